This design comes from an exercise in tuning for small area, a short achievable clock period and few clock cycles per item on the open sky130 flow, not from production work.
RTL that was checked went through simulation tests only; none was proved equivalent to the original.
The runs stand in the order in which they began. Some may have run side by side, so a run need not build on the results above it, and the first need not be the original design.
Not every run is shown, and edits may drop behaviour that the tests do not exercise.
No functional check of the RTL was part of runs 1 to 8, 10, 11, 24, 25, 28, 33, 34, 39, 44 and 45.
No activity file was given, so power comes from the tool's default toggle rates.

`config.mk`:
```
export PLATFORM = sky130hd
export DESIGN_NAME = SSE
export DESIGN_NICKNAME = SSE
export VERILOG_FILES = /design/flow/design.v
export SDC_FILE = /design/flow/constraint.sdc
export NUM_CORES = 4
export LEC_CHECK = 0
export CAP_MARGIN = 20
export CORE_MARGIN = 2
export CORE_UTILIZATION = 40
export PLACE_DENSITY = 0.6
export SLEW_MARGIN = 20
```
`constraint.sdc`:
```
create_clock -name core_clock -period 10.0 [get_ports {clk}]
set_input_delay 2.0000 -clock core_clock [delete_from_list [all_inputs] [get_ports {clk}]]
set_output_delay 2.0000 -clock core_clock [all_outputs]
set_load 0.01 [all_outputs]
```
`design.v`:
```
module adder_fp(
	input logic clk, rst, start, op,
	input logic [31:0] A, B,
	output logic ready, busy,
	output logic [31:0] Y	
);
	logic [3:0] state;
	parameter idle = 4'd0, checks = 4'd1, operation = 4'd2, addition = 4'd3, subtraction = 4'd4, leadingZero = 4'd5, 
		finished = 4'd6;
	logic A_sign, B_sign, isSet, group2;
	logic [23:0] A_mantissa, B_mantissa, final_mantissa;
	logic [7:0] A_exponent, B_exponent, final_exponent;
	logic [24:0] output_mantissa;
	always_ff @(posedge clk) begin
		if (rst) begin
			state <= idle;
			ready <= 0;
			busy <= 0;
		end
		else case(state)
			idle: begin
				ready <= 0;
				busy <= 0;
				if (start) begin
					state <= checks;
					A_sign <= A[31];
					A_exponent <= A[30:23];
					A_mantissa <= {1'b1, A[22:0]};
					B_sign <= B[31];
					B_exponent <= B[30:23];
					B_mantissa <= {1'b1, B[22:0]};
					isSet <= 0;
					group2 <= 0;
				end
			end
			checks: begin
				busy <= 1;
				if(((A_exponent == 8'b11111111) && (A_mantissa[22:0] > 0)) || ((B_exponent == 8'b11111111) && (B_mantissa[22:0] > 0))) begin
					Y <= {1'b0,8'b11111111,22'b0,1'b1};
					isSet <= 1;
					state <= finished;
				end
				else if ((A_exponent == 8'b11111111 && A_mantissa[22:0] == 0) && (B_exponent == 8'b11111111 && B_mantissa[22:0] == 0)) begin
					if (A_sign == B_sign) begin
						Y <= {A_sign, A_exponent, A_mantissa[22:0]};
						isSet <= 1;
						state <= finished;
					end
					else begin
						Y <= {1'b0,8'b11111111,22'b0,1'b1};
						isSet <= 1;
						state <= finished;
					end
				end
				else if (A_exponent == 8'b11111111 && A_mantissa[22:0] == 0) begin
					Y <= {A_sign, A_exponent, A_mantissa[22:0]};
					isSet <= 1;
					state <= finished;
				end
				else if (B_exponent == 8'b11111111 && B_mantissa[22:0] == 0) begin
					Y <= {B_sign, B_exponent, B_mantissa[22:0]};
					isSet <= 1;
					state <= finished;
				end
				else if (A_exponent == 0 && B_exponent == 0) begin
					Y <= 0;
					isSet <= 1;
					state <= finished;
				end
				else if (A_exponent == 0) begin
					Y <= {B_sign ^ op, B_exponent, B_mantissa[22:0]};
					isSet <= 1;
					state <= finished;
				end
				else if (B_exponent == 0) begin
					Y <= {A_sign, A_exponent, A_mantissa[22:0]};
					isSet <= 1;
					state <= finished;
				end
				else begin
					if (A_exponent < B_exponent) begin
						A_mantissa <= A_mantissa >> (B_exponent - A_exponent);
						final_exponent <= B_exponent;
					end
					else begin 
						B_mantissa <= B_mantissa >> (A_exponent - B_exponent);
						final_exponent <= A_exponent;
					end
					state <= operation;
				end
			end
			operation: begin
					if ((!op && !A_sign && !B_sign) || (!op && A_sign && B_sign) || (op && !A_sign && B_sign) || (op && A_sign && !B_sign)) begin
						output_mantissa <= A_mantissa + B_mantissa;
						state <= addition;
					end
					else begin
						group2 <= 1;
						state <= subtraction;
					end
			end
			addition: begin
				if (output_mantissa[24] == 1) begin
					final_exponent <= final_exponent + 1;
					if (output_mantissa[0] == 1) begin
						final_mantissa <= output_mantissa[24:1] + 1;
					end
					else begin
						final_mantissa <= output_mantissa[24:1];
					end
					if (final_exponent == 255) begin
						final_mantissa <= 0;
					end
				end
				else begin
					final_mantissa <= output_mantissa[23:0];
				end
				state <= finished;
			end
			subtraction: begin
				if (A_mantissa < B_mantissa) begin 
					output_mantissa <= B_mantissa - A_mantissa;
					state <= leadingZero;
				end
				else if (B_mantissa < A_mantissa) begin
					output_mantissa <= A_mantissa - B_mantissa;
					state <= leadingZero;
				end
				else begin
						Y <= 0;
						isSet <= 1;
						state <= finished;
				end
			end
			leadingZero: begin
				if (output_mantissa[23] != 0) begin
					final_mantissa <= output_mantissa[23:0];
					state <= finished;
				end
				else begin
					output_mantissa <= output_mantissa << 1;
					final_exponent <= final_exponent - 1;
					state <= leadingZero;
				end
			end
			finished: begin
				if (isSet) begin
				end
				else if ((A_mantissa < B_mantissa) && group2 ) begin
					Y <= {!A_sign, final_exponent, final_mantissa[22:0]};
				end
				else begin
					Y <= {A_sign, final_exponent, final_mantissa[22:0]};
				end
				ready <= 1;
				state <= idle; 
			end
		endcase
	end
endmodule
module multiplier_fp(
	input logic clk, rst, start,
	input logic [31:0] A, B,
	output logic ready, busy,
	output logic [31:0] Y
);
	logic [3:0] state;
	parameter idle = 4'd0, checks = 4'd1, normalize = 4'd2, round = 4'd3, stillnormalized = 4'd4, finished = 4'd5;
	logic A_sign, B_sign, isSet;
	logic [23:0] A_mantissa, B_mantissa;
	logic [24:0] final_mantissa;
	logic [7:0] A_exponent, B_exponent;
	logic signed [9:0] final_exponent;
	logic [47:0] output_mantissa;
	always_ff @(posedge clk) begin
		if (rst) begin
			state <= idle;
			ready <= 0;
			busy <= 0;
		end
		else case(state)
			idle: begin
				ready <= 0;
				busy <= 0;
				if (start) begin
					state <= checks;
					A_sign <= A[31];
					A_exponent <= A[30:23];
					A_mantissa <= {1'b1, A[22:0]};
					B_sign <= B[31];
					B_exponent <= B[30:23];
					B_mantissa <= {1'b1, B[22:0]};
					isSet <= 0;
				end
			end
			checks: begin
				busy <= 1;
				if(((A_exponent == 8'b11111111) && (A_mantissa[22:0] > 0)) || ((B_exponent == 8'b11111111) && (B_mantissa[22:0] > 0))) begin
					Y <= {1'b0,8'b11111111,22'b0,1'b1};
					isSet <= 1;
					state <= finished;
				end
				else if ((A_exponent == 8'b11111111 && A_mantissa[22:0] == 0) && (B_exponent == 8'b11111111 && B_mantissa[22:0] == 0)) begin
					if (A_sign == B_sign) begin
						Y <= {A_sign, A_exponent, A_mantissa[22:0]};
						isSet <= 1;
						state <= finished;
					end
					else begin
						Y <= {1'b0,8'b11111111,22'b0,1'b1};
						isSet <= 1;
						state <= finished;
					end
				end
				else if (A_exponent == 8'b11111111 && A_mantissa[22:0] == 0) begin
					Y <= {A_sign, A_exponent, A_mantissa[22:0]};
					isSet <= 1;
					state <= finished;
				end
				else if (B_exponent == 8'b11111111 && B_mantissa[22:0] == 0) begin
					Y <= {B_sign, B_exponent, B_mantissa[22:0]};
					isSet <= 1;
					state <= finished;
				end
				else if (A_exponent == 0 || B_exponent == 0) begin
					Y <= {A_sign ^ B_sign, 31'b0};
					isSet <= 1;
					state <= finished;
				end
				else begin
					final_exponent <= (A_exponent + B_exponent) - 127;
					output_mantissa <= A_mantissa * B_mantissa;
					state <= normalize;
				end
			end
			normalize: begin
				if(final_exponent > 254) begin
					Y <= {A_sign ^ B_sign, 8'b11111111, 23'b0};
					state <= finished;
					isSet <= 1;
				end
				else if(final_exponent < 1) begin
					Y <= {A_sign ^ B_sign, 31'b0};
					state <= finished;
					isSet <= 1;
				end
				else if (output_mantissa[47] == 1) begin
					final_exponent <= final_exponent + 1;
					output_mantissa <= output_mantissa >> 23;
					state <= round;
				end
				else begin
					final_mantissa <= output_mantissa[46:23];
					state <= finished;
				end
			end
			round: begin
				if(final_exponent[8] == 1) begin
					Y <= {1'b0,8'b11111111,22'b0,1'b1};
					state <= finished;
					isSet <= 1;
				end
				else begin
					if (output_mantissa[0] == 1) begin
						final_mantissa <= output_mantissa[24:1] + 1;
					end
					else begin
						final_mantissa <= output_mantissa[24:1];
					end
				end
				state <= stillnormalized;
			end
			stillnormalized: begin
				if(final_exponent[8] == 1) begin
					Y <= {1'b0,8'b11111111,22'b0,1'b1};
					state <= finished;
					isSet <= 1;
				end
				else if(final_mantissa[24] == 1) begin
					if (final_mantissa[0] == 0) begin
						final_mantissa <= final_mantissa >> 1;
						final_exponent <= final_exponent + 1;
						state <= finished;
					end
					else begin
						final_mantissa <= final_mantissa[24:1] + 1;
						final_exponent <= final_exponent + 1;
						state <= stillnormalized;
					end
				end
				else begin
					state <= finished;
				end
			end
			finished: begin
				if (isSet) begin
				end
				else if( A_sign == B_sign ) begin
					Y <= {1'b0, final_exponent[7:0], final_mantissa[22:0]};
				end
				else begin
					Y <= {1'b1, final_exponent[7:0], final_mantissa[22:0]};
				end
				ready <= 1;
				state <= idle;
			end
		endcase
	end
endmodule
module SSE (
	input  logic        clk,
	input  logic        rst,
	input  logic        in_valid,
	input  logic        in_last,
	input  logic [31:0] A,
	input  logic [31:0] B,
	output logic        in_ready,
	output logic        out_valid,
	output logic [31:0] Y
);
	logic [31:0] difference, product, sum, acc, acc_in;
	logic start1, ready1, busy1, start2, ready2, busy2, start3, ready3, busy3;
	logic run1, full1, last1;
	logic run2, full2, last2;
	logic run3, last3;
	logic have1, free1, have2, free2, free3;
	adder_fp adder1 (
		.clk(clk), .rst(rst), .start(start1), .op(1'b1),
		.A(A), .B(B),
		.ready(ready1), .busy(busy1),
		.Y(difference)
	);
	multiplier_fp multiplier1 (
		.clk(clk), .rst(rst), .start(start2),
		.A(difference), .B(difference),
		.ready(ready2), .busy(busy2),
		.Y(product)
	);
	adder_fp adder2 (
		.clk(clk), .rst(rst), .start(start3), .op(1'b0),
		.A(acc_in), .B(product),
		.ready(ready3), .busy(busy3),
		.Y(sum)
	);
	assign have1 = full1 | ready1;
	assign free1 = ~run1 | ready1;
	assign have2 = full2 | ready2;
	assign free2 = ~run2 | ready2;
	assign free3 = ~run3 | ready3;
	assign start3 = have2 & free3;
	assign start2 = have1 & free2 & (~have2 | start3);
	assign in_ready = ~rst & free1 & (~have1 | start2);
	assign start1 = in_valid & in_ready;
	assign acc_in = ready3 ? (last3 ? 32'd0 : sum) : acc;
	always_ff @(posedge clk) begin
		if (rst) begin
			run1 <= 0;
			full1 <= 0;
			last1 <= 0;
			run2 <= 0;
			full2 <= 0;
			last2 <= 0;
			run3 <= 0;
			last3 <= 0;
			acc <= 0;
			out_valid <= 0;
			Y <= 0;
		end
		else begin
			run1 <= start1 | (run1 & ~ready1);
			full1 <= have1 & ~start2;
			if (start1) last1 <= in_last;
			run2 <= start2 | (run2 & ~ready2);
			full2 <= have2 & ~start3;
			if (start2) last2 <= last1;
			run3 <= start3 | (run3 & ~ready3);
			if (start3) last3 <= last2;
			acc <= acc_in;
			out_valid <= ready3 & last3;
			if (ready3 & last3) Y <= sum;
		end
	end
endmodule
```
`run.sh`:
```
#!/bin/bash
# synth_recipe.tcl (not shown) runs the flow's synth.tcl, then flattens the netlist and writes it again
# the make line also repeats each setting of config.mk as NAME=value (left out here)
make -C /OpenROAD-flow-scripts/flow DESIGN_CONFIG=/design/flow/config.mk WORK_HOME=/design/flow/orfs CLKGATE_MAP_FILE= SYNTH_SCRIPT=/design/flow/synth_recipe.tcl finish
```
==> summary.txt, run 1 <==
Status
  – Status: finished clean

Timing
  – Slew @ Worst Pin: 1.08 ns
  – Relative slew slack: 0.276
  – Final setup fails: 0
  – Hold Vio Cnt, Final: 0
  – Tmin final: about 8.1 ns
  – Max Slew Vio Count: 0
  – Crit share post-route: 0.808
  – RSZ-0062 raised after global routing: false
  – Peak Freq: 0.124 GHz
  – Hold_ws: about 0.42 ns
  – Setup TNS: 0 ns
  – Clk_skew: between 0.03 and 0.04 ns

Layout
  – Nets@finish: between 7,000 and 8,000
  – Fraction of layout cells with a size suffix above 1: 0.0547
  – Fill cells: ~13,000
  – Layout area overhead: 9.80%

Critical path
  – Worst R2R Setup Slack: 1.92 ns
  – Worst path bufs/invs: 5
  – CP Capture Type: register
  – Crit Path Class: reg2reg
  – Critical path arrival: 8.47 ns
  – CP cell instances: clkinv_1, nor2_1, fa_1, fa_1, inv_1, fa_1, inv_1, fa_1, fa_1, fa_1, inv_1, fa_1, inv_1, ha_1, a21o_1, a21o_1, a21oi_1, o21ai_0, a211o_1, a221o_1, a41oi_1, o21ai_0, xnor2_1, nor2_1
  – WP depth: 24
  – Slowest stage delay, CP: roughly 0.7 ns
  – Worst reg2reg path depth: 24
  – Crit path top cell by count: fa_1
  – Crit start category: register
  – Worst Path Required: approximately 10 ns
  – Critical Path Slowest Stage Cell: edfxtp_1
  – Crit path max-delay family: adder cells
  – CP max FO: 11

Synth
  – Ys async rst share: 0
  – Dominant synthesized flop cell: edfxtp_1
  – Post-synth EDFFs: 460
  – Mapped cell area: around 55,000 µm²
  – Synth area leader: edfxtp_1
  – Synth top area share: 0.253
  – FF+latch count, synth: 545
  – Post-synth top cells: inv_1, nand2_1, nor2_1
  – Ys Warns: 3
  – Seq/Total Area, Yosys: 0.284
  – Distinct cells, synth: 84
  – Synth area leaders: edfxtp_1, fa_1, ha_1
  – Count leader, synth: inv_1
  – Mapped Cells: about 6,200
  – Avg Inst Size Synth: just under 9 µm²

Pwr
  – P_int: around 5.3 mW
  – Max VDD drop: about 0.14 mV
  – Gate power share: 0.355
  – Switching portion of total power: 0.373
  – NetSw: roughly 3.2 mW
  – Pwr/cell area: 142 nW/µm²
  – Pleak: about 26 nW
  – Clk pwr share: 0.307
  – Sequential Power Share: 0.338

Place
  – Input/output buffers: 101
  – Dpl hpwl: 131,000 µm
  – Gp weighted congestion: roughly 0.94

Floorplan
  – DIE HEIGHT: 373 µm
  – Num rows: around 140
  – Core Footprint: 135,000 µm²
  – Die width: 373 µm
  – Full die area: about 140,000 µm²
  – Starting density of the core: 0.403
  – Ports: 102

Clocking
  – CTS tree: done
  – Root Driver: clkbuf_16
  – H-tree depth: 3
  – CTS Buf Count: 67
  – CTS Hold Bufs: 0
  – Clock-pin transition on the worst setup and hold timing paths: 0.06 ns
  – CTS Buffer Depth: 3
  – Clock sink count: 545
  – Post-CTS Setup Bufs: 0
  – Clock Latency Late Sink: a little under 0.7 ns
  – Resize count post-CTS: 0

Detailed routing
  – Final ANT Viol Nets: 0
  – First-pass iteration count of the detailed router: 6
  – Vias: between 40,000 and 50,000
  – Drt total wl: 170,000 µm
  – Routed wire length per instance: 21.3 µm
  – Drt via density: ~5.7
  – Initial drt markers: between 4,000 and 5,000
  – DRC viols: 0

Global route
  – Initial antenna violation count: 2
  – Vias in the first global route: 43,900
  – Largest net degree at the start of global routing: 71
  – Residual overflow from global routing: 0
  – Gr usage total: 0.240
  – First-pass GRT wire length: ~260,000 µm

Hold path
  – Hold Path Stages: 0
  – Worst hold-check path type: reg2reg

Run
  – Max-cap violation count: 0
==> power by group through the flow <==
stage | clock, mW | sequential [mW] | combinational, mW
finish | 2.61 | 2.87 | 3.01
global route | 2.74 | 2.88 | 3.32
CTS | 2.65 | 2.86 | 2.97
detailed placement | 0 | 2.91 | 2.95
global placement | 0 | 2.91 | 2.94
floorplan | 0 | 2.83 | 2.13
==> worst reg2reg max path, stage by stage (launching register included) <==
cell	delay, ns
edfxtp_1	0.72
clkinv_1	0.49
nor2_1	0.36
fa_1	0.48
fa_1	0.53
inv_1	0.06
fa_1	0.53
inv_1	0.05
fa_1	0.42
fa_1	0.50
fa_1	0.58
inv_1	0.06
fa_1	0.49
inv_1	0.06
ha_1	0.38
a21o_1	0.21
a21o_1	0.17
a21oi_1	0.22
o21ai_0	0.15
a211o_1	0.33
a221o_1	0.37
a41oi_1	0.30
o21ai_0	0.16
xnor2_1	0.15
nor2_1	0.05
==> state kept, by name (all words and copies together), names as in the netlist, 10 cells and up <==
| signal | count |
|---|---|
| multiplier1.Y | 32 |
| adder1.output_mantissa | 25 |
| multiplier1.B_mantissa | 23 |
| multiplier1.final_mantissa | 25 |
| adder1.final_mantissa | 23 |
| acc | 32 |
| adder2.B_mantissa | 24 |
| multiplier1.final_exponent | 10 |
| adder1.A_mantissa | 24 |
| multiplier1.output_mantissa | 48 |
| Y | 32 |
| adder2.final_mantissa | 23 |
| adder2.output_mantissa | 25 |
| adder2.A_mantissa | 24 |
| adder1.Y | 32 |
| adder1.B_mantissa | 24 |
| adder2.Y | 32 |
==> cells by family (layout without fill, tap and decap cells) <==
group | after synthesis | in the layout | synth area share
simple gates | 1842 | 1842 | 0.151
compound gates | 1439 | 1439 | 0.167
buf+inv | 1165 | 1192 | 0.0815
fa+ha+maj | 815 | 815 | 0.247
flops | 545 | 545 | 0.284
xor+xnor | 198 | 198 | 0.0318
mux | 153 | 153 | 0.0375
other cells | 0 | 2 | 0
==> path summary, 6_finish.rpt <==
path,endpoint,from
max,multiplier1.output_mantissa[46],multiplier1.B_mantissa[4]
min,adder2.B_sign,multiplier1.Y[31]
max reg2reg,multiplier1.output_mantissa[46],multiplier1.B_mantissa[4]
min reg2reg,adder2.B_sign,multiplier1.Y[31]
==> area by class of cell <==
class	instances	area, µm²	share of cell area
Timing Repair Buffer	213	1860	0.0310
Inverter	855	3210	0.0535
Antenna cell	2	5.00	0.0000835
Sequential cell	545	15500	0.259
Tap cell	1781	2230	0.0372
Clock inverter	45	549	0.00916
Clock buffer	79	1750	0.0292
Multi-Input combinational cell	4447	34800	0.581
==> placed cells by master, fill, tap and decap left out, drive strengths merged, types with 40 or more instances in the layout <==
master           n
dfxtp           85
a211oi          44
nor2           473
o221ai          55
a21oi          424
nand2          773
a22o            46
ha             380
mux2i          104
a21o            69
nor4            42
xor2            87
xnor2          111
nand3          106
clkbuf          79
nand4           63
nor3            66
fa             435
edfxtp         460
o211ai          43
clkdlybuf4s50  100
inv            853
buf            113
and2           114
mux4            40
o21ai          391
nor2b           60
==> per-stage QoR <==
step	power (mW)	area [µm²]	utilization	setup WS [ns]	cells
finish	8.49	60000	0.443	1.92	7967
detailed placement	5.86	57600	0.425	2.01	7841
CTS	8.49	59900	0.442	1.99	7965
global placement	5.85	57600	0.425	2.07	7840
global route	8.94	59900	0.443	1.45	7965
floorplan	4.96	54600	-	2.65	6157
==> metal layers <==
metal,track usage,part of all wire
met5,0,0.000065
met4,0.0788,0.036
met3,0.0390,0.068
met2,0.388,0.47
met1,0.326,0.43
## Run 2: large edit since run 1, in outline
design.v: 383 -> 829 lines; modules unchanged: 0
  sse_acc: new, 85 lines, not shown
  sse_sq_tree: new, 564 lines, shown in part
  SSE: edited, 74 -> 180 lines, not shown
  removed: adder_fp, multiplier_fp
==> module sse_sq_tree as of run 2, first 30 of 564 lines <==
module sse_sq_tree (
	input  logic [22:0] f,
	output logic [47:0] r0,
	output logic [47:0] r1
);
	wire t1 = (f[0] & f[17]) ^ (f[1] & f[16]);
	wire t2 = (f[0] & f[17]) & (f[1] & f[16]);
	wire t3 = (f[0] & f[18]) ^ (f[1] & f[17]);
	wire t4 = (f[0] & f[18]) & (f[1] & f[17]);
	wire t5 = (f[0] & f[19]) ^ (f[1] & f[18]) ^ (f[2] & f[17]);
	wire t6 = ((f[0] & f[19]) & (f[1] & f[18])) | ((f[0] & f[19]) & (f[2] & f[17])) | ((f[1] & f[18]) & (f[2] & f[17]));
	wire t7 = (f[3] & f[16]) ^ (f[4] & f[15]);
	wire t8 = (f[3] & f[16]) & (f[4] & f[15]);
	wire t9 = (f[0] & f[20]) ^ (f[1] & f[19]) ^ (f[2] & f[18]);
	wire t10 = ((f[0] & f[20]) & (f[1] & f[19])) | ((f[0] & f[20]) & (f[2] & f[18])) | ((f[1] & f[19]) & (f[2] & f[18]));
	wire t11 = (f[3] & f[17]) ^ (f[4] & f[16]);
	wire t12 = (f[3] & f[17]) & (f[4] & f[16]);
	wire t13 = (f[0] & f[21]) ^ (f[1] & f[20]) ^ (f[2] & f[19]);
	wire t14 = ((f[0] & f[21]) & (f[1] & f[20])) | ((f[0] & f[21]) & (f[2] & f[19])) | ((f[1] & f[20]) & (f[2] & f[19]));
	wire t15 = (f[3] & f[18]) ^ (f[4] & f[17]) ^ (f[5] & f[16]);
	wire t16 = ((f[3] & f[18]) & (f[4] & f[17])) | ((f[3] & f[18]) & (f[5] & f[16])) | ((f[4] & f[17]) & (f[5] & f[16]));
	wire t17 = (f[6] & f[15]) ^ (f[7] & f[14]);
	wire t18 = (f[6] & f[15]) & (f[7] & f[14]);
	wire t19 = (f[0] & f[22]) ^ (f[1] & f[21]) ^ (f[2] & f[20]);
	wire t20 = ((f[0] & f[22]) & (f[1] & f[21])) | ((f[0] & f[22]) & (f[2] & f[20])) | ((f[1] & f[21]) & (f[2] & f[20]));
	wire t21 = (f[3] & f[19]) ^ (f[4] & f[18]) ^ (f[5] & f[17]);
	wire t22 = ((f[3] & f[19]) & (f[4] & f[18])) | ((f[3] & f[19]) & (f[5] & f[17])) | ((f[4] & f[18]) & (f[5] & f[17]));
	wire t23 = (f[6] & f[16]) ^ (f[7] & f[15]);
	wire t24 = (f[6] & f[16]) & (f[7] & f[15]);
	wire t25 = f[0] ^ (f[1] & f[22]) ^ (f[2] & f[21]);
==> run 2 against run 1 <==
Net effect: still clean; clock skew is 0.016 ns lower; die area down 39%; sequential share of layout area down 2.6 points; synthesized cell count shrank 37%; hold slack got worse by 0.10 ns; register-to-register slack better by 1.2 ns; clock-buffer cell count is 20 lower; first-iteration DRC count fell by 53%; via count is 38% lower; largest cell class unchanged.
==> summary.txt, run 2 <==
Synth
  – Synth area leader: dfxtp_1
  – Distinct cells, synth: 107 (+27%)
  – Seq/Total Area, Yosys: 0.259 (-0.0256)
  – FF+latch count, synth: 411 (-25%)
  – Avg Inst Size Synth: 8.49 µm² (-4.2%)
  – Synth area leaders: dfxtp_1, fa_1, ha_1
  – Largest family of logic cells by synthesized area: adder cells
  – Synth Area in XOR/XNOR: 0.0407 (+0.00896)
  – Post-Synth Simple-Gate Area: 0.187 (+0.0360)
  – Multiplexer share of the synthesized area: 0.0624 (+0.0249)
  – Dominant synthesized flop cell: dfxtp_1
  – Post-synth top cells: dfxtp_1, inv_1, nand2_1
  – Mapped Cells: 3,893 (-37%)
  – Post-Synth Adder-Cell Area: 0.203 (-0.0438)
  – Compound-gate portion of the synthesized area: 0.182 (+0.0141)
  – Ys Warns: 2 (-1)
  – Post-synth EDFFs: 32 (-93%)
  – Count leader, synth: dfxtp_1
  – Synth top area share: 0.229 (-0.0235)
  – Ys async rst share: 0 (unchanged)
  – Mapped cell area: 33,100 µm² (-39%)

Clocking
  – Clock sink count: 411 (-25%)
  – Clock-pin transition on the worst setup and hold timing paths: 0.06 ns (about the same)
  – CTS Hold Bufs: 0 (unchanged)
  – Root Driver: clkbuf_16
  – CTS Buffer Depth: 3 (unchanged)
  – H-tree depth: 2 (-1)
  – Resize count post-CTS: 0 (unchanged)
  – CTS tree: done
  – CTS Buf Count: 47 (-30%)
  – Post-CTS Setup Bufs: 0 (unchanged)
  – Clock Latency Late Sink: 0.61 ns (-0.07 ns)

Timing
  – RSZ-0062 raised after global routing: false
  – Hold Vio Cnt, Final: 0 (unchanged)
  – Peak Freq: 0.145 GHz (+17%)
  – Setup TNS: 0 ns (unchanged)
  – Relative slew slack: 0.291 (+0.0148)
  – Tmin final: 6.88 ns (-1.20 ns)
  – Max Slew Vio Count: 0 (unchanged)
  – Clk_skew: 0.0216 ns (-0.0155 ns)
  – Slew @ Worst Pin: 1.06 ns (-0.0220 ns)
  – Crit share post-route: 0.688 (-0.120)
  – Final setup fails: 0 (unchanged)

Detailed routing
  – Drt via density: 5.58 (-1.3%)
  – Drt total wl: 92,600 µm (-45%)
  – Routed wl met3: 4770 µm (-59%)
  – Wl on met1: 41,000 µm (-44%)
  – First-pass iteration count of the detailed router: 6 (unchanged)
  – Initial drt markers: 2,015 (-53%)
  – DRC viols: 0 (unchanged)
  – Vias: 27,800 (-38%)
  – Final ANT Viol Nets: 0 (unchanged)
  – Routed wire length per instance: 18.6 µm (-13%)
  – Top routing layer in use: met4
  – Met2 WL: 44,100 µm (-44%)

Floorplan
  – Die width: 291 µm (-22%)
  – Full die area: 85,000 µm² (-39%)
  – Core Footprint: 82,000 µm² (-39%)
  – DIE HEIGHT: 291 µm (-22%)
  – Starting density of the core: 0.403 (about the same)
  – Ports: 102 (unchanged)
  – Num rows: 105 (-22%)

Run
  – Max-cap violation count: 0 (unchanged)

Place
  – Gp weighted congestion: 0.904 (-3.6%)
  – Input/output buffers: 101 (unchanged)
  – Dpl hpwl: 70,400 µm (-46%)

Global route
  – Vias in the first global route: 27,400 (-38%)
  – Residual overflow from global routing: 0 (unchanged)
  – Gr usage total: 0.216 (-0.0237)
  – Largest net degree at the start of global routing: 56 (-21%)
  – Initial antenna violation count: 0 (-2)
  – First-pass GRT wire length: 150,000 µm (-43%)

Critical path
  – Worst Path Required: 10.34 ns (-0.05 ns)
  – CP Capture Type: register
  – CP max FO: 26 (+15)
  – Crit start category: register
  – Worst reg2reg path depth: 26 (+8.3%)
  – Crit Path Class: reg2reg
  – Critical path arrival: 7.21 ns (-1.26 ns)

Status
  – Status: finished clean

Layout
  – Fill cells: 8,121 (-38%)
  – Ant. Diodes: 0 (-2)
  – Leading cell types in the layout, fill and taps excluded: dfxtp_1, inv_1, nand2_1
  – Fraction of layout cells with a size suffix above 1: 0.0679 (+0.0133)
  – Layout area overhead: 10.9%
  – Multi-input logic area: 22,400 µm² (-36%)
  – Nets@finish: 4,357 (-38%)
  – Area taken by flip-flops and latches: 8550 µm² (-45%)
  – Commonest non-fill, non-tap cell in the layout: dfxtp_1

Hold path
  – Hold Path Stages: 0 (unchanged)
  – Worst hold-check path type: reg2reg
==> run 2: changes by cell type after synthesis, sizes merged, moves of 153 or more <==
cell,previous run,this run
fa,435,208
edfxtp,460,32
dfxtp,85,379
o21ai,391,194
inv,847,367
ha,380,203
nand2,773,339
a21oi,424,271
==> run 2: logic make-up after synthesis <==
logic type	Yosys count
compound gates	924
buf+inv	583
mux	171
xor+xnor	152
flops	411
fa+ha+maj	411
simple gates	1241
==> run 2: cell type report <==
| cell class | instances | share of cell area |
|---|---|---|
| Clock buffer | 59 | 0.0347 |
| Clock inverter | 28 | 0.00945 |
| Timing Repair Buffer | 149 | 0.0374 |
| Sequential cell | 411 | 0.233 |
| Multi-Input combinational cell | 2899 | 0.611 |
| Tap cell | 1070 | 0.0365 |
| Inverter | 370 | 0.0379 |
==> run 2: through the flow <==
step           worst slack (ns)  cells  hold slack, ns   util  instance area [µm²]
3_5_place_dp               3.28   4899           0.312  0.427                35000
5_1_grt                    2.50   4986           0.319  0.447                36700
4_1_cts                    3.25   4986           0.312  0.447                36600
6_report                   3.12   4986           0.316  0.447                36700
2_1_floorplan              4.16   3893           0.310      -                33100
3_3_place_gp               3.39   4899           0.310  0.427                35000
==> run 2: worst paths after layout <==
path,to,slack [ns],from
setup / recovery,acc.acc[29],3.12,acc.shP[0]
hold / removal,acc.p2[13],0.32,p1[13]
setup reg to reg,acc.acc[29],3.12,acc.shP[0]
hold reg to reg,acc.p2[13],0.32,p1[13]
==> run 2: worst max-delay path, cell delays in order, from the launching register on <==
cell	delay [ns]
dfxtp_1	1.01
inv_1	0.41
a21oi_1	0.32
mux2i_1	0.19
nand2_1	0.11
o21ai_0	0.09
o22ai_1	0.23
ha_1	0.23
fa_1	0.21
a21o_1	0.14
a21oi_1	0.12
o21bai_1	0.33
nand2_1	0.19
o221ai_1	0.32
a21oi_1	0.15
o31ai_2	0.47
a31oi_2	0.14
buf_4	0.24
inv_2	0.36
ha_1	0.26
ha_1	0.19
nand3b_1	0.16
a21oi_1	0.27
nand3_1	0.10
o21ai_0	0.09
a22oi_1	0.09
o22a_1	0.19
==> run 2: metal layers <==
metal / up-vias / GRT usage
met1: 13300 / 0.283
met5: - / 0
met4: 0 / 0.0650
li1: 13500 / -
met2: 835 / 0.371
met3: 169 / 0.0267
Power of run 2 is not shown: the default activity estimate is doubtful for this run.
==> run 3, diff against run 2 <==
--- a/config.mk
+++ b/config.mk
@@ -9,4 +9,5 @@
 export CORE_MARGIN = 2
 export CORE_UTILIZATION = 40
 export PLACE_DENSITY = 0.6
+export SETUP_SLACK_MARGIN = 5
 export SLEW_MARGIN = 20
==> run 3 against run 2 <==
Net effect: clock-buffer cell count decreased by 3; synthesized cell count unchanged; clock skew up 0.025 ns; critical path type unchanged; highest routed layer unchanged; largest cell class unchanged.
==> summary.txt, run 3 <==
Timing
  – Relative slew slack: 0.273 (-0.0178)
  – Final setup fails: 0 (unchanged)
  – Peak Freq: 0.197 GHz (+35%)
  – Clk_skew: 0.0464 ns (+0.0248 ns)
  – Max Slew Vio Count: 0 (unchanged)
  – Crit share post-route: 0.508 (-0.180)
  – Slew @ Worst Pin: 1.09 ns (+0.0328 ns)
  – Tmin final: 5.08 ns (-1.80 ns)
  – Hold Vio Cnt, Final: 0 (unchanged)
  – Setup TNS: 0 ns (unchanged)
  – RSZ-0062 raised after global routing: true

Critical path
  – Reg-to-reg startpoint: acc.acc[13]
  – Worst Path Required: 10.34 ns (about the same)
  – Crit start category: register
  – WP depth: 17 (-35%)
  – Slowest stage delay, CP: 0.54 ns (-0.47 ns)
  – Crit path top cell by count: mux4_2
  – Crit Path Class: reg2reg
  – CP startpoint: acc.acc[13]
  – Critical path arrival: 5.42 ns (-1.79 ns)
  – Worst reg2reg path depth: 17 (-35%)
  – CP cell instances: mux4_2, mux4_2, inv_2, o22ai_2, ha_2, buf_4, a21o_1, a21o_4, a2111oi_2, o21bai_1, xor2_2, nand4_1, or4_4, nor3_4, a211o_1, o2111ai_1, a22o_1
  – Critical Path Slowest Stage Cell: or4_4
  – Crit path max-delay family: compound AO/OA/AOI/OAI gates
  – CP Capture Type: register
  – Worst path bufs/invs: 2 (-1)
  – CP max FO: 6 (-77%)

Hold path
  – Worst hold-check path type: reg2reg
  – Hold_sp: p1[31]
  – Hold Path Stages: 0 (unchanged)

Floorplan
  – Core Footprint: 82,000 µm² (unchanged)
  – Die width: 291 µm (unchanged)
  – Starting density of the core: 0.403 (unchanged)
  – Num rows: 105 (unchanged)
  – DIE HEIGHT: 291 µm (unchanged)
  – Ports: 102 (unchanged)
  – Full die area: 85,000 µm² (unchanged)

Synth
  – Ys async rst share: 0 (unchanged)
  – Mapped Cells: 3,893 (unchanged)
  – Synth Area in XOR/XNOR: 0.0407 (unchanged)
  – Post-Synth Simple-Gate Area: 0.187 (unchanged)
  – Avg Inst Size Synth: 8.49 µm² (unchanged)
  – FF+latch count, synth: 411 (unchanged)
  – Seq/Total Area, Yosys: 0.259 (unchanged)
  – Synth top area share: 0.229 (unchanged)
  – Post-synth EDFFs: 32 (unchanged)
  – Synth area leader: dfxtp_1
  – Post-synth top cells: dfxtp_1, inv_1, nand2_1
  – Ys Warns: 2 (unchanged)
  – Largest family of logic cells by synthesized area: adder cells
  – Post-Synth Adder-Cell Area: 0.203 (unchanged)
  – Distinct cells, synth: 107 (unchanged)
  – Dominant synthesized flop cell: dfxtp_1
  – Compound-gate portion of the synthesized area: 0.182 (unchanged)
  – Mapped cell area: 33,100 µm² (unchanged)
  – Count leader, synth: dfxtp_1
  – Multiplexer share of the synthesized area: 0.0624 (unchanged)
  – Synth area leaders: dfxtp_1, fa_1, ha_1

Global route
  – Gr usage total: 0.221 (+0.00536)
  – Vias in the first global route: 28,000 (+2.2%)
  – Initial antenna violation count: 0 (unchanged)
  – Largest net degree at the start of global routing: 55 (-1.8%)
  – Residual overflow from global routing: 0 (unchanged)
  – First-pass GRT wire length: 153,000 µm (+2.1%)

Layout
  – Nets@finish: 4,464 (+2.5%)
  – Ant. Diodes: 0 (unchanged)
  – Leading cell types in the layout, fill and taps excluded: dfxtp_1, inv_1, nand2_1
  – Fraction of layout cells with a size suffix above 1: 0.125 (+0.0566)
  – Layout area overhead: 17.0%
  – Commonest non-fill, non-tap cell in the layout: dfxtp_1
  – Final core occ: 0.472 (+0.0248)

Clocking
  – Root Driver: clkbuf_16
  – Clock Latency Late Sink: 0.63 ns (+0.02 ns)
  – CTS Hold Bufs: 0 (unchanged)
  – Clock-pin transition on the worst setup and hold timing paths: 0.06 ns (about the same)
  – CTS Buf Count: 48 (+2.1%)
  – Clock sink count: 411 (unchanged)
  – CTS Buffer Depth: 3 (unchanged)
  – CTS tree: done
  – H-tree depth: 2 (unchanged)

Place
  – Dpl hpwl: 70,800 µm (+0.61%)
  – Gp weighted congestion: 0.929 (+2.7%)
  – Input/output buffers: 101 (unchanged)

Detailed routing
  – First-pass iteration count of the detailed router: 6 (unchanged)
  – Routed wire length per instance: 19.1 µm (+2.6%)
  – Drt via density: 5.62 (+0.75%)
  – Drt total wl: 97,000 µm (+4.8%)
  – Initial drt markers: 2,174 (+7.9%)
  – Vias: 28,600 (+2.9%)
  – DRC viols: 0 (unchanged)
  – Final ANT Viol Nets: 0 (unchanged)

Status
  – Status: finished clean

Run
  – Max-cap violation count: 0 (unchanged)
-- run 3: cell counts after synthesis --
No cell type changed its count.
-- run 3: path summary, 6_finish.rpt --
check | slack, ns | end
hold / removal | 0.32 | acc.p2[31]
setup reg to reg | 4.92 | acc.acc[18]
hold reg to reg | 0.32 | acc.p2[31]
setup / recovery | 4.92 | acc.acc[18]
-- run 3: what timing repair did --
| action | in CTS | in global routing |
|---|---|---|
| endpoints found under the setup margin | 55 | 38 |
| cloned | 6 | 3 |
| pin swaps | 34 | 39 |
| gates resized for setup | 111 | 103 |
| buffers inserted | 40 | 58 |
-- run 3: logic make-up (layout without fill, tap and decap cells) --
kind of cell               count (synthesis)  count (layout)
AOI/OAI and AO/OA                        924             924
xor gates and xnor gates                 152             152
adders and majority gates                411             411
buffers and inverters                    583             712
DFF                                      411             411
muxes                                    171             171
and+or+nand+nor                         1241            1241
-- run 3: cell type report --
class                      instances  area, µm²
timing repair buffer             252       2350
sequential                       411       8560
inverter                         370       1410
timing repair inverter             3       22.5
tap                             1070       1340
multi-input combinational       2899      23300
fill                            7900      43300
clock buffer                      56       1300
clock inverter                    31        385
-- run 3: layer usage --
metal / vias up / part of all wire / track usage
met3: 208 / 0.056 / 0.0246
met4: 0 / 0.034 / 0.0684
met5: - / 0 / 0
met2: 973 / 0.48 / 0.388
met1: 13800 / 0.43 / 0.285
li1: 13700 / - / -
-- run 3: through the flow --
stage	instance area (µm²)	cells	hold slack [ns]	setup slack, ns
3_3_place_gp	35000	4898	0.310	3.61
3_5_place_dp	35000	4898	0.312	3.52
4_1_cts	37600	5031	0.317	4.87
5_1_grt	38700	5092	0.321	4.68
6_report	38700	5092	0.317	4.92
2_1_floorplan	33100	3893	0.310	4.99
-- run 3: worst reg2reg max path: stages, from the launching register on --
cell	delay, ns
edfxtp_1	0.53
mux4_2	0.52
mux4_2	0.50
inv_2	0.08
o22ai_2	0.08
ha_2	0.23
buf_4	0.13
a21o_1	0.15
a21o_4	0.23
a2111oi_2	0.46
o21bai_1	0.19
xor2_2	0.26
nand4_1	0.20
or4_4	0.55
nor3_4	0.24
a211o_1	0.16
o2111ai_1	0.10
a22o_1	0.23
Power of run 3 is not shown: the default activity estimate is doubtful for this run.
==> run 4, diff against run 3 <==
--- a/design.v
+++ b/design.v
@@ -10,7 +10,9 @@
 	localparam logic [31:0] NAN = 32'h7f800001;
 	logic [31:0] p2, acc;
 	logic        v6, l6, fresh;
-	logic [4:0]  shA, shP;
+	logic [23:0] yp;
+	logic [3:0]  shH;    
+	logic [7:0]  shL;    
 	logic        selP;
 	logic        as, ps;
 	logic [7:0]  ae, pe;
@@ -26,50 +28,68 @@
 	assign pZ = ~(|pe);
 	logic normal;
 	assign normal = ~aZ & ~aNaN & ~aInf & ~pNaN & ~pInf & ~pZ;
-	logic [23:0] ya, yp;
+	logic [23:0] ya;
 	logic [24:0] S, S1;
 	logic        ovf;
-	logic [7:0]  E;
-	assign ya = {1'b1, af} >> shA;
-	assign yp = {1'b1, pf} >> shP;
-	assign S = {1'b0, ya} + {1'b0, yp};
-	assign S1 = {1'b0, ya} + {1'b0, yp} + 25'd1;
+	logic [7:0]  E, E1;
+	logic [23:0] ma, yh;
+	assign ma = {1'b1, af};
+	always_comb begin
+		for (int i = 0; i < 24; i++) begin
+			yh[i] = (shH[0] & ma[i]) | (shH[1] & (i + 8 < 24 ? ma[(i + 8) % 24] : 1'b0))
+				| (shH[2] & (i + 16 < 24 ? ma[(i + 16) % 24] : 1'b0));
+			ya[i] = 0;
+			for (int j = 0; j < 8; j++)
+				if (i + j < 24) ya[i] = ya[i] | (shL[j] & yh[i + j]);
+		end
+	end
+	sse_cadd #(.W(24)) add (.a(ya), .b(yp), .s0(S), .s1(S1));
 	assign ovf = S[24];
 	assign E = selP ? pe : ae;
-	logic [31:0] res;
+	assign E1 = E + 8'd1;
+	logic [31:0] nres, sres;
+	assign nres = ovf ? {as, E1, S1[23:1]} : {as, E, S[22:0]};
 	always_comb begin
-		if (aZ) res = pNaN ? NAN : pZ ? 32'd0 : p2;
-		else if (aNaN | pNaN) res = NAN;
-		else if (aInf & pInf) res = (as == ps) ? acc : NAN;
-		else if (aInf) res = acc;
-		else if (pInf) res = p2;
-		else if (pZ) res = acc;
-		else res = {as, E + {7'd0, ovf}, ovf ? S1[23:1] : S[22:0]};
+		if (~v6) sres = acc;
+		else if (aZ) sres = pNaN ? NAN : pZ ? 32'd0 : p2;
+		else if (aNaN | pNaN) sres = NAN;
+		else if (aInf & pInf) sres = (as == ps) ? acc : NAN;
+		else if (aInf) sres = acc;
+		else if (pInf) sres = p2;
+		else sres = acc;
 	end
-	logic [7:0]  eb, e1n;
-	logic [8:0]  dP0, dP1, dA0, dA1;
-	logic [4:0]  shA0, shP0, shA1, shP1;
+	logic [7:0]  e1n;
+	logic [23:0] m1n, yp0, yp1;
+	logic [8:0]  dP0, dA0;
+	logic [4:0]  shA0, shA1, shA;
 	logic        sel0, sel1, inc;
 	assign e1n = p1[30:23];
-	assign eb = (v6 & (aZ | (normal & selP))) ? pe : ae;
-	assign inc = v6 & normal & ovf;
-	assign dP0 = {1'b0, eb} - {1'b0, e1n};
-	assign dP1 = {1'b0, eb} + 9'd1 - {1'b0, e1n};
-	assign dA0 = {1'b0, e1n} - {1'b0, eb};
-	assign dA1 = {1'b0, e1n} - {1'b0, eb} - 9'd1;
+	assign m1n = {1'b1, p1[22:0]};
+	assign inc = v6 & ~aZ & ~pZ & ovf;
+	logic       ebP;
+	logic [8:0] dPa, dPp, dAa, dAp;
+	assign ebP = v6 & (aZ | selP);
+	assign dPa = {1'b0, ae} - {1'b0, e1n};
+	assign dPp = {1'b0, pe} - {1'b0, e1n};
+	assign dAa = {1'b0, e1n} - {1'b0, ae};
+	assign dAp = {1'b0, e1n} - {1'b0, pe};
+	assign dP0 = ebP ? dPp : dPa;
+	assign dA0 = ebP ? dAp : dAa;
 	assign sel0 = dP0[8];
-	assign sel1 = dP1[8];
-	assign shP0 = sel0 ? 5'd0 : (dP0[7:0] > 8'd23) ? 5'd31 : dP0[4:0];
-	assign shA0 = ~sel0 ? 5'd0 : (dA0[7:0] > 8'd23) ? 5'd31 : dA0[4:0];
-	assign shP1 = sel1 ? 5'd0 : (dP1[7:0] > 8'd23) ? 5'd31 : dP1[4:0];
-	assign shA1 = ~sel1 ? 5'd0 : (dA1[7:0] > 8'd23) ? 5'd31 : dA1[4:0];
+	assign sel1 = sel0 & (dA0 != 9'd1);
+	assign yp0 = sel0 ? m1n : (dP0[7:0] > 8'd23) ? 24'd0 : (m1n >> dP0[4:0]);
+	assign yp1 = sel0 ? m1n : {1'b0, yp0[23:1]};
+	assign shA0 = ~sel0 ? 5'd0 : (dA0[7:0] > 8'd23) ? 5'd24 : dA0[4:0];
+	assign shA1 = ~sel1 ? 5'd0 : (dA0[7:0] > 8'd24) ? 5'd24 : (dA0[4:0] - 5'd1);
+	assign shA = inc ? shA1 : shA0;
 	always_ff @(posedge clk) begin
 		p2 <= p1;
 		l6 <= l5;
-		if (v6) acc <= res;
+		acc <= (v6 & normal) ? nres : sres;
 		selP <= inc ? sel1 : sel0;
-		shA <= inc ? shA1 : shA0;
-		shP <= inc ? shP1 : shP0;
+		shH <= {1'b0, shA[4:3] == 2'd2, shA[4:3] == 2'd1, shA[4:3] == 2'd0};
+		for (int j = 0; j < 8; j++) shL[j] <= (shA[2:0] == j);
+		yp <= inc ? yp1 : yp0;
 		if (rst) begin
 			v6 <= 0;
 			fresh <= 1;
@@ -83,6 +103,35 @@
 	end
 	assign Y = acc;
 endmodule
+module sse_cadd #(parameter int W = 24) (
+	input  logic [W-1:0] a,
+	input  logic [W-1:0] b,
+	output logic [W:0]   s0,
+	output logic [W:0]   s1
+);
+	localparam int L = $clog2(W);
+	logic [W-1:0] g [0:L];
+	logic [W-1:0] p [0:L];
+	assign g[0] = a & b;
+	assign p[0] = a ^ b;
+	genvar l, i;
+	generate
+		for (l = 0; l < L; l++) begin : g_lvl
+			for (i = 0; i < W; i++) begin : g_bit
+				if (i >= (1 << l)) begin : g_op
+					assign g[l + 1][i] = g[l][i] | (p[l][i] & g[l][i - (1 << l)]);
+					assign p[l + 1][i] = p[l][i] & p[l][i - (1 << l)];
+				end
+				else begin : g_pass
+					assign g[l + 1][i] = g[l][i];
+					assign p[l + 1][i] = p[l][i];
+				end
+			end
+		end
+	endgenerate
+	assign s0 = {g[L][W-1], p[0] ^ {g[L][W-2:0], 1'b0}};
+	assign s1 = {g[L][W-1] | p[L][W-1], p[0] ^ {g[L][W-2:0] | p[L][W-2:0], 1'b1}};
+endmodule
 module sse_sq_tree (
 	input  logic [22:0] f,
 	output logic [47:0] r0,
@@ -752,29 +801,67 @@
 		sub2 <= sub1;
 	end
 	logic [24:0] inc3;
-	logic [31:0] addres3;
 	assign inc3 = r2 + 25'd1;
-	assign addres3 = r2[24] ? {s2, e2 + 8'd1, inc3[23:1]} : {s2, e2, r2[22:0]};
-	logic [23:0] n16, n8, n4, n2, n1;
+	logic [31:0] zx;
+	logic [7:0]  nz1;
+	logic [15:0] nc1;
+	logic [3:0]  nz2;
+	logic [11:0] nc2;
+	logic [1:0]  nz3;
+	logic [7:0]  nc3;
 	logic [4:0]  lz;
-	assign lz[4] = ~(|r2[23:8]);
-	assign n16 = lz[4] ? {r2[7:0], 16'd0} : r2[23:0];
-	assign lz[3] = ~(|n16[23:16]);
-	assign n8 = lz[3] ? {n16[15:0], 8'd0} : n16;
-	assign lz[2] = ~(|n8[23:20]);
-	assign n4 = lz[2] ? {n8[19:0], 4'd0} : n8;
-	assign lz[1] = ~(|n4[23:22]);
-	assign n2 = lz[1] ? {n4[21:0], 2'd0} : n4;
-	assign lz[0] = ~n2[23];
-	assign n1 = lz[0] ? {n2[22:0], 1'd0} : n2;
-	logic [31:0] subres3;
-	assign subres3 = (r2[23:0] == 0) ? 32'd0 : {s2, e2 - {3'd0, lz}, n1[22:0]};
-	logic [31:0] d3;
-	always_ff @(posedge clk) d3 <= sub2 ? subres3 : addres3;
+	assign zx = {r2[23:0], 8'hff};
+	genvar gi;
+	generate
+		for (gi = 0; gi < 8; gi++) begin : g_l1
+			logic [3:0] q;
+			assign q = zx[4 * gi +: 4];
+			assign nz1[gi] = |q;
+			assign nc1[2 * gi +: 2] = q[3] ? 2'd0 : q[2] ? 2'd1 : q[1] ? 2'd2 : 2'd3;
+		end
+		for (gi = 0; gi < 4; gi++) begin : g_l2
+			assign nz2[gi] = nz1[2 * gi + 1] | nz1[2 * gi];
+			assign nc2[3 * gi +: 3] = nz1[2 * gi + 1] ? {1'b0, nc1[4 * gi + 2 +: 2]} : {1'b1, nc1[4 * gi +: 2]};
+		end
+		for (gi = 0; gi < 2; gi++) begin : g_l3
+			assign nz3[gi] = nz2[2 * gi + 1] | nz2[2 * gi];
+			assign nc3[4 * gi +: 4] = nz2[2 * gi + 1] ? {1'b0, nc2[6 * gi + 3 +: 3]} : {1'b1, nc2[6 * gi +: 3]};
+		end
+	endgenerate
+	assign lz = nz3[1] ? {1'b0, nc3[7:4]} : {1'b1, nc3[3:0]};
+	logic [23:0] n1;
+	assign n1 = r2[23:0] << lz;
+	logic        s3;
+	logic [7:0]  e3;
+	logic [4:0]  lz3;
+	logic [22:0] f3;
+	always_ff @(posedge clk) begin
+		if (sub2) begin
+			if (r2[23:0] == 0) begin
+				s3 <= 0;
+				e3 <= 0;
+				lz3 <= 0;
+			end
+			else begin
+				s3 <= s2;
+				e3 <= e2;
+				lz3 <= lz;
+			end
+			f3 <= n1[22:0];
+		end
+		else begin
+			s3 <= s2;
+			e3 <= r2[24] ? e2 + 8'd1 : e2;
+			lz3 <= 0;
+			f3 <= r2[24] ? inc3[23:1] : r2[22:0];
+		end
+	end
 	logic        sd;
 	logic [7:0]  ed;
 	logic [22:0] fd;
-	assign {sd, ed, fd} = d3;
+	assign sd = s3;
+	assign ed = e3 - {3'd0, lz3};
+	assign fd = f3;
 	logic [9:0] ex4;
 	assign ex4 = {1'b0, ed, 1'b0} - 10'd127;
 	logic [47:0] q0, q1;
==> run 4 against run 3 <==
Net effect: still clean; core utilization down 1.1 points; sequential share of layout area increased by 2.1 points; via count fell by 0.97%; hold slack better by 0.0089 ns; wire length about the same; global-route usage up 0.20 points; critical path type unchanged.
==> summary.txt, run 4 <==
Layout
  – Layout area overhead: 14.0%
  – Commonest non-fill, non-tap cell in the layout: dfxtp_1
  – Fraction of layout cells with a size suffix above 1: 0.0813 (-0.0433)
  – Leading cell types in the layout, fill and taps excluded: dfxtp_1, inv_1, nand2_1
  – Nets@finish: 4,375 (-2.0%)
  – Ant. Diodes: 0 (unchanged)
  – Fill cells: 7,983 (+1.1%)

Critical path
  – CP max FO: 11 (+5)
  – Worst r2r dst: acc.acc[28]
  – Worst path bufs/invs: 3 (+1)
  – Worst reg2reg path depth: 18 (+1)
  – Worst R2R Setup Slack: 5.07 ns (+0.14 ns)
  – Reg-to-reg startpoint: acc.acc[20]
  – Worst Path Required: 10.37 ns (+0.03 ns)
  – CP startpoint: acc.acc[20]
  – Crit path max-delay family: compound AO/OA/AOI/OAI gates
  – Critical Path Slowest Stage Cell: edfxtp_1
  – Crit path to: acc.acc[28]
  – CP cell instances: buf_4, a22o_1, a222oi_1, nand3_1, ha_1, and2_1, and3_1, a221o_1, o21ba_4, a2111o_1, a31o_4, a21oi_4, buf_12, clkbuf_16, nand4b_1, a31oi_1, o22ai_1, a21oi_1
  – Critical path arrival: 5.31 ns (-0.11 ns)
  – CP Capture Type: register
  – WP depth: 18 (+1)
  – Crit Path Class: reg2reg
  – Crit start category: register
  – Slowest stage delay, CP: 0.47 ns (-0.07 ns)

Clocking
  – Root Driver: clkbuf_16
  – CTS Buf Count: 51 (+6.3%)
  – CTS tree: done
  – Clock sink count: 441 (+7.3%)
  – Clock-pin transition on the worst setup and hold timing paths: 0.06 ns (about the same)
  – CTS Hold Bufs: 0 (unchanged)
  – Clock Latency Late Sink: 0.64 ns (about the same)
  – H-tree depth: 2 (unchanged)
  – CTS Buffer Depth: 3 (unchanged)

Global route
  – Initial antenna violation count: 0 (unchanged)
  – Vias in the first global route: 27,700 (-1.3%)
  – Largest net degree at the start of global routing: 53 (-3.6%)
  – Gr usage total: 0.223 (+0.00200)
  – First-pass GRT wire length: 154,000 µm (+0.87%)
  – Residual overflow from global routing: 0 (unchanged)

Detailed routing
  – Met2 WL: 45,600 µm (-2.4%)
  – Initial drt markers: 2,414 (+11%)
  – Drt total wl: 97,000 µm (about the same)
  – Routed wire length per instance: 19.3 µm (+1.5%)
  – First-pass iteration count of the detailed router: 6 (unchanged)
  – Top routing layer in use: met4
  – Final ANT Viol Nets: 0 (unchanged)
  – Routed wl met3: 5620 µm (+3.0%)
  – DRC viols: 0 (unchanged)
  – Drt via density: 5.65 (+0.47%)
  – Vias: 28,400 (-0.97%)
  – Wl on met1: 42,800 µm (+3.1%)

Hold path
  – Hold_sp: l5
  – Worst hold-check path type: reg2reg

Floorplan
  – DIE HEIGHT: 292 µm (+0.19%)
  – Starting density of the core: 0.404 (+0.000879)
  – Core Footprint: 82,100 µm² (+0.16%)
  – Ports: 102 (unchanged)
  – Die width: 292 µm (+0.19%)
  – Num rows: 105 (unchanged)
  – Full die area: 85,300 µm² (+0.37%)

Timing
  – Slew @ Worst Pin: 1.06 ns (-0.0298 ns)
  – Hold Vio Cnt, Final: 0 (unchanged)
  – Max Slew Vio Count: 0 (unchanged)
  – Final setup fails: 0 (unchanged)
  – Peak Freq: 0.203 GHz (+2.9%)
  – Clk_skew: 0.0567 ns (+0.0103 ns)
  – Tmin final: 4.93 ns (-0.145 ns)
  – RSZ-0062 raised after global routing: true
  – Crit share post-route: 0.493 (-0.0145)
  – Setup TNS: 0 ns (unchanged)
  – Relative slew slack: 0.293 (+0.0199)

Place
  – Dpl hpwl: 70,900 µm (+0.11%)
  – Input/output buffers: 101 (unchanged)
  – Gp weighted congestion: 0.972 (+4.7%)

Synth
  – Mapped Cells: 3,873 (-0.51%)
  – Post-synth top cells: dfxtp_1, inv_1, nand2_1
  – Avg Inst Size Synth: 8.57 µm² (+0.90%)
  – Post-synth EDFFs: 32 (unchanged)
  – Dominant synthesized flop cell: dfxtp_1
  – Synth top area share: 0.247 (+0.0172)
  – Seq/Total Area, Yosys: 0.276 (+0.0171)
  – Ys Warns: 5 (+3)
  – Synth area leaders: dfxtp_1, fa_1, ha_1
  – Synth area leader: dfxtp_1
  – Count leader, synth: dfxtp_1
  – Ys async rst share: 0 (unchanged)
  – Mapped cell area: 33,200 µm² (+0.38%)
  – FF+latch count, synth: 441 (+7.3%)
  – Distinct cells, synth: 89 (-17%)

Status
  – Status: finished clean

Run
  – Max-cap violation count: 0 (unchanged)
[run 4: cell count changes after synthesis, sizes merged, moves of 14 or more]
cell,change
dfxtp,+30
o22ai,-33
a21oi,-29
nand3,+31
a22o,+24
nor2,-54
a22oi,+33
a211oi,-16
xnor2,+23
nor3,-25
a222oi,+15
nand3b,-14
mux2i,+42
[run 4: cells by family after synthesis]
family | share of synthesized area
AO/OA/AOI/OAI | 0.181
XOR/XNOR | 0.0435
adder cells (fa/ha/maj) | 0.197
buffers and inverters | 0.0681
flip-flops | 0.276
multiplexers | 0.0633
AND/OR/NAND/NOR | 0.172
[run 4: worst min path at each step]
stage,end,depth (start not counted),slack [ns]
3_5_place_dp,l4,0,0.31
6_report,acc.l6,0,0.33
2_1_floorplan,acc.l6,0,0.31
4_1_cts,l1,0,0.33
5_1_grt,e2[0],0,0.33
3_3_place_gp,s2,0,0.31
[run 4: area by class of cell]
cell class / count / area [µm²] / share of cell area
multi-input cells: 2835 / 22200 / 0.586
flip-flops and latches: 441 / 9160 / 0.242
repair buffers: 201 / 1910 / 0.0506
inverters: 377 / 1420 / 0.0374
clock buffers: 57 / 1340 / 0.0354
well taps: 1070 / 1340 / 0.0354
clock inverters: 38 / 503 / 0.0133
[run 4: routing by layer]
| metal | global-route usage | vias to the layer above |
|---|---|---|
| met5 | 0 | - |
| met4 | 0.0698 | 0 |
| met3 | 0.0257 | 178 |
| met2 | 0.377 | 942 |
| met1 | 0.299 | 13700 |
| li1 | - | 13500 |
[run 4: through the flow]
step	hold WS [ns]	area (µm²)	cells	utilization	setup WS, ns
5_1_grt	0.332	37800	5019	0.461	4.91
3_3_place_gp	0.310	35100	4865	0.427	3.70
2_1_floorplan	0.310	33200	3873	-	5.00
3_5_place_dp	0.312	35100	4865	0.427	3.64
6_report	0.326	37800	5019	0.461	5.07
4_1_cts	0.327	37300	4985	0.454	5.02
[run 4: repair_timing]
item,CTS,global route
setup buffers,21,32
endpoints found under the setup margin,68,89
endpoints found under the hold margin,0,0
pin swaps,8,28
gates cloned,4,1
gates resized for setup,23,65
Power of run 4 is not shown: the default activity estimate is doubtful for this run.
==> run 5, diff against run 4 <==
==> flow/run.sh (new file) <==
#!/bin/bash
set -euo pipefail
bash standard.sh SETUP_SLACK_MARGIN=6.5 finish > standard.log 2>&1
==> standard.sh (new file) <==
#!/bin/bash
# synth_recipe.tcl (not shown) runs the flow's synth.tcl, then flattens the netlist and writes it again
# the make line also repeats each setting of config.mk as NAME=value (left out here)
make -C /OpenROAD-flow-scripts/flow DESIGN_CONFIG=/design/flow/config.mk WORK_HOME=/design/flow/orfs CLKGATE_MAP_FILE= SYNTH_SCRIPT=/design/flow/synth_recipe.tcl "${@:-finish}"
removed: run.sh
==> run 5 against run 4 <==
Net effect: hold slack got worse by 0.020 ns; wire length is 7.4% higher; core utilization is 4.3 points higher; worst setup slack better by 0.18 ns; critical path type unchanged; largest cell class unchanged.
==> summary.txt, run 5 <==
Place
  – Placed cells: 4,868 (+0.062%)
  – Dpl hpwl: 71,700 µm (+1.2%)
  – Input/output buffers: 101 (unchanged)
  – Gp weighted congestion: 0.988 (+1.6%)
  – Pre-CTS setup slack: 4.06 ns (+0.423 ns)

Floorplan
  – Starting density of the core: 0.404 (unchanged)
  – Num rows: 105 (unchanged)
  – DIE HEIGHT: 292 µm (unchanged)
  – Full die area: 85,300 µm² (unchanged)
  – Core Footprint: 82,100 µm² (unchanged)
  – Die width: 292 µm (unchanged)
  – Ports: 102 (unchanged)

Critical path
  – Critical path arrival: 5.10 ns (-0.21 ns)
  – Worst Path Required: 10.35 ns (-0.02 ns)
  – CP max FO: 8 (-3)
  – Crit path to: acc.acc[29]
  – Worst R2R Setup Slack: 5.25 ns (+0.18 ns)
  – Crit start category: register
  – Reg-to-reg startpoint: acc.acc[15]
  – Crit Path Class: reg2reg
  – CP startpoint: acc.acc[15]
  – Worst r2r dst: acc.acc[29]
  – Worst reg2reg path depth: 19 (+1)
  – CP Capture Type: register

Synth
  – Seq/Total Area, Yosys: 0.276 (unchanged)
  – Ys Warns: 5 (unchanged)
  – Synth top area share: 0.247 (unchanged)
  – Distinct cells, synth: 89 (unchanged)
  – Post-synth EDFFs: 32 (unchanged)
  – Avg Inst Size Synth: 8.57 µm² (unchanged)
  – Post-synth top cells: dfxtp_1, inv_1, nand2_1
  – FF+latch count, synth: 441 (unchanged)
  – Mapped cell area: 33,200 µm² (unchanged)
  – Synth area leaders: dfxtp_1, fa_1, ha_1
  – Dominant synthesized flop cell: dfxtp_1
  – Ys async rst share: 0 (unchanged)
  – Count leader, synth: dfxtp_1
  – Synth area leader: dfxtp_1
  – Mapped Cells: 3,873 (unchanged)

Layout
  – Layout area overhead: 24.6%
  – Fraction of layout cells with a size suffix above 1: 0.195 (+0.114)
  – Commonest non-fill, non-tap cell in the layout: dfxtp_1
  – Final core occ: 0.504 (+0.0428)
  – Leading cell types in the layout, fill and taps excluded: dfxtp_1, inv_1, nand2_1
  – Final Instance Count excl. Fillers: 5,182 (+3.2%)
  – Ant. Diodes: 0 (unchanged)
  – Nets@finish: 4,539 (+3.7%)

Clocking
  – CTS Buffer Depth: 3 (unchanged)
  – Clock-pin transition on the worst setup and hold timing paths: 0.06 ns (about the same)
  – CTS tree: done
  – Clock Latency Late Sink: 0.63 ns (about the same)
  – CTS Buf Count: 50 (-2.0%)
  – Root Driver: clkbuf_16
  – Clock sink count: 441 (unchanged)
  – H-tree depth: 2 (unchanged)
  – CTS Hold Bufs: 0 (unchanged)

Timing
  – Tmin final: 4.75 ns (-0.181 ns)
  – Hold Vio Cnt, Final: 0 (unchanged)
  – Peak Freq: 0.210 GHz (+3.8%)
  – Relative slew slack: 0.375 (+0.0812)
  – Crit share post-route: 0.475 (-0.0181)
  – Final setup fails: 0 (unchanged)
  – Max Slew Vio Count: 0 (unchanged)
  – Slew @ Worst Pin: 0.937 ns (-0.122 ns)
  – Clk_skew: 0.0572 ns (+0.000470 ns)
  – Setup TNS: 0 ns (unchanged)
  – Final worst slack: 5.25 ns (+0.181 ns)
  – RSZ-0062 raised after global routing: true

Detailed routing
  – Initial drt markers: 2,333 (-3.4%)
  – Drt via density: 5.70 (+0.88%)
  – Routed wire length per instance: 20.1 µm (+4.0%)
  – Drt total wl: 104,000 µm (+7.4%)
  – Vias: 29,500 (+4.2%)
  – First-pass iteration count of the detailed router: 9 (+3)
  – Final ANT Viol Nets: 0 (unchanged)
  – DRC viols: 0 (unchanged)

Status
  – Status: finished clean

Global route
  – Residual overflow from global routing: 0 (unchanged)
  – First-pass GRT wire length: 160,000 µm (+3.7%)
  – Initial antenna violation count: 0 (unchanged)
  – Gr usage total: 0.232 (+0.00855)
  – Largest net degree at the start of global routing: 46 (-13%)
  – Vias in the first global route: 28,500 (+3.1%)

Hold path
  – Worst hold-check path type: reg2reg

Run
  – Max-cap violation count: 0 (unchanged)
[run 5: cells by family (layout without fill, tap and decap cells)]
family                   after synthesis  in the layout  share of synthesized area
AO/OA/AOI/OAI                        912            912                      0.181
XOR/XNOR                             165            165                     0.0435
adder cells (fa/ha/maj)              400            400                      0.197
buffers and inverters                598            831                     0.0681
flip-flops                           441            441                      0.276
multiplexers                         190            192                     0.0633
AND/OR/NAND/NOR                     1167           1171                      0.172
[run 5: area by class of cell]
class	instances	area, µm²
Sequential cell	441	9190
Timing Repair Buffer	361	3680
Multi-Input combinational cell	2840	23900
Clock inverter	30	415
Fill cell	7514	40800
Tap cell	1070	1340
Clock buffer	63	1410
Inverter	377	1450
[run 5: timing repair]
item,4_1_cts,5_1_grt
setup buffers,136,64
pin swaps,96,91
cloned,15,6
resized for setup,413,254
setup endpoints to repair,204,196
[run 5: how the worst min path moves through the flow]
stage,cells after the start,endpoint,start,slack (ns)
finish,0,acc.p2[31],p1[31],0.31
global route,0,e2[1],e1[1],0.33
CTS,0,acc.p2[31],p1[31],0.30
detailed placement,0,e2[0],e1[0],0.31
global placement,0,e2[2],e1[2],0.31
floorplan,0,acc.l6,l5,0.31
[run 5: critical path, cell delays in order (launching register included)]
cell	delay, ns
edfxtp_1	0.42
a221o_2	0.41
a22o_1	0.22
or4_4	0.54
ha_4	0.18
inv_2	0.05
fa_2	0.20
nor2b_2	0.05
o21ai_2	0.15
a21oi_2	0.09
o311a_1	0.32
o21ba_2	0.21
a2111o_1	0.39
a31o_4	0.24
a21oi_4	0.22
buf_12	0.18
nor3_2	0.06
or3_1	0.35
a21oi_2	0.17
a21oi_2	0.04
[run 5: stage by stage]
| stage | area, µm² | hold slack (ns) |
|---|---|---|
| 3_3_place_gp | 35300 | 0.312 |
| 3_5_place_dp | 35300 | 0.312 |
| 2_1_floorplan | 33500 | 0.310 |
| 5_1_grt | 41400 | 0.329 |
| 4_1_cts | 39800 | 0.304 |
| 6_report | 41400 | 0.306 |
[run 5: layer usage]
layer,part of all wire,global-route usage
met4,0.034,0.0762
met1,0.43,0.307
met5,0,0
met2,0.47,0.389
met3,0.066,0.0328
Power of run 5 is not shown: the default activity estimate is doubtful for this run.
==> run 6, diff against run 5 <==
--- a/design.v
+++ b/design.v
@@ -8,23 +8,23 @@
 	output logic [31:0] Y
 );
 	localparam logic [31:0] NAN = 32'h7f800001;
-	logic [31:0] p2, acc;
+	logic [31:0] acc;
+	logic        ps;
+	logic [7:0]  pe;
+	logic        pNaN, pInf;   
 	logic        v6, l6, fresh;
 	logic [23:0] yp;
 	logic [3:0]  shH;    
 	logic [7:0]  shL;    
 	logic        selP;
-	logic        as, ps;
-	logic [7:0]  ae, pe;
-	logic [22:0] af, pf;
+	logic        as;
+	logic [7:0]  ae;
+	logic [22:0] af;
 	assign {as, ae, af} = acc;
-	assign {ps, pe, pf} = p2;
-	logic aNaN, aInf, aZ, pNaN, pInf, pZ;
+	logic aNaN, aInf, aZ, pZ;
 	assign aNaN = (&ae) & (|af);
 	assign aInf = (&ae) & ~(|af);
 	assign aZ = fresh | ~(|ae);
-	assign pNaN = (&pe) & (|pf);
-	assign pInf = (&pe) & ~(|pf);
 	assign pZ = ~(|pe);
 	logic normal;
 	assign normal = ~aZ & ~aNaN & ~aInf & ~pNaN & ~pInf & ~pZ;
@@ -51,11 +51,11 @@
 	assign nres = ovf ? {as, E1, S1[23:1]} : {as, E, S[22:0]};
 	always_comb begin
 		if (~v6) sres = acc;
-		else if (aZ) sres = pNaN ? NAN : pZ ? 32'd0 : p2;
+		else if (aZ) sres = pNaN ? NAN : pZ ? 32'd0 : {ps, pe, yp[22:0]};
 		else if (aNaN | pNaN) sres = NAN;
 		else if (aInf & pInf) sres = (as == ps) ? acc : NAN;
 		else if (aInf) sres = acc;
-		else if (pInf) sres = p2;
+		else if (pInf) sres = {ps, 8'hff, 23'd0};
 		else sres = acc;
 	end
 	logic [7:0]  e1n;
@@ -82,14 +82,19 @@
 	assign shA0 = ~sel0 ? 5'd0 : (dA0[7:0] > 8'd23) ? 5'd24 : dA0[4:0];
 	assign shA1 = ~sel1 ? 5'd0 : (dA0[7:0] > 8'd24) ? 5'd24 : (dA0[4:0] - 5'd1);
 	assign shA = inc ? shA1 : shA0;
+	logic azn;
+	assign azn = v6 ? (l6 | (aZ & pZ)) : aZ;
 	always_ff @(posedge clk) begin
-		p2 <= p1;
+		ps <= p1[31];
+		pe <= p1[30:23];
+		pNaN <= (&p1[30:23]) & (|p1[22:0]);
+		pInf <= (&p1[30:23]) & ~(|p1[22:0]);
 		l6 <= l5;
 		acc <= (v6 & normal) ? nres : sres;
 		selP <= inc ? sel1 : sel0;
 		shH <= {1'b0, shA[4:3] == 2'd2, shA[4:3] == 2'd1, shA[4:3] == 2'd0};
 		for (int j = 0; j < 8; j++) shL[j] <= (shA[2:0] == j);
-		yp <= inc ? yp1 : yp0;
+		yp <= azn ? m1n : inc ? yp1 : yp0;
 		if (rst) begin
 			v6 <= 0;
 			fresh <= 1;
==> run.sh (new file) <==
#!/bin/bash
# synth_recipe.tcl (not shown) runs the flow's synth.tcl, then flattens the netlist and writes it again
# the make line also repeats each setting of config.mk as NAME=value (left out here)
make -C /OpenROAD-flow-scripts/flow DESIGN_CONFIG=/design/flow/config.mk WORK_HOME=/design/flow/orfs CLKGATE_MAP_FILE= SYNTH_SCRIPT=/design/flow/synth_recipe.tcl finish
--- a/config.mk
+++ b/config.mk
@@ -5,6 +5,7 @@
 export SDC_FILE = /design/flow/constraint.sdc
 export NUM_CORES = 4
 export LEC_CHECK = 0
+export ABC_AREA = 1
 export CAP_MARGIN = 20
 export CORE_MARGIN = 2
 export CORE_UTILIZATION = 40
removed: flow/run.sh
removed: standard.sh
==> run 6 against run 5 <==
Net effect: still clean on timing, DRC and antenna; clock-buffer cell count decreased by 1; critical path depth is 2 lower; sequential share of layout area fell by 0.38 points; register-to-register slack hardly changed; hold slack improved by 0.019 ns; first-iteration DRC count rose by 24%; synthesized cell count grew 38%; wire length grew 7.9%; synthesized area grew 8.7%; highest routed layer unchanged.
==> summary.txt, run 6 <==
Global route
  – First-pass GRT wire length: 180,000 µm (+13%)
  – Vias in the first global route: 33,300 (+17%)
  – Largest net degree at the start of global routing: 45 (-2.2%)
  – Residual overflow from global routing: 0 (unchanged)
  – Gr usage total: 0.240 (+0.00757)
  – Initial antenna violation count: 2 (+2)

Clocking
  – CTS Buf Count: 48 (-4.0%)
  – CTS tree: done
  – Clock Latency Late Sink: 0.61 ns (-0.02 ns)
  – Root Driver: clkbuf_16
  – Clock sink count: 420 (-4.8%)
  – Clock-pin transition on the worst setup and hold timing paths: 0.06 ns (about the same)
  – H-tree depth: 2 (unchanged)
  – CTS Buffer Depth: 3 (unchanged)

Floorplan
  – Full die area: 92,600 µm² (+8.6%)
  – Core Footprint: 89,700 µm² (+9.3%)
  – Num rows: 110 (+4.8%)
  – DIE HEIGHT: 304 µm (+4.2%)
  – Die width: 304 µm (+4.2%)
  – Ports: 102 (unchanged)
  – Starting density of the core: 0.402 (-0.00201)

Timing
  – Setup TNS: 0 ns (unchanged)
  – Hold Vio Cnt, Final: 0 (unchanged)
  – Tmin final: 4.76 ns (+0.00876 ns)
  – Final setup fails: 0 (unchanged)
  – Peak Freq: 0.210 GHz (-0.18%)
  – Relative slew slack: 0.276 (-0.0985)
  – RSZ-0062 raised after global routing: true
  – Clk_skew: 0.0302 ns (-0.0269 ns)
  – Crit share post-route: 0.476 (+0.000876)
  – Max Slew Vio Count: 0 (unchanged)
  – Final worst slack: 5.24 ns (-0.00876 ns)
  – Slew @ Worst Pin: 1.08 ns (+0.148 ns)

Critical path
  – Critical Path Slowest Stage Cell: o221ai_1
  – Crit path max-delay family: compound AO/OA/AOI/OAI gates
  – Worst reg2reg path depth: 17 (-2)
  – CP cell instances: clkinvlp_4, o221ai_1, a22o_1, nor4_1, inv_1, ha_1, inv_1, fa_1, o21ai_1, nand3_1, nand2_1, nand3b_1, nand3_4, clkinvlp_4, buf_4, o21ai_0, o21ai_0
  – WP depth: 17 (-2)
  – CP max FO: 15 (+7)
  – Slowest stage delay, CP: 0.64 ns (+0.10 ns)
  – Critical path arrival: 5.01 ns (-0.09 ns)
  – Crit Path Class: reg2reg
  – CP Capture Type: register
  – Worst Path Required: 10.25 ns (-0.10 ns)
  – Worst path bufs/invs: 5 (+3)
  – Crit start category: register

Synth
  – Ys Warns: 5 (unchanged)
  – Dominant synthesized flop cell: dfxtp_1
  – Mapped Cells: 5,337 (+38%)
  – Post-synth EDFFs: 32 (unchanged)
  – Synth top area share: 0.215 (-0.0315)
  – Distinct cells, synth: 74 (-17%)
  – Synth area leaders: dfxtp_1, nand2_1, fa_1
  – Post-synth top cells: nand2_1, inv_1, dfxtp_1
  – Synth area leader: dfxtp_1
  – Count leader, synth: nand2_1
  – Seq/Total Area, Yosys: 0.242 (-0.0338)
  – Mapped cell area: 36,100 µm² (+8.7%)
  – Avg Inst Size Synth: 6.76 µm² (-21%)
  – FF+latch count, synth: 420 (-4.8%)
  – Ys async rst share: 0 (unchanged)

Run
  – Max-cap violation count: 0 (unchanged)

Detailed routing
  – First-pass iteration count of the detailed router: 8 (-1)
  – Vias: 34,400 (+16%)
  – Initial drt markers: 2,884 (+24%)
  – DRC viols: 0 (unchanged)
  – Drt via density: 5.23 (-8.2%)
  – Drt total wl: 112,000 µm (+7.9%)
  – Final ANT Viol Nets: 0 (unchanged)
  – Routed wire length per instance: 17.1 µm (-15%)

Layout
  – Leading cell types in the layout, fill and taps excluded: nand2_1, inv_1, dfxtp_1
  – Commonest non-fill, non-tap cell in the layout: nand2_1
  – Nets@finish: 5,822 (+28%)
  – Fill cells: 9,444 (+26%)
  – Multi-input logic area: 22,900 µm² (-4.2%)
  – Layout area overhead: 10.8%
  – Fraction of layout cells with a size suffix above 1: 0.0491 (-0.146)
  – Ant. Diodes: 0 (unchanged)
  – Area taken by flip-flops and latches: 8730 µm² (-5.0%)

Place
  – Pre-CTS setup slack: 3.59 ns (-0.469 ns)
  – Gp weighted congestion: 0.969 (-1.9%)
  – Dpl hpwl: 86,500 µm (+21%)
  – Input/output buffers: 101 (unchanged)

Hold path
  – Worst hold-check path type: reg2reg
  – Hold Path Stages: 0 (unchanged)

Status
  – Status: finished clean
[run 6: repair_timing]
| action | in CTS | in global routing |
|---|---|---|
| hold buffers | 0 | 0 |
| cloned | 5 | 0 |
| pin swaps | 4 | 2 |
| buffers inserted | 8 | 19 |
| endpoints found under the setup margin | 56 | 77 |
| gates resized for setup | 23 | 15 |
[run 6: final cells by class]
type                       count  area share
tap                         1176      0.0368
clock inverter                27     0.00798
sequential                   420       0.218
timing repair buffer         167      0.0378
multi-input combinational   3721       0.572
clock buffer                  62      0.0326
timing repair inverter         2    0.000375
inverter                     994      0.0944
[run 6: worst paths after layout]
kind / start / end / slack (ns)
hold reg to reg: l3 / l4 / 0.33
setup reg to reg: acc.shH[1] / acc.acc[19] / 5.24
setup / recovery: acc.shH[1] / acc.acc[19] / 5.24
hold / removal: l3 / l4 / 0.33
[run 6: layer usage]
metal	vias to the layer above	global-route usage	routed length, µm	part of all wire
li1	17000	-	-	-
met1	16000	0.316	49600	0.44
met2	1124	0.407	52300	0.47
met3	223	0.0249	6460	0.057
met4	0	0.0835	3990	0.035
met5	-	0	0	0
[run 6: stage by stage]
stage	hold WS (ns)	instance area, µm²	cells	util
2_1_floorplan	0.310	36100	5337	-
3_3_place_gp	0.311	37900	6448	0.423
3_5_place_dp	0.312	38000	6448	0.423
4_1_cts	0.325	39800	6550	0.443
5_1_grt	0.330	40000	6569	0.446
6_report	0.325	40000	6569	0.446
[run 6: logic make-up after synthesis]
family / synth area share
flops: 0.242
mux: 0.00139
buf+inv: 0.129
xor+xnor: 0.0375
fa+ha+maj: 0.181
compound gates: 0.144
simple gates: 0.265
Power of run 6 is not shown: the default activity estimate is doubtful for this run.
==> run 7, diff against run 6 <==
--- a/config.mk
+++ b/config.mk
@@ -5,7 +5,6 @@
 export SDC_FILE = /design/flow/constraint.sdc
 export NUM_CORES = 4
 export LEC_CHECK = 0
-export ABC_AREA = 1
 export CAP_MARGIN = 20
 export CORE_MARGIN = 2
 export CORE_UTILIZATION = 40
==> run 7 against run 6 <==
Net effect: die area shrank 8.4%; flip-flop and latch count unchanged; core utilization rose by 0.72 points; synthesized area fell by 8.5%; critical path depth is the same; non-clock buffer count up 13; critical endpoint is now acc.acc[21]; first-iteration DRC count is 21% lower; via count fell by 18%; clock-buffer cell count decreased by 5; cell count shrank 24%; clock skew increased by 0.0012 ns; fmax down 0.12%.
==> summary.txt, run 7 <==
Timing
  – RSZ-0062 raised after global routing: true
  – Clk_skew: 0.0314 ns (+0.00121 ns)
  – Crit share post-route: 0.477 (+0.000550)
  – Peak Freq: 0.210 GHz (-0.12%)
  – Final worst slack: 5.23 ns (-0.00550 ns)
  – Max Slew Vio Count: 0 (unchanged)
  – Hold Vio Cnt, Final: 0 (unchanged)
  – Final setup fails: 0 (unchanged)
  – Slew @ Worst Pin: 1.12 ns (+0.0334 ns)
  – Setup TNS: 0 ns (unchanged)
  – Tmin final: 4.77 ns (+0.00550 ns)
  – Relative slew slack: 0.248 (-0.0284)

Synth
  – Count leader, synth: dfxtp_1
  – Ys Warns: 5 (unchanged)
  – Post-synth EDFFs: 32 (unchanged)
  – Seq/Total Area, Yosys: 0.264 (+0.0225)
  – Ys async rst share: 0 (unchanged)
  – Mapped Cells: 3,888 (-27%)
  – Mapped cell area: 33,000 µm² (-8.5%)
  – Synth top area share: 0.235 (+0.0200)
  – FF+latch count, synth: 420 (unchanged)
  – Synth area leaders: dfxtp_1, fa_1, ha_1
  – Avg Inst Size Synth: 8.49 µm² (+26%)
  – Synth area leader: dfxtp_1
  – Post-synth top cells: dfxtp_1, inv_1, nand2_1
  – Dominant synthesized flop cell: dfxtp_1
  – Distinct cells, synth: 88 (+19%)

Critical path
  – CP max FO: 8 (-7)
  – Worst r2r dst: acc.acc[21]
  – Critical path arrival: 5.13 ns (+0.12 ns)
  – Worst Path Required: 10.36 ns (+0.11 ns)
  – Crit Path Class: reg2reg
  – Worst reg2reg path depth: 17 (unchanged)
  – Worst R2R Setup Slack: 5.23 ns (about the same)
  – CP Capture Type: register
  – Reg-to-reg startpoint: acc.acc[15]
  – Crit start category: register

Global route
  – Gr usage total: 0.220 (-0.0199)
  – Initial antenna violation count: 0 (-2)
  – Vias in the first global route: 27,900 (-16%)
  – Largest net degree at the start of global routing: 37 (-18%)
  – First-pass GRT wire length: 152,000 µm (-16%)
  – Residual overflow from global routing: 0 (unchanged)

Layout
  – Fill cells: 8,090 (-14%)
  – Layout area overhead: 12.3%
  – Commonest non-fill, non-tap cell in the layout: dfxtp_1
  – Ant. Diodes: 0 (unchanged)
  – Nets@finish: 4,369 (-25%)
  – Final std cell area, no fill: 37,100 µm² (-7.3%)
  – Fraction of layout cells with a size suffix above 1: 0.0693 (+0.0201)
  – Multi-input logic area: 22,200 µm² (-2.8%)
  – Area taken by flip-flops and latches: 8750 µm² (+0.20%)
  – Leading cell types in the layout, fill and taps excluded: dfxtp_1, inv_1, nand2_1

Floorplan
  – Full die area: 84,900 µm² (-8.4%)
  – Starting density of the core: 0.403 (+0.00123)
  – Num rows: 105 (-4.5%)
  – Ports: 102 (unchanged)
  – DIE HEIGHT: 291 µm (-4.3%)
  – Core Footprint: 81,800 µm² (-8.8%)
  – Die width: 291 µm (-4.3%)

Detailed routing
  – Initial drt markers: 2,282 (-21%)
  – Routed wire length per instance: 18.9 µm (+10%)
  – Final ANT Viol Nets: 0 (unchanged)
  – DRC viols: 0 (unchanged)
  – Vias: 28,200 (-18%)
  – First-pass iteration count of the detailed router: 6 (-2)
  – Drt total wl: 94,600 µm (-16%)
  – Drt via density: 5.62 (+7.4%)

Clocking
  – Clock sink count: 420 (unchanged)
  – Clock-pin transition on the worst setup and hold timing paths: 0.06 ns (about the same)
  – CTS Buf Count: 50 (+4.2%)
  – Root Driver: clkbuf_16
  – CTS Hold Bufs: 0 (unchanged)
  – Clock Latency Late Sink: 0.62 ns (about the same)
  – H-tree depth: 2 (unchanged)
  – CTS tree: done
  – CTS Buffer Depth: 3 (unchanged)

Place
  – Dpl hpwl: 70,700 µm (-18%)
  – Pre-CTS setup slack: 4.46 ns (+0.872 ns)
  – Input/output buffers: 101 (unchanged)
  – Placed cell area: 34,900 µm² (-7.9%)
  – Gp weighted congestion: 0.941 (-2.9%)

Hold path
  – Hold Path Stages: 0 (unchanged)
  – Hold Path Sink: s2
  – Hold_sp: s1
  – Worst hold-check path type: reg2reg

Run
  – Max-cap violation count: 0 (unchanged)

Status
  – Status: finished clean
## run 7: per-stage QoR
step	utilization	cells	hold WS, ns
after floorplan	-	3888	0.310
after global placement	0.427	4884	0.310
after detailed placement	0.427	4884	0.312
after CTS	0.449	4985	0.319
after global routing	0.453	5012	0.328
final	0.453	5012	0.320
## run 7: per-layer routing
| metal | GRT usage | routed length, µm |
|---|---|---|
| met2 | 0.371 | 44600 |
| met3 | 0.0279 | 5070 |
| met1 | 0.292 | 42200 |
| met5 | 0 | 0 |
| met4 | 0.0679 | 2720 |
## run 7: worst max path at each step
stage	slack, ns	startpoint	to	depth (start not counted)
after floorplan	5.05	acc.acc[28]	acc.shL[2]	18
after global placement	4.54	acc.acc[27]	acc.shL[2]	20
after detailed placement	4.46	acc.shH[0]	acc.shH[2]	18
after CTS	5.01	acc.acc[22]	acc.shL[1]	19
after global routing	4.91	acc.acc[27]	acc.yp[22]	16
final	5.23	acc.acc[15]	acc.acc[21]	17
## run 7: critical path, stage by stage (launching register included)
cell	delay (ns)
edfxtp_1	0.48
a221o_2	0.46
a22o_1	0.25
or4_1	0.59
ha_1	0.26
inv_1	0.08
fa_1	0.23
nor2b_1	0.06
o21ai_1	0.26
a21oi_2	0.11
o21ai_2	0.19
and3b_1	0.25
o21a_1	0.21
o31ai_2	0.13
a221oi_2	0.31
o21ai_0	0.14
xor2_1	0.18
a221o_1	0.32
## run 7: cell families (layout without fill, tap and decap cells)
group                      after synthesis  after routing  share of synthesized area
adders and majority gates              400            400                      0.198
AOI/OAI and AO/OA                      928            928                      0.183
xor gates and xnor gates               155            155                     0.0411
buffers and inverters                  597            651                     0.0684
and+or+nand+nor                       1152           1152                      0.171
DFF                                    420            420                      0.264
muxes                                  236            236                     0.0750
## run 7: layout make-up
cell class / count / area share
inverter: 378 / 0.0384
sequential: 420 / 0.236
clock buffer: 57 / 0.0355
tap: 1070 / 0.0361
multi-input combinational: 2871 / 0.599
clock inverter: 36 / 0.0108
timing repair buffer: 180 / 0.0436
## run 7: timing repair
| item | 4_1_cts | 5_1_grt |
|---|---|---|
| resized for setup | 13 | 38 |
| setup buffers | 8 | 27 |
| pin swaps | 2 | 3 |
| endpoints found under the setup margin | 48 | 63 |
Power of run 7 is not shown: the default activity estimate is doubtful for this run.
==> run 8, diff against run 7 <==
--- a/design.v
+++ b/design.v
@@ -47,17 +47,15 @@
 	assign ovf = S[24];
 	assign E = selP ? pe : ae;
 	assign E1 = E + 8'd1;
-	logic [31:0] nres, sres;
+	logic [31:0] nres, pval, res;
+	logic        selN, selA, selP2, selNaN;
 	assign nres = ovf ? {as, E1, S1[23:1]} : {as, E, S[22:0]};
-	always_comb begin
-		if (~v6) sres = acc;
-		else if (aZ) sres = pNaN ? NAN : pZ ? 32'd0 : {ps, pe, yp[22:0]};
-		else if (aNaN | pNaN) sres = NAN;
-		else if (aInf & pInf) sres = (as == ps) ? acc : NAN;
-		else if (aInf) sres = acc;
-		else if (pInf) sres = {ps, 8'hff, 23'd0};
-		else sres = acc;
-	end
+	assign pval = {ps, pe, aZ ? yp[22:0] : 23'd0};
+	assign selN = v6 & normal;
+	assign selNaN = v6 & (aZ ? pNaN : (aNaN | pNaN | (aInf & pInf & (as != ps))));
+	assign selA = ~v6 | (~aZ & ~aNaN & ~pNaN & (aInf ? (~pInf | (as == ps)) : (~pInf & pZ)));
+	assign selP2 = v6 & (aZ ? (~pNaN & ~pZ) : (~aNaN & ~pNaN & ~aInf & pInf));
+	assign res = ({32{selN}} & nres) | ({32{selA}} & acc) | ({32{selP2}} & pval) | ({32{selNaN}} & NAN);
 	logic [7:0]  e1n;
 	logic [23:0] m1n, yp0, yp1;
 	logic [8:0]  dP0, dA0;
@@ -90,7 +88,7 @@
 		pNaN <= (&p1[30:23]) & (|p1[22:0]);
 		pInf <= (&p1[30:23]) & ~(|p1[22:0]);
 		l6 <= l5;
-		acc <= (v6 & normal) ? nres : sres;
+		acc <= res;
 		selP <= inc ? sel1 : sel0;
 		shH <= {1'b0, shA[4:3] == 2'd2, shA[4:3] == 2'd1, shA[4:3] == 2'd0};
 		for (int j = 0; j < 8; j++) shL[j] <= (shA[2:0] == j);
==> run 8 against run 7 <==
Net effect: synthesized cell count up 0.39%; non-clock buffer count is 14 lower; still clean; sequential share of layout area is 0.72 points lower; highest routed layer unchanged; critical endpoint is now acc.shL[3].
==> summary.txt, run 8 <==
Synth
  – Distinct cells, synth: 97 (+10%)
  – Mapped Cells: 3,903 (+0.39%)
  – Synth area leader: dfxtp_1
  – FF+latch count, synth: 420 (unchanged)
  – Mapped cell area: 32,900 µm² (-0.38%)
  – Avg Inst Size Synth: 8.43 µm² (-0.76%)
  – Synth area leaders: dfxtp_1, fa_1, ha_1
  – Synth Area in XOR/XNOR: 0.0402 (-0.000909)
  – Multiplexer share of the synthesized area: 0.0672 (-0.00778)
  – Post-synth EDFFs: 0 (-100%)
  – Synth top area share: 0.256 (+0.0204)
  – Post-Synth Adder-Cell Area: 0.198 (+0.000751)
  – Count leader, synth: dfxtp_1
  – Ys Warns: 5 (unchanged)
  – Compound-gate portion of the synthesized area: 0.192 (+0.00975)
  – Seq/Total Area, Yosys: 0.256 (-0.00873)
  – Post-Synth Simple-Gate Area: 0.178 (+0.00723)
  – Post-synth top cells: dfxtp_1, nand2_1, inv_1
  – Largest family of logic cells by synthesized area: adder cells
  – Ys async rst share: 0 (unchanged)
  – Dominant synthesized flop cell: dfxtp_1

Place
  – Pre-CTS setup slack: 4.16 ns (-0.302 ns)
  – Gp weighted congestion: 0.913 (-3.0%)
  – Dpl hpwl: 70,300 µm (-0.66%)
  – Input/output buffers: 101 (unchanged)
  – Placed cells: 4,899 (+0.31%)

Critical path
  – Crit Path Class: reg2reg
  – CP startpoint: acc.shH[1]
  – Crit start category: register
  – Reg-to-reg startpoint: acc.shH[1]
  – CP max FO: 31 (+23)
  – Worst Path Required: 10.51 ns (+0.15 ns)
  – Worst r2r dst: acc.shL[3]
  – Critical path arrival: 5.30 ns (+0.17 ns)
  – Worst reg2reg path depth: 17 (unchanged)
  – Worst R2R Setup Slack: 5.21 ns (-0.02 ns)
  – CP Capture Type: register
  – Crit path to: acc.shL[3]

Detailed routing
  – Final ANT Viol Nets: 0 (unchanged)
  – DRC viols: 0 (unchanged)
  – Drt via density: 5.62 (about the same)
  – Routed wire length per instance: 18.7 µm (-1.1%)
  – Vias: 28,000 (-0.38%)
  – Drt total wl: 93,200 µm (-1.5%)
  – Initial drt markers: 2,083 (-8.7%)
  – First-pass iteration count of the detailed router: 6 (unchanged)

Global route
  – Gr usage total: 0.219 (-0.00106)
  – Vias in the first global route: 27,500 (-1.3%)
  – Largest net degree at the start of global routing: 43 (+16%)
  – Residual overflow from global routing: 0 (unchanged)
  – Initial antenna violation count: 0 (unchanged)
  – First-pass GRT wire length: 151,000 µm (-0.51%)

Timing
  – Final setup fails: 0 (unchanged)
  – Tmin final: 4.79 ns (+0.0208 ns)
  – Crit share post-route: 0.479 (+0.00208)
  – Peak Freq: 0.209 GHz (-0.43%)
  – Slew @ Worst Pin: 1.01 ns (-0.104 ns)
  – Clk_skew: 0.0276 ns (-0.00385 ns)
  – RSZ-0062 raised after global routing: true
  – Hold Vio Cnt, Final: 0 (unchanged)
  – Final worst slack: 5.21 ns (-0.0208 ns)
  – Max Slew Vio Count: 0 (unchanged)
  – Hold_ws: 0.310 ns (-0.00960 ns)
  – Relative slew slack: 0.319 (+0.0712)
  – Setup TNS: 0 ns (unchanged)

Clocking
  – CTS Buf Count: 47 (-6.0%)
  – Root Driver: clkbuf_16
  – H-tree depth: 2 (unchanged)
  – CTS Hold Bufs: 0 (unchanged)
  – Clock sink count: 420 (unchanged)
  – CTS tree: done
  – Clock Latency Late Sink: 0.62 ns (about the same)
  – Clock-pin transition on the worst setup and hold timing paths: 0.06 ns (about the same)
  – CTS Buffer Depth: 3 (unchanged)

Run
  – Max-cap violation count: 0 (unchanged)

Layout
  – Nets@finish: 4,356 (-0.30%)
  – Commonest non-fill, non-tap cell in the layout: dfxtp_1
  – Ant. Diodes: 0 (unchanged)
  – Leading cell types in the layout, fill and taps excluded: dfxtp_1, nand2_1, inv_1
  – Layout area overhead: 11.9%
  – Fraction of layout cells with a size suffix above 1: 0.0671 (-0.00220)
  – Final Instance Count excl. Fillers: 4,992 (-0.40%)

Floorplan
  – Full die area: 84,500 µm² (-0.37%)
  – Num rows: 105 (unchanged)
  – Die width: 291 µm (-0.19%)
  – Core Footprint: 81,700 µm² (-0.16%)
  – Ports: 102 (unchanged)
  – Starting density of the core: 0.402 (-0.000883)
  – DIE HEIGHT: 291 µm (-0.19%)

Status
  – Status: finished clean

Hold path
  – Worst hold-check path type: reg2reg
==> run 8: metal layers <==
layer | part of all wire | track usage | vias up
met5 | 0 | 0 | -
met4 | 0.028 | 0.0642 | 0
met3 | 0.051 | 0.0235 | 164
met2 | 0.48 | 0.374 | 815
met1 | 0.44 | 0.291 | 13500
li1 | - | - | 13600
==> run 8: kinds of logic after synthesis <==
| logic type | count (synthesis) |
|---|---|
| AO/OA/AOI/OAI | 932 |
| XOR/XNOR | 151 |
| adder cells (fa/ha/maj) | 400 |
| buffers and inverters | 590 |
| flip-flops | 420 |
| multiplexers | 210 |
| AND/OR/NAND/NOR | 1200 |
==> run 8: area by class of cell <==
type / count / area, µm²
clock buffers: 59 / 1300
clock inverters: 24 / 370
fillers: 8053 / 44900
inverters: 359 / 1350
multi-input cells: 2894 / 22500
flip-flops and latches: 420 / 8420
well taps: 1070 / 1340
repair buffers: 166 / 1520
==> run 8: how the worst min path moves through the flow <==
stage               slack, ns  start  cells after the start     end
detailed placement       0.31  e1[2]                      0   e2[2]
global placement         0.31  e1[7]                      0   e2[7]
floorplan                0.31     l5                      0  acc.l6
CTS                      0.31     s1                      0      s2
finish                   0.31     s1                      0      s2
global route             0.32     s1                      0      s2
==> run 8: worst max-delay path: stages (launching register included) <==
cell and delay (ns):
dfxtp_4 0.40, a221o_2 0.41, buf_4 0.16, a222oi_1 0.33, nand3_1 0.15, ha_2 0.42
a21o_1 0.17, a21oi_4 0.08, o2111ai_1 0.25, or3b_4 0.44, a21boi_2 0.21, o21ai_2 0.09
a2111oi_2 0.43, nor2_2 0.10, buf_12 0.18, and3_1 0.21, a221o_1 0.41, a221oi_1 0.22
==> run 8: stage by stage <==
step	utilization	cell area [µm²]
finish	0.450	36800
global route	0.450	36800
CTS	0.448	36600
detailed placement	0.427	34900
global placement	0.427	34900
floorplan	-	32900
==> run 8: repair_timing <==
action	in CTS	in global routing
setup endpoints to repair	66	74
buffers inserted	2	7
hold endpoints to repair	0	0
gates resized for setup	21	29
pin swaps	4	5
cloned	1	0
Power of run 8 is not shown: the default activity estimate is doubtful for this run.
==> run 9, diff against run 8 <==
--- a/design.v
+++ b/design.v
@@ -47,15 +47,17 @@
 	assign ovf = S[24];
 	assign E = selP ? pe : ae;
 	assign E1 = E + 8'd1;
-	logic [31:0] nres, pval, res;
-	logic        selN, selA, selP2, selNaN;
+	logic [31:0] nres, sres;
 	assign nres = ovf ? {as, E1, S1[23:1]} : {as, E, S[22:0]};
-	assign pval = {ps, pe, aZ ? yp[22:0] : 23'd0};
-	assign selN = v6 & normal;
-	assign selNaN = v6 & (aZ ? pNaN : (aNaN | pNaN | (aInf & pInf & (as != ps))));
-	assign selA = ~v6 | (~aZ & ~aNaN & ~pNaN & (aInf ? (~pInf | (as == ps)) : (~pInf & pZ)));
-	assign selP2 = v6 & (aZ ? (~pNaN & ~pZ) : (~aNaN & ~pNaN & ~aInf & pInf));
-	assign res = ({32{selN}} & nres) | ({32{selA}} & acc) | ({32{selP2}} & pval) | ({32{selNaN}} & NAN);
+	always_comb begin
+		if (~v6) sres = acc;
+		else if (aZ) sres = pNaN ? NAN : pZ ? 32'd0 : {ps, pe, yp[22:0]};
+		else if (aNaN | pNaN) sres = NAN;
+		else if (aInf & pInf) sres = (as == ps) ? acc : NAN;
+		else if (aInf) sres = acc;
+		else if (pInf) sres = {ps, 8'hff, 23'd0};
+		else sres = acc;
+	end
 	logic [7:0]  e1n;
 	logic [23:0] m1n, yp0, yp1;
 	logic [8:0]  dP0, dA0;
@@ -88,7 +90,7 @@
 		pNaN <= (&p1[30:23]) & (|p1[22:0]);
 		pInf <= (&p1[30:23]) & ~(|p1[22:0]);
 		l6 <= l5;
-		acc <= res;
+		acc <= (v6 & normal) ? nres : sres;
 		selP <= inc ? sel1 : sel0;
 		shH <= {1'b0, shA[4:3] == 2'd2, shA[4:3] == 2'd1, shA[4:3] == 2'd0};
 		for (int j = 0; j < 8; j++) shL[j] <= (shA[2:0] == j);
@@ -106,13 +108,12 @@
 	end
 	assign Y = acc;
 endmodule
-module sse_cadd #(parameter int W = 24) (
+module sse_cadd #(parameter int W = 24, parameter int L = 5) (
 	input  logic [W-1:0] a,
 	input  logic [W-1:0] b,
 	output logic [W:0]   s0,
 	output logic [W:0]   s1
 );
-	localparam int L = $clog2(W);
 	logic [W-1:0] g [0:L];
 	logic [W-1:0] p [0:L];
 	assign g[0] = a & b;
==> run 9 against run 8 <==
Net effect: largest cell class unchanged; critical path depth unchanged; synthesized cell count decreased by 0.38%; clock skew increased by 0.0039 ns; cell count increased by 0.40%; first-iteration DRC count increased by 9.6%.
==> summary.txt, run 9 <==
Synth
  – Post-synth top cells: dfxtp_1, inv_1, nand2_1
  – Ys Warns: 5 (unchanged)
  – Ys async rst share: 0 (unchanged)
  – Mapped cell area: 33,000 µm² (+0.38%)
  – FF+latch count, synth: 420 (unchanged)
  – Dominant synthesized flop cell: dfxtp_1
  – Post-synth EDFFs: 32 (+32)
  – Mapped Cells: 3,888 (-0.38%)
  – Seq/Total Area, Yosys: 0.264 (+0.00873)
  – Synth area leader: dfxtp_1
  – Avg Inst Size Synth: 8.49 µm² (+0.77%)
  – Synth area leaders: dfxtp_1, fa_1, ha_1
  – Post-Synth Adder-Cell Area: 0.198 (-0.000751)
  – Distinct cells, synth: 88 (-9.3%)
  – Multiplexer share of the synthesized area: 0.0750 (+0.00778)
  – Count leader, synth: dfxtp_1
  – Compound-gate portion of the synthesized area: 0.183 (-0.00975)
  – Synth top area share: 0.235 (-0.0204)
  – Post-Synth Simple-Gate Area: 0.171 (-0.00723)
  – Synth Area in XOR/XNOR: 0.0411 (+0.000909)
  – Largest family of logic cells by synthesized area: adder cells

Timing
  – Peak Freq: 0.210 GHz (+0.44%)
  – Hold Vio Cnt, Final: 0 (unchanged)
  – RSZ-0062 raised after global routing: true
  – Final setup fails: 0 (unchanged)
  – Relative slew slack: 0.248 (-0.0712)
  – Clk_skew: 0.0314 ns (+0.00385 ns)
  – Max Slew Vio Count: 0 (unchanged)
  – Tmin final: 4.77 ns (-0.0208 ns)
  – Crit share post-route: 0.477 (-0.00208)
  – Setup TNS: 0 ns (unchanged)
  – Slew @ Worst Pin: 1.12 ns (+0.104 ns)

Clocking
  – Clock-pin transition on the worst setup and hold timing paths: 0.06 ns (about the same)
  – Clock sink count: 420 (unchanged)
  – Clock Latency Late Sink: 0.62 ns (about the same)
  – CTS Buffer Depth: 3 (unchanged)
  – Root Driver: clkbuf_16
  – CTS Buf Count: 50 (+6.4%)
  – CTS tree: done
  – H-tree depth: 2 (unchanged)

Global route
  – First-pass GRT wire length: 152,000 µm (+0.51%)
  – Residual overflow from global routing: 0 (unchanged)
  – Largest net degree at the start of global routing: 37 (-14%)
  – Gr usage total: 0.220 (+0.00106)
  – Vias in the first global route: 27,900 (+1.3%)
  – Initial antenna violation count: 0 (unchanged)

Place
  – Gp weighted congestion: 0.941 (+3.1%)
  – Dpl hpwl: 70,700 µm (+0.66%)
  – Placed cells: 4,884 (-0.31%)
  – Input/output buffers: 101 (unchanged)

Hold path
  – Hold_sp: s1
  – Worst hold-check path type: reg2reg

Critical path
  – CP startpoint: acc.acc[15]
  – Critical path arrival: 5.13 ns (-0.17 ns)
  – CP Capture Type: register
  – Crit path max-delay family: compound AO/OA/AOI/OAI gates
  – Crit start category: register
  – Crit Path Class: reg2reg
  – Worst Path Required: 10.36 ns (-0.15 ns)
  – CP max FO: 8 (-74%)
  – Slowest stage delay, CP: 0.59 ns (+0.15 ns)
  – Critical Path Slowest Stage Cell: or4_1
  – CP cell instances: a221o_2, a22o_1, or4_1, ha_1, inv_1, fa_1, nor2b_1, o21ai_1, a21oi_2, o21ai_2, and3b_1, o21a_1, o31ai_2, a221oi_2, o21ai_0, xor2_1, a221o_1
  – Reg-to-reg startpoint: acc.acc[15]
  – Worst path bufs/invs: 1 (-1)

Layout
  – Leading cell types in the layout, fill and taps excluded: dfxtp_1, inv_1, nand2_1
  – Final Instance Count excl. Fillers: 5,012 (+0.40%)
  – Commonest non-fill, non-tap cell in the layout: dfxtp_1
  – Ant. Diodes: 0 (unchanged)
  – Layout area overhead: 12.3%
  – Fill cells: 8,090 (+0.46%)
  – Nets@finish: 4,369 (+0.30%)
  – Fraction of layout cells with a size suffix above 1: 0.0693 (+0.00220)

Floorplan
  – Starting density of the core: 0.403 (+0.000883)
  – DIE HEIGHT: 291 µm (+0.19%)
  – Die width: 291 µm (+0.19%)
  – Ports: 102 (unchanged)
  – Full die area: 84,900 µm² (+0.38%)
  – Core Footprint: 81,800 µm² (+0.16%)
  – Num rows: 105 (unchanged)

Detailed routing
  – Drt total wl: 94,600 µm (+1.5%)
  – DRC viols: 0 (unchanged)
  – First-pass iteration count of the detailed router: 6 (unchanged)
  – Drt via density: 5.62 (about the same)
  – Routed wire length per instance: 18.9 µm (+1.1%)
  – Final ANT Viol Nets: 0 (unchanged)
  – Vias: 28,200 (+0.38%)
  – Initial drt markers: 2,282 (+9.6%)

Status
  – Status: finished clean

Run
  – Max-cap violation count: 0 (unchanged)
==> run 9: cell count changes in the layout (fill, tap and decap cells not counted), moves of 19 or more <==
cell      before  now
a21oi_1      227  255
a22oi_1       71   48
dfxtp_1      412  377
edfxtp_1       0   32
inv_1        353  372
mux2i_1      177  208
nand2_1      358  335
nand3_1       92   64
o22ai_1       25   45
==> run 9: cells by family after synthesis <==
logic type                 Yosys count
buffers and inverters              597
AOI/OAI and AO/OA                  928
adders and majority gates          400
muxes                              236
xor gates and xnor gates           155
and+or+nand+nor                   1152
DFF                                420
==> run 9: final timing paths <==
| kind | end | slack [ns] | cells past startpoint |
|---|---|---|---|
| setup / recovery | acc.acc[21] | 5.23 | 17 |
| hold / removal | s2 | 0.32 | 0 |
| setup reg to reg | acc.acc[21] | 5.23 | 17 |
| hold reg to reg | s2 | 0.32 | 0 |
==> run 9: through the flow <==
| step | area, µm² | hold WS (ns) | setup WS, ns | utilization |
|---|---|---|---|---|
| 2_1_floorplan | 33000 | 0.310 | 5.05 | - |
| 3_3_place_gp | 34900 | 0.310 | 4.54 | 0.427 |
| 3_5_place_dp | 34900 | 0.312 | 4.46 | 0.427 |
| 4_1_cts | 36700 | 0.319 | 5.01 | 0.449 |
| 5_1_grt | 37100 | 0.328 | 4.91 | 0.453 |
| 6_report | 37100 | 0.320 | 5.23 | 0.453 |
==> run 9: cell type report <==
| class | count | area [µm²] | share of cell area |
|---|---|---|---|
| Clock buffer | 57 | 1320 | 0.0355 |
| Clock inverter | 36 | 400 | 0.0108 |
| Inverter | 378 | 1420 | 0.0384 |
| Multi-Input combinational cell | 2871 | 22200 | 0.599 |
| Sequential cell | 420 | 8750 | 0.236 |
| Tap cell | 1070 | 1340 | 0.0361 |
| Timing Repair Buffer | 180 | 1620 | 0.0436 |
==> run 9: routing by layer <==
layer  GRT usage  part of all wire  vias to the layer above
met5           0                 0                        -
met4      0.0679             0.029                        0
met3      0.0279             0.054                      170
met2       0.371              0.47                      888
met1       0.292              0.45                    13500
li1            -                 -                    13500
==> run 9: worst register-to-register path, delay by kind of cell (launching register included) <==
kind                       cells  cell delay, ns
buffers and inverters          1            0.08
xor gates and xnor gates       1            0.18
adders and majority gates      2            0.49
DFF                            1            0.48
AOI/OAI and AO/OA             10            2.38
and+or+nand+nor                3            0.90
==> run 9: what timing repair did <==
action,CTS,global route
setup buffers,8,27
hold buffers,0,0
gates resized for setup,13,38
pin swaps,2,3
endpoints found under the hold margin,0,0
endpoints found under the setup margin,48,63
Testbench counts for the RTL of run 9, summed over its fixed seeds: cycles 8,154, items 8,082.
Power of run 9 is not shown: the default activity estimate is doubtful for this run.
==> run 10, diff against run 9 <==
--- a/design.v
+++ b/design.v
@@ -47,17 +47,15 @@
 	assign ovf = S[24];
 	assign E = selP ? pe : ae;
 	assign E1 = E + 8'd1;
-	logic [31:0] nres, sres;
+	logic [31:0] nres, pval, res;
+	logic        selN, selA, selP2, selNaN;
 	assign nres = ovf ? {as, E1, S1[23:1]} : {as, E, S[22:0]};
-	always_comb begin
-		if (~v6) sres = acc;
-		else if (aZ) sres = pNaN ? NAN : pZ ? 32'd0 : {ps, pe, yp[22:0]};
-		else if (aNaN | pNaN) sres = NAN;
-		else if (aInf & pInf) sres = (as == ps) ? acc : NAN;
-		else if (aInf) sres = acc;
-		else if (pInf) sres = {ps, 8'hff, 23'd0};
-		else sres = acc;
-	end
+	assign pval = {ps, pe, aZ ? yp[22:0] : 23'd0};
+	assign selN = v6 & normal;
+	assign selNaN = v6 & (aZ ? pNaN : (aNaN | pNaN | (aInf & pInf & (as != ps))));
+	assign selA = ~v6 | (~aZ & ~aNaN & ~pNaN & (aInf ? (~pInf | (as == ps)) : (~pInf & pZ)));
+	assign selP2 = v6 & (aZ ? (~pNaN & ~pZ) : (~aNaN & ~pNaN & ~aInf & pInf));
+	assign res = ({32{selN}} & nres) | ({32{selA}} & acc) | ({32{selP2}} & pval) | ({32{selNaN}} & NAN);
 	logic [7:0]  e1n;
 	logic [23:0] m1n, yp0, yp1;
 	logic [8:0]  dP0, dA0;
@@ -90,7 +88,7 @@
 		pNaN <= (&p1[30:23]) & (|p1[22:0]);
 		pInf <= (&p1[30:23]) & ~(|p1[22:0]);
 		l6 <= l5;
-		acc <= (v6 & normal) ? nres : sres;
+		acc <= res;
 		selP <= inc ? sel1 : sel0;
 		shH <= {1'b0, shA[4:3] == 2'd2, shA[4:3] == 2'd1, shA[4:3] == 2'd0};
 		for (int j = 0; j < 8; j++) shL[j] <= (shA[2:0] == j);
@@ -136,6 +134,54 @@
 	assign s0 = {g[L][W-1], p[0] ^ {g[L][W-2:0], 1'b0}};
 	assign s1 = {g[L][W-1] | p[L][W-1], p[0] ^ {g[L][W-2:0] | p[L][W-2:0], 1'b1}};
 endmodule
+module sse_add #(parameter int W = 24, parameter int L = 5) (
+	input  logic [W-1:0] a,
+	input  logic [W-1:0] b,
+	input  logic         ci,
+	output logic [W:0]   s
+);
+	logic [W:0] g [0:L];
+	logic [W:0] p [0:L];
+	assign g[0] = {a & b, ci};
+	assign p[0] = {a ^ b, 1'b0};
+	genvar l, i;
+	generate
+		for (l = 0; l < L; l++) begin : g_lvl
+			for (i = 0; i <= W; i++) begin : g_bit
+				if ((i >> l) & 1) begin : g_op
+					assign g[l + 1][i] = g[l][i] | (p[l][i] & g[l][((i >> l) << l) - 1]);
+					assign p[l + 1][i] = p[l][i] & p[l][((i >> l) << l) - 1];
+				end
+				else begin : g_pass
+					assign g[l + 1][i] = g[l][i];
+					assign p[l + 1][i] = p[l][i];
+				end
+			end
+		end
+	endgenerate
+	assign s = {g[L][W], p[0][W:1] ^ g[L][W-1:0]};
+endmodule
+module sse_inc #(parameter int W = 24, parameter int L = 5) (
+	input  logic [W-1:0] a,
+	output logic [W:0]   s
+);
+	logic [W-1:0] p [0:L];
+	assign p[0] = a;
+	genvar l, i;
+	generate
+		for (l = 0; l < L; l++) begin : g_lvl
+			for (i = 0; i < W; i++) begin : g_bit
+				if ((i >> l) & 1) begin : g_op
+					assign p[l + 1][i] = p[l][i] & p[l][((i >> l) << l) - 1];
+				end
+				else begin : g_pass
+					assign p[l + 1][i] = p[l][i];
+				end
+			end
+		end
+	endgenerate
+	assign s = {p[L][W-1], a ^ {p[L][W-2:0], 1'b1}};
+endmodule
 module sse_sq_tree (
 	input  logic [22:0] f,
 	output logic [47:0] r0,
@@ -794,7 +840,7 @@
 		end
 	end
 	logic [24:0] sum2;
-	assign sum2 = {1'b0, 1'b1, x1} + {1'b0, sub1 ? ~y1 : y1} + {24'd0, sub1};
+	sse_add #(.W(24), .L(5)) add1 (.a({1'b1, x1}), .b(sub1 ? ~y1 : y1), .ci(sub1), .s(sum2));
 	logic [24:0] r2;
 	logic [7:0]  e2;
 	logic        s2, sub2;
@@ -805,7 +851,9 @@
 		sub2 <= sub1;
 	end
 	logic [24:0] inc3;
-	assign inc3 = r2 + 25'd1;
+	logic [25:0] inc3x;
+	assign inc3 = inc3x[24:0];
+	sse_inc #(.W(25), .L(5)) inc1 (.a(r2), .s(inc3x));
 	logic [31:0] zx;
 	logic [7:0]  nz1;
 	logic [15:0] nc1;
@@ -898,9 +946,11 @@
 	logic [47:0] P;
 	logic [24:0] U;
 	logic [25:0] R;
-	assign P = r40 + r41;
+	logic [48:0] Px;
+	sse_add #(.W(48), .L(6)) add2 (.a(r40), .b(r41), .ci(1'b0), .s(Px));
+	assign P = Px[47:0];
 	assign U = P[47:23];
-	assign R = {1'b0, U} + 26'd1;
+	sse_inc #(.W(25), .L(5)) inc2 (.a(U), .s(R));
 	logic [31:0] p5;
 	always_comb begin
 		if (spec5i) p5 = {ssp5i, {8{esp5i}}, 22'd0, nsp5i};
==> run 10 against run 9 <==
Net effect: cell count decreased by 2.1%; synthesized area is 2.3% lower; hold slack gained 0.0028 ns; register-to-register slack got worse by 0.06 ns; core utilization about the same; final area decreased by 2.1%; critical path type unchanged.
==> summary.txt, run 10 <==
Status
  – Status: finished clean

Place
  – Placed cell area: 34,200 µm² (-2.0%)
  – Dpl hpwl: 67,700 µm (-4.2%)
  – Input/output buffers: 101 (unchanged)
  – Gp weighted congestion: 0.933 (-0.83%)

Floorplan
  – Full die area: 82,900 µm² (-2.3%)
  – Core Footprint: 80,200 µm² (-2.1%)
  – Num rows: 104 (-0.95%)
  – DIE HEIGHT: 288 µm (-1.1%)
  – Ports: 102 (unchanged)
  – Die width: 288 µm (-1.1%)
  – Starting density of the core: 0.402 (-0.000953)

Detailed routing
  – DRC viols: 0 (unchanged)
  – Initial drt markers: 2,195 (-3.8%)
  – First-pass iteration count of the detailed router: 8 (+2)
  – Final ANT Viol Nets: 0 (unchanged)
  – Vias: 27,200 (-3.5%)
  – Drt via density: 5.54 (-1.4%)
  – Drt total wl: 90,700 µm (-4.1%)
  – Routed wire length per instance: 18.5 µm (-2.0%)

Synth
  – Mapped cell area: 32,300 µm² (-2.3%)
  – Avg Inst Size Synth: 8.48 µm² (-0.19%)
  – FF+latch count, synth: 420 (unchanged)
  – Post-synth top cells: dfxtp_1, inv_1, nand2_1
  – Synth area leader: dfxtp_1
  – Ys Warns: 13 (+8)
  – Dominant synthesized flop cell: dfxtp_1
  – Seq/Total Area, Yosys: 0.261 (-0.00372)
  – Ys async rst share: 0 (unchanged)
  – Post-synth EDFFs: 0 (-100%)
  – Mapped Cells: 3,806 (-2.1%)
  – Distinct cells, synth: 82 (-6.8%)
  – Synth top area share: 0.261 (+0.0254)
  – Count leader, synth: dfxtp_1
  – Synth area leaders: dfxtp_1, fa_1, ha_1

Layout
  – Fraction of layout cells with a size suffix above 1: 0.0697 (+0.000447)
  – Nets@finish: 4,288 (-1.9%)
  – Layout area overhead: 12.5%
  – Ant. Diodes: 0 (unchanged)
  – Commonest non-fill, non-tap cell in the layout: dfxtp_1
  – Leading cell types in the layout, fill and taps excluded: dfxtp_1, inv_1, nand2_1
  – Final std cell area, no fill: 36,300 µm² (-2.1%)

Global route
  – Initial antenna violation count: 1 (+1)
  – Residual overflow from global routing: 0 (unchanged)
  – First-pass GRT wire length: 145,000 µm (-4.3%)
  – Vias in the first global route: 26,600 (-4.6%)
  – Gr usage total: 0.217 (-0.00241)
  – Largest net degree at the start of global routing: 41 (+11%)

Timing
  – Setup TNS: 0 ns (unchanged)
  – Relative slew slack: 0.311 (+0.0632)
  – RSZ-0062 raised after global routing: true
  – Tmin final: 4.83 ns (+0.0638 ns)
  – Final setup fails: 0 (unchanged)
  – Hold Vio Cnt, Final: 0 (unchanged)
  – Max Slew Vio Count: 0 (unchanged)
  – Clk_skew: 0.0286 ns (-0.00282 ns)
  – Crit share post-route: 0.483 (+0.00638)
  – Peak Freq: 0.207 GHz (-1.3%)
  – Slew @ Worst Pin: 1.03 ns (-0.0864 ns)

Critical path
  – CP cell instances: a221o_2, a22o_1, or4_4, ha_2, fa_2, a21o_1, a211oi_2, o21ai_2, a221o_1, a2111o_1, a31oi_4, nor2b_1, o21a_1, o41ai_2, xnor2_1, o221ai_1
  – CP max FO: 5 (-3)
  – CP Capture Type: register
  – Worst path bufs/invs: 0 (-1)
  – Critical path arrival: 5.30 ns (+0.17 ns)
  – Critical Path Slowest Stage Cell: or4_4
  – Crit path max-delay family: compound AO/OA/AOI/OAI gates
  – Worst Path Required: 10.47 ns (+0.11 ns)
  – Crit start category: register
  – Slowest stage delay, CP: 0.57 ns (-0.02 ns)
  – Crit Path Class: reg2reg

Clocking
  – Clock sink count: 420 (unchanged)
  – CTS Buffer Depth: 3 (unchanged)
  – CTS Buf Count: 49 (-2.0%)
  – Clock Latency Late Sink: 0.61 ns (about the same)
  – Root Driver: clkbuf_16
  – Clock-pin transition on the worst setup and hold timing paths: 0.06 ns (about the same)
  – CTS Hold Bufs: 0 (unchanged)
  – H-tree depth: 2 (unchanged)
  – CTS tree: done

Run
  – Max-cap violation count: 0 (unchanged)

Hold path
  – Worst hold-check path type: reg2reg
==> run 10: cell families (layout without fill, tap and decap cells) <==
| family | after synthesis | in the layout | synth area share |
|---|---|---|---|
| AO/OA/AOI/OAI | 857 | 857 | 0.180 |
| AND/OR/NAND/NOR | 1134 | 1135 | 0.169 |
| flip-flops | 420 | 420 | 0.261 |
| buffers and inverters | 615 | 653 | 0.0722 |
| multiplexers | 204 | 204 | 0.0665 |
| adder cells (fa/ha/maj) | 412 | 412 | 0.208 |
| XOR/XNOR | 164 | 164 | 0.0445 |
==> run 10: timing repair <==
action / in CTS / in global routing
gates cloned: 1 / 1
gates resized for setup: 35 / 38
pin swaps: 7 / 14
setup buffers: 4 / 13
setup endpoints to repair: 109 / 94
==> run 10: path summary, 6_finish.rpt <==
path	end	cells after the start	slack (ns)	startpoint
setup / recovery	acc.acc[21]	16	5.17	acc.acc[15]
hold / removal	acc.l6	0	0.32	l5
setup reg to reg	acc.acc[21]	16	5.17	acc.acc[15]
hold reg to reg	acc.l6	0	0.32	l5
==> run 10: worst reg2reg max path, cell delays in order, from the launching register on <==
cell and delay (ns):
dfxtp_1 0.37, a221o_2 0.43, a22o_1 0.24, or4_4 0.57, ha_2 0.23, fa_2 0.39
a21o_1 0.22, a211oi_2 0.27, o21ai_2 0.12, a221o_1 0.34, a2111o_1 0.44, a31oi_4 0.18
nor2b_1 0.07, o21a_1 0.19, o41ai_2 0.35, xnor2_1 0.16, o221ai_1 0.14
==> run 10: area by class of cell <==
| type | count | area (µm²) |
|---|---|---|
| Tap cell | 1060 | 1330 |
| Timing Repair Buffer | 173 | 1600 |
| Clock buffer | 65 | 1370 |
| Multi-Input combinational cell | 2772 | 21800 |
| Clock inverter | 23 | 269 |
| Sequential cell | 420 | 8420 |
| Fill cell | 7920 | 43900 |
| Inverter | 392 | 1470 |
==> run 10: layer usage <==
layer / global-route usage / share of wire
met5: 0 / 0
met4: 0.0639 / 0.027
met3: 0.0258 / 0.057
met2: 0.363 / 0.47
met1: 0.294 / 0.45
==> run 10: metrics by stage <==
step / utilization / std cells / worst slack [ns] / hold WS (ns)
2_1_floorplan: - / 3806 / 4.91 / 0.310
3_3_place_gp: 0.427 / 4798 / 4.36 / 0.312
3_5_place_dp: 0.427 / 4798 / 4.23 / 0.315
4_1_cts: 0.450 / 4891 / 5.01 / 0.330
5_1_grt: 0.453 / 4905 / 4.91 / 0.340
6_report: 0.453 / 4905 / 5.17 / 0.323
Power of run 10 is not shown: the default activity estimate is doubtful for this run.
==> run 11, diff against run 10 <==
--- a/design.v
+++ b/design.v
@@ -1,7 +1,9 @@
 module sse_acc (
 	input  logic        clk,
 	input  logic        rst,
-	input  logic [31:0] p1,
+	input  logic        ps1,
+	input  logic [7:0]  pe1,
+	input  logic [24:0] pu1,
 	input  logic        v5,
 	input  logic        l5,
 	output logic        out_valid,
@@ -9,10 +11,10 @@
 );
 	localparam logic [31:0] NAN = 32'h7f800001;
 	logic [31:0] acc;
+	logic        v6, l6, fresh;
 	logic        ps;
 	logic [7:0]  pe;
 	logic        pNaN, pInf;   
-	logic        v6, l6, fresh;
 	logic [23:0] yp;
 	logic [3:0]  shH;    
 	logic [7:0]  shL;    
@@ -43,7 +45,7 @@
 				if (i + j < 24) ya[i] = ya[i] | (shL[j] & yh[i + j]);
 		end
 	end
-	sse_cadd #(.W(24)) add (.a(ya), .b(yp), .s0(S), .s1(S1));
+	sse_cadd #(.W(24), .L(5)) add (.a(ya), .b(yp), .s0(S), .s1(S1));
 	assign ovf = S[24];
 	assign E = selP ? pe : ae;
 	assign E1 = E + 8'd1;
@@ -56,43 +58,70 @@
 	assign selA = ~v6 | (~aZ & ~aNaN & ~pNaN & (aInf ? (~pInf | (as == ps)) : (~pInf & pZ)));
 	assign selP2 = v6 & (aZ ? (~pNaN & ~pZ) : (~aNaN & ~pNaN & ~aInf & pInf));
 	assign res = ({32{selN}} & nres) | ({32{selA}} & acc) | ({32{selP2}} & pval) | ({32{selNaN}} & NAN);
+	logic [25:0] pinc;
+	logic [22:0] f1n;
+	logic [23:0] m1n;
 	logic [7:0]  e1n;
-	logic [23:0] m1n, yp0, yp1;
-	logic [8:0]  dP0, dA0;
-	logic [4:0]  shA0, shA1, shA;
-	logic        sel0, sel1, inc;
-	assign e1n = p1[30:23];
-	assign m1n = {1'b1, p1[22:0]};
-	assign inc = v6 & ~aZ & ~pZ & ovf;
-	logic       ebP;
-	logic [8:0] dPa, dPp, dAa, dAp;
+	sse_inc #(.W(25), .L(5)) inc1 (.a(pu1), .s(pinc));
+	assign f1n = pu1[24] ? pinc[23:1] : pu1[22:0];
+	assign m1n = {1'b1, f1n};
+	assign e1n = pe1;
+	logic       ebP, inc;
 	assign ebP = v6 & (aZ | selP);
+	assign inc = v6 & ~aZ & ~pZ & ovf;
+	logic [8:0]  dPa, dPp, dP0;
+	logic        sel0;
+	logic [23:0] yp0, yp1;
 	assign dPa = {1'b0, ae} - {1'b0, e1n};
 	assign dPp = {1'b0, pe} - {1'b0, e1n};
-	assign dAa = {1'b0, e1n} - {1'b0, ae};
-	assign dAp = {1'b0, e1n} - {1'b0, pe};
 	assign dP0 = ebP ? dPp : dPa;
-	assign dA0 = ebP ? dAp : dAa;
 	assign sel0 = dP0[8];
-	assign sel1 = sel0 & (dA0 != 9'd1);
 	assign yp0 = sel0 ? m1n : (dP0[7:0] > 8'd23) ? 24'd0 : (m1n >> dP0[4:0]);
 	assign yp1 = sel0 ? m1n : {1'b0, yp0[23:1]};
-	assign shA0 = ~sel0 ? 5'd0 : (dA0[7:0] > 8'd23) ? 5'd24 : dA0[4:0];
-	assign shA1 = ~sel1 ? 5'd0 : (dA0[7:0] > 8'd24) ? 5'd24 : (dA0[4:0] - 5'd1);
-	assign shA = inc ? shA1 : shA0;
+	logic [8:0]  dA [0:3];     
+	logic [3:0]  shHc [0:3];
+	logic [7:0]  shLc [0:3];
+	logic [3:0]  selc;
+	assign dA[0] = {1'b0, e1n} - {1'b0, ae};
+	assign dA[1] = {1'b0, e1n} + {1'b1, ~ae};
+	assign dA[2] = {1'b0, e1n} - {1'b0, pe};
+	assign dA[3] = {1'b0, e1n} + {1'b1, ~pe};
+	always_comb
+		for (int c = 0; c < 4; c++) begin
+			selc[c] = ~dA[c][8] & (dA[c] != 0);
+			if (~selc[c]) begin
+				shHc[c] = 4'b0001;
+				shLc[c] = 8'b00000001;
+			end
+			else begin
+				shHc[c] = (dA[c][7:5] != 0) ? 4'b0000 : {1'b0, dA[c][4:3] == 2'd2, dA[c][4:3] == 2'd1, dA[c][4:3] == 2'd0};
+				for (int j = 0; j < 8; j++) shLc[c][j] = (dA[c][2:0] == j);
+			end
+		end
+	logic [3:0] shH0, shH1;
+	logic [7:0] shL0, shL1;
+	logic       sel1;
+	assign shH0 = ebP ? shHc[2] : shHc[0];
+	assign shH1 = ebP ? shHc[3] : shHc[1];
+	assign shL0 = ebP ? shLc[2] : shLc[0];
+	assign shL1 = ebP ? shLc[3] : shLc[1];
+	assign sel1 = ebP ? selc[3] : selc[1];
 	logic azn;
 	assign azn = v6 ? (l6 | (aZ & pZ)) : aZ;
+	logic [23:0] ypc0, ypc1;
+	assign ypc0 = azn ? m1n : yp0;
+	assign ypc1 = azn ? m1n : yp1;
 	always_ff @(posedge clk) begin
-		ps <= p1[31];
-		pe <= p1[30:23];
-		pNaN <= (&p1[30:23]) & (|p1[22:0]);
-		pInf <= (&p1[30:23]) & ~(|p1[22:0]);
+		ps <= ps1;
+		pe <= e1n;
+		pNaN <= (&e1n) & (|f1n);
+		pInf <= (&e1n) & ~(|f1n);
 		l6 <= l5;
 		acc <= res;
 		selP <= inc ? sel1 : sel0;
-		shH <= {1'b0, shA[4:3] == 2'd2, shA[4:3] == 2'd1, shA[4:3] == 2'd0};
-		for (int j = 0; j < 8; j++) shL[j] <= (shA[2:0] == j);
-		yp <= azn ? m1n : inc ? yp1 : yp0;
+		shH <= inc ? shH1 : shH0;
+		shL <= inc ? shL1 : shL0;
+		yp <= inc ? ypc1 : ypc0;
 		if (rst) begin
 			v6 <= 0;
 			fresh <= 1;
@@ -113,26 +142,28 @@
 	output logic [W:0]   s1
 );
 	logic [W-1:0] g [0:L];
-	logic [W-1:0] p [0:L];
+	logic [W-1:0] t [0:L];
+	logic [W-1:0] h;
 	assign g[0] = a & b;
-	assign p[0] = a ^ b;
+	assign t[0] = a | b;
+	assign h = a ^ b;
 	genvar l, i;
 	generate
 		for (l = 0; l < L; l++) begin : g_lvl
 			for (i = 0; i < W; i++) begin : g_bit
 				if (i >= (1 << l)) begin : g_op
-					assign g[l + 1][i] = g[l][i] | (p[l][i] & g[l][i - (1 << l)]);
-					assign p[l + 1][i] = p[l][i] & p[l][i - (1 << l)];
+					assign g[l + 1][i] = g[l][i] | (t[l][i] & g[l][i - (1 << l)]);
+					assign t[l + 1][i] = t[l][i] & t[l][i - (1 << l)];
 				end
 				else begin : g_pass
 					assign g[l + 1][i] = g[l][i];
-					assign p[l + 1][i] = p[l][i];
+					assign t[l + 1][i] = t[l][i];
 				end
 			end
 		end
 	endgenerate
-	assign s0 = {g[L][W-1], p[0] ^ {g[L][W-2:0], 1'b0}};
-	assign s1 = {g[L][W-1] | p[L][W-1], p[0] ^ {g[L][W-2:0] | p[L][W-2:0], 1'b1}};
+	assign s0 = {g[L][W-1], h ^ {g[L][W-2:0], 1'b0}};
+	assign s1 = {g[L][W-1] | t[L][W-1], h ^ {g[L][W-2:0] | t[L][W-2:0], 1'b1}};
 endmodule
 module sse_add #(parameter int W = 24, parameter int L = 5) (
 	input  logic [W-1:0] a,
@@ -758,30 +789,25 @@
 	output logic [31:0] Y
 );
 	localparam logic [31:0] NAN = 32'h7f800001;
-	logic v0, v1, v2, v3, v4, v5;
-	logic l0, l1, l2, l3, l4, l5;
+	logic v0, v2, v3, v4, v5;
+	logic l0, l2, l3, l4, l5;
 	always_ff @(posedge clk) begin
 		if (rst) begin
 			in_ready <= 0;
-			{v0, v1, v2, v3, v4, v5} <= 0;
+			{v0, v2, v3, v4, v5} <= 0;
 		end
 		else begin
 			in_ready <= 1;
 			v0 <= in_valid & in_ready;
-			{v1, v2, v3, v4, v5} <= {v0, v1, v2, v3, v4};
+			{v2, v3, v4, v5} <= {v0, v2, v3, v4};
 		end
-		{l0, l1, l2, l3, l4, l5} <= {in_last, l0, l1, l2, l3, l4};
-	end
-	logic [31:0] a0, b0;
-	always_ff @(posedge clk) begin
-		a0 <= A;
-		b0 <= B;
+		{l0, l2, l3, l4, l5} <= {in_last, l0, l2, l3, l4};
 	end
 	logic        sA, sB;
 	logic [7:0]  eA, eB;
 	logic [22:0] fA, fB;
-	assign {sA, eA, fA} = a0;
-	assign {sB, eB, fB} = b0;
+	assign {sA, eA, fA} = A;
+	assign {sB, eB, fB} = B;
 	logic nanA, nanB, infA, infB, zA, zB;
 	assign nanA = (&eA) & (|fA);
 	assign nanB = (&eB) & (|fB);
@@ -789,27 +815,26 @@
 	assign infB = (&eB) & ~(|fB);
 	assign zA = ~(|eA);
 	assign zB = ~(|eB);
-	logic        spec1;
-	logic [31:0] sval1;
+	logic        spec;
+	logic [31:0] sval;
 	always_comb begin
-		spec1 = 1;
-		if (nanA | nanB) sval1 = NAN;
-		else if (infA & infB) sval1 = (sA == sB) ? a0 : NAN;
-		else if (infA) sval1 = a0;
-		else if (infB) sval1 = b0;
-		else if (zA & zB) sval1 = 0;
-		else if (zA) sval1 = {~sB, b0[30:0]};
-		else if (zB) sval1 = a0;
+		spec = 1;
+		if (nanA | nanB) sval = NAN;
+		else if (infA & infB) sval = (sA == sB) ? A : NAN;
+		else if (infA) sval = A;
+		else if (infB) sval = B;
+		else if (zA & zB) sval = 0;
+		else if (zA) sval = {~sB, B[30:0]};
+		else if (zB) sval = A;
 		else begin
-			spec1 = 0;
-			sval1 = a0;
+			spec = 0;
+			sval = A;
 		end
 	end
 	logic [8:0]  dAB;
 	logic [7:0]  dBA;
 	logic        aLess, eEq, fLess, swp;
 	logic [7:0]  k;
-	logic [23:0] ysrc, ysh;
 	assign dAB = {1'b0, eA} - {1'b0, eB};
 	assign dBA = eB - eA;
 	assign aLess = dAB[8];
@@ -817,38 +842,39 @@
 	assign fLess = fA < fB;
 	assign swp = aLess | (eEq & fLess);
 	assign k = aLess ? dBA : dAB[7:0];
-	assign ysrc = aLess ? {1'b1, fA} : {1'b1, fB};
-	assign ysh = (k > 8'd23) ? 24'd0 : (ysrc >> k[4:0]);
-	logic [22:0] x1;
-	logic [23:0] y1;
-	logic [7:0]  e1;
-	logic        s1, sub1;
+	logic [22:0] x0, y0;
+	logic [4:0]  k0;
+	logic [7:0]  e0;
+	logic        s0, sub0;
 	always_ff @(posedge clk) begin
-		if (spec1) begin
-			x1 <= sval1[22:0];
-			y1 <= 0;
-			e1 <= sval1[30:23];
-			s1 <= sval1[31];
-			sub1 <= 0;
+		y0 <= (swp ? fA : fB) ^ {23{sA == sB}};
+		if (spec) begin
+			x0 <= sval[22:0];
+			k0 <= 5'd24;
+			e0 <= sval[30:23];
+			s0 <= sval[31];
+			sub0 <= 0;
 		end
 		else begin
-			x1 <= swp ? fB : fA;
-			y1 <= (eEq & fLess) ? {1'b1, fA} : ysh;
-			e1 <= aLess ? eB : eA;
-			s1 <= (sA == sB) ? (swp ^ sA) : sA;
-			sub1 <= (sA == sB);
+			x0 <= swp ? fB : fA;
+			k0 <= (k > 8'd23) ? 5'd24 : k[4:0];
+			e0 <= aLess ? eB : eA;
+			s0 <= (sA == sB) ? (swp ^ sA) : sA;
+			sub0 <= (sA == sB);
 		end
 	end
+	logic [23:0] y1;
+	assign y1 = ({~sub0, y0} >> k0) | ({24{sub0}} & ~(24'hffffff >> k0));
 	logic [24:0] sum2;
-	sse_add #(.W(24), .L(5)) add1 (.a({1'b1, x1}), .b(sub1 ? ~y1 : y1), .ci(sub1), .s(sum2));
+	sse_add #(.W(24), .L(5)) add1 (.a({1'b1, x0}), .b(y1), .ci(sub0), .s(sum2));
 	logic [24:0] r2;
 	logic [7:0]  e2;
 	logic        s2, sub2;
 	always_ff @(posedge clk) begin
-		r2 <= {sum2[24] & ~sub1, sum2[23:0]};
-		e2 <= e1;
-		s2 <= s1;
-		sub2 <= sub1;
+		r2 <= {sum2[24] & ~sub0, sum2[23:0]};
+		e2 <= e0;
+		s2 <= s0;
+		sub2 <= sub0;
 	end
 	logic [24:0] inc3;
 	logic [25:0] inc3x;
@@ -944,27 +970,37 @@
 		nsp5i <= nsp4;
 	end
 	logic [47:0] P;
-	logic [24:0] U;
-	logic [25:0] R;
 	logic [48:0] Px;
+	logic [24:0] U;
 	sse_add #(.W(48), .L(6)) add2 (.a(r40), .b(r41), .ci(1'b0), .s(Px));
 	assign P = Px[47:0];
 	assign U = P[47:23];
-	sse_inc #(.W(25), .L(5)) inc2 (.a(U), .s(R));
-	logic [31:0] p5;
+	logic        ps5;
+	logic [7:0]  pe5;
+	logic [24:0] pu5;
 	always_comb begin
-		if (spec5i) p5 = {ssp5i, {8{esp5i}}, 22'd0, nsp5i};
-		else if (U[24]) begin
-			if (R[25]) p5 = {1'b0, e4 + 8'd2, 23'd0};
-			else p5 = {1'b0, e4 + 8'd1, R[23:1]};
+		if (spec5i) begin
+			ps5 = ssp5i;
+			pe5 = {8{esp5i}};
+			pu5 = {24'd0, nsp5i};
+		end
+		else begin
+			ps5 = 0;
+			pe5 = U[24] ? ((&U) ? e4 + 8'd2 : e4 + 8'd1) : e4;
+			pu5 = U;
 		end
-		else p5 = {1'b0, e4, U[22:0]};
 	end
-	logic [31:0] p1;
-	always_ff @(posedge clk) p1 <= p5;
+	logic        ps1;
+	logic [7:0]  pe1;
+	logic [24:0] pu1;
+	always_ff @(posedge clk) begin
+		ps1 <= ps5;
+		pe1 <= pe5;
+		pu1 <= pu5;
+	end
 	sse_acc acc (
 		.clk(clk), .rst(rst),
-		.p1(p1), .v5(v5), .l5(l5),
+		.ps1(ps1), .pe1(pe1), .pu1(pu1), .v5(v5), .l5(l5),
 		.out_valid(out_valid), .Y(Y)
 	);
 endmodule
==> run 11 against run 10 <==
Net effect: synthesized area rose by 2.6%; fmax barely moved; wire length rose by 9.8%; flip-flop and latch count fell by 60; non-clock buffer count fell by 20; clock-buffer cell count fell by 7; first-iteration DRC count fell by 4.0%; still clean on timing, DRC and antenna; final area rose by 1.5%; critical path type is now in2reg; synthesized cell count rose by 6.2%; via count rose by 6.2%.
==> summary.txt, run 11 <==
Hold path
  – Worst hold-check path type: reg2reg
  – Hold Path Sink: e2[1]
  – Hold_sp: e0[1]
  – Hold Path Stages: 0 (unchanged)

Floorplan
  – Num rows: 105 (+0.96%)
  – Die width: 292 µm (+1.3%)
  – Starting density of the core: 0.404 (+0.00134)
  – Core Footprint: 82,000 µm² (+2.3%)
  – Full die area: 85,100 µm² (+2.6%)
  – Ports: 102 (unchanged)
  – DIE HEIGHT: 292 µm (+1.3%)

Clocking
  – Root Driver: clkbuf_16
  – H-tree depth: 2 (unchanged)
  – Clock sink count: 360 (-14%)
  – CTS Buffer Depth: 3 (unchanged)
  – CTS Buf Count: 44 (-10%)
  – CTS tree: done
  – Clock-pin transition on the worst setup and hold timing paths: 0.07 ns (about the same)
  – Clock Latency Late Sink: 0.59 ns (-0.02 ns)

Critical path
  – CP cell instances: clkdlybuf4s50_1, inv_1, ha_1, a21o_1, a21o_1, a21o_1, a211oi_1, o21ai_0, a21oi_1, o211a_1, a21oi_1, o21ai_4, buf_12, a21oi_2, a22o_1
  – Worst Path Required: 10.53 ns (+0.06 ns)
  – Worst path bufs/invs: 3 (+3)
  – Slowest stage delay, CP: 0.63 ns (+0.06 ns)
  – Crit start category: input port
  – Reg-to-reg startpoint: acc.shH[2]
  – CP max FO: 37 (+32)
  – Crit path top cell by count: a21o_1
  – CP Capture Type: register
  – Crit path max-delay family: compound AO/OA/AOI/OAI gates
  – Worst R2R Setup Slack: 5.18 ns (about the same)
  – Worst reg2reg path depth: 19 (+3)
  – Critical path arrival: 5.36 ns (+0.06 ns)
  – Crit Path Class: in2reg
  – Worst r2r dst: acc.acc[21]
  – Critical Path Slowest Stage Cell: clkdlybuf4s50_1

Timing
  – Crit share post-route: 0.483 (about the same)
  – Final setup fails: 0 (unchanged)
  – Setup TNS: 0 ns (unchanged)
  – Tmin final: 4.83 ns (+0.00197 ns)
  – RSZ-0062 raised after global routing: false
  – Peak Freq: 0.207 GHz (about the same)
  – Max Slew Vio Count: 0 (unchanged)
  – Hold Vio Cnt, Final: 0 (unchanged)
  – Hold_ws: 0.324 ns (+0.00106 ns)
  – Slew @ Worst Pin: 1.07 ns (+0.0406 ns)
  – Relative slew slack: 0.284 (-0.0268)
  – Clk_skew: 0.0277 ns (-0.000900 ns)

Synth
  – Synth area leader: dfxtp_1
  – Avg Inst Size Synth: 8.19 µm² (-3.4%)
  – Mapped Cells: 4,041 (+6.2%)
  – Dominant synthesized flop cell: dfxtp_1
  – Mapped cell area: 33,100 µm² (+2.6%)
  – Post-synth EDFFs: 0 (unchanged)
  – FF+latch count, synth: 360 (-14%)
  – Ys Warns: 16 (+3)
  – Count leader, synth: inv_1
  – Synth area leaders: dfxtp_1, fa_1, ha_1
  – Ys async rst share: 0 (unchanged)
  – Distinct cells, synth: 98 (+20%)
  – Post-synth top cells: inv_1, dfxtp_1, nand2_1
  – Synth top area share: 0.218 (-0.0429)
  – Seq/Total Area, Yosys: 0.218 (-0.0429)

Global route
  – Most crowded layer after global routing: met2
  – Residual overflow from global routing: 0 (unchanged)
  – Largest net degree at the start of global routing: 53 (+29%)
  – Met2 Usage GRT: 0.390 (+0.0268)
  – M3 GR Usage: 0.0288 (+0.00302)
  – Initial antenna violation count: 2 (+1)
  – Gr usage total: 0.230 (+0.0125)
  – Vias in the first global route: 28,200 (+5.8%)
  – First-pass GRT wire length: 157,000 µm (+8.3%)
  – Met1 Track Usage GR: 0.296 (+0.00251)

Layout
  – Fill cells: 8,203 (+3.6%)
  – Commonest non-fill, non-tap cell in the layout: inv_1
  – Fraction of layout cells with a size suffix above 1: 0.0669 (-0.00282)
  – Nets@finish: 4,530 (+5.6%)
  – Layout area overhead: 11.3%
  – Leading cell types in the layout, fill and taps excluded: inv_1, dfxtp_1, nand2_1
  – Final core occ: 0.449 (-0.00339)
  – Final std cell area, no fill: 36,800 µm² (+1.5%)

Detailed routing
  – Final ANT Viol Nets: 0 (unchanged)
  – Vias: 28,800 (+6.2%)
  – Drt via density: 5.63 (+1.7%)
  – Drt total wl: 99,600 µm (+9.8%)
  – DRC viols: 0 (unchanged)
  – Initial drt markers: 2,108 (-4.0%)
  – First-pass iteration count of the detailed router: 6 (-2)
  – Routed wire length per instance: 19.4 µm (+5.1%)

Run
  – Max-cap violation count: 0 (unchanged)

Place
  – Input/output buffers: 101 (unchanged)
  – Gp weighted congestion: 0.931 (-0.29%)
  – Placed cell area: 34,900 µm² (+1.9%)
  – Dpl hpwl: 75,400 µm (+11%)

Status
  – Status: finished clean
## run 11: worst max path at each step
stage | startpoint | to | depth (start not counted)
global placement | acc.shH[0] | acc.yp[3] | 15
detailed placement | acc.shH[0] | acc.yp[0] | 17
finish | B[8] | x0[9] | 15
global route | acc.shH[2] | acc.acc[21] | 17
CTS | acc.shH[0] | acc.yp[0] | 18
floorplan | k0[1] | r2[24] | 18
## run 11: what timing repair did
action,4_1_cts,5_1_grt
cloned,0,1
buffers inserted,3,6
gates resized for setup,26,56
pin swaps,4,5
hold buffers,0,0
setup endpoints to repair,88,90
## run 11: per-stage QoR
step / worst slack (ns) / cells
CTS: 4.98 / 5114
global placement: 4.18 / 5030
finish: 5.17 / 5123
floorplan: 5.13 / 4041
detailed placement: 4.06 / 5030
global route: 4.97 / 5122
## run 11: layer usage
| layer | wire, µm | vias to the layer above |
|---|---|---|
| li1 | - | 13900 |
| met1 | 42800 | 13800 |
| met2 | 47600 | 963 |
| met3 | 5430 | 191 |
| met4 | 3700 | 0 |
| met5 | 0 | - |
## run 11: final cells by class
type	instances	area, µm²	area share
diodes	1	2.50	0.0000679
clock buffers	58	1220	0.0332
clock inverters	23	335	0.00910
inverters	468	1760	0.0478
multi-input cells	2989	23500	0.637
flip-flops and latches	360	7230	0.196
well taps	1070	1340	0.0363
repair buffers	153	1470	0.0398
repair inverters	1	5.00	0.000136
## run 11: cells by family (layout without fill, tap and decap cells)
family / after synthesis / after routing / share of synthesized area
other: 0 / 1 / 0
AOI/OAI and AO/OA: 927 / 927 / 0.185
buffers and inverters: 692 / 703 / 0.0805
DFF: 360 / 360 / 0.218
muxes: 186 / 186 / 0.0632
adders and majority gates: 445 / 445 / 0.216
xor gates and xnor gates: 186 / 186 / 0.0492
and+or+nand+nor: 1245 / 1245 / 0.188
Power of run 11 is not shown: the default activity estimate is doubtful for this run.
==> run 12, diff against run 11 <==
--- a/design.v
+++ b/design.v
@@ -66,51 +66,40 @@
 	assign f1n = pu1[24] ? pinc[23:1] : pu1[22:0];
 	assign m1n = {1'b1, f1n};
 	assign e1n = pe1;
-	logic       ebP, inc;
-	assign ebP = v6 & (aZ | selP);
-	assign inc = v6 & ~aZ & ~pZ & ovf;
-	logic [8:0]  dPa, dPp, dP0;
-	logic        sel0;
 	logic [23:0] yp0, yp1;
+	logic [8:0]  dP0, dA0;
+	logic [4:0]  shA0, shA1;
+	logic        sel0, sel1, inc;
+	logic       ebP;
+	logic [8:0] dPa, dPp, dAa, dAp;
+	assign ebP = v6 & (aZ | selP);
 	assign dPa = {1'b0, ae} - {1'b0, e1n};
 	assign dPp = {1'b0, pe} - {1'b0, e1n};
+	assign dAa = {1'b0, e1n} - {1'b0, ae};
+	assign dAp = {1'b0, e1n} - {1'b0, pe};
 	assign dP0 = ebP ? dPp : dPa;
+	assign dA0 = ebP ? dAp : dAa;
+	assign inc = v6 & ~aZ & ~pZ & ovf;
 	assign sel0 = dP0[8];
+	assign sel1 = sel0 & (dA0 != 9'd1);
 	assign yp0 = sel0 ? m1n : (dP0[7:0] > 8'd23) ? 24'd0 : (m1n >> dP0[4:0]);
 	assign yp1 = sel0 ? m1n : {1'b0, yp0[23:1]};
-	logic [8:0]  dA [0:3];     
-	logic [3:0]  shHc [0:3];
-	logic [7:0]  shLc [0:3];
-	logic [3:0]  selc;
-	assign dA[0] = {1'b0, e1n} - {1'b0, ae};
-	assign dA[1] = {1'b0, e1n} + {1'b1, ~ae};
-	assign dA[2] = {1'b0, e1n} - {1'b0, pe};
-	assign dA[3] = {1'b0, e1n} + {1'b1, ~pe};
-	always_comb
-		for (int c = 0; c < 4; c++) begin
-			selc[c] = ~dA[c][8] & (dA[c] != 0);
-			if (~selc[c]) begin
-				shHc[c] = 4'b0001;
-				shLc[c] = 8'b00000001;
-			end
-			else begin
-				shHc[c] = (dA[c][7:5] != 0) ? 4'b0000 : {1'b0, dA[c][4:3] == 2'd2, dA[c][4:3] == 2'd1, dA[c][4:3] == 2'd0};
-				for (int j = 0; j < 8; j++) shLc[c][j] = (dA[c][2:0] == j);
-			end
-		end
-	logic [3:0] shH0, shH1;
-	logic [7:0] shL0, shL1;
-	logic       sel1;
-	assign shH0 = ebP ? shHc[2] : shHc[0];
-	assign shH1 = ebP ? shHc[3] : shHc[1];
-	assign shL0 = ebP ? shLc[2] : shLc[0];
-	assign shL1 = ebP ? shLc[3] : shLc[1];
-	assign sel1 = ebP ? selc[3] : selc[1];
+	assign shA0 = ~sel0 ? 5'd0 : (dA0[7:0] > 8'd23) ? 5'd24 : dA0[4:0];
+	assign shA1 = ~sel1 ? 5'd0 : (dA0[7:0] > 8'd24) ? 5'd24 : (dA0[4:0] - 5'd1);
 	logic azn;
 	assign azn = v6 ? (l6 | (aZ & pZ)) : aZ;
 	logic [23:0] ypc0, ypc1;
+	logic [3:0]  shH0, shH1;
+	logic [7:0]  shL0, shL1;
 	assign ypc0 = azn ? m1n : yp0;
 	assign ypc1 = azn ? m1n : yp1;
+	assign shH0 = {1'b0, shA0[4:3] == 2'd2, shA0[4:3] == 2'd1, shA0[4:3] == 2'd0};
+	assign shH1 = {1'b0, shA1[4:3] == 2'd2, shA1[4:3] == 2'd1, shA1[4:3] == 2'd0};
+	always_comb
+		for (int j = 0; j < 8; j++) begin
+			shL0[j] = (shA0[2:0] == j);
+			shL1[j] = (shA1[2:0] == j);
+		end
 	always_ff @(posedge clk) begin
 		ps <= ps1;
 		pe <= e1n;
@@ -847,7 +836,7 @@
 	logic [7:0]  e0;
 	logic        s0, sub0;
 	always_ff @(posedge clk) begin
-		y0 <= (swp ? fA : fB) ^ {23{sA == sB}};
+		y0 <= swp ? fA : fB;
 		if (spec) begin
 			x0 <= sval[22:0];
 			k0 <= 5'd24;
@@ -864,9 +853,9 @@
 		end
 	end
 	logic [23:0] y1;
-	assign y1 = ({~sub0, y0} >> k0) | ({24{sub0}} & ~(24'hffffff >> k0));
+	assign y1 = {1'b1, y0} >> k0;
 	logic [24:0] sum2;
-	sse_add #(.W(24), .L(5)) add1 (.a({1'b1, x0}), .b(y1), .ci(sub0), .s(sum2));
+	sse_add #(.W(24), .L(5)) add1 (.a({1'b1, x0}), .b(sub0 ? ~y1 : y1), .ci(sub0), .s(sum2));
 	logic [24:0] r2;
 	logic [7:0]  e2;
 	logic        s2, sub2;
==> run 12 against run 11 <==
Net effect: clock skew is 0.0080 ns lower; critical path depth is 1 higher; first-iteration DRC count fell by 0.24%; cell count shrank 3.1%; synthesized cell count down 3.5%; wire length fell by 7.2%; hold slack better by 0.00071 ns; via count shrank 4.1%; die area down 3.2%; flip-flop and latch count stayed put; sequential share of layout area is 0.56 points higher; core utilization up 0.35 points.
==> summary.txt, run 12 <==
Floorplan
  – Core Footprint: 79,100 µm² (-3.5%)
  – Num rows: 103 (-1.9%)
  – Starting density of the core: 0.405 (+0.00107)
  – Full die area: 82,400 µm² (-3.2%)
  – Ports: 102 (unchanged)
  – DIE HEIGHT: 287 µm (-1.6%)
  – Die width: 287 µm (-1.6%)

Synth
  – Post-synth EDFFs: 0 (unchanged)
  – Mapped cell area: 32,000 µm² (-3.2%)
  – Dominant synthesized flop cell: dfxtp_1
  – Seq/Total Area, Yosys: 0.225 (+0.00725)
  – Post-synth top cells: inv_1, dfxtp_1, nor2_1
  – Distinct cells, synth: 100 (+2.0%)
  – Mapped Cells: 3,901 (-3.5%)
  – Synth area leader: dfxtp_1
  – FF+latch count, synth: 360 (unchanged)
  – Count leader, synth: inv_1
  – Ys async rst share: 0 (unchanged)
  – Synth area leaders: dfxtp_1, fa_1, ha_1
  – Ys Warns: 13 (-3)
  – Avg Inst Size Synth: 8.21 µm² (+0.25%)
  – Synth top area share: 0.225 (+0.00725)

Timing
  – RSZ-0062 raised after global routing: true
  – Setup TNS: 0 ns (unchanged)
  – Final setup fails: 0 (unchanged)
  – Clk_skew: 0.0197 ns (-0.00804 ns)
  – Relative slew slack: 0.265 (-0.0195)
  – Peak Freq: 0.206 GHz (-0.19%)
  – Max Slew Vio Count: 0 (unchanged)
  – Crit share post-route: 0.484 (+0.000942)
  – Tmin final: 4.84 ns (+0.00942 ns)
  – Hold Vio Cnt, Final: 0 (unchanged)
  – Slew @ Worst Pin: 1.10 ns (+0.0269 ns)

Run
  – Max-cap violation count: 0 (unchanged)

Critical path
  – Worst path bufs/invs: 2 (-1)
  – Crit path top cell by count: or3_1
  – Crit start category: register
  – Crit path max-delay family: simple AND/OR/NAND/NOR gates
  – Critical path arrival: 5.31 ns (-0.05 ns)
  – CP Capture Type: register
  – Crit Path Class: reg2reg
  – Critical Path Slowest Stage Cell: dfxtp_1
  – CP cell instances: a22oi_1, nand2_1, or3_1, inv_1, ha_1, or3_1, or3_1, a221oi_2, o2111ai_1, nand3_1, a31o_2, buf_8, or4b_4, o22ai_2, a22oi_2, nor2b_1
  – CP max FO: 54 (+46%)
  – Slowest stage delay, CP: 0.95 ns (+0.32 ns)
  – Worst Path Required: 10.47 ns (-0.06 ns)

Layout
  – Layout area overhead: 11.8%
  – Commonest non-fill, non-tap cell in the layout: inv_1
  – Fraction of layout cells with a size suffix above 1: 0.0715 (+0.00462)
  – Fill cells: 7,871 (-4.0%)
  – Nets@finish: 4,385 (-3.2%)
  – Ant. Diodes: 0 (-1)
  – Multi-input logic area: 22,500 µm² (-4.0%)
  – Leading cell types in the layout, fill and taps excluded: inv_1, dfxtp_1, nor2_1
  – Area taken by flip-flops and latches: 7230 µm² (about the same)

Global route
  – Vias in the first global route: 26,700 (-5.3%)
  – Initial antenna violation count: 0 (-2)
  – Largest net degree at the start of global routing: 58 (+9.4%)
  – Met1 Track Usage GR: 0.297 (+0.000664)
  – Most crowded layer after global routing: met2
  – First-pass GRT wire length: 148,000 µm (-6.3%)
  – Residual overflow from global routing: 0 (unchanged)
  – Gr usage total: 0.221 (-0.00866)
  – Met2 Usage GRT: 0.376 (-0.0141)
  – M3 GR Usage: 0.0248 (-0.00401)

Clocking
  – H-tree depth: 2 (unchanged)
  – CTS tree: done
  – Root Driver: clkbuf_16
  – Clock-pin transition on the worst setup and hold timing paths: 0.06 ns (about the same)
  – Clock sink count: 360 (unchanged)
  – CTS Buf Count: 43 (-2.3%)
  – CTS Buffer Depth: 3 (unchanged)
  – Clock Latency Late Sink: 0.58 ns (about the same)

Detailed routing
  – Drt via density: 5.57 (-1.1%)
  – Routed wire length per instance: 18.6 µm (-4.3%)
  – First-pass iteration count of the detailed router: 6 (unchanged)
  – DRC viols: 0 (unchanged)
  – Initial drt markers: 2,103 (-0.24%)
  – Final ANT Viol Nets: 0 (unchanged)
  – Drt total wl: 92,400 µm (-7.2%)
  – Vias: 27,700 (-4.1%)

Place
  – Input/output buffers: 101 (unchanged)
  – Dpl hpwl: 69,600 µm (-7.6%)
  – Gp weighted congestion: 0.932 (+0.13%)

Status
  – Status: finished clean

Hold path
  – Worst hold-check path type: reg2reg
-- run 12: layout make-up --
type                    instances  area share
clock buffers                  55      0.0335
inverters                     449      0.0472
flip-flops and latches        360       0.202
repair buffers                161      0.0434
multi-input cells            2867       0.629
clock inverters                24     0.00831
well taps                    1050      0.0367
-- run 12: per-stage QoR --
stage	hold WS [ns]	worst slack, ns	cells	util	instance area, µm²
finish	0.325	5.16	4966	0.453	35800
global route	0.332	4.98	4966	0.453	35800
CTS	0.326	5.01	4955	0.448	35500
detailed placement	0.312	3.99	4874	0.428	33800
global placement	0.312	4.01	4874	0.428	33800
floorplan	0.310	5.07	3901	-	32000
-- run 12: cell families after synthesis --
logic type / Yosys count / synth area share
flip-flops: 360 / 0.225
XOR/XNOR: 168 / 0.0459
AO/OA/AOI/OAI: 914 / 0.191
AND/OR/NAND/NOR: 1176 / 0.180
multiplexers: 174 / 0.0587
buffers and inverters: 674 / 0.0813
adder cells (fa/ha/maj): 435 / 0.218
-- run 12: final timing paths --
check                           startpoint    endpoint  slack (ns)  cells after the start
worst max-delay path            acc.shL[1]  acc.shL[2]        5.16                     16
worst min-delay path                    l0          l2        0.32                      0
worst max register to register  acc.shL[1]  acc.shL[2]        5.16                     16
worst min register to register          l0          l2        0.32                      0
-- run 12: timing repair --
item	in CTS	in global routing
pin swaps	3	9
hold buffers	0	0
buffers inserted	2	8
setup endpoints to repair	68	65
resized for setup	32	68
gates cloned	0	2
-- run 12: layer usage --
layer	up-vias	wire length [µm]	share of wire
li1	13400	-	-
met2	778	44100	0.48
met1	13400	41300	0.45
met5	-	0	0
met4	0	2130	0.023
met3	133	4840	0.052
Testbench counts for the RTL of run 12, summed over its fixed seeds: cycles 8,146, items 8,082.
Power of run 12 is not shown: the default activity estimate is doubtful for this run.
==> run 13, diff against run 12 <==
==> flow/run.sh (new file) <==
#!/bin/bash
set -euo pipefail
bash standard.sh SETUP_SLACK_MARGIN=6.0 finish > standard.log 2>&1
==> standard.sh (new file) <==
#!/bin/bash
# synth_recipe.tcl (not shown) runs the flow's synth.tcl, then flattens the netlist and writes it again
# the make line also repeats each setting of config.mk as NAME=value (left out here)
make -C /OpenROAD-flow-scripts/flow DESIGN_CONFIG=/design/flow/config.mk WORK_HOME=/design/flow/orfs CLKGATE_MAP_FILE= SYNTH_SCRIPT=/design/flow/synth_recipe.tcl "${@:-finish}"
removed: run.sh
==> run 13 against run 12 <==
Net effect: worst setup slack better by 0.41 ns; highest routed layer is now met5; non-clock buffer count rose by 176; synthesized cell count did not move; die area stayed put; critical endpoint is now pe1[0].
==> summary.txt, run 13 <==
Global route
  – Gr usage total: 0.232 (+0.0112)
  – First-pass GRT wire length: 155,000 µm (+5.2%)
  – Largest net degree at the start of global routing: 55 (-5.2%)
  – Vias in the first global route: 28,100 (+5.4%)
  – Residual overflow from global routing: 0 (unchanged)
  – Initial antenna violation count: 1 (+1)

Clocking
  – CTS Buf Count: 45 (+4.7%)
  – H-tree depth: 2 (unchanged)
  – CTS tree: done
  – Clock sink count: 360 (unchanged)
  – Root Driver: clkbuf_16
  – Clock Latency Late Sink: 0.60 ns (+0.02 ns)
  – CTS Buffer Depth: 3 (unchanged)
  – Clock-pin transition on the worst setup and hold timing paths: 0.06 ns (about the same)
  – CTS Hold Bufs: 0 (unchanged)

Timing
  – Final setup fails: 0 (unchanged)
  – Crit share post-route: 0.443 (-0.0411)
  – Hold_ws: 0.327 ns (+0.00190 ns)
  – Tmin final: 4.43 ns (-0.411 ns)
  – Slew @ Worst Pin: 1.33 ns (+0.235 ns)
  – RSZ-0062 raised after global routing: true
  – Setup TNS: 0 ns (unchanged)
  – Clk_skew: 0.0217 ns (+0.00201 ns)
  – Peak Freq: 0.226 GHz (+9.3%)
  – Hold Vio Cnt, Final: 0 (unchanged)
  – Max Slew Vio Count: 0 (unchanged)
  – Relative slew slack: 0.107 (-0.157)

Synth
  – Seq/Total Area, Yosys: 0.225 (unchanged)
  – Synth top area share: 0.225 (unchanged)
  – Dominant synthesized flop cell: dfxtp_1
  – Ys Warns: 13 (unchanged)
  – Count leader, synth: inv_1
  – Distinct cells, synth: 100 (unchanged)
  – Synth area leader: dfxtp_1
  – FF+latch count, synth: 360 (unchanged)
  – Post-synth top cells: inv_1, dfxtp_1, nor2_1
  – Mapped Cells: 3,901 (unchanged)
  – Post-synth EDFFs: 0 (unchanged)
  – Avg Inst Size Synth: 8.21 µm² (unchanged)
  – Mapped cell area: 32,000 µm² (unchanged)
  – Ys async rst share: 0 (unchanged)
  – Synth area leaders: dfxtp_1, fa_1, ha_1

Floorplan
  – Full die area: 82,400 µm² (unchanged)
  – DIE HEIGHT: 287 µm (unchanged)
  – Die width: 287 µm (unchanged)
  – Starting density of the core: 0.405 (unchanged)
  – Num rows: 103 (unchanged)
  – Ports: 102 (unchanged)
  – Core Footprint: 79,100 µm² (unchanged)

Detailed routing
  – Routed wire length per instance: 19.3 µm (+3.9%)
  – Final ANT Viol Nets: 0 (unchanged)
  – Vias: 28,900 (+4.7%)
  – DRC viols: 0 (unchanged)
  – Initial drt markers: 1,835 (-13%)
  – First-pass iteration count of the detailed router: 7 (+1)
  – Drt total wl: 99,600 µm (+7.8%)
  – Drt via density: 5.62 (+0.93%)

Place
  – Dpl hpwl: 69,400 µm (-0.32%)
  – Gp weighted congestion: 0.935 (+0.28%)
  – Placed cell area: 34,100 µm² (+0.66%)
  – Input/output buffers: 101 (unchanged)

Critical path
  – CP max FO: 2 (-96%)
  – Crit Path Class: reg2reg
  – Worst Path Required: 10.53 ns (+0.06 ns)
  – CP Capture Type: register
  – Critical path arrival: 4.96 ns (-0.35 ns)
  – Worst R2R Setup Slack: 5.57 ns (+0.41 ns)
  – Crit start category: register

Layout
  – Fill cells: 7,457 (-5.3%)
  – Fraction of layout cells with a size suffix above 1: 0.193 (+0.122)
  – Ant. Diodes: 0 (unchanged)
  – Final std cell area, no fill: 39,900 µm² (+11%)
  – Nets@finish: 4,569 (+4.2%)
  – Layout area overhead: 24.7%
  – Leading cell types in the layout, fill and taps excluded: inv_1, dfxtp_1, nor2_1
  – Commonest non-fill, non-tap cell in the layout: inv_1

Hold path
  – Worst hold-check path type: reg2reg

Run
  – Max-cap violation count: 0 (unchanged)

Status
  – Status: finished clean
==> run 13: cell count changes in the layout (fill, tap and decap cells not counted), sizes merged, moves of 5 or more <==
cell / previous run / this run
clkbuf: 57 / 66
clkdlybuf4s50: 98 / 54
dlygate4sd2: 0 / 20
inv: 449 / 444
buf: 58 / 234
clkdlybuf4s15: 0 / 19
==> run 13: final cells by class <==
| class | count | area [µm²] | share of cell area |
|---|---|---|---|
| tap | 1050 | 1310 | 0.0329 |
| clock buffer | 59 | 1280 | 0.0320 |
| sequential | 360 | 7300 | 0.183 |
| clock inverter | 22 | 355 | 0.00890 |
| inverter | 449 | 1720 | 0.0431 |
| timing repair buffer | 337 | 3510 | 0.0879 |
| multi-input combinational | 2873 | 24500 | 0.612 |
==> run 13: final timing paths <==
check | start | to | cells after the start
max | add2.b[4] | pe1[0] | 18
min | l4 | l5 | 0
max reg2reg | add2.b[4] | pe1[0] | 18
min reg2reg | l4 | l5 | 0
==> run 13: critical path, stage by stage (launching register included) <==
cell and delay (ns):
dfxtp_1 0.30, ha_1 0.28, a41o_1 0.19, a211o_1 0.27, a221o_1 0.41, a22oi_2 0.21, a211oi_2 0.12, buf_4 0.19
o21ai_4 0.15, inv_2 0.05, fa_1 0.40, xnor2_2 0.18, nor4_2 0.29, nand3_1 0.12, a2111oi_2 0.24, nand4b_1 0.24
nor4_2 0.27, nand4_1 0.30, nand2_1 0.15
==> run 13: what timing repair did <==
| item | in CTS | in global routing |
|---|---|---|
| pin swaps | 149 | 155 |
| gates resized for setup | 389 | 341 |
| cloned | 11 | 11 |
| endpoints found under the setup margin | 167 | 153 |
| buffers inserted | 112 | 63 |
==> run 13: cells by family after synthesis <==
| family | synth area share |
|---|---|
| compound gates | 0.191 |
| xor+xnor | 0.0459 |
| fa+ha+maj | 0.218 |
| buf+inv | 0.0813 |
| flops | 0.225 |
| mux | 0.0587 |
| simple gates | 0.180 |
==> run 13: metrics by stage <==
step           utilization  setup slack, ns  std cells
2_1_floorplan            -             5.49       3901
3_3_place_gp         0.430             3.61       4871
3_5_place_dp         0.430             3.58       4871
4_1_cts              0.480             5.27       5075
5_1_grt              0.505             5.37       5150
6_report             0.505             5.57       5150
==> run 13: per-layer routing <==
metal | share of wire | GRT usage | up-vias
met5 | 0.00013 | 0 | -
met4 | 0.030 | 0.0686 | 2
met3 | 0.054 | 0.0267 | 191
met2 | 0.48 | 0.397 | 915
met1 | 0.43 | 0.307 | 14100
li1 | - | - | 13800
Power of run 13 is not shown: the default activity estimate is doubtful for this run.
==> run 14, diff against run 13 <==
==> flow/run.sh (replaced) <==
#!/bin/bash
set -euo pipefail
bash standard.sh SETUP_SLACK_MARGIN=6.3 finish > standard.log 2>&1
==> run 14 against run 13 <==
Net effect: still clean; clock skew rose by 0.0021 ns; non-clock buffer count is 41 higher; final area increased by 1.8%; core utilization increased by 0.90 points; first-iteration DRC count rose by 21%; flip-flop and latch count did not move; worst setup slack improved by 0.092 ns; critical path depth did not move; hold slack worse by 0.0049 ns; critical endpoint unchanged.
==> summary.txt, run 14 <==
Synth
  – Mapped Cells: 3,901 (unchanged)
  – Post-Synth Adder-Cell Area: 0.218 (unchanged)
  – Distinct cells, synth: 100 (unchanged)
  – Largest family of logic cells by synthesized area: adder cells
  – Post-Synth Simple-Gate Area: 0.180 (unchanged)
  – Seq/Total Area, Yosys: 0.225 (unchanged)
  – Synth top area share: 0.225 (unchanged)
  – Ys Warns: 13 (unchanged)
  – Avg Inst Size Synth: 8.21 µm² (unchanged)
  – Post-synth top cells: inv_1, dfxtp_1, nor2_1
  – Ys async rst share: 0 (unchanged)
  – Post-synth EDFFs: 0 (unchanged)
  – Compound-gate portion of the synthesized area: 0.191 (unchanged)
  – Synth Area in XOR/XNOR: 0.0459 (unchanged)
  – Synth area leaders: dfxtp_1, fa_1, ha_1
  – Multiplexer share of the synthesized area: 0.0587 (unchanged)
  – Mapped cell area: 32,000 µm² (unchanged)
  – FF+latch count, synth: 360 (unchanged)
  – Synth area leader: dfxtp_1
  – Count leader, synth: inv_1
  – Dominant synthesized flop cell: dfxtp_1

Layout
  – Leading cell types in the layout, fill and taps excluded: inv_1, dfxtp_1, nor2_1
  – Nets@finish: 4,611 (+0.92%)
  – Fraction of layout cells with a size suffix above 1: 0.213 (+0.0200)
  – Ant. Diodes: 0 (unchanged)
  – Layout area overhead: 26.9%
  – Commonest non-fill, non-tap cell in the layout: inv_1

Detailed routing
  – First-pass iteration count of the detailed router: 7 (unchanged)
  – Drt via density: 5.70 (+1.4%)
  – DRC viols: 0 (unchanged)
  – Routed wire length per instance: 19.7 µm (+2.1%)
  – Initial drt markers: 2,224 (+21%)
  – Final ANT Viol Nets: 0 (unchanged)
  – Vias: 29,600 (+2.2%)
  – Drt total wl: 102,000 µm (+2.9%)

Critical path
  – CP cell instances: ha_1, a41o_1, a211o_1, a221o_1, a22oi_2, a211oi_2, buf_4, o21ai_4, inv_2, fa_2, nand3_2, nor4_2, nand3_1, a2111oi_4, nand4b_1, nor4_2, nand4_1, nand2_1
  – Crit path top cell by count: nor4_2
  – CP max FO: 2 (unchanged)
  – Worst Path Required: 10.53 ns (about the same)
  – CP Capture Type: register
  – Worst path bufs/invs: 2 (unchanged)
  – Critical Path Slowest Stage Cell: fa_2
  – Critical path arrival: 4.87 ns (-0.09 ns)
  – Crit start category: register
  – Crit path max-delay family: compound AO/OA/AOI/OAI gates
  – Crit Path Class: reg2reg
  – Slowest stage delay, CP: 0.58 ns (+0.17 ns)

Floorplan
  – Full die area: 82,400 µm² (unchanged)
  – Ports: 102 (unchanged)
  – DIE HEIGHT: 287 µm (unchanged)
  – Num rows: 103 (unchanged)
  – Core Footprint: 79,100 µm² (unchanged)
  – Die width: 287 µm (unchanged)
  – Starting density of the core: 0.405 (unchanged)

Timing
  – Clk_skew: 0.0238 ns (+0.00213 ns)
  – Max Slew Vio Count: 0 (unchanged)
  – Relative slew slack: 0.212 (+0.105)
  – Slew @ Worst Pin: 1.18 ns (-0.152 ns)
  – Crit share post-route: 0.434 (-0.00919)
  – Peak Freq: 0.230 GHz (+2.1%)
  – Final setup fails: 0 (unchanged)
  – Hold Vio Cnt, Final: 0 (unchanged)
  – RSZ-0062 raised after global routing: true
  – Setup TNS: 0 ns (unchanged)
  – Tmin final: 4.34 ns (-0.0919 ns)

Clocking
  – H-tree depth: 2 (unchanged)
  – Clock-pin transition on the worst setup and hold timing paths: 0.06 ns (about the same)
  – CTS tree: done
  – Clock sink count: 360 (unchanged)
  – Clock Latency Late Sink: 0.60 ns (about the same)
  – CTS Buffer Depth: 3 (unchanged)
  – Root Driver: clkbuf_16
  – CTS Hold Bufs: 0 (unchanged)
  – CTS Buf Count: 45 (unchanged)

Global route
  – First-pass GRT wire length: 160,000 µm (+3.0%)
  – Gr usage total: 0.240 (+0.00785)
  – Vias in the first global route: 28,700 (+2.1%)
  – Residual overflow from global routing: 0 (unchanged)
  – Largest net degree at the start of global routing: 55 (unchanged)
  – Initial antenna violation count: 0 (-1)

Hold path
  – Worst hold-check path type: reg2reg

Place
  – Gp weighted congestion: 0.959 (+2.6%)
  – Dpl hpwl: 69,400 µm (about the same)
  – Input/output buffers: 101 (unchanged)

Run
  – Max-cap violation count: 0 (unchanged)

Status
  – Status: finished clean
run 14: final timing paths:
kind	from	endpoint	slack, ns	cells past startpoint
worst max-delay path	add2.b[4]	pe1[0]	5.66	18
worst min-delay path	l3	l4	0.32	0
worst max register to register	add2.b[4]	pe1[0]	5.66	18
worst min register to register	l3	l4	0.32	0
run 14: what timing repair did:
action | in CTS | in global routing
endpoints found under the setup margin | 205 | 173
endpoints found under the hold margin | 0 | 0
gates resized for setup | 507 | 239
buffers inserted | 152 | 63
cloned | 21 | 4
pin swaps | 165 | 131
run 14: logic make-up (layout without fill, tap and decap cells):
logic type                 after synthesis  after routing
xor gates and xnor gates               168            168
muxes                                  174            174
and+or+nand+nor                       1176           1179
adders and majority gates              435            435
AOI/OAI and AO/OA                      914            917
DFF                                    360            360
buffers and inverters                  674            909
run 14: area by class of cell:
cell class	instances	area, µm²
fillers	7268	38500
multi-input cells	2873	24800
flip-flops and latches	360	7320
repair buffers	378	3930
inverters	449	1740
well taps	1050	1310
clock buffers	57	1220
clock inverters	24	294
repair inverters	1	5.00
run 14: routing by layer:
layer / vias up / track usage / share of wire
li1: 13900 / - / -
met1: 14400 / 0.319 / 0.42
met2: 1121 / 0.402 / 0.48
met3: 230 / 0.0337 / 0.067
met4: 0 / 0.0764 / 0.033
met5: - / 0 / 0
run 14: through the flow:
| step | setup WS (ns) | hold WS, ns | cell area (µm²) | util | std cells |
|---|---|---|---|---|---|
| 2_1_floorplan | 5.49 | 0.310 | 32800 | - | 3901 |
| 3_3_place_gp | 4.01 | 0.312 | 34300 | 0.433 | 4871 |
| 3_5_place_dp | 4.01 | 0.312 | 34300 | 0.433 | 4871 |
| 4_1_cts | 5.39 | 0.327 | 39100 | 0.494 | 5125 |
| 5_1_grt | 5.48 | 0.328 | 40700 | 0.514 | 5192 |
| 6_report | 5.66 | 0.322 | 40700 | 0.514 | 5192 |
Power of run 14 is not shown: the default activity estimate is doubtful for this run.
==> run 15, diff against run 14 <==
==> flow/run.sh (replaced) <==
#!/bin/bash
set -euo pipefail
bash standard.sh SETUP_SLACK_MARGIN=5.6 finish > standard.log 2>&1
==> run 15 against run 14 <==
Net effect: clock skew is 0.00050 ns higher; clock-buffer cell count up 1; via count shrank 4.1%; cell count shrank 3.1%; critical path type unchanged; wire length is 6.6% lower; hold slack better by 0.0023 ns; register-to-register slack worse by 0.04 ns; core utilization fell by 4.1 points; synthesized cell count is the same; sequential share of layout area grew 1.5 points.
==> summary.txt, run 15 <==
Critical path
  – Worst R2R Setup Slack: 5.62 ns (-0.04 ns)
  – CP max FO: 2 (unchanged)
  – Crit Path Class: reg2reg
  – CP cell instances: ha_4, a41o_1, a211o_1, a221o_1, a22oi_2, a211oi_2, buf_4, o21ai_4, inv_2, fa_2, xnor2_2, nor4_4, nand3_1, a2111oi_2, nand4b_1, nor4_4, nand4_1, nand2_1
  – Crit path max-delay family: compound AO/OA/AOI/OAI gates
  – Crit path top cell by count: nor4_4
  – Worst path bufs/invs: 2 (unchanged)
  – Worst r2r dst: pe1[0]
  – Slowest stage delay, CP: 0.38 ns (-0.20 ns)
  – Critical Path Slowest Stage Cell: a221o_1
  – Crit start category: register
  – Worst reg2reg path depth: 18 (unchanged)
  – Worst Path Required: 10.53 ns (about the same)
  – CP Capture Type: register
  – Critical path arrival: 4.91 ns (+0.04 ns)
  – Reg-to-reg startpoint: add2.b[4]

Layout
  – Nets@finish: 4,450 (-3.5%)
  – Fraction of layout cells with a size suffix above 1: 0.115 (-0.0986)
  – Fill cells: 7,690 (+5.8%)
  – Commonest non-fill, non-tap cell in the layout: inv_1
  – Leading cell types in the layout, fill and taps excluded: inv_1, dfxtp_1, nor2_1
  – Layout area overhead: 16.7%

Global route
  – First-pass GRT wire length: 152,000 µm (-5.0%)
  – Largest net degree at the start of global routing: 55 (unchanged)
  – Residual overflow from global routing: 0 (unchanged)
  – Gr usage total: 0.227 (-0.0129)
  – Vias in the first global route: 27,300 (-4.9%)
  – Initial antenna violation count: 1 (+1)

Hold path
  – Hold Path Stages: 0 (unchanged)
  – Hold Path Sink: acc.l6
  – Hold_sp: l5
  – Worst hold-check path type: reg2reg

Synth
  – Ys async rst share: 0 (unchanged)
  – Synth area leader: dfxtp_1
  – Mapped Cells: 3,901 (unchanged)
  – Avg Inst Size Synth: 8.21 µm² (unchanged)
  – Synth area leaders: dfxtp_1, fa_1, ha_1
  – Dominant synthesized flop cell: dfxtp_1
  – Mapped cell area: 32,000 µm² (unchanged)
  – Ys Warns: 13 (unchanged)
  – Post-synth top cells: inv_1, dfxtp_1, nor2_1
  – Seq/Total Area, Yosys: 0.225 (unchanged)
  – Synth top area share: 0.225 (unchanged)
  – FF+latch count, synth: 360 (unchanged)
  – Distinct cells, synth: 100 (unchanged)
  – Count leader, synth: inv_1
  – Post-synth EDFFs: 0 (unchanged)

Place
  – Dpl hpwl: 68,900 µm (-0.66%)
  – Input/output buffers: 101 (unchanged)
  – Gp weighted congestion: 0.958 (about the same)

Status
  – Status: finished clean

Clocking
  – CTS Buffer Depth: 3 (unchanged)
  – CTS tree: done
  – CTS Hold Bufs: 0 (unchanged)
  – Clock Latency Late Sink: 0.60 ns (about the same)
  – Clock-pin transition on the worst setup and hold timing paths: 0.06 ns (about the same)
  – H-tree depth: 2 (unchanged)
  – Root Driver: clkbuf_16
  – Clock sink count: 360 (unchanged)
  – CTS Buf Count: 45 (unchanged)

Run
  – Max-cap violation count: 0 (unchanged)

Detailed routing
  – Routed wire length per instance: 19.0 µm (-3.6%)
  – Drt total wl: 95,700 µm (-6.6%)
  – Vias: 28,400 (-4.1%)
  – Drt via density: 5.64 (-1.0%)
  – Final ANT Viol Nets: 0 (unchanged)
  – First-pass iteration count of the detailed router: 6 (-1)
  – DRC viols: 0 (unchanged)
  – Initial drt markers: 2,222 (-0.090%)

Timing
  – Final setup fails: 0 (unchanged)
  – Clk_skew: 0.0243 ns (+0.000503 ns)
  – Setup TNS: 0 ns (unchanged)
  – RSZ-0062 raised after global routing: true
  – Peak Freq: 0.228 GHz (-1.0%)
  – Hold Vio Cnt, Final: 0 (unchanged)
  – Tmin final: 4.38 ns (+0.0445 ns)
  – Relative slew slack: 0.201 (-0.0113)
  – Crit share post-route: 0.438 (+0.00445)
  – Slew @ Worst Pin: 1.17 ns (-0.0133 ns)
  – Max Slew Vio Count: 0 (unchanged)

Floorplan
  – Starting density of the core: 0.405 (unchanged)
  – DIE HEIGHT: 287 µm (unchanged)
  – Die width: 287 µm (unchanged)
  – Core Footprint: 79,100 µm² (unchanged)
  – Num rows: 103 (unchanged)
  – Full die area: 82,400 µm² (unchanged)
  – Ports: 102 (unchanged)
## run 15: cell counts after synthesis
Identical to the previous run, type by type.
## run 15: timing repair
item                       4_1_cts  5_1_grt
gates cloned                     7        2
buffers inserted                42       31
setup endpoints to repair      140      116
pin swaps                       47       65
gates resized for setup        179      118
## run 15: worst max path at each step
stage,endpoint,cells after the start,slack [ns],from
3_3_place_gp,x0[20],14,4.04,A[23]
4_1_cts,pe1[0],18,5.39,add2.b[4]
6_report,pe1[0],18,5.62,add2.b[4]
3_5_place_dp,x0[6],14,3.97,A[23]
2_1_floorplan,k0[3],14,5.49,A[23]
5_1_grt,pe1[0],18,5.43,add2.b[4]
## run 15: metal layers
metal | vias to the layer above | routed length, µm | global-route usage
li1 | 13500 | - | -
met4 | 0 | 2580 | 0.0671
met5 | - | 0 | 0
met1 | 13800 | 42300 | 0.307
met2 | 905 | 45500 | 0.382
met3 | 146 | 5250 | 0.0255
## run 15: cell type report
class / count / area (µm²) / share of cell area
repair buffers: 222 / 2230 / 0.0597
inverters: 449 / 1710 / 0.0458
flip-flops and latches: 360 / 7280 / 0.195
multi-input cells: 2869 / 23200 / 0.621
diodes: 1 / 2.50 / 0.0000669
well taps: 1050 / 1310 / 0.0351
clock inverters: 22 / 383 / 0.0102
clock buffers: 58 / 1240 / 0.0333
## run 15: per-stage QoR
stage                     instance area [µm²]  instances  setup WS [ns]  utilization  hold WS (ns)
final                                   37400       5031           5.62        0.473         0.324
after global routing                    37400       5030           5.43        0.473         0.328
after floorplan                         32100       3901           5.49            -         0.310
after global placement                  33900       4868           4.04        0.428         0.311
after CTS                               36600       4997           5.39        0.463         0.326
after detailed placement                33900       4868           3.97        0.428         0.312
## run 15: cells by family after synthesis
| group | Yosys count | synth area share |
|---|---|---|
| AND/OR/NAND/NOR | 1176 | 0.180 |
| XOR/XNOR | 168 | 0.0459 |
| AO/OA/AOI/OAI | 914 | 0.191 |
| multiplexers | 174 | 0.0587 |
| flip-flops | 360 | 0.225 |
| adder cells (fa/ha/maj) | 435 | 0.218 |
| buffers and inverters | 674 | 0.0813 |
Power of run 15 is not shown: the default activity estimate is doubtful for this run.
==> run 16, diff against run 15 <==
--- a/config.mk
+++ b/config.mk
@@ -8,6 +8,7 @@
 export CAP_MARGIN = 20
 export CORE_MARGIN = 2
 export CORE_UTILIZATION = 40
+export CTS_BUF_LIST = sky130_fd_sc_hd__clkbuf_4 sky130_fd_sc_hd__clkbuf_8
 export PLACE_DENSITY = 0.6
 export SETUP_SLACK_MARGIN = 5
 export SLEW_MARGIN = 20
==> run 16 against run 15 <==
Net effect: worst setup slack got worse by 0.0050 ns; flip-flop and latch count unchanged; critical path type unchanged; critical endpoint unchanged; synthesized area unchanged; cell count increased by 0.80%; still clean on timing, DRC and antenna.
==> summary.txt, run 16 <==
Detailed routing
  – DRC viols: 0 (unchanged)
  – Drt total wl: 95,500 µm (-0.19%)
  – First-pass iteration count of the detailed router: 8 (+2)
  – Routed wire length per instance: 18.8 µm (-0.98%)
  – Vias: 28,500 (+0.38%)
  – Drt via density: 5.62 (-0.41%)
  – Initial drt markers: 2,248 (+1.2%)
  – Final ANT Viol Nets: 0 (unchanged)

Timing
  – Relative slew slack: 0.187 (-0.0135)
  – Hold_ws: 0.322 ns (-0.00164 ns)
  – RSZ-0062 raised after global routing: true
  – Slew @ Worst Pin: 1.21 ns (+0.0396 ns)
  – Setup TNS: 0 ns (unchanged)
  – Crit share post-route: 0.439 (+0.000496)
  – Tmin final: 4.39 ns (+0.00496 ns)
  – Max Slew Vio Count: 0 (unchanged)
  – Hold Vio Cnt, Final: 0 (unchanged)
  – Peak Freq: 0.228 GHz (-0.11%)
  – Final setup fails: 0 (unchanged)
  – Clk_skew: 0.0324 ns (+0.00811 ns)

Floorplan
  – Die width: 287 µm (unchanged)
  – Starting density of the core: 0.405 (unchanged)
  – Core Footprint: 79,100 µm² (unchanged)
  – Full die area: 82,400 µm² (unchanged)
  – DIE HEIGHT: 287 µm (unchanged)
  – Num rows: 103 (unchanged)
  – Ports: 102 (unchanged)

Synth
  – Synth top area share: 0.225 (unchanged)
  – Count leader, synth: inv_1
  – Mapped cell area: 32,000 µm² (unchanged)
  – FF+latch count, synth: 360 (unchanged)
  – Post-synth top cells: inv_1, dfxtp_1, nor2_1
  – Synth area leader: dfxtp_1
  – Mapped Cells: 3,901 (unchanged)
  – Ys async rst share: 0 (unchanged)
  – Synth area leaders: dfxtp_1, fa_1, ha_1
  – Ys Warns: 13 (unchanged)
  – Distinct cells, synth: 100 (unchanged)
  – Post-synth EDFFs: 0 (unchanged)
  – Dominant synthesized flop cell: dfxtp_1
  – Seq/Total Area, Yosys: 0.225 (unchanged)
  – Avg Inst Size Synth: 8.21 µm² (unchanged)

Layout
  – Final Instance Count excl. Fillers: 5,071 (+0.80%)
  – Commonest non-fill, non-tap cell in the layout: inv_1
  – Nets@finish: 4,468 (+0.40%)
  – Fill cells: 7,742 (+0.68%)
  – Layout area overhead: 16.3%
  – Fraction of layout cells with a size suffix above 1: 0.126 (+0.0110)
  – Final std cell area, no fill: 37,200 µm² (-0.41%)
  – Leading cell types in the layout, fill and taps excluded: inv_1, dfxtp_1, nor2_1

Global route
  – First-pass GRT wire length: 153,000 µm (+0.43%)
  – Met2 Usage GRT: 0.382 (+0.000542)
  – Vias in the first global route: 27,600 (+0.98%)
  – Largest net degree at the start of global routing: 55 (unchanged)
  – Gr usage total: 0.229 (+0.00141)
  – M3 GR Usage: 0.0340 (+0.00857)
  – Met1 Track Usage GR: 0.305 (-0.00161)
  – Initial antenna violation count: 2 (+1)
  – Most crowded layer after global routing: met2
  – Residual overflow from global routing: 0 (unchanged)

Hold path
  – Hold Path Stages: 0 (unchanged)
  – Worst hold-check path type: reg2reg
  – Hold Path Sink: e2[6]
  – Hold_sp: e0[6]

Clocking
  – CTS Buf Count: 70 (+56%)
  – CTS tree: done
  – Clock Latency Late Sink: 0.66 ns (+0.06 ns)
  – CTS Buffer Depth: 3 (unchanged)
  – Clock sink count: 360 (unchanged)
  – Clock-pin transition on the worst setup and hold timing paths: 0.06 ns (about the same)
  – H-tree depth: 3 (+1)
  – Root Driver: clkbuf_8

Place
  – Dpl hpwl: 68,900 µm (unchanged)
  – Placed cell area: 33,900 µm² (unchanged)
  – Placed cells: 4,868 (unchanged)
  – Gp weighted congestion: 0.958 (unchanged)
  – Input/output buffers: 101 (unchanged)

Critical path
  – Worst reg2reg path depth: 18 (unchanged)
  – CP max FO: 2 (unchanged)
  – Slowest stage delay, CP: 0.38 ns (about the same)
  – CP Capture Type: register
  – CP cell instances: ha_4, a41o_1, a211o_1, a221o_1, a22oi_2, a211oi_2, buf_4, o21ai_4, inv_2, fa_2, xnor2_2, nor4_4, nand3_1, a2111oi_2, nand4b_1, nor4_4, nand4_1, nand2_1
  – Crit path top cell by count: nor4_4
  – Critical path arrival: 4.97 ns (+0.06 ns)
  – Critical Path Slowest Stage Cell: a221o_1
  – Worst r2r dst: pe1[0]
  – Worst Path Required: 10.58 ns (+0.05 ns)
  – Crit Path Class: reg2reg
  – Crit start category: register
  – Reg-to-reg startpoint: add2.b[4]
  – Worst R2R Setup Slack: 5.61 ns (about the same)

Status
  – Status: finished clean

Run
  – Max-cap violation count: 0 (unchanged)
-- run 16: worst max-delay path by stage --
stage,startpoint,endpoint
4_1_cts,add2.b[4],pe1[0]
2_1_floorplan,A[23],k0[3]
5_1_grt,add2.b[4],pe1[0]
3_5_place_dp,A[23],x0[6]
6_report,add2.b[4],pe1[0]
3_3_place_gp,A[23],x0[20]
-- run 16: cells by family (layout without fill, tap and decap cells) --
| group | Yosys count | count (layout) | share of synthesized area |
|---|---|---|---|
| AOI/OAI and AO/OA | 914 | 916 | 0.191 |
| xor gates and xnor gates | 168 | 168 | 0.0459 |
| adders and majority gates | 435 | 435 | 0.218 |
| buffers and inverters | 674 | 791 | 0.0813 |
| DFF | 360 | 360 | 0.225 |
| muxes | 174 | 174 | 0.0587 |
| other | 0 | 1 | 0 |
| and+or+nand+nor | 1176 | 1176 | 0.180 |
-- run 16: worst max-delay path, delay by kind of cell, from the launching register on --
kind / cells / cell delay, ns
flops: 1 / 0.33
xor+xnor: 1 / 0.18
fa+ha+maj: 2 / 0.58
simple gates: 6 / 1.30
buf+inv: 2 / 0.23
compound gates: 7 / 1.69
-- run 16: per-layer routing --
| layer | vias to the layer above | part of all wire |
|---|---|---|
| li1 | 13600 | - |
| met1 | 13900 | 0.44 |
| met2 | 900 | 0.47 |
| met3 | 176 | 0.055 |
| met4 | 0 | 0.027 |
| met5 | - | 0 |
-- run 16: cell type report --
type	instances	area [µm²]	area share
Multi-Input combinational cell	2869	23200	0.624
Sequential cell	360	7280	0.196
Timing Repair Buffer	215	2130	0.0573
Inverter	449	1710	0.0460
Tap cell	1050	1310	0.0353
Clock buffer	94	1190	0.0320
Clock inverter	33	369	0.00991
Antenna cell	1	2.50	0.0000672
-- run 16: what timing repair did --
item                                    CTS  global route
gates resized for setup                 165           124
endpoints found under the setup margin  140           117
hold buffers                              0             0
buffers inserted                         41            26
cloned                                    7             1
pin swaps                                42            66
-- run 16: per-stage QoR --
stage	util	setup slack, ns
floorplan	-	5.49
global placement	0.428	4.04
detailed placement	0.428	3.97
CTS	0.461	5.38
global route	0.471	5.45
finish	0.471	5.61
Power of run 16 is not shown: the default activity estimate is doubtful for this run.
==> run 17, diff against run 16 <==
--- a/design.v
+++ b/design.v
@@ -823,14 +823,12 @@
 	logic [8:0]  dAB;
 	logic [7:0]  dBA;
 	logic        aLess, eEq, fLess, swp;
-	logic [7:0]  k;
 	assign dAB = {1'b0, eA} - {1'b0, eB};
 	assign dBA = eB - eA;
 	assign aLess = dAB[8];
 	assign eEq = (eA == eB);
 	assign fLess = fA < fB;
-	assign swp = aLess | (eEq & fLess);
-	assign k = aLess ? dBA : dAB[7:0];
+	assign swp = A[30:0] < B[30:0];    
 	logic [22:0] x0, y0;
 	logic [4:0]  k0;
 	logic [7:0]  e0;
@@ -846,7 +844,7 @@
 		end
 		else begin
 			x0 <= swp ? fB : fA;
-			k0 <= (k > 8'd23) ? 5'd24 : k[4:0];
+			k0 <= aLess ? ((dBA > 8'd23) ? 5'd24 : dBA[4:0]) : ((dAB[7:0] > 8'd23) ? 5'd24 : dAB[4:0]);
 			e0 <= aLess ? eB : eA;
 			s0 <= (sA == sB) ? (swp ^ sA) : sA;
 			sub0 <= (sA == sB);
@@ -975,7 +973,7 @@
 		end
 		else begin
 			ps5 = 0;
-			pe5 = U[24] ? ((&U) ? e4 + 8'd2 : e4 + 8'd1) : e4;
+			pe5 = U[24] ? e4 + 8'd1 : e4;
 			pu5 = U;
 		end
 	end
--- a/config.mk
+++ b/config.mk
@@ -8,7 +8,6 @@
 export CAP_MARGIN = 20
 export CORE_MARGIN = 2
 export CORE_UTILIZATION = 40
-export CTS_BUF_LIST = sky130_fd_sc_hd__clkbuf_4 sky130_fd_sc_hd__clkbuf_8
 export PLACE_DENSITY = 0.6
 export SETUP_SLACK_MARGIN = 5
 export SLEW_MARGIN = 20
==> run 17 against run 16 <==
Net effect: still clean; largest cell class unchanged; critical path depth decreased by 2; synthesized cell count decreased by 1.5%; non-clock buffer count increased by 1; clock skew increased by 0.028 ns; critical path type unchanged; worst setup slack improved by 0.073 ns.
==> summary.txt, run 17 <==
Global route
  – Vias in the first global route: 26,800 (-2.8%)
  – Residual overflow from global routing: 0 (unchanged)
  – Gr usage total: 0.216 (-0.0132)
  – First-pass GRT wire length: 145,000 µm (-5.2%)
  – Initial antenna violation count: 0 (-2)
  – Largest net degree at the start of global routing: 51 (-7.3%)

Critical path
  – Crit start category: register
  – Crit Path Class: reg2reg
  – Critical Path Slowest Stage Cell: or4_4
  – CP cell instances: a22oi_2, nand2_2, a22o_1, or4_4, ha_4, fa_2, nand2b_1, a21oi_1, o21ai_2, a21oi_4, o21ai_2, a21oi_4, a21o_4, or3_4, mux2_4, and3_1
  – Worst reg2reg path depth: 16 (-2)
  – CP max FO: 13 (+11)
  – Worst Path Required: 10.49 ns (-0.09 ns)
  – CP Capture Type: register
  – Slowest stage delay, CP: 0.57 ns (+0.19 ns)
  – Critical path arrival: 4.81 ns (-0.16 ns)

Place
  – Dpl hpwl: 65,300 µm (-5.3%)
  – Gp weighted congestion: 0.946 (-1.2%)
  – Pre-CTS setup slack: 3.76 ns (-0.205 ns)
  – Input/output buffers: 101 (unchanged)

Timing
  – Final setup fails: 0 (unchanged)
  – Tmin final: 4.32 ns (-0.0727 ns)
  – Hold Vio Cnt, Final: 0 (unchanged)
  – Slew @ Worst Pin: 1.25 ns (+0.0386 ns)
  – Final worst slack: 5.68 ns (+0.0727 ns)
  – RSZ-0062 raised after global routing: true
  – Max Slew Vio Count: 0 (unchanged)
  – Clk_skew: 0.0602 ns (+0.0278 ns)
  – Crit share post-route: 0.432 (-0.00727)
  – Relative slew slack: 0.162 (-0.0249)
  – Peak Freq: 0.232 GHz (+1.7%)
  – Setup TNS: 0 ns (unchanged)

Floorplan
  – Ports: 102 (unchanged)
  – Die width: 286 µm (-0.24%)
  – Core Footprint: 79,000 µm² (-0.16%)
  – Full die area: 82,000 µm² (-0.47%)
  – Starting density of the core: 0.404 (-0.00129)
  – Num rows: 103 (unchanged)
  – DIE HEIGHT: 286 µm (-0.24%)

Synth
  – Mapped cell area: 31,900 µm² (-0.48%)
  – Synth top area share: 0.226 (+0.00109)
  – Synth area leader: dfxtp_1
  – Mapped Cells: 3,844 (-1.5%)
  – Seq/Total Area, Yosys: 0.226 (+0.00109)
  – FF+latch count, synth: 360 (unchanged)
  – Post-synth top cells: inv_1, dfxtp_1, nand2_1
  – Ys async rst share: 0 (unchanged)
  – Ys Warns: 13 (unchanged)
  – Post-synth EDFFs: 0 (unchanged)
  – Avg Inst Size Synth: 8.29 µm² (+1.0%)
  – Synth area leaders: dfxtp_1, fa_1, ha_1
  – Distinct cells, synth: 95 (-5.0%)
  – Dominant synthesized flop cell: dfxtp_1
  – Count leader, synth: inv_1

Layout
  – Commonest non-fill, non-tap cell in the layout: inv_1
  – Ant. Diodes: 0 (-1)
  – Area taken by flip-flops and latches: 7250 µm² (-0.46%)
  – Fill cells: 7,624 (-1.5%)
  – Leading cell types in the layout, fill and taps excluded: inv_1, dfxtp_1, nand2_1
  – Layout area overhead: 15.9%
  – Multi-input logic area: 23,000 µm² (-0.98%)
  – Nets@finish: 4,394 (-1.7%)
  – Fraction of layout cells with a size suffix above 1: 0.111 (-0.0146)

Detailed routing
  – Vias: 27,900 (-2.0%)
  – Final ANT Viol Nets: 0 (unchanged)
  – Initial drt markers: 2,205 (-1.9%)
  – Drt total wl: 90,700 µm (-5.0%)
  – First-pass iteration count of the detailed router: 6 (-2)
  – DRC viols: 0 (unchanged)
  – Routed wire length per instance: 18.2 µm (-3.2%)
  – Drt via density: 5.61 (-0.18%)

Status
  – Status: finished clean

Clocking
  – Clock-pin transition on the worst setup and hold timing paths: 0.06 ns (about the same)
  – CTS tree: done
  – CTS Buf Count: 45 (-36%)
  – Root Driver: clkbuf_16
  – CTS Buffer Depth: 3 (unchanged)
  – CTS Hold Bufs: 0 (unchanged)
  – Clock Latency Late Sink: 0.61 ns (-0.05 ns)
  – Clock sink count: 360 (unchanged)
  – H-tree depth: 2 (-1)

Hold path
  – Hold Path Stages: 0 (unchanged)
  – Worst hold-check path type: reg2reg

Run
  – Max-cap violation count: 0 (unchanged)
[run 17: what timing repair did]
action                     4_1_cts  5_1_grt
gates cloned                     3        4
setup buffers                   28       39
resized for setup               98      119
pin swaps                       25       50
setup endpoints to repair      124      145
[run 17: layer usage]
layer | part of all wire | global-route usage
met1 | 0.45 | 0.293
met2 | 0.47 | 0.361
met3 | 0.059 | 0.0248
met4 | 0.029 | 0.0598
met5 | 0 | 0
[run 17: worst max-delay path: cells and delay by family, from the launching register on]
family	cells	cell delay [ns]
compound gates	8	1.55
simple gates	5	1.37
fa+ha+maj	2	0.55
flops	1	0.42
mux	1	0.30
[run 17: final cells by class]
| cell class | count | share of cell area |
|---|---|---|
| tap | 1050 | 0.0355 |
| multi-input combinational | 2819 | 0.622 |
| clock inverter | 30 | 0.0115 |
| inverter | 449 | 0.0458 |
| timing repair buffer | 216 | 0.0562 |
| sequential | 360 | 0.196 |
| clock buffer | 53 | 0.0324 |
[run 17: through the flow]
step           hold WS (ns)  std cells   util  cell area, µm²
2_1_floorplan         0.310       3844      -           32000
3_3_place_gp          0.313       4820  0.428           33800
3_5_place_dp          0.314       4820  0.428           33800
4_1_cts               0.328       4934  0.457           36100
5_1_grt               0.334       4977  0.468           37000
6_report              0.325       4977  0.468           37000
[run 17: worst paths after layout]
path / startpoint / slack (ns) / end
setup / recovery: acc.acc[21] / 5.68 / acc.shL[2]
hold / removal: e0[7] / 0.32 / e2[7]
hold reg to reg: e0[7] / 0.32 / e2[7]
setup reg to reg: acc.acc[21] / 5.68 / acc.shL[2]
[run 17: logic make-up after synthesis]
family | after synthesis | share of synthesized area
AOI/OAI and AO/OA | 886 | 0.186
muxes | 187 | 0.0673
DFF | 360 | 0.226
xor gates and xnor gates | 153 | 0.0420
adders and majority gates | 435 | 0.219
buffers and inverters | 668 | 0.0799
and+or+nand+nor | 1155 | 0.180
Testbench counts for the RTL of run 17, summed over its fixed seeds: cycles 8,146, items 8,082.
Power of run 17 is not shown: the default activity estimate is doubtful for this run.
==> run 18, diff against run 17 <==
==> flow/run.sh (replaced) <==
#!/bin/bash
set -euo pipefail
bash standard.sh SETUP_SLACK_MARGIN=5.8 finish > standard.log 2>&1
==> run 18 against run 17 <==
Net effect: fmax rose by 0.54%; register-to-register slack improved by 0.02 ns; first-iteration DRC count fell by 5.9%; critical path depth rose by 2; still clean; clock skew fell by 0.034 ns; cell count rose by 0.68%; synthesized area did not move.
==> summary.txt, run 18 <==
Timing
  – Peak Freq: 0.233 GHz (+0.54%)
  – Final setup fails: 0 (unchanged)
  – RSZ-0062 raised after global routing: true
  – Clk_skew: 0.0261 ns (-0.0341 ns)
  – Hold Vio Cnt, Final: 0 (unchanged)
  – Tmin final: 4.29 ns (-0.0230 ns)
  – Setup TNS: 0 ns (unchanged)
  – Relative slew slack: 0.244 (+0.0814)
  – Crit share post-route: 0.429 (-0.00230)
  – Slew @ Worst Pin: 1.13 ns (-0.113 ns)
  – Max Slew Vio Count: 0 (unchanged)

Layout
  – Commonest non-fill, non-tap cell in the layout: inv_1
  – Fraction of layout cells with a size suffix above 1: 0.137 (+0.0256)
  – Area taken by flip-flops and latches: 7270 µm² (+0.35%)
  – Leading cell types in the layout, fill and taps excluded: inv_1, dfxtp_1, nand2_1
  – Multi-input logic area: 23,400 µm² (+1.8%)
  – Ant. Diodes: 0 (unchanged)
  – Nets@finish: 4,428 (+0.77%)
  – Layout area overhead: 18.4%
  – Fill cells: 7,589 (-0.46%)

Global route
  – M3 GR Usage: 0.0256 (+0.000795)
  – Residual overflow from global routing: 0 (unchanged)
  – Initial antenna violation count: 0 (unchanged)
  – Met1 Track Usage GR: 0.295 (+0.00181)
  – Gr usage total: 0.220 (+0.00424)
  – First-pass GRT wire length: 147,000 µm (+1.5%)
  – Vias in the first global route: 27,000 (+0.74%)
  – Largest net degree at the start of global routing: 51 (unchanged)
  – Most crowded layer after global routing: met2
  – Met2 Usage GRT: 0.371 (+0.00975)

Floorplan
  – Starting density of the core: 0.404 (unchanged)
  – Core Footprint: 79,000 µm² (unchanged)
  – Ports: 102 (unchanged)
  – Num rows: 103 (unchanged)
  – Die width: 286 µm (unchanged)
  – Full die area: 82,000 µm² (unchanged)
  – DIE HEIGHT: 286 µm (unchanged)

Synth
  – Synth area leader: dfxtp_1
  – Synth area leaders: dfxtp_1, fa_1, ha_1
  – Ys Warns: 13 (unchanged)
  – Count leader, synth: inv_1
  – Avg Inst Size Synth: 8.29 µm² (unchanged)
  – Post-synth top cells: inv_1, dfxtp_1, nand2_1
  – Synth top area share: 0.226 (unchanged)
  – Mapped Cells: 3,844 (unchanged)
  – Dominant synthesized flop cell: dfxtp_1
  – Ys async rst share: 0 (unchanged)
  – Mapped cell area: 31,900 µm² (unchanged)
  – Seq/Total Area, Yosys: 0.226 (unchanged)
  – Distinct cells, synth: 95 (unchanged)
  – FF+latch count, synth: 360 (unchanged)
  – Post-synth EDFFs: 0 (unchanged)

Detailed routing
  – DRC viols: 0 (unchanged)
  – Drt total wl: 92,900 µm (+2.3%)
  – First-pass iteration count of the detailed router: 7 (+1)
  – Initial drt markers: 2,076 (-5.9%)
  – Final ANT Viol Nets: 0 (unchanged)
  – Vias: 28,100 (+0.84%)
  – Routed wire length per instance: 18.5 µm (+1.6%)
  – Drt via density: 5.62 (+0.16%)

Critical path
  – Critical Path Slowest Stage Cell: or4_4
  – Worst R2R Setup Slack: 5.71 ns (+0.02 ns)
  – CP Capture Type: register
  – CP max FO: 6 (-7)
  – CP cell instances: nor4_4, a21oi_4, a21boi_4, mux2_4, inv_4, ha_4, inv_2, fa_2, a21o_1, a21oi_4, o21ai_2, or2_1, and2_4, or2_4, or3_4, or4_4, o21ai_4, a221o_1
  – Crit start category: register
  – Slowest stage delay, CP: 0.45 ns (-0.12 ns)
  – Crit path top cell by count: a21oi_4
  – Crit Path Class: reg2reg
  – Worst Path Required: 10.54 ns (+0.05 ns)
  – Critical path arrival: 4.84 ns (+0.03 ns)

Clocking
  – Clock sink count: 360 (unchanged)
  – CTS Buf Count: 46 (+2.2%)
  – Clock-pin transition on the worst setup and hold timing paths: 0.06 ns (about the same)
  – Root Driver: clkbuf_16
  – CTS tree: done
  – CTS Buffer Depth: 3 (unchanged)
  – H-tree depth: 2 (unchanged)
  – CTS Hold Bufs: 0 (unchanged)
  – Clock Latency Late Sink: 0.60 ns (about the same)

Hold path
  – Worst hold-check path type: reg2reg

Place
  – Gp weighted congestion: 0.955 (+0.92%)
  – Dpl hpwl: 66,100 µm (+1.2%)
  – Input/output buffers: 101 (unchanged)

Status
  – Status: finished clean

Run
  – Max-cap violation count: 0 (unchanged)
run 18: worst paths after layout:
| kind | start | end | cells after the start |
|---|---|---|---|
| setup / recovery | acc.acc[30] | acc.yp[13] | 18 |
| hold / removal | e0[5] | e2[5] | 0 |
| setup reg to reg | acc.acc[30] | acc.yp[13] | 18 |
| hold reg to reg | e0[5] | e2[5] | 0 |
run 18: cells by family after synthesis:
kind of cell | Yosys count | share of synthesized area
and+or+nand+nor | 1155 | 0.180
adders and majority gates | 435 | 0.219
DFF | 360 | 0.226
buffers and inverters | 668 | 0.0799
xor gates and xnor gates | 153 | 0.0420
muxes | 187 | 0.0673
AOI/OAI and AO/OA | 886 | 0.186
run 18: area by class of cell:
type                       instances  share of cell area
multi-input combinational       2818               0.620
sequential                       360               0.193
timing repair buffer             250              0.0630
inverter                         449              0.0453
tap                             1050              0.0348
clock buffer                      58              0.0341
clock inverter                    26             0.00964
run 18: per-layer routing:
| layer | part of all wire | vias to the layer above |
|---|---|---|
| met4 | 0.030 | 0 |
| li1 | - | 13400 |
| met2 | 0.47 | 918 |
| met1 | 0.44 | 13600 |
| met5 | 0 | - |
| met3 | 0.055 | 200 |
run 18: stage by stage:
stage | instance area [µm²] | hold slack (ns) | cells | setup WS, ns | utilization
detailed placement | 34000 | 0.315 | 4821 | 4.13 | 0.430
floorplan | 32100 | 0.310 | 3844 | 5.68 | -
global placement | 34000 | 0.317 | 4821 | 4.20 | 0.430
finish | 37800 | 0.316 | 5011 | 5.71 | 0.478
global route | 37800 | 0.331 | 5011 | 5.54 | 0.478
CTS | 36700 | 0.325 | 4964 | 5.68 | 0.465
run 18: worst max-delay path, delay by kind of cell, from the launching register on:
family / cells / cell delay (ns)
simple gates: 6 / 1.84
compound gates: 7 / 1.07
fa+ha+maj: 2 / 0.50
flops: 1 / 0.37
mux: 1 / 0.34
buf+inv: 2 / 0.10
run 18: repair_timing:
item	4_1_cts	5_1_grt
endpoints found under the setup margin	134	136
resized for setup	174	164
gates cloned	6	3
pin swaps	53	67
buffers inserted	53	44
Power of run 18 is not shown: the default activity estimate is doubtful for this run.
==> run 19, diff against run 18 <==
==> flow/run.sh (replaced) <==
#!/bin/bash
set -euo pipefail
bash standard.sh SETUP_SLACK_MARGIN=5.6 "BUFFER_PORTS_ARGS=-buffer_cell sky130_fd_sc_hd__buf_1" finish > standard.log 2>&1
--- a/config.mk
+++ b/config.mk
@@ -8,6 +8,8 @@
 export CAP_MARGIN = 20
 export CORE_MARGIN = 2
 export CORE_UTILIZATION = 40
+export CTS_CLUSTER_DIAMETER = 100
+export CTS_CLUSTER_SIZE = 30
 export PLACE_DENSITY = 0.6
 export SETUP_SLACK_MARGIN = 5
 export SLEW_MARGIN = 20
==> run 19 against run 18 <==
Net effect: still clean on timing, DRC and antenna; clock skew fell by 0.0019 ns; via count fell by 2.0%; worst setup slack improved by 0.0049 ns; critical path depth did not move; fmax rose by 0.11%; final area fell by 7.0%; first-iteration DRC count rose by 7.1%; synthesized area did not move; global-route usage fell by 0.73 points; clock-buffer cell count fell by 33; die area did not move; critical endpoint unchanged; largest cell class unchanged.
==> summary.txt, run 19 <==
Detailed routing
  – Drt via density: 5.61 (-0.14%)
  – Initial drt markers: 2,224 (+7.1%)
  – Drt total wl: 89,000 µm (-4.1%)
  – Routed wire length per instance: 18.1 µm (-2.3%)
  – DRC viols: 0 (unchanged)
  – First-pass iteration count of the detailed router: 6 (-1)
  – Vias: 27,600 (-2.0%)
  – Final ANT Viol Nets: 0 (unchanged)

Hold path
  – Hold Path Stages: 0 (unchanged)
  – Worst hold-check path type: reg2reg
  – Hold Path Sink: e2[2]
  – Hold_sp: e0[2]

Critical path
  – Worst r2r dst: acc.yp[13]
  – Crit Path Class: reg2reg
  – Worst R2R Setup Slack: 5.71 ns (about the same)
  – Critical Path Slowest Stage Cell: or4_4
  – Crit start category: register
  – CP cell instances: nor4_4, a21oi_4, a21boi_4, mux2_4, inv_4, ha_4, inv_2, fa_2, a21o_1, a21oi_2, o21ai_2, or2_1, and2_4, or2_4, or3_4, or4_4, o21ai_4, a221o_1
  – Critical path arrival: 4.82 ns (-0.02 ns)
  – CP Capture Type: register
  – Worst Path Required: 10.53 ns (about the same)
  – Slowest stage delay, CP: 0.45 ns (about the same)
  – Reg-to-reg startpoint: acc.acc[30]
  – CP max FO: 8 (+2)
  – Worst reg2reg path depth: 18 (unchanged)

Clocking
  – Root Driver: clkbuf_16
  – Clock Latency Late Sink: 0.60 ns (about the same)
  – Clock-pin transition on the worst setup and hold timing paths: 0.11 ns (+0.05 ns)
  – H-tree depth: 1 (-1)
  – CTS Buffer Depth: 3 (unchanged)
  – Clock sink count: 360 (unchanged)
  – CTS Hold Bufs: 0 (unchanged)
  – CTS Buf Count: 24 (-48%)
  – CTS tree: done

Floorplan
  – Num rows: 103 (unchanged)
  – Starting density of the core: 0.404 (unchanged)
  – Full die area: 82,000 µm² (unchanged)
  – Core Footprint: 79,000 µm² (unchanged)
  – DIE HEIGHT: 286 µm (unchanged)
  – Die width: 286 µm (unchanged)
  – Ports: 102 (unchanged)

Run
  – Max-cap violation count: 0 (unchanged)

Place
  – Gp weighted congestion: 0.962 (+0.69%)
  – Input/output buffers: 101 (unchanged)
  – Dpl hpwl: 66,000 µm (about the same)

Timing
  – Clk_skew: 0.0242 ns (-0.00186 ns)
  – Crit share post-route: 0.429 (-0.000489)
  – Final setup fails: 0 (unchanged)
  – Setup TNS: 0 ns (unchanged)
  – Slew @ Worst Pin: 1.17 ns (+0.0330 ns)
  – Relative slew slack: 0.221 (-0.0231)
  – Max Slew Vio Count: 0 (unchanged)
  – Peak Freq: 0.233 GHz (+0.11%)
  – Hold Vio Cnt, Final: 0 (unchanged)
  – Tmin final: 4.29 ns (-0.00489 ns)
  – RSZ-0062 raised after global routing: true

Layout
  – Nets@finish: 4,350 (-1.8%)
  – Layout area overhead: 10.2%
  – Leading cell types in the layout, fill and taps excluded: inv_1, dfxtp_1, nand2_1
  – Commonest non-fill, non-tap cell in the layout: inv_1
  – Fraction of layout cells with a size suffix above 1: 0.0929 (-0.0439)

Synth
  – Ys Warns: 13 (unchanged)
  – Synth area leader: dfxtp_1
  – Post-synth EDFFs: 0 (unchanged)
  – Seq/Total Area, Yosys: 0.226 (unchanged)
  – Distinct cells, synth: 95 (unchanged)
  – Mapped Cells: 3,844 (unchanged)
  – Dominant synthesized flop cell: dfxtp_1
  – Synth top area share: 0.226 (unchanged)
  – Mapped cell area: 31,900 µm² (unchanged)
  – Synth area leaders: dfxtp_1, fa_1, ha_1
  – Count leader, synth: inv_1
  – Ys async rst share: 0 (unchanged)
  – Avg Inst Size Synth: 8.29 µm² (unchanged)
  – FF+latch count, synth: 360 (unchanged)
  – Post-synth top cells: inv_1, dfxtp_1, nand2_1

Global route
  – Largest net degree at the start of global routing: 59 (+16%)
  – First-pass GRT wire length: 143,000 µm (-2.2%)
  – Initial antenna violation count: 2 (+2)
  – Residual overflow from global routing: 0 (unchanged)
  – Gr usage total: 0.212 (-0.00733)
  – Vias in the first global route: 26,500 (-1.8%)

Status
  – Status: finished clean
## run 19: what timing repair did
| item | 4_1_cts | 5_1_grt |
|---|---|---|
| gates cloned | 1 | 1 |
| pin swaps | 17 | 40 |
| endpoints found under the setup margin | 91 | 94 |
| setup buffers | 17 | 30 |
| gates resized for setup | 77 | 94 |
## run 19: worst max path at each step
stage | startpoint | end | slack [ns] | cells past startpoint
3_5_place_dp | B[17] | x0[21] | 4.06 | 10
3_3_place_gp | B[17] | x0[20] | 4.09 | 10
6_report | acc.acc[30] | acc.yp[13] | 5.71 | 18
4_1_cts | acc.acc[26] | acc.yp[20] | 5.60 | 18
5_1_grt | k0[0] | r2[15] | 5.51 | 18
2_1_floorplan | B[17] | x0[10] | 5.59 | 10
## run 19: layout make-up
type,count,area (µm²)
antenna,1,2.50
clock buffer,25,626
clock inverter,19,264
fill,7951,43900
inverter,449,1690
multi-input combinational,2817,22800
sequential,360,7260
tap,1050,1310
timing repair buffer,195,1150
## run 19: per-layer routing
metal	GRT usage	share of wire	wire length (µm)
met1	0.287	0.45	40300
met2	0.361	0.47	41700
met4	0.0542	0.026	2350
met3	0.0242	0.053	4730
met5	0	0	0
## run 19: cells by family (layout without fill, tap and decap cells)
kind of cell	count (synthesis)	count (layout)	synth area share
buf+inv	668	688	0.0799
fa+ha+maj	435	435	0.219
simple gates	1155	1155	0.180
flops	360	360	0.226
compound gates	886	887	0.186
other cells	0	1	0
xor+xnor	153	153	0.0420
mux	187	187	0.0673
## run 19: per-stage QoR
| step | util | instances | area [µm²] | hold WS, ns | setup slack (ns) |
|---|---|---|---|---|---|
| finish | 0.445 | 4916 | 35100 | 0.315 | 5.71 |
| CTS | 0.437 | 4884 | 34500 | 0.319 | 5.60 |
| global placement | 0.421 | 4822 | 33200 | 0.313 | 4.09 |
| global route | 0.445 | 4915 | 35100 | 0.327 | 5.51 |
| floorplan | - | 3844 | 32000 | 0.310 | 5.59 |
| detailed placement | 0.421 | 4822 | 33200 | 0.312 | 4.06 |
## run 19: worst max-delay path: cells and delay by family (launching register included)
family,cells,cell delay (ns)
compound gates,7,1.05
fa+ha+maj,2,0.50
buf+inv,2,0.11
flops,1,0.37
mux,1,0.35
simple gates,6,1.86
Power of run 19 is not shown: the default activity estimate is doubtful for this run.
==> run 20, diff against run 19 <==
--- a/config.mk
+++ b/config.mk
@@ -8,8 +8,6 @@
 export CAP_MARGIN = 20
 export CORE_MARGIN = 2
 export CORE_UTILIZATION = 40
-export CTS_CLUSTER_DIAMETER = 100
-export CTS_CLUSTER_SIZE = 30
 export PLACE_DENSITY = 0.6
 export SETUP_SLACK_MARGIN = 5
 export SLEW_MARGIN = 20
==> run 20 against run 19 <==
Net effect: fmax decreased by 1.1%; final area rose by 2.6%; global-route usage is 0.25 points higher; worst setup slack worse by 0.046 ns; clock-buffer cell count is 25 higher; die area unchanged; wire length rose by 1.0%; cell count rose by 0.81%; still clean on timing, DRC and antenna; clock skew up 0.022 ns; sequential share of layout area is 0.55 points lower; synthesized area stayed put.
==> summary.txt, run 20 <==
Status
  – Status: finished clean

Floorplan
  – Die width: 286 µm (unchanged)
  – DIE HEIGHT: 286 µm (unchanged)
  – Core Footprint: 79,000 µm² (unchanged)
  – Num rows: 103 (unchanged)
  – Full die area: 82,000 µm² (unchanged)
  – Ports: 102 (unchanged)
  – Starting density of the core: 0.404 (unchanged)

Synth
  – Distinct cells, synth: 95 (unchanged)
  – Ys async rst share: 0 (unchanged)
  – Post-synth top cells: inv_1, dfxtp_1, nand2_1
  – Post-Synth Adder-Cell Area: 0.219 (unchanged)
  – Synth area leaders: dfxtp_1, fa_1, ha_1
  – Count leader, synth: inv_1
  – Synth Area in XOR/XNOR: 0.0420 (unchanged)
  – Largest family of logic cells by synthesized area: adder cells
  – Multiplexer share of the synthesized area: 0.0673 (unchanged)
  – Compound-gate portion of the synthesized area: 0.186 (unchanged)
  – Synth top area share: 0.226 (unchanged)
  – Seq/Total Area, Yosys: 0.226 (unchanged)
  – FF+latch count, synth: 360 (unchanged)
  – Mapped cell area: 31,900 µm² (unchanged)
  – Dominant synthesized flop cell: dfxtp_1
  – Post-Synth Simple-Gate Area: 0.180 (unchanged)
  – Synth area leader: dfxtp_1
  – Post-synth EDFFs: 0 (unchanged)
  – Avg Inst Size Synth: 8.29 µm² (unchanged)
  – Mapped Cells: 3,844 (unchanged)
  – Ys Warns: 13 (unchanged)

Critical path
  – Worst reg2reg path depth: 18 (unchanged)
  – Critical path arrival: 4.87 ns (+0.05 ns)
  – Crit Path Class: reg2reg
  – Crit start category: register
  – CP Capture Type: register
  – CP max FO: 7 (-1)
  – Worst Path Required: 10.54 ns (about the same)

Timing
  – Crit share post-route: 0.434 (+0.00464)
  – Clk_skew: 0.0462 ns (+0.0220 ns)
  – Peak Freq: 0.231 GHz (-1.1%)
  – Max Slew Vio Count: 0 (unchanged)
  – Final worst slack: 5.66 ns (-0.0464 ns)
  – Slew @ Worst Pin: 1.13 ns (-0.0339 ns)
  – Setup TNS: 0 ns (unchanged)
  – RSZ-0062 raised after global routing: true
  – Final setup fails: 0 (unchanged)
  – Relative slew slack: 0.243 (+0.0227)
  – Hold Vio Cnt, Final: 0 (unchanged)
  – Tmin final: 4.34 ns (+0.0464 ns)

Detailed routing
  – Routed wire length per instance: 18.1 µm (+0.20%)
  – Drt total wl: 89,900 µm (+1.0%)
  – First-pass iteration count of the detailed router: 6 (unchanged)
  – DRC viols: 0 (unchanged)
  – Vias: 27,700 (+0.63%)
  – Drt via density: 5.60 (-0.18%)
  – Initial drt markers: 2,226 (+0.090%)
  – Final ANT Viol Nets: 0 (unchanged)

Layout
  – Layout area overhead: 13.1%
  – Final std cell area, no fill: 36,000 µm² (+2.6%)
  – Final core occ: 0.456 (+0.0118)
  – Fraction of layout cells with a size suffix above 1: 0.102 (+0.00955)
  – Fill cells: 7,846 (-1.3%)
  – Leading cell types in the layout, fill and taps excluded: inv_1, dfxtp_1, nand2_1
  – Nets@finish: 4,373 (+0.53%)
  – Area taken by flip-flops and latches: 7260 µm² (about the same)
  – Multi-input logic area: 22,900 µm² (+0.25%)
  – Commonest non-fill, non-tap cell in the layout: inv_1

Clocking
  – Root Driver: clkbuf_16
  – H-tree depth: 2 (+1)
  – CTS Buffer Depth: 3 (unchanged)
  – CTS tree: done
  – CTS Buf Count: 45 (+88%)
  – Clock sink count: 360 (unchanged)
  – Clock-pin transition on the worst setup and hold timing paths: 0.06 ns (-0.05 ns)
  – Clock Latency Late Sink: 0.60 ns (about the same)

Global route
  – Largest net degree at the start of global routing: 59 (unchanged)
  – Residual overflow from global routing: 0 (unchanged)
  – Vias in the first global route: 26,700 (+0.82%)
  – First-pass GRT wire length: 144,000 µm (+0.51%)
  – Gr usage total: 0.215 (+0.00249)
  – Initial antenna violation count: 2 (unchanged)

Place
  – Placed cell area: 33,200 µm² (unchanged)
  – Dpl hpwl: 66,000 µm (unchanged)
  – Input/output buffers: 101 (unchanged)
  – Pre-CTS setup slack: 4.06 ns (unchanged)
  – Gp weighted congestion: 0.962 (unchanged)

Run
  – Max-cap violation count: 0 (unchanged)

Hold path
  – Worst hold-check path type: reg2reg
  – Hold Path Stages: 0 (unchanged)
## run 20: metrics by stage
stage                     std cells  hold slack, ns
after floorplan                3844           0.310
after global placement         4822           0.313
after detailed placement       4822           0.312
after CTS                      4922           0.327
after global routing           4955           0.332
final                          4956           0.326
## run 20: final timing paths
| check | endpoint | from | slack, ns |
|---|---|---|---|
| hold reg to reg | e2[3] | e0[3] | 0.33 |
| setup reg to reg | acc.yp[13] | acc.acc[29] | 5.66 |
| setup / recovery | acc.yp[13] | acc.acc[29] | 5.66 |
| hold / removal | e2[3] | e0[3] | 0.33 |
## run 20: routing by layer
| layer | vias up | wire, µm | share of wire | global-route usage |
|---|---|---|---|---|
| li1 | 13300 | - | - | - |
| met1 | 13500 | 40200 | 0.45 | 0.286 |
| met2 | 774 | 42000 | 0.47 | 0.361 |
| met3 | 161 | 5180 | 0.058 | 0.0304 |
| met4 | 0 | 2500 | 0.028 | 0.0648 |
| met5 | - | 0 | 0 | 0 |
## run 20: cell type report
| cell class | instances | share of cell area |
|---|---|---|
| Clock inverter | 32 | 0.0150 |
| Multi-Input combinational cell | 2817 | 0.634 |
| Sequential cell | 360 | 0.201 |
| Timing Repair Buffer | 197 | 0.0334 |
| Inverter | 449 | 0.0469 |
| Antenna cell | 1 | 0.0000694 |
| Tap cell | 1050 | 0.0364 |
| Clock buffer | 50 | 0.0326 |
## run 20: worst max-delay path, cell delays in order (launching register included)
cell and delay (ns):
dfxtp_4 0.36, nor4_4 0.31, a21oi_2 0.13, a21boi_4 0.20, mux2_4 0.34, inv_2 0.07, ha_4 0.14, inv_2 0.04
fa_2 0.33, a21o_1 0.17, a21oi_2 0.15, o21ai_2 0.09, or2_1 0.26, and2_4 0.15, or2_4 0.27, or3_4 0.39
or4_4 0.51, o21ai_4 0.19, a221o_1 0.17
## run 20: cells by family (layout without fill, tap and decap cells)
kind of cell | count (synthesis) | count (layout)
multiplexers | 187 | 187
XOR/XNOR | 153 | 153
flip-flops | 360 | 360
AO/OA/AOI/OAI | 886 | 887
AND/OR/NAND/NOR | 1155 | 1155
adder cells (fa/ha/maj) | 435 | 435
other | 0 | 1
buffers and inverters | 668 | 728
## run 20: repair_timing
item | 4_1_cts | 5_1_grt
gates cloned | 1 | 2
setup buffers | 17 | 31
hold buffers | 0 | 0
resized for setup | 75 | 100
setup endpoints to repair | 91 | 93
pin swaps | 21 | 36
Power of run 20 is not shown: the default activity estimate is doubtful for this run.
--- run 21: outline of the changes from run 20 ---
design.v: 993 -> 1000 lines; modules unchanged: 5
  sse_sq_tree: edited, 564 -> 564 lines, shown in part
  sse_fa: new, 7 lines
==> module sse_sq_tree, changes in run 21, first 28 of 885 lines <==
@@ -7,464 +7,464 @@
 	wire t2 = (f[0] & f[17]) & (f[1] & f[16]);
 	wire t3 = (f[0] & f[18]) ^ (f[1] & f[17]);
 	wire t4 = (f[0] & f[18]) & (f[1] & f[17]);
-	wire t5 = (f[0] & f[19]) ^ (f[1] & f[18]) ^ (f[2] & f[17]);
-	wire t6 = ((f[0] & f[19]) & (f[1] & f[18])) | ((f[0] & f[19]) & (f[2] & f[17])) | ((f[1] & f[18]) & (f[2] & f[17]));
+	wire t5, t6;
+	sse_fa ut5 (.a((f[0] & f[19])), .b((f[1] & f[18])), .c((f[2] & f[17])), .s(t5), .co(t6));
 	wire t7 = (f[3] & f[16]) ^ (f[4] & f[15]);
 	wire t8 = (f[3] & f[16]) & (f[4] & f[15]);
-	wire t9 = (f[0] & f[20]) ^ (f[1] & f[19]) ^ (f[2] & f[18]);
-	wire t10 = ((f[0] & f[20]) & (f[1] & f[19])) | ((f[0] & f[20]) & (f[2] & f[18])) | ((f[1] & f[19]) & (f[2] & f[18]));
+	wire t9, t10;
+	sse_fa ut9 (.a((f[0] & f[20])), .b((f[1] & f[19])), .c((f[2] & f[18])), .s(t9), .co(t10));
 	wire t11 = (f[3] & f[17]) ^ (f[4] & f[16]);
 	wire t12 = (f[3] & f[17]) & (f[4] & f[16]);
-	wire t13 = (f[0] & f[21]) ^ (f[1] & f[20]) ^ (f[2] & f[19]);
-	wire t14 = ((f[0] & f[21]) & (f[1] & f[20])) | ((f[0] & f[21]) & (f[2] & f[19])) | ((f[1] & f[20]) & (f[2] & f[19]));
-	wire t15 = (f[3] & f[18]) ^ (f[4] & f[17]) ^ (f[5] & f[16]);
-	wire t16 = ((f[3] & f[18]) & (f[4] & f[17])) | ((f[3] & f[18]) & (f[5] & f[16])) | ((f[4] & f[17]) & (f[5] & f[16]));
+	wire t13, t14;
+	sse_fa ut13 (.a((f[0] & f[21])), .b((f[1] & f[20])), .c((f[2] & f[19])), .s(t13), .co(t14));
+	wire t15, t16;
+	sse_fa ut15 (.a((f[3] & f[18])), .b((f[4] & f[17])), .c((f[5] & f[16])), .s(t15), .co(t16));
 	wire t17 = (f[6] & f[15]) ^ (f[7] & f[14]);
 	wire t18 = (f[6] & f[15]) & (f[7] & f[14]);
-	wire t19 = (f[0] & f[22]) ^ (f[1] & f[21]) ^ (f[2] & f[20]);
-	wire t20 = ((f[0] & f[22]) & (f[1] & f[21])) | ((f[0] & f[22]) & (f[2] & f[20])) | ((f[1] & f[21]) & (f[2] & f[20]));
==> module sse_fa as of run 21 <==
module sse_fa (
	input  logic a, b, c,
	output logic s, co
);
	assign s = a ^ b ^ c;
	assign co = (a & b) | (a & c) | (b & c);
endmodule
--- a/config.mk
+++ b/config.mk
@@ -11,3 +11,5 @@
 export PLACE_DENSITY = 0.6
 export SETUP_SLACK_MARGIN = 5
 export SLEW_MARGIN = 20
+export SYNTH_HIERARCHICAL = 1
+export SYNTH_MINIMUM_KEEP_SIZE = 0
==> run 21 against run 20 <==
Net effect: global-route usage shrank 0.25 points; first-iteration DRC count is 1.2% lower; hold slack lost 0.0012 ns; wire length increased by 1.7%; fmax is 0.55% higher; worst setup slack improved by 0.024 ns; register-to-register slack better by 0.06 ns; synthesized area increased by 2.7%; largest cell class unchanged; still clean; die area is 2.7% higher; clock skew rose by 0.014 ns; non-clock buffer count is 40 lower; cell count shrank 6.3%.
==> summary.txt, run 21 <==
Timing
  – Clk_skew: 0.0599 ns (+0.0136 ns)
  – Setup TNS: 0 ns (unchanged)
  – Crit share post-route: 0.431 (-0.00237)
  – Slew @ Worst Pin: 1.07 ns (-0.0595 ns)
  – Final setup fails: 0 (unchanged)
  – Tmin final: 4.31 ns (-0.0237 ns)
  – Peak Freq: 0.232 GHz (+0.55%)
  – Max Slew Vio Count: 0 (unchanged)
  – Relative slew slack: 0.283 (+0.0397)
  – RSZ-0062 raised after global routing: true
  – Hold Vio Cnt, Final: 0 (unchanged)

Detailed routing
  – Final ANT Viol Nets: 0 (unchanged)
  – First-pass iteration count of the detailed router: 8 (+2)
  – Initial drt markers: 2,199 (-1.2%)
  – Routed wire length per instance: 19.7 µm (+8.5%)
  – Drt via density: 5.72 (+2.2%)
  – Drt total wl: 91,400 µm (+1.7%)
  – Vias: 26,600 (-4.2%)
  – DRC viols: 0 (unchanged)

Hold path
  – Hold_sp: e0[0]
  – Worst hold-check path type: reg2reg

Clocking
  – CTS tree: done
  – Root Driver: clkbuf_16
  – CTS Buffer Depth: 3 (unchanged)
  – Clock sink count: 368 (+2.2%)
  – Clock-pin transition on the worst setup and hold timing paths: 0.06 ns (about the same)
  – CTS Buf Count: 44 (-2.2%)
  – CTS Hold Bufs: 0 (unchanged)
  – Clock Latency Late Sink: 0.61 ns (about the same)
  – H-tree depth: 2 (unchanged)

Critical path
  – Worst r2r dst: acc.yp[3]
  – Crit start category: input port
  – Critical path arrival: 4.76 ns (-0.11 ns)
  – Reg-to-reg startpoint: acc.acc[23]
  – CP Capture Type: register
  – CP max FO: 10 (+3)
  – Worst R2R Setup Slack: 5.72 ns (+0.06 ns)
  – CP startpoint: A[28]
  – Worst reg2reg path depth: 16 (-2)
  – Crit Path Class: in2reg
  – Crit path to: x0[0]
  – Worst Path Required: 10.45 ns (-0.09 ns)

Place
  – Input/output buffers: 101 (unchanged)
  – Dpl hpwl: 68,500 µm (+3.7%)
  – Gp weighted congestion: 0.979 (+1.8%)
  – Placed cell area: 33,200 µm² (about the same)

Global route
  – Residual overflow from global routing: 0 (unchanged)
  – Vias in the first global route: 26,400 (-1.1%)
  – First-pass GRT wire length: 147,000 µm (+1.6%)
  – Gr usage total: 0.212 (-0.00248)
  – Largest net degree at the start of global routing: 45 (-24%)
  – Initial antenna violation count: 4 (+2)

Layout
  – Layout area overhead: 7.87%
  – Nets@finish: 4,052 (-7.3%)
  – Final std cell area, no fill: 35,300 µm² (-2.0%)
  – Commonest non-fill, non-tap cell in the layout: dfxtp_1
  – Fill cells: 7,881 (+0.45%)
  – Fraction of layout cells with a size suffix above 1: 0.0986 (-0.00380)
  – Leading cell types in the layout, fill and taps excluded: dfxtp_1, and2_1, fa_1

Floorplan
  – DIE HEIGHT: 290 µm (+1.3%)
  – Starting density of the core: 0.405 (+0.00175)
  – Num rows: 104 (+0.97%)
  – Die width: 290 µm (+1.3%)
  – Ports: 102 (unchanged)
  – Full die area: 84,200 µm² (+2.7%)
  – Core Footprint: 80,800 µm² (+2.3%)

Synth
  – Ys Warns: 19 (+6)
  – Mapped Cells: 3,620 (-5.8%)
  – Mapped cell area: 32,800 µm² (+2.7%)
  – Avg Inst Size Synth: 9.05 µm² (+9.1%)

Run
  – Max-cap violation count: 0 (unchanged)

Status
  – Status: finished clean
run 21: worst max-delay path, stage by stage:
cell and delay, ns:
buf_1 0.25, inv_1 0.08, ha_1 0.44, a21o_1 0.23, a21o_1 0.17, a21oi_1 0.25
o21ai_1 0.21, a211oi_4 0.29, buf_4 0.20, buf_4 0.15, mux2i_1 0.07, a21oi_1 0.42
run 21: metal layers:
| layer | wire, µm | track usage | vias up |
|---|---|---|---|
| met4 | 2720 | 0.0652 | 0 |
| li1 | - | - | 12600 |
| met3 | 5040 | 0.0271 | 178 |
| met5 | 0 | 0 | - |
| met1 | 39900 | 0.279 | 12900 |
| met2 | 43800 | 0.363 | 839 |
run 21: layout make-up:
cell class | instances | area (µm²) | share of cell area
multi-input combinational | 2769 | 23300 | 0.661
sequential | 368 | 7420 | 0.210
tap | 1060 | 1330 | 0.0375
clock buffer | 53 | 1160 | 0.0330
timing repair buffer | 157 | 846 | 0.0239
inverter | 206 | 783 | 0.0222
clock inverter | 25 | 435 | 0.0123
antenna | 6 | 15.0 | 0.000425
timing repair inverter | 1 | 5.00 | 0.000142
run 21: per-stage QoR:
stage               setup slack, ns  utilization  hold WS (ns)  std cells
finish                         5.69        0.437         0.325       4645
global route                   5.58        0.437         0.331       4643
CTS                            5.39        0.432         0.324       4629
detailed placement             4.62        0.411         0.312       4545
global placement               4.67        0.411         0.312       4545
floorplan                      5.62            -         0.310       3625
run 21: worst min path at each step:
stage	endpoint	slack [ns]	cells past startpoint
final	e2[0]	0.32	0
after global routing	e2[5]	0.33	0
after CTS	e2[0]	0.32	0
after detailed placement	e2[6]	0.31	0
after global placement	e2[4]	0.31	0
after floorplan	acc.l6	0.31	0
run 21: what timing repair did:
action / 4_1_cts / 5_1_grt
cloned: 1 / 1
setup buffers: 5 / 9
setup endpoints to repair: 79 / 82
pin swaps: 2 / 9
gates resized for setup: 32 / 70
Testbench counts for the RTL of run 21, summed over its fixed seeds: cycles 8,146, items 8,082.
Power of run 21 is not shown: the default activity estimate is doubtful for this run.
==> run 22, diff against run 21 <==
==> design.v: back to that of run 17 <==
--- a/config.mk
+++ b/config.mk
@@ -8,8 +8,8 @@
 export CAP_MARGIN = 20
 export CORE_MARGIN = 2
 export CORE_UTILIZATION = 40
+export CTS_CLUSTER_DIAMETER = 100
+export CTS_CLUSTER_SIZE = 40
 export PLACE_DENSITY = 0.6
 export SETUP_SLACK_MARGIN = 5
 export SLEW_MARGIN = 20
-export SYNTH_HIERARCHICAL = 1
-export SYNTH_MINIMUM_KEEP_SIZE = 0
==> run 22 against run 21 <==
Net effect: first-iteration DRC count grew 2.5%; clock skew down 0.033 ns; register-to-register slack hardly changed; hold slack worse by 0.0081 ns; cell count increased by 5.9%; wire length fell by 2.4%; final area fell by 0.46%.
==> summary.txt, run 22 <==
Detailed routing
  – Final ANT Viol Nets: 0 (unchanged)
  – Drt total wl: 89,200 µm (-2.4%)
  – Vias: 27,600 (+3.7%)
  – Initial drt markers: 2,254 (+2.5%)
  – DRC viols: 0 (unchanged)
  – Drt via density: 5.60 (-2.1%)
  – Routed wire length per instance: 18.1 µm (-7.8%)
  – First-pass iteration count of the detailed router: 6 (-2)

Floorplan
  – DIE HEIGHT: 286 µm (-1.3%)
  – Full die area: 82,000 µm² (-2.6%)
  – Starting density of the core: 0.404 (-0.00175)
  – Ports: 102 (unchanged)
  – Die width: 286 µm (-1.3%)
  – Core Footprint: 79,000 µm² (-2.2%)
  – Num rows: 103 (-0.96%)

Place
  – Gp weighted congestion: 0.962 (-1.8%)
  – Input/output buffers: 101 (unchanged)
  – Dpl hpwl: 66,000 µm (-3.6%)

Timing
  – Hold Vio Cnt, Final: 0 (unchanged)
  – Tmin final: 4.29 ns (-0.0184 ns)
  – Clk_skew: 0.0271 ns (-0.0328 ns)
  – Max Slew Vio Count: 0 (unchanged)
  – Crit share post-route: 0.429 (-0.00184)
  – Relative slew slack: 0.229 (-0.0538)
  – Hold_ws: 0.317 ns (-0.00812 ns)
  – Setup TNS: 0 ns (unchanged)
  – Slew @ Worst Pin: 1.15 ns (+0.0807 ns)
  – RSZ-0062 raised after global routing: true
  – Final setup fails: 0 (unchanged)
  – Peak Freq: 0.233 GHz (+0.43%)

Hold path
  – Hold_sp: e0[2]
  – Hold Path Stages: 0 (unchanged)
  – Worst hold-check path type: reg2reg
  – Hold Path Sink: e2[2]

Critical path
  – CP Capture Type: register
  – Worst r2r dst: acc.yp[4]
  – Crit path max-delay family: simple AND/OR/NAND/NOR gates
  – CP max FO: 4 (-6)
  – Crit Path Class: reg2reg
  – Worst reg2reg path depth: 18 (+2)
  – Critical Path Slowest Stage Cell: or4_4
  – Worst path bufs/invs: 2 (-2)
  – Worst R2R Setup Slack: 5.71 ns (about the same)
  – CP startpoint: acc.acc[30]
  – CP cell instances: nor4_4, a21oi_4, a21boi_4, mux2_4, inv_4, ha_4, inv_2, fa_2, a21o_1, a21oi_2, o21ai_2, or2_1, and2_4, or4_4, nor4_4, o21ai_2, or3_1, o211ai_1
  – Worst Path Required: 10.51 ns (+0.06 ns)
  – Reg-to-reg startpoint: acc.acc[30]
  – Crit start category: register
  – Critical path arrival: 4.80 ns (+0.04 ns)
  – Slowest stage delay, CP: 0.52 ns (+0.08 ns)

Clocking
  – Clock-pin transition on the worst setup and hold timing paths: 0.11 ns (+0.05 ns)
  – CTS Hold Bufs: 0 (unchanged)
  – Clock Latency Late Sink: 0.61 ns (about the same)
  – CTS Buffer Depth: 3 (unchanged)
  – Clock sink count: 360 (-2.2%)
  – H-tree depth: 1 (-1)
  – Root Driver: clkbuf_16
  – CTS tree: done
  – CTS Buf Count: 24 (-45%)

Synth
  – Seq/Total Area, Yosys: 0.226
  – Ys Warns: 13 (-6)
  – Post-synth top cells: inv_1, dfxtp_1, nand2_1
  – Count leader, synth: inv_1
  – Mapped Cells: 3,844 (+6.2%)
  – Synth top area share: 0.226
  – Mapped cell area: 31,900 µm² (-2.7%)
  – Ys async rst share: 0
  – Post-synth EDFFs: 0
  – Synth area leader: dfxtp_1
  – Avg Inst Size Synth: 8.29 µm² (-8.3%)
  – Synth area leaders: dfxtp_1, fa_1, ha_1
  – FF+latch count, synth: 360
  – Dominant synthesized flop cell: dfxtp_1
  – Distinct cells, synth: 95

Layout
  – Leading cell types in the layout, fill and taps excluded: inv_1, dfxtp_1, nand2_1
  – Final core occ: 0.445 (+0.00795)
  – Commonest non-fill, non-tap cell in the layout: inv_1
  – Fraction of layout cells with a size suffix above 1: 0.0936 (-0.00499)
  – Layout area overhead: 10.3%
  – Nets@finish: 4,351 (+7.4%)

Global route
  – Largest net degree at the start of global routing: 59 (+31%)
  – Initial antenna violation count: 2 (-2)
  – First-pass GRT wire length: 143,000 µm (-2.1%)
  – Residual overflow from global routing: 0 (unchanged)
  – Vias in the first global route: 26,500 (+0.19%)
  – Gr usage total: 0.213 (about the same)

Status
  – Status: finished clean

Run
  – Max-cap violation count: 0 (unchanged)
## run 22: through the flow
step                cell area, µm²  cells  setup WS (ns)
floorplan                    32000   3844           5.59
global placement             33200   4822           4.09
detailed placement           33200   4822           4.06
CTS                          34500   4884           5.60
global route                 35200   4916           5.54
finish                       35200   4917           5.71
## run 22: cell families (layout without fill, tap and decap cells)
group	Yosys count	count (layout)	share of synthesized area
multiplexers	187	187	0.0673
adder cells (fa/ha/maj)	435	435	0.219
flip-flops	360	360	0.226
AND/OR/NAND/NOR	1155	1155	0.180
AO/OA/AOI/OAI	886	887	0.186
other	0	1	0
buffers and inverters	668	689	0.0799
XOR/XNOR	153	153	0.0420
## run 22: routing by layer
metal  share of wire  wire length (µm)  global-route usage
met2            0.47             41800               0.362
met4           0.025              2250              0.0533
met3           0.054              4850              0.0246
met5               0                 0                   0
met1            0.45             40300               0.287
## run 22: what timing repair did
action | 4_1_cts | 5_1_grt
pin swaps | 17 | 41
cloned | 1 | 2
setup endpoints to repair | 91 | 93
setup buffers | 17 | 30
resized for setup | 78 | 97
## run 22: worst max-delay path by stage
stage / to / slack [ns] / cells after the start
6_report: acc.yp[4] / 5.71 / 18
5_1_grt: acc.yp[21] / 5.54 / 11
2_1_floorplan: x0[10] / 5.59 / 10
4_1_cts: acc.yp[20] / 5.60 / 18
3_3_place_gp: x0[20] / 4.09 / 10
3_5_place_dp: x0[21] / 4.06 / 10
## run 22: cell type report
type                            count  area, µm²
Sequential cell                   360       7270
Tap cell                         1050       1310
Antenna cell                        1       2.50
Multi-Input combinational cell   2817      22800
Fill cell                        7955      43800
Timing Repair Buffer              196       1180
Clock inverter                     19        263
Inverter                          449       1690
Clock buffer                       25        626
## run 22: worst reg2reg max path, delay by kind of cell, from the launching register on
kind | cells | cell delay [ns]
simple gates | 6 | 1.97
compound gates | 7 | 0.94
fa+ha+maj | 2 | 0.50
flops | 1 | 0.37
mux | 1 | 0.35
buf+inv | 2 | 0.11
Testbench counts for the RTL of run 22, summed over its fixed seeds: cycles 8,146, items 8,082.
Power of run 22 is not shown: the default activity estimate is doubtful for this run.
==> run 23, diff against run 22 <==
==> design.v: back to that of run 21 <==
--- a/config.mk
+++ b/config.mk
@@ -9,7 +9,9 @@
 export CORE_MARGIN = 2
 export CORE_UTILIZATION = 40
 export CTS_CLUSTER_DIAMETER = 100
-export CTS_CLUSTER_SIZE = 40
+export CTS_CLUSTER_SIZE = 30
 export PLACE_DENSITY = 0.6
 export SETUP_SLACK_MARGIN = 5
 export SLEW_MARGIN = 20
+export SYNTH_HIERARCHICAL = 1
+export SYNTH_MINIMUM_KEEP_SIZE = 0
==> run 23 against run 22 <==
Net effect: synthesized area increased by 2.7%; final area decreased by 1.7%; flip-flop and latch count increased by 8; clock skew increased by 0.030 ns; fmax decreased by 0.17%; wire length increased by 1.4%; via count decreased by 4.0%; core utilization decreased by 1.7 points; hold slack improved by 0.00093 ns; critical endpoint is now k0[3]; largest cell class unchanged.
==> summary.txt, run 23 <==
Critical path
  – CP startpoint: A[28]
  – Reg-to-reg startpoint: acc.acc[28]
  – Crit Path Class: in2reg
  – Crit start category: input port
  – CP Capture Type: register
  – Critical path arrival: 4.79 ns (about the same)
  – Worst Path Required: 10.49 ns (-0.02 ns)
  – CP max FO: 18 (+14)

Timing
  – Slew @ Worst Pin: 1.07 ns (-0.0812 ns)
  – Final setup fails: 0 (unchanged)
  – Crit share post-route: 0.430 (+0.000739)
  – Relative slew slack: 0.284 (+0.0542)
  – Setup TNS: 0 ns (unchanged)
  – Max Slew Vio Count: 0 (unchanged)
  – RSZ-0062 raised after global routing: true
  – Hold Vio Cnt, Final: 0 (unchanged)
  – Peak Freq: 0.233 GHz (-0.17%)
  – Clk_skew: 0.0574 ns (+0.0303 ns)
  – Tmin final: 4.30 ns (+0.00739 ns)

Layout
  – Area taken by flip-flops and latches: 7420 µm² (+2.1%)
  – Leading cell types in the layout, fill and taps excluded: dfxtp_1, and2_1, fa_1
  – Layout area overhead: 5.59%
  – Fill cells: 7,947 (-0.10%)
  – Nets@finish: 4,030 (-7.4%)
  – Multi-input logic area: 23,300 µm² (+2.2%)
  – Commonest non-fill, non-tap cell in the layout: dfxtp_1
  – Fraction of layout cells with a size suffix above 1: 0.0895 (-0.00409)

Place
  – Dpl hpwl: 68,500 µm (+3.7%)
  – Input/output buffers: 101 (unchanged)
  – Gp weighted congestion: 0.979 (+1.8%)

Detailed routing
  – First-pass iteration count of the detailed router: 9 (+3)
  – Initial drt markers: 2,217 (-1.6%)
  – Vias: 26,500 (-4.0%)
  – Routed wire length per instance: 19.6 µm (+8.3%)
  – DRC viols: 0 (unchanged)
  – Final ANT Viol Nets: 0 (unchanged)
  – Drt total wl: 90,400 µm (+1.4%)
  – Drt via density: 5.75 (+2.6%)

Clocking
  – H-tree depth: 1 (unchanged)
  – Root Driver: clkbuf_16
  – CTS Buf Count: 22 (-8.3%)
  – Clock-pin transition on the worst setup and hold timing paths: 0.11 ns (about the same)
  – CTS tree: done
  – Clock Latency Late Sink: 0.61 ns (about the same)
  – CTS Buffer Depth: 3 (unchanged)
  – Clock sink count: 368 (+2.2%)

Global route
  – Initial antenna violation count: 4 (+2)
  – Vias in the first global route: 26,200 (-1.0%)
  – Largest net degree at the start of global routing: 45 (-24%)
  – Residual overflow from global routing: 0 (unchanged)
  – First-pass GRT wire length: 146,000 µm (+1.5%)
  – Gr usage total: 0.210 (-0.00250)

Floorplan
  – Num rows: 104 (+0.97%)
  – Starting density of the core: 0.405 (+0.00175)
  – Core Footprint: 80,800 µm² (+2.3%)
  – Full die area: 84,200 µm² (+2.7%)
  – Ports: 102 (unchanged)
  – Die width: 290 µm (+1.3%)
  – DIE HEIGHT: 290 µm (+1.3%)

Synth
  – Ys Warns: 19 (+6)
  – Mapped Cells: 3,620 (-5.8%)
  – Mapped cell area: 32,800 µm² (+2.7%)
  – Avg Inst Size Synth: 9.05 µm² (+9.1%)

Hold path
  – Worst hold-check path type: reg2reg
  – Hold_sp: e0[0]

Run
  – Max-cap violation count: 0 (unchanged)

Status
  – Status: finished clean
run 23: critical path, cell delays in order:
cell,delay (ns)
buf_1,0.25
inv_1,0.08
ha_1,0.44
a21o_1,0.23
a21o_1,0.17
a21oi_1,0.25
o21ai_2,0.28
a221oi_1,0.30
o211ai_1,0.28
buf_4,0.22
o32a_1,0.28
run 23: what timing repair did:
item	4_1_cts	5_1_grt
resized for setup	41	57
setup endpoints to repair	80	73
gates cloned	1	1
setup buffers	7	7
hold buffers	0	0
pin swaps	3	10
run 23: path summary, 6_finish.rpt:
path	depth (start not counted)	slack [ns]	endpoint
max	11	5.70	k0[3]
min	0	0.32	e2[0]
max reg2reg	15	5.73	acc.yp[3]
min reg2reg	0	0.32	e2[0]
run 23: final cells by class:
type	count	area share
well taps	1060	0.0384
inverters	206	0.0227
multi-input cells	2769	0.675
repair buffers	157	0.0242
clock inverters	17	0.00933
clock buffers	22	0.0159
flip-flops and latches	368	0.214
diodes	4	0.000289
repair inverters	1	0.000145
run 23: layer usage:
layer	global-route usage	vias up	share of wire
li1	-	12600	-
met1	0.281	12900	0.44
met2	0.360	810	0.48
met3	0.0221	155	0.054
met4	0.0553	0	0.028
met5	0	-	0
run 23: metrics by stage:
stage	hold WS, ns	util	setup WS, ns	std cells	cell area, µm²
finish	0.318	0.428	5.70	4604	34600
detailed placement	0.312	0.411	4.62	4545	33200
global route	0.328	0.428	5.59	4604	34600
global placement	0.312	0.411	4.67	4545	33200
floorplan	0.310	-	5.62	3625	32800
CTS	0.322	0.424	5.57	4592	34300
Testbench counts for the RTL of run 23, summed over its fixed seeds: cycles 8,146, items 8,082.
Power of run 23 is not shown: the default activity estimate is doubtful for this run.
==> run 24, diff against run 23 <==
--- a/design.v
+++ b/design.v
@@ -11,7 +11,8 @@
 );
 	localparam logic [31:0] NAN = 32'h7f800001;
 	logic [31:0] acc;
-	logic        v6, l6, fresh;
+	logic        v6, l6;
+	logic        aZ;     
 	logic        ps;
 	logic [7:0]  pe;
 	logic        pNaN, pInf;   
@@ -23,10 +24,9 @@
 	logic [7:0]  ae;
 	logic [22:0] af;
 	assign {as, ae, af} = acc;
-	logic aNaN, aInf, aZ, pZ;
+	logic aNaN, aInf, pZ;
 	assign aNaN = (&ae) & (|af);
 	assign aInf = (&ae) & ~(|af);
-	assign aZ = fresh | ~(|ae);
 	assign pZ = ~(|pe);
 	logic normal;
 	assign normal = ~aZ & ~aNaN & ~aInf & ~pNaN & ~pInf & ~pZ;
@@ -113,12 +113,12 @@
 		yp <= inc ? ypc1 : ypc0;
 		if (rst) begin
 			v6 <= 0;
-			fresh <= 1;
+			aZ <= 1;
 			out_valid <= 0;
 		end
 		else begin
 			v6 <= v5;
-			if (v6) fresh <= l6;
+			aZ <= azn;
 			out_valid <= v6 & l6;
 		end
 	end
==> run 24 against run 23 <==
Net effect: critical path depth is 2 higher; largest cell class unchanged; synthesized cell count up 0.33%; still clean; register-to-register slack gained 0.07 ns; clock-buffer cell count increased by 3; core utilization shrank 0.42 points; worst setup slack got worse by 0.024 ns; die area rose by 1.1%.
==> summary.txt, run 24 <==
Status
  – Status: finished clean

Detailed routing
  – Final ANT Viol Nets: 0 (unchanged)
  – Drt via density: 5.78 (+0.56%)
  – First-pass iteration count of the detailed router: 7 (-2)
  – Initial drt markers: 2,450 (+11%)
  – Routed wire length per instance: 19.7 µm (+0.54%)
  – Vias: 26,700 (+0.78%)
  – DRC viols: 0 (unchanged)
  – Drt total wl: 91,100 µm (+0.76%)

Layout
  – Fraction of layout cells with a size suffix above 1: 0.0894 (-0.000101)
  – Leading cell types in the layout, fill and taps excluded: dfxtp_1, and2_1, fa_1
  – Final core occ: 0.424 (-0.00416)
  – Layout area overhead: 4.91%
  – Commonest non-fill, non-tap cell in the layout: dfxtp_1
  – Nets@finish: 4,031 (+0.025%)
  – Final Instance Count excl. Fillers: 4,614 (+0.22%)
  – Ant. Diodes: 0 (-4)

Floorplan
  – Ports: 102 (unchanged)
  – Starting density of the core: 0.404 (-0.00132)
  – Full die area: 85,100 µm² (+1.1%)
  – Core Footprint: 82,000 µm² (+1.4%)
  – DIE HEIGHT: 292 µm (+0.55%)
  – Die width: 292 µm (+0.55%)
  – Num rows: 105 (+0.96%)

Place
  – Gp weighted congestion: 0.946 (-3.4%)
  – Placed cells: 4,562 (+0.37%)
  – Input/output buffers: 101 (unchanged)
  – Dpl hpwl: 68,600 µm (+0.13%)

Critical path
  – Critical path arrival: 4.81 ns (+0.02 ns)
  – Slowest stage delay, CP: 0.48 ns (+0.04 ns)
  – Crit path top cell by count: buf_4
  – Crit start category: input port
  – CP Capture Type: register
  – Worst R2R Setup Slack: 5.80 ns (+0.07 ns)
  – CP max FO: 18 (unchanged)
  – Critical Path Slowest Stage Cell: fa_1
  – CP cell instances: buf_1, inv_1, fa_1, a21o_1, a21oi_1, o21ai_1, buf_4, a221oi_1, o211ai_1, buf_4, buf_4, o32ai_1, o22ai_1
  – Crit Path Class: in2reg
  – Worst Path Required: 10.48 ns (about the same)

Synth
  – Avg Inst Size Synth: 9.12 µm² (+0.79%)
  – Mapped Cells: 3,632 (+0.33%)
  – Mapped cell area: 33,100 µm² (+1.1%)
  – Ys Warns: 19 (unchanged)

Timing
  – Setup TNS: 0 ns (unchanged)
  – RSZ-0062 raised after global routing: true
  – Tmin final: 4.32 ns (+0.0236 ns)
  – Peak Freq: 0.231 GHz (-0.55%)
  – Final setup fails: 0 (unchanged)
  – Max Slew Vio Count: 0 (unchanged)
  – Relative slew slack: 0.252 (-0.0311)
  – Slew @ Worst Pin: 1.12 ns (+0.0465 ns)
  – Crit share post-route: 0.432 (+0.00237)
  – Hold Vio Cnt, Final: 0 (unchanged)
  – Clk_skew: 0.0618 ns (+0.00438 ns)

Global route
  – Initial antenna violation count: 1 (-3)
  – Gr usage total: 0.209 (-0.000944)
  – Largest net degree at the start of global routing: 57 (+27%)
  – Residual overflow from global routing: 0 (unchanged)
  – Vias in the first global route: 26,100 (-0.32%)
  – First-pass GRT wire length: 146,000 µm (+0.28%)

Clocking
  – CTS Buf Count: 24 (+9.1%)
  – CTS Buffer Depth: 3 (unchanged)
  – Clock-pin transition on the worst setup and hold timing paths: 0.10 ns (about the same)
  – Clock Latency Late Sink: 0.62 ns (about the same)
  – Clock sink count: 368 (unchanged)
  – Root Driver: clkbuf_16
  – CTS tree: done
  – H-tree depth: 1 (unchanged)

Run
  – Max-cap violation count: 0 (unchanged)

Hold path
  – Worst hold-check path type: reg2reg
==> run 24: metal layers <==
metal	track usage	part of all wire	vias to the layer above
met4	0.0587	0.029	2
met3	0.0244	0.058	171
met2	0.355	0.48	908
li1	-	-	12600
met1	0.280	0.44	13000
met5	0	0.00011	-
==> run 24: critical path, delay by kind of cell <==
family / cells / cell delay (ns)
adder cells (fa/ha/maj): 1 / 0.48
AO/OA/AOI/OAI: 7 / 1.33
buffers and inverters: 5 / 0.99
==> run 24: what timing repair did <==
action / 4_1_cts / 5_1_grt
setup buffers: 0 / 7
setup endpoints to repair: 68 / 70
hold buffers: 0 / 0
resized for setup: 27 / 42
pin swaps: 0 / 4
gates cloned: 1 / 1
==> run 24: cell type report <==
cell class / instances / area (µm²)
Tap cell: 1070 / 1340
Fill cell: 8109 / 47200
Timing Repair inverter: 1 / 5.00
Multi-Input combinational cell: 2781 / 23500
Inverter: 201 / 758
Sequential cell: 368 / 7410
Timing Repair Buffer: 150 / 786
Clock inverter: 18 / 320
Clock buffer: 25 / 604
==> run 24: final timing paths <==
| kind | from | end | cells past startpoint |
|---|---|---|---|
| worst max-delay path | B[24] | k0[4] | 13 |
| worst min-delay path | l4 | l5 | 0 |
| worst max register to register | acc.acc[16] | acc.acc[27] | 17 |
| worst min register to register | l4 | l5 | 0 |
==> run 24: per-stage QoR <==
step	setup WS (ns)	area [µm²]	hold slack (ns)
after floorplan	5.61	33100	0.310
after global placement	4.75	33500	0.312
after detailed placement	4.90	33500	0.312
after CTS	5.59	34500	0.336
after global routing	5.51	34700	0.344
final	5.68	34700	0.335
Power of run 24 is not shown: the default activity estimate is doubtful for this run.
==> run 25: too many edits to list; what changed since run 24 <==
design.v: 1000 -> 1007 lines; modules unchanged: 5
  sse_sq_tree: edited, 564 -> 564 lines, shown in part
  sse_sq_sum: new, 9 lines
  SSE: edited, 225 -> 223 lines
==> module sse_sq_tree, changes in run 25, first 37 of 641 lines <==
@@ -1,222 +1,222 @@
 module sse_sq_tree (
 	input  logic [22:0] f,
-	output logic [47:0] r0,
-	output logic [47:0] r1
+	output logic [47:0] q0,
+	output logic [47:0] q1
 );
-	wire t1 = (f[0] & f[17]) ^ (f[1] & f[16]);
-	wire t2 = (f[0] & f[17]) & (f[1] & f[16]);
-	wire t3 = (f[0] & f[18]) ^ (f[1] & f[17]);
-	wire t4 = (f[0] & f[18]) & (f[1] & f[17]);
+	wire t1 = ~(~(f[0] & f[17]) ^ ~(f[1] & f[16]));
+	wire t2 = ~(f[0] & f[17]) | ~(f[1] & f[16]);
+	wire t3 = ~(~(f[0] & f[18]) ^ ~(f[1] & f[17]));
+	wire t4 = ~(f[0] & f[18]) | ~(f[1] & f[17]);
 	wire t5, t6;
-	sse_fa ut5 (.a((f[0] & f[19])), .b((f[1] & f[18])), .c((f[2] & f[17])), .s(t5), .co(t6));
-	wire t7 = (f[3] & f[16]) ^ (f[4] & f[15]);
-	wire t8 = (f[3] & f[16]) & (f[4] & f[15]);
+	sse_fa ut5 (.a(~(f[0] & f[19])), .b(~(f[1] & f[18])), .c(~(f[2] & f[17])), .s(t5), .co(t6));
+	wire t7 = ~(~(f[3] & f[16]) ^ ~(f[4] & f[15]));
+	wire t8 = ~(f[3] & f[16]) | ~(f[4] & f[15]);
 	wire t9, t10;
-	sse_fa ut9 (.a((f[0] & f[20])), .b((f[1] & f[19])), .c((f[2] & f[18])), .s(t9), .co(t10));
-	wire t11 = (f[3] & f[17]) ^ (f[4] & f[16]);
-	wire t12 = (f[3] & f[17]) & (f[4] & f[16]);
+	sse_fa ut9 (.a(~(f[0] & f[20])), .b(~(f[1] & f[19])), .c(~(f[2] & f[18])), .s(t9), .co(t10));
+	wire t11 = ~(~(f[3] & f[17]) ^ ~(f[4] & f[16]));
+	wire t12 = ~(f[3] & f[17]) | ~(f[4] & f[16]);
 	wire t13, t14;
-	sse_fa ut13 (.a((f[0] & f[21])), .b((f[1] & f[20])), .c((f[2] & f[19])), .s(t13), .co(t14));
+	sse_fa ut13 (.a(~(f[0] & f[21])), .b(~(f[1] & f[20])), .c(~(f[2] & f[19])), .s(t13), .co(t14));
 	wire t15, t16;
-	sse_fa ut15 (.a((f[3] & f[18])), .b((f[4] & f[17])), .c((f[5] & f[16])), .s(t15), .co(t16));
-	wire t17 = (f[6] & f[15]) ^ (f[7] & f[14]);
-	wire t18 = (f[6] & f[15]) & (f[7] & f[14]);
==> module sse_sq_sum as of run 25 <==
module sse_sq_sum (
	input  logic [47:0] q0,
	input  logic [47:0] q1,
	output logic [47:0] P
);
	logic [48:0] s;
	sse_add #(.W(48), .L(6)) add (.a(q0), .b(q1), .ci(1'b1), .s(s));
	assign P = ~s[47:0];
endmodule
==> module SSE, changes in run 25 <==
@@ -162,7 +162,7 @@
 	logic [9:0] ex4;
 	assign ex4 = {1'b0, ed, 1'b0} - 10'd127;
 	logic [47:0] q0, q1;
-	sse_sq_tree sq (.f(fd), .r0(q0), .r1(q1));
+	sse_sq_tree sq (.f(fd), .q0(q0), .q1(q1));
 	logic spec4, ssp4, esp4, nsp4;
 	always_comb begin
 		spec4 = 1;
@@ -189,10 +189,8 @@
 		nsp5i <= nsp4;
 	end
 	logic [47:0] P;
-	logic [48:0] Px;
 	logic [24:0] U;
-	sse_add #(.W(48), .L(6)) add2 (.a(r40), .b(r41), .ci(1'b0), .s(Px));
-	assign P = Px[47:0];
+	sse_sq_sum sqs (.q0(r40), .q1(r41), .P(P));
 	assign U = P[47:23];
 	logic        ps5;
 	logic [7:0]  pe5;
==> run 25 against run 24 <==
Net effect: critical path type unchanged; first-iteration DRC count shrank 0.90%; still clean on timing, DRC and antenna; die area shrank 0.23%; core utilization shrank 0.075 points; global-route usage grew 0.30 points; register-to-register slack gained 0.03 ns; worst setup slack gained 0.093 ns.
==> summary.txt, run 25 <==
Status
  – Status: finished clean

Layout
  – Nets@finish: 4,109 (+1.9%)
  – Commonest non-fill, non-tap cell in the layout: nand2_1
  – Multi-input logic area: 23,100 µm² (-1.6%)
  – Leading cell types in the layout, fill and taps excluded: nand2_1, dfxtp_1, inv_1
  – Final Instance Count excl. Fillers: 4,692 (+1.7%)
  – Ant. Diodes: 0 (unchanged)
  – Layout area overhead: 4.97% (about the same)
  – Area taken by flip-flops and latches: 7420 µm² (about the same)
  – Fill cells: 8,267 (+1.9%)
  – Fraction of layout cells with a size suffix above 1: 0.0950 (+0.00553)

Synth
  – Avg Inst Size Synth: 8.91 µm² (-2.3%)
  – Ys Warns: 19 (unchanged)
  – Mapped Cells: 3,708 (+2.1%)
  – Mapped cell area: 33,000 µm² (-0.24%)

Place
  – Placed cells: 4,640 (+1.7%)
  – Gp weighted congestion: 0.966 (+2.2%)
  – Input/output buffers: 101 (unchanged)
  – Dpl hpwl: 69,400 µm (+1.1%)

Global route
  – Residual overflow from global routing: 0 (unchanged)
  – Gr usage total: 0.212 (+0.00305)
  – First-pass GRT wire length: 148,000 µm (+1.1%)
  – Largest net degree at the start of global routing: 44 (-23%)
  – Vias in the first global route: 26,400 (+1.2%)
  – Initial antenna violation count: 0 (-1)

Run
  – Max-cap violation count: 0 (unchanged)

Critical path
  – Crit Path Class: in2reg
  – Worst Path Required: 10.51 ns (+0.03 ns)
  – CP Capture Type: register
  – Critical path arrival: 4.74 ns (-0.07 ns)
  – Crit start category: input port
  – CP max FO: 36 (+18)

Detailed routing
  – Routed wire length per instance: 19.7 µm (about the same)
  – DRC viols: 0 (unchanged)
  – Vias: 27,000 (+1.1%)
  – Drt via density: 5.75 (-0.55%)
  – Drt total wl: 92,600 µm (+1.7%)
  – First-pass iteration count of the detailed router: 6 (-1)
  – Final ANT Viol Nets: 0 (unchanged)
  – Initial drt markers: 2,428 (-0.90%)

Hold path
  – Worst hold-check path type: reg2reg

Timing
  – Clk_skew: 0.0441 ns (-0.0176 ns)
  – Final setup fails: 0 (unchanged)
  – Hold Vio Cnt, Final: 0 (unchanged)
  – Slew @ Worst Pin: 1.06 ns (-0.0565 ns)
  – Tmin final: 4.23 ns (-0.0932 ns)
  – Peak Freq: 0.236 GHz (+2.2%)
  – RSZ-0062 raised after global routing: true
  – Hold_ws: 0.337 ns (+0.00160 ns)
  – Relative slew slack: 0.290 (+0.0377)
  – Max Slew Vio Count: 0 (unchanged)
  – Crit share post-route: 0.423 (-0.00932)
  – Setup TNS: 0 ns (unchanged)

Clocking
  – CTS Buffer Depth: 3 (unchanged)
  – Clock Latency Late Sink: 0.62 ns (about the same)
  – Clock sink count: 368 (unchanged)
  – CTS Hold Bufs: 0 (unchanged)
  – CTS Buf Count: 23 (-4.2%)
  – Root Driver: clkbuf_16
  – CTS tree: done
  – Clock-pin transition on the worst setup and hold timing paths: 0.10 ns (about the same)
  – H-tree depth: 1 (unchanged)

Floorplan
  – Full die area: 84,900 µm² (-0.23%)
  – Core Footprint: 82,000 µm² (unchanged)
  – Ports: 102 (unchanged)
  – Die width: 291 µm (-0.12%)
  – Num rows: 105 (unchanged)
  – DIE HEIGHT: 291 µm (-0.12%)
  – Starting density of the core: 0.403 (-0.000962)
-- run 25: routing by layer --
metal,vias to the layer above,GRT usage,share of wire,wire length (µm)
li1,12800,-,-,-
met1,13200,0.285,0.44,40600
met2,927,0.358,0.48,44300
met3,133,0.0257,0.058,5380
met4,0,0.0600,0.026,2410
met5,-,0,0,0
-- run 25: area by class of cell --
class                   count  share of cell area
inverters                 289              0.0314
flip-flops and latches    368               0.214
well taps                1070              0.0386
repair buffers            148              0.0225
clock inverters            18             0.00934
clock buffers              24              0.0170
repair inverters            1            0.000144
multi-input cells        2774               0.667
-- run 25: final timing paths --
| kind | startpoint | to | slack (ns) | depth (start not counted) |
|---|---|---|---|---|
| max | A[28] | x0[7] | 5.77 | 12 |
| min | l2 | l3 | 0.34 | 0 |
| max reg2reg | acc.shH[0] | acc.shL[6] | 5.83 | 18 |
| min reg2reg | l2 | l3 | 0.34 | 0 |
-- run 25: what timing repair did --
item | CTS | global route
pin swaps | 0 | 3
cloned | 0 | 4
setup buffers | 0 | 6
setup endpoints to repair | 68 | 79
resized for setup | 30 | 39
-- run 25: worst max-delay path: stages --
cell,delay (ns)
buf_1,0.23
inv_1,0.11
ha_1,0.46
a21oi_1,0.27
o21bai_1,0.12
a21oi_1,0.20
o21ai_0,0.13
a21oi_1,0.24
o21ai_4,0.10
buf_4,0.29
o21ba_4,0.33
a22o_1,0.25
-- run 25: metrics by stage --
stage	util	setup slack (ns)	instance area (µm²)
floorplan	-	5.61	33100
global placement	0.408	4.81	33500
detailed placement	0.408	4.77	33500
CTS	0.420	5.61	34400
global route	0.423	5.55	34700
finish	0.423	5.77	34700
Power of run 25 is not shown: the default activity estimate is doubtful for this run.
==> run 26, diff against run 25 <==
--- a/design.v
+++ b/design.v
@@ -11,8 +11,7 @@
 );
 	localparam logic [31:0] NAN = 32'h7f800001;
 	logic [31:0] acc;
-	logic        v6, l6;
-	logic        aZ;     
+	logic        v6, l6, fresh;
 	logic        ps;
 	logic [7:0]  pe;
 	logic        pNaN, pInf;   
@@ -24,9 +23,10 @@
 	logic [7:0]  ae;
 	logic [22:0] af;
 	assign {as, ae, af} = acc;
-	logic aNaN, aInf, pZ;
+	logic aNaN, aInf, aZ, pZ;
 	assign aNaN = (&ae) & (|af);
 	assign aInf = (&ae) & ~(|af);
+	assign aZ = fresh | ~(|ae);
 	assign pZ = ~(|pe);
 	logic normal;
 	assign normal = ~aZ & ~aNaN & ~aInf & ~pNaN & ~pInf & ~pZ;
@@ -113,12 +113,12 @@
 		yp <= inc ? ypc1 : ypc0;
 		if (rst) begin
 			v6 <= 0;
-			aZ <= 1;
+			fresh <= 1;
 			out_valid <= 0;
 		end
 		else begin
 			v6 <= v5;
-			aZ <= azn;
+			if (v6) fresh <= l6;
 			out_valid <= v6 & l6;
 		end
 	end
==> flow/run.sh (replaced) <==
#!/bin/bash
set -euo pipefail
bash standard.sh SETUP_SLACK_MARGIN=5.8 "BUFFER_PORTS_ARGS=-buffer_cell sky130_fd_sc_hd__buf_1" finish > standard.log 2>&1
==> run 26 against run 25 <==
Net effect: critical path depth up 6; global-route usage barely moved; hold slack lost 0.014 ns; non-clock buffer count is 34 higher.
==> summary.txt, run 26 <==
Critical path
  – Worst R2R Setup Slack: 5.90 ns (+0.07 ns)
  – Crit start category: register
  – Critical Path Slowest Stage Cell: dfxtp_4
  – Crit Path Class: reg2reg
  – Crit path max-delay family: compound AO/OA/AOI/OAI gates
  – Critical path arrival: 4.62 ns (-0.12 ns)
  – CP max FO: 26 (-28%)
  – Slowest stage delay, CP: 0.37 ns (-0.09 ns)
  – Worst Path Required: 10.52 ns (about the same)
  – CP cell instances: clkbuf_4, a22o_2, a222oi_1, nand3_1, inv_1, ha_2, inv_1, a21oi_4, a21boi_2, o21ai_0, a21o_1, o21ai_4, buf_12, and3_1, buf_12, a21o_1, a211o_1, nor3_1
  – Worst path bufs/invs: 5 (+2)
  – CP Capture Type: register

Clocking
  – CTS Buffer Depth: 3 (unchanged)
  – H-tree depth: 1 (unchanged)
  – CTS tree: done
  – CTS Buf Count: 22 (-4.3%)
  – Clock sink count: 368 (unchanged)
  – Root Driver: clkbuf_16
  – Clock Latency Late Sink: 0.61 ns (about the same)
  – Clock-pin transition on the worst setup and hold timing paths: 0.12 ns (+0.02 ns)

Timing
  – Hold_ws: 0.322 ns (-0.0144 ns)
  – Setup TNS: 0 ns (unchanged)
  – Hold Vio Cnt, Final: 0 (unchanged)
  – Final setup fails: 0 (unchanged)
  – Clk_skew: 0.0718 ns (+0.0277 ns)
  – Crit share post-route: 0.410 (-0.0129)
  – RSZ-0062 raised after global routing: true
  – Tmin final: 4.10 ns (-0.129 ns)
  – Peak Freq: 0.244 GHz (+3.1%)
  – Relative slew slack: 0.249 (-0.0407)
  – Slew @ Worst Pin: 1.12 ns (+0.0609 ns)
  – Final worst slack: 5.90 ns (+0.129 ns)
  – Max Slew Vio Count: 0 (unchanged)

Floorplan
  – Starting density of the core: 0.405 (+0.00214)
  – Core Footprint: 80,700 µm² (-1.6%)
  – DIE HEIGHT: 290 µm (-0.53%)
  – Full die area: 84,000 µm² (-1.1%)
  – Die width: 290 µm (-0.53%)
  – Num rows: 104 (-0.95%)
  – Ports: 102 (unchanged)

Global route
  – Vias in the first global route: 26,600 (+0.58%)
  – Residual overflow from global routing: 0 (unchanged)
  – Initial antenna violation count: 0 (unchanged)
  – Gr usage total: 0.212 (-0.000277)
  – Largest net degree at the start of global routing: 39 (-11%)
  – First-pass GRT wire length: 147,000 µm (-0.67%)

Layout
  – Fill cells: 7,955 (-3.8%)
  – Nets@finish: 4,146 (+0.90%)
  – Fraction of layout cells with a size suffix above 1: 0.113 (+0.0181)
  – Leading cell types in the layout, fill and taps excluded: nand2_1, dfxtp_1, inv_1
  – Ant. Diodes: 0 (unchanged)
  – Layout area overhead: 7.34%
  – Commonest non-fill, non-tap cell in the layout: nand2_1
  – Multi-input logic area: 23,300 µm² (+0.83%)
  – Area taken by flip-flops and latches: 7420 µm² (about the same)

Synth
  – Mapped cell area: 32,700 µm² (-1.1%)
  – Avg Inst Size Synth: 8.83 µm² (-0.88%)
  – Ys Warns: 19 (unchanged)
  – Mapped Cells: 3,701 (-0.19%)

Detailed routing
  – Drt via density: 5.75 (about the same)
  – First-pass iteration count of the detailed router: 7 (+1)
  – DRC viols: 0 (unchanged)
  – Routed wire length per instance: 19.4 µm (-1.5%)
  – Vias: 27,100 (+0.56%)
  – Initial drt markers: 2,257 (-7.0%)
  – Final ANT Viol Nets: 0 (unchanged)
  – Drt total wl: 91,600 µm (-1.1%)

Place
  – Dpl hpwl: 69,000 µm (-0.56%)
  – Pre-CTS setup slack: 4.14 ns (-0.627 ns)
  – Input/output buffers: 101 (unchanged)
  – Gp weighted congestion: 0.960 (-0.61%)

Hold path
  – Worst hold-check path type: reg2reg

Status
  – Status: finished clean

Run
  – Max-cap violation count: 0 (unchanged)
==> run 26: cell count changes in the layout (fill, tap and decap cells not counted), moves of 11 or more <==
cell     previous run  this run
buf_4              43        68
nor3_1             72        55
a21oi_1           163       177
and3_1             15        26
ha_1              213       202
o21a_1             26        15
==> run 26: worst paths after layout <==
| kind | start | endpoint | cells past startpoint |
|---|---|---|---|
| hold / removal | s0 | s2 | 0 |
| setup reg to reg | acc.shH[0] | acc.shL[5] | 18 |
| hold reg to reg | s0 | s2 | 0 |
| setup / recovery | acc.shH[0] | acc.shL[5] | 18 |
==> run 26: per-stage QoR <==
stage,cell area (µm²),util,std cells
floorplan,32700,-,3706
global placement,33200,0.411,4636
detailed placement,33200,0.411,4636
CTS,34400,0.426,4687
global route,35100,0.435,4714
finish,35100,0.435,4714
==> run 26: area by class of cell <==
| class | count | share of cell area |
|---|---|---|
| Clock buffer | 23 | 0.0161 |
| Clock inverter | 14 | 0.00674 |
| Inverter | 287 | 0.0315 |
| Multi-Input combinational cell | 2779 | 0.665 |
| Sequential cell | 368 | 0.212 |
| Tap cell | 1060 | 0.0378 |
| Timing Repair Buffer | 182 | 0.0312 |
| Timing Repair inverter | 1 | 0.000143 |
==> run 26: metal layers <==
layer	routed length, µm	vias to the layer above	GRT usage
met5	0	-	0
met4	3200	0	0.0691
met3	4960	188	0.0186
met2	44000	891	0.364
met1	39400	13200	0.281
li1	-	12800	-
==> run 26: repair_timing <==
| action | 4_1_cts | 5_1_grt |
|---|---|---|
| resized for setup | 79 | 103 |
| setup buffers | 12 | 26 |
| endpoints found under the setup margin | 103 | 103 |
| hold buffers | 0 | 0 |
| pin swaps | 8 | 19 |
| cloned | 2 | 1 |
==> run 26: worst reg2reg max path, delay by kind of cell, from the launching register on <==
family                   cells  cell delay [ns]
AND/OR/NAND/NOR              3             0.58
AO/OA/AOI/OAI                9             2.09
adder cells (fa/ha/maj)      1             0.28
flip-flops                   1             0.37
buffers and inverters        5             0.73
Testbench counts for the RTL of run 26, summed over its fixed seeds: cycles 8,146, items 8,082.
Power of run 26 is not shown: the default activity estimate is doubtful for this run.
==> run 27, diff against run 26 <==
==> flow/run.sh (replaced) <==
#!/bin/bash
set -euo pipefail
bash standard.sh SETUP_SLACK_MARGIN=5.6 "BUFFER_PORTS_ARGS=-buffer_cell sky130_fd_sc_hd__buf_1" finish > standard.log 2>&1
==> run 27 against run 26 <==
Net effect: clock skew decreased by 0.0034 ns; synthesized area unchanged; critical path type unchanged; die area unchanged; synthesized cell count unchanged; via count decreased by 0.17%; hold slack improved by 0.014 ns; sequential share of layout area increased by 0.29 points; cell count decreased by 0.53%.
==> summary.txt, run 27 <==
Timing
  – Final setup fails: 0 (unchanged)
  – Clk_skew: 0.0684 ns (-0.00339 ns)
  – Hold_ws: 0.336 ns (+0.0139 ns)
  – Relative slew slack: 0.322 (+0.0720)
  – Max Slew Vio Count: 0 (unchanged)
  – Hold Vio Cnt, Final: 0 (unchanged)
  – Crit share post-route: 0.420 (+0.0102)
  – RSZ-0062 raised after global routing: true
  – Final worst slack: 5.80 ns (-0.102 ns)
  – Slew @ Worst Pin: 1.02 ns (-0.108 ns)
  – Tmin final: 4.20 ns (+0.102 ns)
  – Setup TNS: 0 ns (unchanged)
  – Peak Freq: 0.238 GHz (-2.4%)

Place
  – Placed cells: 4,639 (+0.065%)
  – Dpl hpwl: 69,000 µm (+0.11%)
  – Pre-CTS setup slack: 4.04 ns (-0.101 ns)
  – Input/output buffers: 101 (unchanged)
  – Gp weighted congestion: 0.972 (+1.3%)

Layout
  – Fill cells: 8,047 (+1.2%)
  – Final Instance Count excl. Fillers: 4,689 (-0.53%)
  – Fraction of layout cells with a size suffix above 1: 0.0940 (-0.0191)
  – Ant. Diodes: 0 (unchanged)
  – Layout area overhead: 5.75%
  – Commonest non-fill, non-tap cell in the layout: nand2_1
  – Nets@finish: 4,121 (-0.60%)
  – Leading cell types in the layout, fill and taps excluded: nand2_1, dfxtp_1, inv_1

Detailed routing
  – DRC viols: 0 (unchanged)
  – First-pass iteration count of the detailed router: 8 (+1)
  – Drt via density: 5.77 (+0.36%)
  – Final ANT Viol Nets: 0 (unchanged)
  – Vias: 27,100 (-0.17%)
  – Initial drt markers: 2,247 (-0.44%)
  – Drt total wl: 91,500 µm (-0.14%)
  – Routed wire length per instance: 19.5 µm (+0.40%)

Critical path
  – Critical Path Slowest Stage Cell: dfxtp_1
  – Critical path arrival: 4.77 ns (+0.15 ns)
  – CP Capture Type: register
  – Crit Path Class: reg2reg
  – Crit start category: register
  – CP cell instances: nor4_1, a21oi_1, buf_4, a21oi_4, mux2_2, inv_1, ha_1, inv_1, fa_2, a21o_1, a21o_2, xnor2_4, nand2_1, a211oi_1, a211oi_1, o32ai_1, a31o_2
  – Crit path max-delay family: compound AO/OA/AOI/OAI gates
  – Worst Path Required: 10.57 ns (+0.05 ns)
  – Worst path bufs/invs: 3 (-2)
  – Slowest stage delay, CP: 0.39 ns (+0.02 ns)
  – CP max FO: 10 (-62%)

Clocking
  – CTS Hold Bufs: 0 (unchanged)
  – CTS tree: done
  – Clock-pin transition on the worst setup and hold timing paths: 0.11 ns (about the same)
  – CTS Buf Count: 23 (+4.5%)
  – Root Driver: clkbuf_16
  – CTS Buffer Depth: 3 (unchanged)
  – Clock Latency Late Sink: 0.62 ns (about the same)
  – H-tree depth: 1 (unchanged)
  – Clock sink count: 368 (unchanged)

Global route
  – Largest net degree at the start of global routing: 39 (unchanged)
  – Gr usage total: 0.211 (-0.000533)
  – Initial antenna violation count: 1 (+1)
  – Residual overflow from global routing: 0 (unchanged)
  – Vias in the first global route: 26,800 (+0.91%)
  – First-pass GRT wire length: 147,000 µm (about the same)

Floorplan
  – Ports: 102 (unchanged)
  – DIE HEIGHT: 290 µm (unchanged)
  – Full die area: 84,000 µm² (unchanged)
  – Num rows: 104 (unchanged)
  – Die width: 290 µm (unchanged)
  – Starting density of the core: 0.405 (unchanged)
  – Core Footprint: 80,700 µm² (unchanged)

Hold path
  – Worst hold-check path type: reg2reg

Run
  – Max-cap violation count: 0 (unchanged)

Synth
  – Avg Inst Size Synth: 8.83 µm² (unchanged)
  – Mapped Cells: 3,701 (unchanged)
  – Mapped cell area: 32,700 µm² (unchanged)
  – Ys Warns: 19 (unchanged)

Status
  – Status: finished clean
[run 27: layer usage]
metal | up-vias | routed length (µm) | global-route usage
li1 | 12700 | - | -
met1 | 13200 | 39300 | 0.279
met2 | 969 | 43900 | 0.360
met3 | 177 | 5300 | 0.0221
met4 | 0 | 3060 | 0.0718
met5 | - | 0 | 0
[run 27: stage by stage]
step / area, µm² / utilization
after floorplan: 32700 / -
after global routing: 34600 / 0.428
after detailed placement: 33200 / 0.411
after CTS: 34100 / 0.423
final: 34600 / 0.428
after global placement: 33200 / 0.411
[run 27: layout make-up]
class / instances / area [µm²] / area share
repair inverters: 1 / 5.00 / 0.000145
flip-flops and latches: 368 / 7410 / 0.214
inverters: 287 / 1090 / 0.0315
multi-input cells: 2779 / 23100 / 0.668
clock inverters: 15 / 238 / 0.00688
repair buffers: 156 / 848 / 0.0245
well taps: 1060 / 1330 / 0.0384
clock buffers: 23 / 576 / 0.0167
[run 27: path summary, 6_finish.rpt]
check / depth (start not counted) / slack [ns] / endpoint / startpoint
setup / recovery: 17 / 5.80 / acc.yp[6] / acc.acc[25]
hold / removal: 0 / 0.34 / e2[0] / e0[0]
setup reg to reg: 17 / 5.80 / acc.yp[6] / acc.acc[25]
hold reg to reg: 0 / 0.34 / e2[0] / e0[0]
[run 27: timing repair]
item | CTS | global route
gates cloned | 1 | 1
gates resized for setup | 35 | 77
setup endpoints to repair | 73 | 59
pin swaps | 3 | 7
setup buffers | 5 | 5
Power of run 27 is not shown: the default activity estimate is doubtful for this run.
==> run 28, diff against run 27 <==
--- a/design.v
+++ b/design.v
@@ -140,9 +140,9 @@
 	generate
 		for (l = 0; l < L; l++) begin : g_lvl
 			for (i = 0; i < W; i++) begin : g_bit
-				if (i >= (1 << l)) begin : g_op
-					assign g[l + 1][i] = g[l][i] | (t[l][i] & g[l][i - (1 << l)]);
-					assign t[l + 1][i] = t[l][i] & t[l][i - (1 << l)];
+				if ((i >> l) & 1) begin : g_op
+					assign g[l + 1][i] = g[l][i] | (t[l][i] & g[l][((i >> l) << l) - 1]);
+					assign t[l + 1][i] = t[l][i] & t[l][((i >> l) << l) - 1];
 				end
 				else begin : g_pass
 					assign g[l + 1][i] = g[l][i];
==> run 28 against run 27 <==
Net effect: first-iteration DRC count grew 2.1%; core utilization grew 0.49 points; register-to-register slack got worse by 0.12 ns; highest routed layer unchanged.
==> summary.txt, run 28 <==
Detailed routing
  – Routed wire length per instance: 19.0 µm (-2.8%)
  – Drt via density: 5.73 (-0.74%)
  – First-pass iteration count of the detailed router: 8 (unchanged)
  – Drt total wl: 87,500 µm (-4.3%)
  – DRC viols: 0 (unchanged)
  – Final ANT Viol Nets: 0 (unchanged)
  – Vias: 26,500 (-2.3%)
  – Initial drt markers: 2,295 (+2.1%)

Timing
  – Max Slew Vio Count: 0 (unchanged)
  – Final setup fails: 0 (unchanged)
  – RSZ-0062 raised after global routing: true
  – Tmin final: 4.32 ns (+0.120 ns)
  – Clk_skew: 0.0566 ns (-0.0118 ns)
  – Crit share post-route: 0.432 (+0.0120)
  – Setup TNS: 0 ns (unchanged)
  – Slew @ Worst Pin: 1.01 ns (-0.00680 ns)
  – Hold Vio Cnt, Final: 0 (unchanged)
  – Final worst slack: 5.68 ns (-0.120 ns)
  – Peak Freq: 0.231 GHz (-2.8%)
  – Relative slew slack: 0.325 (+0.00358)

Clocking
  – Clock Latency Late Sink: 0.61 ns (about the same)
  – Root Driver: clkbuf_16
  – Clock-pin transition on the worst setup and hold timing paths: 0.11 ns (about the same)
  – CTS Buffer Depth: 3 (unchanged)
  – H-tree depth: 1 (unchanged)
  – CTS Buf Count: 23 (unchanged)
  – Clock sink count: 368 (unchanged)
  – CTS tree: done

Synth
  – Mapped cell area: 32,000 µm² (-2.0%)
  – Mapped Cells: 3,619 (-2.2%)
  – Avg Inst Size Synth: 8.85 µm² (+0.21%)
  – Ys Warns: 19 (unchanged)

Place
  – Placed cells: 4,531 (-2.3%)
  – Dpl hpwl: 64,100 µm (-7.1%)
  – Pre-CTS setup slack: 4.16 ns (+0.117 ns)
  – Input/output buffers: 101 (unchanged)
  – Gp weighted congestion: 0.959 (-1.4%)

Floorplan
  – Starting density of the core: 0.405 (about the same)
  – DIE HEIGHT: 287 µm (-1.0%)
  – Ports: 102 (unchanged)
  – Die width: 287 µm (-1.0%)
  – Num rows: 103 (-0.96%)
  – Full die area: 82,400 µm² (-2.0%)
  – Core Footprint: 79,100 µm² (-1.9%)

Critical path
  – Crit start category: register
  – Critical path arrival: 4.84 ns (+0.07 ns)
  – CP Capture Type: register
  – Crit Path Class: reg2reg
  – Worst Path Required: 10.52 ns (-0.05 ns)
  – CP max FO: 9 (-1)

Global route
  – Vias in the first global route: 25,400 (-5.2%)
  – Residual overflow from global routing: 0 (unchanged)
  – First-pass GRT wire length: 140,000 µm (-4.8%)
  – Met2 Usage GRT: 0.351 (-0.00884)
  – Met1 Track Usage GR: 0.277 (-0.00175)
  – M3 GR Usage: 0.0212 (-0.000945)
  – Largest net degree at the start of global routing: 39 (unchanged)
  – Most crowded layer after global routing: met2
  – Gr usage total: 0.206 (-0.00495)
  – Initial antenna violation count: 0 (-1)

Status
  – Status: finished clean

Run
  – Max-cap violation count: 0 (unchanged)

Hold path
  – Worst hold-check path type: reg2reg

Layout
  – Leading cell types in the layout, fill and taps excluded: nand2_1, dfxtp_1, inv_1
  – Nets@finish: 4,059 (-1.5%)
  – Fraction of layout cells with a size suffix above 1: 0.107 (+0.0132)
  – Layout area overhead: 7.06%
  – Fill cells: 7,755 (-3.6%)
  – Area taken by flip-flops and latches: 7410 µm² (about the same)
  – Final Instance Count excl. Fillers: 4,616 (-1.6%)
  – Ant. Diodes: 0 (unchanged)
  – Multi-input logic area: 22,500 µm² (-2.3%)
  – Commonest non-fill, non-tap cell in the layout: nand2_1
==> run 28: path summary, 6_finish.rpt <==
kind / depth (start not counted) / from / slack (ns) / end
worst max-delay path: 17 / acc.shH[0] / 5.68 / acc.shL[1]
worst min-delay path: 0 / e0[5] / 0.32 / e2[5]
worst max register to register: 17 / acc.shH[0] / 5.68 / acc.shL[1]
worst min register to register: 0 / e0[5] / 0.32 / e2[5]
==> run 28: timing repair <==
action                                  4_1_cts  5_1_grt
setup buffers                                17       22
pin swaps                                    16       29
hold endpoints to repair                      0        0
hold buffers                                  0        0
gates cloned                                  2        4
gates resized for setup                      61       96
endpoints found under the setup margin       90       71
==> run 28: critical path, cell delays in order, from the launching register on <==
cell,delay (ns)
dfxtp_4,0.36
buf_12,0.13
a221o_2,0.38
a21oi_1,0.17
nand4_1,0.23
ha_2,0.27
fa_2,0.35
nor3b_4,0.17
o31ai_4,0.25
nand3_4,0.16
a211oi_4,0.34
o221ai_2,0.15
a21o_4,0.23
buf_12,0.14
and3_4,0.20
a21o_4,0.22
a211o_1,0.30
nor3b_2,0.17
==> run 28: through the flow <==
stage                     hold slack, ns  utilization  cell area, µm²
after floorplan                    0.310            -           32100
after global placement             0.310        0.410           32400
after detailed placement           0.312        0.410           32500
after CTS                          0.315        0.425           33600
after global routing               0.314        0.433           34300
final                              0.316        0.433           34300
==> run 28: final cells by class <==
class / count / share of cell area
clock buffers: 24 / 0.0169
flip-flops and latches: 368 / 0.216
repair buffers: 186 / 0.0319
multi-input cells: 2680 / 0.657
repair inverters: 1 / 0.000146
clock inverters: 15 / 0.00693
well taps: 1050 / 0.0383
inverters: 292 / 0.0326
==> run 28: metal layers <==
layer  part of all wire  wire (µm)  vias up
met5                  0          0        -
met4              0.031       2740        0
met3              0.055       4820      191
met2               0.48      41600      927
met1               0.44      38400    12900
li1                   -          -    12500
Power of run 28 is not shown: the default activity estimate is doubtful for this run.
==> run 29, diff against run 28 <==
--- a/design.v
+++ b/design.v
@@ -140,9 +140,9 @@
 	generate
 		for (l = 0; l < L; l++) begin : g_lvl
 			for (i = 0; i < W; i++) begin : g_bit
-				if ((i >> l) & 1) begin : g_op
-					assign g[l + 1][i] = g[l][i] | (t[l][i] & g[l][((i >> l) << l) - 1]);
-					assign t[l + 1][i] = t[l][i] & t[l][((i >> l) << l) - 1];
+				if (i >= (1 << l)) begin : g_op
+					assign g[l + 1][i] = g[l][i] | (t[l][i] & g[l][i - (1 << l)]);
+					assign t[l + 1][i] = t[l][i] & t[l][i - (1 << l)];
 				end
 				else begin : g_pass
 					assign g[l + 1][i] = g[l][i];
==> flow/run.sh (replaced) <==
#!/bin/bash
set -euo pipefail
bash standard.sh SETUP_SLACK_MARGIN=6.0 "BUFFER_PORTS_ARGS=-buffer_cell sky130_fd_sc_hd__buf_1" finish > standard.log 2>&1
==> run 29 against run 28 <==
Net effect: still clean on timing, DRC and antenna; largest cell class unchanged; sequential share of layout area shrank 0.88 points; global-route usage rose by 0.80 points; core utilization grew 1.2 points; hold slack better by 0.019 ns; critical endpoint is now x0[3]; wire length up 7.1%; via count increased by 3.4%; non-clock buffer count increased by 36; final area rose by 4.8%; synthesized area rose by 2.1%; highest routed layer unchanged.
==> summary.txt, run 29 <==
Run
  – Max-cap violation count: 0 (unchanged)

Hold path
  – Worst hold-check path type: reg2reg
  – Hold Path Sink: l4
  – Hold_sp: l3
  – Hold Path Stages: 0 (unchanged)

Timing
  – Setup TNS: 0 ns (unchanged)
  – Max Slew Vio Count: 0 (unchanged)
  – Hold Vio Cnt, Final: 0 (unchanged)
  – Tmin final: 3.97 ns (-0.358 ns)
  – Peak Freq: 0.252 GHz (+9.0%)
  – Clk_skew: 0.0529 ns (-0.00369 ns)
  – Final worst slack: 6.03 ns (+0.358 ns)
  – Relative slew slack: 0.260 (-0.0655)
  – Crit share post-route: 0.397 (-0.0358)
  – RSZ-0062 raised after global routing: true
  – Final setup fails: 0 (unchanged)
  – Slew @ Worst Pin: 1.11 ns (+0.101 ns)

Detailed routing
  – Drt total wl: 93,700 µm (+7.1%)
  – Routed wire length per instance: 19.7 µm (+3.9%)
  – Drt via density: 5.75 (+0.32%)
  – Initial drt markers: 2,175 (-5.2%)
  – Vias: 27,400 (+3.4%)
  – Final ANT Viol Nets: 0 (unchanged)
  – DRC viols: 0 (unchanged)
  – First-pass iteration count of the detailed router: 13 (+5)

Critical path
  – Worst R2R Setup Slack: 6.07 ns (+0.39 ns)
  – Crit start category: input port
  – Crit path max-delay family: simple AND/OR/NAND/NOR gates
  – WP depth: 8 (-9)
  – Slowest stage delay, CP: 0.57 ns (+0.19 ns)
  – Worst r2r dst: acc.acc[16]
  – Worst reg2reg path depth: 16 (-1)
  – Worst Path Required: 10.51 ns (about the same)
  – CP startpoint: A[24]
  – Reg-to-reg startpoint: acc.shH[0]
  – Critical Path Slowest Stage Cell: or4_1
  – CP Capture Type: register
  – Worst path bufs/invs: 1 (-1)
  – Crit Path Class: in2reg
  – Critical path arrival: 4.47 ns (-0.37 ns)
  – CP max FO: 17 (+8)
  – CP cell instances: clkbuf_2, or4_1, nor2_1, nor3_1, nand2_2, and3_1, nand3_2, o22ai_1

Global route
  – Gr usage total: 0.214 (+0.00801)
  – First-pass GRT wire length: 148,000 µm (+5.9%)
  – Residual overflow from global routing: 0 (unchanged)
  – Largest net degree at the start of global routing: 40 (+2.6%)
  – Vias in the first global route: 26,500 (+4.3%)
  – Initial antenna violation count: 0 (unchanged)

Layout
  – Commonest non-fill, non-tap cell in the layout: nand2_1
  – Final Instance Count excl. Fillers: 4,757 (+3.1%)
  – Final core occ: 0.445 (+0.0120)
  – Fraction of layout cells with a size suffix above 1: 0.142 (+0.0352)
  – Layout area overhead: 9.93%
  – Nets@finish: 4,187 (+3.2%)
  – Ant. Diodes: 0 (unchanged)
  – Leading cell types in the layout, fill and taps excluded: nand2_1, dfxtp_1, inv_1

Clocking
  – H-tree depth: 1 (unchanged)
  – Clock-pin transition on the worst setup and hold timing paths: 0.11 ns (about the same)
  – Clock Latency Late Sink: 0.61 ns (about the same)
  – Clock sink count: 368 (unchanged)
  – CTS Buf Count: 23 (unchanged)
  – CTS Buffer Depth: 3 (unchanged)
  – CTS tree: done
  – Root Driver: clkbuf_16

Floorplan
  – Die width: 290 µm (+1.0%)
  – Ports: 102 (unchanged)
  – Core Footprint: 80,700 µm² (+2.0%)
  – DIE HEIGHT: 290 µm (+1.0%)
  – Starting density of the core: 0.405 (about the same)
  – Full die area: 84,000 µm² (+2.0%)
  – Num rows: 104 (+0.97%)

Place
  – Placed cells: 4,638 (+2.4%)
  – Input/output buffers: 101 (unchanged)
  – Gp weighted congestion: 0.960 (+0.18%)
  – Pre-CTS setup slack: 3.97 ns (-0.194 ns)
  – Dpl hpwl: 69,600 µm (+8.5%)

Status
  – Status: finished clean

Synth
  – Mapped cell area: 32,700 µm² (+2.1%)
  – Avg Inst Size Synth: 8.83 µm² (-0.21%)
  – Mapped Cells: 3,701 (+2.3%)
  – Ys Warns: 19 (unchanged)
==> run 29: routing by layer <==
layer,track usage,vias up,routed length (µm)
met5,0,-,0
met4,0.0690,0,3200
met3,0.0221,191,4960
met2,0.368,922,45400
met1,0.282,13300,40200
li1,-,12900,-
==> run 29: metrics by stage <==
stage	area [µm²]	hold WS, ns
2_1_floorplan	32800	0.310
4_1_cts	34900	0.339
3_5_place_dp	33300	0.312
3_3_place_gp	33300	0.311
6_report	35900	0.335
5_1_grt	35900	0.344
==> run 29: worst reg2reg max path, cell delays in order, from the launching register on <==
cell and delay [ns]:
dfxtp_4 0.39, buf_12 0.14, a22oi_2 0.19, nand2_2 0.14
a222oi_1 0.37, nand4_1 0.25, inv_1 0.12, ha_2 0.20
inv_1 0.04, a21o_1 0.20, a221o_1 0.38, a221oi_4 0.45
o21bai_1 0.12, xor2_1 0.16, mux2i_1 0.33, nor2_1 0.11
a221o_1 0.27
==> run 29: timing repair <==
| item | CTS | global route |
|---|---|---|
| endpoints found under the setup margin | 141 | 118 |
| pin swaps | 13 | 52 |
| setup buffers | 22 | 52 |
| hold buffers | 0 | 0 |
| resized for setup | 150 | 123 |
| gates cloned | 1 | 3 |
==> run 29: area by class of cell <==
type | count | area (µm²)
Clock buffer | 24 | 589
Inverter | 287 | 1110
Timing Repair Buffer | 222 | 1480
Tap cell | 1060 | 1330
Timing Repair inverter | 1 | 7.51
Clock inverter | 16 | 284
Multi-Input combinational cell | 2779 | 23700
Fill cell | 7914 | 44700
Sequential cell | 368 | 7440
==> run 29: worst max path at each step <==
stage	endpoint
2_1_floorplan	k0[2]
6_report	x0[3]
5_1_grt	acc.acc[18]
3_5_place_dp	acc.shH[0]
3_3_place_gp	acc.shH[0]
4_1_cts	acc.shL[5]
Testbench counts for the RTL of run 29, summed over its fixed seeds: cycles 8,146, items 8,082.
Power of run 29 is not shown: the default activity estimate is doubtful for this run.
==> run 30, diff against run 29 <==
==> flow/run.sh (replaced) <==
#!/bin/bash
set -euo pipefail
bash standard.sh SETUP_SLACK_MARGIN=6.2 "BUFFER_PORTS_ARGS=-buffer_cell sky130_fd_sc_hd__buf_1" finish > standard.log 2>&1
==> run 30 against run 29 <==
Net effect: still clean on timing, DRC and antenna; worst setup slack improved by 0.056 ns; synthesized cell count did not move; flip-flop and latch count is the same; via count increased by 1.7%; fmax increased by 1.4%; cell count increased by 1.2%; die area is the same; clock skew rose by 0.010 ns; critical path depth grew 8; critical path type is now reg2reg; critical endpoint is now acc.yp[2]; highest routed layer unchanged.
==> summary.txt, run 30 <==
Status
  – Status: finished clean

Hold path
  – Worst hold-check path type: reg2reg
  – Hold_sp: s0

Global route
  – Vias in the first global route: 27,300 (+3.1%)
  – Residual overflow from global routing: 0 (unchanged)
  – First-pass GRT wire length: 153,000 µm (+3.7%)
  – Largest net degree at the start of global routing: 40 (unchanged)
  – Initial antenna violation count: 2 (+2)
  – Gr usage total: 0.223 (+0.00874)

Critical path
  – CP max FO: 4 (-13)
  – CP startpoint: acc.acc[27]
  – Critical path arrival: 4.41 ns (-0.06 ns)
  – Worst r2r dst: acc.yp[2]
  – Crit Path Class: reg2reg
  – Reg-to-reg startpoint: acc.acc[27]
  – Worst R2R Setup Slack: 6.09 ns (+0.02 ns)
  – Worst Path Required: 10.50 ns (about the same)
  – Worst reg2reg path depth: 16 (unchanged)
  – Crit start category: register
  – Crit path to: acc.yp[2]
  – CP Capture Type: register

Floorplan
  – Core Footprint: 80,700 µm² (unchanged)
  – Ports: 102 (unchanged)
  – Num rows: 104 (unchanged)
  – Full die area: 84,000 µm² (unchanged)
  – DIE HEIGHT: 290 µm (unchanged)
  – Starting density of the core: 0.405 (unchanged)
  – Die width: 290 µm (unchanged)

Detailed routing
  – Drt total wl: 97,600 µm (+4.1%)
  – Vias: 27,800 (+1.7%)
  – DRC viols: 0 (unchanged)
  – Initial drt markers: 2,402 (+10%)
  – Final ANT Viol Nets: 0 (unchanged)
  – First-pass iteration count of the detailed router: 6 (-7)
  – Drt via density: 5.78 (+0.47%)
  – Routed wire length per instance: 20.3 µm (+2.9%)

Timing
  – Max Slew Vio Count: 0 (unchanged)
  – RSZ-0062 raised after global routing: true
  – Relative slew slack: 0.285 (+0.0253)
  – Clk_skew: 0.0633 ns (+0.0104 ns)
  – Final setup fails: 0 (unchanged)
  – Crit share post-route: 0.391 (-0.00561)
  – Hold Vio Cnt, Final: 0 (unchanged)
  – Tmin final: 3.91 ns (-0.0561 ns)
  – Slew @ Worst Pin: 1.07 ns (-0.0402 ns)
  – Setup TNS: 0 ns (unchanged)
  – Peak Freq: 0.256 GHz (+1.4%)

Clocking
  – Clock sink count: 368 (unchanged)
  – Clock-pin transition on the worst setup and hold timing paths: 0.11 ns (about the same)
  – H-tree depth: 1 (unchanged)
  – CTS tree: done
  – Clock Latency Late Sink: 0.61 ns (about the same)
  – CTS Hold Bufs: 0 (unchanged)
  – CTS Buffer Depth: 3 (unchanged)
  – Root Driver: clkbuf_16
  – CTS Buf Count: 22 (-4.3%)

Layout
  – Multi-input logic area: 24,400 µm² (+3.1%)
  – Layout area overhead: 13.8%
  – Fraction of layout cells with a size suffix above 1: 0.181 (+0.0389)
  – Commonest non-fill, non-tap cell in the layout: nand2_1
  – Leading cell types in the layout, fill and taps excluded: nand2_1, dfxtp_1, inv_1
  – Fill cells: 7,812 (-1.3%)
  – Area taken by flip-flops and latches: 7450 µm² (about the same)
  – Nets@finish: 4,244 (+1.4%)

Synth
  – Avg Inst Size Synth: 8.83 µm² (unchanged)
  – Mapped Cells: 3,701 (unchanged)
  – Ys Warns: 19 (unchanged)
  – Mapped cell area: 32,700 µm² (unchanged)

Run
  – Max-cap violation count: 0 (unchanged)

Place
  – Dpl hpwl: 70,800 µm (+1.7%)
  – Input/output buffers: 101 (unchanged)
  – Gp weighted congestion: 0.963 (+0.25%)
[run 30: critical path, cell delays in order, from the launching register on]
cell and delay, ns:
dfxtp_4 0.38, nor4_4 0.27, a21oi_2 0.09, buf_6 0.13, a21oi_4 0.22, mux2_4 0.36, inv_2 0.08, ha_4 0.13
inv_2 0.03, fa_2 0.39, a21o_1 0.21, a21o_4 0.26, xnor2_4 0.32, nor2_4 0.07, a221o_1 0.39, mux2_4 0.29
a22o_1 0.17
[run 30: worst min path at each step]
| stage | end | cells after the start |
|---|---|---|
| after floorplan | acc.l6 | 0 |
| after global placement | acc.l6 | 0 |
| after detailed placement | acc.l6 | 0 |
| after CTS | e2[5] | 0 |
| after global routing | e2[5] | 0 |
| final | s2 | 0 |
[run 30: cell type report]
type,instances,share of cell area
inverters,287,0.0297
well taps,1060,0.0357
repair buffers,278,0.0551
clock buffers,22,0.0148
clock inverters,16,0.00690
diodes,2,0.000135
flip-flops and latches,368,0.200
multi-input cells,2781,0.657
repair inverters,1,0.000202
[run 30: through the flow]
step | area, µm² | setup WS (ns) | cells | utilization | hold WS (ns)
final | 37200 | 6.09 | 4815 | 0.461 | 0.337
after global routing | 37200 | 5.95 | 4815 | 0.461 | 0.341
after CTS | 35800 | 6.14 | 4747 | 0.444 | 0.338
after detailed placement | 33300 | 3.59 | 4637 | 0.413 | 0.312
after global placement | 33300 | 3.69 | 4637 | 0.413 | 0.310
after floorplan | 33000 | 5.90 | 3706 | - | 0.310
[run 30: routing by layer]
layer	part of all wire	global-route usage	vias up
met3	0.053	0.0209	190
li1	-	-	13000
met4	0.036	0.0722	0
met1	0.43	0.294	13700
met5	0	0	-
met2	0.48	0.385	974
[run 30: repair_timing]
item / in CTS / in global routing
buffers inserted: 66 / 61
setup endpoints to repair: 148 / 131
gates resized for setup: 245 / 184
pin swaps: 72 / 95
gates cloned: 6 / 5
Power of run 30 is not shown: the default activity estimate is doubtful for this run.
==> run 31, diff against run 30 <==
==> flow/run.sh (replaced) <==
#!/bin/bash
set -euo pipefail
bash standard.sh SETUP_SLACK_MARGIN=6.0 "BUFFER_PORTS_ARGS=-buffer_cell sky130_fd_sc_hd__buf_1" finish > standard.log 2>&1
--- a/config.mk
+++ b/config.mk
@@ -7,10 +7,10 @@
 export LEC_CHECK = 0
 export CAP_MARGIN = 20
 export CORE_MARGIN = 2
-export CORE_UTILIZATION = 40
+export CORE_UTILIZATION = 55
 export CTS_CLUSTER_DIAMETER = 100
 export CTS_CLUSTER_SIZE = 30
-export PLACE_DENSITY = 0.6
+export PLACE_DENSITY = 0.72
 export SETUP_SLACK_MARGIN = 5
 export SLEW_MARGIN = 20
 export SYNTH_HIERARCHICAL = 1
==> run 31 against run 30 <==
Net effect: global-route usage is 5.9 points higher; clock-buffer cell count is 1 lower; still clean on timing, DRC and antenna; hold slack worse by 0.0080 ns; fmax is 2.8% lower; largest cell class unchanged; sequential share of layout area is 0.88 points higher; die area is 27% lower; worst setup slack worse by 0.11 ns; critical path depth stayed put.
==> summary.txt, run 31 <==
Critical path
  – CP Capture Type: register
  – Crit Path Class: reg2reg
  – Crit start category: register
  – Worst Path Required: 10.47 ns (-0.03 ns)
  – CP max FO: 6 (+2)
  – Critical path arrival: 4.49 ns (+0.08 ns)
  – Worst R2R Setup Slack: 5.98 ns (-0.11 ns)

Clocking
  – H-tree depth: 1 (unchanged)
  – CTS Hold Bufs: 0 (unchanged)
  – CTS Buf Count: 20 (-9.1%)
  – CTS Buffer Depth: 3 (unchanged)
  – Root Driver: clkbuf_16
  – CTS tree: done
  – Clock sink count: 368 (unchanged)
  – Clock-pin transition on the worst setup and hold timing paths: 0.11 ns (about the same)
  – Clock Latency Late Sink: 0.58 ns (-0.03 ns)

Timing
  – Max Slew Vio Count: 0 (unchanged)
  – Clk_skew: 0.0265 ns (-0.0369 ns)
  – Final worst slack: 5.98 ns (-0.112 ns)
  – Setup TNS: 0 ns (unchanged)
  – Slew @ Worst Pin: 1.18 ns (+0.110 ns)
  – Tmin final: 4.02 ns (+0.112 ns)
  – Final setup fails: 0 (unchanged)
  – Peak Freq: 0.249 GHz (-2.8%)
  – Relative slew slack: 0.213 (-0.0718)
  – Crit share post-route: 0.402 (+0.0112)
  – Hold_ws: 0.329 ns (-0.00804 ns)
  – Hold Vio Cnt, Final: 0 (unchanged)
  – RSZ-0062 raised after global routing: true

Layout
  – Fill cells: 4,998 (-36%)
  – Leading cell types in the layout, fill and taps excluded: nand2_1, dfxtp_1, inv_1
  – Ant. Diodes: 0 (-2)
  – Final Instance Count excl. Fillers: 4,471 (-7.1%)
  – Nets@finish: 4,193 (-1.2%)
  – Layout area overhead: 8.87%
  – Fraction of layout cells with a size suffix above 1: 0.141 (-0.0398)
  – Commonest non-fill, non-tap cell in the layout: nand2_1

Floorplan
  – Ports: 102 (unchanged)
  – Full die area: 61,400 µm² (-27%)
  – Die width: 248 µm (-15%)
  – DIE HEIGHT: 248 µm (-15%)
  – Starting density of the core: 0.555 (+0.150)
  – Core Footprint: 58,900 µm² (-27%)
  – Num rows: 89 (-14%)

Run
  – Max-cap violation count: 0 (unchanged)

Global route
  – Largest net degree at the start of global routing: 40 (unchanged)
  – Residual overflow from global routing: 0 (unchanged)
  – Initial antenna violation count: 0 (-2)
  – First-pass GRT wire length: 140,000 µm (-8.6%)
  – Gr usage total: 0.282 (+0.0587)
  – Vias in the first global route: 25,900 (-5.3%)

Place
  – Input/output buffers: 101 (unchanged)
  – Placed cells: 4,345 (-6.3%)
  – Gp weighted congestion: 0.993 (+3.1%)
  – Pre-CTS setup slack: 4.74 ns (+1.15 ns)
  – Dpl hpwl: 66,000 µm (-6.8%)

Synth
  – Ys Warns: 19 (unchanged)
  – Mapped Cells: 3,701 (unchanged)
  – Mapped cell area: 32,700 µm² (unchanged)
  – Avg Inst Size Synth: 8.83 µm² (unchanged)

Detailed routing
  – DRC viols: 0 (unchanged)
  – First-pass iteration count of the detailed router: 9 (+3)
  – Routed wire length per instance: 20.1 µm (-0.73%)
  – Final ANT Viol Nets: 0 (unchanged)
  – Initial drt markers: 2,822 (+17%)
  – Vias: 28,000 (+0.55%)
  – Drt via density: 6.26 (+8.3%)
  – Drt total wl: 90,000 µm (-7.8%)

Hold path
  – Worst hold-check path type: reg2reg

Status
  – Status: finished clean
## run 31: cell count changes in the layout (fill, tap and decap cells not counted), moves of 9 or more
cell / previous run / this run
buf_6: 16 / 5
o22ai_2: 12 / 2
a21oi_2: 24 / 11
o22ai_1: 27 / 37
a21oi_1: 156 / 170
ha_1: 183 / 192
o21ai_0: 93 / 107
buf_4: 145 / 110
mux2i_1: 125 / 134
## run 31: path summary, 6_finish.rpt
| path | from | endpoint | depth (start not counted) |
|---|---|---|---|
| setup / recovery | acc.acc[30] | acc.yp[13] | 16 |
| hold / removal | l2 | l3 | 0 |
| setup reg to reg | acc.acc[30] | acc.yp[13] | 16 |
| hold reg to reg | l2 | l3 | 0 |
## run 31: critical path: stages, from the launching register on
cell	delay [ns]
dfxtp_4	0.37
nor4_4	0.31
a21oi_2	0.10
buf_6	0.13
a21oi_4	0.20
buf_4	0.16
mux2_4	0.32
ha_4	0.27
a21o_1	0.21
a21o_1	0.20
or4_1	0.50
o221ai_2	0.24
nand2_2	0.13
nor2_4	0.28
buf_4	0.17
a21oi_1	0.07
a221oi_2	0.23
## run 31: layout make-up
type                    count  area [µm²]  area share
multi-input cells        2781       23800       0.668
clock buffers              21         514      0.0145
inverters                 287        1130      0.0317
repair inverters            1        5.00    0.000141
well taps                 773         967      0.0272
clock inverters            11         205     0.00577
repair buffers            229        1560      0.0438
flip-flops and latches    368        7440       0.209
## run 31: repair_timing
item	CTS	global route
pin swaps	16	62
gates resized for setup	127	153
setup endpoints to repair	141	127
cloned	4	3
buffers inserted	19	68
## run 31: layer usage
layer  share of wire  global-route usage  vias to the layer above
met3           0.070              0.0321                      263
met5               0                   0                        -
met4           0.040              0.0953                        0
met2            0.47               0.467                     1299
li1                -                   -                    12900
met1            0.42               0.382                    13500
## run 31: stage by stage
step                 util  instance area (µm²)
floorplan               -                32800
global placement    0.558                32900
detailed placement  0.558                32900
CTS                 0.582                34300
global route        0.604                35600
finish              0.604                35600
Power of run 31 is not shown: the default activity estimate is doubtful for this run.
==> run 32, diff against run 31 <==
--- a/config.mk
+++ b/config.mk
@@ -7,10 +7,10 @@
 export LEC_CHECK = 0
 export CAP_MARGIN = 20
 export CORE_MARGIN = 2
-export CORE_UTILIZATION = 55
+export CORE_UTILIZATION = 68
 export CTS_CLUSTER_DIAMETER = 100
 export CTS_CLUSTER_SIZE = 30
-export PLACE_DENSITY = 0.72
+export PLACE_DENSITY = 0.82
 export SETUP_SLACK_MARGIN = 5
 export SLEW_MARGIN = 20
 export SYNTH_HIERARCHICAL = 1
==> run 32 against run 31 <==
Net effect: still clean on timing, DRC and antenna; first-iteration DRC count up 32%; cell count fell by 4.0%; final area fell by 1.5%; core utilization rose by 13 points; register-to-register slack better by 0.09 ns; hold slack improved by 0.0095 ns.
==> summary.txt, run 32 <==
Clocking
  – Root Driver: clkbuf_16
  – Clock Latency Late Sink: 0.57 ns (about the same)
  – CTS tree: done
  – H-tree depth: 1 (unchanged)
  – CTS Buffer Depth: 3 (unchanged)
  – CTS Buf Count: 19 (-5.0%)
  – Clock-pin transition on the worst setup and hold timing paths: 0.11 ns (about the same)
  – Clock sink count: 368 (unchanged)

Synth
  – Mapped Cells: 3,701 (unchanged)
  – Ys Warns: 19 (unchanged)
  – Mapped cell area: 32,700 µm² (unchanged)
  – Avg Inst Size Synth: 8.83 µm² (unchanged)

Layout
  – Fraction of layout cells with a size suffix above 1: 0.135 (-0.00599)
  – Ant. Diodes: 0 (unchanged)
  – Layout area overhead: 7.27%
  – Nets@finish: 4,173 (-0.48%)
  – Leading cell types in the layout, fill and taps excluded: nand2_1, dfxtp_1, inv_1
  – Commonest non-fill, non-tap cell in the layout: nand2_1
  – Final std cell area, no fill: 35,100 µm² (-1.5%)
  – Final core occ: 0.738 (+0.133)

Place
  – Placed cell area: 32,700 µm² (-0.55%)
  – Dpl hpwl: 72,100 µm (+9.4%)
  – Input/output buffers: 101 (unchanged)
  – Gp weighted congestion: 0.998 (+0.49%)

Timing
  – Max Slew Vio Count: 0 (unchanged)
  – Crit share post-route: 0.402 (about the same)
  – Slew @ Worst Pin: 1.18 ns (-0.00253 ns)
  – Clk_skew: 0.0286 ns (+0.00209 ns)
  – Hold Vio Cnt, Final: 0 (unchanged)
  – Tmin final: 4.02 ns (-0.00310 ns)
  – Peak Freq: 0.249 GHz (about the same)
  – RSZ-0062 raised after global routing: true
  – Relative slew slack: 0.209 (-0.00435)
  – Setup TNS: 0 ns (unchanged)
  – Final setup fails: 0 (unchanged)

Critical path
  – Worst R2R Setup Slack: 6.07 ns (+0.09 ns)
  – Worst r2r dst: acc.acc[20]
  – Crit Path Class: in2reg
  – Critical path arrival: 4.54 ns (+0.05 ns)
  – CP max FO: 6 (unchanged)
  – Worst Path Required: 10.52 ns (+0.05 ns)
  – CP Capture Type: register
  – Crit start category: input port
  – Reg-to-reg startpoint: acc.shH[0]
  – Worst reg2reg path depth: 19 (+3)

Hold path
  – Hold Path Stages: 0 (unchanged)
  – Worst hold-check path type: reg2reg
  – Hold Path Sink: e2[0]
  – Hold_sp: e0[0]

Status
  – Status: finished clean

Detailed routing
  – Vias: 29,000 (+3.8%)
  – Routed wire length per instance: 22.9 µm (+14%)
  – Initial drt markers: 3,718 (+32%)
  – Final ANT Viol Nets: 0 (unchanged)
  – Drt total wl: 98,500 µm (+9.4%)
  – First-pass iteration count of the detailed router: 8 (-1)
  – Drt via density: 6.77 (+8.2%)
  – DRC viols: 0 (unchanged)

Floorplan
  – DIE HEIGHT: 223 µm (-9.9%)
  – Core Footprint: 47,500 µm² (-19%)
  – Num rows: 80 (-10%)
  – Ports: 102 (unchanged)
  – Starting density of the core: 0.688 (+0.133)
  – Die width: 223 µm (-9.9%)
  – Full die area: 49,800 µm² (-19%)

Global route
  – First-pass GRT wire length: 154,000 µm (+9.8%)
  – Largest net degree at the start of global routing: 40 (unchanged)
  – Vias in the first global route: 28,800 (+11%)
  – Residual overflow from global routing: 0 (unchanged)
  – Gr usage total: 0.383 (+0.101)
  – Initial antenna violation count: 0 (unchanged)

Run
  – Max-cap violation count: 0 (unchanged)
==> run 32: what timing repair did <==
item | in CTS | in global routing
pin swaps | 16 | 53
hold endpoints to repair | 0 | 0
hold buffers | 0 | 0
gates resized for setup | 135 | 143
setup buffers | 19 | 46
setup endpoints to repair | 137 | 140
cloned | 5 | 3
==> run 32: layer usage <==
metal  GRT usage  part of all wire
met5           0                 0
met1       0.475              0.38
met4       0.169             0.057
met2       0.658              0.48
met3      0.0640             0.086
==> run 32: how the worst max path moves through the flow <==
stage          slack [ns]  cells past startpoint  startpoint          to
2_1_floorplan        5.90                     12       A[23]       k0[2]
3_3_place_gp         4.30                     18  acc.shH[0]  acc.shL[5]
3_5_place_dp         4.06                     18  acc.shH[0]  acc.shL[5]
4_1_cts              5.95                     20  acc.shH[0]  acc.shL[5]
5_1_grt              5.89                     19  acc.shH[0]  acc.shL[4]
6_report             5.98                     14       B[23]       k0[4]
==> run 32: critical path, cell delays in order <==
cell and delay (ns):
clkbuf_4 0.16, inv_1 0.09, ha_1 0.18, inv_1 0.08
fa_1 0.29, a21o_1 0.19, nand4_1 0.17, and3_1 0.22
a221o_1 0.34, nand4_1 0.08, buf_4 0.15, nor2_4 0.05
a221oi_1 0.39, a21o_1 0.13
==> run 32: final cells by class <==
cell class	instances	area (µm²)
repair buffers	210	1410
fillers	3430	12500
repair inverters	1	7.51
multi-input cells	2781	23700
flip-flops and latches	368	7440
well taps	615	769
inverters	287	1110
clock inverters	9	139
clock buffers	21	483
==> run 32: metrics by stage <==
| step | hold slack, ns | cells | setup slack, ns |
|---|---|---|---|
| floorplan | 0.310 | 3706 | 5.90 |
| global placement | 0.310 | 4188 | 4.30 |
| detailed placement | 0.312 | 4189 | 4.06 |
| CTS | 0.338 | 4243 | 5.95 |
| global route | 0.344 | 4292 | 5.89 |
| finish | 0.339 | 4292 | 5.98 |
Power of run 32 is not shown: the default activity estimate is doubtful for this run.
==> run 33, diff against run 32 <==
--- a/design.v
+++ b/design.v
@@ -838,46 +838,50 @@
 	end
 	logic [8:0]  dAB;
 	logic [7:0]  dBA;
-	logic        aLess, eEq, fLess, swp;
+	logic        aLess, eEq, fLess, swp, neg;
 	assign dAB = {1'b0, eA} - {1'b0, eB};
 	assign dBA = eB - eA;
 	assign aLess = dAB[8];
 	assign eEq = (eA == eB);
 	assign fLess = fA < fB;
-	assign swp = A[30:0] < B[30:0];    
+	assign swp = aLess | (eEq & fLess);
+	assign neg = eEq & fLess & (sA == sB);
 	logic [22:0] x0, y0;
 	logic [4:0]  k0;
 	logic [7:0]  e0;
-	logic        s0, sub0;
+	logic        s0, sub0, neg0;
 	always_ff @(posedge clk) begin
-		y0 <= swp ? fA : fB;
+		y0 <= aLess ? fA : fB;
 		if (spec) begin
 			x0 <= sval[22:0];
 			k0 <= 5'd24;
 			e0 <= sval[30:23];
 			s0 <= sval[31];
 			sub0 <= 0;
+			neg0 <= 0;
 		end
 		else begin
-			x0 <= swp ? fB : fA;
+			x0 <= aLess ? fB : fA;
 			k0 <= aLess ? ((dBA > 8'd23) ? 5'd24 : dBA[4:0]) : ((dAB[7:0] > 8'd23) ? 5'd24 : dAB[4:0]);
 			e0 <= aLess ? eB : eA;
 			s0 <= (sA == sB) ? (swp ^ sA) : sA;
 			sub0 <= (sA == sB);
+			neg0 <= neg;
 		end
 	end
 	logic [23:0] y1;
 	assign y1 = {1'b1, y0} >> k0;
 	logic [24:0] sum2;
-	sse_add #(.W(24), .L(5)) add1 (.a({1'b1, x0}), .b(sub0 ? ~y1 : y1), .ci(sub0), .s(sum2));
+	sse_add #(.W(24), .L(5)) add1 (.a({1'b1, x0}), .b(sub0 ? ~y1 : y1), .ci(sub0 & ~neg0), .s(sum2));
 	logic [24:0] r2;
 	logic [7:0]  e2;
-	logic        s2, sub2;
+	logic        s2, sub2, neg2;
 	always_ff @(posedge clk) begin
 		r2 <= {sum2[24] & ~sub0, sum2[23:0]};
 		e2 <= e0;
 		s2 <= s0;
 		sub2 <= sub0;
+		neg2 <= neg0;
 	end
 	logic [24:0] inc3;
 	logic [25:0] inc3x;
@@ -891,7 +895,9 @@
 	logic [1:0]  nz3;
 	logic [7:0]  nc3;
 	logic [4:0]  lz;
-	assign zx = {r2[23:0], 8'hff};
+	logic [23:0] rr;     
+	assign rr = r2[23:0] ^ {24{neg2}};
+	assign zx = {rr, 8'hff};
 	genvar gi;
 	generate
 		for (gi = 0; gi < 8; gi++) begin : g_l1
@@ -911,14 +917,14 @@
 	endgenerate
 	assign lz = nz3[1] ? {1'b0, nc3[7:4]} : {1'b1, nc3[3:0]};
 	logic [23:0] n1;
-	assign n1 = r2[23:0] << lz;
+	assign n1 = rr << lz;
 	logic        s3;
 	logic [7:0]  e3;
 	logic [4:0]  lz3;
 	logic [22:0] f3;
 	always_ff @(posedge clk) begin
 		if (sub2) begin
-			if (r2[23:0] == 0) begin
+			if (rr == 0) begin
 				s3 <= 0;
 				e3 <= 0;
 				lz3 <= 0;
--- a/config.mk
+++ b/config.mk
@@ -7,10 +7,10 @@
 export LEC_CHECK = 0
 export CAP_MARGIN = 20
 export CORE_MARGIN = 2
-export CORE_UTILIZATION = 68
+export CORE_UTILIZATION = 40
 export CTS_CLUSTER_DIAMETER = 100
 export CTS_CLUSTER_SIZE = 30
-export PLACE_DENSITY = 0.82
+export PLACE_DENSITY = 0.6
 export SETUP_SLACK_MARGIN = 5
 export SLEW_MARGIN = 20
 export SYNTH_HIERARCHICAL = 1
==> run 33 against run 32 <==
Net effect: synthesized cell count rose by 2.3%; die area rose by 70%; fmax fell by 0.90%; clock skew rose by 0.00080 ns; highest routed layer unchanged; synthesized area rose by 1.1%.
==> summary.txt, run 33 <==
Floorplan
  – Ports: 102 (unchanged)
  – Die width: 291 µm (+31%)
  – Num rows: 105 (+31%)
  – Core Footprint: 82,000 µm² (+72%)
  – Full die area: 84,900 µm² (+70%)
  – Starting density of the core: 0.403 (-0.284)
  – DIE HEIGHT: 291 µm (+31%)

Timing
  – Final setup fails: 0 (unchanged)
  – Relative slew slack: 0.248 (+0.0391)
  – Tmin final: 4.06 ns (+0.0366 ns)
  – RSZ-0062 raised after global routing: true
  – Max Slew Vio Count: 0 (unchanged)
  – Peak Freq: 0.247 GHz (-0.90%)
  – Crit share post-route: 0.406 (+0.00366)
  – Final worst slack: 5.94 ns (-0.0366 ns)
  – Hold Vio Cnt, Final: 0 (unchanged)
  – Clk_skew: 0.0294 ns (+0.000804 ns)
  – Setup TNS: 0 ns (unchanged)
  – Slew @ Worst Pin: 1.13 ns (-0.0511 ns)

Critical path
  – CP Capture Type: register
  – Crit start category: input port
  – Critical path arrival: 4.56 ns (+0.02 ns)
  – Crit Path Class: in2reg
  – Worst Path Required: 10.50 ns (-0.02 ns)
  – CP max FO: 4 (-2)

Place
  – Pre-CTS setup slack: 4.31 ns (+0.255 ns)
  – Dpl hpwl: 69,300 µm (-3.9%)
  – Placed cell area: 33,600 µm² (+2.9%)
  – Input/output buffers: 101 (unchanged)
  – Gp weighted congestion: 0.928 (-7.0%)

Clocking
  – Root Driver: clkbuf_16
  – CTS Buffer Depth: 3 (unchanged)
  – CTS tree: done
  – Clock-pin transition on the worst setup and hold timing paths: 0.11 ns (about the same)
  – CTS Buf Count: 22 (+3)
  – Clock Latency Late Sink: 0.60 ns (+0.03 ns)
  – Clock sink count: 370 (+0.54%)
  – H-tree depth: 1 (unchanged)
  – CTS Hold Bufs: 0 (unchanged)

Synth
  – Mapped Cells: 3,786 (+2.3%)
  – Ys Warns: 19 (unchanged)
  – Mapped cell area: 33,000 µm² (+1.1%)
  – Avg Inst Size Synth: 8.73 µm² (-1.2%)

Global route
  – Vias in the first global route: 27,100 (-6.0%)
  – First-pass GRT wire length: 151,000 µm (-1.7%)
  – Largest net degree at the start of global routing: 40 (unchanged)
  – Residual overflow from global routing: 0 (unchanged)
  – Initial antenna violation count: 0 (unchanged)
  – Gr usage total: 0.217 (-0.165)

Layout
  – Final std cell area, no fill: 36,700 µm² (+4.6%)
  – Layout area overhead: 10.9%
  – Fill cells: 8,008 (+130%)
  – Nets@finish: 4,270 (+2.3%)
  – Ant. Diodes: 0 (unchanged)
  – Fraction of layout cells with a size suffix above 1: 0.135 (-0.000251)
  – Leading cell types in the layout, fill and taps excluded: nand2_1, dfxtp_1, inv_1
  – Commonest non-fill, non-tap cell in the layout: nand2_1

Detailed routing
  – Vias: 28,100 (-3.4%)
  – Initial drt markers: 2,635 (-29%)
  – DRC viols: 0 (unchanged)
  – First-pass iteration count of the detailed router: 8 (unchanged)
  – Drt total wl: 95,300 µm (-3.2%)
  – Drt via density: 5.79 (-14%)
  – Routed wire length per instance: 19.6 µm (-14%)
  – Final ANT Viol Nets: 0 (unchanged)

Run
  – Max-cap violation count: 0 (unchanged)

Status
  – Status: finished clean

Hold path
  – Worst hold-check path type: reg2reg
-- run 33: per-layer routing --
metal | GRT usage | up-vias | share of wire | wire [µm]
li1 | - | 13200 | - | -
met2 | 0.360 | 1130 | 0.47 | 44800
met3 | 0.0202 | 170 | 0.064 | 6120
met5 | 0 | - | 0 | 0
met1 | 0.302 | 13600 | 0.44 | 41400
met4 | 0.0617 | 0 | 0.030 | 2870
-- run 33: path summary, 6_finish.rpt --
check / from / end / slack, ns / cells past startpoint
setup / recovery: A[23] / k0[2] / 5.94 / 16
hold / removal: l4 / l5 / 0.33 / 0
setup reg to reg: acc.shH[0] / acc.acc[29] / 6.02 / 17
hold reg to reg: l4 / l5 / 0.33 / 0
-- run 33: worst max-delay path, cell delays in order --
cell	delay, ns
buf_12	0.11
buf_12	0.10
ha_4	0.12
inv_2	0.03
fa_2	0.33
a21o_1	0.19
a21oi_4	0.17
nor2b_1	0.08
nor3_2	0.14
a21oi_1	0.06
a21oi_1	0.17
a31oi_2	0.13
a2111oi_4	0.41
buf_4	0.21
nand2b_1	0.05
a311oi_1	0.24
-- run 33: area by class of cell --
class / count / area (µm²) / share of cell area
Clock buffer: 23 / 576 / 0.0157
Clock inverter: 15 / 239 / 0.00652
Inverter: 276 / 1100 / 0.0300
Multi-Input combinational cell: 2864 / 24400 / 0.665
Sequential cell: 370 / 7470 / 0.204
Tap cell: 1070 / 1340 / 0.0365
Timing Repair Buffer: 231 / 1560 / 0.0426
Timing Repair inverter: 1 / 7.51 / 0.000205
-- run 33: per-stage QoR --
step,hold slack (ns),utilization,instances
2_1_floorplan,0.310,-,3791
3_3_place_gp,0.310,0.410,4714
3_5_place_dp,0.312,0.410,4714
4_1_cts,0.338,0.430,4790
5_1_grt,0.338,0.447,4850
6_report,0.328,0.447,4850
-- run 33: timing repair --
| action | in CTS | in global routing |
|---|---|---|
| buffers inserted | 30 | 56 |
| setup endpoints to repair | 150 | 145 |
| cloned | 8 | 4 |
| pin swaps | 26 | 45 |
| gates resized for setup | 120 | 192 |
Power of run 33 is not shown: the default activity estimate is doubtful for this run.
==> run 34, diff against run 33 <==
--- a/design.v
+++ b/design.v
@@ -11,7 +11,8 @@
 );
 	localparam logic [31:0] NAN = 32'h7f800001;
 	logic [31:0] acc;
-	logic        v6, l6, fresh;
+	logic        v6, l6;
+	logic        aZ;     
 	logic        ps;
 	logic [7:0]  pe;
 	logic        pNaN, pInf;   
@@ -23,10 +24,9 @@
 	logic [7:0]  ae;
 	logic [22:0] af;
 	assign {as, ae, af} = acc;
-	logic aNaN, aInf, aZ, pZ;
+	logic aNaN, aInf, pZ;
 	assign aNaN = (&ae) & (|af);
 	assign aInf = (&ae) & ~(|af);
-	assign aZ = fresh | ~(|ae);
 	assign pZ = ~(|pe);
 	logic normal;
 	assign normal = ~aZ & ~aNaN & ~aInf & ~pNaN & ~pInf & ~pZ;
@@ -70,9 +70,8 @@
 	logic [8:0]  dP0, dA0;
 	logic [4:0]  shA0, shA1;
 	logic        sel0, sel1, inc;
-	logic       ebP;
+	logic       ebP;     
 	logic [8:0] dPa, dPp, dAa, dAp;
-	assign ebP = v6 & (aZ | selP);
 	assign dPa = {1'b0, ae} - {1'b0, e1n};
 	assign dPp = {1'b0, pe} - {1'b0, e1n};
 	assign dAa = {1'b0, e1n} - {1'b0, ae};
@@ -108,17 +107,18 @@
 		l6 <= l5;
 		acc <= res;
 		selP <= inc ? sel1 : sel0;
+		ebP <= v5 & (azn | (inc ? sel1 : sel0));
 		shH <= inc ? shH1 : shH0;
 		shL <= inc ? shL1 : shL0;
 		yp <= inc ? ypc1 : ypc0;
 		if (rst) begin
 			v6 <= 0;
-			fresh <= 1;
+			aZ <= 1;
 			out_valid <= 0;
 		end
 		else begin
 			v6 <= v5;
-			if (v6) fresh <= l6;
+			aZ <= azn;
 			out_valid <= v6 & l6;
 		end
 	end
==> run 34 against run 33 <==
Net effect: via count shrank 0.61%; still clean on timing, DRC and antenna; cell count up 0.56%; sequential share of layout area increased by 0.17 points; largest cell class unchanged.
==> summary.txt, run 34 <==
Synth
  – Mapped cell area: 33,500 µm² (+1.3%)
  – Avg Inst Size Synth: 8.74 µm² (+0.15%)
  – Mapped Cells: 3,830 (+1.2%)
  – Ys Warns: 19 (unchanged)

Critical path
  – Slowest stage delay, CP: 0.57 ns (+0.16 ns)
  – Worst Path Required: 10.52 ns (+0.02 ns)
  – Worst path bufs/invs: 3 (-1)
  – Critical Path Slowest Stage Cell: dfxtp_1
  – CP Capture Type: register
  – Crit start category: register
  – Crit path max-delay family: compound AO/OA/AOI/OAI gates
  – CP cell instances: a222oi_1, nor2b_1, a21oi_2, nand4_1, ha_2, inv_2, fa_2, o21bai_4, a211oi_4, o21ai_4, nand2_2, o21ai_4, buf_12, or3b_4, buf_12, a41o_4, nor2_4, a32oi_2, nor3b_2
  – Critical path arrival: 4.56 ns (about the same)
  – Crit Path Class: reg2reg
  – CP max FO: 5 (+1)

Clocking
  – Clock-pin transition on the worst setup and hold timing paths: 0.11 ns (about the same)
  – CTS Buf Count: 23 (+4.5%)
  – CTS Hold Bufs: 0 (unchanged)
  – Clock Latency Late Sink: 0.60 ns (about the same)
  – Root Driver: clkbuf_16
  – Clock sink count: 371 (+0.27%)
  – H-tree depth: 1 (unchanged)
  – CTS Buffer Depth: 3 (unchanged)
  – CTS tree: done

Floorplan
  – Core Footprint: 83,300 µm² (+1.6%)
  – Die width: 293 µm (+0.65%)
  – Full die area: 86,000 µm² (+1.3%)
  – DIE HEIGHT: 293 µm (+0.65%)
  – Starting density of the core: 0.402 (-0.00113)
  – Ports: 102 (unchanged)
  – Num rows: 106 (+0.95%)

Layout
  – Ant. Diodes: 0 (unchanged)
  – Final std cell area, no fill: 36,400 µm² (-0.60%)
  – Fraction of layout cells with a size suffix above 1: 0.125 (-0.0103)
  – Layout area overhead: 8.85%
  – Commonest non-fill, non-tap cell in the layout: nand2_1
  – Nets@finish: 4,285 (+0.35%)
  – Leading cell types in the layout, fill and taps excluded: nand2_1, dfxtp_1, inv_1
  – Fill cells: 8,280 (+3.4%)

Detailed routing
  – Drt via density: 5.72 (-1.2%)
  – Drt total wl: 95,400 µm (about the same)
  – Routed wire length per instance: 19.6 µm (-0.46%)
  – First-pass iteration count of the detailed router: 6 (-2)
  – Vias: 27,900 (-0.61%)
  – Initial drt markers: 2,305 (-13%)
  – Final ANT Viol Nets: 0 (unchanged)
  – DRC viols: 0 (unchanged)

Run
  – Max-cap violation count: 0 (unchanged)

Place
  – Placed cell area: 34,100 µm² (+1.3%)
  – Gp weighted congestion: 0.923 (-0.46%)
  – Input/output buffers: 101 (unchanged)
  – Dpl hpwl: 70,900 µm (+2.3%)

Timing
  – Max Slew Vio Count: 0 (unchanged)
  – Final setup fails: 0 (unchanged)
  – Hold Vio Cnt, Final: 0 (unchanged)
  – Relative slew slack: 0.293 (+0.0452)
  – Setup TNS: 0 ns (unchanged)
  – RSZ-0062 raised after global routing: true
  – Peak Freq: 0.248 GHz (+0.51%)
  – Clk_skew: 0.0322 ns (+0.00286 ns)
  – Tmin final: 4.04 ns (-0.0207 ns)
  – Slew @ Worst Pin: 1.06 ns (-0.0677 ns)
  – Crit share post-route: 0.404 (-0.00207)

Hold path
  – Worst hold-check path type: reg2reg

Status
  – Status: finished clean

Global route
  – Initial antenna violation count: 0 (unchanged)
  – First-pass GRT wire length: 152,000 µm (+0.33%)
  – Vias in the first global route: 27,000 (-0.23%)
  – Residual overflow from global routing: 0 (unchanged)
  – Gr usage total: 0.217 (-0.000502)
  – Largest net degree at the start of global routing: 47 (+18%)
[run 34: layer usage]
metal / routed length [µm] / part of all wire / track usage
met5: 0 / 0 / 0
met4: 3410 / 0.036 / 0.0750
met3: 5610 / 0.059 / 0.0237
met2: 45200 / 0.47 / 0.363
met1: 41200 / 0.43 / 0.291
[run 34: timing repair]
action | in CTS | in global routing
cloned | 5 | 1
buffers inserted | 18 | 39
endpoints found under the setup margin | 141 | 111
hold endpoints to repair | 0 | 0
resized for setup | 112 | 130
pin swaps | 14 | 53
[run 34: through the flow]
stage	worst slack, ns	std cells	hold slack, ns	util
final	5.96	4877	0.333	0.438
after global placement	4.64	4772	0.310	0.409
after detailed placement	4.58	4772	0.312	0.409
after global routing	5.85	4877	0.343	0.438
after floorplan	5.85	3835	0.310	-
after CTS	5.93	4837	0.338	0.427
[run 34: area by class of cell]
cell class | instances | area [µm²] | share of cell area
clock inverters | 18 | 255 | 0.00700
multi-input cells | 2889 | 24200 | 0.664
repair buffers | 209 | 1460 | 0.0399
inverters | 285 | 1090 | 0.0300
flip-flops and latches | 371 | 7490 | 0.206
clock buffers | 24 | 579 | 0.0159
repair inverters | 1 | 7.51 | 0.000206
well taps | 1080 | 1350 | 0.0371
[run 34: worst reg2reg max path: stages (launching register included)]
cell and delay, ns:
dfxtp_1 0.57, a222oi_1 0.15, nor2b_1 0.16, a21oi_2 0.04, nand4_1 0.14, ha_2 0.20
inv_2 0.05, fa_2 0.39, o21bai_4 0.19, a211oi_4 0.09, o21ai_4 0.18, nand2_2 0.11
o21ai_4 0.20, buf_12 0.15, or3b_4 0.40, buf_12 0.14, a41o_4 0.25, nor2_4 0.17
a32oi_2 0.16, nor3b_2 0.22
[run 34: path summary, 6_finish.rpt]
kind	from	end	slack, ns	depth (start not counted)
setup / recovery	acc.acc[8]	acc.shL[1]	5.96	19
setup reg to reg	acc.acc[8]	acc.shL[1]	5.96	19
hold / removal	l4	l5	0.33	0
hold reg to reg	l4	l5	0.33	0
Power of run 34 is not shown: the default activity estimate is doubtful for this run.
==> run 35, diff against run 34 <==
==> design.v: back to that of run 26 <==
==> flow/run.sh (replaced) <==
#!/bin/bash
set -euo pipefail
bash standard.sh SETUP_SLACK_MARGIN=5.8 "BUFFER_PORTS_ARGS=-buffer_cell sky130_fd_sc_hd__buf_1" finish > standard.log 2>&1
--- a/config.mk
+++ b/config.mk
@@ -7,10 +7,10 @@
 export LEC_CHECK = 0
 export CAP_MARGIN = 20
 export CORE_MARGIN = 2
-export CORE_UTILIZATION = 40
+export CORE_UTILIZATION = 55
 export CTS_CLUSTER_DIAMETER = 100
 export CTS_CLUSTER_SIZE = 30
-export PLACE_DENSITY = 0.6
+export PLACE_DENSITY = 0.72
 export SETUP_SLACK_MARGIN = 5
 export SLEW_MARGIN = 20
 export SYNTH_HIERARCHICAL = 1
==> run 35 against run 34 <==
Net effect: still clean on timing, DRC and antenna; clock skew rose by 0.012 ns; global-route usage rose by 6.3 points; synthesized cell count fell by 3.4%; synthesized area fell by 2.4%; non-clock buffer count fell by 49; hold slack got worse by 0.00060 ns; fmax fell by 1.9%; cell count fell by 9.7%; final area fell by 5.8%; worst setup slack got worse by 0.080 ns; core utilization rose by 15 points; die area fell by 29%; highest routed layer unchanged.
==> summary.txt, run 35 <==
Timing
  – Peak Freq: 0.243 GHz (-1.9%)
  – Clk_skew: 0.0444 ns (+0.0121 ns)
  – Slew @ Worst Pin: 1.08 ns (+0.0219 ns)
  – Relative slew slack: 0.278 (-0.0152)
  – Final setup fails: 0 (unchanged)
  – Max Slew Vio Count: 0 (unchanged)
  – Crit share post-route: 0.412 (+0.00797)
  – Hold Vio Cnt, Final: 0 (unchanged)
  – RSZ-0062 raised after global routing: true
  – Setup TNS: 0 ns (unchanged)
  – Tmin final: 4.12 ns (+0.0797 ns)

Detailed routing
  – Drt via density: 6.19 (+8.2%)
  – Vias: 27,300 (-2.3%)
  – Drt total wl: 87,100 µm (-8.7%)
  – DRC viols: 0 (unchanged)
  – First-pass iteration count of the detailed router: 7 (+1)
  – Initial drt markers: 2,412 (+4.6%)
  – Routed wire length per instance: 19.8 µm (+1.1%)
  – Final ANT Viol Nets: 0 (unchanged)

Place
  – Dpl hpwl: 65,700 µm (-7.4%)
  – Gp weighted congestion: 1.00 (+8.4%)
  – Placed cell area: 32,800 µm² (-3.7%)
  – Input/output buffers: 101 (unchanged)

Critical path
  – Crit path max-delay family: compound AO/OA/AOI/OAI gates
  – Critical Path Slowest Stage Cell: fa_1
  – Crit start category: input port
  – Worst Path Required: 10.48 ns (-0.04 ns)
  – CP cell instances: buf_1, inv_1, ha_1, inv_1, fa_1, a21o_1, a21o_1, o221a_2, o21a_1, o2111ai_2, nor4_4, a221oi_1, a21oi_1
  – Critical path arrival: 4.60 ns (+0.04 ns)
  – Worst path bufs/invs: 3 (unchanged)
  – Crit Path Class: in2reg
  – Slowest stage delay, CP: 0.42 ns (-0.15 ns)
  – CP Capture Type: register
  – CP max FO: 7 (+2)

Status
  – Status: finished clean

Synth
  – Mapped cell area: 32,700 µm² (-2.4%)
  – Mapped Cells: 3,701 (-3.4%)
  – Ys Warns: 19 (unchanged)
  – Avg Inst Size Synth: 8.83 µm² (+1.0%)

Floorplan
  – Starting density of the core: 0.555 (+0.153)
  – Ports: 102 (unchanged)
  – Core Footprint: 58,900 µm² (-29%)
  – Full die area: 61,400 µm² (-29%)
  – DIE HEIGHT: 248 µm (-16%)
  – Die width: 248 µm (-16%)
  – Num rows: 89 (-16%)

Global route
  – Met1 Track Usage GR: 0.371 (+0.0800)
  – Residual overflow from global routing: 0 (unchanged)
  – First-pass GRT wire length: 139,000 µm (-8.4%)
  – Gr usage total: 0.280 (+0.0633)
  – M3 GR Usage: 0.0398 (+0.0161)
  – Most crowded layer after global routing: met2
  – Met2 Usage GRT: 0.465 (+0.102)
  – Largest net degree at the start of global routing: 40 (-15%)
  – Vias in the first global route: 26,100 (-3.4%)
  – Initial antenna violation count: 0 (unchanged)

Layout
  – Fraction of layout cells with a size suffix above 1: 0.101 (-0.0235)
  – Final core occ: 0.583 (+0.145)
  – Leading cell types in the layout, fill and taps excluded: nand2_1, dfxtp_1, inv_1
  – Nets@finish: 4,124 (-3.8%)
  – Fill cells: 5,144 (-38%)
  – Final std cell area, no fill: 34,300 µm² (-5.8%)
  – Layout area overhead: 5.00%
  – Commonest non-fill, non-tap cell in the layout: nand2_1
  – Ant. Diodes: 0 (unchanged)

Clocking
  – CTS tree: done
  – Root Driver: clkbuf_16
  – Clock-pin transition on the worst setup and hold timing paths: 0.11 ns (about the same)
  – Clock Latency Late Sink: 0.60 ns (about the same)
  – CTS Hold Bufs: 0 (unchanged)
  – H-tree depth: 1 (unchanged)
  – CTS Buf Count: 20 (-13%)
  – CTS Buffer Depth: 3 (unchanged)
  – Clock sink count: 368 (-0.81%)

Hold path
  – Worst hold-check path type: reg2reg

Run
  – Max-cap violation count: 0 (unchanged)
## run 35: path summary, 6_finish.rpt
check	startpoint	end	slack (ns)	cells past startpoint
worst max-delay path	A[23]	k0[2]	5.88	13
worst min-delay path	l3	l4	0.33	0
worst min register to register	l3	l4	0.33	0
worst max register to register	acc.shL[2]	acc.acc[29]	5.93	14
## run 35: metal layers
layer | vias up | routed length [µm] | share of wire
met5 | - | 0 | 0
met4 | 0 | 3470 | 0.040
met3 | 212 | 6390 | 0.073
met2 | 1166 | 41300 | 0.47
met1 | 13100 | 36000 | 0.41
li1 | 12800 | - | -
## run 35: through the flow
| stage | setup WS, ns | instances | hold WS, ns |
|---|---|---|---|
| floorplan | 5.77 | 3706 | 0.310 |
| global placement | 4.75 | 4345 | 0.311 |
| detailed placement | 4.66 | 4346 | 0.312 |
| CTS | 5.80 | 4390 | 0.331 |
| global route | 5.67 | 4404 | 0.339 |
| finish | 5.88 | 4404 | 0.332 |
## run 35: cell type report
cell class                      instances  area [µm²]  area share
Clock buffer                           21         514      0.0150
Multi-Input combinational cell       2781       23200       0.676
Clock inverter                         13         205     0.00598
Sequential cell                       368        7420       0.216
Tap cell                              773         967      0.0282
Timing Repair Buffer                  160         907      0.0264
Timing Repair inverter                  1        5.00    0.000146
Inverter                              287        1090      0.0318
## run 35: timing repair
| item | in CTS | in global routing |
|---|---|---|
| pin swaps | 5 | 11 |
| setup endpoints to repair | 98 | 113 |
| gates resized for setup | 79 | 67 |
| gates cloned | 3 | 2 |
| setup buffers | 7 | 12 |
## run 35: worst register-to-register path: stages, from the launching register on
cell,delay (ns)
dfxtp_2,0.64
a22oi_1,0.16
a21oi_1,0.31
inv_1,0.08
ha_1,0.29
nor3_1,0.64
nand4b_1,0.27
o21ai_4,0.30
buf_12,0.22
nand2_1,0.15
nor3_4,0.27
a21oi_1,0.10
a31oi_1,0.14
o21ai_0,0.09
a221o_1,0.29
Testbench counts for the RTL of run 35, summed over its fixed seeds: cycles 8,146, items 8,082.
Power of run 35 is not shown: the default activity estimate is doubtful for this run.
==> run 36, diff against run 35 <==
--- a/design.v
+++ b/design.v
@@ -820,21 +820,18 @@
 	assign infB = (&eB) & ~(|fB);
 	assign zA = ~(|eA);
 	assign zB = ~(|eB);
-	logic        spec;
-	logic [31:0] sval;
+	logic spec, isNaN, kill, ssgn;
+	assign spec = zA | zB | (&eA) | (&eB);
+	assign isNaN = nanA | nanB | (infA & infB & (sA != sB));
+	assign kill = isNaN | (zA & zB);
 	always_comb begin
-		spec = 1;
-		if (nanA | nanB) sval = NAN;
-		else if (infA & infB) sval = (sA == sB) ? A : NAN;
-		else if (infA) sval = A;
-		else if (infB) sval = B;
-		else if (zA & zB) sval = 0;
-		else if (zA) sval = {~sB, B[30:0]};
-		else if (zB) sval = A;
-		else begin
-			spec = 0;
-			sval = A;
-		end
+		if (nanA | nanB) ssgn = 0;
+		else if (infA & infB) ssgn = (sA == sB) ? sA : 1'b0;
+		else if (infA) ssgn = sA;
+		else if (infB) ssgn = sB;
+		else if (zA & zB) ssgn = 0;
+		else if (zA) ssgn = ~sB;
+		else ssgn = sA;
 	end
 	logic [8:0]  dAB;
 	logic [7:0]  dBA;
@@ -851,17 +848,15 @@
 	logic        s0, sub0;
 	always_ff @(posedge clk) begin
 		y0 <= swp ? fA : fB;
+		x0 <= kill ? {22'd0, isNaN} : swp ? fB : fA;
+		e0 <= aLess ? eB : eA;
 		if (spec) begin
-			x0 <= sval[22:0];
 			k0 <= 5'd24;
-			e0 <= sval[30:23];
-			s0 <= sval[31];
+			s0 <= ssgn;
 			sub0 <= 0;
 		end
 		else begin
-			x0 <= swp ? fB : fA;
 			k0 <= aLess ? ((dBA > 8'd23) ? 5'd24 : dBA[4:0]) : ((dAB[7:0] > 8'd23) ? 5'd24 : dAB[4:0]);
-			e0 <= aLess ? eB : eA;
 			s0 <= (sA == sB) ? (swp ^ sA) : sA;
 			sub0 <= (sA == sB);
 		end
==> run 36 against run 35 <==
Net effect: global-route usage rose by 0.076 points; core utilization up 0.72 points; critical path depth down 2; critical path type unchanged; clock-buffer cell count rose by 1; final area fell by 0.47%; highest routed layer unchanged; clock skew is 0.013 ns lower; flip-flop and latch count unchanged.
==> summary.txt, run 36 <==
Detailed routing
  – Drt via density: 6.19 (about the same)
  – DRC viols: 0 (unchanged)
  – Initial drt markers: 2,595 (+7.6%)
  – Drt total wl: 87,100 µm (about the same)
  – Final ANT Viol Nets: 0 (unchanged)
  – Vias: 26,900 (-1.4%)
  – Routed wire length per instance: 20.1 µm (+1.5%)
  – First-pass iteration count of the detailed router: 10 (+3)

Clocking
  – Clock sink count: 368 (unchanged)
  – CTS Buffer Depth: 3 (unchanged)
  – CTS Hold Bufs: 0 (unchanged)
  – Clock Latency Late Sink: 0.60 ns (about the same)
  – H-tree depth: 1 (unchanged)
  – CTS Buf Count: 21 (+5.0%)
  – Clock-pin transition on the worst setup and hold timing paths: 0.12 ns (about the same)
  – CTS tree: done
  – Root Driver: clkbuf_16

Timing
  – Setup TNS: 0 ns (unchanged)
  – RSZ-0062 raised after global routing: true
  – Hold Vio Cnt, Final: 0 (unchanged)
  – Max Slew Vio Count: 0 (unchanged)
  – Relative slew slack: 0.287 (+0.00946)
  – Crit share post-route: 0.414 (+0.00265)
  – Final setup fails: 0 (unchanged)
  – Clk_skew: 0.0316 ns (-0.0128 ns)
  – Slew @ Worst Pin: 1.07 ns (-0.0133 ns)
  – Tmin final: 4.14 ns (+0.0265 ns)
  – Peak Freq: 0.241 GHz (-0.64%)

Layout
  – Leading cell types in the layout, fill and taps excluded: nand2_1, dfxtp_1, inv_1
  – Ant. Diodes: 0 (unchanged)
  – Final Instance Count excl. Fillers: 4,339 (-1.5%)
  – Final std cell area, no fill: 34,200 µm² (-0.47%)
  – Fraction of layout cells with a size suffix above 1: 0.105 (+0.00330)
  – Layout area overhead: 5.64%
  – Nets@finish: 4,066 (-1.4%)
  – Commonest non-fill, non-tap cell in the layout: nand2_1
  – Final core occ: 0.590 (+0.00722)

Status
  – Status: finished clean

Global route
  – Gr usage total: 0.281 (+0.000761)
  – Vias in the first global route: 25,600 (-2.0%)
  – First-pass GRT wire length: 138,000 µm (-0.70%)
  – Largest net degree at the start of global routing: 39 (-2.5%)
  – Initial antenna violation count: 0 (unchanged)
  – Residual overflow from global routing: 0 (unchanged)

Floorplan
  – Starting density of the core: 0.558 (+0.00348)
  – Core Footprint: 57,900 µm² (-1.7%)
  – DIE HEIGHT: 246 µm (-0.53%)
  – Ports: 102 (unchanged)
  – Die width: 246 µm (-0.53%)
  – Full die area: 60,800 µm² (-1.1%)
  – Num rows: 88 (-1.1%)

Critical path
  – CP cell instances: buf_1, inv_1, ha_1, nand4_1, or4_4, or3_1, o221ai_4, buf_4, buf_12, mux2_4, a21o_1
  – CP max FO: 12 (+5)
  – Worst R2R Setup Slack: 5.93 ns (about the same)
  – Slowest stage delay, CP: 0.56 ns (+0.14 ns)
  – Reg-to-reg startpoint: acc.acc[30]
  – Crit Path Class: in2reg
  – Worst Path Required: 10.51 ns (+0.03 ns)
  – Crit start category: input port
  – Worst reg2reg path depth: 13 (-1)
  – Worst path bufs/invs: 4 (+1)
  – Critical path arrival: 4.65 ns (+0.05 ns)
  – Critical Path Slowest Stage Cell: or4_4
  – Crit path max-delay family: simple AND/OR/NAND/NOR gates
  – CP Capture Type: register
  – Worst r2r dst: acc.yp[2]

Hold path
  – Worst hold-check path type: reg2reg
  – Hold_sp: e0[1]
  – Hold Path Sink: e2[1]
  – Hold Path Stages: 0 (unchanged)

Run
  – Max-cap violation count: 0 (unchanged)

Place
  – Placed cells: 4,279 (-1.5%)
  – Gp weighted congestion: 1.01 (+1.0%)
  – Input/output buffers: 101 (unchanged)
  – Placed cell area: 32,500 µm² (-0.87%)
  – Dpl hpwl: 65,200 µm (-0.83%)

Synth
  – Mapped Cells: 3,643 (-1.6%)
  – Avg Inst Size Synth: 8.88 µm² (+0.51%)
  – Ys Warns: 19 (unchanged)
  – Mapped cell area: 32,300 µm² (-1.1%)
[run 36: final cells by class]
| class | instances | area, µm² |
|---|---|---|
| Multi-Input combinational cell | 2720 | 22900 |
| Timing Repair inverter | 1 | 5.00 |
| Clock buffer | 22 | 529 |
| Fill cell | 5143 | 23800 |
| Sequential cell | 368 | 7430 |
| Clock inverter | 13 | 224 |
| Timing Repair Buffer | 159 | 967 |
| Inverter | 291 | 1110 |
| Tap cell | 765 | 957 |
[run 36: through the flow]
stage / hold WS (ns) / setup WS, ns
6_report: 0.335 / 5.86
5_1_grt: 0.342 / 5.74
4_1_cts: 0.335 / 5.79
3_5_place_dp: 0.312 / 4.74
3_3_place_gp: 0.311 / 4.78
2_1_floorplan: 0.310 / 5.78
[run 36: worst max-delay path by stage]
stage / slack, ns / to / cells past startpoint / start
global route: 5.74 / acc.shL[5] / 16 / acc.shH[0]
floorplan: 5.78 / y0[15] / 9 / A[25]
global placement: 4.78 / x0[0] / 10 / A[27]
CTS: 5.79 / y0[18] / 9 / A[28]
finish: 5.86 / x0[0] / 11 / A[23]
detailed placement: 4.74 / acc.shL[5] / 17 / acc.shH[0]
[run 36: repair_timing]
item / 4_1_cts / 5_1_grt
buffers inserted: 6 / 12
setup endpoints to repair: 115 / 109
gates resized for setup: 66 / 86
pin swaps: 6 / 14
gates cloned: 3 / 4
[run 36: routing by layer]
layer / up-vias / track usage / part of all wire
met5: - / 0 / 0
met4: 0 / 0.101 / 0.040
met3: 214 / 0.0412 / 0.072
met2: 1165 / 0.470 / 0.47
met1: 13000 / 0.369 / 0.41
li1: 12500 / - / -
[run 36: worst reg2reg max path, cell delays in order, from the launching register on]
cell	delay [ns]
dfxtp_2	0.39
nor4_4	0.32
a21oi_4	0.12
a21oi_4	0.20
mux2_2	0.39
ha_1	0.29
buf_4	0.41
mux4_2	0.45
and2_0	0.18
a211oi_1	0.22
a21oi_1	0.12
a221o_1	0.40
mux2_2	0.28
a22o_1	0.19
Testbench counts for the RTL of run 36, summed over its fixed seeds: cycles 8,146, items 8,082.
Power of run 36 is not shown: the default activity estimate is doubtful for this run.
==> run 37, diff against run 36 <==
--- a/config.mk
+++ b/config.mk
@@ -9,7 +9,7 @@
 export CORE_MARGIN = 2
 export CORE_UTILIZATION = 55
 export CTS_CLUSTER_DIAMETER = 100
-export CTS_CLUSTER_SIZE = 30
+export CTS_CLUSTER_SIZE = 26
 export PLACE_DENSITY = 0.72
 export SETUP_SLACK_MARGIN = 5
 export SLEW_MARGIN = 20
==> run 37 against run 36 <==
Net effect: wire length decreased by 0.42%; critical path depth down 1; cell count hardly changed; first-iteration DRC count down 4.2%; largest cell class unchanged; still clean on timing, DRC and antenna; die area is the same; non-clock buffer count is 1 lower; clock skew grew 0.0017 ns; highest routed layer unchanged; critical endpoint unchanged.
==> summary.txt, run 37 <==
Clocking
  – H-tree depth: 1 (unchanged)
  – CTS tree: done
  – CTS Hold Bufs: 0 (unchanged)
  – CTS Buf Count: 21 (unchanged)
  – CTS Buffer Depth: 3 (unchanged)
  – Root Driver: clkbuf_16
  – Clock-pin transition on the worst setup and hold timing paths: 0.10 ns (-0.02 ns)
  – Clock Latency Late Sink: 0.58 ns (-0.02 ns)
  – Clock sink count: 368 (unchanged)

Hold path
  – Hold_sp: l3
  – Worst hold-check path type: reg2reg
  – Hold Path Stages: 0 (unchanged)
  – Hold Path Sink: l4

Floorplan
  – Full die area: 60,800 µm² (unchanged)
  – Core Footprint: 57,900 µm² (unchanged)
  – Num rows: 88 (unchanged)
  – DIE HEIGHT: 246 µm (unchanged)
  – Starting density of the core: 0.558 (unchanged)
  – Ports: 102 (unchanged)
  – Die width: 246 µm (unchanged)

Detailed routing
  – DRC viols: 0 (unchanged)
  – First-pass iteration count of the detailed router: 8 (-2)
  – Vias: 26,800 (-0.41%)
  – Final ANT Viol Nets: 0 (unchanged)
  – Drt via density: 6.17 (-0.31%)
  – Drt total wl: 86,800 µm (-0.42%)
  – Initial drt markers: 2,486 (-4.2%)
  – Routed wire length per instance: 20.0 µm (-0.33%)

Place
  – Gp weighted congestion: 1.01 (unchanged)
  – Input/output buffers: 101 (unchanged)
  – Pre-CTS setup slack: 4.74 ns (unchanged)
  – Dpl hpwl: 65,200 µm (unchanged)

Critical path
  – Crit Path Class: in2reg
  – Worst R2R Setup Slack: 5.91 ns (-0.02 ns)
  – CP max FO: 24 (+12)
  – Worst path bufs/invs: 3 (-1)
  – Worst r2r dst: acc.acc[13]
  – CP cell instances: buf_1, inv_1, ha_1, nand4_1, or4_4, or3_1, o221ai_4, buf_12, mux2_4, a21o_1
  – Worst Path Required: 10.48 ns (-0.03 ns)
  – Crit path max-delay family: simple AND/OR/NAND/NOR gates
  – Slowest stage delay, CP: 0.56 ns (about the same)
  – Crit start category: input port
  – Worst reg2reg path depth: 15 (+2)
  – Critical Path Slowest Stage Cell: or4_4
  – Reg-to-reg startpoint: acc.shH[0]
  – CP Capture Type: register
  – Critical path arrival: 4.60 ns (-0.05 ns)

Synth
  – Mapped cell area: 32,300 µm² (unchanged)
  – Mapped Cells: 3,643 (unchanged)
  – Avg Inst Size Synth: 8.88 µm² (unchanged)
  – Ys Warns: 19 (unchanged)

Status
  – Status: finished clean

Layout
  – Ant. Diodes: 0 (unchanged)
  – Nets@finish: 4,065 (-0.025%)
  – Commonest non-fill, non-tap cell in the layout: nand2_1
  – Layout area overhead: 5.07%
  – Leading cell types in the layout, fill and taps excluded: nand2_1, dfxtp_1, inv_1
  – Fraction of layout cells with a size suffix above 1: 0.102 (-0.00240)

Global route
  – First-pass GRT wire length: 137,000 µm (-0.57%)
  – Initial antenna violation count: 0 (unchanged)
  – Residual overflow from global routing: 0 (unchanged)
  – Largest net degree at the start of global routing: 39 (unchanged)
  – Gr usage total: 0.279 (-0.00160)
  – Vias in the first global route: 25,600 (-0.086%)

Run
  – Max-cap violation count: 0 (unchanged)

Timing
  – Hold Vio Cnt, Final: 0 (unchanged)
  – Peak Freq: 0.243 GHz (+0.53%)
  – Final setup fails: 0 (unchanged)
  – Slew @ Worst Pin: 1.07 ns (+0.000654 ns)
  – Crit share post-route: 0.412 (-0.00219)
  – Relative slew slack: 0.287 (-0.000437)
  – Setup TNS: 0 ns (unchanged)
  – Tmin final: 4.12 ns (-0.0219 ns)
  – Max Slew Vio Count: 0 (unchanged)
  – Final worst slack: 5.88 ns (+0.0219 ns)
  – RSZ-0062 raised after global routing: true
  – Clk_skew: 0.0333 ns (+0.00171 ns)
[run 37: cell type report]
cell class	instances	area, µm²
fillers	5172	23900
multi-input cells	2720	22900
flip-flops and latches	368	7420
inverters	291	1110
well taps	765	957
repair buffers	158	902
clock buffers	24	557
clock inverters	8	114
repair inverters	1	5.00
[run 37: routing by layer]
| layer | part of all wire | GRT usage | vias up | routed length (µm) |
|---|---|---|---|---|
| li1 | - | - | 12500 | - |
| met1 | 0.41 | 0.370 | 12900 | 36000 |
| met2 | 0.47 | 0.467 | 1114 | 41000 |
| met3 | 0.074 | 0.0392 | 204 | 6410 |
| met4 | 0.039 | 0.0978 | 0 | 3390 |
| met5 | 0 | 0 | - | 0 |
[run 37: how the worst max path moves through the flow]
stage | start | to | slack (ns) | cells after the start
4_1_cts | A[28] | y0[20] | 5.77 | 9
6_report | A[23] | x0[0] | 5.88 | 10
3_3_place_gp | A[27] | x0[0] | 4.78 | 10
2_1_floorplan | A[25] | y0[15] | 5.78 | 9
3_5_place_dp | acc.shH[0] | acc.shL[5] | 4.74 | 17
5_1_grt | acc.shH[0] | acc.acc[29] | 5.74 | 20
[run 37: per-stage QoR]
step,instances,hold slack (ns),util,cell area (µm²)
floorplan,3648,0.310,-,32500
global placement,4279,0.311,0.562,32500
detailed placement,4279,0.312,0.562,32500
CTS,4319,0.329,0.579,33500
global route,4335,0.339,0.587,34000
finish,4335,0.330,0.587,34000
[run 37: repair_timing]
| item | in CTS | in global routing |
|---|---|---|
| setup endpoints to repair | 116 | 114 |
| setup buffers | 6 | 13 |
| cloned | 2 | 3 |
| pin swaps | 4 | 16 |
| gates resized for setup | 61 | 82 |
[run 37: worst reg2reg max path, delay by kind of cell (launching register included)]
family	cells	cell delay, ns
flops	1	0.42
simple gates	5	1.00
fa+ha+maj	1	0.26
mux	1	0.18
xor+xnor	1	0.17
compound gates	5	1.62
buf+inv	2	0.34
Power of run 37 is not shown: the default activity estimate is doubtful for this run.
==> run 38, diff against run 37 <==
==> flow/run.sh (replaced) <==
#!/bin/bash
set -euo pipefail
bash standard.sh SETUP_SLACK_MARGIN=6.0 "BUFFER_PORTS_ARGS=-buffer_cell sky130_fd_sc_hd__buf_1" finish > standard.log 2>&1
==> run 38 against run 37 <==
Net effect: register-to-register slack better by 0.18 ns; fmax is 2.5% higher; core utilization increased by 1.5 points; highest routed layer unchanged.
==> summary.txt, run 38 <==
Detailed routing
  – Routed wire length per instance: 20.3 µm (+1.6%)
  – Drt via density: 6.17 (-0.11%)
  – Wl on met1: 37,200 µm (+3.4%)
  – Top routing layer in use: met4
  – Met2 WL: 41,200 µm (+0.66%)
  – Routed wl met3: 6720 µm (+4.9%)
  – Initial drt markers: 2,697 (+8.5%)
  – DRC viols: 0 (unchanged)
  – First-pass iteration count of the detailed router: 8 (unchanged)
  – Vias: 27,000 (+0.86%)
  – Drt total wl: 89,000 µm (+2.6%)
  – Final ANT Viol Nets: 0 (unchanged)

Critical path
  – Crit start category: input port
  – CP max FO: 8 (-67%)
  – Critical path arrival: 4.47 ns (-0.13 ns)
  – Worst path bufs/invs: 3 (unchanged)
  – Critical Path Slowest Stage Cell: or4_4
  – Worst Path Required: 10.45 ns (-0.03 ns)
  – Worst R2R Setup Slack: 6.09 ns (+0.18 ns)
  – Slowest stage delay, CP: 0.53 ns (-0.03 ns)
  – CP Capture Type: register
  – Crit Path Class: in2reg
  – Crit path max-delay family: simple AND/OR/NAND/NOR gates
  – Worst r2r dst: acc.yp[2]
  – Worst reg2reg path depth: 13 (-2)
  – CP cell instances: buf_2, inv_1, ha_1, nand4_1, or4_4, or3_4, o221ai_4, buf_4, mux2i_2, nor2_1
  – Reg-to-reg startpoint: acc.acc[28]

Timing
  – Max Slew Vio Count: 0 (unchanged)
  – Hold Vio Cnt, Final: 0 (unchanged)
  – RSZ-0062 raised after global routing: true
  – Clk_skew: 0.0384 ns (+0.00511 ns)
  – Setup TNS: 0 ns (unchanged)
  – Tmin final: 4.02 ns (-0.101 ns)
  – Relative slew slack: 0.242 (-0.0448)
  – Slew @ Worst Pin: 1.14 ns (+0.0671 ns)
  – Crit share post-route: 0.402 (-0.0101)
  – Final setup fails: 0 (unchanged)
  – Peak Freq: 0.249 GHz (+2.5%)

Place
  – Input/output buffers: 101 (unchanged)
  – Gp weighted congestion: 0.976 (-3.5%)
  – Dpl hpwl: 65,000 µm (-0.28%)
  – Placed cell area: 32,600 µm² (+0.11%)

Floorplan
  – Core Footprint: 57,900 µm² (unchanged)
  – DIE HEIGHT: 246 µm (unchanged)
  – Die width: 246 µm (unchanged)
  – Full die area: 60,800 µm² (unchanged)
  – Starting density of the core: 0.558 (unchanged)
  – Ports: 102 (unchanged)
  – Num rows: 88 (unchanged)

Clocking
  – Clock Latency Late Sink: 0.59 ns (about the same)
  – CTS Hold Bufs: 0 (unchanged)
  – Clock-pin transition on the worst setup and hold timing paths: 0.10 ns (about the same)
  – CTS Buf Count: 22 (+4.8%)
  – Root Driver: clkbuf_16
  – Clock sink count: 368 (unchanged)
  – CTS Buffer Depth: 3 (unchanged)
  – H-tree depth: 1 (unchanged)
  – CTS tree: done

Synth
  – Ys Warns: 19 (unchanged)
  – Mapped cell area: 32,300 µm² (unchanged)
  – Avg Inst Size Synth: 8.88 µm² (unchanged)
  – Mapped Cells: 3,643 (unchanged)

Global route
  – Residual overflow from global routing: 0 (unchanged)
  – Gr usage total: 0.282 (+0.00298)
  – Largest net degree at the start of global routing: 39 (unchanged)
  – Initial antenna violation count: 1 (+1)
  – Vias in the first global route: 25,900 (+1.3%)
  – First-pass GRT wire length: 139,000 µm (+1.0%)

Hold path
  – Hold Path Sink: l4
  – Hold_sp: l3
  – Hold Path Stages: 0 (unchanged)
  – Worst hold-check path type: reg2reg

Layout
  – Leading cell types in the layout, fill and taps excluded: nand2_1, dfxtp_1, inv_1
  – Commonest non-fill, non-tap cell in the layout: nand2_1
  – Final std cell area, no fill: 34,900 µm² (+2.6%)
  – Layout area overhead: 7.78%
  – Fraction of layout cells with a size suffix above 1: 0.131 (+0.0287)
  – Nets@finish: 4,103 (+0.93%)

Status
  – Status: finished clean

Run
  – Max-cap violation count: 0 (unchanged)
==> run 38: metrics by stage <==
stage	setup WS, ns	hold slack (ns)	utilization	instances
6_report	5.98	0.330	0.602	4377
5_1_grt	5.90	0.340	0.602	4377
4_1_cts	5.96	0.333	0.586	4335
3_5_place_dp	4.54	0.312	0.562	4280
3_3_place_gp	4.60	0.310	0.562	4279
2_1_floorplan	5.83	0.310	-	3648
==> run 38: worst max-delay path by stage <==
| stage | from | end | depth (start not counted) |
|---|---|---|---|
| floorplan | A[29] | y0[15] | 10 |
| global placement | A[27] | x0[0] | 10 |
| detailed placement | A[27] | x0[0] | 10 |
| CTS | acc.shH[0] | acc.acc[29] | 17 |
| global route | acc.acc[28] | acc.yp[0] | 14 |
| finish | B[19] | x0[22] | 10 |
==> run 38: routing by layer <==
metal,GRT usage,vias up
li1,-,12600
met5,0,-
met4,0.116,0
met1,0.377,13000
met3,0.0432,217
met2,0.458,1173
==> run 38: repair_timing <==
action                     in CTS  in global routing
resized for setup             115                133
cloned                          4                  7
buffers inserted               15                 34
setup endpoints to repair     134                126
pin swaps                      17                 39
==> run 38: layout make-up <==
type,count,area (µm²)
timing repair buffer,194,1310
tap,765,957
clock buffer,24,589
clock inverter,12,161
sequential,368,7440
inverter,291,1120
multi-input combinational,2721,23300
antenna,1,2.50
fill,5086,23100
timing repair inverter,1,5.00
Power of run 38 is not shown: the default activity estimate is doubtful for this run.
==> run 39, diff against run 38 <==
--- a/design.v
+++ b/design.v
@@ -835,44 +835,48 @@
 	end
 	logic [8:0]  dAB;
 	logic [7:0]  dBA;
-	logic        aLess, eEq, fLess, swp;
+	logic        aLess, eEq, fLess, swp, neg;
 	assign dAB = {1'b0, eA} - {1'b0, eB};
 	assign dBA = eB - eA;
 	assign aLess = dAB[8];
 	assign eEq = (eA == eB);
 	assign fLess = fA < fB;
 	assign swp = A[30:0] < B[30:0];    
+	assign neg = eEq & fLess & (sA == sB);
 	logic [22:0] x0, y0;
 	logic [4:0]  k0;
 	logic [7:0]  e0;
-	logic        s0, sub0;
+	logic        s0, sub0, neg0;
 	always_ff @(posedge clk) begin
-		y0 <= swp ? fA : fB;
-		x0 <= kill ? {22'd0, isNaN} : swp ? fB : fA;
+		y0 <= aLess ? fA : fB;
+		x0 <= kill ? {22'd0, isNaN} : aLess ? fB : fA;
 		e0 <= aLess ? eB : eA;
 		if (spec) begin
 			k0 <= 5'd24;
 			s0 <= ssgn;
 			sub0 <= 0;
+			neg0 <= 0;
 		end
 		else begin
 			k0 <= aLess ? ((dBA > 8'd23) ? 5'd24 : dBA[4:0]) : ((dAB[7:0] > 8'd23) ? 5'd24 : dAB[4:0]);
 			s0 <= (sA == sB) ? (swp ^ sA) : sA;
 			sub0 <= (sA == sB);
+			neg0 <= neg;
 		end
 	end
 	logic [23:0] y1;
 	assign y1 = {1'b1, y0} >> k0;
 	logic [24:0] sum2;
-	sse_add #(.W(24), .L(5)) add1 (.a({1'b1, x0}), .b(sub0 ? ~y1 : y1), .ci(sub0), .s(sum2));
+	sse_add #(.W(24), .L(5)) add1 (.a({1'b1, x0}), .b(sub0 ? ~y1 : y1), .ci(sub0 & ~neg0), .s(sum2));
 	logic [24:0] r2;
 	logic [7:0]  e2;
-	logic        s2, sub2;
+	logic        s2, sub2, neg2;
 	always_ff @(posedge clk) begin
 		r2 <= {sum2[24] & ~sub0, sum2[23:0]};
 		e2 <= e0;
 		s2 <= s0;
 		sub2 <= sub0;
+		neg2 <= neg0;
 	end
 	logic [24:0] inc3;
 	logic [25:0] inc3x;
@@ -886,7 +890,9 @@
 	logic [1:0]  nz3;
 	logic [7:0]  nc3;
 	logic [4:0]  lz;
-	assign zx = {r2[23:0], 8'hff};
+	logic [23:0] rr;     
+	assign rr = r2[23:0] ^ {24{neg2}};
+	assign zx = {rr, 8'hff};
 	genvar gi;
 	generate
 		for (gi = 0; gi < 8; gi++) begin : g_l1
@@ -906,14 +912,14 @@
 	endgenerate
 	assign lz = nz3[1] ? {1'b0, nc3[7:4]} : {1'b1, nc3[3:0]};
 	logic [23:0] n1;
-	assign n1 = r2[23:0] << lz;
+	assign n1 = rr << lz;
 	logic        s3;
 	logic [7:0]  e3;
 	logic [4:0]  lz3;
 	logic [22:0] f3;
 	always_ff @(posedge clk) begin
 		if (sub2) begin
-			if (r2[23:0] == 0) begin
+			if (rr == 0) begin
 				s3 <= 0;
 				e3 <= 0;
 				lz3 <= 0;
==> run 39 against run 38 <==
Net effect: flip-flop and latch count rose by 2; synthesized area rose by 1.1%; register-to-register slack got worse by 0.07 ns; core utilization rose by 0.39 points; cell count rose by 3.8%; hold slack improved by 0.0036 ns; wire length rose by 3.0%; global-route usage rose by 0.60 points; first-iteration DRC count rose by 0.82%; sequential share of layout area fell by 0.41 points; critical path depth rose by 8; still clean; fmax rose by 1.0%.
==> summary.txt, run 39 <==
Critical path
  – Worst path bufs/invs: 4 (+1)
  – WP depth: 18 (+8)
  – Worst r2r dst: acc.acc[22]
  – Worst reg2reg path depth: 18 (+5)
  – Reg-to-reg startpoint: acc.acc[22]
  – Critical Path Slowest Stage Cell: dfxtp_2
  – Critical path arrival: 4.44 ns (-0.03 ns)
  – Crit path to: acc.acc[22]
  – CP max FO: 13 (+5)
  – Crit start category: register
  – Slowest stage delay, CP: 0.50 ns (-0.03 ns)
  – Crit path max-delay family: compound AO/OA/AOI/OAI gates
  – CP Capture Type: register
  – CP startpoint: acc.acc[22]
  – Worst Path Required: 10.47 ns (+0.02 ns)
  – Worst R2R Setup Slack: 6.02 ns (-0.07 ns)
  – CP cell instances: a22oi_1, nand2_2, a22oi_1, nand4_1, ha_2, inv_2, fa_2, o21bai_4, a211oi_2, buf_4, o21ai_4, nand2_2, o21ai_4, buf_12, buf_4, mux2i_1, nor2_1, a221o_1
  – Crit Path Class: reg2reg

Timing
  – Tmin final: 3.98 ns (-0.0413 ns)
  – Max Slew Vio Count: 0 (unchanged)
  – Clk_skew: 0.0445 ns (+0.00607 ns)
  – Final setup fails: 0 (unchanged)
  – Crit share post-route: 0.398 (-0.00413)
  – Slew @ Worst Pin: 1.13 ns (-0.00288 ns)
  – RSZ-0062 raised after global routing: true
  – Hold Vio Cnt, Final: 0 (unchanged)
  – Relative slew slack: 0.240 (-0.00171)
  – Setup TNS: 0 ns (unchanged)
  – Peak Freq: 0.251 GHz (+1.0%)

Global route
  – Initial antenna violation count: 0 (-1)
  – Met1 Track Usage GR: 0.391 (+0.0141)
  – Vias in the first global route: 26,400 (+2.0%)
  – Residual overflow from global routing: 0 (unchanged)
  – First-pass GRT wire length: 143,000 µm (+3.3%)
  – Most crowded layer after global routing: met2
  – Met2 Usage GRT: 0.468 (+0.0107)
  – M3 GR Usage: 0.0377 (-0.00551)
  – Largest net degree at the start of global routing: 69 (+77%)
  – Gr usage total: 0.288 (+0.00600)

Detailed routing
  – Initial drt markers: 2,719 (+0.82%)
  – Routed wire length per instance: 20.2 µm (-0.74%)
  – Drt via density: 6.20 (+0.51%)
  – DRC viols: 0 (unchanged)
  – Final ANT Viol Nets: 0 (unchanged)
  – Drt total wl: 91,700 µm (+3.0%)
  – First-pass iteration count of the detailed router: 7 (-1)
  – Vias: 28,200 (+4.3%)

Layout
  – Ant. Diodes: 0 (-1)
  – Commonest non-fill, non-tap cell in the layout: nand2_1
  – Fraction of layout cells with a size suffix above 1: 0.133 (+0.00243)
  – Leading cell types in the layout, fill and taps excluded: nand2_1, dfxtp_1, inv_1
  – Final core occ: 0.606 (+0.00395)
  – Nets@finish: 4,264 (+3.9%)
  – Fill cells: 5,043 (-0.85%)
  – Layout area overhead: 9.10%

Clocking
  – CTS Buf Count: 22 (unchanged)
  – Clock Latency Late Sink: 0.60 ns (about the same)
  – Clock sink count: 370 (+0.54%)
  – Root Driver: clkbuf_16
  – CTS Buffer Depth: 3 (unchanged)
  – CTS Hold Bufs: 0 (unchanged)
  – CTS tree: done
  – H-tree depth: 1 (unchanged)
  – Clock-pin transition on the worst setup and hold timing paths: 0.09 ns (about the same)

Synth
  – Ys Warns: 19 (unchanged)
  – Avg Inst Size Synth: 8.69 µm² (-2.1%)
  – Mapped cell area: 32,700 µm² (+1.1%)
  – Mapped Cells: 3,762 (+3.3%)

Floorplan
  – Starting density of the core: 0.555 (-0.00314)
  – Die width: 248 µm (+0.56%)
  – Full die area: 61,400 µm² (+1.1%)
  – Num rows: 89 (+1.1%)
  – DIE HEIGHT: 248 µm (+0.56%)
  – Core Footprint: 58,900 µm² (+1.7%)
  – Ports: 102 (unchanged)

Place
  – Gp weighted congestion: 0.977 (about the same)
  – Input/output buffers: 101 (unchanged)
  – Dpl hpwl: 65,900 µm (+1.4%)

Run
  – Max-cap violation count: 0 (unchanged)

Status
  – Status: finished clean

Hold path
  – Worst hold-check path type: reg2reg
## run 39: how the worst min path moves through the flow
stage | start | end | slack, ns | depth (start not counted)
after global routing | e0[2] | e2[2] | 0.34 | 0
after CTS | e0[0] | e2[0] | 0.34 | 0
after detailed placement | e0[0] | e2[0] | 0.31 | 0
after global placement | l5 | acc.l6 | 0.31 | 0
final | l0 | l2 | 0.33 | 0
after floorplan | l5 | acc.l6 | 0.31 | 0
## run 39: per-layer routing
layer  share of wire  wire, µm  vias to the layer above
li1                -         -                    13000
met5               0         0                        -
met3           0.074      6750                      259
met1            0.41     37900                    13600
met2            0.47     43000                     1301
met4           0.044      4080                        0
## run 39: through the flow
stage          area, µm²  hold slack (ns)  setup slack [ns]  cells
2_1_floorplan      32800            0.310              5.91   3767
3_3_place_gp       32900            0.310              4.30   4398
3_5_place_dp       32900            0.312              4.16   4398
4_1_cts            34300            0.336              5.83   4465
5_1_grt            35700            0.342              5.90   4543
6_report           35700            0.334              6.02   4543
## run 39: timing repair
action	4_1_cts	5_1_grt
pin swaps	21	65
gates cloned	7	4
setup endpoints to repair	122	131
gates resized for setup	114	168
setup buffers	26	74
hold endpoints to repair	0	0
## run 39: cell type report
cell class                      instances  area [µm²]  share of cell area
Inverter                              293        1110              0.0312
Multi-Input combinational cell       2823       23700               0.665
Timing Repair Buffer                  249        1670              0.0469
Timing Repair inverter                  1        7.51            0.000210
Clock inverter                         11         159             0.00445
Clock buffer                           23         564              0.0158
Sequential cell                       370        7470               0.209
Tap cell                              773         967              0.0271
## run 39: worst reg2reg max path, delay by kind of cell (launching register included)
| kind | cells | cell delay (ns) |
|---|---|---|
| buffers and inverters | 4 | 0.60 |
| DFF | 1 | 0.50 |
| and+or+nand+nor | 4 | 0.54 |
| adders and majority gates | 2 | 0.63 |
| muxes | 1 | 0.43 |
| AOI/OAI and AO/OA | 7 | 1.16 |
Power of run 39 is not shown: the default activity estimate is doubtful for this run.
==> run 40, diff against run 39 <==
--- a/design.v
+++ b/design.v
@@ -835,48 +835,44 @@
 	end
 	logic [8:0]  dAB;
 	logic [7:0]  dBA;
-	logic        aLess, eEq, fLess, swp, neg;
+	logic        aLess, eEq, fLess, swp;
 	assign dAB = {1'b0, eA} - {1'b0, eB};
 	assign dBA = eB - eA;
 	assign aLess = dAB[8];
 	assign eEq = (eA == eB);
 	assign fLess = fA < fB;
 	assign swp = A[30:0] < B[30:0];    
-	assign neg = eEq & fLess & (sA == sB);
 	logic [22:0] x0, y0;
 	logic [4:0]  k0;
 	logic [7:0]  e0;
-	logic        s0, sub0, neg0;
+	logic        s0, sub0;
 	always_ff @(posedge clk) begin
-		y0 <= aLess ? fA : fB;
-		x0 <= kill ? {22'd0, isNaN} : aLess ? fB : fA;
+		y0 <= swp ? fA : fB;
+		x0 <= kill ? {22'd0, isNaN} : swp ? fB : fA;
 		e0 <= aLess ? eB : eA;
 		if (spec) begin
 			k0 <= 5'd24;
 			s0 <= ssgn;
 			sub0 <= 0;
-			neg0 <= 0;
 		end
 		else begin
 			k0 <= aLess ? ((dBA > 8'd23) ? 5'd24 : dBA[4:0]) : ((dAB[7:0] > 8'd23) ? 5'd24 : dAB[4:0]);
 			s0 <= (sA == sB) ? (swp ^ sA) : sA;
 			sub0 <= (sA == sB);
-			neg0 <= neg;
 		end
 	end
 	logic [23:0] y1;
 	assign y1 = {1'b1, y0} >> k0;
 	logic [24:0] sum2;
-	sse_add #(.W(24), .L(5)) add1 (.a({1'b1, x0}), .b(sub0 ? ~y1 : y1), .ci(sub0 & ~neg0), .s(sum2));
+	sse_add #(.W(24), .L(5)) add1 (.a({1'b1, x0}), .b(sub0 ? ~y1 : y1), .ci(sub0), .s(sum2));
 	logic [24:0] r2;
 	logic [7:0]  e2;
-	logic        s2, sub2, neg2;
+	logic        s2, sub2;
 	always_ff @(posedge clk) begin
 		r2 <= {sum2[24] & ~sub0, sum2[23:0]};
 		e2 <= e0;
 		s2 <= s0;
 		sub2 <= sub0;
-		neg2 <= neg0;
 	end
 	logic [24:0] inc3;
 	logic [25:0] inc3x;
@@ -890,9 +886,7 @@
 	logic [1:0]  nz3;
 	logic [7:0]  nc3;
 	logic [4:0]  lz;
-	logic [23:0] rr;     
-	assign rr = r2[23:0] ^ {24{neg2}};
-	assign zx = {rr, 8'hff};
+	assign zx = {r2[23:0], 8'hff};
 	genvar gi;
 	generate
 		for (gi = 0; gi < 8; gi++) begin : g_l1
@@ -912,14 +906,14 @@
 	endgenerate
 	assign lz = nz3[1] ? {1'b0, nc3[7:4]} : {1'b1, nc3[3:0]};
 	logic [23:0] n1;
-	assign n1 = rr << lz;
+	assign n1 = r2[23:0] << lz;
 	logic        s3;
 	logic [7:0]  e3;
 	logic [4:0]  lz3;
 	logic [22:0] f3;
 	always_ff @(posedge clk) begin
 		if (sub2) begin
-			if (rr == 0) begin
+			if (r2[23:0] == 0) begin
 				s3 <= 0;
 				e3 <= 0;
 				lz3 <= 0;
==> flow/run.sh (replaced) <==
#!/bin/bash
set -euo pipefail
bash standard.sh SETUP_SLACK_MARGIN=6.2 "BUFFER_PORTS_ARGS=-buffer_cell sky130_fd_sc_hd__buf_1" finish > standard.log 2>&1
==> run 40 against run 39 <==
Net effect: critical path type is now in2reg; register-to-register slack gained 0.02 ns; critical path depth fell by 6; wire length rose by 2.5%; global-route usage grew 0.26 points; clock-buffer cell count is 2 higher; synthesized cell count is 3.2% lower; synthesized area down 1.1%; highest routed layer unchanged; sequential share of layout area decreased by 0.95 points; clock skew is 0.0082 ns lower.
==> summary.txt, run 40 <==
Timing
  – Tmin final: 4.03 ns (+0.0485 ns)
  – Relative slew slack: 0.137 (-0.103)
  – Setup TNS: 0 ns (unchanged)
  – Max Slew Vio Count: 0 (unchanged)
  – Slew @ Worst Pin: 1.29 ns (+0.162 ns)
  – Clk_skew: 0.0363 ns (-0.00820 ns)
  – RSZ-0062 raised after global routing: true
  – Final setup fails: 0 (unchanged)
  – Crit share post-route: 0.403 (+0.00485)
  – Peak Freq: 0.248 GHz (-1.2%)
  – Hold Vio Cnt, Final: 0 (unchanged)

Status
  – Status: finished clean

Synth
  – Avg Inst Size Synth: 8.88 µm² (+2.1%)
  – Mapped Cells: 3,643 (-3.2%)
  – Mapped cell area: 32,300 µm² (-1.1%)
  – Ys Warns: 19 (unchanged)

Critical path
  – Crit start category: input port
  – Critical Path Slowest Stage Cell: or4_4
  – Reg-to-reg startpoint: acc.acc[30]
  – CP cell instances: buf_4, inv_2, ha_4, nand4_1, or4_4, or3_4, o221ai_4, buf_6, buf_6, buf_16, mux2i_4, nor2_1
  – Slowest stage delay, CP: 0.58 ns (+0.08 ns)
  – Worst Path Required: 10.47 ns (about the same)
  – Crit path top cell by count: buf_6
  – CP max FO: 6 (-7)
  – Crit Path Class: in2reg
  – Critical path arrival: 4.50 ns (+0.06 ns)
  – CP startpoint: B[17]
  – CP Capture Type: register

Place
  – Placed cell area: 32,600 µm² (-0.86%)
  – Dpl hpwl: 64,300 µm (-2.4%)
  – Input/output buffers: 101 (unchanged)
  – Gp weighted congestion: 1.03 (+5.1%)

Clocking
  – H-tree depth: 1 (unchanged)
  – CTS tree: done
  – Clock sink count: 368 (-0.54%)
  – Clock-pin transition on the worst setup and hold timing paths: 0.11 ns (+0.02 ns)
  – CTS Buf Count: 22 (unchanged)
  – CTS Buffer Depth: 3 (unchanged)
  – Clock Latency Late Sink: 0.60 ns (about the same)
  – Root Driver: clkbuf_16
  – CTS Hold Bufs: 0 (unchanged)

Detailed routing
  – DRC viols: 0 (unchanged)
  – Final ANT Viol Nets: 0 (unchanged)
  – Drt total wl: 94,000 µm (+2.5%)
  – Initial drt markers: 2,977 (+9.5%)
  – Routed wire length per instance: 20.8 µm (+3.3%)
  – First-pass iteration count of the detailed router: 12 (+5)
  – Vias: 28,400 (+0.71%)
  – Drt via density: 6.29 (+1.5%)

Layout
  – Layout area overhead: 15.4%
  – Commonest non-fill, non-tap cell in the layout: nand2_1
  – Final std cell area, no fill: 37,300 µm² (+4.6%)
  – Nets@finish: 4,236 (-0.66%)
  – Ant. Diodes: 0 (unchanged)
  – Fraction of layout cells with a size suffix above 1: 0.202 (+0.0682)
  – Leading cell types in the layout, fill and taps excluded: nand2_1, dfxtp_1, inv_1

Hold path
  – Hold_sp: e0[1]
  – Worst hold-check path type: reg2reg

Global route
  – Gr usage total: 0.291 (+0.00261)
  – Vias in the first global route: 26,700 (+0.94%)
  – Initial antenna violation count: 0 (unchanged)
  – Largest net degree at the start of global routing: 39 (-43%)
  – First-pass GRT wire length: 143,000 µm (about the same)
  – Residual overflow from global routing: 0 (unchanged)

Floorplan
  – DIE HEIGHT: 246 µm (-0.56%)
  – Full die area: 60,800 µm² (-1.1%)
  – Core Footprint: 57,900 µm² (-1.7%)
  – Ports: 102 (unchanged)
  – Starting density of the core: 0.558 (+0.00314)
  – Num rows: 88 (-1.1%)
  – Die width: 246 µm (-0.56%)

Run
  – Max-cap violation count: 0 (unchanged)
==> run 40: area by class of cell <==
class,instances,area (µm²)
inverter,291,1120
multi-input combinational,2721,24200
timing repair buffer,327,2770
fill,4584,20600
clock buffer,25,593
clock inverter,12,175
tap,765,957
timing repair inverter,1,7.51
sequential,368,7460
==> run 40: per-stage QoR <==
stage	hold WS [ns]	util	std cells	worst slack, ns
2_1_floorplan	0.310	-	3648	5.83
3_3_place_gp	0.310	0.563	4280	4.80
3_5_place_dp	0.312	0.563	4280	4.77
4_1_cts	0.330	0.610	4417	6.05
5_1_grt	0.335	0.644	4510	5.88
6_report	0.330	0.644	4510	5.97
==> run 40: what timing repair did <==
item,in CTS,in global routing
gates cloned,11,7
endpoints found under the setup margin,151,132
pin swaps,56,119
endpoints found under the hold margin,0,0
buffers inserted,89,86
resized for setup,282,264
==> run 40: worst max-delay path, delay by kind of cell <==
family,cells,cell delay (ns)
buffers and inverters,5,0.61
adders and majority gates,1,0.27
AOI/OAI and AO/OA,1,0.21
muxes,1,0.22
and+or+nand+nor,4,1.18
==> run 40: worst paths after layout <==
| kind | depth (start not counted) | to | slack [ns] |
|---|---|---|---|
| setup reg to reg | 18 | acc.shL[1] | 6.04 |
| hold reg to reg | 0 | e2[1] | 0.33 |
| setup / recovery | 12 | x0[10] | 5.97 |
| hold / removal | 0 | e2[1] | 0.33 |
==> run 40: routing by layer <==
layer,GRT usage,up-vias,share of wire
met1,0.387,13700,0.40
li1,-,12800,-
met3,0.0339,346,0.080
met5,0,-,0
met4,0.124,0,0.053
met2,0.479,1489,0.47
Testbench counts for the RTL of run 40, summed over its fixed seeds: cycles 8,146, items 8,082.
Power of run 40 is not shown: the default activity estimate is doubtful for this run.
==> run 41, diff against run 40 <==
--- a/design.v
+++ b/design.v
@@ -843,26 +843,27 @@
 	assign fLess = fA < fB;
 	assign swp = A[30:0] < B[30:0];    
 	logic [22:0] x0, y0;
+	logic        h0;
 	logic [4:0]  k0;
 	logic [7:0]  e0;
 	logic        s0, sub0;
 	always_ff @(posedge clk) begin
-		y0 <= swp ? fA : fB;
+		y0 <= spec ? 23'd0 : swp ? fA : fB;
+		h0 <= ~spec;
 		x0 <= kill ? {22'd0, isNaN} : swp ? fB : fA;
 		e0 <= aLess ? eB : eA;
+		k0 <= aLess ? ((dBA > 8'd23) ? 5'd24 : dBA[4:0]) : ((dAB[7:0] > 8'd23) ? 5'd24 : dAB[4:0]);
 		if (spec) begin
-			k0 <= 5'd24;
 			s0 <= ssgn;
 			sub0 <= 0;
 		end
 		else begin
-			k0 <= aLess ? ((dBA > 8'd23) ? 5'd24 : dBA[4:0]) : ((dAB[7:0] > 8'd23) ? 5'd24 : dAB[4:0]);
 			s0 <= (sA == sB) ? (swp ^ sA) : sA;
 			sub0 <= (sA == sB);
 		end
 	end
 	logic [23:0] y1;
-	assign y1 = {1'b1, y0} >> k0;
+	assign y1 = {h0, y0} >> k0;
 	logic [24:0] sum2;
 	sse_add #(.W(24), .L(5)) add1 (.a({1'b1, x0}), .b(sub0 ? ~y1 : y1), .ci(sub0), .s(sum2));
 	logic [24:0] r2;
==> flow/run.sh (replaced) <==
#!/bin/bash
set -euo pipefail
bash standard.sh SETUP_SLACK_MARGIN=6.0 "BUFFER_PORTS_ARGS=-buffer_cell sky130_fd_sc_hd__buf_1" finish > standard.log 2>&1
==> run 41 against run 40 <==
Net effect: still clean on timing, DRC and antenna; via count decreased by 4.3%; register-to-register slack about the same; clock skew decreased by 0.0047 ns; hold slack got worse by 0.0085 ns.
==> summary.txt, run 41 <==
Status
  – Status: finished clean

Layout
  – Nets@finish: 4,159 (-1.8%)
  – Commonest non-fill, non-tap cell in the layout: nand2_1
  – Fill cells: 5,087 (+11%)
  – Layout area overhead: 8.00%
  – Ant. Diodes: 0 (unchanged)
  – Leading cell types in the layout, fill and taps excluded: nand2_1, dfxtp_1, inv_1
  – Fraction of layout cells with a size suffix above 1: 0.129 (-0.0723)

Critical path
  – Crit path max-delay family: compound AO/OA/AOI/OAI gates
  – Slowest stage delay, CP: 0.49 ns (-0.09 ns)
  – CP max FO: 7 (+1)
  – Worst path bufs/invs: 3 (-2)
  – CP cell instances: nor4_4, a21oi_2, buf_6, a21oi_4, buf_4, buf_4, mux2_2, ha_4, a21o_1, a21o_1, or4_1, o221ai_2, nand2_2, nor2_4, a21oi_1, a221oi_2
  – Worst r2r dst: acc.yp[14]
  – CP Capture Type: register
  – Reg-to-reg startpoint: acc.acc[30]
  – Worst Path Required: 10.49 ns (+0.02 ns)
  – Worst reg2reg path depth: 16 (-2)
  – Crit start category: register
  – Worst R2R Setup Slack: 6.05 ns (about the same)
  – Critical path arrival: 4.44 ns (-0.06 ns)
  – Critical Path Slowest Stage Cell: or4_1
  – Crit Path Class: reg2reg

Hold path
  – Hold Path Sink: e2[6]
  – Worst hold-check path type: reg2reg
  – Hold_sp: e0[6]
  – Hold Path Stages: 0 (unchanged)

Clocking
  – H-tree depth: 1 (unchanged)
  – Root Driver: clkbuf_16
  – Clock Latency Late Sink: 0.58 ns (-0.02 ns)
  – CTS tree: done
  – Clock-pin transition on the worst setup and hold timing paths: 0.10 ns (about the same)
  – CTS Buffer Depth: 3 (unchanged)
  – CTS Buf Count: 21 (-4.5%)
  – Clock sink count: 369 (+0.27%)

Timing
  – Max Slew Vio Count: 0 (unchanged)
  – Crit share post-route: 0.395 (-0.00780)
  – Hold Vio Cnt, Final: 0 (unchanged)
  – Clk_skew: 0.0316 ns (-0.00467 ns)
  – Peak Freq: 0.253 GHz (+2.0%)
  – Slew @ Worst Pin: 1.12 ns (-0.173 ns)
  – Setup TNS: 0 ns (unchanged)
  – RSZ-0062 raised after global routing: true
  – Hold_ws: 0.322 ns (-0.00846 ns)
  – Final setup fails: 0 (unchanged)
  – Relative slew slack: 0.246 (+0.109)
  – Tmin final: 3.95 ns (-0.0780 ns)

Synth
  – Ys Warns: 19 (unchanged)
  – Mapped cell area: 32,500 µm² (+0.55%)
  – Avg Inst Size Synth: 8.84 µm² (-0.38%)
  – Mapped Cells: 3,677 (+0.93%)

Global route
  – Vias in the first global route: 25,700 (-3.4%)
  – Met2 Usage GRT: 0.455 (-0.0238)
  – Largest net degree at the start of global routing: 49 (+26%)
  – First-pass GRT wire length: 138,000 µm (-3.6%)
  – Met1 Track Usage GR: 0.379 (-0.00834)
  – Gr usage total: 0.279 (-0.0119)
  – Most crowded layer after global routing: met2
  – Initial antenna violation count: 1 (+1)
  – M3 GR Usage: 0.0365 (+0.00259)
  – Residual overflow from global routing: 0 (unchanged)

Detailed routing
  – Final ANT Viol Nets: 0 (unchanged)
  – First-pass iteration count of the detailed router: 10 (-2)
  – Initial drt markers: 2,507 (-16%)
  – Vias: 27,100 (-4.3%)
  – DRC viols: 0 (unchanged)
  – Routed wire length per instance: 19.7 µm (-5.6%)
  – Drt via density: 6.11 (-2.8%)
  – Drt total wl: 87,300 µm (-7.1%)

Floorplan
  – DIE HEIGHT: 247 µm (+0.27%)
  – Core Footprint: 58,700 µm² (+1.3%)
  – Full die area: 61,100 µm² (+0.54%)
  – Ports: 102 (unchanged)
  – Die width: 247 µm (+0.27%)
  – Starting density of the core: 0.554 (-0.00427)
  – Num rows: 89 (+1.1%)

Place
  – Dpl hpwl: 63,900 µm (-0.71%)
  – Input/output buffers: 101 (unchanged)
  – Gp weighted congestion: 1.02 (-0.81%)

Run
  – Max-cap violation count: 0 (unchanged)
## run 41: changes by cell type in the layout (fill, tap and decap cells not counted), moves of 21 or more
cell and change:
buf_4 -62, mux2i_1 +61, nor2_1 +33, buf_6 -29, mux2_4 -26, buf_1 +23, a21oi_1 +21
## run 41: cell type report
class	count	area, µm²	share of cell area
clock inverters	10	128	0.00363
inverters	284	1090	0.0311
clock buffers	24	557	0.0159
flip-flops and latches	369	7470	0.213
repair buffers	222	1470	0.0417
multi-input cells	2757	23400	0.667
well taps	773	967	0.0275
## run 41: how the worst max path moves through the flow
stage	slack, ns	cells past startpoint	endpoint	start
2_1_floorplan	5.89	11	k0[4]	A[28]
3_3_place_gp	4.83	16	acc.shL[5]	acc.shH[0]
3_5_place_dp	4.71	17	acc.shL[5]	acc.shH[0]
4_1_cts	6.00	19	acc.acc[29]	acc.shH[0]
5_1_grt	5.81	15	acc.yp[14]	acc.acc[30]
6_report	6.05	16	acc.yp[14]	acc.acc[30]
## run 41: what timing repair did
action,CTS,global route
endpoints found under the setup margin,123,133
hold buffers,0,0
pin swaps,12,56
gates resized for setup,93,133
setup buffers,15,62
hold endpoints to repair,0,0
cloned,4,5
## run 41: worst register-to-register path: stages, from the launching register on
cell      delay [ns]
dfxtp_2         0.37
nor4_4          0.31
a21oi_2         0.09
buf_6           0.12
a21oi_4         0.21
buf_4           0.15
buf_4           0.09
mux2_2          0.36
ha_4            0.18
a21o_1          0.18
a21o_1          0.20
or4_1           0.49
o221ai_2        0.25
nand2_2         0.15
nor2_4          0.25
a21oi_1         0.16
a221oi_2        0.31
## run 41: through the flow
stage                     setup slack, ns  cell area, µm²  utilization  instances
after global placement               4.83           32700        0.558       4319
after floorplan                      5.89           32700            -       3682
after global routing                 5.81           35100        0.598       4439
after CTS                            6.00           34000        0.579       4372
final                                6.05           35100        0.598       4439
after detailed placement             4.71           32700        0.558       4319
## run 41: per-layer routing
layer,share of wire,vias to the layer above
met2,0.47,1181
met5,0.00015,-
li1,-,12700
met3,0.070,254
met1,0.42,13000
met4,0.043,2
Testbench counts for the RTL of run 41, summed over its fixed seeds: cycles 8,146, items 8,082.
Power of run 41 is not shown: the default activity estimate is doubtful for this run.
## Run 42: large edit since run 41, in outline
design.v: 1003 -> 1003 lines; modules unchanged: 7
  sse_sq_tree: edited, 564 -> 564 lines, shown in part
==> module sse_sq_tree, changes in run 42, first 29 of 509 lines <==
@@ -84,89 +84,89 @@
 	wire t79 = ~(~(f[6] & f[10]) ^ ~(f[7] & f[9]));
 	wire t80 = ~(f[6] & f[10]) | ~(f[7] & f[9]);
 	wire t81, t82;
-	sse_fa ut81 (.a(t1), .b(~(f[2] & f[15])), .c(~(f[3] & f[14])), .s(t81), .co(t82));
+	sse_fa ut81 (.a(~(f[2] & f[15])), .b(~(f[3] & f[14])), .c(~(f[4] & f[13])), .s(t81), .co(t82));
 	wire t83, t84;
-	sse_fa ut83 (.a(~(f[4] & f[13])), .b(~(f[5] & f[12])), .c(~(f[6] & f[11])), .s(t83), .co(t84));
+	sse_fa ut83 (.a(~(f[5] & f[12])), .b(~(f[6] & f[11])), .c(~(f[7] & f[10])), .s(t83), .co(t84));
 	wire t85, t86;
-	sse_fa ut85 (.a(~(f[7] & f[10])), .b(~(f[8] & f[9])), .c(~f[9]), .s(t85), .co(t86));
+	sse_fa ut85 (.a(~(f[8] & f[9])), .b(~f[9]), .c(t1), .s(t85), .co(t86));
 	wire t87, t88;
-	sse_fa ut87 (.a(t2), .b(t3), .c(~(f[2] & f[16])), .s(t87), .co(t88));
+	sse_fa ut87 (.a(~(f[2] & f[16])), .b(~(f[3] & f[15])), .c(~(f[4] & f[14])), .s(t87), .co(t88));
 	wire t89, t90;
-	sse_fa ut89 (.a(~(f[3] & f[15])), .b(~(f[4] & f[14])), .c(~(f[5] & f[13])), .s(t89), .co(t90));
+	sse_fa ut89 (.a(~(f[5] & f[13])), .b(~(f[6] & f[12])), .c(~(f[7] & f[11])), .s(t89), .co(t90));
 	wire t91, t92;
-	sse_fa ut91 (.a(~(f[6] & f[12])), .b(~(f[7] & f[11])), .c(~(f[8] & f[10])), .s(t91), .co(t92));
+	sse_fa ut91 (.a(~(f[8] & f[10])), .b(t2), .c(t3), .s(t91), .co(t92));
 	wire t93, t94;
-	sse_fa ut93 (.a(t4), .b(t5), .c(t7), .s(t93), .co(t94));
+	sse_fa ut93 (.a(~(f[5] & f[14])), .b(~(f[6] & f[13])), .c(~(f[7] & f[12])), .s(t93), .co(t94));
 	wire t95, t96;
-	sse_fa ut95 (.a(~(f[5] & f[14])), .b(~(f[6] & f[13])), .c(~(f[7] & f[12])), .s(t95), .co(t96));
+	sse_fa ut95 (.a(~(f[8] & f[11])), .b(~(f[9] & f[10])), .c(~f[10]), .s(t95), .co(t96));
 	wire t97, t98;
-	sse_fa ut97 (.a(~(f[8] & f[11])), .b(~(f[9] & f[10])), .c(~f[10]), .s(t97), .co(t98));
==> run 42 against run 41 <==
Net effect: non-clock buffer count shrank 19; first-iteration DRC count rose by 8.2%; flip-flop and latch count is the same; synthesized cell count unchanged; clock-buffer cell count is 2 lower; via count increased by 0.37%; critical endpoint is now k0[4]; still clean on timing, DRC and antenna; critical path depth decreased by 3; clock skew down 0.0022 ns; worst setup slack improved by 0.027 ns; highest routed layer is now met4; hold slack better by 0.0069 ns.
==> summary.txt, run 42 <==
Status
  – Status: finished clean

Global route
  – Largest net degree at the start of global routing: 49 (unchanged)
  – Residual overflow from global routing: 0 (unchanged)
  – First-pass GRT wire length: 137,000 µm (-0.50%)
  – Vias in the first global route: 25,700 (-0.023%)
  – Initial antenna violation count: 0 (-1)
  – Gr usage total: 0.278 (-0.000871)

Critical path
  – Worst path bufs/invs: 4 (+1)
  – Worst r2r dst: acc.shL[1]
  – Slowest stage delay, CP: 0.40 ns (-0.09 ns)
  – Worst R2R Setup Slack: 6.08 ns (+0.03 ns)
  – Crit path max-delay family: compound AO/OA/AOI/OAI gates
  – CP max FO: 7 (unchanged)
  – WP depth: 13 (-3)
  – Critical Path Slowest Stage Cell: fa_2
  – CP Capture Type: register
  – Worst reg2reg path depth: 16 (unchanged)
  – Critical path arrival: 4.39 ns (-0.05 ns)
  – Crit Path Class: in2reg
  – Reg-to-reg startpoint: acc.acc[29]
  – Worst Path Required: 10.47 ns (-0.02 ns)
  – Crit path top cell by count: a21o_1
  – CP cell instances: clkbuf_4, clkinvlp_4, buf_4, fa_2, a21o_1, a21o_1, nand2_1, o31ai_1, a221o_1, a211oi_4, buf_4, a22oi_1, a21o_1
  – Crit start category: input port

Layout
  – Layout area overhead: 7.29%
  – Area taken by flip-flops and latches: 7460 µm² (-0.10%)
  – Nets@finish: 4,139 (-0.48%)
  – Final core occ: 0.595 (-0.00392)
  – Final std cell area, no fill: 34,900 µm² (-0.66%)
  – Fill cells: 5,052 (-0.69%)
  – Multi-input logic area: 23,400 µm² (about the same)
  – Fraction of layout cells with a size suffix above 1: 0.123 (-0.00584)
  – Ant. Diodes: 0 (unchanged)
  – Commonest non-fill, non-tap cell in the layout: nand2_1
  – Leading cell types in the layout, fill and taps excluded: nand2_1, dfxtp_1, inv_1

Timing
  – Max Slew Vio Count: 0 (unchanged)
  – Crit share post-route: 0.392 (-0.00272)
  – Tmin final: 3.92 ns (-0.0272 ns)
  – Slew @ Worst Pin: 1.09 ns (-0.0304 ns)
  – Setup TNS: 0 ns (unchanged)
  – Peak Freq: 0.255 GHz (+0.69%)
  – Final setup fails: 0 (unchanged)
  – Clk_skew: 0.0295 ns (-0.00216 ns)
  – Hold Vio Cnt, Final: 0 (unchanged)
  – Relative slew slack: 0.273 (+0.0272)
  – RSZ-0062 raised after global routing: true

Run
  – Max-cap violation count: 0 (unchanged)

Floorplan
  – DIE HEIGHT: 247 µm (unchanged)
  – Full die area: 61,100 µm² (unchanged)
  – Die width: 247 µm (unchanged)
  – Num rows: 89 (unchanged)
  – Ports: 102 (unchanged)
  – Starting density of the core: 0.554 (unchanged)
  – Core Footprint: 58,700 µm² (unchanged)

Hold path
  – Worst hold-check path type: reg2reg
  – Hold Path Sink: l4
  – Hold Path Stages: 0 (unchanged)
  – Hold_sp: l3

Clocking
  – Clock sink count: 369 (unchanged)
  – Clock Latency Late Sink: 0.58 ns (about the same)
  – H-tree depth: 1 (unchanged)
  – Clock-pin transition on the worst setup and hold timing paths: 0.09 ns (about the same)
  – CTS Buffer Depth: 3 (unchanged)
  – CTS Buf Count: 20 (-4.8%)
  – CTS tree: done
  – CTS Hold Bufs: 0 (unchanged)
  – Root Driver: clkbuf_16

Synth
  – Mapped cell area: 32,500 µm² (unchanged)
  – Avg Inst Size Synth: 8.84 µm² (unchanged)
  – Mapped Cells: 3,677 (unchanged)
  – Ys Warns: 19 (unchanged)

Detailed routing
  – DRC viols: 0 (unchanged)
  – Initial drt markers: 2,713 (+8.2%)
  – Routed wire length per instance: 19.9 µm (+1.0%)
  – Drt via density: 6.17 (+0.85%)
  – Drt total wl: 87,800 µm (+0.53%)
  – First-pass iteration count of the detailed router: 6 (-4)
  – Vias: 27,200 (+0.37%)
  – Final ANT Viol Nets: 0 (unchanged)

Place
  – Placed cell area: 32,700 µm² (about the same)
  – Gp weighted congestion: 0.992 (-2.6%)
  – Dpl hpwl: 63,700 µm (-0.26%)
  – Input/output buffers: 101 (unchanged)
[run 42: cell type report]
type                    count  area share
well taps                 773      0.0277
inverters                 284      0.0312
clock inverters            10     0.00308
clock buffers              22      0.0146
flip-flops and latches    369       0.214
multi-input cells        2757       0.672
repair buffers            203      0.0377
[run 42: what timing repair did]
action | CTS | global route
gates resized for setup | 100 | 122
setup buffers | 24 | 33
setup endpoints to repair | 124 | 120
pin swaps | 15 | 44
cloned | 5 | 5
[run 42: worst register-to-register path: stages, from the launching register on]
cell      delay, ns
dfxtp_4        0.37
nor4_4         0.30
a21oi_2        0.10
buf_6          0.13
a21oi_4        0.22
buf_4          0.16
buf_4          0.12
mux2_2         0.37
ha_4           0.28
a21o_1         0.18
a21oi_1        0.16
nor2_1         0.09
a311oi_4       0.45
o41ai_4        0.17
or2_2          0.34
and2_1         0.20
nor3b_2        0.20
[run 42: worst max path at each step]
stage	startpoint	end	slack, ns
floorplan	A[28]	k0[4]	5.89
global placement	acc.shH[0]	acc.shL[5]	4.84
detailed placement	acc.shH[0]	acc.shL[5]	4.69
CTS	acc.acc[25]	acc.shL[5]	6.00
global route	acc.shL[0]	acc.acc[17]	5.88
finish	A[24]	k0[4]	6.08
[run 42: per-stage QoR]
stage	instances	hold WS (ns)	setup WS, ns
2_1_floorplan	3682	0.310	5.89
3_3_place_gp	4318	0.310	4.84
3_5_place_dp	4318	0.312	4.69
4_1_cts	4379	0.335	6.00
5_1_grt	4418	0.340	5.88
6_report	4418	0.329	6.08
[run 42: routing by layer]
metal | GRT usage | vias up | share of wire
li1 | - | 12700 | -
met1 | 0.380 | 13200 | 0.42
met2 | 0.457 | 1198 | 0.48
met3 | 0.0309 | 189 | 0.068
met4 | 0.0987 | 0 | 0.036
met5 | 0 | - | 0
Testbench counts for the RTL of run 42, summed over its fixed seeds: cycles 8,146, items 8,082.
Power of run 42 is not shown: the default activity estimate is doubtful for this run.
==> run 43, diff against run 42 <==
==> flow/run.sh (replaced) <==
#!/bin/bash
set -euo pipefail
bash standard.sh SETUP_SLACK_MARGIN=6.1 "BUFFER_PORTS_ARGS=-buffer_cell sky130_fd_sc_hd__buf_1" finish > standard.log 2>&1
==> run 43 against run 42 <==
Net effect: critical path depth grew 3; first-iteration DRC count shrank 3.6%; synthesized cell count is the same; sequential share of layout area shrank 0.41 points; critical path type is now reg2reg; largest cell class unchanged; highest routed layer unchanged.
==> summary.txt, run 43 <==
Status
  – Status: finished clean

Clocking
  – CTS Hold Bufs: 0 (unchanged)
  – Clock sink count: 369 (unchanged)
  – Clock Latency Late Sink: 0.58 ns (about the same)
  – Root Driver: clkbuf_16
  – H-tree depth: 1 (unchanged)
  – CTS Buffer Depth: 3 (unchanged)
  – Clock-pin transition on the worst setup and hold timing paths: 0.10 ns (about the same)
  – CTS Buf Count: 20 (unchanged)
  – CTS tree: done

Run
  – Max-cap violation count: 0 (unchanged)

Timing
  – Setup TNS: 0 ns (unchanged)
  – Tmin final: 3.87 ns (-0.0535 ns)
  – Crit share post-route: 0.387 (-0.00535)
  – Slew @ Worst Pin: 1.09 ns (+0.00141 ns)
  – Final setup fails: 0 (unchanged)
  – Max Slew Vio Count: 0 (unchanged)
  – Relative slew slack: 0.265 (-0.00765)
  – RSZ-0062 raised after global routing: true
  – Peak Freq: 0.259 GHz (+1.4%)
  – Clk_skew: 0.0367 ns (+0.00728 ns)
  – Hold Vio Cnt, Final: 0 (unchanged)

Layout
  – Ant. Diodes: 0 (unchanged)
  – Commonest non-fill, non-tap cell in the layout: nand2_1
  – Final core occ: 0.606 (+0.0117)
  – Final std cell area, no fill: 35,600 µm² (+2.0%)
  – Nets@finish: 4,178 (+0.94%)
  – Layout area overhead: 9.41%
  – Fraction of layout cells with a size suffix above 1: 0.148 (+0.0248)
  – Final Instance Count excl. Fillers: 4,455 (+0.84%)
  – Fill cells: 5,011 (-0.81%)
  – Leading cell types in the layout, fill and taps excluded: nand2_1, dfxtp_1, inv_1

Detailed routing
  – Drt via density: 6.14 (-0.46%)
  – Final ANT Viol Nets: 0 (unchanged)
  – Routed wire length per instance: 19.9 µm (about the same)
  – DRC viols: 0 (unchanged)
  – First-pass iteration count of the detailed router: 9 (+3)
  – Initial drt markers: 2,615 (-3.6%)
  – Vias: 27,300 (+0.37%)
  – Drt total wl: 88,500 µm (+0.86%)

Synth
  – Ys Warns: 19 (unchanged)
  – Mapped cell area: 32,500 µm² (unchanged)
  – Mapped Cells: 3,677 (unchanged)
  – Avg Inst Size Synth: 8.84 µm² (unchanged)

Floorplan
  – DIE HEIGHT: 247 µm (unchanged)
  – Num rows: 89 (unchanged)
  – Starting density of the core: 0.554 (unchanged)
  – Die width: 247 µm (unchanged)
  – Ports: 102 (unchanged)
  – Core Footprint: 58,700 µm² (unchanged)
  – Full die area: 61,100 µm² (unchanged)

Place
  – Placed cell area: 32,800 µm² (+0.24%)
  – Gp weighted congestion: 1.01 (+2.2%)
  – Dpl hpwl: 64,400 µm (+1.1%)
  – Input/output buffers: 101 (unchanged)
  – Placed cells: 4,317 (-0.023%)

Critical path
  – Worst Path Required: 10.50 ns (+0.03 ns)
  – CP Capture Type: register
  – CP max FO: 5 (-2)
  – Critical path arrival: 4.36 ns (-0.03 ns)
  – Crit start category: register
  – Crit Path Class: reg2reg

Global route
  – Gr usage total: 0.282 (+0.00372)
  – Vias in the first global route: 26,200 (+1.9%)
  – Residual overflow from global routing: 0 (unchanged)
  – First-pass GRT wire length: 140,000 µm (+1.5%)
  – Largest net degree at the start of global routing: 44 (-10%)
  – Initial antenna violation count: 0 (unchanged)

Hold path
  – Worst hold-check path type: reg2reg
## run 43: routing by layer
metal | global-route usage | vias to the layer above | part of all wire | routed length, µm
met5 | 0 | - | 0 | 0
met4 | 0.0982 | 0 | 0.035 | 3120
met3 | 0.0291 | 193 | 0.069 | 6070
met2 | 0.476 | 1133 | 0.48 | 42400
met1 | 0.376 | 13300 | 0.42 | 37000
li1 | - | 12700 | - | -
## run 43: layout make-up
class	count	area, µm²	area share
multi-input combinational	2755	23700	0.667
inverter	284	1110	0.0312
clock buffer	22	528	0.0148
tap	773	967	0.0272
sequential	369	7460	0.210
timing repair inverter	3	16.3	0.000457
clock inverter	8	106	0.00299
timing repair buffer	241	1670	0.0469
## run 43: final timing paths
path                             startpoint  cells past startpoint   endpoint  slack (ns)
worst max-delay path            acc.acc[23]                     16  acc.yp[8]        6.13
worst min-delay path                     l4                      0         l5        0.33
worst max register to register  acc.acc[23]                     16  acc.yp[8]        6.13
worst min register to register           l4                      0         l5        0.33
## run 43: metrics by stage
stage | hold slack, ns | worst slack (ns)
global route | 0.341 | 5.91
finish | 0.331 | 6.13
CTS | 0.332 | 5.97
global placement | 0.310 | 4.07
detailed placement | 0.312 | 4.04
floorplan | 0.310 | 5.91
## run 43: worst max-delay path: stages (launching register included)
cell and delay (ns):
dfxtp_4 0.38, nor4_4 0.32, a21oi_4 0.11, a21oi_4 0.23
buf_4 0.16, buf_4 0.11, mux2_2 0.37, ha_4 0.17
a21o_1 0.19, a21o_1 0.20, or4_1 0.49, o221ai_2 0.24
nand2_2 0.13, nor2_4 0.19, buf_12 0.13, nand2_2 0.08
o32ai_1 0.27
## run 43: repair_timing
item,4_1_cts,5_1_grt
setup endpoints to repair,123,113
pin swaps,15,66
setup buffers,21,76
cloned,5,6
resized for setup,115,172
hold endpoints to repair,0,0
Power of run 43 is not shown: the default activity estimate is doubtful for this run.
==> run 44, diff against run 43 <==
--- a/design.v
+++ b/design.v
@@ -30,22 +30,12 @@
 	assign pZ = ~(|pe);
 	logic normal;
 	assign normal = ~aZ & ~aNaN & ~aInf & ~pNaN & ~pInf & ~pZ;
-	logic [23:0] ya;
 	logic [24:0] S, S1;
 	logic        ovf;
 	logic [7:0]  E, E1;
-	logic [23:0] ma, yh;
+	logic [23:0] ma;
 	assign ma = {1'b1, af};
-	always_comb begin
-		for (int i = 0; i < 24; i++) begin
-			yh[i] = (shH[0] & ma[i]) | (shH[1] & (i + 8 < 24 ? ma[(i + 8) % 24] : 1'b0))
-				| (shH[2] & (i + 16 < 24 ? ma[(i + 16) % 24] : 1'b0));
-			ya[i] = 0;
-			for (int j = 0; j < 8; j++)
-				if (i + j < 24) ya[i] = ya[i] | (shL[j] & yh[i + j]);
-		end
-	end
-	sse_cadd #(.W(24), .L(5)) add (.a(ya), .b(yp), .s0(S), .s1(S1));
+	sse_shadd add (.ma(ma), .shH(shH[2:0]), .shL(shL), .yp(yp), .s0(S), .s1(S1));
 	assign ovf = S[24];
 	assign E = selP ? pe : ae;
 	assign E1 = E + 8'd1;
@@ -124,6 +114,48 @@
 	end
 	assign Y = acc;
 endmodule
+module sse_shadd (
+	input  logic [23:0] ma,
+	input  logic [2:0]  shH,
+	input  logic [7:0]  shL,
+	input  logic [23:0] yp,
+	output logic [24:0] s0,
+	output logic [24:0] s1
+);
+	logic [23:0] yh, ya;
+	always_comb begin
+		for (int i = 0; i < 24; i++) begin
+			yh[i] = (shH[0] & ma[i]) | (shH[1] & (i + 8 < 24 ? ma[(i + 8) % 24] : 1'b0))
+				| (shH[2] & (i + 16 < 24 ? ma[(i + 16) % 24] : 1'b0));
+			ya[i] = 0;
+			for (int j = 0; j < 8; j++)
+				if (i + j < 24) ya[i] = ya[i] | (shL[j] & yh[i + j]);
+		end
+	end
+	logic [23:0] g [0:5];
+	logic [23:0] t [0:5];
+	logic [23:0] h;
+	assign g[0] = ya & yp;
+	assign t[0] = ya | yp;
+	assign h = ya ^ yp;
+	genvar l, i;
+	generate
+		for (l = 0; l < 5; l++) begin : g_lvl
+			for (i = 0; i < 24; i++) begin : g_bit
+				if (i >= (1 << l)) begin : g_op
+					assign g[l + 1][i] = g[l][i] | (t[l][i] & g[l][i - (1 << l)]);
+					assign t[l + 1][i] = t[l][i] & t[l][i - (1 << l)];
+				end
+				else begin : g_pass
+					assign g[l + 1][i] = g[l][i];
+					assign t[l + 1][i] = t[l][i];
+				end
+			end
+		end
+	endgenerate
+	assign s0 = {g[5][23], h ^ {g[5][22:0], 1'b0}};
+	assign s1 = {g[5][23] | t[5][23], h ^ {g[5][22:0] | t[5][22:0], 1'b1}};
+endmodule
 module sse_cadd #(parameter int W = 24, parameter int L = 5) (
 	input  logic [W-1:0] a,
 	input  logic [W-1:0] b,
==> flow/run.sh (replaced) <==
#!/bin/bash
set -euo pipefail
bash standard.sh SETUP_SLACK_MARGIN=6.0 "BUFFER_PORTS_ARGS=-buffer_cell sky130_fd_sc_hd__buf_1" finish > standard.log 2>&1
==> run 44 against run 43 <==
Net effect: global-route usage decreased by 1.1 points; synthesized area about the same; core utilization is 0.72 points lower; sequential share of layout area rose by 0.22 points; register-to-register slack got worse by 0.20 ns; die area barely moved; final area decreased by 1.2%; flip-flop and latch count unchanged; critical path depth is 2 higher; non-clock buffer count down 27.
==> summary.txt, run 44 <==
Timing
  – Max Slew Vio Count: 0 (unchanged)
  – Setup TNS: 0 ns (unchanged)
  – Crit share post-route: 0.407 (+0.0198)
  – Relative slew slack: 0.242 (-0.0235)
  – Peak Freq: 0.246 GHz (-4.9%)
  – Final setup fails: 0 (unchanged)
  – Slew @ Worst Pin: 1.14 ns (+0.0454 ns)
  – Clk_skew: 0.0257 ns (-0.0111 ns)
  – Tmin final: 4.07 ns (+0.198 ns)
  – RSZ-0062 raised after global routing: true
  – Hold Vio Cnt, Final: 0 (unchanged)

Clocking
  – CTS tree: done
  – Clock-pin transition on the worst setup and hold timing paths: 0.09 ns (about the same)
  – Clock Latency Late Sink: 0.59 ns (about the same)
  – CTS Hold Bufs: 0 (unchanged)
  – CTS Buf Count: 24 (+20%)
  – Root Driver: clkbuf_16
  – CTS Buffer Depth: 3 (unchanged)
  – Clock sink count: 369 (unchanged)
  – H-tree depth: 1 (unchanged)

Layout
  – Final Instance Count excl. Fillers: 4,403 (-1.2%)
  – Area taken by flip-flops and latches: 7450 µm² (-0.17%)
  – Ant. Diodes: 0 (unchanged)
  – Commonest non-fill, non-tap cell in the layout: nand2_1
  – Fraction of layout cells with a size suffix above 1: 0.134 (-0.0139)
  – Multi-input logic area: 23,400 µm² (-1.5%)
  – Fill cells: 5,089 (+1.6%)
  – Layout area overhead: 8.13%
  – Final core occ: 0.599 (-0.00718)
  – Nets@finish: 4,120 (-1.4%)
  – Leading cell types in the layout, fill and taps excluded: nand2_1, dfxtp_1, inv_1

Synth
  – Avg Inst Size Synth: 8.92 µm² (+0.83%)
  – Mapped Cells: 3,646 (-0.84%)
  – Mapped cell area: 32,500 µm² (about the same)
  – Ys Warns: 19 (unchanged)

Floorplan
  – Core Footprint: 58,700 µm² (unchanged)
  – DIE HEIGHT: 247 µm (about the same)
  – Die width: 247 µm (about the same)
  – Num rows: 89 (unchanged)
  – Ports: 102 (unchanged)
  – Starting density of the core: 0.554 (about the same)
  – Full die area: 61,100 µm² (about the same)

Detailed routing
  – First-pass iteration count of the detailed router: 7 (-2)
  – DRC viols: 0 (unchanged)
  – Initial drt markers: 2,466 (-5.7%)
  – Drt total wl: 84,600 µm (-4.4%)
  – Routed wire length per instance: 19.2 µm (-3.3%)
  – Final ANT Viol Nets: 0 (unchanged)
  – Vias: 26,600 (-2.6%)
  – Drt via density: 6.05 (-1.4%)

Critical path
  – Worst Path Required: 10.51 ns (about the same)
  – Crit start category: register
  – CP Capture Type: register
  – Crit Path Class: reg2reg
  – CP max FO: 7 (+2)
  – Critical path arrival: 4.58 ns (+0.22 ns)

Place
  – Gp weighted congestion: 0.967 (-4.5%)
  – Dpl hpwl: 62,100 µm (-3.6%)
  – Placed cells: 4,288 (-0.67%)
  – Input/output buffers: 101 (unchanged)

Status
  – Status: finished clean

Global route
  – Residual overflow from global routing: 0 (unchanged)
  – First-pass GRT wire length: 134,000 µm (-4.0%)
  – Gr usage total: 0.271 (-0.0112)
  – Initial antenna violation count: 0 (unchanged)
  – Vias in the first global route: 25,400 (-3.3%)
  – Largest net degree at the start of global routing: 49 (+11%)

Run
  – Max-cap violation count: 0 (unchanged)

Hold path
  – Worst hold-check path type: reg2reg
-- run 44: critical path, stage by stage, from the launching register on --
cell and delay, ns:
dfxtp_4 0.38, buf_6 0.14, a22oi_2 0.25, nand2_2 0.11
a22o_1 0.19, or4_4 0.44, ha_4 0.18, fa_2 0.37
nor2b_4 0.14, o21ai_4 0.19, a31oi_4 0.15, a21boi_4 0.22
o21bai_4 0.08, buf_12 0.15, and3_4 0.16, a21oi_4 0.17
nand3_4 0.13, or3_4 0.41, a21boi_1 0.12
-- run 44: final cells by class --
cell class                 instances  share of cell area
clock buffer                      26              0.0179
clock inverter                    13             0.00819
inverter                         277              0.0298
multi-input combinational       2731               0.664
sequential                       369               0.212
tap                              773              0.0275
timing repair buffer             214              0.0404
-- run 44: final timing paths --
kind,from,end,slack [ns],depth (start not counted)
worst max-delay path,acc.shH[0],acc.shL[5],5.93,18
worst min-delay path,e0[5],e2[5],0.34,0
worst max register to register,acc.shH[0],acc.shL[5],5.93,18
worst min register to register,e0[5],e2[5],0.34,0
-- run 44: metrics by stage --
stage	setup WS [ns]	hold slack, ns	instance area, µm²
2_1_floorplan	5.88	0.310	32700
3_3_place_gp	4.57	0.310	32700
3_5_place_dp	4.54	0.312	32700
4_1_cts	5.98	0.334	34300
5_1_grt	5.81	0.341	35200
6_report	5.93	0.335	35200
-- run 44: routing by layer --
layer / GRT usage / vias up / wire length, µm
met1: 0.368 / 12900 / 35900
li1: - / 12500 / -
met5: 0 / - / 0
met2: 0.445 / 1006 / 40000
met4: 0.0967 / 0 / 3030
met3: 0.0313 / 173 / 5790
-- run 44: repair_timing --
item / in CTS / in global routing
resized for setup: 102 / 126
pin swaps: 25 / 41
endpoints found under the setup margin: 125 / 122
buffers inserted: 40 / 30
cloned: 3 / 3
Power of run 44 is not shown: the default activity estimate is doubtful for this run.
==> run 45, diff against run 44 <==
--- a/design.v
+++ b/design.v
@@ -30,12 +30,22 @@
 	assign pZ = ~(|pe);
 	logic normal;
 	assign normal = ~aZ & ~aNaN & ~aInf & ~pNaN & ~pInf & ~pZ;
+	logic [23:0] ya;
 	logic [24:0] S, S1;
 	logic        ovf;
 	logic [7:0]  E, E1;
-	logic [23:0] ma;
+	logic [23:0] ma, yh;
 	assign ma = {1'b1, af};
-	sse_shadd add (.ma(ma), .shH(shH[2:0]), .shL(shL), .yp(yp), .s0(S), .s1(S1));
+	always_comb begin
+		for (int i = 0; i < 24; i++) begin
+			yh[i] = (shH[0] & ma[i]) | (shH[1] & (i + 8 < 24 ? ma[(i + 8) % 24] : 1'b0))
+				| (shH[2] & (i + 16 < 24 ? ma[(i + 16) % 24] : 1'b0));
+			ya[i] = 0;
+			for (int j = 0; j < 8; j++)
+				if (i + j < 24) ya[i] = ya[i] | (shL[j] & yh[i + j]);
+		end
+	end
+	sse_cadd #(.W(24), .L(5)) add (.a(ya), .b(yp), .s0(S), .s1(S1));
 	assign ovf = S[24];
 	assign E = selP ? pe : ae;
 	assign E1 = E + 8'd1;
@@ -114,48 +124,6 @@
 	end
 	assign Y = acc;
 endmodule
-module sse_shadd (
-	input  logic [23:0] ma,
-	input  logic [2:0]  shH,
-	input  logic [7:0]  shL,
-	input  logic [23:0] yp,
-	output logic [24:0] s0,
-	output logic [24:0] s1
-);
-	logic [23:0] yh, ya;
-	always_comb begin
-		for (int i = 0; i < 24; i++) begin
-			yh[i] = (shH[0] & ma[i]) | (shH[1] & (i + 8 < 24 ? ma[(i + 8) % 24] : 1'b0))
-				| (shH[2] & (i + 16 < 24 ? ma[(i + 16) % 24] : 1'b0));
-			ya[i] = 0;
-			for (int j = 0; j < 8; j++)
-				if (i + j < 24) ya[i] = ya[i] | (shL[j] & yh[i + j]);
-		end
-	end
-	logic [23:0] g [0:5];
-	logic [23:0] t [0:5];
-	logic [23:0] h;
-	assign g[0] = ya & yp;
-	assign t[0] = ya | yp;
-	assign h = ya ^ yp;
-	genvar l, i;
-	generate
-		for (l = 0; l < 5; l++) begin : g_lvl
-			for (i = 0; i < 24; i++) begin : g_bit
-				if (i >= (1 << l)) begin : g_op
-					assign g[l + 1][i] = g[l][i] | (t[l][i] & g[l][i - (1 << l)]);
-					assign t[l + 1][i] = t[l][i] & t[l][i - (1 << l)];
-				end
-				else begin : g_pass
-					assign g[l + 1][i] = g[l][i];
-					assign t[l + 1][i] = t[l][i];
-				end
-			end
-		end
-	endgenerate
-	assign s0 = {g[5][23], h ^ {g[5][22:0], 1'b0}};
-	assign s1 = {g[5][23] | t[5][23], h ^ {g[5][22:0] | t[5][22:0], 1'b1}};
-endmodule
 module sse_cadd #(parameter int W = 24, parameter int L = 5) (
 	input  logic [W-1:0] a,
 	input  logic [W-1:0] b,
@@ -213,6 +181,35 @@
 	endgenerate
 	assign s = {g[L][W], p[0][W:1] ^ g[L][W-1:0]};
 endmodule
+module sse_addsub #(parameter int W = 24, parameter int L = 5) (
+	input  logic [W-1:0] a,
+	input  logic [W-1:0] b,
+	input  logic         sub,
+	output logic [W:0]   s
+);
+	logic [W-1:0] bb;
+	assign bb = b ^ {W{sub}};
+	logic [W:0] g [0:L];
+	logic [W:0] p [0:L];
+	assign g[0] = {a & bb, sub};
+	assign p[0] = {a ^ bb, 1'b0};
+	genvar l, i;
+	generate
+		for (l = 0; l < L; l++) begin : g_lvl
+			for (i = 0; i <= W; i++) begin : g_bit
+				if ((i >> l) & 1) begin : g_op
+					assign g[l + 1][i] = g[l][i] | (p[l][i] & g[l][((i >> l) << l) - 1]);
+					assign p[l + 1][i] = p[l][i] & p[l][((i >> l) << l) - 1];
+				end
+				else begin : g_pass
+					assign g[l + 1][i] = g[l][i];
+					assign p[l + 1][i] = p[l][i];
+				end
+			end
+		end
+	endgenerate
+	assign s = {g[L][W], p[0][W:1] ^ g[L][W-1:0]};
+endmodule
 module sse_inc #(parameter int W = 24, parameter int L = 5) (
 	input  logic [W-1:0] a,
 	output logic [W:0]   s
@@ -897,7 +894,7 @@
 	logic [23:0] y1;
 	assign y1 = {h0, y0} >> k0;
 	logic [24:0] sum2;
-	sse_add #(.W(24), .L(5)) add1 (.a({1'b1, x0}), .b(sub0 ? ~y1 : y1), .ci(sub0), .s(sum2));
+	sse_addsub #(.W(24), .L(5)) add1 (.a({1'b1, x0}), .b(y1), .sub(sub0), .s(sum2));
 	logic [24:0] r2;
 	logic [7:0]  e2;
 	logic        s2, sub2;
==> run 45 against run 44 <==
Net effect: sequential share of layout area shrank 0.22 points; synthesized cell count shrank 0.36%; flip-flop and latch count is the same; cell count grew 0.25%; final area grew 1.2%; die area shrank 0.57%; wire length grew 4.9%; synthesized area shrank 0.58%; clock skew grew 0.013 ns; hold slack lost 0.0010 ns.
==> summary.txt, run 45 <==
Synth
  – Mapped cell area: 32,300 µm² (-0.58%)
  – Ys Warns: 19 (unchanged)
  – Mapped Cells: 3,633 (-0.36%)
  – Avg Inst Size Synth: 8.90 µm² (-0.23%)

Clocking
  – Clock sink count: 369 (unchanged)
  – CTS Buf Count: 21 (-13%)
  – H-tree depth: 1 (unchanged)
  – Clock Latency Late Sink: 0.59 ns (about the same)
  – CTS Hold Bufs: 0 (unchanged)
  – CTS tree: done
  – Root Driver: clkbuf_16
  – CTS Buffer Depth: 3 (unchanged)
  – Clock-pin transition on the worst setup and hold timing paths: 0.09 ns (about the same)

Place
  – Gp weighted congestion: 0.981 (+1.4%)
  – Dpl hpwl: 64,100 µm (+3.3%)
  – Input/output buffers: 101 (unchanged)

Floorplan
  – Ports: 102 (unchanged)
  – Starting density of the core: 0.558 (+0.00410)
  – Full die area: 60,700 µm² (-0.57%)
  – Num rows: 88 (-1.1%)
  – Die width: 246 µm (-0.29%)
  – Core Footprint: 57,900 µm² (-1.3%)
  – DIE HEIGHT: 246 µm (-0.29%)

Detailed routing
  – Drt via density: 6.13 (+1.4%)
  – Vias: 27,100 (+1.6%)
  – First-pass iteration count of the detailed router: 9 (+2)
  – Final ANT Viol Nets: 0 (unchanged)
  – Initial drt markers: 2,576 (+4.5%)
  – Drt total wl: 88,800 µm (+4.9%)
  – DRC viols: 0 (unchanged)
  – Routed wire length per instance: 20.1 µm (+4.7%)

Timing
  – Crit share post-route: 0.413 (+0.00664)
  – Max Slew Vio Count: 0 (unchanged)
  – Clk_skew: 0.0384 ns (+0.0127 ns)
  – Peak Freq: 0.242 GHz (-1.6%)
  – Tmin final: 4.13 ns (+0.0664 ns)
  – Final setup fails: 0 (unchanged)
  – Hold Vio Cnt, Final: 0 (unchanged)
  – Relative slew slack: 0.286 (+0.0446)
  – RSZ-0062 raised after global routing: true
  – Setup TNS: 0 ns (unchanged)
  – Slew @ Worst Pin: 1.07 ns (-0.0669 ns)

Layout
  – Area taken by flip-flops and latches: 7460 µm² (+0.13%)
  – Fill cells: 4,964 (-2.5%)
  – Multi-input logic area: 23,600 µm² (+1.0%)
  – Commonest non-fill, non-tap cell in the layout: nand2_1
  – Leading cell types in the layout, fill and taps excluded: nand2_1, dfxtp_1, inv_1
  – Layout area overhead: 10.1%
  – Fraction of layout cells with a size suffix above 1: 0.143 (+0.00889)
  – Final core occ: 0.614 (+0.0153)
  – Ant. Diodes: 0 (unchanged)
  – Nets@finish: 4,142 (+0.53%)

Critical path
  – Crit start category: register
  – CP Capture Type: register
  – Worst reg2reg path depth: 16 (-2)
  – Worst Path Required: 10.48 ns (-0.03 ns)
  – Crit Path Class: reg2reg
  – CP max FO: 6 (-1)
  – Critical path arrival: 4.61 ns (+0.03 ns)

Global route
  – First-pass GRT wire length: 139,000 µm (+3.7%)
  – Vias in the first global route: 25,900 (+2.1%)
  – Gr usage total: 0.283 (+0.0126)
  – Initial antenna violation count: 0 (unchanged)
  – Residual overflow from global routing: 0 (unchanged)
  – Largest net degree at the start of global routing: 48 (-2.0%)

Hold path
  – Hold Path Stages: 0 (unchanged)
  – Worst hold-check path type: reg2reg

Status
  – Status: finished clean

Run
  – Max-cap violation count: 0 (unchanged)
-- run 45: cell count changes in the layout (fill, tap and decap cells not counted), sizes merged, moves of 12 or more --
| cell | delta |
|---|---|
| and2 | +14 |
| a21o | +20 |
| buf | +28 |
| xnor2 | -12 |
| nand2 | -44 |
| a211oi | +19 |
-- run 45: repair_timing --
| action | CTS | global route |
|---|---|---|
| pin swaps | 33 | 75 |
| cloned | 6 | 4 |
| endpoints found under the setup margin | 130 | 116 |
| setup buffers | 35 | 59 |
| resized for setup | 152 | 170 |
-- run 45: worst paths after layout --
path / start / end / slack [ns]
setup / recovery: k0[0] / r2[23] / 5.87
hold / removal: e0[4] / e2[4] / 0.33
setup reg to reg: k0[0] / r2[23] / 5.87
hold reg to reg: e0[4] / e2[4] / 0.33
-- run 45: area by class of cell --
| type | count | share of cell area |
|---|---|---|
| timing repair buffer | 246 | 0.0511 |
| inverter | 280 | 0.0306 |
| tap | 765 | 0.0269 |
| sequential | 369 | 0.210 |
| multi-input combinational | 2720 | 0.663 |
| timing repair inverter | 1 | 0.000141 |
| clock inverter | 11 | 0.00369 |
| clock buffer | 22 | 0.0149 |
-- run 45: stage by stage --
step	cell area, µm²	hold WS [ns]	std cells	setup WS, ns
floorplan	32400	0.310	3638	5.67
global placement	32500	0.311	4276	4.45
detailed placement	32500	0.312	4276	4.38
CTS	34300	0.334	4350	5.87
global route	35600	0.341	4414	5.72
finish	35600	0.334	4414	5.87
-- run 45: worst max-delay path: stages (launching register included) --
cell       delay (ns)
dfxtp_4          0.41
buf_12           0.14
mux4_2           0.55
buf_4            0.16
mux2i_2          0.22
a211oi_2         0.12
xor2_1           0.18
ha_1             0.35
nand4_1          0.20
nor2_2           0.09
nor4_4           0.39
a21boi_4         0.12
a311oi_4         0.33
o2111ai_2        0.19
o31a_1           0.29
buf_4            0.14
xor2_2           0.14
-- run 45: routing by layer --
| layer | part of all wire | wire length, µm | GRT usage |
|---|---|---|---|
| met5 | 0 | 0 | 0 |
| met4 | 0.041 | 3610 | 0.111 |
| met3 | 0.071 | 6280 | 0.0352 |
| met2 | 0.47 | 42100 | 0.469 |
| met1 | 0.41 | 36800 | 0.377 |
Power of run 45 is not shown: the default activity estimate is doubtful for this run.
==> run 46, diff against run 45 <==
--- a/design.v
+++ b/design.v
@@ -181,35 +181,6 @@
 	endgenerate
 	assign s = {g[L][W], p[0][W:1] ^ g[L][W-1:0]};
 endmodule
-module sse_addsub #(parameter int W = 24, parameter int L = 5) (
-	input  logic [W-1:0] a,
-	input  logic [W-1:0] b,
-	input  logic         sub,
-	output logic [W:0]   s
-);
-	logic [W-1:0] bb;
-	assign bb = b ^ {W{sub}};
-	logic [W:0] g [0:L];
-	logic [W:0] p [0:L];
-	assign g[0] = {a & bb, sub};
-	assign p[0] = {a ^ bb, 1'b0};
-	genvar l, i;
-	generate
-		for (l = 0; l < L; l++) begin : g_lvl
-			for (i = 0; i <= W; i++) begin : g_bit
-				if ((i >> l) & 1) begin : g_op
-					assign g[l + 1][i] = g[l][i] | (p[l][i] & g[l][((i >> l) << l) - 1]);
-					assign p[l + 1][i] = p[l][i] & p[l][((i >> l) << l) - 1];
-				end
-				else begin : g_pass
-					assign g[l + 1][i] = g[l][i];
-					assign p[l + 1][i] = p[l][i];
-				end
-			end
-		end
-	endgenerate
-	assign s = {g[L][W], p[0][W:1] ^ g[L][W-1:0]};
-endmodule
 module sse_inc #(parameter int W = 24, parameter int L = 5) (
 	input  logic [W-1:0] a,
 	output logic [W:0]   s
@@ -894,7 +865,7 @@
 	logic [23:0] y1;
 	assign y1 = {h0, y0} >> k0;
 	logic [24:0] sum2;
-	sse_addsub #(.W(24), .L(5)) add1 (.a({1'b1, x0}), .b(y1), .sub(sub0), .s(sum2));
+	sse_add #(.W(24), .L(5)) add1 (.a({1'b1, x0}), .b(sub0 ? ~y1 : y1), .ci(sub0), .s(sum2));
 	logic [24:0] r2;
 	logic [7:0]  e2;
 	logic        s2, sub2;
--- a/config.mk
+++ b/config.mk
@@ -7,10 +7,10 @@
 export LEC_CHECK = 0
 export CAP_MARGIN = 20
 export CORE_MARGIN = 2
-export CORE_UTILIZATION = 55
+export CORE_UTILIZATION = 65
 export CTS_CLUSTER_DIAMETER = 100
 export CTS_CLUSTER_SIZE = 26
-export PLACE_DENSITY = 0.72
+export PLACE_DENSITY = 0.8
 export SETUP_SLACK_MARGIN = 5
 export SLEW_MARGIN = 20
 export SYNTH_HIERARCHICAL = 1
==> run 46 against run 45 <==
Net effect: critical path type is now in2reg; core utilization increased by 8.9 points; first-iteration DRC count is 20% higher; non-clock buffer count is 46 lower; global-route usage up 4.6 points; fmax rose by 4.4%; wire length fell by 0.99%; synthesized area rose by 0.60%; flip-flop and latch count did not move; worst setup slack improved by 0.17 ns; final area shrank 2.8%.
==> summary.txt, run 46 <==
Layout
  – Leading cell types in the layout, fill and taps excluded: nand2_1, dfxtp_1, inv_1
  – Final core occ: 0.703 (+0.0889)
  – Fill cells: 3,801 (-23%)
  – Ant. Diodes: 0 (unchanged)
  – Final Instance Count excl. Fillers: 4,300 (-2.6%)
  – Layout area overhead: 6.30%
  – Nets@finish: 4,134 (-0.19%)
  – Final std cell area, no fill: 34,600 µm² (-2.8%)
  – Fraction of layout cells with a size suffix above 1: 0.121 (-0.0223)
  – Commonest non-fill, non-tap cell in the layout: nand2_1

Timing
  – Peak Freq: 0.253 GHz (+4.4%)
  – Max Slew Vio Count: 0 (unchanged)
  – Relative slew slack: 0.274 (-0.0126)
  – RSZ-0062 raised after global routing: true
  – Slew @ Worst Pin: 1.09 ns (+0.0174 ns)
  – Tmin final: 3.96 ns (-0.173 ns)
  – Crit share post-route: 0.396 (-0.0173)
  – Final setup fails: 0 (unchanged)
  – Hold Vio Cnt, Final: 0 (unchanged)
  – Setup TNS: 0 ns (unchanged)
  – Clk_skew: 0.0250 ns (-0.0134 ns)

Floorplan
  – Full die area: 51,800 µm² (-15%)
  – Num rows: 81 (-8.0%)
  – Core Footprint: 49,200 µm² (-15%)
  – Die width: 228 µm (-7.6%)
  – Starting density of the core: 0.662 (+0.103)
  – DIE HEIGHT: 228 µm (-7.6%)
  – Ports: 102 (unchanged)

Clocking
  – Root Driver: clkbuf_16
  – CTS Buf Count: 20 (-4.8%)
  – Clock Latency Late Sink: 0.58 ns (about the same)
  – CTS tree: done
  – CTS Buffer Depth: 3 (unchanged)
  – H-tree depth: 1 (unchanged)
  – Clock-pin transition on the worst setup and hold timing paths: 0.11 ns (+0.02 ns)
  – Clock sink count: 369 (unchanged)

Global route
  – First-pass GRT wire length: 137,000 µm (-1.5%)
  – Residual overflow from global routing: 0 (unchanged)
  – Initial antenna violation count: 0 (unchanged)
  – Gr usage total: 0.329 (+0.0457)
  – Vias in the first global route: 26,300 (+1.6%)
  – Largest net degree at the start of global routing: 49 (+2.1%)

Place
  – Dpl hpwl: 63,800 µm (-0.46%)
  – Gp weighted congestion: 1.00 (+2.0%)
  – Placed cells: 4,206 (-1.6%)
  – Input/output buffers: 101 (unchanged)
  – Placed cell area: 32,600 µm² (+0.20%)

Critical path
  – CP max FO: 24 (+18)
  – Crit start category: input port
  – Critical path arrival: 4.42 ns (-0.19 ns)
  – Crit Path Class: in2reg
  – CP Capture Type: register
  – Worst Path Required: 10.46 ns (-0.02 ns)

Detailed routing
  – DRC viols: 0 (unchanged)
  – Drt total wl: 87,900 µm (-0.99%)
  – Initial drt markers: 3,104 (+20%)
  – Drt via density: 6.41 (+4.6%)
  – Final ANT Viol Nets: 0 (unchanged)
  – Routed wire length per instance: 20.5 µm (+1.6%)
  – Vias: 27,600 (+1.9%)
  – First-pass iteration count of the detailed router: 9 (unchanged)

Synth
  – Ys Warns: 19 (unchanged)
  – Mapped Cells: 3,677 (+1.2%)
  – Mapped cell area: 32,500 µm² (+0.60%)
  – Avg Inst Size Synth: 8.84 µm² (-0.60%)

Hold path
  – Worst hold-check path type: reg2reg

Status
  – Status: finished clean

Run
  – Max-cap violation count: 0 (unchanged)
-- run 46: routing by layer --
layer	track usage	vias up	wire [µm]
met3	0.0444	289	6480
li1	-	12600	-
met2	0.555	1345	42200
met1	0.429	13300	35400
met4	0.132	0	3900
met5	0	-	0
-- run 46: worst paths after layout --
path,from,endpoint,slack (ns),cells after the start
setup / recovery,B[8],x0[17],6.04,12
hold / removal,e0[4],e2[4],0.32,0
setup reg to reg,acc.shH[0],acc.acc[13],6.08,15
hold reg to reg,e0[4],e2[4],0.32,0
-- run 46: through the flow --
| step | hold slack [ns] | setup WS (ns) |
|---|---|---|
| after detailed placement | 0.312 | 4.75 |
| after global routing | 0.340 | 5.87 |
| after global placement | 0.311 | 4.89 |
| after floorplan | 0.310 | 5.89 |
| after CTS | 0.332 | 5.99 |
| final | 0.324 | 6.04 |
-- run 46: what timing repair did --
action | 4_1_cts | 5_1_grt
pin swaps | 11 | 51
endpoints found under the setup margin | 139 | 125
endpoints found under the hold margin | 0 | 0
gates resized for setup | 90 | 108
cloned | 2 | 6
hold buffers | 0 | 0
setup buffers | 20 | 38
-- run 46: cell type report --
cell class | instances | area [µm²] | share of cell area
Timing Repair Buffer | 200 | 1260 | 0.0364
Inverter | 284 | 1090 | 0.0315
Clock inverter | 8 | 121 | 0.00351
Multi-Input combinational cell | 2754 | 23300 | 0.674
Timing Repair inverter | 1 | 5.00 | 0.000145
Sequential cell | 369 | 7450 | 0.216
Clock buffer | 20 | 500 | 0.0145
Tap cell | 664 | 831 | 0.0240
-- run 46: critical path: stages --
cell,delay (ns)
buf_1,0.14
inv_1,0.06
ha_1,0.29
a21o_1,0.17
a21o_1,0.18
a21oi_1,0.17
o21bai_1,0.11
a221oi_2,0.39
o211a_2,0.31
clkbuf_16,0.26
mux2i_1,0.27
nor2_1,0.07
Testbench counts for the RTL of run 46, summed over its fixed seeds: cycles 8,146, items 8,082.
Power of run 46 is not shown: the default activity estimate is doubtful for this run.

re-timing with driven ports:
The results above use ideal ports. As a check the final layouts listed here were re-extracted and re-timed, cells and wires unchanged. Step 1: set_driving_cell puts a clkbuf_16 on clk and a buf_2 on each other input, an assumption about the parent block. Step 2 also shifts input and output timing later by t, the mid clock arrival at the registers, as if the neighbouring blocks saw the same clock. Three values: ideal ports, drivers, drivers and shift; two values: the first two.
run	t, ns	slack for setup (ns)	slew at the worst register clock pin (ns)	pins driven straight from the clock port
run 1	0.734	1.919 / 1.919 / 1.919	0.07 / 0.07	1
run 2	0.659	3.122 / 3.122 / 3.122	0.07 / 0.07	1
run 3	0.671	4.921 / 4.921 / 4.921	0.07 / 0.07	1
run 4	0.676	5.065 / 5.065 / 5.065	0.07 / 0.07	1
run 5	0.673	5.246 / 5.246 / 5.246	0.07 / 0.07	1
run 6	0.659	5.237 / 5.237 / 5.237	0.07 / 0.07	1
run 7	0.679	5.232 / 5.232 / 5.232	0.07 / 0.07	1
run 8	0.671	5.211 / 5.211 / 5.211	0.07 / 0.07	1
run 9	0.679	5.232 / 5.232 / 5.232	0.07 / 0.07	1
run 10	0.663	5.168 / 5.168 / 5.168	0.06 / 0.06	1
run 11	0.638	5.166 / 5.179 / 4.567	0.07 / 0.07	1
run 12	0.637	5.157 / 5.157 / 4.576	0.06 / 0.06	1
run 13	0.654	5.568 / 5.568 / 5.067	0.07 / 0.07	1
run 14	0.654	5.660 / 5.660 / 5.126	0.07 / 0.07	1
run 15	0.651	5.615 / 5.615 / 5.066	0.07 / 0.07	1
run 16	0.708	5.610 / 5.610 / 5.029	0.07 / 0.07	1
run 17	0.641	5.683 / 5.683 / 5.095	0.07 / 0.07	1
run 18	0.653	5.706 / 5.706 / 5.227	0.07 / 0.07	1
run 19	0.657	5.711 / 5.711 / 5.108	0.11 / 0.11	1
run 20	0.646	5.665 / 5.665 / 5.116	0.06 / 0.06	1
run 21	0.644	5.688 / 5.724 / 5.085	0.07 / 0.07	1
run 22	0.663	5.707 / 5.707 / 5.117	0.11 / 0.11	1
run 23	0.645	5.699 / 5.731 / 5.096	0.11 / 0.11	1
run 24	0.651	5.676 / 5.716 / 5.065	0.11 / 0.11	1
run 25	0.662	5.769 / 5.808 / 5.145	0.11 / 0.11	1
run 26	0.639	5.898 / 5.898 / 5.340	0.12 / 0.12	1
run 27	0.649	5.796 / 5.796 / 5.198	0.11 / 0.11	1
run 28	0.648	5.676 / 5.676 / 5.099	0.11 / 0.11	1
run 29	0.645	6.034 / 6.066 / 5.425	0.11 / 0.11	1
run 30	0.639	6.090 / 6.090 / 5.539	0.12 / 0.12	1
run 31	0.635	5.977 / 5.977 / 5.483	0.12 / 0.12	1
run 32	0.617	5.980 / 6.018 / 5.400	0.12 / 0.12	1
run 33	0.649	5.944 / 5.949 / 5.299	0.11 / 0.11	1
run 34	0.655	5.965 / 5.965 / 5.429	0.11 / 0.11	1
run 35	0.635	5.885 / 5.925 / 5.289	0.11 / 0.11	1
run 36	0.647	5.858 / 5.901 / 5.254	0.12 / 0.12	1
run 37	0.631	5.880 / 5.906 / 5.290	0.11 / 0.11	1
run 38	0.635	5.981 / 6.025 / 5.389	0.11 / 0.11	1
run 39	0.644	6.023 / 6.023 / 5.465	0.10 / 0.10	1
run 40	0.647	5.974 / 6.013 / 5.366	0.11 / 0.11	1
run 41	0.633	6.052 / 6.052 / 5.507	0.11 / 0.11	1
run 42	0.639	6.079 / 6.084 / 5.488	0.11 / 0.11	1
run 43	0.627	6.133 / 6.133 / 5.580	0.11 / 0.11	1
run 44	0.639	5.934 / 5.934 / 5.496	0.10 / 0.10	1
run 45	0.635	5.868 / 5.868 / 5.303	0.11 / 0.11	1
run 46	0.631	6.040 / 6.079 / 5.448	0.11 / 0.11	1
After both steps setup and hold are still met in every run listed. For run 33, which loses most, drivers alone change the setup slack by +0.005 ns; drivers and shift together by -0.645 ns.
